What follows belongs to an exercise in optimizing a design on an open flow for small area and a short achievable clock period; a production flow would make more cautious choices.
At most, simulation tests tie the RTL to the original design; equivalence was not proved.
The runs stand in the order in which they began. Some may have run side by side, so a run need not build on the results above it, and the first need not be the original design.
Not every run is shown, and edits may drop behaviour that the tests do not exercise.
The RTL of runs 2 to 13, 15, 16, 18, 20 to 22, 24, 30 and 35 was laid out without a check of its function. The flow treats the clock pin as an ideal source, which a real chip does not have.

$ cat flow/run.sh
#!/bin/bash
# synth_recipe.tcl (not shown) runs the flow's synth.tcl, then flattens the netlist and writes it again
# the make line also repeats each setting of config.mk as NAME=value (left out here)
make -C /OpenROAD-flow-scripts/flow DESIGN_CONFIG=/design/flow/config.mk WORK_HOME=/design/flow/orfs CLKGATE_MAP_FILE= SYNTH_SCRIPT=/design/flow/synth_recipe.tcl finish
$ cat flow/config.mk
export PLATFORM = sky130hd
export DESIGN_NAME = cordic
export DESIGN_NICKNAME = cordic
export VERILOG_FILES = /design/flow/design.v
export SDC_FILE = /design/flow/constraint.sdc
export NUM_CORES = 4
export LEC_CHECK = 0
export CAP_MARGIN = 20
export CORE_MARGIN = 2
export CORE_UTILIZATION = 40
export SLEW_MARGIN = 20
$ cat flow/constraint.sdc
create_clock -name core_clock -period 4.0 [get_ports {clk}]
set_input_delay 0.8000 -clock core_clock [delete_from_list [all_inputs] [get_ports {clk}]]
set_output_delay 0.8000 -clock core_clock [all_outputs]
set_load 0.01 [all_outputs]
$ cat flow/design.v
module cordic #(
    parameter data_width = 16,
    parameter iterations = 15
    )(
    input clk,
    input reset_n,
    input logic signed [data_width-1:0] angle,
    input logic signed [data_width-1:0] x_i,
    input logic signed [data_width-1:0] y_i,
    output logic signed [data_width-1:0] cos,
    output logic signed [data_width-1:0] sin,
    input valid_in,
    output logic valid_out
    );
    logic signed [data_width-1:0] atan_table [0:iterations-1];
    assign atan_table[0]  = 'd12867;   
    assign atan_table[1]  = 'd7596;    
    assign atan_table[2]  = 'd4013;    
    assign atan_table[3]  = 'd2037;    
    assign atan_table[4]  = 'd1021;    
    assign atan_table[5]  = 'd511;     
    assign atan_table[6]  = 'd256;     
    assign atan_table[7]  = 'd128;     
    assign atan_table[8]  = 'd64;      
    assign atan_table[9]  = 'd32;      
    assign atan_table[10] = 'd16;      
    assign atan_table[11] = 'd8;       
    assign atan_table[12] = 'd4;       
    assign atan_table[13] = 'd2;       
    assign atan_table[14] = 'd1;       
    logic signed [data_width-1:0] x [0:iterations], y [0:iterations], z [0:iterations];
    logic [$clog2(iterations)-1:0] iteration;
    logic valid_pipe [0:iterations];
    always_ff @(posedge clk or negedge reset_n) begin
        if (!reset_n) begin
            x[0] <= 0;
            y[0] <= 0;
            z[0] <= 0;
            valid_pipe[0] <= 0;
        end else if (valid_in) begin
            case (angle[15:14])
                2'b00: begin
                    x[0] <= x_i;
                    y[0] <= y_i;
                    z[0] <= angle;
                end
                2'b01: begin
                    x[0] <= -y_i;
                    y[0] <= x_i;
                    z[0] <= {2'b00, angle[13:0]};
                end
                2'b10: begin
                    x[0] <= -x_i;
                    y[0] <= -y_i;
                    z[0] <= {2'b11, angle[13:0]};
                end
                2'b11: begin
                    x[0] <= y_i;
                    y[0] <= -x_i;
                    z[0] <= -angle;
                end
            endcase
            valid_pipe[0] <= 1;
        end else begin
            valid_pipe[0] <= 0;
        end
    end
    genvar i;
    generate
        for (i = 0; i < iterations; i = i + 1) begin : cordic_pipeline
            always_ff @(posedge clk or negedge reset_n) begin
                if (!reset_n) begin
                    x[i+1] <= 0;
                    y[i+1] <= 0;
                    z[i+1] <= 0;
                    valid_pipe[i+1] <= 0;
                end else if (valid_pipe[i]) begin
                    if (z[i] < 0) begin
                        x[i+1] <= x[i] + (y[i] >>> i);
                        y[i+1] <= y[i] - (x[i] >>> i);
                        z[i+1] <= z[i] + atan_table[i];
                    end else begin
                        x[i+1] <= x[i] - (y[i] >>> i);
                        y[i+1] <= y[i] + (x[i] >>> i);
                        z[i+1] <= z[i] - atan_table[i];
                    end
                    valid_pipe[i+1] <= 1;
                end else begin
                    valid_pipe[i+1] <= 0;
                end
            end
        end
    endgenerate
    assign cos = x[iterations];
    assign sin = y[iterations];
    assign valid_out = valid_pipe[iterations];
endmodule
==> impl_metrics.yaml, run 1 <==
outcome:
  status: "timing/DRC/antenna clean"
critical_path:
  crit_fanout: 6
  crit_type: "reg2reg"
  endpoint_kind: "flop"
  worstPathRequired_ns: 4.54
  arrival_ns: 4.24
  setup.worst_path.start_class: "flop"
timing:
  period_needed_ns: 3.704
  slew_viol_final: 0
  rsz0062_at_grt: "false"
  hold_viol: 0
  setup_violations: 0
  tns_ns: 0
  layout_worst_path_cycle_share_pct: 92.60
  fin_skew_ns: 0.05209
  maxSlewHeadroom_pct: 39.65
  timing_worst_slew_pin_value_ns: 0.9053
  timing.fmax_ghz: 0.2700
clocking:
  path_clk_slew_ns: 0.06
  root_buffer: "clkbuf_16"
  cts-hold-fix-buffers: 0
  cts_sinks: 744
  ctsResizeCount: 0
  clock_latency_ns: 0.72
  h-tree-depth: 3
  clock_path_buffers: 3
  cts_tree: "done"
  cts_setup_buffers: 0
  cts_buffers: 93
placed_design:
  portBuffers: 83
  dp_hpwl_mm: 116.3
  gp_congestion: 0.8799
synthesis:
  synth_cell_types: 87
  synth_top_family_by_area: "compound AO/OA/AOI/OAI gates"
  synthMuxAreaShare_pct: 9.107
  ys_ff_latch: 744
  synth-adder-area-share_pct: 16.05
  yosysSeqAreaShare_pct: 30.56
  synth.avg_cell_area_um2: 9.173
  synth_edf_count: 0
  synthTopCellsByArea: "dfrtp_1, ha_1, mux2_2"
  synthCells: 6641
  synth_compound_area_share_pct: 19.25
  ys.flop_type: "dfrtp_1"
  yosys_warnings: 6
  synthSimpleGateAreaFrac_pct: 11.08
  syn_area_um2: 60920
  syn_nets: 7447
  yosys.area_share.xor_xnor_pct: 10.52
  yosys.area.top_type_share_pct: 30.56
  async_reset_ff_share_pct: 100.0
  yosys.area.top_type: "dfrtp_1"
floorplanning:
  start_util_pct: 40.20
  die_area_um2: 155400
  die_h_um: 394.3
  fp.dieW_um: 394.3
  core_area_um2: 151500
  io-pin-count: 84
  rows: 143
routing:
  dr.pass1.iters: 5
  dr.first_iter.drc_count: 2508
  wl_per_cell_um: 16.97
  routed.top_layer: "met4"
  drc: 0
  wl_mm: 149.4
  final_antenna_net_count: 0
  viasPerCell: 5.416
  vias: 47690
  wl_met2_mm: 72.10
  route.met3.wl_mm: 4.001
  wl_met1_mm: 69.74
global_routing:
  antenna_found_initial: 0
  grt.total_usage_pct: 19.14
  grt_overflow: 0
  grt_pass1_vias: 47410
  grt_first_pass_wirelength_mm: 248.6
  grt_max_degree: 108
worst_hold_path:
  hp-class: "in2async"
run:
  max_cap_viol_count: 0
final_layout:
  drive_gt1_share_pct: 10.61
  finalNetCount: 7503
  num_antenna_cells: 0
  area_growth_pct: 11.09
[placed cells by master, fill, tap and decap left out, types with 81 or more instances in the layout]
cell / count
ha_1: 711
clkbuf_16: 94
nand2b_1: 84
mux2_2: 411
o21ai_0: 423
clkdlybuf4s50_1: 81
xor2_1: 230
xnor2_1: 499
a21oi_1: 654
a21o_1: 208
nor2_1: 529
inv_1: 350
nor3_1: 129
nand3_1: 89
nand2_1: 372
mux2i_1: 86
dfrtp_1: 731
[Yosys cell counts (25+ instances only)]
library cell / n
nand2b_1: 84
ha_1: 711
mux2_2: 411
a211oi_1: 65
nor2b_1: 56
nand3_1: 89
a21o_1: 208
buf_1: 45
fa_1: 44
o31ai_1: 50
nor4_1: 25
nor3_1: 129
mux2i_1: 86
or3_1: 34
dfrtp_1: 744
o211ai_1: 54
nor2_1: 529
o21a_1: 77
o21bai_1: 77
xnor2_1: 499
a31oi_1: 80
o21ai_0: 423
xor2_1: 230
nand2_1: 372
inv_1: 350
clkbuf_1: 146
a21oi_1: 654
[cells by family after synthesis]
kind of cell,Yosys count
buffers and inverters,552
multiplexers,500
AND/OR/NAND/NOR,1464
AO/OA/AOI/OAI,1896
adder cells (fa/ha/maj),755
flip-flops,744
XOR/XNOR,730
[path summary, 6_finish.rpt]
check,start,end,cells after the start,slack [ns]
min reg2reg,y[15][3],y[15][3],1,0.48
max in group asynchronous,reset_n,valid_pipe[5],2,2.90
max,y[3][8],x[4][15],12,0.30
min,reset_n,y[9][0],1,0.05
min in group core_clock,y[15][3],y[15][3],1,0.48
max reg2reg,y[3][8],x[4][15],12,0.30
[critical path: stages, from the launching register on]
cell and delay [ns]:
dfrtp_1 0.44, or3_1 0.42, nor3b_1 0.50, nor2_1 0.10, xnor2_1 0.15, ha_1 0.36, a21oi_1 0.23, o211ai_1 0.12
a221oi_1 0.28, o31ai_1 0.19, a21o_1 0.21, a2111oi_0 0.48, a211oi_1 0.08
[routing by layer]
layer | GRT usage, % | vias up
met3 | 2.213 | 194
met1 | 25.15 | 22970
met5 | 0 | -
li1 | - | 23940
met2 | 33.29 | 586
met4 | 4.899 | 0
[stage by stage]
| step | cell area (um2) | hold WS, ns | setup slack [ns] | instances | utilization, % |
|---|---|---|---|---|---|
| after floorplan | 60920 | 0.3519 | 0.6269 | 6641 | - |
| after global placement | 64220 | 0.4673 | 0.3242 | 8632 | 42.37 |
| after detailed placement | 64220 | 0.4712 | 0.3513 | 8632 | 42.37 |
| after CTS | 67670 | 0.02128 | 0.3228 | 8805 | 44.65 |
| after global routing | 67680 | 0.04295 | 0.03062 | 8805 | 44.66 |
| final | 67680 | 0.05053 | 0.2960 | 8805 | 44.66 |
[sequential cells by signal (all words and copies together) (netlist names)]
| signal | cells |
|---|---|
| valid_pipe | 16 |
| x | 255 |
| y | 256 |
| z | 217 |
[final cells by class]
type                    count  area (um2)
fillers                 14670       83870
flip-flops and latches    744       18640
well taps                2030        2540
repair buffers            160        1509
inverters                 353        1325
clock inverters            55       899.6
clock buffers             118        2552
multi-input cells        5345       40210
Power of run 1 is left out: the tool's default activity adds up to more than one toggle a clock period on the data nets, which glitch-free logic cannot reach.
==> inputs of run 2 (changes only) <==
==> flow/design.v (replaced) <==
module cordic #(
    parameter data_width = 16,
    parameter iterations = 15
    )(
    input clk,
    input reset_n,
    input logic signed [data_width-1:0] angle,
    input logic signed [data_width-1:0] x_i,
    input logic signed [data_width-1:0] y_i,
    output logic signed [data_width-1:0] cos,
    output logic signed [data_width-1:0] sin,
    input valid_in,
    output logic valid_out
    );
    logic [14:0] vp;
    always_ff @(posedge clk or negedge reset_n)
        if (!reset_n) vp <= '0;
        else vp <= {vp[13:0], valid_in};
    assign valid_out = vp[14];
    logic [15:0] s0, d0, e0, n0;
    assign s0 = x_i + y_i;
    assign d0 = x_i - y_i;
    assign e0 = y_i - x_i;
    assign n0 = ~x_i + ~y_i + 16'd2;
    logic [15:0] z0;
    always_comb case (angle[15:14])
        2'b00: z0 = angle;
        2'b01: z0 = {2'b00, angle[13:0]};
        2'b10: z0 = {2'b11, angle[13:0]};
        default: z0 = -angle;
    endcase
    logic [15:0] x1n, y1n;
    always_comb case (angle[15:14])
        2'b00: begin x1n = d0; y1n = s0; end
        2'b11: begin x1n = s0; y1n = e0; end
        default: begin x1n = n0; y1n = d0; end
    endcase
    logic [15:0] z1n;
    assign z1n = (angle[15] & ~angle[14]) ? z0 + 16'sd12867 : z0 - 16'sd12867;
    logic signed [15:0] x1, y1;
    logic signed [14:0] z1;
    always_ff @(posedge clk) begin x1 <= x1n; y1 <= y1n; z1 <= z1n[14:0]; end
    logic signed [15:0] x2_c, y2_c;
    logic signed [15:0] xh1, yh1;
    assign xh1 = x1 >>> 1;
    assign yh1 = y1 >>> 1;
    assign x2_c = x1 + (yh1 ^ {16{~z1[14]}}) + {15'd0, ~z1[14]};
    assign y2_c = y1 + (xh1 ^ {16{z1[14]}}) + {15'd0, z1[14]};
    logic signed [13:0] z2_c;
    logic signed [14:0] z2_f;
    assign z2_f = z1[14] ? z1 + 15'sd7596 : z1 - 15'sd7596;
    assign z2_c = z2_f[13:0];
    logic signed [15:0] x2, y2;
    logic signed [13:0] z2;
    always_ff @(posedge clk) begin x2 <= x2_c; y2 <= y2_c; z2 <= z2_c; end
    logic signed [15:0] x3_c, y3_c;
    logic signed [15:0] xh2, yh2;
    assign xh2 = x2 >>> 2;
    assign yh2 = y2 >>> 2;
    assign x3_c = x2 + (yh2 ^ {16{~z2[13]}}) + {15'd0, ~z2[13]};
    assign y3_c = y2 + (xh2 ^ {16{z2[13]}}) + {15'd0, z2[13]};
    logic signed [12:0] z3_c;
    logic signed [13:0] z3_f;
    assign z3_f = z2[13] ? z2 + 14'sd4013 : z2 - 14'sd4013;
    assign z3_c = z3_f[12:0];
    logic signed [15:0] x3, y3;
    logic signed [12:0] z3;
    always_ff @(posedge clk) begin x3 <= x3_c; y3 <= y3_c; z3 <= z3_c; end
    logic signed [15:0] x4_c, y4_c;
    logic signed [15:0] xh3, yh3;
    assign xh3 = x3 >>> 3;
    assign yh3 = y3 >>> 3;
    assign x4_c = x3 + (yh3 ^ {16{~z3[12]}}) + {15'd0, ~z3[12]};
    assign y4_c = y3 + (xh3 ^ {16{z3[12]}}) + {15'd0, z3[12]};
    logic signed [11:0] z4_c;
    logic signed [12:0] z4_f;
    assign z4_f = z3[12] ? z3 + 13'sd2037 : z3 - 13'sd2037;
    assign z4_c = z4_f[11:0];
    logic signed [15:0] x4, y4;
    logic signed [11:0] z4;
    always_ff @(posedge clk) begin x4 <= x4_c; y4 <= y4_c; z4 <= z4_c; end
    logic signed [15:0] x5_c, y5_c;
    logic signed [15:0] xh4, yh4;
    assign xh4 = x4 >>> 4;
    assign yh4 = y4 >>> 4;
    assign x5_c = x4 + (yh4 ^ {16{~z4[11]}}) + {15'd0, ~z4[11]};
    assign y5_c = y4 + (xh4 ^ {16{z4[11]}}) + {15'd0, z4[11]};
    logic signed [10:0] z5_c;
    logic signed [11:0] z5_f;
    assign z5_f = z4[11] ? z4 + 12'sd1021 : z4 - 12'sd1021;
    assign z5_c = z5_f[10:0];
    logic signed [15:0] x5, y5;
    logic signed [10:0] z5;
    always_ff @(posedge clk) begin x5 <= x5_c; y5 <= y5_c; z5 <= z5_c; end
    logic signed [15:0] x6_c, y6_c;
    logic signed [15:0] xh5, yh5;
    assign xh5 = x5 >>> 5;
    assign yh5 = y5 >>> 5;
    assign x6_c = x5 + (yh5 ^ {16{~z5[10]}}) + {15'd0, ~z5[10]};
    assign y6_c = y5 + (xh5 ^ {16{z5[10]}}) + {15'd0, z5[10]};
    logic signed [9:0] z6_c;
    logic signed [10:0] z6_f;
    assign z6_f = z5[10] ? z5 + 11'sd511 : z5 - 11'sd511;
    assign z6_c = z6_f[9:0];
    logic signed [15:0] x6, y6;
    logic signed [9:0] z6;
    always_ff @(posedge clk) begin x6 <= x6_c; y6 <= y6_c; z6 <= z6_c; end
    logic signed [15:0] x7_c, y7_c;
    logic signed [15:0] xh6, yh6;
    assign xh6 = x6 >>> 6;
    assign yh6 = y6 >>> 6;
    assign x7_c = x6 + (yh6 ^ {16{~z6[9]}}) + {15'd0, ~z6[9]};
    assign y7_c = y6 + (xh6 ^ {16{z6[9]}}) + {15'd0, z6[9]};
    logic signed [8:0] z7_c;
    assign z7_c = {~z6[8], z6[7:0]};
    logic signed [15:0] x7, y7;
    logic signed [8:0] z7;
    always_ff @(posedge clk) begin x7 <= x7_c; y7 <= y7_c; z7 <= z7_c; end
    logic signed [15:0] x8_c, y8_c;
    logic signed [15:0] xh7, yh7;
    assign xh7 = x7 >>> 7;
    assign yh7 = y7 >>> 7;
    assign x8_c = x7 + (yh7 ^ {16{~z7[8]}}) + {15'd0, ~z7[8]};
    assign y8_c = y7 + (xh7 ^ {16{z7[8]}}) + {15'd0, z7[8]};
    logic signed [7:0] z8_c;
    assign z8_c = {~z7[7], z7[6:0]};
    logic signed [15:0] x8, y8;
    logic signed [7:0] z8;
    always_ff @(posedge clk) begin x8 <= x8_c; y8 <= y8_c; z8 <= z8_c; end
    logic signed [15:0] x9_c, y9_c;
    logic signed [15:0] xh8, yh8;
    assign xh8 = x8 >>> 8;
    assign yh8 = y8 >>> 8;
    assign x9_c = x8 + (yh8 ^ {16{~z8[7]}}) + {15'd0, ~z8[7]};
    assign y9_c = y8 + (xh8 ^ {16{z8[7]}}) + {15'd0, z8[7]};
    logic signed [6:0] z9_c;
    assign z9_c = {~z8[6], z8[5:0]};
    logic signed [15:0] x9, y9;
    logic signed [6:0] z9;
    always_ff @(posedge clk) begin x9 <= x9_c; y9 <= y9_c; z9 <= z9_c; end
    logic signed [15:0] x10_c, y10_c;
    logic signed [15:0] xh9, yh9;
    assign xh9 = x9 >>> 9;
    assign yh9 = y9 >>> 9;
    assign x10_c = x9 + (yh9 ^ {16{~z9[6]}}) + {15'd0, ~z9[6]};
    assign y10_c = y9 + (xh9 ^ {16{z9[6]}}) + {15'd0, z9[6]};
    logic signed [5:0] z10_c;
    assign z10_c = {~z9[5], z9[4:0]};
    logic signed [15:0] x10, y10;
    logic signed [5:0] z10;
    always_ff @(posedge clk) begin x10 <= x10_c; y10 <= y10_c; z10 <= z10_c; end
    logic signed [15:0] x11_c, y11_c;
    logic signed [15:0] xh10, yh10;
    assign xh10 = x10 >>> 10;
    assign yh10 = y10 >>> 10;
    assign x11_c = x10 + (yh10 ^ {16{~z10[5]}}) + {15'd0, ~z10[5]};
    assign y11_c = y10 + (xh10 ^ {16{z10[5]}}) + {15'd0, z10[5]};
    logic signed [4:0] z11_c;
    assign z11_c = {~z10[4], z10[3:0]};
    logic signed [15:0] x11, y11;
    logic signed [4:0] z11;
    always_ff @(posedge clk) begin x11 <= x11_c; y11 <= y11_c; z11 <= z11_c; end
    logic signed [15:0] x12_c, y12_c;
    logic signed [15:0] xh11, yh11;
    assign xh11 = x11 >>> 11;
    assign yh11 = y11 >>> 11;
    assign x12_c = x11 + (yh11 ^ {16{~z11[4]}}) + {15'd0, ~z11[4]};
    assign y12_c = y11 + (xh11 ^ {16{z11[4]}}) + {15'd0, z11[4]};
    logic signed [3:0] z12_c;
    assign z12_c = {~z11[3], z11[2:0]};
    logic signed [15:0] x12, y12;
    logic signed [3:0] z12;
    always_ff @(posedge clk) begin x12 <= x12_c; y12 <= y12_c; z12 <= z12_c; end
    logic signed [15:0] x13_c, y13_c;
    logic signed [15:0] xh12, yh12;
    assign xh12 = x12 >>> 12;
    assign yh12 = y12 >>> 12;
    assign x13_c = x12 + (yh12 ^ {16{~z12[3]}}) + {15'd0, ~z12[3]};
    assign y13_c = y12 + (xh12 ^ {16{z12[3]}}) + {15'd0, z12[3]};
    logic signed [2:0] z13_c;
    assign z13_c = {~z12[2], z12[1:0]};
    logic signed [15:0] x13, y13;
    logic signed [2:0] z13;
    always_ff @(posedge clk) begin x13 <= x13_c; y13 <= y13_c; z13 <= z13_c; end
    logic signed [15:0] x14_c, y14_c;
    logic signed [15:0] xh13, yh13;
    assign xh13 = x13 >>> 13;
    assign yh13 = y13 >>> 13;
    assign x14_c = x13 + (yh13 ^ {16{~z13[2]}}) + {15'd0, ~z13[2]};
    assign y14_c = y13 + (xh13 ^ {16{z13[2]}}) + {15'd0, z13[2]};
    logic signed [1:0] z14_c;
    assign z14_c = {~z13[1], z13[0:0]};
    logic signed [15:0] x14, y14;
    logic signed [1:0] z14;
    always_ff @(posedge clk) begin x14 <= x14_c; y14 <= y14_c; z14 <= z14_c; end
    logic signed [15:0] x15_c, y15_c;
    logic signed [15:0] xh14, yh14;
    assign xh14 = x14 >>> 14;
    assign yh14 = y14 >>> 14;
    assign x15_c = x14 + (yh14 ^ {16{~z14[1]}}) + {15'd0, ~z14[1]};
    assign y15_c = y14 + (xh14 ^ {16{z14[1]}}) + {15'd0, z14[1]};
    logic signed [15:0] x15, y15;
    always_ff @(posedge clk) begin x15 <= x15_c; y15 <= y15_c; end
    assign cos = x15;
    assign sin = y15;
endmodule
--- a/flow/config.mk
+++ b/flow/config.mk
@@ -7,2 +7,3 @@
 export LEC_CHECK = 0
+export ABC_AREA = 1
 export CAP_MARGIN = 20
==> impl_metrics.yaml, run 2 <==
critical_path:
  rr_worst_depth: 9
  arrival_ns: 3.68
  critPathTopFamily: "compound AO/OA/AOI/OAI gates"
  endpoint_kind: "flop"
  worst_path_largest_cell_delay_ns: 0.75
  cp_num_cells: 9
  crit_slowest_cell: "dfxtp_1"
  crit_type: "reg2reg"
  critPathLaunch: "z4[11]"
  worstPathRequired_ns: 4.48
  crit_chain: "buf_4 -> xor2_1 -> ha_1 -> a21oi_1 -> a21boi_0 -> o21ai_0 -> a31oi_1 -> o21ai_0 -> xor2_1"
  setup.worst_path.start_class: "flop"
  crit_fanout: 13
  regToRegStartpoint: "z4[11]"
  path_buf_inv: 1
final_layout:
  nFillCells: 9673
  fin_util_pct: 45.24
  area_growth_pct: 12.46
  multi_input_area_um2: 25290
  num_antenna_cells: 0
  seq_area_um2: 12170
  layout_common_cells: "nand2_1, dfxtp_1, ha_1, xor2_1, a21oi_1"
  final_cell_area_um2: 44330
  finalNetCount: 5555
  mostFrequentLayoutCell: "nand2_1"
  drive_gt1_share_pct: 4.668
clocking:
  cts-hold-fix-buffers: 0
  path_clk_slew_ns: 0.06
  cts_tree: "done"
  cts_buffers: 70
  clock_latency_ns: 0.63
  root_buffer: "clkbuf_16"
  ctsResizeCount: 0
  clock_path_buffers: 3
  cts_setup_buffers: 0
  h-tree-depth: 3
  cts_sinks: 604
routing:
  drc: 0
  final_antenna_net_count: 0
  wl_mm: 88.10
  wl_per_cell_um: 14.03
  vias: 31010
  viasPerCell: 4.939
  dr.first_iter.drc_count: 1453
  dr.pass1.iters: 5
timing:
  timing.fmax_ghz: 0.3129
  rsz0062_at_grt: "false"
  fin_skew_ns: 0.02957
  timing_worst_slew_pin_value_ns: 0.8361
  hold_viol: 0
  maxSlewHeadroom_pct: 43.86
  setup_violations: 0
  period_needed_ns: 3.196
  slew_viol_final: 0
  holdWs_ns: 0.3012
  tns_ns: 0
  layout_worst_path_cycle_share_pct: 79.90
synthesis:
  ys.flop_type: "dfxtp_1"
  synth_cell_types: 55
  async_reset_ff_share_pct: 2.483
  ys_top_cells_by_count: "nand2_1, dfxtp_1, ha_1"
  syn_area_um2: 39420
  synthCells: 4794
  syn_nets: 5412
  synth.most_common_cell: "nand2_1"
  ys_ff_latch: 604
  yosys.area.top_type: "dfxtp_1"
  synthTopCellsByArea: "dfxtp_1, ha_1, xor2_1"
  yosys_warnings: 1
  synth.avg_cell_area_um2: 8.222
  yosys.area.top_type_share_pct: 29.91
  synth_edf_count: 0
  yosysSeqAreaShare_pct: 30.87
floorplanning:
  rows: 115
  fp.dieW_um: 317.9
  die_h_um: 317.9
  io-pin-count: 84
  start_util_pct: 40.23
  core_area_um2: 97990
  die_area_um2: 101100
run:
  max_cap_viol_count: 0
placed_design:
  gp_congestion: 0.9074
  portBuffers: 83
  dpl_cell_area_um2: 41860
  dp_hpwl_mm: 72.35
global_routing:
  grt_max_degree: 47
  grt_first_pass_wirelength_mm: 148.2
  grt_pass1_vias: 30640
  grt_overflow: 0
  grt.total_usage_pct: 17.32
  antenna_found_initial: 0
outcome:
  status: "timing/DRC/antenna clean"
worst_hold_path:
  min-delay-start: "z6[4]"
  hold_depth: 0
  hp-class: "reg2reg"
## run 2: cell count changes after synthesis, moves of 267 or more
cell     previous run  this run
nor2_1            529       175
dfxtp_1             0       589
nand2_1           372       871
mux2_2            411         0
dfrtp_1           744        15
xor2_1            230       497
## run 2: final timing paths
check | to | slack, ns
max | y5[12] | 0.80
min | z7[4] | 0.30
max reg2reg | y5[12] | 0.80
min reg2reg | z7[4] | 0.30
max in group asynchronous | vp[11] | 3.06
min in group asynchronous | vp[12] | 0.55
## run 2: layout make-up
| type | count | share of cell area (%) |
|---|---|---|
| tap | 1287 | 3.633 |
| timing repair buffer | 123 | 2.552 |
| clock inverter | 29 | 1.016 |
| clock buffer | 97 | 4.522 |
| multi-input combinational | 3692 | 57.04 |
| inverter | 446 | 3.782 |
| sequential | 604 | 27.45 |
## run 2: cells by family (layout without fill, tap and decap cells)
group	count (synthesis)	in the layout	synth area share, %
simple gates	1433	1433	15.61
xor+xnor	732	732	16.26
flops	604	604	30.87
compound gates	960	960	13.52
fa+ha+maj	567	567	18.70
buf+inv	498	695	5.041
## run 2: per-stage QoR
stage | setup WS [ns] | cells
final | 0.8041 | 6278
after global routing | 0.5150 | 6278
after floorplan | 1.096 | 4794
after CTS | 0.6280 | 6278
after global placement | 0.2647 | 6152
after detailed placement | 0.2640 | 6152
## run 2: layer usage
metal | vias up | global-route usage, % | routed length [um] | share of wire [%]
li1 | 16460 | - | - | -
met1 | 14000 | 22.07 | 41100 | 47
met2 | 423 | 30.60 | 42560 | 48
met3 | 127 | 2.197 | 2642 | 3.0
met4 | 0 | 4.720 | 1794 | 2.0
met5 | - | 0 | 0 | 0
Power of run 2 is left out for the same reason.
==> inputs of run 3 (changes only) <==
--- a/flow/design.v
+++ b/flow/design.v
@@ -14,2 +14,86 @@
     );
+    function automatic [15:0] rca(input [15:0] a, input [15:0] b, input cin);
+        logic c;
+        c = cin;
+        for (int k = 0; k < 16; k++) begin
+            rca[k] = a[k] ^ b[k] ^ c;
+            c = (a[k] & b[k]) | (c & (a[k] ^ b[k]));
+        end
+    endfunction
+    function automatic [15:0] sk(input [15:0] a, input [15:0] b, input cin);
+        logic [15:0] p0, g, p;
+        p0 = a ^ b;
+        g = a & b;
+        p = p0;
+        g[0] = g[0] | (p0[0] & cin);
+        for (int l = 0; l < 4; l++)
+            for (int j = 0; j < 16; j++)
+                if ((j >> l) & 1) begin
+                    g[j] = g[j] | (p[j] & g[((j >> l) << l) - 1]);
+                    p[j] = p[j] & p[((j >> l) << l) - 1];
+                end
+        sk = p0 ^ {g[14:0], cin};
+    endfunction
+    function automatic [15:0] ks(input [15:0] a, input [15:0] b, input cin);
+        logic [15:0] p0, g, p, gn, pn;
+        p0 = a ^ b;
+        g = a & b;
+        p = p0;
+        g[0] = g[0] | (p0[0] & cin);
+        for (int l = 0; l < 4; l++) begin
+            gn = g; pn = p;
+            for (int j = 0; j < 16; j++)
+                if (j >= (1 << l)) begin
+                    gn[j] = g[j] | (p[j] & g[j - (1 << l)]);
+                    pn[j] = p[j] & p[j - (1 << l)];
+                end
+            g = gn; p = pn;
+        end
+        ks = p0 ^ {g[14:0], cin};
+    endfunction
+    function automatic [15:0] bk(input [15:0] a, input [15:0] b, input cin);
+        logic [15:0] p0, g, p;
+        p0 = a ^ b;
+        g = a & b;
+        p = p0;
+        g[0] = g[0] | (p0[0] & cin);
+        for (int l = 0; l < 4; l++)
+            for (int j = 0; j < 16; j++)
+                if (((j + 1) % (2 << l)) == 0) begin
+                    g[j] = g[j] | (p[j] & g[j - (1 << l)]);
+                    p[j] = p[j] & p[j - (1 << l)];
+                end
+        for (int l = 2; l >= 0; l--)
+            for (int j = 0; j < 16; j++)
+                if (((j + 1) % (2 << l)) == (1 << l) && j >= (2 << l)) begin
+                    g[j] = g[j] | (p[j] & g[j - (1 << l)]);
+                    p[j] = p[j] & p[j - (1 << l)];
+                end
+        bk = p0 ^ {g[14:0], cin};
+    endfunction
+    function automatic [15:0] rpg(input [15:0] a, input [15:0] b, input cin);
+        logic [15:0] p0, g;
+        p0 = a ^ b;
+        g = a & b;
+        g[0] = g[0] | (p0[0] & cin);
+        for (int j = 1; j < 16; j++) g[j] = g[j] | (p0[j] & g[j-1]);
+        rpg = p0 ^ {g[14:0], cin};
+    endfunction
+    function automatic [15:0] csel(input [15:0] a, input [15:0] b, input cin);
+        logic c, c0, c1;
+        logic [7:0] h0, h1;
+        c = cin;
+        for (int k = 0; k < 8; k++) begin
+            csel[k] = a[k] ^ b[k] ^ c;
+            c = (a[k] & b[k]) | (c & (a[k] ^ b[k]));
+        end
+        c0 = 1'b0; c1 = 1'b1;
+        for (int k = 8; k < 16; k++) begin
+            h0[k-8] = a[k] ^ b[k] ^ c0;
+            h1[k-8] = a[k] ^ b[k] ^ c1;
+            c0 = (a[k] & b[k]) | (c0 & (a[k] ^ b[k]));
+            c1 = (a[k] & b[k]) | (c1 & (a[k] ^ b[k]));
+        end
+        csel[15:8] = c ? h1 : h0;
+    endfunction
     logic [14:0] vp;
@@ -42,2 +126,4 @@
     always_ff @(posedge clk) begin x1 <= x1n; y1 <= y1n; z1 <= z1n[14:0]; end
+    logic sx1;
+    always_ff @(posedge clk) sx1 <= ~z1n[14];
     logic signed [15:0] x2_c, y2_c;
@@ -46,4 +132,4 @@
     assign yh1 = y1 >>> 1;
-    assign x2_c = x1 + (yh1 ^ {16{~z1[14]}}) + {15'd0, ~z1[14]};
-    assign y2_c = y1 + (xh1 ^ {16{z1[14]}}) + {15'd0, z1[14]};
+    assign x2_c = sk(x1, yh1 ^ {16{sx1}}, sx1);
+    assign y2_c = sk(y1, xh1 ^ {16{z1[14]}}, z1[14]);
     logic signed [13:0] z2_c;
@@ -55,2 +141,4 @@
     always_ff @(posedge clk) begin x2 <= x2_c; y2 <= y2_c; z2 <= z2_c; end
+    logic sx2;
+    always_ff @(posedge clk) sx2 <= ~z2_c[13];
     logic signed [15:0] x3_c, y3_c;
@@ -59,4 +147,4 @@
     assign yh2 = y2 >>> 2;
-    assign x3_c = x2 + (yh2 ^ {16{~z2[13]}}) + {15'd0, ~z2[13]};
-    assign y3_c = y2 + (xh2 ^ {16{z2[13]}}) + {15'd0, z2[13]};
+    assign x3_c = sk(x2, yh2 ^ {16{sx2}}, sx2);
+    assign y3_c = sk(y2, xh2 ^ {16{z2[13]}}, z2[13]);
     logic signed [12:0] z3_c;
@@ -68,2 +156,4 @@
     always_ff @(posedge clk) begin x3 <= x3_c; y3 <= y3_c; z3 <= z3_c; end
+    logic sx3;
+    always_ff @(posedge clk) sx3 <= ~z3_c[12];
     logic signed [15:0] x4_c, y4_c;
@@ -72,4 +162,4 @@
     assign yh3 = y3 >>> 3;
-    assign x4_c = x3 + (yh3 ^ {16{~z3[12]}}) + {15'd0, ~z3[12]};
-    assign y4_c = y3 + (xh3 ^ {16{z3[12]}}) + {15'd0, z3[12]};
+    assign x4_c = sk(x3, yh3 ^ {16{sx3}}, sx3);
+    assign y4_c = sk(y3, xh3 ^ {16{z3[12]}}, z3[12]);
     logic signed [11:0] z4_c;
@@ -81,2 +171,4 @@
     always_ff @(posedge clk) begin x4 <= x4_c; y4 <= y4_c; z4 <= z4_c; end
+    logic sx4;
+    always_ff @(posedge clk) sx4 <= ~z4_c[11];
     logic signed [15:0] x5_c, y5_c;
@@ -85,4 +177,4 @@
     assign yh4 = y4 >>> 4;
-    assign x5_c = x4 + (yh4 ^ {16{~z4[11]}}) + {15'd0, ~z4[11]};
-    assign y5_c = y4 + (xh4 ^ {16{z4[11]}}) + {15'd0, z4[11]};
+    assign x5_c = sk(x4, yh4 ^ {16{sx4}}, sx4);
+    assign y5_c = sk(y4, xh4 ^ {16{z4[11]}}, z4[11]);
     logic signed [10:0] z5_c;
@@ -94,2 +186,4 @@
     always_ff @(posedge clk) begin x5 <= x5_c; y5 <= y5_c; z5 <= z5_c; end
+    logic sx5;
+    always_ff @(posedge clk) sx5 <= ~z5_c[10];
     logic signed [15:0] x6_c, y6_c;
@@ -98,4 +192,4 @@
     assign yh5 = y5 >>> 5;
-    assign x6_c = x5 + (yh5 ^ {16{~z5[10]}}) + {15'd0, ~z5[10]};
-    assign y6_c = y5 + (xh5 ^ {16{z5[10]}}) + {15'd0, z5[10]};
+    assign x6_c = sk(x5, yh5 ^ {16{sx5}}, sx5);
+    assign y6_c = sk(y5, xh5 ^ {16{z5[10]}}, z5[10]);
     logic signed [9:0] z6_c;
@@ -107,2 +201,4 @@
     always_ff @(posedge clk) begin x6 <= x6_c; y6 <= y6_c; z6 <= z6_c; end
+    logic sx6;
+    always_ff @(posedge clk) sx6 <= ~z6_c[9];
     logic signed [15:0] x7_c, y7_c;
@@ -111,4 +207,4 @@
     assign yh6 = y6 >>> 6;
-    assign x7_c = x6 + (yh6 ^ {16{~z6[9]}}) + {15'd0, ~z6[9]};
-    assign y7_c = y6 + (xh6 ^ {16{z6[9]}}) + {15'd0, z6[9]};
+    assign x7_c = sk(x6, yh6 ^ {16{sx6}}, sx6);
+    assign y7_c = sk(y6, xh6 ^ {16{z6[9]}}, z6[9]);
     logic signed [8:0] z7_c;
@@ -118,2 +214,4 @@
     always_ff @(posedge clk) begin x7 <= x7_c; y7 <= y7_c; z7 <= z7_c; end
+    logic sx7;
+    always_ff @(posedge clk) sx7 <= ~z7_c[8];
     logic signed [15:0] x8_c, y8_c;
@@ -122,4 +220,4 @@
     assign yh7 = y7 >>> 7;
-    assign x8_c = x7 + (yh7 ^ {16{~z7[8]}}) + {15'd0, ~z7[8]};
-    assign y8_c = y7 + (xh7 ^ {16{z7[8]}}) + {15'd0, z7[8]};
+    assign x8_c = sk(x7, yh7 ^ {16{sx7}}, sx7);
+    assign y8_c = sk(y7, xh7 ^ {16{z7[8]}}, z7[8]);
     logic signed [7:0] z8_c;
@@ -129,2 +227,4 @@
     always_ff @(posedge clk) begin x8 <= x8_c; y8 <= y8_c; z8 <= z8_c; end
+    logic sx8;
+    always_ff @(posedge clk) sx8 <= ~z8_c[7];
     logic signed [15:0] x9_c, y9_c;
@@ -133,4 +233,4 @@
     assign yh8 = y8 >>> 8;
-    assign x9_c = x8 + (yh8 ^ {16{~z8[7]}}) + {15'd0, ~z8[7]};
-    assign y9_c = y8 + (xh8 ^ {16{z8[7]}}) + {15'd0, z8[7]};
+    assign x9_c = sk(x8, yh8 ^ {16{sx8}}, sx8);
+    assign y9_c = sk(y8, xh8 ^ {16{z8[7]}}, z8[7]);
     logic signed [6:0] z9_c;
@@ -140,2 +240,4 @@
     always_ff @(posedge clk) begin x9 <= x9_c; y9 <= y9_c; z9 <= z9_c; end
+    logic sx9;
+    always_ff @(posedge clk) sx9 <= ~z9_c[6];
     logic signed [15:0] x10_c, y10_c;
@@ -144,4 +246,4 @@
     assign yh9 = y9 >>> 9;
-    assign x10_c = x9 + (yh9 ^ {16{~z9[6]}}) + {15'd0, ~z9[6]};
-    assign y10_c = y9 + (xh9 ^ {16{z9[6]}}) + {15'd0, z9[6]};
+    assign x10_c = sk(x9, yh9 ^ {16{sx9}}, sx9);
+    assign y10_c = sk(y9, xh9 ^ {16{z9[6]}}, z9[6]);
     logic signed [5:0] z10_c;
@@ -151,2 +253,4 @@
     always_ff @(posedge clk) begin x10 <= x10_c; y10 <= y10_c; z10 <= z10_c; end
+    logic sx10;
+    always_ff @(posedge clk) sx10 <= ~z10_c[5];
     logic signed [15:0] x11_c, y11_c;
@@ -155,4 +259,4 @@
     assign yh10 = y10 >>> 10;
-    assign x11_c = x10 + (yh10 ^ {16{~z10[5]}}) + {15'd0, ~z10[5]};
-    assign y11_c = y10 + (xh10 ^ {16{z10[5]}}) + {15'd0, z10[5]};
+    assign x11_c = sk(x10, yh10 ^ {16{sx10}}, sx10);
+    assign y11_c = sk(y10, xh10 ^ {16{z10[5]}}, z10[5]);
     logic signed [4:0] z11_c;
@@ -162,2 +266,4 @@
     always_ff @(posedge clk) begin x11 <= x11_c; y11 <= y11_c; z11 <= z11_c; end
+    logic sx11;
+    always_ff @(posedge clk) sx11 <= ~z11_c[4];
     logic signed [15:0] x12_c, y12_c;
@@ -166,4 +272,4 @@
     assign yh11 = y11 >>> 11;
-    assign x12_c = x11 + (yh11 ^ {16{~z11[4]}}) + {15'd0, ~z11[4]};
-    assign y12_c = y11 + (xh11 ^ {16{z11[4]}}) + {15'd0, z11[4]};
+    assign x12_c = sk(x11, yh11 ^ {16{sx11}}, sx11);
+    assign y12_c = sk(y11, xh11 ^ {16{z11[4]}}, z11[4]);
     logic signed [3:0] z12_c;
@@ -173,2 +279,4 @@
     always_ff @(posedge clk) begin x12 <= x12_c; y12 <= y12_c; z12 <= z12_c; end
+    logic sx12;
+    always_ff @(posedge clk) sx12 <= ~z12_c[3];
     logic signed [15:0] x13_c, y13_c;
@@ -177,4 +285,4 @@
     assign yh12 = y12 >>> 12;
-    assign x13_c = x12 + (yh12 ^ {16{~z12[3]}}) + {15'd0, ~z12[3]};
-    assign y13_c = y12 + (xh12 ^ {16{z12[3]}}) + {15'd0, z12[3]};
+    assign x13_c = sk(x12, yh12 ^ {16{sx12}}, sx12);
+    assign y13_c = sk(y12, xh12 ^ {16{z12[3]}}, z12[3]);
     logic signed [2:0] z13_c;
@@ -184,2 +292,4 @@
     always_ff @(posedge clk) begin x13 <= x13_c; y13 <= y13_c; z13 <= z13_c; end
+    logic sx13;
+    always_ff @(posedge clk) sx13 <= ~z13_c[2];
     logic signed [15:0] x14_c, y14_c;
@@ -188,4 +298,4 @@
     assign yh13 = y13 >>> 13;
-    assign x14_c = x13 + (yh13 ^ {16{~z13[2]}}) + {15'd0, ~z13[2]};
-    assign y14_c = y13 + (xh13 ^ {16{z13[2]}}) + {15'd0, z13[2]};
+    assign x14_c = sk(x13, yh13 ^ {16{sx13}}, sx13);
+    assign y14_c = sk(y13, xh13 ^ {16{z13[2]}}, z13[2]);
     logic signed [1:0] z14_c;
@@ -195,2 +305,4 @@
     always_ff @(posedge clk) begin x14 <= x14_c; y14 <= y14_c; z14 <= z14_c; end
+    logic sx14;
+    always_ff @(posedge clk) sx14 <= ~z14_c[1];
     logic signed [15:0] x15_c, y15_c;
@@ -199,4 +311,4 @@
     assign yh14 = y14 >>> 14;
-    assign x15_c = x14 + (yh14 ^ {16{~z14[1]}}) + {15'd0, ~z14[1]};
-    assign y15_c = y14 + (xh14 ^ {16{z14[1]}}) + {15'd0, z14[1]};
+    assign x15_c = sk(x14, yh14 ^ {16{sx14}}, sx14);
+    assign y15_c = sk(y14, xh14 ^ {16{z14[1]}}, z14[1]);
     logic signed [15:0] x15, y15;
==> impl_metrics.yaml, run 3 <==
synthesis:
  syn_nets: 4873
  yosys.area.top_type: "dfxtp_1"
  async_reset_ff_share_pct: 2.427
  yosys_warnings: 1
  synth.avg_cell_area_um2: 8.755
  ys_ff_latch: 618
  yosysSeqAreaShare_pct: 33.82
  synthCells: 4203
  yosys.area.top_type_share_pct: 32.80
  synth.most_common_cell: "nand2_1"
  synthTopCellsByArea: "dfxtp_1, ha_1, xor2_1"
  synth_cell_types: 55
  synth_edf_count: 0
  ys_top_cells_by_count: "nand2_1, dfxtp_1, xor2_1"
  ys.flop_type: "dfxtp_1"
  syn_area_um2: 36800
critical_path:
  endpoint_kind: "flop"
  setup.worst_path.start_class: "primary input"
  rr_worst_depth: 13
  critPathLaunch: "x_i[1]"
  crit_type: "in2reg"
  regToRegStartpoint: "x14[15]"
  crit_fanout: 4
  timing.reg2reg.setup_slack_ns: 1.03
  r2r-end: "y15[9]"
  arrival_ns: 3.51
  worstPathRequired_ns: 4.49
worst_hold_path:
  min-delay-start: "z10[1]"
  hold_depth: 0
  holdPathEnd: "z11[1]"
  hp-class: "reg2reg"
clocking:
  ctsResizeCount: 0
  clock_path_buffers: 3
  cts_tree: "done"
  cts-hold-fix-buffers: 0
  root_buffer: "clkbuf_16"
  cts_sinks: 618
  cts_setup_buffers: 0
  h-tree-depth: 3
  cts_buffers: 70
  path_clk_slew_ns: 0.06
  clock_latency_ns: 0.62
timing:
  setup_violations: 0
  timing.fmax_ghz: 0.3314
  tns_ns: 0
  rsz0062_at_grt: "false"
  hold_viol: 0
  maxSlewHeadroom_pct: 49.68
  fin_skew_ns: 0.02610
  layout_worst_path_cycle_share_pct: 75.43
  timing_worst_slew_pin_value_ns: 0.7538
  slew_viol_final: 0
  holdWs_ns: 0.3024
  period_needed_ns: 3.017
floorplanning:
  fp.dieW_um: 307.3
  die_h_um: 307.3
  die_area_um2: 94440
  core_area_um2: 91390
  start_util_pct: 40.27
  io-pin-count: 84
  rows: 111
routing:
  wl_per_cell_um: 12.72
  wl_mm: 70.97
  viasPerCell: 4.719
  dr.pass1.iters: 5
  vias: 26330
  final_antenna_net_count: 0
  dr.first_iter.drc_count: 891
  drc: 0
final_layout:
  drive_gt1_share_pct: 3.940
  finalNetCount: 5008
  mostFrequentLayoutCell: "nand2_1"
  fin_util_pct: 45.39
  layout_common_cells: "nand2_1, dfxtp_1, xor2_1, ha_1, inv_1"
  nFillCells: 8769
  area_growth_pct: 12.73
global_routing:
  grt_max_degree: 40
  grt.total_usage_pct: 15.34
  met2_usage_pct: 28.82
  grt_first_pass_wirelength_mm: 121.6
  antenna_found_initial: 5
  gr-usage-met3_pct: 2.560
  grt_overflow: 0
  grt_pass1_vias: 26360
  grt_util_met1_pct: 17.47
  busiest_layer: "met2"
run:
  max_cap_viol_count: 0
placed_design:
  portBuffers: 83
  gp_congestion: 0.9006
  dp_hpwl_mm: 57.70
outcome:
  status: "timing/DRC/antenna clean"
==> run 3: worst max-delay path by stage <==
stage                     endpoint  slack, ns
after floorplan              y3[8]       1.00
after global placement       x1[9]       0.36
after detailed placement     x1[9]       0.34
after CTS                   x15[9]       0.99
after global routing        x1[14]       0.66
final                        x1[9]       0.98
==> run 3: critical path, cell delays in order <==
cell	delay (ns)
clkdlybuf4s50_1	0.58
inv_1	0.15
ha_1	0.37
ha_1	0.19
inv_1	0.07
fa_1	0.49
o21bai_2	0.18
a21o_1	0.12
nand2_1	0.04
nand2_1	0.13
inv_1	0.07
o21ai_0	0.14
nand2_1	0.07
nand3_1	0.07
nand2_1	0.05
==> run 3: kinds of logic (layout without fill, tap and decap cells) <==
| family | after synthesis | in the layout | share of synthesized area [%] |
|---|---|---|---|
| and+or+nand+nor | 1316 | 1316 | 14.80 |
| muxes | 26 | 26 | 0.7072 |
| xor gates and xnor gates | 580 | 580 | 13.88 |
| buffers and inverters | 493 | 681 | 5.172 |
| AOI/OAI and AO/OA | 551 | 551 | 8.089 |
| other | 0 | 2 | 0 |
| DFF | 618 | 618 | 33.82 |
| adders and majority gates | 619 | 619 | 23.54 |
==> run 3: area by class of cell <==
cell class	instances	area, um2	area share, %
Antenna cell	2	5.005	0.01206
Clock buffer	100	2036	4.907
Clock inverter	25	321.6	0.7751
Inverter	437	1640	3.954
Multi-Input combinational cell	3092	22450	54.12
Sequential cell	618	12450	30.00
Tap cell	1186	1484	3.577
Timing Repair Buffer	119	1101	2.654
==> run 3: stage by stage <==
| step | setup slack (ns) | instances | instance area, um2 |
|---|---|---|---|
| 2_1_floorplan | 1.004 | 4203 | 36800 |
| 3_3_place_gp | 0.3639 | 5452 | 39120 |
| 3_5_place_dp | 0.3428 | 5452 | 39120 |
| 4_1_cts | 0.9940 | 5577 | 41480 |
| 5_1_grt | 0.6609 | 5577 | 41480 |
| 6_report | 0.9826 | 5579 | 41480 |
==> run 3: per-layer routing <==
layer,vias up,wire length (um)
met5,-,34
met4,6,2075
met3,147,2189
met2,311,35890
met1,11900,30790
li1,13960,-
Power of run 3 is left out for the same reason.
==> inputs of run 4 (changes only) <==
==> flow/design.v: back to that of run 2 <==
--- a/flow/config.mk
+++ b/flow/config.mk
@@ -11,2 +11,3 @@
 export CORE_UTILIZATION = 40
+export SETUP_SLACK_MARGIN = 1.0
 export SLEW_MARGIN = 20
==> impl_metrics.yaml, run 4 <==
floorplanning:
  start_util_pct: 40.23
  core_area_um2: 97990
  die_h_um: 317.9
  io-pin-count: 84
  fp.dieW_um: 317.9
  rows: 115
  die_area_um2: 101100
final_layout:
  seq_area_um2: 12190
  finalNonFillerCells: 6278
  multi_input_area_um2: 25430
  num_antenna_cells: 0
  mostFrequentLayoutCell: "nand2_1"
  nFillCells: 9655
  layout_common_cells: "nand2_1, dfxtp_1, ha_1, xor2_1, a21oi_1"
  area_growth_pct: 12.89
  finalNetCount: 5555
  drive_gt1_share_pct: 5.029
synthesis:
  synth.avg_cell_area_um2: 8.222
  syn_area_um2: 39420
  syn_nets: 5412
  synthTopCellsByArea: "dfxtp_1, ha_1, xor2_1"
  synth_edf_count: 0
  ys_top_cells_by_count: "nand2_1, dfxtp_1, ha_1"
  synth_cell_types: 55
  synth.most_common_cell: "nand2_1"
  async_reset_ff_share_pct: 2.483
  yosysSeqAreaShare_pct: 30.87
  yosys.area.top_type_share_pct: 29.91
  yosys_warnings: 1
  synthCells: 4794
  yosys.area.top_type: "dfxtp_1"
  ys_ff_latch: 604
  ys.flop_type: "dfxtp_1"
clocking:
  cts_buffers: 70
  clock_path_buffers: 3
  root_buffer: "clkbuf_16"
  clock_latency_ns: 0.64
  path_clk_slew_ns: 0.06
  cts_sinks: 604
  cts_tree: "done"
  h-tree-depth: 3
global_routing:
  grt_overflow: 0
  grt_max_degree: 47
  grt.total_usage_pct: 17.32
  grt_first_pass_wirelength_mm: 148.3
  antenna_found_initial: 0
  grt_pass1_vias: 30650
routing:
  vias: 31060
  route.met3.wl_mm: 2.538
  final_antenna_net_count: 0
  drc: 0
  dr.first_iter.drc_count: 1488
  wl_per_cell_um: 14.05
  viasPerCell: 4.947
  wl_mm: 88.19
  dr.pass1.iters: 5
  routed.top_layer: "met4"
  wl_met2_mm: 42.60
  wl_met1_mm: 41.23
critical_path:
  endpoint_kind: "flop"
  arrival_ns: 3.33
  crit_fanout: 7
  setup.worst_path.start_class: "primary input"
  worstPathRequired_ns: 4.48
  crit_type: "in2reg"
placed_design:
  place_ws_ns: 0.2640
  portBuffers: 83
  placedCellCount: 6152
  dp_hpwl_mm: 72.35
  gp_congestion: 0.9074
timing:
  setup_violations: 0
  tns_ns: 0
  fin_skew_ns: 0.02968
  layout_worst_path_cycle_share_pct: 71.29
  rsz0062_at_grt: "true"
  maxSlewHeadroom_pct: 43.10
  period_needed_ns: 2.852
  slew_viol_final: 0
  timing_worst_slew_pin_value_ns: 0.8474
  hold_viol: 0
  timing.final.ws_setup_ns: 1.148
  timing.fmax_ghz: 0.3507
worst_hold_path:
  hp-class: "reg2reg"
outcome:
  status: "timing/DRC/antenna clean"
run:
  max_cap_viol_count: 0
run 4: changes by cell type after synthesis, moves of 26 or more:
cell,delta
nand3_1,-40
a21oi_1,+125
ha_1,+33
o21ai_0,+120
fa_1,-85
o31ai_1,+26
nand4_1,+45
xnor2_1,+174
a211oi_1,+29
a31oi_1,+82
mux2i_1,-26
a21boi_0,+26
nand2_1,+44
run 4: layout make-up:
cell class,count,share of cell area (%)
multi-input combinational,3692,57.15
timing repair buffer,123,2.567
tap,1287,3.619
sequential,604,27.38
clock inverter,29,1.012
clock buffer,97,4.504
inverter,446,3.768
run 4: cell families (layout without fill, tap and decap cells):
family | Yosys count | after routing | synth area share (%)
flops | 604 | 604 | 30.87
compound gates | 960 | 960 | 13.52
buf+inv | 498 | 695 | 5.041
simple gates | 1433 | 1433 | 15.61
xor+xnor | 732 | 732 | 16.26
fa+ha+maj | 567 | 567 | 18.70
run 4: timing repair:
action	in CTS	in global routing
resized for setup	7	39
setup endpoints to repair	17	55
hold buffers	0	0
pin swaps	0	2
setup buffers	0	0
run 4: layer usage:
metal,vias up,GRT usage [%]
met5,-,0
met4,0,4.741
met3,127,2.216
met2,396,30.59
met1,14080,22.08
li1,16460,-
run 4: worst paths after layout:
kind / startpoint / to / depth (start not counted) / slack [ns]
hold / removal: z6[4] / z7[4] / 0 / 0.30
max in group asynchronous: reset_n / vp[11] / 1 / 3.06
hold reg to reg: z6[4] / z7[4] / 0 / 0.30
setup / recovery: x_i[2] / x1[10] / 12 / 1.15
setup reg to reg: z11[4] / x12[12] / 9 / 1.16
min in group asynchronous: reset_n / vp[12] / 1 / 0.55
run 4: critical path: stages:
cell,delay (ns)
clkdlybuf4s50_1,0.51
inv_1,0.08
ha_1,0.33
buf_4,0.18
ha_1,0.18
a21oi_1,0.19
nand2_1,0.11
a21oi_1,0.25
o21ai_1,0.19
or2_2,0.31
a21oi_1,0.13
a31oi_1,0.06
run 4: per-stage QoR:
step / hold slack, ns / util [%] / area, um2
after detailed placement: 0.3121 / 42.72 / 41860
after CTS: 0.2984 / 45.27 / 44360
after global placement: 0.3100 / 42.71 / 41850
final: 0.3013 / 45.41 / 44500
after floorplan: 0.3096 / - / 39420
after global routing: 0.3088 / 45.41 / 44500
Power of run 4 is left out for the same reason.
==> inputs of run 5 (changes only) <==
==> flow/design.v: back to that of run 3 <==
--- a/flow/config.mk
+++ b/flow/config.mk
@@ -11,3 +11,3 @@
 export CORE_UTILIZATION = 40
-export SETUP_SLACK_MARGIN = 1.0
+export SETUP_SLACK_MARGIN = 2.5
 export SLEW_MARGIN = 20
==> impl_metrics.yaml, run 5 <==
placed_design:
  dpl_cell_area_um2: 40980
  portBuffers: 83
  dp_hpwl_mm: 59.20
  placedCellCount: 5428
  gp_congestion: 0.8706
global_routing:
  grt_util_met1_pct: 21.29
  grt_max_degree: 23
  antenna_found_initial: 0
  busiest_layer: "met2"
  grt_first_pass_wirelength_mm: 148.2
  grt_pass1_vias: 31310
  grt_overflow: 0
  grt.total_usage_pct: 18.92
  met2_usage_pct: 35.85
  gr-usage-met3_pct: 2.257
floorplanning:
  start_util_pct: 40.27
  fp.dieW_um: 307.3
  io-pin-count: 84
  rows: 111
  die_h_um: 307.3
  die_area_um2: 94440
  core_area_um2: 91390
critical_path:
  rr_worst_depth: 13
  regToRegStartpoint: "sx14"
  r2r-end: "x15[9]"
  crit_end: "x15[9]"
  crit_path_frequent_cell: "nand2_2"
  worst_path_largest_cell_delay_ns: 0.36
  worstPathRequired_ns: 4.50
  crit_chain: "or2_4 -> nand2_4 -> clkinvlp_4 -> ha_4 -> a21oi_2 -> nand2_2 -> nand3_2 -> nand2_2 -> nand2_2 -> nand2_2 -> a21o_1 -> fa_2 -> xor2_1"
  crit_slowest_cell: "dfxtp_4"
  endpoint_kind: "flop"
  arrival_ns: 3.03
  setup.worst_path.start_class: "flop"
  critPathLaunch: "sx14"
  timing.reg2reg.setup_slack_ns: 1.47
  crit_type: "reg2reg"
  crit_fanout: 6
synthesis:
  syn_nets: 4873
  ys_ff_latch: 618
  synthCells: 4203
  yosys.area.top_type_share_pct: 32.80
  ys_top_cells_by_count: "nand2_1, dfxtp_1, xor2_1"
  synthTopCellsByArea: "dfxtp_1, ha_1, xor2_1"
  syn_area_um2: 36800
  synth.most_common_cell: "nand2_1"
  async_reset_ff_share_pct: 2.427
  yosys.area.top_type: "dfxtp_1"
  ys.flop_type: "dfxtp_1"
  yosysSeqAreaShare_pct: 33.82
  synth_cell_types: 55
  synth_edf_count: 0
  synth.avg_cell_area_um2: 8.755
  yosys_warnings: 1
timing:
  slew_viol_final: 0
  timing.fmax_ghz: 0.3946
  hold_viol: 0
  setup_violations: 0
  holdWs_ns: 0.3150
  fin_skew_ns: 0.02334
  maxSlewHeadroom_pct: 58.05
  layout_worst_path_cycle_share_pct: 63.36
  period_needed_ns: 2.534
  rsz0062_at_grt: "true"
  timing_worst_slew_pin_value_ns: 0.6273
  tns_ns: 0
worst_hold_path:
  hp-class: "reg2reg"
  min-delay-start: "z9[3]"
  hold_depth: 0
routing:
  dr.pass1.iters: 5
  drc: 0
  viasPerCell: 4.892
  dr.first_iter.drc_count: 993
  wl_mm: 101.4
  vias: 30970
  final_antenna_net_count: 0
  wl_per_cell_um: 16.01
clocking:
  root_buffer: "clkbuf_16"
  cts_sinks: 618
  clock_latency_ns: 0.62
  cts_tree: "done"
  h-tree-depth: 3
  path_clk_slew_ns: 0.06
  cts_buffers: 71
  clock_path_buffers: 3
final_layout:
  layout_common_cells: "dfxtp_1, nand2_1, buf_6, xor2_1, ha_1"
  drive_gt1_share_pct: 48.14
  mostFrequentLayoutCell: "dfxtp_1"
  num_antenna_cells: 0
  final_cell_area_um2: 57480
  finalNetCount: 5759
  finalNonFillerCells: 6331
  area_growth_pct: 56.19
run:
  max_cap_viol_count: 0
outcome:
  status: "timing/DRC/antenna clean"
-- run 5: cell types whose count changed after synthesis, sizes merged, moves of 26 or more --
cell,before,now
nand4,68,23
a211oi,30,1
ha,530,497
a21oi,469,339
a21boi,28,2
o21ai,273,132
fa,37,122
mux2i,0,26
nand2,889,834
o31ai,27,1
xnor2,235,61
a31oi,85,3
nand3,193,232
-- run 5: how the worst min path moves through the flow --
stage	endpoint	slack (ns)
floorplan	z10[1]	0.31
global placement	z7[4]	0.31
detailed placement	z10[2]	0.31
CTS	z10[3]	0.32
global route	z13[1]	0.33
finish	z10[3]	0.32
-- run 5: metal layers --
metal  wire length (um)  part of all wire (%)
met4               4425                   4.4
met3               2611                   2.6
met5                  0                     0
met2              54680                    54
met1              39650                    39
-- run 5: critical path, delay by kind of cell (launching register included) --
kind	cells	cell delay, ns
adders and majority gates	2	0.65
buffers and inverters	1	0.20
and+or+nand+nor	7	0.69
AOI/OAI and AO/OA	2	0.36
DFF	1	0.36
xor gates and xnor gates	1	0.14
-- run 5: logic make-up after synthesis --
kind of cell	share of synthesized area, %
DFF	33.82
AOI/OAI and AO/OA	8.089
muxes	0.7072
xor gates and xnor gates	13.88
and+or+nand+nor	14.80
buffers and inverters	5.172
adders and majority gates	23.54
-- run 5: cell type report --
class	count	area, um2
Clock buffer	104	2112
Timing Repair Buffer	868	8574
Sequential cell	618	12680
Timing Repair inverter	1	7.507
Inverter	437	1785
Clock inverter	25	307.8
Multi-Input combinational cell	3092	30530
Tap cell	1186	1484
Fill cell	6717	33910
-- run 5: metrics by stage --
step | setup WS (ns) | util, %
after floorplan | 1.433 | -
after global placement | 0.4514 | 44.84
after detailed placement | 0.4201 | 44.84
after CTS | 1.590 | 57.39
after global routing | 1.318 | 62.90
final | 1.466 | 62.90
-- run 5: timing repair --
item	in CTS	in global routing
endpoints found under the setup margin	530	521
pin swaps	537	488
hold buffers	0	0
setup buffers	574	198
cloned	2	0
resized for setup	1440	727
Power of run 5 is left out for the same reason.
==> inputs of run 6 (changes only) <==
--- a/flow/config.mk
+++ b/flow/config.mk
@@ -11,3 +11,3 @@
 export CORE_UTILIZATION = 40
-export SETUP_SLACK_MARGIN = 2.5
+export SETUP_SLACK_MARGIN = 1.5
 export SLEW_MARGIN = 20
==> impl_metrics.yaml, run 6 <==
outcome:
  status: "timing/DRC/antenna clean"
synthesis:
  async_reset_ff_share_pct: 2.427
  yosys.area.top_type_share_pct: 32.80
  synth_cell_types: 55
  yosysSeqAreaShare_pct: 33.82
  synthTopCellsByArea: "dfxtp_1, ha_1, xor2_1"
  ys.flop_type: "dfxtp_1"
  yosys.area.top_type: "dfxtp_1"
  synth_edf_count: 0
  synthCells: 4203
  syn_area_um2: 36800
  ys_ff_latch: 618
  yosys_warnings: 1
  synth.avg_cell_area_um2: 8.755
  syn_nets: 4873
  synth.most_common_cell: "nand2_1"
  ys_top_cells_by_count: "nand2_1, dfxtp_1, xor2_1"
floorplanning:
  io-pin-count: 84
  die_h_um: 307.3
  core_area_um2: 91390
  rows: 111
  start_util_pct: 40.27
  fp.dieW_um: 307.3
  die_area_um2: 94440
timing:
  hold_viol: 0
  timing.fmax_ghz: 0.3969
  tns_ns: 0
  slew_viol_final: 0
  setup_violations: 0
  maxSlewHeadroom_pct: 59.30
  fin_skew_ns: 0.01723
  period_needed_ns: 2.520
  timing_worst_slew_pin_value_ns: 0.6085
  layout_worst_path_cycle_share_pct: 62.99
  rsz0062_at_grt: "true"
worst_hold_path:
  hp-class: "reg2reg"
  hold_depth: 0
routing:
  dr.first_iter.drc_count: 902
  wl_mm: 76.58
  final_antenna_net_count: 0
  drc: 0
  viasPerCell: 4.755
  vias: 27040
  wl_per_cell_um: 13.47
  dr.pass1.iters: 7
final_layout:
  finalNetCount: 5113
  final_cell_area_um2: 44220
  drive_gt1_share_pct: 14.54
  area_growth_pct: 20.17
  mostFrequentLayoutCell: "nand2_1"
  layout_common_cells: "nand2_1, dfxtp_1, xor2_1, ha_1, inv_1"
critical_path:
  rr_worst_depth: 13
  setup.worst_path.start_class: "flop"
  crit_path_frequent_cell: "nand2_2"
  arrival_ns: 3.02
  crit_slowest_cell: "fa_2"
  critPathTopFamily: "simple AND/OR/NAND/NOR gates"
  crit_fanout: 6
  worstPathRequired_ns: 4.50
  endpoint_kind: "flop"
  cp_num_cells: 13
  crit_chain: "or2_4 -> nand2_4 -> clkinvlp_4 -> ha_4 -> a21oi_2 -> nand2_2 -> nand3_2 -> nand2_2 -> nand2_2 -> nand2_2 -> a21o_4 -> fa_2 -> xor2_1"
  worst_path_largest_cell_delay_ns: 0.35
  path_buf_inv: 1
  crit_type: "reg2reg"
global_routing:
  grt_first_pass_wirelength_mm: 126.7
  grt_overflow: 0
  grt_max_degree: 23
  grt.total_usage_pct: 16.17
  grt_pass1_vias: 26810
  antenna_found_initial: 2
clocking:
  h-tree-depth: 3
  clock_path_buffers: 3
  cts_buffers: 70
  cts-hold-fix-buffers: 0
  cts_tree: "done"
  path_clk_slew_ns: 0.06
  cts_sinks: 618
  clock_latency_ns: 0.61
  root_buffer: "clkbuf_16"
placed_design:
  portBuffers: 83
  dp_hpwl_mm: 59.70
  dpl_cell_area_um2: 39360
  gp_congestion: 0.9001
run:
  max_cap_viol_count: 0
-- run 6: cell count changes in the layout (fill, tap and decap cells not counted), moves of 83 or more --
| cell | previous run | this run |
|---|---|---|
| nand2_2 | 297 | 97 |
| a21oi_2 | 145 | 44 |
| nand2_4 | 88 | 5 |
| a21oi_1 | 149 | 289 |
| xor2_1 | 385 | 492 |
| nand2_1 | 445 | 732 |
| fa_1 | 2 | 110 |
| ha_4 | 118 | 30 |
| nand3_2 | 128 | 13 |
| nand3_1 | 76 | 217 |
| buf_4 | 342 | 127 |
| buf_6 | 412 | 8 |
| ha_1 | 372 | 458 |
| fa_2 | 120 | 12 |
-- run 6: metrics by stage --
| stage | instances | hold WS, ns | utilization (%) | worst slack, ns |
|---|---|---|---|---|
| after floorplan | 4203 | 0.3096 | - | 1.391 |
| after global placement | 5437 | 0.3107 | 43.07 | 0.4162 |
| after detailed placement | 5437 | 0.3121 | 43.07 | 0.4321 |
| after CTS | 5610 | 0.3196 | 46.81 | 1.388 |
| after global routing | 5684 | 0.3275 | 48.39 | 1.397 |
| final | 5686 | 0.3176 | 48.39 | 1.480 |
-- run 6: kinds of logic (layout without fill, tap and decap cells) --
logic type	count (synthesis)	in the layout	share of synthesized area (%)
AO/OA/AOI/OAI	551	551	8.089
XOR/XNOR	580	580	13.88
adder cells (fa/ha/maj)	619	619	23.54
buffers and inverters	493	788	5.172
flip-flops	618	618	33.82
multiplexers	26	26	0.7072
other	0	2	0
AND/OR/NAND/NOR	1316	1316	14.80
-- run 6: final cells by class --
type	count	area, um2
antenna	2	5.005
clock buffer	93	2022
clock inverter	34	554.3
fill	8630	47160
inverter	437	1668
multi-input combinational	3092	23900
sequential	618	12590
tap	1186	1484
timing repair buffer	224	2002
-- run 6: metal layers --
| metal | share of wire, % | GRT usage (%) |
|---|---|---|
| met5 | 0 | 0 |
| met4 | 3.3 | 5.468 |
| met3 | 2.9 | 2.409 |
| met2 | 51 | 30.23 |
| met1 | 43 | 18.68 |
-- run 6: repair_timing --
action,CTS,global route
setup endpoints to repair,228,224
gates resized for setup,137,313
buffers inserted,46,74
pin swaps,32,105
-- run 6: worst reg2reg max path: cells and delay by family (launching register included) --
| kind | cells | cell delay (ns) |
|---|---|---|
| AND/OR/NAND/NOR | 7 | 0.72 |
| adder cells (fa/ha/maj) | 2 | 0.65 |
| AO/OA/AOI/OAI | 2 | 0.38 |
| flip-flops | 1 | 0.32 |
| buffers and inverters | 1 | 0.20 |
| XOR/XNOR | 1 | 0.14 |
-- run 6: worst paths after layout --
path                       endpoint  startpoint  slack (ns)
max                          x15[9]     y14[15]        1.48
min in group asynchronous     vp[2]     reset_n        0.58
min reg2reg                   z8[5]       z7[5]        0.32
max reg2reg                  x15[9]     y14[15]        1.48
max in group asynchronous     vp[5]     reset_n        3.03
min                           z8[5]       z7[5]        0.32
Power of run 6 is left out for the same reason.
--- run 7: outline of the changes from run 6 ---
flow/design.v: 318 -> 1758 lines; modules unchanged: 0
  cordic: edited, 318 -> 1758 lines, shown in part
==> module cordic as of run 7, first 52 of 1758 lines <==
module cordic #(
    parameter data_width = 16,
    parameter iterations = 15
    )(
    input clk,
    input reset_n,
    input logic signed [data_width-1:0] angle,
    input logic signed [data_width-1:0] x_i,
    input logic signed [data_width-1:0] y_i,
    output logic signed [data_width-1:0] cos,
    output logic signed [data_width-1:0] sin,
    input valid_in,
    output logic valid_out
    );
    logic [14:0] vp;
    always_ff @(posedge clk or negedge reset_n)
        if (!reset_n) vp <= '0;
        else vp <= {vp[13:0], valid_in};
    assign valid_out = vp[14];
    logic [15:0] s0, d0, e0, n0;
    assign s0 = x_i + y_i;
    assign d0 = x_i - y_i;
    assign e0 = y_i - x_i;
    assign n0 = ~x_i + ~y_i + 16'd2;
    logic [14:0] zop, zc;
    always_comb case (angle[15:14])
        2'b00: begin zop = angle[14:0]; zc = -15'sd12867; end
        2'b01: begin zop = {1'b0, angle[13:0]}; zc = -15'sd12867; end
        2'b10: begin zop = {1'b1, angle[13:0]}; zc = 15'sd12867; end
        default: begin zop = ~angle[14:0]; zc = -15'sd12866; end
    endcase
    logic [15:0] x1n, y1n;
    always_comb case (angle[15:14])
        2'b00: begin x1n = d0; y1n = s0; end
        2'b11: begin x1n = s0; y1n = e0; end
        default: begin x1n = n0; y1n = d0; end
    endcase
    logic [14:0] z1n;
    assign z1n = zop + zc;
    logic signed [15:0] x1, y1;
    logic signed [14:0] z1;
    always_ff @(posedge clk) begin x1 <= x1n; y1 <= y1n; z1 <= z1n[14:0]; end
    logic sx1;
    always_ff @(posedge clk) sx1 <= ~z1n[14];
    logic [15:0] xo1, yo1;
    logic signed [15:0] ys1, xs1;
    assign ys1 = y1 >>> 1;
    assign xs1 = x1 >>> 1;
    assign xo1 = ys1 ^ {16{sx1}};
    assign yo1 = xs1 ^ {16{z1[14]}};
    logic [15:0] xn2;
    logic [13:0] xn2_p, xn2_g;
==> impl_metrics.yaml, run 7 <==
routing:
  vias: 28300
  final_antenna_net_count: 0
  dr.pass1.iters: 5
  wl_mm: 78.16
  dr.first_iter.drc_count: 1222
  wl_per_cell_um: 13.05
  drc: 0
  viasPerCell: 4.724
critical_path:
  setup.worst_path.start_class: "flop"
  crit_type: "reg2reg"
  arrival_ns: 3.22
  worstPathRequired_ns: 4.53
  endpoint_kind: "flop"
  crit_fanout: 5
  timing.reg2reg.setup_slack_ns: 1.31
clocking:
  h-tree-depth: 3
  cts-hold-fix-buffers: 0
  path_clk_slew_ns: 0.06
  cts_sinks: 618
  root_buffer: "clkbuf_16"
  cts_tree: "done"
  cts_buffers: 71
  clock_path_buffers: 3
  clock_latency_ns: 0.61
outcome:
  status: "timing/DRC/antenna clean"
final_layout:
  drive_gt1_share_pct: 14.29
  finalNonFillerCells: 5990
  finalNetCount: 5182
  mostFrequentLayoutCell: "nand2_1"
  area_growth_pct: 19.69
  nFillCells: 8614
  layout_common_cells: "nand2_1, inv_1, dfxtp_1, xor2_1, nand3_1"
  fin_util_pct: 48.28
synthesis:
  synthTopCellsByArea: "dfxtp_1, ha_1, xor2_1"
  async_reset_ff_share_pct: 2.427
  syn_area_um2: 36260
  yosys_warnings: 1
  synth.most_common_cell: "nand2_1"
  yosys.area.top_type: "dfxtp_1"
  yosys.area.top_type_share_pct: 33.30
  ys.flop_type: "dfxtp_1"
  yosysSeqAreaShare_pct: 34.33
  synthCells: 4526
  syn_nets: 4948
  synth.avg_cell_area_um2: 8.011
  ys_top_cells_by_count: "nand2_1, inv_1, dfxtp_1"
  ys_ff_latch: 618
  synth_edf_count: 0
  synth_cell_types: 67
timing:
  timing.final.ws_setup_ns: 1.309
  period_needed_ns: 2.691
  timing.fmax_ghz: 0.3716
  setup_violations: 0
  timing_worst_slew_pin_value_ns: 0.8764
  maxSlewHeadroom_pct: 41.57
  layout_worst_path_cycle_share_pct: 67.28
  fin_skew_ns: 0.02394
  hold_viol: 0
  tns_ns: 0
  rsz0062_at_grt: "true"
  slew_viol_final: 0
floorplanning:
  die_h_um: 305.1
  die_area_um2: 93060
  core_area_um2: 89870
  fp.dieW_um: 305.1
  rows: 110
  io-pin-count: 84
  start_util_pct: 40.34
global_routing:
  antenna_found_initial: 1
  grt_overflow: 0
  grt_pass1_vias: 27100
  grt_first_pass_wirelength_mm: 128.1
  grt_max_degree: 45
  grt.total_usage_pct: 16.41
placed_design:
  place_ws_ns: 0.5261
  dp_hpwl_mm: 60.58
  gp_congestion: 0.9003
  placedCellCount: 5732
  portBuffers: 83
worst_hold_path:
  hp-class: "reg2reg"
run:
  max_cap_viol_count: 0
==> run 7: cell type report <==
class,count,area [um2],area share (%)
well taps,1176,1471,3.391
clock buffers,89,1924,4.434
repair buffers,234,2095,4.827
inverters,718,2733,6.297
multi-input cells,3117,22130,51.00
clock inverters,37,478.0,1.101
diodes,1,2.502,0.005767
flip-flops and latches,618,12560,28.94
==> run 7: critical path, cell delays in order (launching register included) <==
cell	delay, ns
dfxtp_4	0.40
xnor2_4	0.14
fa_2	0.40
nor2_2	0.10
a211oi_2	0.05
o21ai_2	0.18
a21o_1	0.17
a21oi_2	0.07
fa_2	0.37
inv_2	0.07
nand4_1	0.13
nor2_2	0.21
nand3_2	0.09
o31ai_2	0.08
xor2_1	0.16
==> run 7: cells by family after synthesis <==
| kind of cell | Yosys count | share of synthesized area, % |
|---|---|---|
| flops | 618 | 34.33 |
| buf+inv | 791 | 8.476 |
| fa+ha+maj | 371 | 14.73 |
| compound gates | 540 | 8.403 |
| simple gates | 1610 | 19.42 |
| mux | 10 | 0.2761 |
| xor+xnor | 586 | 14.36 |
==> run 7: through the flow <==
step | instance area, um2 | hold slack [ns]
2_1_floorplan | 36510 | 0.3096
3_3_place_gp | 38540 | 0.3109
3_5_place_dp | 38540 | 0.3121
4_1_cts | 41810 | 0.3203
5_1_grt | 43400 | 0.3176
6_report | 43400 | 0.3212
==> run 7: final timing paths <==
kind,endpoint,startpoint,depth (start not counted)
worst max-delay path,y7[15],z6[9],14
worst min-delay path,z13[1],z12[1],0
worst max register to register,y7[15],z6[9],14
worst min register to register,z13[1],z12[1],0
max in group asynchronous,vp[0],reset_n,1
min in group asynchronous,vp[4],reset_n,1
==> run 7: per-layer routing <==
metal / routed length, um / track usage, %
met5: 0 / 0
met4: 1915 / 4.743
met3: 2457 / 2.441
met2: 38830 / 29.40
met1: 34960 / 20.30
==> run 7: timing repair <==
action,CTS,global route
endpoints found under the setup margin,186,163
gates resized for setup,156,275
buffers inserted,43,88
pin swaps,48,101
Power of run 7 is not shown: the default activity estimate is doubtful for this run.
## Run 8: large edit since run 7, in outline
flow/design.v: 1758 -> 2502 lines; modules unchanged: 0
  cordic: edited, 1758 -> 2502 lines, shown in part
==> module cordic, changes in run 8, first 53 of 1758 lines <==
@@ -58,2 +58,6 @@
     assign xn2_G1_1 = xn2_g[1] | (xn2_p[1] & xn2_G0_0);
+    logic xn2_G1_2;
+    assign xn2_G1_2 = xn2_g[2] | (xn2_p[2] & xn2_g[1]);
+    logic xn2_P1_2;
+    assign xn2_P1_2 = xn2_p[2] & xn2_p[1];
     logic xn2_G1_3;
@@ -62,2 +66,6 @@
     assign xn2_P1_3 = xn2_p[3] & xn2_p[2];
+    logic xn2_G1_4;
+    assign xn2_G1_4 = xn2_g[4] | (xn2_p[4] & xn2_g[3]);
+    logic xn2_P1_4;
+    assign xn2_P1_4 = xn2_p[4] & xn2_p[3];
     logic xn2_G1_5;
@@ -66,2 +74,6 @@
     assign xn2_P1_5 = xn2_p[5] & xn2_p[4];
+    logic xn2_G1_6;
+    assign xn2_G1_6 = xn2_g[6] | (xn2_p[6] & xn2_g[5]);
+    logic xn2_P1_6;
+    assign xn2_P1_6 = xn2_p[6] & xn2_p[5];
     logic xn2_G1_7;
@@ -70,2 +82,6 @@
     assign xn2_P1_7 = xn2_p[7] & xn2_p[6];
+    logic xn2_G1_8;
+    assign xn2_G1_8 = xn2_g[8] | (xn2_p[8] & xn2_g[7]);
+    logic xn2_P1_8;
+    assign xn2_P1_8 = xn2_p[8] & xn2_p[7];
     logic xn2_G1_9;
@@ -74,2 +90,6 @@
     assign xn2_P1_9 = xn2_p[9] & xn2_p[8];
+    logic xn2_G1_10;
+    assign xn2_G1_10 = xn2_g[10] | (xn2_p[10] & xn2_g[9]);
+    logic xn2_P1_10;
+    assign xn2_P1_10 = xn2_p[10] & xn2_p[9];
     logic xn2_G1_11;
@@ -78,2 +98,6 @@
     assign xn2_P1_11 = xn2_p[11] & xn2_p[10];
+    logic xn2_G1_12;
+    assign xn2_G1_12 = xn2_g[12] | (xn2_p[12] & xn2_g[11]);
+    logic xn2_P1_12;
+    assign xn2_P1_12 = xn2_p[12] & xn2_p[11];
     logic xn2_G1_13;
@@ -83,9 +107,17 @@
     logic xn2_G2_2;
-    assign xn2_G2_2 = xn2_g[2] | (xn2_p[2] & xn2_G1_1);
+    assign xn2_G2_2 = xn2_G1_2 | (xn2_P1_2 & xn2_G0_0);
     logic xn2_G2_3;
     assign xn2_G2_3 = xn2_G1_3 | (xn2_P1_3 & xn2_G1_1);
+    logic xn2_G2_4;
+    assign xn2_G2_4 = xn2_G1_4 | (xn2_P1_4 & xn2_G1_2);
+    logic xn2_P2_4;
+    assign xn2_P2_4 = xn2_P1_4 & xn2_P1_2;
+    logic xn2_G2_5;
==> impl_metrics.yaml, run 8 <==
global_routing:
  grt_first_pass_wirelength_mm: 135.5
  grt_max_degree: 39
  grt.total_usage_pct: 17.16
  grt_overflow: 0
  gr-usage-met3_pct: 2.295
  busiest_layer: "met2"
  antenna_found_initial: 0
  met2_usage_pct: 30.74
  grt_util_met1_pct: 21.14
  grt_pass1_vias: 28240
timing:
  timing_worst_slew_pin_value_ns: 0.6325
  timing.final.ws_setup_ns: 1.551
  maxSlewHeadroom_pct: 57.70
  timing.fmax_ghz: 0.4083
  rsz0062_at_grt: "true"
  slew_viol_final: 0
  tns_ns: 0
  period_needed_ns: 2.449
  fin_skew_ns: 0.03869
  setup_violations: 0
  layout_worst_path_cycle_share_pct: 61.24
  hold_viol: 0
routing:
  wl_mm: 82.57
  dr.first_iter.drc_count: 1374
  final_antenna_net_count: 0
  dr.pass1.iters: 7
  viasPerCell: 4.794
  drc: 0
  wl_per_cell_um: 13.48
  vias: 29360
floorplanning:
  core_area_um2: 91660
  rows: 111
  die_h_um: 308.0
  die_area_um2: 94890
  start_util_pct: 40.34
  io-pin-count: 84
  fp.dieW_um: 308.0
synthesis:
  ys.flop_type: "dfxtp_1"
  yosys_warnings: 1
  syn_area_um2: 36980
  synth_edf_count: 0
  synth.avg_cell_area_um2: 7.822
  synthTopCellsByArea: "dfxtp_1, xor2_1, ha_1"
  synthCells: 4727
  synth_cell_types: 65
  syn_nets: 5123
  async_reset_ff_share_pct: 2.427
  synth.most_common_cell: "nand2_1"
  yosysSeqAreaShare_pct: 33.66
  ys_ff_latch: 618
  ys_top_cells_by_count: "nand2_1, dfxtp_1, xor2_1"
  yosys.area.top_type_share_pct: 32.65
  yosys.area.top_type: "dfxtp_1"
final_layout:
  fin_util_pct: 47.08
  finalNetCount: 5275
  nFillCells: 8981
  final_cell_area_um2: 43150
  area_growth_pct: 16.71
  num_antenna_cells: 0
  layout_common_cells: "nand2_1, xor2_1, dfxtp_1, inv_1, nor2_1"
  mostFrequentLayoutCell: "nand2_1"
  drive_gt1_share_pct: 10.06
clocking:
  cts-hold-fix-buffers: 0
  clock_path_buffers: 3
  h-tree-depth: 3
  cts_sinks: 618
  path_clk_slew_ns: 0.06
  clock_latency_ns: 0.63
  cts_tree: "done"
  cts_buffers: 72
  root_buffer: "clkbuf_16"
critical_path:
  critPathTopFamily: "simple AND/OR/NAND/NOR gates"
  crit_chain: "clkdlybuf4s50_1 -> inv_2 -> ha_4 -> ha_4 -> nand2_1 -> nor2_2 -> nand3_1 -> nand3_2 -> nand2_1 -> o21bai_1 -> a21oi_1 -> o21ai_0 -> nand2_1"
  setup.worst_path.start_class: "primary input"
  crit_slowest_cell: "clkdlybuf4s50_1"
  crit_type: "in2reg"
  worst_path_largest_cell_delay_ns: 0.53
  endpoint_kind: "flop"
  path_buf_inv: 2
  worstPathRequired_ns: 4.52
  crit_fanout: 6
  crit_path_frequent_cell: "nand2_1"
  timing.reg2reg.setup_slack_ns: 1.66
  arrival_ns: 2.97
run:
  max_cap_viol_count: 0
worst_hold_path:
  hp-class: "reg2reg"
placed_design:
  portBuffers: 83
  place_ws_ns: 0.4864
  dpl_cell_area_um2: 39100
  gp_congestion: 0.8800
  dp_hpwl_mm: 65.62
outcome:
  status: "timing/DRC/antenna clean"
==> run 8: per-stage QoR <==
stage / hold slack, ns / instances
detailed placement: 0.3121 / 5944
global placement: 0.3096 / 5944
global route: 0.3147 / 6124
CTS: 0.2937 / 6081
floorplan: 0.3096 / 4727
finish: 0.2952 / 6124
==> run 8: path summary, 6_finish.rpt <==
check	start	end	cells past startpoint
min in group asynchronous	reset_n	vp[14]	1
hold reg to reg	z8[3]	z9[3]	0
max in group asynchronous	reset_n	vp[10]	1
hold / removal	z8[3]	z9[3]	0
setup reg to reg	z3[12]	y4[13]	11
setup / recovery	y_i[10]	x1[15]	13
==> run 8: cell families (layout without fill, tap and decap cells) <==
| family | count (synthesis) | in the layout | share of synthesized area, % |
|---|---|---|---|
| AO/OA/AOI/OAI | 739 | 739 | 11.03 |
| XOR/XNOR | 677 | 677 | 16.26 |
| adder cells (fa/ha/maj) | 345 | 345 | 12.43 |
| buffers and inverters | 646 | 857 | 6.967 |
| flip-flops | 618 | 618 | 33.66 |
| multiplexers | 1 | 1 | 0.02707 |
| AND/OR/NAND/NOR | 1701 | 1701 | 19.63 |
==> run 8: metal layers <==
layer  part of all wire (%)  up-vias
met1                     45    13220
met5                      0        -
met2                     49      428
met4                    2.4        0
met3                    3.4      129
li1                       -    15580
==> run 8: area by class of cell <==
class / instances / area, um2 / share of cell area, %
clock buffers: 95 / 2019 / 4.680
multi-input cells: 3463 / 22820 / 52.87
well taps: 1186 / 1484 / 3.439
inverters: 576 / 2186 / 5.065
repair buffers: 148 / 1425 / 3.302
clock inverters: 38 / 711.9 / 1.650
flip-flops and latches: 618 / 12510 / 28.99
==> run 8: what timing repair did <==
action | in CTS | in global routing
setup endpoints to repair | 97 | 123
gates resized for setup | 75 | 215
gates cloned | 0 | 1
setup buffers | 4 | 42
pin swaps | 5 | 27
==> run 8: worst reg2reg max path: stages, from the launching register on <==
cell	delay, ns
dfxtp_1	0.33
buf_12	0.17
inv_2	0.19
or2_2	0.16
nand2_1	0.08
fa_1	0.41
nand3_1	0.10
nand2_2	0.12
nand3_1	0.15
o2111ai_4	0.19
o21ai_0	0.23
xor2_1	0.16
Power of run 8 is not shown: default switching activity piles up to over one toggle a cycle in this logic, so the estimate is an artifact.
==> inputs of run 9 (changes only) <==
==> flow/design.v: back to that of run 3 <==
--- a/flow/config.mk
+++ b/flow/config.mk
@@ -11,2 +11,4 @@
 export CORE_UTILIZATION = 40
+export CTS_BUF_LIST = sky130_fd_sc_hd__clkbuf_4
+export CTS_CLUSTER_SIZE = 20
 export SETUP_SLACK_MARGIN = 1.5
==> impl_metrics.yaml, run 9 <==
final_layout:
  drive_gt1_share_pct: 14.40
  fin_util_pct: 47.07
  finalNetCount: 5185
  multi_input_area_um2: 23410
  area_growth_pct: 16.88
  finalNonFillerCells: 5842
  mostFrequentLayoutCell: "nand2_1"
  seq_area_um2: 12590
  layout_common_cells: "nand2_1, dfxtp_1, xor2_1, ha_1, inv_1"
  nFillCells: 8819
routing:
  wl_mm: 75.87
  final_antenna_net_count: 0
  drc: 0
  dr.first_iter.drc_count: 924
  wl_per_cell_um: 12.99
  viasPerCell: 4.707
  vias: 27500
  dr.pass1.iters: 5
clocking:
  path_clk_slew_ns: 0.07
  cts_buffers: 167
  h-tree-depth: 4
  clock_latency_ns: 1.01
  cts_sinks: 618
  cts_tree: "done"
  clock_path_buffers: 3
  root_buffer: "clkbuf_4"
  cts-hold-fix-buffers: 0
timing:
  tns_ns: 0
  layout_worst_path_cycle_share_pct: 63.27
  fin_skew_ns: 0.09034
  period_needed_ns: 2.531
  slew_viol_final: 0
  holdWs_ns: 0.1901
  timing_worst_slew_pin_value_ns: 0.6283
  timing.fmax_ghz: 0.3951
  hold_viol: 0
  maxSlewHeadroom_pct: 57.97
  rsz0062_at_grt: "true"
  setup_violations: 0
floorplanning:
  core_area_um2: 91390
  io-pin-count: 84
  die_area_um2: 94440
  die_h_um: 307.3
  rows: 111
  fp.dieW_um: 307.3
  start_util_pct: 40.27
placed_design:
  portBuffers: 83
  placedCellCount: 5437
  gp_congestion: 0.9001
  dp_hpwl_mm: 59.70
critical_path:
  crit_type: "reg2reg"
  endpoint_kind: "flop"
  setup.worst_path.start_class: "flop"
  arrival_ns: 3.38
  crit_chain: "or2_4 -> nand2_4 -> clkinvlp_4 -> ha_1 -> a21oi_1 -> nand2_2 -> nand2_2 -> nand2_2 -> a21o_4 -> fa_2 -> xor2_1"
  crit_slowest_cell: "ha_1"
  crit_fanout: 6
  worstPathRequired_ns: 4.85
  crit_path_frequent_cell: "nand2_2"
  worst_path_largest_cell_delay_ns: 0.39
synthesis:
  synth.most_common_cell: "nand2_1"
  syn_nets: 4873
  ys_top_cells_by_count: "nand2_1, dfxtp_1, xor2_1"
  async_reset_ff_share_pct: 2.427
  synth_edf_count: 0
  synth.avg_cell_area_um2: 8.755
  yosysSeqAreaShare_pct: 33.82
  synthCells: 4203
  yosys.area.top_type: "dfxtp_1"
  synth_cell_types: 55
  ys.flop_type: "dfxtp_1"
  synthTopCellsByArea: "dfxtp_1, ha_1, xor2_1"
  ys_ff_latch: 618
  yosys.area.top_type_share_pct: 32.80
  syn_area_um2: 36800
  yosys_warnings: 1
outcome:
  status: "timing/DRC/antenna clean"
global_routing:
  grt_overflow: 0
  antenna_found_initial: 4
  grt_max_degree: 23
  grt_pass1_vias: 27330
  grt.total_usage_pct: 16.18
  grt_first_pass_wirelength_mm: 125.9
worst_hold_path:
  hp-class: "in2async"
run:
  max_cap_viol_count: 0
run 9: path summary, 6_finish.rpt:
kind	from	cells past startpoint	endpoint	slack [ns]
setup / recovery	sx14	11	x15[9]	1.47
hold / removal	reset_n	1	vp[8]	0.19
setup reg to reg	sx14	11	x15[9]	1.47
hold reg to reg	z11[2]	0	z12[2]	0.31
max in group asynchronous	reset_n	1	vp[6]	3.40
min in group core_clock	valid_in	1	vp[0]	0.25
run 9: per-stage QoR:
stage	area (um2)	setup WS (ns)
after floorplan	37210	1.391
after global placement	39360	0.4162
after detailed placement	39360	0.4321
after CTS	41770	1.483
after global routing	42990	1.377
final	43010	1.469
run 9: what timing repair did:
item | 4_1_cts | 5_1_grt
endpoints found under the setup margin | 223 | 214
resized for setup | 91 | 233
buffers inserted | 32 | 63
pin swaps | 13 | 62
run 9: per-layer routing:
| metal | global-route usage (%) | wire (um) | up-vias |
|---|---|---|---|
| li1 | - | - | 14440 |
| met1 | 17.91 | 31910 | 12470 |
| met2 | 29.64 | 38590 | 418 |
| met3 | 3.331 | 2902 | 172 |
| met4 | 7.317 | 2473 | 0 |
| met5 | 0 | 0 | - |
run 9: cell type report:
| cell class | count | share of cell area [%] |
|---|---|---|
| multi-input cells | 3092 | 54.43 |
| flip-flops and latches | 618 | 29.27 |
| repair buffers | 199 | 4.148 |
| clock buffers | 225 | 3.927 |
| inverters | 437 | 3.846 |
| well taps | 1186 | 3.450 |
| clock inverters | 76 | 0.8727 |
| diodes | 9 | 0.05236 |
run 9: critical path: cells and delay by family (launching register included):
kind | cells | cell delay, ns
buffers and inverters | 1 | 0.20
adder cells (fa/ha/maj) | 2 | 0.72
AO/OA/AOI/OAI | 2 | 0.45
AND/OR/NAND/NOR | 5 | 0.57
flip-flops | 1 | 0.32
XOR/XNOR | 1 | 0.14
run 9: logic make-up after synthesis:
| family | count (synthesis) | synth area share [%] |
|---|---|---|
| compound gates | 551 | 8.089 |
| fa+ha+maj | 619 | 23.54 |
| simple gates | 1316 | 14.80 |
| buf+inv | 493 | 5.172 |
| flops | 618 | 33.82 |
| mux | 26 | 0.7072 |
| xor+xnor | 580 | 13.88 |
Power of run 9 is left out for the same reason.
==> inputs of run 10 (changes only) <==
==> flow/flow/run.sh (new file) <==
#!/bin/bash
# Standard ORFS layout, except that synthesis does not extract full/half adder cells
# (ADDER_MAP_FILE empty), so ABC maps all arithmetic to plain gates.
set -euo pipefail
bash standard.sh ADDER_MAP_FILE= finish > make_finish.log 2>&1
==> flow/standard.sh (new file) <==
#!/bin/bash
# synth_recipe.tcl (not shown) runs the flow's synth.tcl, then flattens the netlist and writes it again
# the make line also repeats each setting of config.mk as NAME=value (left out here)
make -C /OpenROAD-flow-scripts/flow DESIGN_CONFIG=/design/flow/config.mk WORK_HOME=/design/flow/orfs CLKGATE_MAP_FILE= SYNTH_SCRIPT=/design/flow/synth_recipe.tcl "${@:-finish}"
--- a/flow/config.mk
+++ b/flow/config.mk
@@ -11,4 +11,2 @@
 export CORE_UTILIZATION = 40
-export CTS_BUF_LIST = sky130_fd_sc_hd__clkbuf_4
-export CTS_CLUSTER_SIZE = 20
 export SETUP_SLACK_MARGIN = 1.5
removed: flow/run.sh
==> impl_metrics.yaml, run 10 <==
timing:
  timing.fmax_ghz: 0.4210
  rsz0062_at_grt: "true"
  layout_worst_path_cycle_share_pct: 59.38
  tns_ns: 0
  fin_skew_ns: 0.01960
  setup_violations: 0
  timing_worst_slew_pin_value_ns: 0.6312
  period_needed_ns: 2.375
  slew_viol_final: 0
  hold_viol: 0
  maxSlewHeadroom_pct: 57.79
synthesis:
  yosys.area.top_type: "dfxtp_1"
  synth.avg_cell_area_um2: 6.314
  synthTopCellsByArea: "dfxtp_1, nand2_1, xor2_1"
  async_reset_ff_share_pct: 2.427
  synth_edf_count: 0
  synthSimpleGateAreaFrac_pct: 38.67
  synthMuxAreaShare_pct: 0
  synth-adder-area-share_pct: 0.04837
  yosys.area.top_type_share_pct: 29.17
  synth_top_family_by_area: "simple AND/OR/NAND/NOR gates"
  synth.most_common_cell: "nand2_1"
  yosys.area_share.xor_xnor_pct: 12.78
  synth_cell_types: 67
  synthCells: 6555
  yosysSeqAreaShare_pct: 30.07
  yosys_warnings: 1
  ys.flop_type: "dfxtp_1"
  syn_nets: 6606
  syn_area_um2: 41390
  ys_ff_latch: 618
  ys_top_cells_by_count: "nand2_1, inv_1, dfxtp_1"
  synth_compound_area_share_pct: 7.948
critical_path:
  path_buf_inv: 4
  timing.reg2reg.setup_slack_ns: 1.73
  setup.worst_path.start_class: "primary input"
  regToRegStartpoint: "z2[13]"
  critPathTopFamily: "simple AND/OR/NAND/NOR gates"
  critPathLaunch: "y_i[6]"
  rr_worst_depth: 13
  crit_type: "in2reg"
  r2r-end: "y3[13]"
  crit_slowest_cell: "clkdlybuf4s50_1"
  crit_fanout: 4
  arrival_ns: 2.90
  worst_path_largest_cell_delay_ns: 0.49
  crit_chain: "clkdlybuf4s50_1 -> inv_1 -> nand2_1 -> inv_1 -> o21ai_0 -> o21ai_0 -> nand2_1 -> nand3_1 -> nor2_1 -> nand3b_1 -> nand2_1 -> inv_1 -> o21ai_1"
  crit_end: "x1[12]"
  cp_num_cells: 13
  endpoint_kind: "flop"
  worstPathRequired_ns: 4.52
clocking:
  clock_latency_ns: 0.63
  cts_tree: "done"
  cts_buffers: 71
  h-tree-depth: 3
  root_buffer: "clkbuf_16"
  path_clk_slew_ns: 0.07
  cts_sinks: 618
  cts-hold-fix-buffers: 0
  clock_path_buffers: 3
run:
  max_cap_viol_count: 0
global_routing:
  grt.total_usage_pct: 18.00
  grt_first_pass_wirelength_mm: 162.5
  grt_overflow: 0
  antenna_found_initial: 0
  grt_max_degree: 35
  grt_pass1_vias: 34940
final_layout:
  layout_common_cells: "nand2_1, inv_1, dfxtp_1, nor2_1, xor2_1"
  finalNonFillerCells: 8089
  num_antenna_cells: 0
  drive_gt1_share_pct: 7.707
  nFillCells: 10790
  mostFrequentLayoutCell: "nand2_1"
  finalNetCount: 6720
  area_growth_pct: 11.19
floorplanning:
  start_util_pct: 40.51
  die_h_um: 325.7
  die_area_um2: 106100
  core_area_um2: 102200
  rows: 117
  io-pin-count: 84
  fp.dieW_um: 325.7
routing:
  dr.pass1.iters: 5
  dr.first_iter.drc_count: 1854
  vias: 37360
  final_antenna_net_count: 0
  wl_per_cell_um: 11.83
  drc: 0
  viasPerCell: 4.618
  wl_mm: 95.71
placed_design:
  dp_hpwl_mm: 77.02
  portBuffers: 83
  gp_congestion: 0.8849
  placedCellCount: 7948
outcome:
  status: "timing/DRC/antenna clean"
worst_hold_path:
  hp-class: "reg2reg"
## run 10: changes by cell type after synthesis, sizes merged, moves of 122 or more
cell	before	now
nand2	834	2485
or2	6	137
inv	435	962
fa	122	0
ha	497	0
nor2	174	550
## run 10: what timing repair did
action                                  4_1_cts  5_1_grt
pin swaps                                     0        4
endpoints found under the setup margin       22      133
gates resized for setup                       4       69
buffers inserted                              0       16
## run 10: cells by family after synthesis
| group | Yosys count |
|---|---|
| simple gates | 3753 |
| buf+inv | 1037 |
| flops | 618 |
| xor+xnor | 590 |
| compound gates | 555 |
| fa+ha+maj | 2 |
## run 10: final cells by class
type	instances	area (um2)	share of cell area [%]
flip-flops and latches	618	12470	27.11
clock inverters	33	401.6	0.8728
clock buffers	92	1956	4.250
well taps	1368	1712	3.720
repair buffers	111	1066	2.317
inverters	967	3672	7.980
multi-input cells	4900	24740	53.76
## run 10: worst min-delay path by stage
stage                from      to  cells past startpoint
finish              z7[2]   z8[2]                      0
detailed placement  z9[1]  z10[1]                      0
floorplan           z9[1]  z10[1]                      0
CTS                 z7[2]   z8[2]                      0
global placement    z8[4]   z9[4]                      0
global route        z7[1]   z8[1]                      0
## run 10: worst reg2reg max path: stages, from the launching register on
cell      delay [ns]
dfxtp_1         0.35
buf_6           0.32
nand2_1         0.16
nand3_1         0.12
and2_1          0.17
nand2_1         0.06
nand2_1         0.12
nand3_1         0.10
nand2_1         0.17
nand3_2         0.15
nand2_4         0.14
nand3_1         0.10
nand3b_1        0.10
nand2_1         0.09
## run 10: layer usage
metal / share of wire [%] / GRT usage, % / wire, um
met1: 47 / 22.57 / 45430
met2: 47 / 32.16 / 44700
met3: 2.8 / 2.083 / 2693
met4: 3.0 / 5.440 / 2882
met5: 0 / 0 / 0
## run 10: metrics by stage
step                      hold slack (ns)  worst slack, ns  area, um2  util (%)
final                              0.3194            1.625      46020     45.04
after CTS                          0.3185            1.500      45700     44.72
after global placement             0.3098           0.8553      43340     42.41
after floorplan                    0.3096            1.842      41390         -
after global routing               0.3308            1.482      46020     45.04
after detailed placement           0.3121           0.8460      43340     42.41
Power of run 10 is left out for the same reason.
==> inputs of run 11 (changes only) <==
==> flow/run.sh (new file) <==
#!/bin/bash
# synth_recipe.tcl (not shown) runs the flow's synth.tcl, then flattens the netlist and writes it again
# the make line also repeats each setting of config.mk as NAME=value (left out here)
make -C /OpenROAD-flow-scripts/flow DESIGN_CONFIG=/design/flow/config.mk WORK_HOME=/design/flow/orfs CLKGATE_MAP_FILE= SYNTH_SCRIPT=/design/flow/synth_recipe.tcl finish
--- a/flow/config.mk
+++ b/flow/config.mk
@@ -10,3 +10,3 @@
 export CORE_MARGIN = 2
-export CORE_UTILIZATION = 40
+export CORE_UTILIZATION = 60
 export SETUP_SLACK_MARGIN = 1.5
removed: flow/flow/run.sh
removed: flow/standard.sh
==> impl_metrics.yaml, run 11 <==
critical_path:
  timing.reg2reg.setup_slack_ns: 1.49
  setup.worst_path.start_class: "flop"
  regToRegStartpoint: "x14[15]"
  r2r-end: "y15[9]"
  arrival_ns: 2.99
  rr_worst_depth: 13
  worstPathRequired_ns: 4.48
  endpoint_kind: "flop"
  crit_type: "reg2reg"
  crit_fanout: 6
synthesis:
  syn_area_um2: 36800
  yosys_warnings: 1
  synthCells: 4203
  yosys.area.top_type: "dfxtp_1"
  yosysSeqAreaShare_pct: 33.82
  synth_cell_types: 55
  syn_nets: 4873
  ys_ff_latch: 618
  synthTopCellsByArea: "dfxtp_1, ha_1, xor2_1"
  synth_edf_count: 0
  async_reset_ff_share_pct: 2.427
  ys.flop_type: "dfxtp_1"
  yosys.area.top_type_share_pct: 32.80
  ys_top_cells_by_count: "nand2_1, dfxtp_1, xor2_1"
  synth.avg_cell_area_um2: 8.755
  synth.most_common_cell: "nand2_1"
clocking:
  h-tree-depth: 3
  path_clk_slew_ns: 0.06
  clock_path_buffers: 3
  cts-hold-fix-buffers: 0
  cts_tree: "done"
  root_buffer: "clkbuf_16"
  clock_latency_ns: 0.61
  cts_sinks: 618
  cts_buffers: 68
timing:
  period_needed_ns: 2.507
  timing.fmax_ghz: 0.3988
  setup_violations: 0
  fin_skew_ns: 0.02108
  slew_viol_final: 0
  timing_worst_slew_pin_value_ns: 0.7026
  timing.final.ws_setup_ns: 1.493
  layout_worst_path_cycle_share_pct: 62.68
  hold_viol: 0
  tns_ns: 0
  maxSlewHeadroom_pct: 53.11
  rsz0062_at_grt: "true"
global_routing:
  grt.total_usage_pct: 24.04
  grt_pass1_vias: 26240
  grt_max_degree: 24
  grt_overflow: 0
  antenna_found_initial: 0
  grt_first_pass_wirelength_mm: 125.8
outcome:
  status: "timing/DRC/antenna clean"
final_layout:
  seq_area_um2: 12590
  drive_gt1_share_pct: 14.49
  layout_common_cells: "nand2_1, dfxtp_1, xor2_1, ha_1, inv_1"
  finalNetCount: 5132
  finalNonFillerCells: 5294
  nFillCells: 4644
  multi_input_area_um2: 23970
  area_growth_pct: 18.73
  num_antenna_cells: 0
  mostFrequentLayoutCell: "nand2_1"
worst_hold_path:
  hold_depth: 0
  hp-class: "reg2reg"
  holdPathEnd: "z7[4]"
  min-delay-start: "z6[4]"
floorplanning:
  start_util_pct: 60.85
  core_area_um2: 60470
  die_area_um2: 63330
  rows: 90
  fp.dieW_um: 251.7
  die_h_um: 251.7
  io-pin-count: 84
routing:
  vias: 27200
  drc: 0
  wl_per_cell_um: 14.57
  viasPerCell: 5.139
  dr.first_iter.drc_count: 1275
  wl_mm: 77.13
  final_antenna_net_count: 0
  dr.pass1.iters: 6
run:
  max_cap_viol_count: 0
placed_design:
  placedCellCount: 5045
  portBuffers: 83
  gp_congestion: 0.9844
  dp_hpwl_mm: 58.90
  place_ws_ns: 0.4287
## run 11: metal layers
metal / vias to the layer above / part of all wire (%) / global-route usage, % / wire length, um
li1: 14190 / - / - / -
met1: 12460 / 45 / 30.97 / 34690
met2: 414 / 49 / 42.27 / 37750
met3: 132 / 3.3 / 2.909 / 2546
met4: 0 / 2.8 / 7.075 / 2147
met5: - / 0 / 0 / 0
## run 11: repair_timing
| item | CTS | global route |
|---|---|---|
| endpoints found under the setup margin | 229 | 224 |
| buffers inserted | 41 | 88 |
| pin swaps | 26 | 83 |
| resized for setup | 136 | 312 |
## run 11: cell families after synthesis
logic type,share of synthesized area (%)
AOI/OAI and AO/OA,8.089
xor gates and xnor gates,13.88
buffers and inverters,5.172
muxes,0.7072
and+or+nand+nor,14.80
adders and majority gates,23.54
DFF,33.82
## run 11: final cells by class
class	count	share of cell area, %
clock inverter	22	0.6815
tap	782	2.239
clock buffer	98	4.499
multi-input combinational	3092	54.87
sequential	618	28.82
inverter	437	3.797
timing repair buffer	245	5.097
## run 11: metrics by stage
stage / utilization, % / area, um2 / hold WS (ns)
after floorplan: - / 37210 / 0.3096
final: 72.26 / 43690 / 0.3162
after global placement: 64.41 / 38950 / 0.3100
after global routing: 72.26 / 43690 / 0.3249
after CTS: 69.39 / 41960 / 0.3057
after detailed placement: 64.41 / 38950 / 0.3121
## run 11: how the worst max path moves through the flow
stage                       start  slack [ns]  cells after the start      end
after floorplan            x_i[1]        1.39                     14    x1[9]
after global placement     x_i[3]        0.45                     14   y1[12]
after detailed placement   x_i[3]        0.43                     14   y1[14]
after CTS                 y_i[10]        1.50                     10   x1[15]
after global routing      y14[15]        1.37                     18  x15[11]
final                     x14[15]        1.49                     13   y15[9]
## run 11: worst max-delay path: stages (launching register included)
cell and delay (ns):
dfxtp_2 0.33, or2_4 0.25, nand2_4 0.09, clkinvlp_4 0.22, ha_4 0.32, a21oi_2 0.13
nand2_2 0.08, nand3_2 0.07, nand2_2 0.07, nand2_2 0.06, nand2_2 0.05, a21o_1 0.22
fa_2 0.34, xor2_1 0.15
Power of run 11 is left out for the same reason.
--- run 12: outline of the changes from run 11 ---
flow/design.v: 318 -> 1270 lines; modules unchanged: 0
  cordic: edited, 318 -> 1270 lines, shown in part
==> module cordic as of run 12, first 52 of 1270 lines <==
module cordic #(
    parameter data_width = 16,
    parameter iterations = 15
    )(
    input clk,
    input reset_n,
    input logic signed [data_width-1:0] angle,
    input logic signed [data_width-1:0] x_i,
    input logic signed [data_width-1:0] y_i,
    output logic signed [data_width-1:0] cos,
    output logic signed [data_width-1:0] sin,
    input valid_in,
    output logic valid_out
    );
    logic [14:0] vp;
    always_ff @(posedge clk or negedge reset_n)
        if (!reset_n) vp <= '0;
        else vp <= {vp[13:0], valid_in};
    assign valid_out = vp[14];
    logic [15:0] s0, d0, e0, n0;
    assign s0 = x_i + y_i;
    assign d0 = x_i - y_i;
    assign e0 = y_i - x_i;
    assign n0 = ~x_i + ~y_i + 16'd2;
    logic [14:0] zop, zc;
    always_comb case (angle[15:14])
        2'b00: begin zop = angle[14:0]; zc = -15'sd12867; end
        2'b01: begin zop = {1'b0, angle[13:0]}; zc = -15'sd12867; end
        2'b10: begin zop = {1'b1, angle[13:0]}; zc = 15'sd12867; end
        default: begin zop = ~angle[14:0]; zc = -15'sd12866; end
    endcase
    logic [15:0] x1n, y1n;
    always_comb case (angle[15:14])
        2'b00: begin x1n = d0; y1n = s0; end
        2'b11: begin x1n = s0; y1n = e0; end
        default: begin x1n = n0; y1n = d0; end
    endcase
    logic [14:0] z1n;
    assign z1n = zop + zc;
    logic signed [15:0] x1, y1;
    logic signed [14:0] z1;
    always_ff @(posedge clk) begin x1 <= x1n; y1 <= y1n; z1 <= z1n[14:0]; end
    logic sx1;
    always_ff @(posedge clk) sx1 <= ~z1n[14];
    logic [15:0] xo1, yo1;
    logic signed [15:0] ys1, xs1;
    assign ys1 = y1 >>> 1;
    assign xs1 = x1 >>> 1;
    assign xo1 = ys1 ^ {16{sx1}};
    assign yo1 = xs1 ^ {16{z1[14]}};
    logic [15:0] xn2;
    logic [13:0] xn2_p, xn2_g;
removed: flow/run.sh
==> flow/flow/run.sh (new file) <==
#!/bin/bash
# Standard ORFS layout, except that synthesis does not extract full/half adder cells
# (ADDER_MAP_FILE empty), so ABC maps all arithmetic to plain gates.
set -euo pipefail
bash standard.sh ADDER_MAP_FILE= finish > make_finish.log 2>&1
==> flow/standard.sh (new file) <==
#!/bin/bash
# synth_recipe.tcl (not shown) runs the flow's synth.tcl, then flattens the netlist and writes it again
# the make line also repeats each setting of config.mk as NAME=value (left out here)
make -C /OpenROAD-flow-scripts/flow DESIGN_CONFIG=/design/flow/config.mk WORK_HOME=/design/flow/orfs CLKGATE_MAP_FILE= SYNTH_SCRIPT=/design/flow/synth_recipe.tcl "${@:-finish}"
--- a/flow/config.mk
+++ b/flow/config.mk
@@ -10,3 +10,5 @@
 export CORE_MARGIN = 2
-export CORE_UTILIZATION = 60
+export CORE_UTILIZATION = 40
+export CTS_BUF_LIST = sky130_fd_sc_hd__clkbuf_4
+export CTS_CLUSTER_SIZE = 20
 export SETUP_SLACK_MARGIN = 1.5
==> impl_metrics.yaml, run 12 <==
timing:
  setup_violations: 0
  hold_viol: 0
  period_needed_ns: 2.891
  slew_viol_final: 0
  rsz0062_at_grt: "true"
  holdWs_ns: 0.2290
  timing_worst_slew_pin_value_ns: 0.7188
  maxSlewHeadroom_pct: 52.08
  layout_worst_path_cycle_share_pct: 72.27
  timing.fmax_ghz: 0.3459
  tns_ns: 0
  fin_skew_ns: 0.07435
synthesis:
  synth_edf_count: 0
  ys_top_cells_by_count: "nand2_1, inv_1, xor2_1"
  ys.flop_type: "dfxtp_1"
  synth.avg_cell_area_um2: 7.595
  synth_cell_types: 74
  synthTopCellsByArea: "dfxtp_1, xor2_1, nand2_1"
  synthCells: 4541
  yosys.area.top_type_share_pct: 35.00
  async_reset_ff_share_pct: 2.427
  yosys.area.top_type: "dfxtp_1"
  syn_area_um2: 34490
  synth.most_common_cell: "nand2_1"
  ys_ff_latch: 618
  syn_nets: 4592
  yosys_warnings: 1
  yosysSeqAreaShare_pct: 36.09
final_layout:
  multi_input_area_um2: 21060
  area_growth_pct: 31.14
  finalNonFillerCells: 6458
  nFillCells: 7841
  finalNetCount: 5241
  mostFrequentLayoutCell: "inv_1"
  drive_gt1_share_pct: 30.36
  layout_common_cells: "inv_1, nand2_1, xor2_1, dfxtp_1, buf_4"
  seq_area_um2: 12570
critical_path:
  timing.reg2reg.setup_slack_ns: 1.11
  endpoint_kind: "flop"
  r2r-end: "y2[1]"
  arrival_ns: 3.76
  crit_type: "reg2reg"
  crit_fanout: 5
  crit_end: "y2[1]"
  critPathLaunch: "z1[14]"
  worstPathRequired_ns: 4.87
  setup.worst_path.start_class: "flop"
  regToRegStartpoint: "z1[14]"
  rr_worst_depth: 21
global_routing:
  grt_max_degree: 31
  grt_overflow: 0
  grt_pass1_vias: 27350
  antenna_found_initial: 2
  grt_first_pass_wirelength_mm: 124.7
  grt.total_usage_pct: 17.02
clocking:
  clock_latency_ns: 1.00
  path_clk_slew_ns: 0.06
  cts_sinks: 618
  cts-hold-fix-buffers: 0
  root_buffer: "clkbuf_4"
  cts_tree: "done"
  cts_buffers: 166
  h-tree-depth: 4
  clock_path_buffers: 3
routing:
  wl_mm: 81.09
  drc: 0
  dr.first_iter.drc_count: 1000
  wl_per_cell_um: 12.56
  vias: 28700
  viasPerCell: 4.444
  dr.pass1.iters: 5
  final_antenna_net_count: 0
floorplanning:
  io-pin-count: 84
  start_util_pct: 40.44
  die_area_um2: 88590
  core_area_um2: 85280
  rows: 107
  die_h_um: 297.6
  fp.dieW_um: 297.6
placed_design:
  gp_congestion: 0.9101
  dp_hpwl_mm: 55.11
  portBuffers: 83
  placedCellCount: 5733
outcome:
  status: "timing/DRC/antenna clean"
run:
  max_cap_viol_count: 0
worst_hold_path:
  hp-class: "in2async"
## run 12: worst max-delay path, stage by stage, from the launching register on
cell	delay, ns
dfxtp_4	0.46
buf_12	0.15
nand2_2	0.06
nand3_4	0.08
nand3_2	0.09
buf_4	0.14
buf_4	0.12
buf_4	0.12
buf_4	0.12
buf_4	0.12
buf_4	0.12
buf_4	0.12
buf_4	0.12
buf_4	0.12
buf_4	0.12
buf_4	0.12
buf_4	0.13
buf_4	0.12
buf_4	0.12
buf_4	0.12
inv_1	0.05
nor2_1	0.04
## run 12: cell families (layout without fill, tap and decap cells)
kind of cell,count (synthesis),after routing,synth area share (%)
simple gates,1688,1689,21.95
xor+xnor,915,915,23.45
buf+inv,861,1631,10.04
flops,618,618,36.09
compound gates,441,442,7.883
mux,17,17,0.5587
fa+ha+maj,1,1,0.02902
other cells,0,1,0
## run 12: what timing repair did
item,CTS,global route
resized for setup,296,572
pin swaps,132,291
endpoints found under the setup margin,204,205
setup buffers,277,151
gates cloned,2,3
## run 12: stage by stage
stage | area [um2] | utilization (%) | setup slack [ns]
2_1_floorplan | 34700 | - | 1.215
4_1_cts | 41820 | 49.03 | 1.296
6_report | 45230 | 53.04 | 1.109
3_5_place_dp | 36740 | 43.08 | 0.1763
3_3_place_gp | 36740 | 43.08 | 0.09760
5_1_grt | 45230 | 53.04 | 0.9528
## run 12: area by class of cell
cell class,count,area share (%)
tap,1144,3.165
clock inverter,50,0.7331
antenna,1,0.005533
inverter,790,6.692
timing repair buffer,550,11.05
multi-input combinational,3064,46.56
clock buffer,241,4.000
sequential,618,27.79
## run 12: worst min path at each step
stage / to / slack [ns] / cells after the start
floorplan: z10[1] / 0.31 / 0
global placement: z12[1] / 0.31 / 0
detailed placement: z7[6] / 0.31 / 0
CTS: vp[12] / 0.11 / 1
global route: vp[12] / 0.17 / 1
finish: vp[3] / 0.23 / 1
## run 12: per-layer routing
metal	track usage (%)	routed length (um)
met5	0	0
met4	8.634	3677
met3	3.265	2577
met2	31.57	41960
met1	18.26	32880
Power of run 12 is left out for the same reason.
==> inputs of run 13 (changes only) <==
==> flow/design.v: back to that of run 8 <==
==> flow/run.sh (new file) <==
#!/bin/bash
# synth_recipe.tcl (not shown) runs the flow's synth.tcl, then flattens the netlist and writes it again
# the make line also repeats each setting of config.mk as NAME=value (left out here)
make -C /OpenROAD-flow-scripts/flow DESIGN_CONFIG=/design/flow/config.mk WORK_HOME=/design/flow/orfs CLKGATE_MAP_FILE= SYNTH_SCRIPT=/design/flow/synth_recipe.tcl finish
--- a/flow/config.mk
+++ b/flow/config.mk
@@ -13,3 +13,3 @@
 export CTS_CLUSTER_SIZE = 20
-export SETUP_SLACK_MARGIN = 1.5
+export SETUP_SLACK_MARGIN = 1.8
 export SLEW_MARGIN = 20
removed: flow/flow/run.sh
removed: flow/standard.sh
==> impl_metrics.yaml, run 13 <==
synthesis:
  synthCells: 4727
  ys.flop_type: "dfxtp_1"
  synth.avg_cell_area_um2: 7.822
  async_reset_ff_share_pct: 2.427
  synth_edf_count: 0
  ys_top_cells_by_count: "nand2_1, dfxtp_1, xor2_1"
  synth_cell_types: 65
  yosys.area.top_type_share_pct: 32.65
  synth.most_common_cell: "nand2_1"
  yosys.area.top_type: "dfxtp_1"
  ys_ff_latch: 618
  syn_area_um2: 36980
  yosys_warnings: 1
  syn_nets: 5123
  synthTopCellsByArea: "dfxtp_1, xor2_1, ha_1"
  yosysSeqAreaShare_pct: 33.66
timing:
  rsz0062_at_grt: "true"
  timing_worst_slew_pin_value_ns: 0.7596
  timing.fmax_ghz: 0.4280
  period_needed_ns: 2.336
  fin_skew_ns: 0.05838
  timing.final.ws_setup_ns: 1.664
  holdWs_ns: 0.1296
  maxSlewHeadroom_pct: 49.05
  slew_viol_final: 0
  tns_ns: 0
  setup_violations: 0
  layout_worst_path_cycle_share_pct: 58.41
  hold_viol: 0
critical_path:
  crit_type: "reg2out"
  critPathLaunch: "vp[14]"
  critPathTopFamily: "flip-flops"
  rr_worst_depth: 15
  crit_chain: "buf_2"
  setup.worst_path.start_class: "flop"
  endpoint_kind: "output port"
  r2r-end: "x7[8]"
  worstPathRequired_ns: 3.20
  worst_path_largest_cell_delay_ns: 0.35
  path_buf_inv: 1
  timing.reg2reg.setup_slack_ns: 1.74
  arrival_ns: 1.54
  regToRegStartpoint: "y6[6]"
  crit_slowest_cell: "dfrtp_1"
  crit_fanout: 1
routing:
  routed.top_layer: "met4"
  vias: 30890
  wl_mm: 89.18
  wl_met2_mm: 44.50
  dr.pass1.iters: 9
  final_antenna_net_count: 0
  route.met3.wl_mm: 3.126
  viasPerCell: 4.798
  drc: 0
  dr.first_iter.drc_count: 1447
  wl_per_cell_um: 13.85
  wl_met1_mm: 39.10
placed_design:
  gp_congestion: 0.8759
  place_ws_ns: 0.5413
  placedCellCount: 5937
  portBuffers: 83
  dp_hpwl_mm: 65.39
global_routing:
  grt_pass1_vias: 29770
  grt_max_degree: 39
  grt_first_pass_wirelength_mm: 140.7
  antenna_found_initial: 2
  grt_overflow: 0
  grt.total_usage_pct: 17.91
final_layout:
  layout_common_cells: "nand2_1, xor2_1, dfxtp_1, inv_1, nor2_1"
  area_growth_pct: 22.30
  finalNonFillerCells: 6437
  mostFrequentLayoutCell: "nand2_1"
  drive_gt1_share_pct: 21.19
  finalNetCount: 5527
  nFillCells: 8816
floorplanning:
  start_util_pct: 40.34
  fp.dieW_um: 308.0
  die_area_um2: 94890
  io-pin-count: 84
  core_area_um2: 91660
  rows: 111
  die_h_um: 308.0
run:
  max_cap_viol_count: 0
clocking:
  cts_tree: "done"
  h-tree-depth: 4
  cts_buffers: 165
  cts_sinks: 618
  clock_latency_ns: 1.08
  root_buffer: "clkbuf_4"
  clock_path_buffers: 3
  path_clk_slew_ns: 0.07
outcome:
  status: "timing/DRC/antenna clean"
worst_hold_path:
  hp-class: "in2async"
[run 13: cell type report]
| cell class | instances | area [um2] | share of cell area [%] |
|---|---|---|---|
| multi-input combinational | 3467 | 24220 | 53.56 |
| timing repair buffer | 303 | 2639 | 5.835 |
| antenna | 7 | 17.52 | 0.03874 |
| inverter | 576 | 2201 | 4.867 |
| tap | 1186 | 1484 | 3.281 |
| clock inverter | 52 | 341.6 | 0.7553 |
| clock buffer | 228 | 1712 | 3.785 |
| sequential | 618 | 12610 | 27.88 |
[run 13: timing repair]
action                     4_1_cts  5_1_grt
pin swaps                       42      216
setup endpoints to repair      226      192
hold buffers                     0        0
setup buffers                   56      149
resized for setup              302      431
cloned                           1        7
[run 13: routing by layer]
| metal | vias up | global-route usage, % |
|---|---|---|
| met3 | 179 | 3.140 |
| met5 | - | 0 |
| li1 | 16210 | - |
| met1 | 13990 | 21.29 |
| met2 | 504 | 31.87 |
| met4 | 0 | 7.033 |
[run 13: cells by family (layout without fill, tap and decap cells)]
kind of cell / Yosys count / after routing / share of synthesized area [%]
AOI/OAI and AO/OA: 739 / 739 / 11.03
DFF: 618 / 618 / 33.66
muxes: 1 / 1 / 0.02707
buffers and inverters: 646 / 1159 / 6.967
adders and majority gates: 345 / 345 / 12.43
other: 0 / 7 / 0
xor gates and xnor gates: 677 / 677 / 16.26
and+or+nand+nor: 1701 / 1705 / 19.63
[run 13: worst max path at each step]
stage	end	slack (ns)	depth (start not counted)
5_1_grt	sin[8]	1.48	1
4_1_cts	sin[8]	1.56	1
3_5_place_dp	sx1	0.54	17
3_3_place_gp	z1[14]	0.59	17
6_report	valid_out	1.66	1
2_1_floorplan	sx1	1.36	17
[run 13: metrics by stage]
stage	area, um2	utilization [%]
floorplan	37670	-
global placement	39570	43.17
detailed placement	39570	43.17
CTS	42490	46.35
global route	45220	49.34
finish	45220	49.34
Power of run 13 is left out for the same reason.
==> run 14: too many edits to list; what changed since run 13 <==
flow/design.v: 2502 -> 1758 lines; modules unchanged: 0
  cordic: edited, 2502 -> 1758 lines, shown in part
==> module cordic, changes in run 14, first 53 of 1680 lines <==
@@ -58,6 +58,2 @@
     assign xn2_G1_1 = xn2_g[1] | (xn2_p[1] & xn2_G0_0);
-    logic xn2_G1_2;
-    assign xn2_G1_2 = xn2_g[2] | (xn2_p[2] & xn2_g[1]);
-    logic xn2_P1_2;
-    assign xn2_P1_2 = xn2_p[2] & xn2_p[1];
     logic xn2_G1_3;
@@ -66,6 +62,2 @@
     assign xn2_P1_3 = xn2_p[3] & xn2_p[2];
-    logic xn2_G1_4;
-    assign xn2_G1_4 = xn2_g[4] | (xn2_p[4] & xn2_g[3]);
-    logic xn2_P1_4;
-    assign xn2_P1_4 = xn2_p[4] & xn2_p[3];
     logic xn2_G1_5;
@@ -74,6 +66,2 @@
     assign xn2_P1_5 = xn2_p[5] & xn2_p[4];
-    logic xn2_G1_6;
-    assign xn2_G1_6 = xn2_g[6] | (xn2_p[6] & xn2_g[5]);
-    logic xn2_P1_6;
-    assign xn2_P1_6 = xn2_p[6] & xn2_p[5];
     logic xn2_G1_7;
@@ -82,6 +70,2 @@
     assign xn2_P1_7 = xn2_p[7] & xn2_p[6];
-    logic xn2_G1_8;
-    assign xn2_G1_8 = xn2_g[8] | (xn2_p[8] & xn2_g[7]);
-    logic xn2_P1_8;
-    assign xn2_P1_8 = xn2_p[8] & xn2_p[7];
     logic xn2_G1_9;
@@ -90,6 +74,2 @@
     assign xn2_P1_9 = xn2_p[9] & xn2_p[8];
-    logic xn2_G1_10;
-    assign xn2_G1_10 = xn2_g[10] | (xn2_p[10] & xn2_g[9]);
-    logic xn2_P1_10;
-    assign xn2_P1_10 = xn2_p[10] & xn2_p[9];
     logic xn2_G1_11;
@@ -98,6 +78,2 @@
     assign xn2_P1_11 = xn2_p[11] & xn2_p[10];
-    logic xn2_G1_12;
-    assign xn2_G1_12 = xn2_g[12] | (xn2_p[12] & xn2_g[11]);
-    logic xn2_P1_12;
-    assign xn2_P1_12 = xn2_p[12] & xn2_p[11];
     logic xn2_G1_13;
@@ -107,17 +83,9 @@
     logic xn2_G2_2;
-    assign xn2_G2_2 = xn2_G1_2 | (xn2_P1_2 & xn2_G0_0);
+    assign xn2_G2_2 = xn2_g[2] | (xn2_p[2] & xn2_G1_1);
     logic xn2_G2_3;
     assign xn2_G2_3 = xn2_G1_3 | (xn2_P1_3 & xn2_G1_1);
-    logic xn2_G2_4;
-    assign xn2_G2_4 = xn2_G1_4 | (xn2_P1_4 & xn2_G1_2);
-    logic xn2_P2_4;
-    assign xn2_P2_4 = xn2_P1_4 & xn2_P1_2;
-    logic xn2_G2_5;
removed: flow/run.sh
==> flow/flow/run.sh (new file) <==
#!/bin/bash
# Standard ORFS layout, except that synthesis does not extract full/half adder cells
# (ADDER_MAP_FILE empty), so ABC maps all arithmetic to plain gates.
set -euo pipefail
bash standard.sh ADDER_MAP_FILE= finish > make_finish.log 2>&1
==> flow/standard.sh (new file) <==
#!/bin/bash
# synth_recipe.tcl (not shown) runs the flow's synth.tcl, then flattens the netlist and writes it again
# the make line also repeats each setting of config.mk as NAME=value (left out here)
make -C /OpenROAD-flow-scripts/flow DESIGN_CONFIG=/design/flow/config.mk WORK_HOME=/design/flow/orfs CLKGATE_MAP_FILE= SYNTH_SCRIPT=/design/flow/synth_recipe.tcl "${@:-finish}"
==> impl_metrics.yaml, run 14 <==
outcome:
  status: "timing/DRC/antenna clean"
synthesis:
  synthTopCellsByArea: "dfxtp_1, nand2_1, inv_1"
  synth.avg_cell_area_um2: 6.518
  ys.flop_type: "dfxtp_1"
  yosys.area.top_type: "dfxtp_1"
  async_reset_ff_share_pct: 2.427
  synth_cell_types: 68
  synth.most_common_cell: "nand2_1"
  ys_top_cells_by_count: "nand2_1, inv_1, dfxtp_1"
  synth_edf_count: 0
  syn_nets: 5872
  yosys.area.top_type_share_pct: 31.82
  ys_ff_latch: 618
  yosysSeqAreaShare_pct: 32.81
  synthCells: 5821
  syn_area_um2: 37940
  yosys_warnings: 1
placed_design:
  dp_hpwl_mm: 73.37
  gp_congestion: 0.9200
  portBuffers: 83
timing:
  tns_ns: 0
  hold_viol: 0
  maxSlewHeadroom_pct: 48.87
  timing_worst_slew_pin_value_ns: 0.7669
  slew_viol_final: 0
  setup_violations: 0
  fin_skew_ns: 0.08539
  timing.fmax_ghz: 0.4288
  period_needed_ns: 2.332
  rsz0062_at_grt: "true"
  layout_worst_path_cycle_share_pct: 58.30
final_layout:
  seq_area_um2: 12530
  nFillCells: 9911
  fin_util_pct: 46.35
  drive_gt1_share_pct: 11.91
  finalNetCount: 6143
  area_growth_pct: 14.36
  mostFrequentLayoutCell: "nand2_1"
  layout_common_cells: "nand2_1, inv_1, dfxtp_1, nand3_1, nor2_1"
  multi_input_area_um2: 22310
floorplanning:
  start_util_pct: 40.53
  core_area_um2: 93610
  io-pin-count: 84
  die_h_um: 312.0
  die_area_um2: 97330
  rows: 112
  fp.dieW_um: 312.0
global_routing:
  grt_max_degree: 37
  grt.total_usage_pct: 19.05
  grt_overflow: 0
  grt_pass1_vias: 33330
  grt_first_pass_wirelength_mm: 154.8
  antenna_found_initial: 2
clocking:
  cts_tree: "done"
  cts_buffers: 169
  root_buffer: "clkbuf_4"
  clock_path_buffers: 3
  clock_latency_ns: 1.07
  cts_sinks: 618
  cts-hold-fix-buffers: 0
  path_clk_slew_ns: 0.06
  h-tree-depth: 4
critical_path:
  setup.worst_path.start_class: "flop"
  crit_fanout: 1
  crit_slowest_cell: "dfrtp_1"
  arrival_ns: 1.53
  path_buf_inv: 1
  worstPathRequired_ns: 3.20
  endpoint_kind: "output port"
  critPathTopFamily: "flip-flops"
  cp_num_cells: 1
  worst_path_largest_cell_delay_ns: 0.36
  crit_type: "reg2out"
  rr_worst_depth: 13
  crit_chain: "buf_2"
routing:
  dr.pass1.iters: 6
  final_antenna_net_count: 0
  vias: 35190
  drc: 0
  wl_per_cell_um: 12.61
  viasPerCell: 4.710
  dr.first_iter.drc_count: 1757
  wl_mm: 94.23
worst_hold_path:
  hp-class: "in2async"
run:
  max_cap_viol_count: 0
==> run 14: cell count changes after synthesis, sizes merged, moves of 27 or more <==
cell	delta
or2	+51
xnor2	+90
nor2	+191
o21ai	-32
a21boi	+27
nand3	+294
xor2	-236
fa	-37
ha	-308
inv	+283
nand2	+897
a21oi	-160
==> run 14: layer usage <==
metal  track usage, %  part of all wire (%)  up-vias
met5                0                     0        -
met3            3.172                   3.5      199
met2            34.58                    49      583
li1                 -                     -    18820
met4            7.878                   3.4        0
met1            22.08                    44    15580
==> run 14: kinds of logic after synthesis <==
group / after synthesis / synth area share [%]
xor+xnor: 531 / 12.47
compound gates: 553 / 8.591
simple gates: 3183 / 35.83
flops: 618 / 32.81
mux: 2 / 0.05277
buf+inv: 934 / 10.25
==> run 14: timing repair <==
item                       in CTS  in global routing
setup endpoints to repair     142                232
buffers inserted                4                 63
resized for setup             186                239
pin swaps                       1                 29
gates cloned                    2                  5
==> run 14: layout make-up <==
| type | count | share of cell area (%) |
|---|---|---|
| multi-input cells | 4273 | 51.42 |
| flip-flops and latches | 618 | 28.87 |
| inverters | 858 | 7.552 |
| clock buffers | 226 | 3.910 |
| repair buffers | 171 | 3.677 |
| well taps | 1254 | 3.616 |
| clock inverters | 64 | 0.9026 |
| diodes | 6 | 0.03460 |
| repair inverters | 1 | 0.01730 |
==> run 14: final timing paths <==
| path | start | to | slack (ns) |
|---|---|---|---|
| worst max-delay path | vp[14] | valid_out | 1.67 |
| worst max register to register | z6[9] | y7[12] | 1.85 |
| worst min register to register | z10[1] | z11[1] | 0.30 |
| min in group core_clock | valid_in | vp[0] | 0.22 |
| worst min-delay path | reset_n | vp[2] | 0.15 |
| max in group asynchronous | reset_n | vp[11] | 3.45 |
==> run 14: per-stage QoR <==
stage	hold slack (ns)	instances	setup slack, ns	area [um2]
after floorplan	0.3096	5821	1.812	37950
after global placement	0.3102	7101	0.7152	39830
after detailed placement	0.3128	7101	0.7394	39830
after CTS	0.02474	7397	1.509	41970
after global routing	0.1027	7470	1.532	43390
final	0.1453	7471	1.668	43390
Power of run 14 is not shown: the default activity estimate is doubtful for this run.
==> inputs of run 15 (changes only) <==
--- a/flow/design.v
+++ b/flow/design.v
@@ -14,21 +14,23 @@
     );
-    logic [14:0] vp;
+    logic [15:0] vp;
     always_ff @(posedge clk or negedge reset_n)
         if (!reset_n) vp <= '0;
-        else vp <= {vp[13:0], valid_in};
-    assign valid_out = vp[14];
+        else vp <= {vp[14:0], valid_in};
+    assign valid_out = vp[15];
+    logic [15:0] a_r, x_r, y_r;
+    always_ff @(posedge clk) begin a_r <= angle; x_r <= x_i; y_r <= y_i; end
     logic [15:0] s0, d0, e0, n0;
-    assign s0 = x_i + y_i;
-    assign d0 = x_i - y_i;
-    assign e0 = y_i - x_i;
-    assign n0 = ~x_i + ~y_i + 16'd2;
+    assign s0 = x_r + y_r;
+    assign d0 = x_r - y_r;
+    assign e0 = y_r - x_r;
+    assign n0 = ~x_r + ~y_r + 16'd2;
     logic [14:0] zop, zc;
-    always_comb case (angle[15:14])
-        2'b00: begin zop = angle[14:0]; zc = -15'sd12867; end
-        2'b01: begin zop = {1'b0, angle[13:0]}; zc = -15'sd12867; end
-        2'b10: begin zop = {1'b1, angle[13:0]}; zc = 15'sd12867; end
-        default: begin zop = ~angle[14:0]; zc = -15'sd12866; end
+    always_comb case (a_r[15:14])
+        2'b00: begin zop = a_r[14:0]; zc = -15'sd12867; end
+        2'b01: begin zop = {1'b0, a_r[13:0]}; zc = -15'sd12867; end
+        2'b10: begin zop = {1'b1, a_r[13:0]}; zc = 15'sd12867; end
+        default: begin zop = ~a_r[14:0]; zc = -15'sd12866; end
     endcase
     logic [15:0] x1n, y1n;
-    always_comb case (angle[15:14])
+    always_comb case (a_r[15:14])
         2'b00: begin x1n = d0; y1n = s0; end
--- a/flow/config.mk
+++ b/flow/config.mk
@@ -11,5 +11,3 @@
 export CORE_UTILIZATION = 40
-export CTS_BUF_LIST = sky130_fd_sc_hd__clkbuf_4
-export CTS_CLUSTER_SIZE = 20
-export SETUP_SLACK_MARGIN = 1.8
+export SETUP_SLACK_MARGIN = 2.0
 export SLEW_MARGIN = 20
==> impl_metrics.yaml, run 15 <==
critical_path:
  regToRegStartpoint: "sx4"
  crit_type: "reg2reg"
  timing.reg2reg.setup_slack_ns: 1.96
  endpoint_kind: "flop"
  crit_fanout: 6
  arrival_ns: 2.57
  worstPathRequired_ns: 4.52
  setup.worst_path.start_class: "flop"
  rr_worst_depth: 13
  r2r-end: "x5[9]"
placed_design:
  portBuffers: 83
  dp_hpwl_mm: 70.21
  gp_congestion: 0.9164
clocking:
  cts_sinks: 667
  h-tree-depth: 3
  clock_path_buffers: 3
  cts-hold-fix-buffers: 0
  cts_tree: "done"
  cts_buffers: 79
  clock_latency_ns: 0.67
  root_buffer: "clkbuf_16"
  path_clk_slew_ns: 0.06
routing:
  drc: 0
  wl_mm: 97.53
  dr.pass1.iters: 6
  final_antenna_net_count: 0
  vias: 35260
  wl_met1_mm: 41.24
  wl_met2_mm: 49.40
  wl_per_cell_um: 13.24
  dr.first_iter.drc_count: 1979
  routed.top_layer: "met4"
  route.met3.wl_mm: 3.038
  viasPerCell: 4.787
final_layout:
  nFillCells: 9146
  layout_common_cells: "nand2_1, inv_1, dfxtp_1, nor2_1, nand3_1"
  multi_input_area_um2: 24420
  area_growth_pct: 26.83
  finalNetCount: 6090
  num_antenna_cells: 0
  drive_gt1_share_pct: 21.19
  mostFrequentLayoutCell: "nand2_1"
  seq_area_um2: 13600
timing:
  period_needed_ns: 2.042
  rsz0062_at_grt: "true"
  setup_violations: 0
  slew_viol_final: 0
  timing_worst_slew_pin_value_ns: 0.6782
  tns_ns: 0
  maxSlewHeadroom_pct: 54.65
  fin_skew_ns: 0.03472
  layout_worst_path_cycle_share_pct: 51.04
  timing.fmax_ghz: 0.4898
  hold_viol: 0
synthesis:
  ys_ff_latch: 667
  synth_edf_count: 0
  yosys_warnings: 1
  yosysSeqAreaShare_pct: 35.34
  syn_nets: 5765
  syn_area_um2: 38010
  ys.flop_type: "dfxtp_1"
  async_reset_ff_share_pct: 2.399
  yosys.area.top_type_share_pct: 34.29
  synth.most_common_cell: "nand2_1"
  synth.avg_cell_area_um2: 6.652
  ys_top_cells_by_count: "nand2_1, inv_1, dfxtp_1"
  yosys.area.top_type: "dfxtp_1"
  synthCells: 5714
  synth_cell_types: 65
  synthTopCellsByArea: "dfxtp_1, nand2_1, xor2_1"
floorplanning:
  rows: 113
  start_util_pct: 40.19
  die_h_um: 312.3
  fp.dieW_um: 312.3
  core_area_um2: 94590
  die_area_um2: 97510
  io-pin-count: 84
run:
  max_cap_viol_count: 0
global_routing:
  antenna_found_initial: 0
  grt.total_usage_pct: 18.54
  grt_max_degree: 29
  grt_pass1_vias: 32260
  grt_overflow: 0
  grt_first_pass_wirelength_mm: 151.8
outcome:
  status: "timing/DRC/antenna clean"
worst_hold_path:
  min-delay-start: "z9[4]"
  hp-class: "reg2reg"
  hold_depth: 0
  holdPathEnd: "z10[4]"
run 15: changes by cell type after synthesis, sizes merged, moves of 5 or more:
cell / previous run / this run
buf: 59 / 54
nor2: 530 / 544
nand4: 70 / 52
dfxtp: 603 / 651
xor2: 345 / 370
nand2b: 10 / 3
nand2: 1858 / 1839
or2: 68 / 62
nand3: 546 / 449
nor3: 41 / 51
a31oi: 12 / 19
inv: 857 / 806
clkbuf: 17 / 8
run 15: layer usage:
layer,vias up,global-route usage [%]
met5,-,0
met4,0,7.539
met3,238,2.376
met2,617,34.14
met1,15950,21.57
li1,18460,-
run 15: kinds of logic after synthesis:
group                     count (synthesis)  synth area share [%]
and+or+nand+nor                        3063                 33.74
buffers and inverters                   870                 9.279
DFF                                     667                 35.34
xor gates and xnor gates                560                 13.19
AOI/OAI and AO/OA                       552                 8.397
muxes                                     2               0.05267
run 15: final cells by class:
class | count | area share, %
clock buffers | 99 | 4.464
clock inverters | 45 | 1.438
inverters | 808 | 6.491
multi-input cells | 4188 | 50.66
flip-flops and latches | 667 | 28.20
well taps | 1265 | 3.283
repair buffers | 295 | 5.463
run 15: metrics by stage:
stage | hold WS, ns | setup WS (ns) | std cells | instance area [um2] | util, %
2_1_floorplan | 0.3096 | 2.199 | 5714 | 38010 | -
4_1_cts | 0.3233 | 1.973 | 7206 | 43930 | 46.44
6_report | 0.3227 | 1.958 | 7367 | 48210 | 50.97
5_1_grt | 0.3273 | 1.844 | 7367 | 48210 | 50.97
3_3_place_gp | 0.3111 | 1.148 | 7011 | 40020 | 42.31
3_5_place_dp | 0.3121 | 1.153 | 7011 | 40020 | 42.31
run 15: timing repair:
item,CTS,global route
setup endpoints to repair,333,269
gates resized for setup,360,871
buffers inserted,48,146
pin swaps,25,247
cloned,3,15
run 15: worst max-delay path, cell delays in order (launching register included):
cell and delay [ns]:
dfxtp_2 0.33, buf_8 0.13, clkinvlp_4 0.20, nand2_2 0.13
nand2_1 0.06, nand2_1 0.09, nand2_2 0.10, nor2_4 0.13
and2_1 0.15, nand2_2 0.07, nand2_4 0.10, buf_4 0.14
a21oi_4 0.06, xor2_2 0.19
run 15: worst max path at each step:
stage | start | end | slack, ns | depth (start not counted)
finish | sx4 | x5[9] | 1.96 | 13
global route | sx4 | x5[14] | 1.84 | 16
CTS | sx4 | x5[14] | 1.97 | 12
detailed placement | z4[11] | y5[12] | 1.15 | 15
global placement | z4[11] | y5[12] | 1.15 | 15
floorplan | z1[14] | y2[15] | 2.20 | 15
Power of run 15 is not shown: default switching activity piles up to over one toggle a cycle in this logic, so the estimate is an artifact.
==> inputs of run 16 (changes only) <==
--- a/flow/config.mk
+++ b/flow/config.mk
@@ -11,2 +11,4 @@
 export CORE_UTILIZATION = 40
+export CTS_BUF_LIST = sky130_fd_sc_hd__clkbuf_8
+export CTS_CLUSTER_SIZE = 20
 export SETUP_SLACK_MARGIN = 2.0
==> impl_metrics.yaml, run 16 <==
floorplanning:
  rows: 113
  die_h_um: 312.3
  start_util_pct: 40.19
  die_area_um2: 97510
  io-pin-count: 84
  fp.dieW_um: 312.3
  core_area_um2: 94590
outcome:
  status: "timing/DRC/antenna clean"
clocking:
  clock_latency_ns: 0.78
  path_clk_slew_ns: 0.06
  cts-hold-fix-buffers: 0
  cts_tree: "done"
  cts_sinks: 667
  root_buffer: "clkbuf_8"
  cts_buffers: 114
  clock_path_buffers: 3
  h-tree-depth: 3
timing:
  maxSlewHeadroom_pct: 54.56
  rsz0062_at_grt: "true"
  tns_ns: 0
  slew_viol_final: 0
  period_needed_ns: 2.070
  layout_worst_path_cycle_share_pct: 51.74
  fin_skew_ns: 0.03568
  setup_violations: 0
  timing.fmax_ghz: 0.4832
  hold_viol: 0
  timing_worst_slew_pin_value_ns: 0.6794
critical_path:
  path_buf_inv: 1
  crit_type: "reg2out"
  crit_slowest_cell: "dfrtp_1"
  regToRegStartpoint: "z1[14]"
  crit_fanout: 1
  arrival_ns: 1.27
  endpoint_kind: "output port"
  critPathTopFamily: "flip-flops"
  worst_path_largest_cell_delay_ns: 0.35
  crit_chain: "buf_2"
  worstPathRequired_ns: 3.20
  critPathLaunch: "vp[15]"
  setup.worst_path.start_class: "flop"
synthesis:
  synth.most_common_cell: "nand2_1"
  syn_nets: 5765
  synthCells: 5714
  ys_top_cells_by_count: "nand2_1, inv_1, dfxtp_1"
  synth_cell_types: 65
  synth_edf_count: 0
  yosys.area.top_type_share_pct: 34.29
  synth.avg_cell_area_um2: 6.652
  syn_area_um2: 38010
  yosys.area.top_type: "dfxtp_1"
  ys_ff_latch: 667
  yosys_warnings: 1
  yosysSeqAreaShare_pct: 35.34
  synthTopCellsByArea: "dfxtp_1, nand2_1, xor2_1"
  async_reset_ff_share_pct: 2.399
  ys.flop_type: "dfxtp_1"
routing:
  final_antenna_net_count: 0
  dr.pass1.iters: 7
  drc: 0
  dr.first_iter.drc_count: 1815
  wl_mm: 97.56
  vias: 35410
  viasPerCell: 4.747
  wl_per_cell_um: 13.08
worst_hold_path:
  hp-class: "reg2reg"
  min-delay-start: "z7[1]"
final_layout:
  layout_common_cells: "nand2_1, inv_1, dfxtp_1, nor2_1, nand3_1"
  finalNetCount: 6146
  mostFrequentLayoutCell: "nand2_1"
  nFillCells: 9171
  multi_input_area_um2: 24480
  seq_area_um2: 13630
  area_growth_pct: 27.30
  drive_gt1_share_pct: 22.78
global_routing:
  grt.total_usage_pct: 18.54
  grt_pass1_vias: 32520
  antenna_found_initial: 1
  grt_max_degree: 29
  grt_overflow: 0
  grt_first_pass_wirelength_mm: 152.0
run:
  max_cap_viol_count: 0
placed_design:
  dp_hpwl_mm: 70.21
  portBuffers: 83
  gp_congestion: 0.9164
## run 16: cell counts after synthesis
Identical to the previous run, type by type.
## run 16: stage by stage
step / utilization [%] / area, um2 / cells / hold slack, ns / setup slack, ns
final: 51.16 / 48390 / 7459 / 0.3058 / 1.930
after detailed placement: 42.31 / 40020 / 7011 / 0.3121 / 1.153
after floorplan: - / 38010 / 5714 / 0.3096 / 2.199
after global routing: 51.16 / 48390 / 7459 / 0.2991 / 1.843
after CTS: 46.11 / 43610 / 7268 / 0.2973 / 1.822
after global placement: 42.31 / 40020 / 7011 / 0.3111 / 1.148
## run 16: layout make-up
cell class | instances | area share (%)
diodes | 1 | 0.005172
clock buffers | 147 | 4.181
clock inverters | 67 | 1.301
inverters | 808 | 6.418
multi-input cells | 4187 | 50.60
flip-flops and latches | 667 | 28.16
well taps | 1265 | 3.271
repair buffers | 317 | 6.061
## run 16: timing repair
| item | 4_1_cts | 5_1_grt |
|---|---|---|
| setup endpoints to repair | 338 | 304 |
| buffers inserted | 41 | 176 |
| pin swaps | 20 | 272 |
| gates cloned | 2 | 14 |
| gates resized for setup | 353 | 934 |
## run 16: cell families after synthesis
family	count (synthesis)	synth area share, %
compound gates	552	8.397
xor+xnor	560	13.19
buf+inv	870	9.279
flops	667	35.34
mux	2	0.05267
simple gates	3063	33.74
## run 16: final timing paths
path / slack (ns) / to / cells past startpoint
max: 1.93 / valid_out / 1
min reg2reg: 0.31 / z8[1] / 0
max in group asynchronous: 3.14 / vp[5] / 1
max reg2reg: 1.97 / y2[10] / 11
min in group asynchronous: 0.43 / vp[2] / 1
min: 0.31 / z8[1] / 0
## run 16: metal layers
layer	GRT usage, %	part of all wire [%]	wire length [um]
met5	0	0	0
met4	7.747	4.5	4385
met3	3.033	3.5	3371
met2	33.67	50	48790
met1	21.46	42	41010
Power of run 16 is left out for the same reason.
==> inputs of run 17 (changes only) <==
--- a/flow/design.v
+++ b/flow/design.v
@@ -14,23 +14,21 @@
     );
-    logic [15:0] vp;
+    logic [14:0] vp;
     always_ff @(posedge clk or negedge reset_n)
         if (!reset_n) vp <= '0;
-        else vp <= {vp[14:0], valid_in};
-    assign valid_out = vp[15];
-    logic [15:0] a_r, x_r, y_r;
-    always_ff @(posedge clk) begin a_r <= angle; x_r <= x_i; y_r <= y_i; end
+        else vp <= {vp[13:0], valid_in};
+    assign valid_out = vp[14];
     logic [15:0] s0, d0, e0, n0;
-    assign s0 = x_r + y_r;
-    assign d0 = x_r - y_r;
-    assign e0 = y_r - x_r;
-    assign n0 = ~x_r + ~y_r + 16'd2;
+    assign s0 = x_i + y_i;
+    assign d0 = x_i - y_i;
+    assign e0 = y_i - x_i;
+    assign n0 = ~x_i + ~y_i + 16'd2;
     logic [14:0] zop, zc;
-    always_comb case (a_r[15:14])
-        2'b00: begin zop = a_r[14:0]; zc = -15'sd12867; end
-        2'b01: begin zop = {1'b0, a_r[13:0]}; zc = -15'sd12867; end
-        2'b10: begin zop = {1'b1, a_r[13:0]}; zc = 15'sd12867; end
-        default: begin zop = ~a_r[14:0]; zc = -15'sd12866; end
+    always_comb case (angle[15:14])
+        2'b00: begin zop = angle[14:0]; zc = -15'sd12867; end
+        2'b01: begin zop = {1'b0, angle[13:0]}; zc = -15'sd12867; end
+        2'b10: begin zop = {1'b1, angle[13:0]}; zc = 15'sd12867; end
+        default: begin zop = ~angle[14:0]; zc = -15'sd12866; end
     endcase
     logic [15:0] x1n, y1n;
-    always_comb case (a_r[15:14])
+    always_comb case (angle[15:14])
         2'b00: begin x1n = d0; y1n = s0; end
--- a/flow/config.mk
+++ b/flow/config.mk
@@ -11,4 +11,2 @@
 export CORE_UTILIZATION = 40
-export CTS_BUF_LIST = sky130_fd_sc_hd__clkbuf_8
-export CTS_CLUSTER_SIZE = 20
 export SETUP_SLACK_MARGIN = 2.0
==> impl_metrics.yaml, run 17 <==
floorplanning:
  die_h_um: 312.0
  fp.dieW_um: 312.0
  io-pin-count: 84
  core_area_um2: 93610
  die_area_um2: 97330
  start_util_pct: 40.53
  rows: 112
critical_path:
  rr_worst_depth: 10
  setup.worst_path.start_class: "flop"
  crit_slowest_cell: "dfxtp_4"
  critPathLaunch: "z4[11]"
  arrival_ns: 2.58
  crit_chain: "buf_12 -> buf_12 -> xnor2_2 -> xor2_2 -> nor3_4 -> buf_4 -> nand2_2 -> nand3_1 -> nand3_2 -> nand2_2"
  worstPathRequired_ns: 4.50
  crit_end: "y5[12]"
  endpoint_kind: "flop"
  timing.reg2reg.setup_slack_ns: 1.92
  crit_type: "reg2reg"
  crit_fanout: 5
  r2r-end: "y5[12]"
  worst_path_largest_cell_delay_ns: 0.39
  regToRegStartpoint: "z4[11]"
final_layout:
  num_antenna_cells: 0
  finalNetCount: 6256
  drive_gt1_share_pct: 24.12
  layout_common_cells: "nand2_1, inv_1, dfxtp_1, nand3_1, nor2_1"
  area_growth_pct: 29.07
  mostFrequentLayoutCell: "nand2_1"
clocking:
  cts_tree: "done"
  cts_sinks: 618
  h-tree-depth: 3
  root_buffer: "clkbuf_16"
  path_clk_slew_ns: 0.06
  cts_buffers: 70
  cts-hold-fix-buffers: 0
  clock_latency_ns: 0.64
  clock_path_buffers: 3
global_routing:
  grt_overflow: 0
  grt_first_pass_wirelength_mm: 157.6
  grt.total_usage_pct: 19.36
  grt_pass1_vias: 33090
  antenna_found_initial: 0
  grt_max_degree: 31
routing:
  wl_per_cell_um: 13.84
  vias: 36540
  wl_mm: 104.0
  viasPerCell: 4.863
  dr.pass1.iters: 6
  drc: 0
  dr.first_iter.drc_count: 1944
  final_antenna_net_count: 0
synthesis:
  syn_area_um2: 37940
  synth.most_common_cell: "nand2_1"
  synthCells: 5821
  ys_ff_latch: 618
  async_reset_ff_share_pct: 2.427
  synth.avg_cell_area_um2: 6.518
  ys.flop_type: "dfxtp_1"
  syn_nets: 5872
  yosys.area.top_type: "dfxtp_1"
  yosys_warnings: 1
  ys_top_cells_by_count: "nand2_1, inv_1, dfxtp_1"
  synthTopCellsByArea: "dfxtp_1, nand2_1, inv_1"
  synth_cell_types: 68
  synth_edf_count: 0
  yosysSeqAreaShare_pct: 32.81
  yosys.area.top_type_share_pct: 31.82
timing:
  maxSlewHeadroom_pct: 50.65
  timing.fmax_ghz: 0.4806
  period_needed_ns: 2.081
  layout_worst_path_cycle_share_pct: 52.02
  tns_ns: 0
  rsz0062_at_grt: "true"
  hold_viol: 0
  timing_worst_slew_pin_value_ns: 0.7384
  setup_violations: 0
  fin_skew_ns: 0.02463
  slew_viol_final: 0
run:
  max_cap_viol_count: 0
worst_hold_path:
  hp-class: "reg2reg"
placed_design:
  dp_hpwl_mm: 73.80
  gp_congestion: 0.9004
  portBuffers: 83
outcome:
  status: "timing/DRC/antenna clean"
run 17: changes by cell type in the layout (fill, tap and decap cells not counted), moves of 34 or more:
cell | previous run | this run
clkbuf_16 | 4 | 80
nand3_1 | 388 | 454
nor2_1 | 393 | 359
nand2_2 | 219 | 271
buf_4 | 183 | 221
clkbuf_8 | 147 | 11
dfxtp_2 | 72 | 31
nand2_1 | 1533 | 1489
run 17: final cells by class:
type | count | area [um2]
flip-flops and latches | 618 | 12590
clock buffers | 94 | 1952
clock inverters | 33 | 430.4
repair inverters | 3 | 21.27
inverters | 858 | 3353
well taps | 1254 | 1569
fillers | 9114 | 44640
repair buffers | 369 | 3413
multi-input cells | 4285 | 25640
run 17: through the flow:
step / setup slack [ns] / hold WS, ns / utilization, % / instance area (um2) / instances
floorplan: 1.904 / 0.3096 / - / 38230 / 5821
CTS: 1.982 / 0.3100 / 47.29 / 44270 / 7328
global placement: 0.7781 / 0.3106 / 42.84 / 40100 / 7101
finish: 1.919 / 0.3075 / 52.31 / 48970 / 7514
detailed placement: 0.7506 / 0.3121 / 42.84 / 40100 / 7101
global route: 1.851 / 0.3121 / 52.31 / 48970 / 7514
run 17: repair_timing:
action                     in CTS  in global routing
resized for setup             427                938
setup endpoints to repair     306                271
setup buffers                  90                165
cloned                         10                 21
pin swaps                      67                289
run 17: how the worst min path moves through the flow:
stage | depth (start not counted) | endpoint | from
2_1_floorplan | 0 | z10[1] | z9[1]
3_3_place_gp | 0 | z12[2] | z11[2]
3_5_place_dp | 0 | z11[2] | z10[2]
4_1_cts | 0 | z7[6] | z6[6]
5_1_grt | 0 | z7[2] | z6[2]
6_report | 0 | z7[2] | z6[2]
run 17: metal layers:
metal / track usage, % / vias up / share of wire, %
met4: 6.184 / 0 / 3.2
met2: 35.82 / 646 / 51
met1: 22.97 / 16720 / 42
li1: - / 18980 / -
met5: 0 / - / 0
met3: 2.601 / 191 / 3.2
run 17: cells by family after synthesis:
group                  Yosys count  share of synthesized area, %
AND/OR/NAND/NOR               3183                         35.83
buffers and inverters          934                         10.25
flip-flops                     618                         32.81
AO/OA/AOI/OAI                  553                         8.591
XOR/XNOR                       531                         12.47
multiplexers                     2                       0.05277
run 17: critical path, delay by kind of cell, from the launching register on:
| family | cells | cell delay [ns] |
|---|---|---|
| buffers and inverters | 3 | 0.46 |
| flip-flops | 1 | 0.39 |
| XOR/XNOR | 2 | 0.60 |
| AND/OR/NAND/NOR | 5 | 0.50 |
Power of run 17 is left out for the same reason.
==> inputs of run 18 (changes only) <==
--- a/flow/design.v
+++ b/flow/design.v
@@ -14,21 +14,23 @@
     );
-    logic [14:0] vp;
+    logic [15:0] vp;
     always_ff @(posedge clk or negedge reset_n)
         if (!reset_n) vp <= '0;
-        else vp <= {vp[13:0], valid_in};
-    assign valid_out = vp[14];
+        else vp <= {vp[14:0], valid_in};
+    assign valid_out = vp[15];
+    logic [15:0] a_r, x_r, y_r;
+    always_ff @(posedge clk) begin a_r <= angle; x_r <= x_i; y_r <= y_i; end
     logic [15:0] s0, d0, e0, n0;
-    assign s0 = x_i + y_i;
-    assign d0 = x_i - y_i;
-    assign e0 = y_i - x_i;
-    assign n0 = ~x_i + ~y_i + 16'd2;
+    assign s0 = x_r + y_r;
+    assign d0 = x_r - y_r;
+    assign e0 = y_r - x_r;
+    assign n0 = ~x_r + ~y_r + 16'd2;
     logic [14:0] zop, zc;
-    always_comb case (angle[15:14])
-        2'b00: begin zop = angle[14:0]; zc = -15'sd12867; end
-        2'b01: begin zop = {1'b0, angle[13:0]}; zc = -15'sd12867; end
-        2'b10: begin zop = {1'b1, angle[13:0]}; zc = 15'sd12867; end
-        default: begin zop = ~angle[14:0]; zc = -15'sd12866; end
+    always_comb case (a_r[15:14])
+        2'b00: begin zop = a_r[14:0]; zc = -15'sd12867; end
+        2'b01: begin zop = {1'b0, a_r[13:0]}; zc = -15'sd12867; end
+        2'b10: begin zop = {1'b1, a_r[13:0]}; zc = 15'sd12867; end
+        default: begin zop = ~a_r[14:0]; zc = -15'sd12866; end
     endcase
     logic [15:0] x1n, y1n;
-    always_comb case (angle[15:14])
+    always_comb case (a_r[15:14])
         2'b00: begin x1n = d0; y1n = s0; end
==> flow/flow/run.sh (replaced) <==
#!/bin/bash
# Standard ORFS layout with two synthesis changes: no full/half adder cell extraction
# (ADDER_MAP_FILE empty) and ABC mapping with flow/abc.script. Everything else, including
# the register mapping, flattening and renaming of synth_recipe.tcl, is unchanged.
set -euo pipefail
W=$PWD
sed "s|log_cmd abc {\*}\$abc_args|log_cmd abc {*}[lreplace \$abc_args 1 1 $W/flow/abc.script]|" \
    "$FLOW_HOME/scripts/synth.tcl" > "$W/synth_abc.tcl"
grep -q "flow/abc.script" "$W/synth_abc.tcl"
sed "s|source \$::env(SCRIPTS_DIR)/synth.tcl|source $W/synth_abc.tcl|" "$W/synth_recipe.tcl" > "$W/my_synth.tcl"
grep -q "synth_abc.tcl" "$W/my_synth.tcl"
bash standard.sh ADDER_MAP_FILE= SYNTH_SCRIPT="$W/my_synth.tcl" finish > "$W/make_finish.log" 2>&1
==> flow/flow/abc.script (new file) <==
strash
dch
amap
topo
stime -c
buffer -c
upsize -c
dnsize -c
==> impl_metrics.yaml, run 18 <==
placed_design:
  place_ws_ns: 0.5372
  dp_hpwl_mm: 59.16
  portBuffers: 83
  gp_congestion: 0.8921
timing:
  period_needed_ns: 3.597
  rsz0062_at_grt: "true"
  setup_violations: 0
  holdWs_ns: 0.3126
  fin_skew_ns: 0.03482
  timing.fmax_ghz: 0.2780
  layout_worst_path_cycle_share_pct: 89.94
  tns_ns: 0
  timing_worst_slew_pin_value_ns: 1.101
  slew_viol_final: 0
  hold_viol: 0
  maxSlewHeadroom_pct: 25.84
  timing.final.ws_setup_ns: 0.4025
synthesis:
  synth_cell_types: 63
  ys_top_cells_by_count: "nand2_1, dfxtp_1, o21ai_0"
  synthTopCellsByArea: "dfxtp_1, o21ai_0, nand2_1"
  yosys.area.top_type: "dfxtp_1"
  synth_edf_count: 0
  synthCells: 4383
  syn_nets: 4434
  yosysSeqAreaShare_pct: 42.91
  synth.avg_cell_area_um2: 7.142
  ys_ff_latch: 667
  synth.most_common_cell: "nand2_1"
  ys.flop_type: "dfxtp_1"
  yosys.area.top_type_share_pct: 41.63
  syn_area_um2: 31300
  async_reset_ff_share_pct: 2.399
  yosys_warnings: 1
routing:
  final_antenna_net_count: 0
  viasPerCell: 5.462
  vias: 36150
  wl_per_cell_um: 17.33
  dr.first_iter.drc_count: 2056
  drc: 0
  dr.pass1.iters: 8
  wl_mm: 114.7
floorplanning:
  rows: 102
  start_util_pct: 40.41
  io-pin-count: 84
  core_area_um2: 77470
  die_area_um2: 80510
  fp.dieW_um: 283.7
  die_h_um: 283.7
final_layout:
  finalNetCount: 5567
  mostFrequentLayoutCell: "nand2_1"
  fin_util_pct: 69.50
  area_growth_pct: 72.00
  layout_common_cells: "nand2_1, dfxtp_1, buf_4, buf_6, nor2_1"
  drive_gt1_share_pct: 46.15
clocking:
  clock_latency_ns: 0.66
  cts-hold-fix-buffers: 0
  root_buffer: "clkbuf_16"
  cts_buffers: 77
  clock_path_buffers: 3
  h-tree-depth: 3
  path_clk_slew_ns: 0.06
  cts_sinks: 667
  cts_tree: "done"
critical_path:
  crit_fanout: 6
  worstPathRequired_ns: 4.58
  endpoint_kind: "flop"
  crit_type: "reg2reg"
  setup.worst_path.start_class: "flop"
  arrival_ns: 4.18
  rr_worst_depth: 14
outcome:
  status: "timing/DRC/antenna clean"
global_routing:
  grt_pass1_vias: 32830
  grt_first_pass_wirelength_mm: 157.8
  grt_overflow: 0
  grt.total_usage_pct: 23.41
  grt_max_degree: 29
  antenna_found_initial: 4
run:
  max_cap_viol_count: 0
worst_hold_path:
  hold_depth: 0
  hp-class: "reg2reg"
run 18: cell count changes after synthesis, moves of 48 or more:
cell	previous run	this run
o22ai_1	9	291
a21oi_1	136	423
xnor2_1	181	2
xor2_1	341	2
nand2_2	48	0
nand2_1	1795	759
nand3_1	540	41
o21ai_0	213	648
inv_1	833	402
dfxtp_1	603	651
nor2_1	512	572
run 18: path summary, 6_finish.rpt:
path                               from  endpoint  slack [ns]
worst min-delay path              z7[5]     z8[5]        0.31
worst min register to register    z7[5]     z8[5]        0.31
max in group asynchronous       reset_n    vp[11]        2.99
min in group asynchronous       reset_n     vp[0]        0.57
worst max register to register   z4[11]    y5[12]        0.40
worst max-delay path             z4[11]    y5[12]        0.40
run 18: routing by layer:
metal  share of wire [%]  vias up  GRT usage, %
met5               0.010        -             0
met4                 6.0        2         10.86
met3                 4.2      432         3.248
met2                  52     1068         44.02
met1                  38    16840         25.82
li1                    -    17810             -
run 18: kinds of logic (layout without fill, tap and decap cells):
family / after synthesis / after routing / synth area share (%)
flip-flops: 667 / 667 / 42.91
other: 0 / 1 / 0
AO/OA/AOI/OAI: 1650 / 1652 / 30.45
AND/OR/NAND/NOR: 1584 / 1584 / 20.76
XOR/XNOR: 4 / 4 / 0.1119
buffers and inverters: 478 / 1671 / 5.764
run 18: area by class of cell:
class	count	area, um2
Clock buffer	113	2303
Clock inverter	28	396.6
Fill cell	5495	23630
Antenna cell	1	2.502
Sequential cell	667	13670
Inverter	414	1899
Timing Repair inverter	9	73.82
Tap cell	1040	1301
Timing Repair Buffer	1107	10500
Multi-Input combinational cell	3240	23690
run 18: what timing repair did:
action	CTS	global route
setup endpoints to repair	418	442
buffers inserted	744	266
cloned	15	0
hold endpoints to repair	0	0
pin swaps	414	423
resized for setup	983	1187
run 18: metrics by stage:
stage	std cells	cell area [um2]
after detailed placement	5452	35340
after global routing	6618	53840
final	6619	53840
after global placement	5452	35340
after CTS	6352	47330
after floorplan	4383	33590
run 18: critical path: stages (launching register included):
cell      delay, ns
dfxtp_4        0.39
clkinv_8       0.08
buf_4          0.15
o21ai_1        0.65
o21ai_0        0.47
nor3_2         0.32
a211oi_2       0.09
o31ai_4        0.46
nand3b_1       0.19
nand3_4        0.14
clkinv_4       0.11
buf_6          0.13
o22ai_4        0.15
nand2_1        0.09
o21ai_1        0.09
Power of run 18 is left out for the same reason.
==> inputs of run 19 (changes only) <==
--- a/flow/design.v
+++ b/flow/design.v
@@ -14,23 +14,21 @@
     );
-    logic [15:0] vp;
+    logic [14:0] vp;
     always_ff @(posedge clk or negedge reset_n)
         if (!reset_n) vp <= '0;
-        else vp <= {vp[14:0], valid_in};
-    assign valid_out = vp[15];
-    logic [15:0] a_r, x_r, y_r;
-    always_ff @(posedge clk) begin a_r <= angle; x_r <= x_i; y_r <= y_i; end
+        else vp <= {vp[13:0], valid_in};
+    assign valid_out = vp[14];
     logic [15:0] s0, d0, e0, n0;
-    assign s0 = x_r + y_r;
-    assign d0 = x_r - y_r;
-    assign e0 = y_r - x_r;
-    assign n0 = ~x_r + ~y_r + 16'd2;
+    assign s0 = x_i + y_i;
+    assign d0 = x_i - y_i;
+    assign e0 = y_i - x_i;
+    assign n0 = ~x_i + ~y_i + 16'd2;
     logic [14:0] zop, zc;
-    always_comb case (a_r[15:14])
-        2'b00: begin zop = a_r[14:0]; zc = -15'sd12867; end
-        2'b01: begin zop = {1'b0, a_r[13:0]}; zc = -15'sd12867; end
-        2'b10: begin zop = {1'b1, a_r[13:0]}; zc = 15'sd12867; end
-        default: begin zop = ~a_r[14:0]; zc = -15'sd12866; end
+    always_comb case (angle[15:14])
+        2'b00: begin zop = angle[14:0]; zc = -15'sd12867; end
+        2'b01: begin zop = {1'b0, angle[13:0]}; zc = -15'sd12867; end
+        2'b10: begin zop = {1'b1, angle[13:0]}; zc = 15'sd12867; end
+        default: begin zop = ~angle[14:0]; zc = -15'sd12866; end
     endcase
     logic [15:0] x1n, y1n;
-    always_comb case (a_r[15:14])
+    always_comb case (angle[15:14])
         2'b00: begin x1n = d0; y1n = s0; end
==> flow/flow/run.sh (replaced) <==
#!/bin/bash
# Standard ORFS layout with two changes: synthesis does not extract full/half adder cells
# (ADDER_MAP_FILE empty), so ABC maps all arithmetic to plain gates; and clock tree
# synthesis inserts no dummy loads.
set -euo pipefail
bash standard.sh ADDER_MAP_FILE= \
  "CTS_ARGS=-sink_clustering_enable -repair_clock_nets -dont_use_dummy_load" \
  finish > make_finish.log 2>&1
--- a/flow/config.mk
+++ b/flow/config.mk
@@ -11,3 +11,3 @@
 export CORE_UTILIZATION = 40
-export SETUP_SLACK_MARGIN = 2.0
+export SETUP_SLACK_MARGIN = 1.9
 export SLEW_MARGIN = 20
removed: flow/flow/abc.script
==> impl_metrics.yaml, run 19 <==
clocking:
  clock_latency_ns: 0.61
  cts_buffers: 71
  clock_path_buffers: 3
  cts_tree: "done"
  h-tree-depth: 3
  path_clk_slew_ns: 0.06
  cts-hold-fix-buffers: 0
  root_buffer: "clkbuf_16"
  cts_sinks: 618
outcome:
  status: "timing/DRC/antenna clean"
routing:
  dr.first_iter.drc_count: 1695
  final_antenna_net_count: 0
  wl_per_cell_um: 13.01
  drc: 0
  wl_mm: 95.34
  viasPerCell: 4.772
  dr.pass1.iters: 6
  vias: 34980
timing:
  fin_skew_ns: 0.06529
  maxSlewHeadroom_pct: 50.43
  layout_worst_path_cycle_share_pct: 54.39
  hold_viol: 0
  tns_ns: 0
  period_needed_ns: 2.176
  timing_worst_slew_pin_value_ns: 0.7417
  timing.fmax_ghz: 0.4597
  slew_viol_final: 0
  rsz0062_at_grt: "true"
  setup_violations: 0
floorplanning:
  io-pin-count: 84
  die_area_um2: 97330
  rows: 112
  start_util_pct: 40.53
  die_h_um: 312.0
  fp.dieW_um: 312.0
  core_area_um2: 93610
global_routing:
  antenna_found_initial: 2
  grt_first_pass_wirelength_mm: 152.7
  grt_pass1_vias: 32370
  grt_max_degree: 37
  grt_overflow: 0
  grt.total_usage_pct: 18.69
critical_path:
  crit_chain: "buf_12 -> clkinvlp_4 -> buf_12 -> nand2_1 -> a21o_1 -> a21boi_1 -> nand2_4 -> buf_4 -> a21oi_1 -> o21ai_0 -> xnor2_1"
  setup.worst_path.start_class: "flop"
  timing.reg2reg.setup_slack_ns: 1.82
  worst_path_largest_cell_delay_ns: 0.37
  regToRegStartpoint: "z5[10]"
  r2r-end: "y6[7]"
  crit_path_frequent_cell: "buf_12"
  crit_slowest_cell: "dfxtp_4"
  worstPathRequired_ns: 4.47
  endpoint_kind: "flop"
  arrival_ns: 2.65
  crit_type: "reg2reg"
  rr_worst_depth: 11
  crit_fanout: 4
final_layout:
  layout_common_cells: "nand2_1, inv_1, dfxtp_1, nand3_1, nor2_1"
  fin_util_pct: 48.13
  nFillCells: 9608
  area_growth_pct: 18.75
  num_antenna_cells: 0
  finalNetCount: 6129
  finalNonFillerCells: 7330
  final_cell_area_um2: 45050
  drive_gt1_share_pct: 14.29
  mostFrequentLayoutCell: "nand2_1"
worst_hold_path:
  min-delay-start: "z9[4]"
  hold_depth: 0
  holdPathEnd: "z10[4]"
  hp-class: "reg2reg"
synthesis:
  yosysSeqAreaShare_pct: 32.81
  yosys.area.top_type_share_pct: 31.82
  ys_ff_latch: 618
  synth.most_common_cell: "nand2_1"
  yosys.area.top_type: "dfxtp_1"
  synthCells: 5821
  syn_nets: 5872
  synth_edf_count: 0
  synth_cell_types: 68
  synthTopCellsByArea: "dfxtp_1, nand2_1, inv_1"
  syn_area_um2: 37940
  yosys_warnings: 1
  ys.flop_type: "dfxtp_1"
  synth.avg_cell_area_um2: 6.518
  async_reset_ff_share_pct: 2.427
  ys_top_cells_by_count: "nand2_1, inv_1, dfxtp_1"
placed_design:
  dpl_cell_area_um2: 39870
  placedCellCount: 7100
  portBuffers: 83
  gp_congestion: 0.9473
  dp_hpwl_mm: 73.13
run:
  max_cap_viol_count: 0
run 19: final cells by class:
type	count	area, um2	share of cell area, %
clock buffer	71	1777	3.943
inverter	858	3327	7.384
multi-input combinational	4280	23550	52.27
sequential	618	12540	27.82
tap	1254	1569	3.482
timing repair buffer	248	2291	5.085
timing repair inverter	1	5.005	0.01111
run 19: worst max path at each step:
stage,startpoint,end,slack (ns)
after global placement,x_i[10],y1[15],0.78
after CTS,z5[10],y6[12],1.90
after global routing,z5[10],y6[7],1.69
after floorplan,angle[15],z1[13],1.89
after detailed placement,x_i[10],y1[15],0.76
final,z5[10],y6[7],1.82
run 19: what timing repair did:
action | CTS | global route
setup endpoints to repair | 252 | 215
setup buffers | 46 | 98
pin swaps | 38 | 95
cloned | 5 | 10
gates resized for setup | 309 | 414
run 19: cells by family after synthesis:
family                    count (synthesis)  share of synthesized area [%]
buffers and inverters                   934                          10.25
DFF                                     618                          32.81
and+or+nand+nor                        3183                          35.83
xor gates and xnor gates                531                          12.47
muxes                                     2                        0.05277
AOI/OAI and AO/OA                       553                          8.591
run 19: stage by stage:
stage	setup WS (ns)	hold WS, ns
2_1_floorplan	1.886	0.3096
3_3_place_gp	0.7802	0.3097
3_5_place_dp	0.7571	0.3146
4_1_cts	1.895	0.2960
5_1_grt	1.691	0.2807
6_report	1.824	0.2919
run 19: worst max-delay path: cells and delay by family (launching register included):
kind | cells | cell delay (ns)
compound gates | 4 | 0.84
xor+xnor | 1 | 0.16
buf+inv | 4 | 0.53
flops | 1 | 0.37
simple gates | 2 | 0.17
run 19: routing by layer:
metal  vias up  global-route usage (%)  share of wire [%]
li1      18660                       -                  -
met1     15540                   22.32                 44
met2       573                   33.82                 49
met3       207                   2.628                3.4
met4         2                   7.037                3.9
met5         -                       0              0.016
Power of run 19 is not shown: the default activity estimate is doubtful for this run.
==> inputs of run 20 (changes only) <==
--- a/flow/design.v
+++ b/flow/design.v
@@ -14,21 +14,23 @@
     );
-    logic [14:0] vp;
+    logic [15:0] vp;
     always_ff @(posedge clk or negedge reset_n)
         if (!reset_n) vp <= '0;
-        else vp <= {vp[13:0], valid_in};
-    assign valid_out = vp[14];
+        else vp <= {vp[14:0], valid_in};
+    assign valid_out = vp[15];
+    logic [15:0] a_r, x_r, y_r;
+    always_ff @(posedge clk) begin a_r <= angle; x_r <= x_i; y_r <= y_i; end
     logic [15:0] s0, d0, e0, n0;
-    assign s0 = x_i + y_i;
-    assign d0 = x_i - y_i;
-    assign e0 = y_i - x_i;
-    assign n0 = ~x_i + ~y_i + 16'd2;
+    assign s0 = x_r + y_r;
+    assign d0 = x_r - y_r;
+    assign e0 = y_r - x_r;
+    assign n0 = ~x_r + ~y_r + 16'd2;
     logic [14:0] zop, zc;
-    always_comb case (angle[15:14])
-        2'b00: begin zop = angle[14:0]; zc = -15'sd12867; end
-        2'b01: begin zop = {1'b0, angle[13:0]}; zc = -15'sd12867; end
-        2'b10: begin zop = {1'b1, angle[13:0]}; zc = 15'sd12867; end
-        default: begin zop = ~angle[14:0]; zc = -15'sd12866; end
+    always_comb case (a_r[15:14])
+        2'b00: begin zop = a_r[14:0]; zc = -15'sd12867; end
+        2'b01: begin zop = {1'b0, a_r[13:0]}; zc = -15'sd12867; end
+        2'b10: begin zop = {1'b1, a_r[13:0]}; zc = 15'sd12867; end
+        default: begin zop = ~a_r[14:0]; zc = -15'sd12866; end
     endcase
     logic [15:0] x1n, y1n;
-    always_comb case (angle[15:14])
+    always_comb case (a_r[15:14])
         2'b00: begin x1n = d0; y1n = s0; end
==> flow/flow/run.sh (replaced) <==
#!/bin/bash
# Standard ORFS layout with three changes: synthesis does not extract full/half adder cells
# (ADDER_MAP_FILE empty), so ABC maps all arithmetic to plain gates; every port still gets
# its own buffer, but a sky130_fd_sc_hd__buf_2 rather than the delay cell the default picks;
# and clock tree synthesis inserts no dummy loads.
set -euo pipefail
bash standard.sh ADDER_MAP_FILE= \
  "BUFFER_PORTS_ARGS=-buffer_cell sky130_fd_sc_hd__buf_2" \
  "CTS_ARGS=-sink_clustering_enable -repair_clock_nets -dont_use_dummy_load" \
  finish > make_finish.log 2>&1
--- a/flow/config.mk
+++ b/flow/config.mk
@@ -11,3 +11,3 @@
 export CORE_UTILIZATION = 40
-export SETUP_SLACK_MARGIN = 1.9
+export SETUP_SLACK_MARGIN = 1.8
 export SLEW_MARGIN = 20
==> impl_metrics.yaml, run 20 <==
timing:
  layout_worst_path_cycle_share_pct: 52.32
  timing_worst_slew_pin_value_ns: 0.5827
  fin_skew_ns: 0.06732
  timing.fmax_ghz: 0.4778
  rsz0062_at_grt: "true"
  setup_violations: 0
  period_needed_ns: 2.093
  slew_viol_final: 0
  tns_ns: 0
  maxSlewHeadroom_pct: 61.15
  hold_viol: 0
floorplanning:
  start_util_pct: 40.19
  die_h_um: 312.3
  rows: 113
  die_area_um2: 97510
  fp.dieW_um: 312.3
  core_area_um2: 94590
  io-pin-count: 84
routing:
  wl_mm: 88.74
  viasPerCell: 4.699
  dr.pass1.iters: 7
  vias: 33530
  wl_per_cell_um: 12.44
  final_antenna_net_count: 0
  dr.first_iter.drc_count: 1685
  drc: 0
critical_path:
  rr_worst_depth: 17
  crit_chain: "buf_8 -> clkinvlp_4 -> buf_6 -> nand2_1 -> nand2_1 -> nand2_1 -> nand2_2 -> nor2_2 -> and2_1 -> nand2_1 -> nand2_2 -> nand2_4 -> buf_4 -> nand3_1 -> nand2_1 -> nand2_1 -> nand2_1"
  crit_slowest_cell: "dfxtp_1"
  arrival_ns: 2.57
  regToRegStartpoint: "sx5"
  r2r-end: "x6[12]"
  endpoint_kind: "flop"
  crit_fanout: 8
  critPathTopFamily: "simple AND/OR/NAND/NOR gates"
  worst_path_largest_cell_delay_ns: 0.33
  path_buf_inv: 4
  setup.worst_path.start_class: "flop"
  crit_path_frequent_cell: "nand2_1"
  worstPathRequired_ns: 4.47
  timing.reg2reg.setup_slack_ns: 1.91
  crit_type: "reg2reg"
synthesis:
  ys_top_cells_by_count: "nand2_1, inv_1, dfxtp_1"
  ys.flop_type: "dfxtp_1"
  synth.most_common_cell: "nand2_1"
  synthTopCellsByArea: "dfxtp_1, nand2_1, xor2_1"
  async_reset_ff_share_pct: 2.399
  synth_cell_types: 65
  syn_nets: 5765
  syn_area_um2: 38010
  synthCells: 5714
  synth_edf_count: 0
  synth.avg_cell_area_um2: 6.652
  yosys.area.top_type: "dfxtp_1"
  yosys_warnings: 1
  ys_ff_latch: 667
  yosys.area.top_type_share_pct: 34.29
  yosysSeqAreaShare_pct: 35.34
final_layout:
  area_growth_pct: 12.30
  drive_gt1_share_pct: 9.199
  finalNetCount: 5923
  layout_common_cells: "nand2_1, inv_1, dfxtp_1, nor2_1, nand3_1"
  num_antenna_cells: 0
  mostFrequentLayoutCell: "nand2_1"
clocking:
  clock_latency_ns: 0.65
  cts_tree: "done"
  clock_path_buffers: 3
  cts_sinks: 667
  path_clk_slew_ns: 0.05
  cts_buffers: 78
  root_buffer: "clkbuf_16"
  h-tree-depth: 3
run:
  max_cap_viol_count: 0
outcome:
  status: "timing/DRC/antenna clean"
global_routing:
  grt.total_usage_pct: 17.86
  grt_first_pass_wirelength_mm: 146.4
  grt_overflow: 0
  grt_pass1_vias: 31360
  grt_max_degree: 37
  antenna_found_initial: 0
placed_design:
  dp_hpwl_mm: 69.93
  gp_congestion: 0.9083
  portBuffers: 83
worst_hold_path:
  hp-class: "in2async"
## run 20: changes by cell type after synthesis, moves of 16 or more
| cell | change |
|---|---|
| dfxtp_1 | +48 |
| nor2_1 | +22 |
| nand4_1 | -17 |
| inv_2 | +20 |
| o21ai_1 | +43 |
| nand2_2 | -16 |
| o21ai_0 | -28 |
| inv_1 | -69 |
| nand3_1 | -94 |
| xor2_1 | +19 |
## run 20: worst max path at each step
stage | start | to | cells past startpoint
global placement | z3[12] | y4[13] | 14
CTS | z3[12] | y4[15] | 13
global route | y11[12] | x12[15] | 15
detailed placement | z3[12] | y4[15] | 13
finish | sx5 | x6[12] | 17
floorplan | z1[14] | y2[15] | 15
## run 20: cell families after synthesis
group,Yosys count,synth area share [%]
AOI/OAI and AO/OA,552,8.397
DFF,667,35.34
buffers and inverters,870,9.279
xor gates and xnor gates,560,13.19
and+or+nand+nor,3063,33.74
muxes,2,0.05267
## run 20: cell type report
cell class                 count  area [um2]
sequential                   667       13510
timing repair buffer         140       935.9
tap                         1265        1583
fill                        9778       51900
clock buffer                  78        1952
inverter                     808        3054
multi-input combinational   4177       21650
## run 20: through the flow
stage	utilization, %	area [um2]	setup slack (ns)	hold slack, ns	cells
global placement	41.89	39620	1.491	0.3110	7013
floorplan	-	38010	2.199	0.3096	5714
finish	45.13	42690	1.907	0.07964	7135
global route	45.13	42690	1.744	0.07205	7135
CTS	44.10	41720	1.799	0.03443	7096
detailed placement	41.89	39620	1.425	0.3121	7013
## run 20: worst register-to-register path, delay by kind of cell, from the launching register on
kind	cells	cell delay, ns
AND/OR/NAND/NOR	13	1.01
flip-flops	1	0.33
buffers and inverters	4	0.63
## run 20: timing repair
action	CTS	global route
setup buffers	5	38
hold buffers	0	0
pin swaps	1	16
cloned	0	1
hold endpoints to repair	0	0
setup endpoints to repair	144	200
resized for setup	35	202
## run 20: layer usage
metal	global-route usage [%]	part of all wire, %
met5	0	0
met4	7.452	3.9
met1	21.18	44
met3	2.349	3.1
met2	32.24	49
Power of run 20 is not shown: the default activity estimate is doubtful for this run.
==> inputs of run 21 (changes only) <==
==> flow/design.v: back to that of run 8 <==
==> impl_metrics.yaml, run 21 <==
outcome:
  status: "timing/DRC/antenna clean"
global_routing:
  grt_first_pass_wirelength_mm: 165.7
  grt_max_degree: 26
  grt_pass1_vias: 33520
  antenna_found_initial: 0
  grt_overflow: 0
  grt.total_usage_pct: 20.20
routing:
  wl_per_cell_um: 13.78
  final_antenna_net_count: 0
  dr.pass1.iters: 5
  dr.first_iter.drc_count: 2261
  vias: 36600
  drc: 0
  wl_mm: 103.0
  viasPerCell: 4.897
synthesis:
  yosys.area.top_type_share_pct: 31.00
  yosysSeqAreaShare_pct: 31.97
  syn_area_um2: 38930
  synth.most_common_cell: "nand2_1"
  synthTopCellsByArea: "dfxtp_1, nand2_1, xor2_1"
  synth_cell_types: 67
  syn_nets: 6094
  synth_edf_count: 0
  synth.avg_cell_area_um2: 6.443
  ys.flop_type: "dfxtp_1"
  ys_ff_latch: 618
  async_reset_ff_share_pct: 2.427
  yosys.area.top_type: "dfxtp_1"
  synthCells: 6043
  ys_top_cells_by_count: "nand2_1, inv_1, dfxtp_1"
  yosys_warnings: 1
placed_design:
  portBuffers: 83
  dp_hpwl_mm: 82.42
  place_ws_ns: 0.9560
  gp_congestion: 0.9302
timing:
  slew_viol_final: 0
  maxSlewHeadroom_pct: 50.19
  rsz0062_at_grt: "true"
  hold_viol: 0
  timing.fmax_ghz: 0.4703
  timing_worst_slew_pin_value_ns: 0.7393
  layout_worst_path_cycle_share_pct: 53.16
  period_needed_ns: 2.126
  fin_skew_ns: 0.04570
  holdWs_ns: 0.07462
  timing.final.ws_setup_ns: 1.874
  tns_ns: 0
  setup_violations: 0
final_layout:
  fin_util_pct: 45.09
  seq_area_um2: 12510
  multi_input_area_um2: 23440
  nFillCells: 10080
  drive_gt1_share_pct: 9.587
  finalNetCount: 6249
  area_growth_pct: 11.84
  layout_common_cells: "nand2_1, inv_1, dfxtp_1, nand3_1, nor2_1"
  mostFrequentLayoutCell: "nand2_1"
clocking:
  cts_tree: "done"
  cts_sinks: 618
  root_buffer: "clkbuf_16"
  h-tree-depth: 3
  clock_path_buffers: 3
  path_clk_slew_ns: 0.05
  cts_buffers: 74
  clock_latency_ns: 0.63
floorplanning:
  die_area_um2: 99850
  io-pin-count: 84
  rows: 114
  core_area_um2: 96570
  fp.dieW_um: 316.0
  die_h_um: 316.0
  start_util_pct: 40.32
critical_path:
  setup.worst_path.start_class: "primary input"
  crit_fanout: 5
  arrival_ns: 2.59
  timing.reg2reg.setup_slack_ns: 1.94
  crit_end: "x1[15]"
  worstPathRequired_ns: 4.47
  endpoint_kind: "flop"
  crit_type: "in2reg"
  regToRegStartpoint: "y5[12]"
  r2r-end: "x6[14]"
  critPathLaunch: "x_i[7]"
  rr_worst_depth: 13
worst_hold_path:
  hp-class: "in2async"
run:
  max_cap_viol_count: 0
==> run 21: how the worst min path moves through the flow <==
stage / end
after detailed placement: z9[3]
after CTS: vp[0]
after global routing: vp[7]
after floorplan: z10[1]
after global placement: z2[0]
final: vp[0]
==> run 21: area by class of cell <==
type / instances / area share, %
Timing Repair Buffer: 146 / 2.279
Antenna cell: 2 / 0.01149
Tap cell: 1276 / 3.667
Multi-Input combinational cell: 4528 / 53.83
Sequential cell: 618 / 28.73
Clock buffer: 74 / 4.253
Inverter: 830 / 7.227
==> run 21: critical path: stages <==
cell and delay, ns:
buf_2 0.11, inv_1 0.06, nand2_1 0.10, nand2_1 0.22
nor2_1 0.11, o21ai_0 0.43, nor2_1 0.12, nor2_2 0.15
nor2_1 0.07, nor2_1 0.14, nand3b_1 0.10, nand3_1 0.08
nand3_1 0.09
==> run 21: per-layer routing <==
layer  up-vias  GRT usage, %  wire length, um
li1      19300             -                -
met3       124         2.532             4668
met4         0         4.976             1921
met1     16470         27.95            49740
met2       701         33.29            46650
met5         -             0                0
==> run 21: through the flow <==
stage | instances | instance area (um2)
finish | 7474 | 43540
global route | 7472 | 43540
CTS | 7419 | 42400
detailed placement | 7344 | 40430
global placement | 7344 | 40430
floorplan | 6043 | 38930
==> run 21: kinds of logic (layout without fill, tap and decap cells) <==
group	count (synthesis)	count (layout)	synth area share, %
xor gates and xnor gates	543	543	12.31
AOI/OAI and AO/OA	630	630	9.486
other	0	2	0
DFF	618	618	31.97
buffers and inverters	899	1050	9.583
and+or+nand+nor	3353	3355	36.65
==> run 21: timing repair <==
item / 4_1_cts / 5_1_grt
cloned: 1 / 2
buffers inserted: 0 / 51
pin swaps: 0 / 24
setup endpoints to repair: 165 / 192
endpoints found under the hold margin: 0 / 0
hold buffers: 0 / 0
resized for setup: 34 / 222
Power of run 21 is not shown: the default activity estimate is doubtful for this run.
## Run 22: large edit since run 21, in outline
flow/design.v: 2502 -> 1638 lines; modules unchanged: 0
  cordic: edited, 2502 -> 1638 lines, shown in part
==> module cordic as of run 22, first 52 of 1638 lines <==
module cordic #(
    parameter data_width = 16,
    parameter iterations = 15
    )(
    input clk,
    input reset_n,
    input logic signed [data_width-1:0] angle,
    input logic signed [data_width-1:0] x_i,
    input logic signed [data_width-1:0] y_i,
    output logic signed [data_width-1:0] cos,
    output logic signed [data_width-1:0] sin,
    input valid_in,
    output logic valid_out
    );
    logic [14:0] vp;
    always_ff @(posedge clk or negedge reset_n)
        if (!reset_n) vp <= '0;
        else vp <= {vp[13:0], valid_in};
    assign valid_out = vp[14];
    logic [15:0] s0, d0, e0, n0;
    assign s0 = x_i + y_i;
    assign d0 = x_i - y_i;
    assign e0 = y_i - x_i;
    assign n0 = ~x_i + ~y_i + 16'd2;
    logic [14:0] zop, zc;
    always_comb case (angle[15:14])
        2'b00: begin zop = angle[14:0]; zc = -15'sd12867; end
        2'b01: begin zop = {1'b0, angle[13:0]}; zc = -15'sd12867; end
        2'b10: begin zop = {1'b1, angle[13:0]}; zc = 15'sd12867; end
        default: begin zop = ~angle[14:0]; zc = -15'sd12866; end
    endcase
    logic [15:0] x1n, y1n;
    always_comb case (angle[15:14])
        2'b00: begin x1n = d0; y1n = s0; end
        2'b11: begin x1n = s0; y1n = e0; end
        default: begin x1n = n0; y1n = d0; end
    endcase
    logic [14:0] z1n;
    assign z1n = zop + zc;
    logic signed [15:0] x1, y1;
    logic signed [14:0] z1;
    always_ff @(posedge clk) begin x1 <= x1n; y1 <= y1n; z1 <= z1n[14:0]; end
    logic sx1;
    always_ff @(posedge clk) sx1 <= ~z1n[14];
    logic [15:0] xo1, yo1;
    logic signed [15:0] ys1, xs1;
    assign ys1 = y1 >>> 1;
    assign xs1 = x1 >>> 1;
    assign xo1 = ys1 ^ {16{sx1}};
    assign yo1 = xs1 ^ {16{z1[14]}};
    logic [15:0] xn2;
    logic [13:0] xn2_p, xn2_g;
==> impl_metrics.yaml, run 22 <==
outcome:
  status: "timing/DRC/antenna clean"
final_layout:
  finalNetCount: 6120
  drive_gt1_share_pct: 9.412
  area_growth_pct: 12.62
  nFillCells: 9762
  mostFrequentLayoutCell: "nand2_1"
  num_antenna_cells: 0
  finalNonFillerCells: 7321
  layout_common_cells: "nand2_1, inv_1, dfxtp_1, nand3_1, nor2_1"
  fin_util_pct: 45.50
critical_path:
  worst_path_largest_cell_delay_ns: 0.41
  crit_fanout: 9
  regToRegStartpoint: "z1[14]"
  arrival_ns: 2.65
  endpoint_kind: "flop"
  crit_chain: "buf_2 -> inv_1 -> nand2_1 -> nand2_2 -> nand2_1 -> nor3_1 -> nand2_1 -> nand3_1 -> nand3b_1 -> nand2_1 -> nand2_1 -> nand3_1 -> nand2_1 -> inv_1 -> nand2_1"
  worstPathRequired_ns: 4.47
  r2r-end: "y2[13]"
  crit_path_frequent_cell: "nand2_1"
  crit_type: "in2reg"
  setup.worst_path.start_class: "primary input"
  rr_worst_depth: 12
  timing.reg2reg.setup_slack_ns: 1.93
  crit_slowest_cell: "nor3_1"
floorplanning:
  die_area_um2: 96730
  core_area_um2: 93330
  rows: 112
  die_h_um: 311.0
  start_util_pct: 40.40
  fp.dieW_um: 311.0
  io-pin-count: 84
global_routing:
  grt_first_pass_wirelength_mm: 150.3
  grt_overflow: 0
  antenna_found_initial: 0
  grt.total_usage_pct: 18.43
  grt_max_degree: 38
  grt_pass1_vias: 31410
routing:
  viasPerCell: 4.690
  route.met3.wl_mm: 2.727
  dr.pass1.iters: 5
  dr.first_iter.drc_count: 1786
  routed.top_layer: "met4"
  drc: 0
  wl_mm: 92.23
  vias: 34340
  wl_per_cell_um: 12.60
  wl_met1_mm: 43.17
  wl_met2_mm: 44.31
  final_antenna_net_count: 0
clocking:
  path_clk_slew_ns: 0.06
  clock_latency_ns: 0.62
  root_buffer: "clkbuf_16"
  cts_buffers: 69
  cts_tree: "done"
  h-tree-depth: 3
  cts_sinks: 618
  clock_path_buffers: 3
placed_design:
  dp_hpwl_mm: 72.31
  gp_congestion: 0.8903
  placedCellCount: 7188
  portBuffers: 83
synthesis:
  synth.most_common_cell: "nand2_1"
  synth_top_family_by_area: "simple AND/OR/NAND/NOR gates"
  ys_ff_latch: 618
  synth.avg_cell_area_um2: 6.379
  synth_cell_types: 55
  ys.flop_type: "dfxtp_1"
  async_reset_ff_share_pct: 2.427
  synthCells: 5910
  synth_edf_count: 0
  synthMuxAreaShare_pct: 0
  synthSimpleGateAreaFrac_pct: 36.05
  synth_compound_area_share_pct: 7.560
  yosys.area.top_type: "dfxtp_1"
  yosys_warnings: 1
  synth-adder-area-share_pct: 0
  syn_area_um2: 37700
  ys_top_cells_by_count: "nand2_1, inv_1, dfxtp_1"
  synthTopCellsByArea: "dfxtp_1, nand2_1, inv_1"
  yosys.area.top_type_share_pct: 32.02
  yosysSeqAreaShare_pct: 33.01
  yosys.area_share.xor_xnor_pct: 12.51
  syn_nets: 5961
timing:
  period_needed_ns: 2.174
  timing.fmax_ghz: 0.4599
  timing_worst_slew_pin_value_ns: 0.7679
  rsz0062_at_grt: "true"
  slew_viol_final: 0
  tns_ns: 0
  layout_worst_path_cycle_share_pct: 54.35
  hold_viol: 0
  setup_violations: 0
  fin_skew_ns: 0.06883
  maxSlewHeadroom_pct: 48.26
worst_hold_path:
  hp-class: "in2async"
run:
  max_cap_viol_count: 0
[run 22: cells by family (layout without fill, tap and decap cells)]
kind of cell,count (synthesis),after routing
compound gates,506,506
xor+xnor,531,531
buf+inv,1011,1165
flops,618,618
simple gates,3244,3247
[run 22: worst max path at each step]
stage                   start      to  cells after the start
floorplan           angle[15]  z1[11]                     14
global placement    angle[15]  z1[10]                     13
detailed placement  angle[15]  z1[14]                     14
CTS                   x_i[11]  x1[14]                     15
global route           y_i[5]  x1[14]                     15
finish                 y_i[5]  x1[14]                     15
[run 22: repair_timing]
action | 4_1_cts | 5_1_grt
endpoints found under the setup margin | 163 | 223
setup buffers | 8 | 52
pin swaps | 0 | 21
cloned | 0 | 4
hold buffers | 0 | 0
resized for setup | 50 | 251
[run 22: cell type report]
class	count	area (um2)	area share, %
multi-input cells	4284	21950	51.69
flip-flops and latches	618	12520	29.49
inverters	935	3560	8.383
clock buffers	69	1727	4.066
repair buffers	161	1136	2.676
well taps	1254	1569	3.695
[run 22: stage by stage]
step / hold slack [ns] / area, um2 / setup WS, ns
after floorplan: 0.3096 / 37720 / 1.765
after global placement: 0.3103 / 39250 / 1.184
after detailed placement: 0.3121 / 39250 / 1.158
after CTS: 0.04953 / 41180 / 1.804
after global routing: 0.07258 / 42460 / 1.730
final: 0.07681 / 42460 / 1.826
[run 22: critical path, delay by kind of cell]
family	cells	cell delay, ns
and+or+nand+nor	12	1.62
buffers and inverters	3	0.23
[run 22: routing by layer]
| metal | GRT usage [%] | vias to the layer above |
|---|---|---|
| met5 | 0 | - |
| met4 | 4.732 | 0 |
| met3 | 2.106 | 128 |
| met2 | 32.73 | 495 |
| met1 | 23.62 | 15180 |
| li1 | - | 18530 |
Power of run 22 is left out: the tool's default activity adds up to more than one toggle a clock period on the data nets, which glitch-free logic cannot reach.
==> inputs of run 23 (changes only) <==
==> flow/design.v: back to that of run 14 <==
==> impl_metrics.yaml, run 23 <==
outcome:
  status: "timing/DRC/antenna clean"
clocking:
  clock_latency_ns: 0.63
  cts-hold-fix-buffers: 0
  cts_tree: "done"
  clock_path_buffers: 3
  root_buffer: "clkbuf_16"
  h-tree-depth: 3
  path_clk_slew_ns: 0.06
  cts_sinks: 618
  cts_buffers: 69
critical_path:
  endpoint_kind: "flop"
  arrival_ns: 2.56
  crit_fanout: 8
  rr_worst_depth: 13
  setup.worst_path.start_class: "primary input"
  worstPathRequired_ns: 4.47
  crit_type: "in2reg"
final_layout:
  final_cell_area_um2: 42410
  layout_common_cells: "nand2_1, inv_1, dfxtp_1, nand3_1, nor2_1"
  fin_util_pct: 45.30
  finalNetCount: 6040
  area_growth_pct: 11.77
  mostFrequentLayoutCell: "nand2_1"
  drive_gt1_share_pct: 9.471
  nFillCells: 9759
synthesis:
  synth.avg_cell_area_um2: 6.518
  ys_ff_latch: 618
  ys_top_cells_by_count: "nand2_1, inv_1, dfxtp_1"
  yosys_warnings: 1
  yosysSeqAreaShare_pct: 32.81
  yosys.area.top_type: "dfxtp_1"
  syn_area_um2: 37940
  synthCells: 5821
  synthMuxAreaShare_pct: 0.05277
  synth_top_family_by_area: "simple AND/OR/NAND/NOR gates"
  synth_compound_area_share_pct: 8.591
  synth_cell_types: 68
  synth.most_common_cell: "nand2_1"
  synthTopCellsByArea: "dfxtp_1, nand2_1, inv_1"
  synthSimpleGateAreaFrac_pct: 35.83
  synth_edf_count: 0
  syn_nets: 5872
  synth-adder-area-share_pct: 0
  yosys.area_share.xor_xnor_pct: 12.47
  ys.flop_type: "dfxtp_1"
  async_reset_ff_share_pct: 2.427
  yosys.area.top_type_share_pct: 31.82
placed_design:
  portBuffers: 83
  dp_hpwl_mm: 73.06
  dpl_cell_area_um2: 39370
  gp_congestion: 0.9427
global_routing:
  grt_max_degree: 37
  antenna_found_initial: 2
  grt_pass1_vias: 31820
  grt.total_usage_pct: 18.48
  grt_overflow: 0
  grt_first_pass_wirelength_mm: 150.7
worst_hold_path:
  hp-class: "in2async"
timing:
  timing_worst_slew_pin_value_ns: 0.7199
  slew_viol_final: 0
  maxSlewHeadroom_pct: 52.01
  timing.fmax_ghz: 0.4781
  period_needed_ns: 2.092
  fin_skew_ns: 0.08254
  setup_violations: 0
  tns_ns: 0
  rsz0062_at_grt: "true"
  hold_viol: 0
  layout_worst_path_cycle_share_pct: 52.29
routing:
  wl_per_cell_um: 12.77
  drc: 0
  final_antenna_net_count: 0
  viasPerCell: 4.748
  dr.first_iter.drc_count: 1776
  dr.pass1.iters: 5
  vias: 34390
  wl_mm: 92.47
floorplanning:
  io-pin-count: 84
  die_h_um: 312.0
  die_area_um2: 97330
  start_util_pct: 40.53
  core_area_um2: 93610
  fp.dieW_um: 312.0
  rows: 112
run:
  max_cap_viol_count: 0
==> run 23: cell type report <==
class	count	area [um2]	area share, %
timing repair inverter	1	7.507	0.01770
multi-input combinational	4273	22140	52.20
antenna	1	2.502	0.005901
inverter	858	3281	7.736
clock buffer	69	1727	4.072
sequential	618	12510	29.51
timing repair buffer	168	1169	2.756
tap	1254	1569	3.700
==> run 23: per-stage QoR <==
stage               worst slack [ns]  hold WS (ns)  cells
global route                   1.781       0.06501   7241
global placement               1.013        0.3104   7095
floorplan                      1.812        0.3096   5821
finish                         1.908       0.06975   7242
detailed placement            0.9985        0.3121   7095
CTS                            1.809       0.04181   7166
==> run 23: logic make-up after synthesis <==
kind of cell / count (synthesis)
AND/OR/NAND/NOR: 3183
XOR/XNOR: 531
multiplexers: 2
flip-flops: 618
AO/OA/AOI/OAI: 553
buffers and inverters: 934
==> run 23: per-layer routing <==
metal	vias up	track usage, %	share of wire [%]
met5	-	0	0
met3	181	2.216	3.0
met4	0	7.266	3.7
li1	18440	-	-
met1	15240	21.98	44
met2	525	33.70	49
==> run 23: final timing paths <==
| path | startpoint | endpoint | slack, ns |
|---|---|---|---|
| max | y_i[8] | x1[12] | 1.91 |
| min | reset_n | vp[4] | 0.07 |
| max reg2reg | sx4 | x5[15] | 1.94 |
| min reg2reg | z7[1] | z8[1] | 0.25 |
| max in group asynchronous | reset_n | vp[11] | 3.70 |
| min in group core_clock | z7[1] | z8[1] | 0.25 |
==> run 23: what timing repair did <==
item,CTS,global route
setup buffers,0,70
hold endpoints to repair,0,0
setup endpoints to repair,155,216
cloned,2,5
pin swaps,1,19
gates resized for setup,47,172
==> run 23: worst max-delay path: stages <==
cell and delay (ns):
buf_2 0.12, inv_1 0.07, nand2_1 0.17, nand2_4 0.17, inv_2 0.09, nand2_1 0.15, nand2_1 0.12, inv_1 0.09
nand2_1 0.11, nor3_1 0.23, nand3_1 0.14, nand3_1 0.10, nand2_1 0.05, nand3_1 0.07, nand3_1 0.08
Power of run 23 is not shown: the default activity estimate is doubtful for this run.
==> inputs of run 24 (changes only) <==
--- a/flow/design.v
+++ b/flow/design.v
@@ -14,7 +14,7 @@
     );
-    logic [14:0] vp;
+    logic [13:0] vp;
     always_ff @(posedge clk or negedge reset_n)
         if (!reset_n) vp <= '0;
-        else vp <= {vp[13:0], valid_in};
-    assign valid_out = vp[14];
+        else vp <= {vp[12:0], valid_in};
+    assign valid_out = vp[13];
     logic [15:0] s0, d0, e0, n0;
@@ -1697,4 +1697,4 @@
     logic sx14;
-    always_ff @(posedge clk) begin x14 <= xn14; y14 <= yn14; z14 <= zn14; end
-    always_ff @(posedge clk) sx14 <= ~zn14[1];
+    assign x14 = xn14; assign y14 = yn14; assign z14 = zn14;
+    assign sx14 = ~zn14[1];
     logic [15:0] xo14, yo14;
@@ -1705,50 +1705,80 @@
     assign yo14 = xs14 ^ {16{z14[1]}};
+    logic [4:0] o13x, o14x, o13y, o14y, ox, oy;
+    assign o13x = {{2{xo13[2]}}, xo13[2:0]} + {4'd0, sx13};
+    assign o14x = {{3{xo14[1]}}, xo14[1:0]} + {4'd0, sx14};
+    assign o13y = {{2{yo13[2]}}, yo13[2:0]} + {4'd0, z13[2]};
+    assign o14y = {{3{yo14[1]}}, yo14[1:0]} + {4'd0, z14[1]};
+    assign ox = o13x + o14x;
+    assign oy = o13y + o14y;
+    logic [15:0] ox16, oy16;
+    assign ox16 = {{11{ox[4]}}, ox};
+    assign oy16 = {{11{oy[4]}}, oy};
     logic [15:0] xn15;
-    logic [0:0] xn15_p, xn15_g;
-    assign xn15_p = x14[0:0] ^ xo14[0:0];
-    assign xn15_g = x14[0:0] & xo14[0:0];
+    logic [3:0] xn15_p, xn15_g;
+    assign xn15_p = x13[3:0] ^ ox16[3:0];
+    assign xn15_g = x13[3:0] & ox16[3:0];
     logic xn15_G0_0;
-    assign xn15_G0_0 = xn15_g[0] | (xn15_p[0] & sx14);
-    assign xn15[0] = xn15_p[0] ^ sx14;
+    assign xn15_G0_0 = xn15_g[0] | (xn15_p[0] & 1'b0);
+    logic xn15_G1_1;
+    assign xn15_G1_1 = xn15_g[1] | (xn15_p[1] & xn15_G0_0);
+    logic xn15_G1_3;
+    assign xn15_G1_3 = xn15_g[3] | (xn15_p[3] & xn15_g[2]);
+    logic xn15_P1_3;
+    assign xn15_P1_3 = xn15_p[3] & xn15_p[2];
+    logic xn15_G2_2;
+    assign xn15_G2_2 = xn15_g[2] | (xn15_p[2] & xn15_G1_1);
+    logic xn15_G2_3;
+    assign xn15_G2_3 = xn15_G1_3 | (xn15_P1_3 & xn15_G1_1);
+    assign xn15[0] = xn15_p[0] ^ 1'b0;
+    assign xn15[1] = xn15_p[1] ^ xn15_G0_0;
+    assign xn15[2] = xn15_p[2] ^ xn15_G1_1;
+    assign xn15[3] = xn15_p[3] ^ xn15_G2_2;
     logic xn15_cH;
-    assign xn15_cH = xn15_G0_0;
-    assign xn15[1] = x14[1] ^ (xn15_cH ? (~xo14[1] & 1'b1) : (xo14[1] & 1'b1));
-    assign xn15[2] = x14[2] ^ (xn15_cH ? (~xo14[1] & x14[1]) : (xo14[1] & ~x14[1]));
-    assign xn15[3] = x14[3] ^ (xn15_cH ? (~xo14[1] & x14[1] & x14[2]) : (xo14[1] & ~x14[1] & ~x14[2]));
-    assign xn15[4] = x14[4] ^ (xn15_cH ? (~xo14[1] & x14[1] & x14[2] & x14[3]) : (xo14[1] & ~x14[1] & ~x14[2] & ~x14[3]));
-    assign xn15[5] = x14[5] ^ (xn15_cH ? (~xo14[1] & x14[1] & x14[2] & x14[3] & x14[4]) : (xo14[1] & ~x14[1] & ~x14[2] & ~x14[3] & ~x14[4]));
-    assign xn15[6] = x14[6] ^ (xn15_cH ? (~xo14[1] & x14[1] & x14[2] & x14[3] & x14[4] & x14[5]) : (xo14[1] & ~x14[1] & ~x14[2] & ~x14[3] & ~x14[4] & ~x14[5]));
-    assign xn15[7] = x14[7] ^ (xn15_cH ? (~xo14[1] & x14[1] & x14[2] & x14[3] & x14[4] & x14[5] & x14[6]) : (xo14[1] & ~x14[1] & ~x14[2] & ~x14[3] & ~x14[4] & ~x14[5] & ~x14[6]));
-    assign xn15[8] = x14[8] ^ (xn15_cH ? (~xo14[1] & x14[1] & x14[2] & x14[3] & x14[4] & x14[5] & x14[6] & x14[7]) : (xo14[1] & ~x14[1] & ~x14[2] & ~x14[3] & ~x14[4] & ~x14[5] & ~x14[6] & ~x14[7]));
-    assign xn15[9] = x14[9] ^ (xn15_cH ? (~xo14[1] & x14[1] & x14[2] & x14[3] & x14[4] & x14[5] & x14[6] & x14[7] & x14[8]) : (xo14[1] & ~x14[1] & ~x14[2] & ~x14[3] & ~x14[4] & ~x14[5] & ~x14[6] & ~x14[7] & ~x14[8]));
-    assign xn15[10] = x14[10] ^ (xn15_cH ? (~xo14[1] & x14[1] & x14[2] & x14[3] & x14[4] & x14[5] & x14[6] & x14[7] & x14[8] & x14[9]) : (xo14[1] & ~x14[1] & ~x14[2] & ~x14[3] & ~x14[4] & ~x14[5] & ~x14[6] & ~x14[7] & ~x14[8] & ~x14[9]));
-    assign xn15[11] = x14[11] ^ (xn15_cH ? (~xo14[1] & x14[1] & x14[2] & x14[3] & x14[4] & x14[5] & x14[6] & x14[7] & x14[8] & x14[9] & x14[10]) : (xo14[1] & ~x14[1] & ~x14[2] & ~x14[3] & ~x14[4] & ~x14[5] & ~x14[6] & ~x14[7] & ~x14[8] & ~x14[9] & ~x14[10]));
-    assign xn15[12] = x14[12] ^ (xn15_cH ? (~xo14[1] & x14[1] & x14[2] & x14[3] & x14[4] & x14[5] & x14[6] & x14[7] & x14[8] & x14[9] & x14[10] & x14[11]) : (xo14[1] & ~x14[1] & ~x14[2] & ~x14[3] & ~x14[4] & ~x14[5] & ~x14[6] & ~x14[7] & ~x14[8] & ~x14[9] & ~x14[10] & ~x14[11]));
-    assign xn15[13] = x14[13] ^ (xn15_cH ? (~xo14[1] & x14[1] & x14[2] & x14[3] & x14[4] & x14[5] & x14[6] & x14[7] & x14[8] & x14[9] & x14[10] & x14[11] & x14[12]) : (xo14[1] & ~x14[1] & ~x14[2] & ~x14[3] & ~x14[4] & ~x14[5] & ~x14[6] & ~x14[7] & ~x14[8] & ~x14[9] & ~x14[10] & ~x14[11] & ~x14[12]));
-    assign xn15[14] = x14[14] ^ (xn15_cH ? (~xo14[1] & x14[1] & x14[2] & x14[3] & x14[4] & x14[5] & x14[6] & x14[7] & x14[8] & x14[9] & x14[10] & x14[11] & x14[12] & x14[13]) : (xo14[1] & ~x14[1] & ~x14[2] & ~x14[3] & ~x14[4] & ~x14[5] & ~x14[6] & ~x14[7] & ~x14[8] & ~x14[9] & ~x14[10] & ~x14[11] & ~x14[12] & ~x14[13]));
-    assign xn15[15] = x14[15] ^ (xn15_cH ? (~xo14[1] & x14[1] & x14[2] & x14[3] & x14[4] & x14[5] & x14[6] & x14[7] & x14[8] & x14[9] & x14[10] & x14[11] & x14[12] & x14[13] & x14[14]) : (xo14[1] & ~x14[1] & ~x14[2] & ~x14[3] & ~x14[4] & ~x14[5] & ~x14[6] & ~x14[7] & ~x14[8] & ~x14[9] & ~x14[10] & ~x14[11] & ~x14[12] & ~x14[13] & ~x14[14]));
+    assign xn15_cH = xn15_G2_3;
+    assign xn15[4] = x13[4] ^ (xn15_cH ? (~ox16[4] & 1'b1) : (ox16[4] & 1'b1));
+    assign xn15[5] = x13[5] ^ (xn15_cH ? (~ox16[4] & x13[4]) : (ox16[4] & ~x13[4]));
+    assign xn15[6] = x13[6] ^ (xn15_cH ? (~ox16[4] & x13[4] & x13[5]) : (ox16[4] & ~x13[4] & ~x13[5]));
+    assign xn15[7] = x13[7] ^ (xn15_cH ? (~ox16[4] & x13[4] & x13[5] & x13[6]) : (ox16[4] & ~x13[4] & ~x13[5] & ~x13[6]));
+    assign xn15[8] = x13[8] ^ (xn15_cH ? (~ox16[4] & x13[4] & x13[5] & x13[6] & x13[7]) : (ox16[4] & ~x13[4] & ~x13[5] & ~x13[6] & ~x13[7]));
+    assign xn15[9] = x13[9] ^ (xn15_cH ? (~ox16[4] & x13[4] & x13[5] & x13[6] & x13[7] & x13[8]) : (ox16[4] & ~x13[4] & ~x13[5] & ~x13[6] & ~x13[7] & ~x13[8]));
+    assign xn15[10] = x13[10] ^ (xn15_cH ? (~ox16[4] & x13[4] & x13[5] & x13[6] & x13[7] & x13[8] & x13[9]) : (ox16[4] & ~x13[4] & ~x13[5] & ~x13[6] & ~x13[7] & ~x13[8] & ~x13[9]));
+    assign xn15[11] = x13[11] ^ (xn15_cH ? (~ox16[4] & x13[4] & x13[5] & x13[6] & x13[7] & x13[8] & x13[9] & x13[10]) : (ox16[4] & ~x13[4] & ~x13[5] & ~x13[6] & ~x13[7] & ~x13[8] & ~x13[9] & ~x13[10]));
+    assign xn15[12] = x13[12] ^ (xn15_cH ? (~ox16[4] & x13[4] & x13[5] & x13[6] & x13[7] & x13[8] & x13[9] & x13[10] & x13[11]) : (ox16[4] & ~x13[4] & ~x13[5] & ~x13[6] & ~x13[7] & ~x13[8] & ~x13[9] & ~x13[10] & ~x13[11]));
+    assign xn15[13] = x13[13] ^ (xn15_cH ? (~ox16[4] & x13[4] & x13[5] & x13[6] & x13[7] & x13[8] & x13[9] & x13[10] & x13[11] & x13[12]) : (ox16[4] & ~x13[4] & ~x13[5] & ~x13[6] & ~x13[7] & ~x13[8] & ~x13[9] & ~x13[10] & ~x13[11] & ~x13[12]));
+    assign xn15[14] = x13[14] ^ (xn15_cH ? (~ox16[4] & x13[4] & x13[5] & x13[6] & x13[7] & x13[8] & x13[9] & x13[10] & x13[11] & x13[12] & x13[13]) : (ox16[4] & ~x13[4] & ~x13[5] & ~x13[6] & ~x13[7] & ~x13[8] & ~x13[9] & ~x13[10] & ~x13[11] & ~x13[12] & ~x13[13]));
+    assign xn15[15] = x13[15] ^ (xn15_cH ? (~ox16[4] & x13[4] & x13[5] & x13[6] & x13[7] & x13[8] & x13[9] & x13[10] & x13[11] & x13[12] & x13[13] & x13[14]) : (ox16[4] & ~x13[4] & ~x13[5] & ~x13[6] & ~x13[7] & ~x13[8] & ~x13[9] & ~x13[10] & ~x13[11] & ~x13[12] & ~x13[13] & ~x13[14]));
     logic [15:0] yn15;
-    logic [0:0] yn15_p, yn15_g;
-    assign yn15_p = y14[0:0] ^ yo14[0:0];
-    assign yn15_g = y14[0:0] & yo14[0:0];
+    logic [3:0] yn15_p, yn15_g;
+    assign yn15_p = y13[3:0] ^ oy16[3:0];
+    assign yn15_g = y13[3:0] & oy16[3:0];
     logic yn15_G0_0;
-    assign yn15_G0_0 = yn15_g[0] | (yn15_p[0] & z14[1]);
-    assign yn15[0] = yn15_p[0] ^ z14[1];
+    assign yn15_G0_0 = yn15_g[0] | (yn15_p[0] & 1'b0);
+    logic yn15_G1_1;
+    assign yn15_G1_1 = yn15_g[1] | (yn15_p[1] & yn15_G0_0);
+    logic yn15_G1_3;
+    assign yn15_G1_3 = yn15_g[3] | (yn15_p[3] & yn15_g[2]);
+    logic yn15_P1_3;
+    assign yn15_P1_3 = yn15_p[3] & yn15_p[2];
+    logic yn15_G2_2;
+    assign yn15_G2_2 = yn15_g[2] | (yn15_p[2] & yn15_G1_1);
+    logic yn15_G2_3;
+    assign yn15_G2_3 = yn15_G1_3 | (yn15_P1_3 & yn15_G1_1);
+    assign yn15[0] = yn15_p[0] ^ 1'b0;
+    assign yn15[1] = yn15_p[1] ^ yn15_G0_0;
+    assign yn15[2] = yn15_p[2] ^ yn15_G1_1;
+    assign yn15[3] = yn15_p[3] ^ yn15_G2_2;
     logic yn15_cH;
-    assign yn15_cH = yn15_G0_0;
-    assign yn15[1] = y14[1] ^ (yn15_cH ? (~yo14[1] & 1'b1) : (yo14[1] & 1'b1));
-    assign yn15[2] = y14[2] ^ (yn15_cH ? (~yo14[1] & y14[1]) : (yo14[1] & ~y14[1]));
-    assign yn15[3] = y14[3] ^ (yn15_cH ? (~yo14[1] & y14[1] & y14[2]) : (yo14[1] & ~y14[1] & ~y14[2]));
-    assign yn15[4] = y14[4] ^ (yn15_cH ? (~yo14[1] & y14[1] & y14[2] & y14[3]) : (yo14[1] & ~y14[1] & ~y14[2] & ~y14[3]));
-    assign yn15[5] = y14[5] ^ (yn15_cH ? (~yo14[1] & y14[1] & y14[2] & y14[3] & y14[4]) : (yo14[1] & ~y14[1] & ~y14[2] & ~y14[3] & ~y14[4]));
-    assign yn15[6] = y14[6] ^ (yn15_cH ? (~yo14[1] & y14[1] & y14[2] & y14[3] & y14[4] & y14[5]) : (yo14[1] & ~y14[1] & ~y14[2] & ~y14[3] & ~y14[4] & ~y14[5]));
-    assign yn15[7] = y14[7] ^ (yn15_cH ? (~yo14[1] & y14[1] & y14[2] & y14[3] & y14[4] & y14[5] & y14[6]) : (yo14[1] & ~y14[1] & ~y14[2] & ~y14[3] & ~y14[4] & ~y14[5] & ~y14[6]));
-    assign yn15[8] = y14[8] ^ (yn15_cH ? (~yo14[1] & y14[1] & y14[2] & y14[3] & y14[4] & y14[5] & y14[6] & y14[7]) : (yo14[1] & ~y14[1] & ~y14[2] & ~y14[3] & ~y14[4] & ~y14[5] & ~y14[6] & ~y14[7]));
-    assign yn15[9] = y14[9] ^ (yn15_cH ? (~yo14[1] & y14[1] & y14[2] & y14[3] & y14[4] & y14[5] & y14[6] & y14[7] & y14[8]) : (yo14[1] & ~y14[1] & ~y14[2] & ~y14[3] & ~y14[4] & ~y14[5] & ~y14[6] & ~y14[7] & ~y14[8]));
-    assign yn15[10] = y14[10] ^ (yn15_cH ? (~yo14[1] & y14[1] & y14[2] & y14[3] & y14[4] & y14[5] & y14[6] & y14[7] & y14[8] & y14[9]) : (yo14[1] & ~y14[1] & ~y14[2] & ~y14[3] & ~y14[4] & ~y14[5] & ~y14[6] & ~y14[7] & ~y14[8] & ~y14[9]));
-    assign yn15[11] = y14[11] ^ (yn15_cH ? (~yo14[1] & y14[1] & y14[2] & y14[3] & y14[4] & y14[5] & y14[6] & y14[7] & y14[8] & y14[9] & y14[10]) : (yo14[1] & ~y14[1] & ~y14[2] & ~y14[3] & ~y14[4] & ~y14[5] & ~y14[6] & ~y14[7] & ~y14[8] & ~y14[9] & ~y14[10]));
-    assign yn15[12] = y14[12] ^ (yn15_cH ? (~yo14[1] & y14[1] & y14[2] & y14[3] & y14[4] & y14[5] & y14[6] & y14[7] & y14[8] & y14[9] & y14[10] & y14[11]) : (yo14[1] & ~y14[1] & ~y14[2] & ~y14[3] & ~y14[4] & ~y14[5] & ~y14[6] & ~y14[7] & ~y14[8] & ~y14[9] & ~y14[10] & ~y14[11]));
-    assign yn15[13] = y14[13] ^ (yn15_cH ? (~yo14[1] & y14[1] & y14[2] & y14[3] & y14[4] & y14[5] & y14[6] & y14[7] & y14[8] & y14[9] & y14[10] & y14[11] & y14[12]) : (yo14[1] & ~y14[1] & ~y14[2] & ~y14[3] & ~y14[4] & ~y14[5] & ~y14[6] & ~y14[7] & ~y14[8] & ~y14[9] & ~y14[10] & ~y14[11] & ~y14[12]));
-    assign yn15[14] = y14[14] ^ (yn15_cH ? (~yo14[1] & y14[1] & y14[2] & y14[3] & y14[4] & y14[5] & y14[6] & y14[7] & y14[8] & y14[9] & y14[10] & y14[11] & y14[12] & y14[13]) : (yo14[1] & ~y14[1] & ~y14[2] & ~y14[3] & ~y14[4] & ~y14[5] & ~y14[6] & ~y14[7] & ~y14[8] & ~y14[9] & ~y14[10] & ~y14[11] & ~y14[12] & ~y14[13]));
-    assign yn15[15] = y14[15] ^ (yn15_cH ? (~yo14[1] & y14[1] & y14[2] & y14[3] & y14[4] & y14[5] & y14[6] & y14[7] & y14[8] & y14[9] & y14[10] & y14[11] & y14[12] & y14[13] & y14[14]) : (yo14[1] & ~y14[1] & ~y14[2] & ~y14[3] & ~y14[4] & ~y14[5] & ~y14[6] & ~y14[7] & ~y14[8] & ~y14[9] & ~y14[10] & ~y14[11] & ~y14[12] & ~y14[13] & ~y14[14]));
+    assign yn15_cH = yn15_G2_3;
+    assign yn15[4] = y13[4] ^ (yn15_cH ? (~oy16[4] & 1'b1) : (oy16[4] & 1'b1));
+    assign yn15[5] = y13[5] ^ (yn15_cH ? (~oy16[4] & y13[4]) : (oy16[4] & ~y13[4]));
+    assign yn15[6] = y13[6] ^ (yn15_cH ? (~oy16[4] & y13[4] & y13[5]) : (oy16[4] & ~y13[4] & ~y13[5]));
+    assign yn15[7] = y13[7] ^ (yn15_cH ? (~oy16[4] & y13[4] & y13[5] & y13[6]) : (oy16[4] & ~y13[4] & ~y13[5] & ~y13[6]));
+    assign yn15[8] = y13[8] ^ (yn15_cH ? (~oy16[4] & y13[4] & y13[5] & y13[6] & y13[7]) : (oy16[4] & ~y13[4] & ~y13[5] & ~y13[6] & ~y13[7]));
+    assign yn15[9] = y13[9] ^ (yn15_cH ? (~oy16[4] & y13[4] & y13[5] & y13[6] & y13[7] & y13[8]) : (oy16[4] & ~y13[4] & ~y13[5] & ~y13[6] & ~y13[7] & ~y13[8]));
+    assign yn15[10] = y13[10] ^ (yn15_cH ? (~oy16[4] & y13[4] & y13[5] & y13[6] & y13[7] & y13[8] & y13[9]) : (oy16[4] & ~y13[4] & ~y13[5] & ~y13[6] & ~y13[7] & ~y13[8] & ~y13[9]));
+    assign yn15[11] = y13[11] ^ (yn15_cH ? (~oy16[4] & y13[4] & y13[5] & y13[6] & y13[7] & y13[8] & y13[9] & y13[10]) : (oy16[4] & ~y13[4] & ~y13[5] & ~y13[6] & ~y13[7] & ~y13[8] & ~y13[9] & ~y13[10]));
+    assign yn15[12] = y13[12] ^ (yn15_cH ? (~oy16[4] & y13[4] & y13[5] & y13[6] & y13[7] & y13[8] & y13[9] & y13[10] & y13[11]) : (oy16[4] & ~y13[4] & ~y13[5] & ~y13[6] & ~y13[7] & ~y13[8] & ~y13[9] & ~y13[10] & ~y13[11]));
+    assign yn15[13] = y13[13] ^ (yn15_cH ? (~oy16[4] & y13[4] & y13[5] & y13[6] & y13[7] & y13[8] & y13[9] & y13[10] & y13[11] & y13[12]) : (oy16[4] & ~y13[4] & ~y13[5] & ~y13[6] & ~y13[7] & ~y13[8] & ~y13[9] & ~y13[10] & ~y13[11] & ~y13[12]));
+    assign yn15[14] = y13[14] ^ (yn15_cH ? (~oy16[4] & y13[4] & y13[5] & y13[6] & y13[7] & y13[8] & y13[9] & y13[10] & y13[11] & y13[12] & y13[13]) : (oy16[4] & ~y13[4] & ~y13[5] & ~y13[6] & ~y13[7] & ~y13[8] & ~y13[9] & ~y13[10] & ~y13[11] & ~y13[12] & ~y13[13]));
+    assign yn15[15] = y13[15] ^ (yn15_cH ? (~oy16[4] & y13[4] & y13[5] & y13[6] & y13[7] & y13[8] & y13[9] & y13[10] & y13[11] & y13[12] & y13[13] & y13[14]) : (oy16[4] & ~y13[4] & ~y13[5] & ~y13[6] & ~y13[7] & ~y13[8] & ~y13[9] & ~y13[10] & ~y13[11] & ~y13[12] & ~y13[13] & ~y13[14]));
     logic signed [15:0] x15, y15;
==> impl_metrics.yaml, run 24 <==
outcome:
  status: "timing/DRC/antenna clean"
synthesis:
  syn_area_um2: 33570
  synth-adder-area-share_pct: 0.02981
  yosys.area.top_type: "dfxtp_1"
  synthCells: 4833
  synthMuxAreaShare_pct: 0.3838
  ys_top_cells_by_count: "nand2_1, inv_1, dfxtp_1"
  yosys_warnings: 1
  synth_edf_count: 0
  yosys.area.top_type_share_pct: 33.93
  synthTopCellsByArea: "dfxtp_1, nand2_1, xor2_1"
  ys.flop_type: "dfxtp_1"
  ys_ff_latch: 583
  syn_nets: 4884
  synth_cell_types: 65
  yosys.area_share.xor_xnor_pct: 20.36
  synth_compound_area_share_pct: 8.102
  synth_top_family_by_area: "simple AND/OR/NAND/NOR gates"
  synth.avg_cell_area_um2: 6.947
  async_reset_ff_share_pct: 2.401
  yosysSeqAreaShare_pct: 34.97
  synthSimpleGateAreaFrac_pct: 26.24
  synth.most_common_cell: "nand2_1"
routing:
  wl_per_cell_um: 15.09
  dr.pass1.iters: 5
  dr.first_iter.drc_count: 1493
  vias: 32550
  wl_mm: 101.4
  drc: 0
  viasPerCell: 4.842
  final_antenna_net_count: 0
critical_path:
  setup.worst_path.start_class: "flop"
  path_buf_inv: 4
  arrival_ns: 3.48
  worstPathRequired_ns: 4.60
  timing.reg2reg.setup_slack_ns: 1.12
  crit_path_frequent_cell: "nand2_4"
  endpoint_kind: "flop"
  crit_slowest_cell: "dfxtp_4"
  critPathTopFamily: "simple AND/OR/NAND/NOR gates"
  crit_fanout: 8
  worst_path_largest_cell_delay_ns: 0.41
  crit_type: "reg2reg"
timing:
  hold_viol: 0
  maxSlewHeadroom_pct: 61.68
  tns_ns: 0
  period_needed_ns: 2.879
  layout_worst_path_cycle_share_pct: 71.97
  timing.fmax_ghz: 0.3473
  setup_violations: 0
  rsz0062_at_grt: "true"
  fin_skew_ns: 0.07498
  timing_worst_slew_pin_value_ns: 0.5688
  slew_viol_final: 0
clocking:
  root_buffer: "clkbuf_16"
  clock_path_buffers: 3
  cts_buffers: 70
  path_clk_slew_ns: 0.06
  cts_sinks: 583
  h-tree-depth: 3
  clock_latency_ns: 0.65
  cts-hold-fix-buffers: 0
  cts_tree: "done"
final_layout:
  fin_util_pct: 60.36
  finalNetCount: 5694
  drive_gt1_share_pct: 40.37
  final_cell_area_um2: 50350
  nFillCells: 6708
  mostFrequentLayoutCell: "nand2_1"
  finalNonFillerCells: 6722
  layout_common_cells: "nand2_1, inv_1, dfxtp_1, xor2_1, buf_4"
  area_growth_pct: 49.97
floorplanning:
  io-pin-count: 84
  die_h_um: 293.7
  start_util_pct: 40.25
  core_area_um2: 83420
  fp.dieW_um: 293.7
  die_area_um2: 86270
  rows: 106
global_routing:
  grt_overflow: 0
  grt_pass1_vias: 30030
  grt_max_degree: 31
  grt_first_pass_wirelength_mm: 141.9
  grt.total_usage_pct: 19.96
  antenna_found_initial: 1
worst_hold_path:
  hp-class: "in2async"
placed_design:
  portBuffers: 83
  dpl_cell_area_um2: 36000
  placedCellCount: 5940
  dp_hpwl_mm: 58.95
  gp_congestion: 0.8954
run:
  max_cap_viol_count: 0
run 24: path summary, 6_finish.rpt:
path	start	to	cells past startpoint
setup reg to reg	x13[13]	x15[15]	26
setup / recovery	x13[13]	x15[15]	26
min in group core_clock	valid_in	vp[0]	1
max in group asynchronous	reset_n	vp[8]	1
hold reg to reg	z8[4]	z9[4]	0
hold / removal	reset_n	vp[1]	1
run 24: repair_timing:
action / CTS / global route
endpoints found under the setup margin: 286 / 295
setup buffers: 471 / 229
pin swaps: 339 / 522
gates cloned: 10 / 1
resized for setup: 750 / 1118
run 24: metrics by stage:
stage / setup WS (ns) / hold WS (ns)
detailed placement: 0.7931 / 0.3121
CTS: 1.295 / 0.03642
global route: 0.9790 / 0.04958
global placement: 0.8104 / 0.3107
floorplan: 1.365 / 0.3096
finish: 1.121 / 0.04661
run 24: cell type report:
class | instances | area (um2) | share of cell area [%]
repair buffers | 806 | 7303 | 14.50
clock buffers | 70 | 1752 | 3.479
well taps | 1080 | 1351 | 2.684
multi-input cells | 3395 | 24850 | 49.34
inverters | 787 | 3128 | 6.212
flip-flops and latches | 583 | 11970 | 23.77
diodes | 1 | 2.502 | 0.004970
run 24: per-layer routing:
metal,track usage [%],part of all wire [%],wire (um),vias up
li1,-,-,-,16400
met1,22.61,39,39840,15170
met2,37.40,53,53720,678
met3,3.104,3.5,3601,303
met4,7.479,4.2,4283,0
met5,0,0,0,-
run 24: logic make-up (layout without fill, tap and decap cells):
family | after synthesis | in the layout
and+or+nand+nor | 2127 | 2131
buffers and inverters | 861 | 1663
xor gates and xnor gates | 778 | 778
DFF | 583 | 583
AOI/OAI and AO/OA | 471 | 473
muxes | 12 | 12
adders and majority gates | 1 | 1
other | 0 | 1
Power of run 24 is left out: the tool's default activity adds up to more than one toggle a clock period on the data nets, which glitch-free logic cannot reach.
==> inputs of run 25 (changes only) <==
==> flow/design.v: back to that of run 14 <==
==> flow/flow/run.sh (replaced) <==
#!/bin/bash
# Standard ORFS layout with three changes: synthesis does not extract full/half adder cells
# (ADDER_MAP_FILE empty), so ABC maps all arithmetic to plain gates; every port still gets
# its own buffer, but a sky130_fd_sc_hd__buf_2 rather than the delay cell the default picks;
# and clock tree synthesis inserts no dummy loads and uses the settings in flow/cts_args.
set -euo pipefail
CTS_EXTRA=$(cat flow/cts_args)
bash standard.sh ADDER_MAP_FILE= \
  "BUFFER_PORTS_ARGS=-buffer_cell sky130_fd_sc_hd__buf_2" \
  "CTS_ARGS=-sink_clustering_enable -repair_clock_nets -dont_use_dummy_load $CTS_EXTRA" \
  finish > make_finish.log 2>&1
==> flow/flow/cts_args (new file) <==
-sink_clustering_size 30 -sink_clustering_max_diameter 120
==> impl_metrics.yaml, run 25 <==
synthesis:
  yosys.area.top_type_share_pct: 31.82
  yosys.area.top_type: "dfxtp_1"
  ys_ff_latch: 618
  synthTopCellsByArea: "dfxtp_1, nand2_1, inv_1"
  yosysSeqAreaShare_pct: 32.81
  synth_edf_count: 0
  synth_compound_area_share_pct: 8.591
  synthCells: 5821
  ys_top_cells_by_count: "nand2_1, inv_1, dfxtp_1"
  yosys_warnings: 1
  synthMuxAreaShare_pct: 0.05277
  synth_cell_types: 68
  synth_top_family_by_area: "simple AND/OR/NAND/NOR gates"
  synthSimpleGateAreaFrac_pct: 35.83
  yosys.area_share.xor_xnor_pct: 12.47
  syn_area_um2: 37940
  syn_nets: 5872
  synth.avg_cell_area_um2: 6.518
  async_reset_ff_share_pct: 2.427
  synth-adder-area-share_pct: 0
  ys.flop_type: "dfxtp_1"
  synth.most_common_cell: "nand2_1"
global_routing:
  grt_first_pass_wirelength_mm: 148.6
  antenna_found_initial: 2
  grt_max_degree: 37
  grt_overflow: 0
  grt_pass1_vias: 31300
  grt.total_usage_pct: 18.02
critical_path:
  worst_path_largest_cell_delay_ns: 0.40
  cp_num_cells: 10
  rr_worst_depth: 10
  path_buf_inv: 4
  crit_chain: "buf_4 -> buf_4 -> xnor2_2 -> or2_1 -> nand2_1 -> inv_1 -> a31oi_4 -> nand2_4 -> xnor2_1 -> inv_1"
  endpoint_kind: "flop"
  arrival_ns: 2.56
  crit_type: "reg2reg"
  crit_slowest_cell: "dfxtp_4"
  timing.reg2reg.setup_slack_ns: 1.90
  crit_fanout: 7
  critPathTopFamily: "buffers and inverters"
  crit_end: "y4[12]"
  critPathLaunch: "z3[12]"
  r2r-end: "y4[12]"
  regToRegStartpoint: "z3[12]"
  worstPathRequired_ns: 4.46
  setup.worst_path.start_class: "flop"
run:
  max_cap_viol_count: 0
clocking:
  cts_tree: "done"
  root_buffer: "clkbuf_16"
  cts-hold-fix-buffers: 0
  h-tree-depth: 1
  cts_buffers: 24
  path_clk_slew_ns: 0.11
  clock_latency_ns: 0.62
  clock_path_buffers: 3
  cts_sinks: 618
timing:
  timing.fmax_ghz: 0.4758
  hold_viol: 0
  setup_violations: 0
  layout_worst_path_cycle_share_pct: 52.54
  maxSlewHeadroom_pct: 55.93
  tns_ns: 0
  period_needed_ns: 2.102
  fin_skew_ns: 0.06908
  rsz0062_at_grt: "true"
  timing.final.ws_setup_ns: 1.898
  slew_viol_final: 0
  timing_worst_slew_pin_value_ns: 0.6610
routing:
  wl_per_cell_um: 12.68
  vias: 34190
  final_antenna_net_count: 0
  dr.pass1.iters: 6
  dr.first_iter.drc_count: 1805
  viasPerCell: 4.750
  drc: 0
  wl_mm: 91.27
placed_design:
  placedCellCount: 7095
  place_ws_ns: 0.9985
  portBuffers: 83
  gp_congestion: 0.9427
  dpl_cell_area_um2: 39370
  dp_hpwl_mm: 73.06
final_layout:
  area_growth_pct: 9.023
  finalNonFillerCells: 7198
  final_cell_area_um2: 41360
  mostFrequentLayoutCell: "nand2_1"
  nFillCells: 9867
  layout_common_cells: "nand2_1, inv_1, dfxtp_1, nand3_1, nor2_1"
  drive_gt1_share_pct: 8.817
  finalNetCount: 5996
floorplanning:
  io-pin-count: 84
  start_util_pct: 40.53
  core_area_um2: 93610
  die_h_um: 312.0
  fp.dieW_um: 312.0
  die_area_um2: 97330
  rows: 112
worst_hold_path:
  hp-class: "in2async"
outcome:
  status: "timing/DRC/antenna clean"
run 25: how the worst min path moves through the flow:
stage	endpoint	slack, ns	cells past startpoint
after global placement	z11[3]	0.31	0
after floorplan	z10[1]	0.31	0
after CTS	vp[1]	0.02	1
after detailed placement	z9[2]	0.31	0
after global routing	vp[13]	0.05	1
final	vp[4]	0.05	1
run 25: area by class of cell:
cell class,instances,area (um2),area share [%]
repair buffers,168,1200,2.901
well taps,1254,1569,3.793
clock buffers,24,600.6,1.452
flip-flops and latches,618,12530,30.29
repair inverters,1,7.507,0.01815
diodes,1,2.502,0.006050
multi-input cells,4274,22180,53.62
inverters,858,3276,7.919
run 25: logic make-up after synthesis:
family,count (synthesis)
AO/OA/AOI/OAI,553
XOR/XNOR,531
multiplexers,2
flip-flops,618
buffers and inverters,934
AND/OR/NAND/NOR,3183
run 25: routing by layer:
layer	part of all wire, %	GRT usage [%]	wire [um]	vias up
met3	2.5	1.321	2237	141
met4	3.3	5.769	3049	0
li1	-	-	-	18340
met1	45	21.97	41000	15220
met2	49	33.42	44990	484
met5	0	0	0	-
run 25: what timing repair did:
item	4_1_cts	5_1_grt
setup endpoints to repair	161	215
resized for setup	42	179
hold endpoints to repair	0	0
buffers inserted	1	69
cloned	2	6
pin swaps	1	23
run 25: per-stage QoR:
step	hold WS [ns]	util, %
2_1_floorplan	0.3096	-
3_3_place_gp	0.3104	42.06
3_5_place_dp	0.3121	42.06
4_1_cts	0.02241	42.85
5_1_grt	0.04553	44.18
6_report	0.05376	44.19
Power of run 25 is not shown: the default activity estimate is doubtful for this run.
==> inputs of run 26 (changes only) <==
==> flow/flow/run.sh (replaced) <==
#!/bin/bash
# Standard ORFS layout with three changes: synthesis does not extract full/half adder cells
# (ADDER_MAP_FILE empty), so ABC maps all arithmetic to plain gates; every port still gets
# its own buffer, but a sky130_fd_sc_hd__buf_2 rather than the delay cell the default picks;
# and clock tree synthesis inserts no dummy loads.
set -euo pipefail
bash standard.sh ADDER_MAP_FILE= \
  "BUFFER_PORTS_ARGS=-buffer_cell sky130_fd_sc_hd__buf_2" \
  "CTS_ARGS=-sink_clustering_enable -repair_clock_nets -dont_use_dummy_load" \
  finish > make_finish.log 2>&1
--- a/flow/config.mk
+++ b/flow/config.mk
@@ -11,3 +11,3 @@
 export CORE_UTILIZATION = 40
-export SETUP_SLACK_MARGIN = 1.8
+export SETUP_SLACK_MARGIN = 2.0
 export SLEW_MARGIN = 20
removed: flow/flow/cts_args
==> impl_metrics.yaml, run 26 <==
floorplanning:
  core_area_um2: 93610
  die_area_um2: 97330
  fp.dieW_um: 312.0
  die_h_um: 312.0
  rows: 112
  io-pin-count: 84
  start_util_pct: 40.53
synthesis:
  yosysSeqAreaShare_pct: 32.81
  ys_top_cells_by_count: "nand2_1, inv_1, dfxtp_1"
  synth_cell_types: 68
  synth.avg_cell_area_um2: 6.518
  synth_edf_count: 0
  syn_area_um2: 37940
  synth.most_common_cell: "nand2_1"
  syn_nets: 5872
  ys.flop_type: "dfxtp_1"
  yosys.area.top_type_share_pct: 31.82
  async_reset_ff_share_pct: 2.427
  yosys_warnings: 1
  yosys.area.top_type: "dfxtp_1"
  ys_ff_latch: 618
  synthTopCellsByArea: "dfxtp_1, nand2_1, inv_1"
  synthCells: 5821
global_routing:
  grt_first_pass_wirelength_mm: 152.1
  grt_max_degree: 27
  grt_overflow: 0
  antenna_found_initial: 0
  gr-usage-met3_pct: 2.555
  grt_util_met1_pct: 22.70
  grt_pass1_vias: 32020
  grt.total_usage_pct: 18.58
  busiest_layer: "met2"
  met2_usage_pct: 33.84
timing:
  layout_worst_path_cycle_share_pct: 51.50
  tns_ns: 0
  timing.fmax_ghz: 0.4854
  hold_viol: 0
  rsz0062_at_grt: "true"
  maxSlewHeadroom_pct: 57.28
  fin_skew_ns: 0.07570
  timing_worst_slew_pin_value_ns: 0.6392
  holdWs_ns: 0.06816
  period_needed_ns: 2.060
  slew_viol_final: 0
  setup_violations: 0
critical_path:
  crit_chain: "buf_8 -> clkinvlp_4 -> buf_6 -> nand2_2 -> nand2_4 -> nor2_4 -> buf_4 -> buf_4 -> buf_4 -> buf_4 -> buf_4 -> buf_4 -> buf_4 -> nand3_1 -> nand3_2 -> nand2_1"
  crit_slowest_cell: "dfxtp_4"
  crit_type: "reg2reg"
  timing.reg2reg.setup_slack_ns: 1.94
  worst_path_largest_cell_delay_ns: 0.37
  critPathTopFamily: "buffers and inverters"
  cp_num_cells: 16
  worstPathRequired_ns: 4.54
  rr_worst_depth: 16
  setup.worst_path.start_class: "flop"
  crit_fanout: 5
  crit_path_frequent_cell: "buf_4"
  regToRegStartpoint: "z5[10]"
  endpoint_kind: "flop"
  path_buf_inv: 10
  arrival_ns: 2.60
  r2r-end: "y6[11]"
placed_design:
  gp_congestion: 0.9326
  dp_hpwl_mm: 72.06
  portBuffers: 83
routing:
  drc: 0
  dr.first_iter.drc_count: 2050
  viasPerCell: 4.813
  wl_per_cell_um: 13.22
  dr.pass1.iters: 7
  wl_mm: 97.36
  vias: 35440
  final_antenna_net_count: 0
clocking:
  cts_buffers: 70
  cts-hold-fix-buffers: 0
  path_clk_slew_ns: 0.06
  clock_latency_ns: 0.62
  h-tree-depth: 3
  cts_sinks: 618
  root_buffer: "clkbuf_16"
  clock_path_buffers: 3
  cts_tree: "done"
worst_hold_path:
  hp-class: "in2async"
outcome:
  status: "timing/DRC/antenna clean"
final_layout:
  finalNetCount: 6161
  area_growth_pct: 21.15
  nFillCells: 9380
  num_antenna_cells: 0
  mostFrequentLayoutCell: "nand2_1"
  layout_common_cells: "nand2_1, inv_1, dfxtp_1, nand3_1, nor2_1"
  drive_gt1_share_pct: 18.99
run:
  max_cap_viol_count: 0
==> run 26: cell counts after synthesis <==
No cell type changed its count.
==> run 26: worst register-to-register path, cell delays in order, from the launching register on <==
cell,delay [ns]
dfxtp_4,0.37
buf_8,0.14
clkinvlp_4,0.13
buf_6,0.13
nand2_2,0.06
nand2_4,0.10
nor2_4,0.04
buf_4,0.13
buf_4,0.12
buf_4,0.12
buf_4,0.12
buf_4,0.12
buf_4,0.12
buf_4,0.12
nand3_1,0.08
nand3_2,0.08
nand2_1,0.08
==> run 26: cell families after synthesis <==
| family | count (synthesis) | synth area share, % |
|---|---|---|
| compound gates | 553 | 8.591 |
| flops | 618 | 32.81 |
| mux | 2 | 0.05277 |
| simple gates | 3183 | 35.83 |
| buf+inv | 934 | 10.25 |
| xor+xnor | 531 | 12.47 |
==> run 26: timing repair <==
item | 4_1_cts | 5_1_grt
pin swaps | 29 | 203
cloned | 5 | 16
gates resized for setup | 151 | 665
buffers inserted | 44 | 130
endpoints found under the setup margin | 269 | 245
==> run 26: layout make-up <==
cell class	instances	area (um2)	area share [%]
inverter	858	3329	7.244
sequential	618	12590	27.39
timing repair buffer	278	2355	5.123
multi-input combinational	4283	24360	53.00
tap	1254	1569	3.414
clock buffer	70	1752	3.811
timing repair inverter	1	7.507	0.01633
==> run 26: worst max path at each step <==
stage	startpoint	end	slack, ns
2_1_floorplan	angle[15]	z1[13]	1.90
3_3_place_gp	x_i[10]	x1[14]	1.25
3_5_place_dp	x_i[10]	x1[14]	1.23
4_1_cts	z5[10]	y6[11]	1.99
5_1_grt	z5[10]	y6[11]	1.82
6_report	z5[10]	y6[11]	1.94
==> run 26: per-layer routing <==
| metal | vias to the layer above | routed length [um] |
|---|---|---|
| met3 | 176 | 3103 |
| li1 | 18710 | - |
| met5 | - | 0 |
| met1 | 15960 | 42690 |
| met4 | 0 | 2891 |
| met2 | 588 | 48680 |
==> run 26: stage by stage <==
stage / setup WS, ns / utilization, % / cell area (um2) / instances
floorplan: 1.904 / - / 38230 / 5821
global placement: 1.252 / 42.36 / 39660 / 7097
detailed placement: 1.232 / 42.36 / 39660 / 7097
CTS: 1.987 / 45.19 / 42300 / 7216
global route: 1.817 / 49.10 / 45960 / 7362
finish: 1.940 / 49.10 / 45960 / 7362
Power of run 26 is left out: the tool's default activity adds up to more than one toggle a clock period on the data nets, which glitch-free logic cannot reach.
==> inputs of run 27 (changes only) <==
==> flow/flow/run.sh (replaced) <==
#!/bin/bash
# Standard ORFS layout with three changes: synthesis does not extract full/half adder cells
# (ADDER_MAP_FILE empty), so ABC maps all arithmetic to plain gates; every port still gets
# its own buffer, but a sky130_fd_sc_hd__buf_2 rather than the delay cell the default picks;
# and clock tree synthesis inserts no dummy loads and uses the settings in flow/cts_args.
set -euo pipefail
CTS_EXTRA=$(cat flow/cts_args)
bash standard.sh ADDER_MAP_FILE= \
  "BUFFER_PORTS_ARGS=-buffer_cell sky130_fd_sc_hd__buf_2" \
  "CTS_ARGS=-sink_clustering_enable -repair_clock_nets -dont_use_dummy_load $CTS_EXTRA" \
  finish > make_finish.log 2>&1
==> flow/flow/cts_args (new file) <==
-buf_list sky130_fd_sc_hd__clkbuf_8
--- a/flow/config.mk
+++ b/flow/config.mk
@@ -11,3 +11,3 @@
 export CORE_UTILIZATION = 40
-export SETUP_SLACK_MARGIN = 2.0
+export SETUP_SLACK_MARGIN = 1.8
 export SLEW_MARGIN = 20
==> impl_metrics.yaml, run 27 <==
final_layout:
  finalNonFillerCells: 7268
  drive_gt1_share_pct: 9.548
  nFillCells: 9854
  finalNetCount: 6065
  seq_area_um2: 12510
  layout_common_cells: "nand2_1, inv_1, dfxtp_1, nand3_1, nor2_1"
  mostFrequentLayoutCell: "nand2_1"
  multi_input_area_um2: 22070
  area_growth_pct: 10.59
floorplanning:
  die_area_um2: 97330
  io-pin-count: 84
  start_util_pct: 40.53
  core_area_um2: 93610
  rows: 112
  fp.dieW_um: 312.0
  die_h_um: 312.0
clocking:
  clock_latency_ns: 0.74
  cts_tree: "done"
  root_buffer: "clkbuf_8"
  cts_buffers: 102
  path_clk_slew_ns: 0.06
  cts_sinks: 618
  clock_path_buffers: 3
  h-tree-depth: 3
global_routing:
  grt.total_usage_pct: 18.46
  antenna_found_initial: 3
  grt_first_pass_wirelength_mm: 150.7
  grt_pass1_vias: 31920
  grt_overflow: 0
  grt_max_degree: 37
  gr-usage-met3_pct: 2.575
  grt_util_met1_pct: 21.82
  busiest_layer: "met2"
  met2_usage_pct: 33.54
synthesis:
  synthTopCellsByArea: "dfxtp_1, nand2_1, inv_1"
  yosysSeqAreaShare_pct: 32.81
  synth.avg_cell_area_um2: 6.518
  async_reset_ff_share_pct: 2.427
  synth.most_common_cell: "nand2_1"
  yosys.area.top_type_share_pct: 31.82
  synthCells: 5821
  synth_edf_count: 0
  ys_top_cells_by_count: "nand2_1, inv_1, dfxtp_1"
  synth_cell_types: 68
  syn_area_um2: 37940
  ys.flop_type: "dfxtp_1"
  syn_nets: 5872
  yosys.area.top_type: "dfxtp_1"
  ys_ff_latch: 618
  yosys_warnings: 1
timing:
  period_needed_ns: 2.078
  layout_worst_path_cycle_share_pct: 51.95
  timing.fmax_ghz: 0.4812
  rsz0062_at_grt: "true"
  hold_viol: 0
  slew_viol_final: 0
  tns_ns: 0
  setup_violations: 0
  timing_worst_slew_pin_value_ns: 0.6711
  maxSlewHeadroom_pct: 55.26
  fin_skew_ns: 0.08099
critical_path:
  crit_slowest_cell: "nor3_1"
  path_buf_inv: 4
  rr_worst_depth: 14
  regToRegStartpoint: "sx5"
  arrival_ns: 2.63
  crit_chain: "buf_2 -> inv_1 -> nand2_1 -> nand2_2 -> inv_2 -> nand2_1 -> nand2_1 -> inv_1 -> nand2_1 -> nor3_1 -> nand3_1 -> nand3_1 -> nand2_1 -> nand3_1 -> nand3_1"
  worstPathRequired_ns: 4.55
  worst_path_largest_cell_delay_ns: 0.26
  critPathTopFamily: "simple AND/OR/NAND/NOR gates"
  setup.worst_path.start_class: "primary input"
  crit_type: "in2reg"
  endpoint_kind: "flop"
  r2r-end: "x6[10]"
  crit_end: "x1[12]"
  critPathLaunch: "y_i[8]"
  cp_num_cells: 15
  timing.reg2reg.setup_slack_ns: 1.92
  crit_path_frequent_cell: "nand2_1"
  crit_fanout: 8
routing:
  dr.first_iter.drc_count: 1695
  final_antenna_net_count: 0
  viasPerCell: 4.749
  wl_mm: 92.37
  drc: 0
  dr.pass1.iters: 6
  vias: 34510
  wl_per_cell_um: 12.71
worst_hold_path:
  hp-class: "in2reg"
  hold_depth: 1
placed_design:
  placedCellCount: 7095
  gp_congestion: 0.9427
  dp_hpwl_mm: 73.06
  portBuffers: 83
run:
  max_cap_viol_count: 0
outcome:
  status: "timing/DRC/antenna clean"
[run 27: worst min path at each step]
stage,slack [ns],end,start
2_1_floorplan,0.31,z10[1],z9[1]
3_3_place_gp,0.31,z11[3],z10[3]
3_5_place_dp,0.31,z9[2],z8[2]
4_1_cts,0.12,vp[0],valid_in
5_1_grt,0.12,vp[0],valid_in
6_report,0.20,vp[0],valid_in
[run 27: kinds of logic after synthesis]
family,count (synthesis),synth area share [%]
AO/OA/AOI/OAI,553,8.591
XOR/XNOR,531,12.47
buffers and inverters,934,10.25
flip-flops,618,32.81
multiplexers,2,0.05277
AND/OR/NAND/NOR,3183,35.83
[run 27: worst register-to-register path: stages, from the launching register on]
cell and delay (ns):
dfxtp_1 0.31, buf_8 0.14, clkinvlp_4 0.14, buf_4 0.13
nand2_1 0.05, nand3_1 0.08, inv_1 0.06, a21boi_0 0.32
nand2_4 0.12, nand2_1 0.14, nand2_4 0.10, nand2_8 0.14
nand2_8 0.08, xnor2_1 0.15, inv_1 0.06
[run 27: cell type report]
cell class | count | area share (%)
repair buffers | 160 | 2.669
well taps | 1254 | 3.739
multi-input cells | 4273 | 52.60
repair inverters | 1 | 0.01193
inverters | 858 | 7.801
diodes | 2 | 0.01193
flip-flops and latches | 618 | 29.82
clock buffers | 102 | 3.346
[run 27: per-layer routing]
metal  share of wire [%]  vias up  wire, um
li1                    -    18480         -
met1                  44    15300     40780
met2                  49      555     45330
met3                 3.3      183      3042
met4                 3.5        0      3220
met5                   0        -         0
[run 27: metrics by stage]
step,utilization (%),setup WS (ns),hold WS (ns),instance area [um2]
after floorplan,-,1.812,0.3096,37950
after global placement,42.06,1.013,0.3104,39370
after detailed placement,42.06,0.9985,0.3121,39370
after CTS,43.70,1.698,0.1157,40910
after global routing,44.82,1.768,0.1238,41960
final,44.82,1.922,0.1995,41960
[run 27: what timing repair did]
item | 4_1_cts | 5_1_grt
hold buffers | 1 | 0
endpoints found under the hold margin | 15 | 0
resized for setup | 41 | 150
endpoints found under the setup margin | 156 | 214
pin swaps | 1 | 18
buffers inserted | 0 | 61
cloned | 2 | 5
Power of run 27 is not shown: the default activity estimate is doubtful for this run.
==> inputs of run 28 (changes only) <==
--- a/flow/design.v
+++ b/flow/design.v
@@ -19,7 +19,12 @@
     assign valid_out = vp[14];
-    logic [15:0] s0, d0, e0, n0;
-    assign s0 = x_i + y_i;
-    assign d0 = x_i - y_i;
-    assign e0 = y_i - x_i;
-    assign n0 = ~x_i + ~y_i + 16'd2;
+    logic nxx, nxy, nyx, nyy;
+    assign nxx = angle[15] ^ angle[14];
+    assign nxy = ~(angle[15] & angle[14]);
+    assign nyx = angle[15] & angle[14];
+    assign nyy = angle[15] ^ angle[14];
+    logic [15:0] my_i;
+    assign my_i = -y_i;
+    logic [15:0] x1n, y1n;
+    assign x1n = (x_i ^ {16{nxx}}) + (nxy ? my_i : y_i) + {15'd0, nxx};
+    assign y1n = (x_i ^ {16{nyx}}) + (y_i ^ {16{nyy}}) + {15'd0, nyx | nyy};
     logic [14:0] zop, zc;
@@ -31,8 +36,2 @@
     endcase
-    logic [15:0] x1n, y1n;
-    always_comb case (angle[15:14])
-        2'b00: begin x1n = d0; y1n = s0; end
-        2'b11: begin x1n = s0; y1n = e0; end
-        default: begin x1n = n0; y1n = d0; end
-    endcase
     logic [14:0] z1n;
==> flow/flow/run.sh (replaced) <==
#!/bin/bash
# Standard ORFS layout with three changes: synthesis does not extract full/half adder cells
# (ADDER_MAP_FILE empty), so ABC maps all arithmetic to plain gates; every port still gets
# its own buffer, but a sky130_fd_sc_hd__buf_2 rather than the delay cell the default picks;
# and clock tree synthesis inserts no dummy loads.
set -euo pipefail
bash standard.sh ADDER_MAP_FILE= \
  "BUFFER_PORTS_ARGS=-buffer_cell sky130_fd_sc_hd__buf_2" \
  "CTS_ARGS=-sink_clustering_enable -repair_clock_nets -dont_use_dummy_load" \
  finish > make_finish.log 2>&1
removed: flow/flow/cts_args
==> impl_metrics.yaml, run 28 <==
synthesis:
  yosysSeqAreaShare_pct: 35.02
  syn_area_um2: 35600
  synthCells: 5329
  ys.flop_type: "dfxtp_1"
  synth.most_common_cell: "nand2_1"
  synth_edf_count: 0
  async_reset_ff_share_pct: 2.423
  syn_nets: 5380
  yosys_warnings: 1
  yosys.area.top_type_share_pct: 33.96
  synth.avg_cell_area_um2: 6.681
  ys_ff_latch: 619
  yosys.area.top_type: "dfxtp_1"
  synthTopCellsByArea: "dfxtp_1, nand2_1, xor2_1"
  ys_top_cells_by_count: "nand2_1, inv_1, dfxtp_1"
  synth_cell_types: 52
floorplanning:
  rows: 109
  fp.dieW_um: 302.3
  core_area_um2: 88240
  io-pin-count: 84
  die_h_um: 302.3
  start_util_pct: 40.35
  die_area_um2: 91410
critical_path:
  worst_path_largest_cell_delay_ns: 0.37
  crit_chain: "bufbuf_16 -> nand2_1 -> inv_1 -> nor2_4 -> inv_1 -> nor4_4 -> nand3_1 -> nand2_2 -> nand3_1 -> nand3_2 -> xor2_4 -> inv_1"
  crit_path_frequent_cell: "inv_1"
  r2r-end: "z3[12]"
  regToRegStartpoint: "z2[13]"
  timing.reg2reg.setup_slack_ns: 1.90
  crit_type: "reg2reg"
  critPathTopFamily: "simple AND/OR/NAND/NOR gates"
  endpoint_kind: "flop"
  crit_fanout: 17
  cp_num_cells: 12
  path_buf_inv: 4
  setup.worst_path.start_class: "flop"
  worstPathRequired_ns: 4.48
  rr_worst_depth: 12
  crit_slowest_cell: "dfxtp_4"
  arrival_ns: 2.58
clocking:
  cts_sinks: 619
  path_clk_slew_ns: 0.06
  cts_buffers: 71
  clock_path_buffers: 3
  clock_latency_ns: 0.64
  cts-hold-fix-buffers: 0
  cts_tree: "done"
  root_buffer: "clkbuf_16"
  h-tree-depth: 3
global_routing:
  grt_max_degree: 24
  grt.total_usage_pct: 16.95
  grt_pass1_vias: 28670
  antenna_found_initial: 0
  grt_overflow: 0
  grt_first_pass_wirelength_mm: 129.5
placed_design:
  dp_hpwl_mm: 61.26
  portBuffers: 83
  gp_congestion: 0.8864
routing:
  viasPerCell: 4.632
  wl_mm: 79.84
  drc: 0
  dr.first_iter.drc_count: 1403
  vias: 31190
  dr.pass1.iters: 5
  wl_per_cell_um: 11.86
  final_antenna_net_count: 0
timing:
  rsz0062_at_grt: "true"
  timing.fmax_ghz: 0.4752
  period_needed_ns: 2.104
  timing_worst_slew_pin_value_ns: 0.6062
  setup_violations: 0
  slew_viol_final: 0
  fin_skew_ns: 0.08438
  hold_viol: 0
  holdWs_ns: 0.07767
  maxSlewHeadroom_pct: 59.59
  layout_worst_path_cycle_share_pct: 52.61
  tns_ns: 0
worst_hold_path:
  hp-class: "in2async"
final_layout:
  finalNetCount: 5622
  mostFrequentLayoutCell: "nand2_1"
  area_growth_pct: 17.03
  drive_gt1_share_pct: 13.72
  num_antenna_cells: 0
  layout_common_cells: "nand2_1, inv_1, dfxtp_1, nor2_1, xor2_1"
run:
  max_cap_viol_count: 0
outcome:
  status: "timing/DRC/antenna clean"
[run 28: changes by cell type in the layout (fill, tap and decap cells not counted), sizes merged, moves of 32 or more]
| cell | change |
|---|---|
| buf | +63 |
| or2 | +54 |
| xor2 | +63 |
| xnor2 | +47 |
| nor2 | -32 |
| inv | -91 |
| nand2 | -192 |
| nand3 | -165 |
| clkbuf | -32 |
[run 28: worst reg2reg max path: cells and delay by family (launching register included)]
| family | cells | cell delay (ns) |
|---|---|---|
| flops | 1 | 0.37 |
| buf+inv | 4 | 0.50 |
| simple gates | 7 | 0.89 |
| xor+xnor | 1 | 0.22 |
[run 28: cell type report]
cell class                 instances  area, um2
fill                            8867      46570
sequential                       619      12570
timing repair buffer             222       1698
tap                             1165       1458
multi-input combinational       3892      21240
clock buffer                      71       1777
inverter                         765       2925
[run 28: timing repair]
item / CTS / global route
pin swaps: 8 / 86
endpoints found under the setup margin: 225 / 230
cloned: 4 / 7
buffers inserted: 22 / 104
gates resized for setup: 105 / 346
[run 28: logic make-up after synthesis]
kind of cell / synth area share, %
AND/OR/NAND/NOR: 32.95
flip-flops: 35.02
AO/OA/AOI/OAI: 6.920
XOR/XNOR: 15.83
buffers and inverters: 9.281
[run 28: worst max path at each step]
stage                         start     end  slack, ns
after floorplan           angle[14]   y1[9]       1.78
after global routing         z2[13]  z3[12]       1.71
after detailed placement  angle[14]  x1[12]       0.88
after CTS                    z2[13]  z3[12]       1.77
after global placement    angle[15]  x1[12]       0.85
final                        z2[13]  z3[12]       1.90
[run 28: stage by stage]
step | setup slack (ns) | cell area [um2] | utilization [%] | instances
6_report | 1.896 | 41670 | 47.22 | 6734
5_1_grt | 1.711 | 41670 | 47.22 | 6734
4_1_cts | 1.768 | 39600 | 44.88 | 6623
3_5_place_dp | 0.8806 | 37230 | 42.19 | 6526
3_3_place_gp | 0.8483 | 37230 | 42.19 | 6526
2_1_floorplan | 1.780 | 35740 | - | 5329
[run 28: layer usage]
layer	part of all wire (%)	GRT usage [%]
met5	0	0
met4	2.7	5.587
met3	3.3	2.241
met2	49	31.01
met1	45	20.34
Power of run 28 is not shown: default switching activity piles up to over one toggle a cycle in this logic, so the estimate is an artifact.
==> inputs of run 29 (changes only) <==
--- a/flow/design.v
+++ b/flow/design.v
@@ -19,12 +19,7 @@
     assign valid_out = vp[14];
-    logic nxx, nxy, nyx, nyy;
-    assign nxx = angle[15] ^ angle[14];
-    assign nxy = ~(angle[15] & angle[14]);
-    assign nyx = angle[15] & angle[14];
-    assign nyy = angle[15] ^ angle[14];
-    logic [15:0] my_i;
-    assign my_i = -y_i;
-    logic [15:0] x1n, y1n;
-    assign x1n = (x_i ^ {16{nxx}}) + (nxy ? my_i : y_i) + {15'd0, nxx};
-    assign y1n = (x_i ^ {16{nyx}}) + (y_i ^ {16{nyy}}) + {15'd0, nyx | nyy};
+    logic [15:0] s0, d0, e0, n0;
+    assign s0 = x_i + y_i;
+    assign d0 = x_i - y_i;
+    assign e0 = y_i - x_i;
+    assign n0 = ~x_i + ~y_i + 16'd2;
     logic [14:0] zop, zc;
@@ -36,2 +31,8 @@
     endcase
+    logic [15:0] x1n, y1n;
+    always_comb case (angle[15:14])
+        2'b00: begin x1n = d0; y1n = s0; end
+        2'b11: begin x1n = s0; y1n = e0; end
+        default: begin x1n = n0; y1n = d0; end
+    endcase
     logic [14:0] z1n;
==> flow/flow/run.sh (replaced) <==
#!/bin/bash
# Standard ORFS layout with three changes: synthesis does not extract full/half adder cells
# (ADDER_MAP_FILE empty), so ABC maps all arithmetic to plain gates; every port still gets
# its own buffer, but a sky130_fd_sc_hd__buf_2 rather than the delay cell the default picks;
# and clock tree synthesis inserts no dummy loads and uses the settings in flow/cts_args.
set -euo pipefail
CTS_EXTRA=$(cat flow/cts_args)
bash standard.sh ADDER_MAP_FILE= \
  "BUFFER_PORTS_ARGS=-buffer_cell sky130_fd_sc_hd__buf_2" \
  "CTS_ARGS=-sink_clustering_enable -repair_clock_nets -dont_use_dummy_load $CTS_EXTRA" \
  finish > make_finish.log 2>&1
==> flow/flow/cts_args (new file) <==
-sink_clustering_size 24 -sink_clustering_max_diameter 100
==> impl_metrics.yaml, run 29 <==
outcome:
  status: "timing/DRC/antenna clean"
critical_path:
  timing.reg2reg.setup_slack_ns: 1.91
  worst_path_largest_cell_delay_ns: 0.39
  worstPathRequired_ns: 4.47
  crit_fanout: 11
  r2r-end: "y4[12]"
  crit_type: "in2reg"
  crit_slowest_cell: "nor2_1"
  arrival_ns: 2.61
  regToRegStartpoint: "z3[12]"
  rr_worst_depth: 10
  crit_path_frequent_cell: "nand2_1"
  endpoint_kind: "flop"
  setup.worst_path.start_class: "primary input"
  crit_chain: "buf_2 -> inv_1 -> nand2_1 -> nand2_2 -> inv_1 -> nand2_1 -> nor2_1 -> nand3_1 -> nand2_1 -> nand2_1 -> nand3_1 -> nand2_1 -> inv_1 -> nand2_1"
final_layout:
  drive_gt1_share_pct: 9.227
  layout_common_cells: "nand2_1, inv_1, dfxtp_1, nand3_1, nor2_1"
  finalNetCount: 6014
  finalNonFillerCells: 7216
  mostFrequentLayoutCell: "nand2_1"
  fin_util_pct: 44.55
  area_growth_pct: 9.920
timing:
  fin_skew_ns: 0.08012
  rsz0062_at_grt: "false"
  slew_viol_final: 0
  timing.fmax_ghz: 0.4673
  tns_ns: 0
  period_needed_ns: 2.140
  setup_violations: 0
  layout_worst_path_cycle_share_pct: 53.49
  maxSlewHeadroom_pct: 55.08
  timing_worst_slew_pin_value_ns: 0.6738
  hold_viol: 0
clocking:
  h-tree-depth: 1
  cts_buffers: 31
  cts_tree: "done"
  path_clk_slew_ns: 0.09
  root_buffer: "clkbuf_16"
  cts_sinks: 618
  clock_latency_ns: 0.68
  clock_path_buffers: 3
synthesis:
  yosysSeqAreaShare_pct: 32.81
  ys.flop_type: "dfxtp_1"
  synthTopCellsByArea: "dfxtp_1, nand2_1, inv_1"
  yosys.area.top_type: "dfxtp_1"
  synth.avg_cell_area_um2: 6.518
  syn_area_um2: 37940
  synth_cell_types: 68
  async_reset_ff_share_pct: 2.427
  synth_edf_count: 0
  synthCells: 5821
  synth.most_common_cell: "nand2_1"
  yosys.area.top_type_share_pct: 31.82
  yosys_warnings: 1
  ys_ff_latch: 618
  syn_nets: 5872
  ys_top_cells_by_count: "nand2_1, inv_1, dfxtp_1"
placed_design:
  dp_hpwl_mm: 73.06
  placedCellCount: 7095
  gp_congestion: 0.9427
  portBuffers: 83
routing:
  wl_mm: 92.02
  wl_per_cell_um: 12.75
  drc: 0
  dr.first_iter.drc_count: 1696
  final_antenna_net_count: 0
  vias: 34270
  dr.pass1.iters: 7
  viasPerCell: 4.749
global_routing:
  antenna_found_initial: 2
  grt.total_usage_pct: 18.14
  grt_max_degree: 37
  grt_first_pass_wirelength_mm: 149.3
  grt_overflow: 0
  grt_pass1_vias: 31490
floorplanning:
  core_area_um2: 93610
  start_util_pct: 40.53
  io-pin-count: 84
  die_area_um2: 97330
  die_h_um: 312.0
  fp.dieW_um: 312.0
  rows: 112
worst_hold_path:
  hp-class: "in2reg"
  hold_depth: 1
  holdPathEnd: "vp[0]"
  min-delay-start: "valid_in"
run:
  max_cap_viol_count: 0
[run 29: logic make-up after synthesis]
logic type / share of synthesized area (%)
compound gates: 8.591
xor+xnor: 12.47
simple gates: 35.83
buf+inv: 10.25
flops: 32.81
mux: 0.05277
[run 29: through the flow]
| stage | setup WS (ns) | hold WS (ns) | cell area [um2] |
|---|---|---|---|
| after floorplan | 1.812 | 0.3096 | 37950 |
| after global placement | 1.013 | 0.3104 | 39370 |
| after detailed placement | 0.9985 | 0.3121 | 39370 |
| after CTS | 1.809 | 0.1896 | 40320 |
| after global routing | 1.714 | 0.1970 | 41700 |
| final | 1.860 | 0.2429 | 41700 |
[run 29: layer usage]
layer / vias to the layer above / track usage, % / share of wire, %
li1: 18370 / - / -
met3: 166 / 1.606 / 2.7
met4: 0 / 6.239 / 3.6
met1: 15230 / 21.99 / 45
met2: 506 / 33.42 / 49
met5: - / 0 / 0
[run 29: critical path, delay by kind of cell]
family / cells / cell delay, ns
buffers and inverters: 4 / 0.43
AND/OR/NAND/NOR: 10 / 1.37
[run 29: cell type report]
cell class | instances | area [um2]
tap | 1254 | 1569
timing repair buffer | 180 | 1330
antenna | 1 | 2.502
multi-input combinational | 4273 | 22220
clock buffer | 31 | 775.7
fill | 9835 | 51910
sequential | 618 | 12530
timing repair inverter | 1 | 5.005
inverter | 858 | 3276
[run 29: timing repair]
| item | CTS | global route |
|---|---|---|
| buffers inserted | 1 | 78 |
| setup endpoints to repair | 162 | 209 |
| cloned | 2 | 7 |
| hold buffers | 1 | 0 |
| hold endpoints to repair | 7 | 0 |
| pin swaps | 1 | 27 |
| gates resized for setup | 47 | 185 |
[run 29: how the worst max path moves through the flow]
| stage | from | end | slack [ns] | cells after the start |
|---|---|---|---|---|
| after floorplan | y_i[3] | x1[8] | 1.81 | 13 |
| after global placement | x_i[10] | x1[15] | 1.01 | 14 |
| after detailed placement | x_i[10] | x1[15] | 1.0 | 14 |
| after CTS | x_i[10] | y1[15] | 1.81 | 13 |
| after global routing | z6[9] | y7[12] | 1.71 | 14 |
| final | x_i[10] | x1[15] | 1.86 | 14 |
Power of run 29 is not shown: the default activity estimate is doubtful for this run.
==> inputs of run 30 (changes only) <==
--- a/flow/design.v
+++ b/flow/design.v
@@ -42,4 +42,2 @@
     always_ff @(posedge clk) begin x1 <= x1n; y1 <= y1n; z1 <= z1n[14:0]; end
-    logic sx1;
-    always_ff @(posedge clk) sx1 <= ~z1n[14];
     logic [15:0] xo1, yo1;
@@ -48,3 +46,3 @@
     assign xs1 = x1 >>> 1;
-    assign xo1 = ys1 ^ {16{sx1}};
+    assign xo1 = ys1 ^ {16{~z1[14]}};
     assign yo1 = xs1 ^ {16{z1[14]}};
@@ -55,3 +53,3 @@
     logic xn2_G0_0;
-    assign xn2_G0_0 = xn2_g[0] | (xn2_p[0] & sx1);
+    assign xn2_G0_0 = xn2_g[0] | (xn2_p[0] & ~z1[14]);
     logic xn2_G1_1;
@@ -130,3 +128,3 @@
     assign xn2_G4_13 = xn2_G3_13 | (xn2_P3_13 & xn2_G3_7);
-    assign xn2[0] = xn2_p[0] ^ sx1;
+    assign xn2[0] = xn2_p[0] ^ ~z1[14];
     assign xn2[1] = xn2_p[1] ^ xn2_G0_0;
@@ -252,5 +250,3 @@
     logic [13:0] z2;
-    logic sx2;
     always_ff @(posedge clk) begin x2 <= xn2; y2 <= yn2; z2 <= zn2; end
-    always_ff @(posedge clk) sx2 <= ~zn2[13];
     logic [15:0] xo2, yo2;
@@ -259,3 +255,3 @@
     assign xs2 = x2 >>> 2;
-    assign xo2 = ys2 ^ {16{sx2}};
+    assign xo2 = ys2 ^ {16{~z2[13]}};
     assign yo2 = xs2 ^ {16{z2[13]}};
@@ -266,3 +262,3 @@
     logic xn3_G0_0;
-    assign xn3_G0_0 = xn3_g[0] | (xn3_p[0] & sx2);
+    assign xn3_G0_0 = xn3_g[0] | (xn3_p[0] & ~z2[13]);
     logic xn3_G1_1;
@@ -331,3 +327,3 @@
     assign xn3_G4_12 = xn3_G3_12 | (xn3_P3_12 & xn3_G3_7);
-    assign xn3[0] = xn3_p[0] ^ sx2;
+    assign xn3[0] = xn3_p[0] ^ ~z2[13];
     assign xn3[1] = xn3_p[1] ^ xn3_G0_0;
@@ -443,5 +439,3 @@
     logic [12:0] z3;
-    logic sx3;
     always_ff @(posedge clk) begin x3 <= xn3; y3 <= yn3; z3 <= zn3; end
-    always_ff @(posedge clk) sx3 <= ~zn3[12];
     logic [15:0] xo3, yo3;
@@ -450,3 +444,3 @@
     assign xs3 = x3 >>> 3;
-    assign xo3 = ys3 ^ {16{sx3}};
+    assign xo3 = ys3 ^ {16{~z3[12]}};
     assign yo3 = xs3 ^ {16{z3[12]}};
@@ -457,3 +451,3 @@
     logic xn4_G0_0;
-    assign xn4_G0_0 = xn4_g[0] | (xn4_p[0] & sx3);
+    assign xn4_G0_0 = xn4_g[0] | (xn4_p[0] & ~z3[12]);
     logic xn4_G1_1;
@@ -516,3 +510,3 @@
     assign xn4_G4_11 = xn4_G2_11 | (xn4_P2_11 & xn4_G3_7);
-    assign xn4[0] = xn4_p[0] ^ sx3;
+    assign xn4[0] = xn4_p[0] ^ ~z3[12];
     assign xn4[1] = xn4_p[1] ^ xn4_G0_0;
@@ -622,5 +616,3 @@
     logic [11:0] z4;
-    logic sx4;
     always_ff @(posedge clk) begin x4 <= xn4; y4 <= yn4; z4 <= zn4; end
-    always_ff @(posedge clk) sx4 <= ~zn4[11];
     logic [15:0] xo4, yo4;
@@ -629,3 +621,3 @@
     assign xs4 = x4 >>> 4;
-    assign xo4 = ys4 ^ {16{sx4}};
+    assign xo4 = ys4 ^ {16{~z4[11]}};
     assign yo4 = xs4 ^ {16{z4[11]}};
@@ -636,3 +628,3 @@
     logic xn5_G0_0;
-    assign xn5_G0_0 = xn5_g[0] | (xn5_p[0] & sx4);
+    assign xn5_G0_0 = xn5_g[0] | (xn5_p[0] & ~z4[11]);
     logic xn5_G1_1;
@@ -685,3 +677,3 @@
     assign xn5_G4_10 = xn5_G2_10 | (xn5_P2_10 & xn5_G3_7);
-    assign xn5[0] = xn5_p[0] ^ sx4;
+    assign xn5[0] = xn5_p[0] ^ ~z4[11];
     assign xn5[1] = xn5_p[1] ^ xn5_G0_0;
@@ -781,5 +773,3 @@
     logic [10:0] z5;
-    logic sx5;
     always_ff @(posedge clk) begin x5 <= xn5; y5 <= yn5; z5 <= zn5; end
-    always_ff @(posedge clk) sx5 <= ~zn5[10];
     logic [15:0] xo5, yo5;
@@ -788,3 +778,3 @@
     assign xs5 = x5 >>> 5;
-    assign xo5 = ys5 ^ {16{sx5}};
+    assign xo5 = ys5 ^ {16{~z5[10]}};
     assign yo5 = xs5 ^ {16{z5[10]}};
@@ -795,3 +785,3 @@
     logic xn6_G0_0;
-    assign xn6_G0_0 = xn6_g[0] | (xn6_p[0] & sx5);
+    assign xn6_G0_0 = xn6_g[0] | (xn6_p[0] & ~z5[10]);
     logic xn6_G1_1;
@@ -838,3 +828,3 @@
     assign xn6_G4_9 = xn6_G1_9 | (xn6_P1_9 & xn6_G3_7);
-    assign xn6[0] = xn6_p[0] ^ sx5;
+    assign xn6[0] = xn6_p[0] ^ ~z5[10];
     assign xn6[1] = xn6_p[1] ^ xn6_G0_0;
@@ -928,5 +918,3 @@
     logic [9:0] z6;
-    logic sx6;
     always_ff @(posedge clk) begin x6 <= xn6; y6 <= yn6; z6 <= zn6; end
-    always_ff @(posedge clk) sx6 <= ~zn6[9];
     logic [15:0] xo6, yo6;
@@ -935,3 +923,3 @@
     assign xs6 = x6 >>> 6;
-    assign xo6 = ys6 ^ {16{sx6}};
+    assign xo6 = ys6 ^ {16{~z6[9]}};
     assign yo6 = xs6 ^ {16{z6[9]}};
@@ -942,3 +930,3 @@
     logic xn7_G0_0;
-    assign xn7_G0_0 = xn7_g[0] | (xn7_p[0] & sx6);
+    assign xn7_G0_0 = xn7_g[0] | (xn7_p[0] & ~z6[9]);
     logic xn7_G1_1;
@@ -979,3 +967,3 @@
     assign xn7_G4_8 = xn7_g[8] | (xn7_p[8] & xn7_G3_7);
-    assign xn7[0] = xn7_p[0] ^ sx6;
+    assign xn7[0] = xn7_p[0] ^ ~z6[9];
     assign xn7[1] = xn7_p[1] ^ xn7_G0_0;
@@ -1061,5 +1049,3 @@
     logic [8:0] z7;
-    logic sx7;
     always_ff @(posedge clk) begin x7 <= xn7; y7 <= yn7; z7 <= zn7; end
-    always_ff @(posedge clk) sx7 <= ~zn7[8];
     logic [15:0] xo7, yo7;
@@ -1068,3 +1054,3 @@
     assign xs7 = x7 >>> 7;
-    assign xo7 = ys7 ^ {16{sx7}};
+    assign xo7 = ys7 ^ {16{~z7[8]}};
     assign yo7 = xs7 ^ {16{z7[8]}};
@@ -1075,3 +1061,3 @@
     logic xn8_G0_0;
-    assign xn8_G0_0 = xn8_g[0] | (xn8_p[0] & sx7);
+    assign xn8_G0_0 = xn8_g[0] | (xn8_p[0] & ~z7[8]);
     logic xn8_G1_1;
@@ -1110,3 +1096,3 @@
     assign xn8_G3_7 = xn8_G2_7 | (xn8_P2_7 & xn8_G2_3);
-    assign xn8[0] = xn8_p[0] ^ sx7;
+    assign xn8[0] = xn8_p[0] ^ ~z7[8];
     assign xn8[1] = xn8_p[1] ^ xn8_G0_0;
@@ -1190,5 +1176,3 @@
     logic [7:0] z8;
-    logic sx8;
     always_ff @(posedge clk) begin x8 <= xn8; y8 <= yn8; z8 <= zn8; end
-    always_ff @(posedge clk) sx8 <= ~zn8[7];
     logic [15:0] xo8, yo8;
@@ -1197,3 +1181,3 @@
     assign xs8 = x8 >>> 8;
-    assign xo8 = ys8 ^ {16{sx8}};
+    assign xo8 = ys8 ^ {16{~z8[7]}};
     assign yo8 = xs8 ^ {16{z8[7]}};
@@ -1204,3 +1188,3 @@
     logic xn9_G0_0;
-    assign xn9_G0_0 = xn9_g[0] | (xn9_p[0] & sx8);
+    assign xn9_G0_0 = xn9_g[0] | (xn9_p[0] & ~z8[7]);
     logic xn9_G1_1;
@@ -1229,3 +1213,3 @@
     assign xn9_G3_6 = xn9_G2_6 | (xn9_P2_6 & xn9_G2_3);
-    assign xn9[0] = xn9_p[0] ^ sx8;
+    assign xn9[0] = xn9_p[0] ^ ~z8[7];
     assign xn9[1] = xn9_p[1] ^ xn9_G0_0;
@@ -1299,5 +1283,3 @@
     logic [6:0] z9;
-    logic sx9;
     always_ff @(posedge clk) begin x9 <= xn9; y9 <= yn9; z9 <= zn9; end
-    always_ff @(posedge clk) sx9 <= ~zn9[6];
     logic [15:0] xo9, yo9;
@@ -1306,3 +1288,3 @@
     assign xs9 = x9 >>> 9;
-    assign xo9 = ys9 ^ {16{sx9}};
+    assign xo9 = ys9 ^ {16{~z9[6]}};
     assign yo9 = xs9 ^ {16{z9[6]}};
@@ -1313,3 +1295,3 @@
     logic xn10_G0_0;
-    assign xn10_G0_0 = xn10_g[0] | (xn10_p[0] & sx9);
+    assign xn10_G0_0 = xn10_g[0] | (xn10_p[0] & ~z9[6]);
     logic xn10_G1_1;
@@ -1332,3 +1314,3 @@
     assign xn10_G3_5 = xn10_G1_5 | (xn10_P1_5 & xn10_G2_3);
-    assign xn10[0] = xn10_p[0] ^ sx9;
+    assign xn10[0] = xn10_p[0] ^ ~z9[6];
     assign xn10[1] = xn10_p[1] ^ xn10_G0_0;
@@ -1396,5 +1378,3 @@
     logic [5:0] z10;
-    logic sx10;
     always_ff @(posedge clk) begin x10 <= xn10; y10 <= yn10; z10 <= zn10; end
-    always_ff @(posedge clk) sx10 <= ~zn10[5];
     logic [15:0] xo10, yo10;
@@ -1403,3 +1383,3 @@
     assign xs10 = x10 >>> 10;
-    assign xo10 = ys10 ^ {16{sx10}};
+    assign xo10 = ys10 ^ {16{~z10[5]}};
     assign yo10 = xs10 ^ {16{z10[5]}};
@@ -1410,3 +1390,3 @@
     logic xn11_G0_0;
-    assign xn11_G0_0 = xn11_g[0] | (xn11_p[0] & sx10);
+    assign xn11_G0_0 = xn11_g[0] | (xn11_p[0] & ~z10[5]);
     logic xn11_G1_1;
@@ -1423,3 +1403,3 @@
     assign xn11_G3_4 = xn11_g[4] | (xn11_p[4] & xn11_G2_3);
-    assign xn11[0] = xn11_p[0] ^ sx10;
+    assign xn11[0] = xn11_p[0] ^ ~z10[5];
     assign xn11[1] = xn11_p[1] ^ xn11_G0_0;
@@ -1481,5 +1461,3 @@
     logic [4:0] z11;
-    logic sx11;
     always_ff @(posedge clk) begin x11 <= xn11; y11 <= yn11; z11 <= zn11; end
-    always_ff @(posedge clk) sx11 <= ~zn11[4];
     logic [15:0] xo11, yo11;
@@ -1488,3 +1466,3 @@
     assign xs11 = x11 >>> 11;
-    assign xo11 = ys11 ^ {16{sx11}};
+    assign xo11 = ys11 ^ {16{~z11[4]}};
     assign yo11 = xs11 ^ {16{z11[4]}};
@@ -1495,3 +1473,3 @@
     logic xn12_G0_0;
-    assign xn12_G0_0 = xn12_g[0] | (xn12_p[0] & sx11);
+    assign xn12_G0_0 = xn12_g[0] | (xn12_p[0] & ~z11[4]);
     logic xn12_G1_1;
@@ -1506,3 +1484,3 @@
     assign xn12_G2_3 = xn12_G1_3 | (xn12_P1_3 & xn12_G1_1);
-    assign xn12[0] = xn12_p[0] ^ sx11;
+    assign xn12[0] = xn12_p[0] ^ ~z11[4];
     assign xn12[1] = xn12_p[1] ^ xn12_G0_0;
@@ -1562,5 +1540,3 @@
     logic [3:0] z12;
-    logic sx12;
     always_ff @(posedge clk) begin x12 <= xn12; y12 <= yn12; z12 <= zn12; end
-    always_ff @(posedge clk) sx12 <= ~zn12[3];
     logic [15:0] xo12, yo12;
@@ -1569,3 +1545,3 @@
     assign xs12 = x12 >>> 12;
-    assign xo12 = ys12 ^ {16{sx12}};
+    assign xo12 = ys12 ^ {16{~z12[3]}};
     assign yo12 = xs12 ^ {16{z12[3]}};
@@ -1576,3 +1552,3 @@
     logic xn13_G0_0;
-    assign xn13_G0_0 = xn13_g[0] | (xn13_p[0] & sx12);
+    assign xn13_G0_0 = xn13_g[0] | (xn13_p[0] & ~z12[3]);
     logic xn13_G1_1;
@@ -1581,3 +1557,3 @@
     assign xn13_G2_2 = xn13_g[2] | (xn13_p[2] & xn13_G1_1);
-    assign xn13[0] = xn13_p[0] ^ sx12;
+    assign xn13[0] = xn13_p[0] ^ ~z12[3];
     assign xn13[1] = xn13_p[1] ^ xn13_G0_0;
@@ -1631,5 +1607,3 @@
     logic [2:0] z13;
-    logic sx13;
     always_ff @(posedge clk) begin x13 <= xn13; y13 <= yn13; z13 <= zn13; end
-    always_ff @(posedge clk) sx13 <= ~zn13[2];
     logic [15:0] xo13, yo13;
@@ -1638,3 +1612,3 @@
     assign xs13 = x13 >>> 13;
-    assign xo13 = ys13 ^ {16{sx13}};
+    assign xo13 = ys13 ^ {16{~z13[2]}};
     assign yo13 = xs13 ^ {16{z13[2]}};
@@ -1645,6 +1619,6 @@
     logic xn14_G0_0;
-    assign xn14_G0_0 = xn14_g[0] | (xn14_p[0] & sx13);
+    assign xn14_G0_0 = xn14_g[0] | (xn14_p[0] & ~z13[2]);
     logic xn14_G1_1;
     assign xn14_G1_1 = xn14_g[1] | (xn14_p[1] & xn14_G0_0);
-    assign xn14[0] = xn14_p[0] ^ sx13;
+    assign xn14[0] = xn14_p[0] ^ ~z13[2];
     assign xn14[1] = xn14_p[1] ^ xn14_G0_0;
@@ -1696,5 +1670,3 @@
     logic [1:0] z14;
-    logic sx14;
     always_ff @(posedge clk) begin x14 <= xn14; y14 <= yn14; z14 <= zn14; end
-    always_ff @(posedge clk) sx14 <= ~zn14[1];
     logic [15:0] xo14, yo14;
@@ -1703,3 +1675,3 @@
     assign xs14 = x14 >>> 14;
-    assign xo14 = ys14 ^ {16{sx14}};
+    assign xo14 = ys14 ^ {16{~z14[1]}};
     assign yo14 = xs14 ^ {16{z14[1]}};
@@ -1710,4 +1682,4 @@
     logic xn15_G0_0;
-    assign xn15_G0_0 = xn15_g[0] | (xn15_p[0] & sx14);
-    assign xn15[0] = xn15_p[0] ^ sx14;
+    assign xn15_G0_0 = xn15_g[0] | (xn15_p[0] & ~z14[1]);
+    assign xn15[0] = xn15_p[0] ^ ~z14[1];
     logic xn15_cH;
==> flow/flow/run.sh (replaced) <==
#!/bin/bash
# Standard ORFS layout with three changes: synthesis does not extract full/half adder cells
# (ADDER_MAP_FILE empty), so ABC maps all arithmetic to plain gates; every port still gets
# its own buffer, but a sky130_fd_sc_hd__buf_2 rather than the delay cell the default picks;
# and clock tree synthesis inserts no dummy loads.
set -euo pipefail
bash standard.sh ADDER_MAP_FILE= \
  "BUFFER_PORTS_ARGS=-buffer_cell sky130_fd_sc_hd__buf_2" \
  "CTS_ARGS=-sink_clustering_enable -repair_clock_nets -dont_use_dummy_load" \
  finish > make_finish.log 2>&1
removed: flow/flow/cts_args
==> impl_metrics.yaml, run 30 <==
run:
  max_cap_viol_count: 0
routing:
  viasPerCell: 4.790
  wl_met2_mm: 44.11
  wl_mm: 91.13
  drc: 0
  dr.first_iter.drc_count: 2026
  route.met3.wl_mm: 2.929
  wl_per_cell_um: 12.74
  wl_met1_mm: 42.19
  dr.pass1.iters: 6
  final_antenna_net_count: 0
  routed.top_layer: "met4"
  vias: 34260
critical_path:
  crit_type: "in2reg"
  crit_chain: "clkbuf_4 -> nand2_1 -> buf_6 -> clkinvlp_4 -> a21oi_1 -> o21ai_0 -> a21oi_1 -> inv_1 -> a21oi_1 -> nand2_1 -> xor2_1"
  regToRegStartpoint: "z1[14]"
  crit_path_frequent_cell: "a21oi_1"
  crit_fanout: 16
  worstPathRequired_ns: 4.46
  setup.worst_path.start_class: "primary input"
  endpoint_kind: "flop"
  critPathLaunch: "angle[15]"
  arrival_ns: 2.60
  crit_slowest_cell: "a21oi_1"
  worst_path_largest_cell_delay_ns: 0.30
synthesis:
  synth.avg_cell_area_um2: 6.499
  yosysSeqAreaShare_pct: 32.63
  synth.most_common_cell: "nand2_1"
  synthCells: 5738
  yosys.area.top_type: "dfxtp_1"
  async_reset_ff_share_pct: 2.483
  synth_edf_count: 0
  ys_top_cells_by_count: "nand2_1, inv_1, dfxtp_1"
  syn_area_um2: 37290
  ys.flop_type: "dfxtp_1"
  synth_cell_types: 68
  yosys_warnings: 1
  yosys.area.top_type_share_pct: 31.62
  synthTopCellsByArea: "dfxtp_1, nand2_1, xor2_1"
  ys_ff_latch: 604
  syn_nets: 5789
global_routing:
  grt.total_usage_pct: 18.63
  grt_first_pass_wirelength_mm: 148.3
  antenna_found_initial: 0
  grt_overflow: 0
  grt_pass1_vias: 31070
  grt_max_degree: 30
floorplanning:
  io-pin-count: 84
  die_h_um: 309.3
  rows: 111
  die_area_um2: 95690
  fp.dieW_um: 309.3
  start_util_pct: 40.50
  core_area_um2: 92080
timing:
  period_needed_ns: 2.138
  fin_skew_ns: 0.1053
  layout_worst_path_cycle_share_pct: 53.44
  timing.final.ws_setup_ns: 1.862
  maxSlewHeadroom_pct: 55.52
  setup_violations: 0
  rsz0062_at_grt: "true"
  slew_viol_final: 0
  holdWs_ns: 0.08177
  tns_ns: 0
  timing_worst_slew_pin_value_ns: 0.6672
  hold_viol: 0
  timing.fmax_ghz: 0.4678
placed_design:
  portBuffers: 83
  gp_congestion: 0.8950
  dp_hpwl_mm: 70.99
  place_ws_ns: 1.052
clocking:
  h-tree-depth: 3
  clock_path_buffers: 3
  cts-hold-fix-buffers: 0
  cts_buffers: 71
  cts_sinks: 604
  cts_tree: "done"
  clock_latency_ns: 0.65
  root_buffer: "clkbuf_16"
  path_clk_slew_ns: 0.06
final_layout:
  finalNetCount: 5963
  seq_area_um2: 12210
  mostFrequentLayoutCell: "nand2_1"
  num_antenna_cells: 0
  drive_gt1_share_pct: 9.628
  nFillCells: 9520
  layout_common_cells: "nand2_1, inv_1, dfxtp_1, nand3_1, nor2_1"
  area_growth_pct: 13.17
  multi_input_area_um2: 22260
outcome:
  status: "timing/DRC/antenna clean"
worst_hold_path:
  hp-class: "in2async"
==> run 30: changes by cell type after synthesis, sizes merged, moves of 6 or more <==
cell,previous run,this run
nand3b,25,39
xnor2,186,154
inv,857,789
dfxtp,603,589
nor2,530,502
nand3,546,538
o21ai,272,279
nand2,1858,1889
a21oi,148,140
nand2b,10,4
or2,68,59
xor2,345,380
==> run 30: repair_timing <==
action / in CTS / in global routing
buffers inserted: 5 / 64
cloned: 2 / 9
endpoints found under the setup margin: 205 / 229
gates resized for setup: 50 / 215
pin swaps: 1 / 21
==> run 30: worst paths after layout <==
path	slack, ns	cells after the start	endpoint
setup / recovery	1.86	11	z1[9]
hold / removal	0.08	1	vp[7]
setup reg to reg	1.91	13	x2[14]
hold reg to reg	0.27	0	z9[1]
max in group asynchronous	3.67	1	vp[6]
min in group core_clock	0.27	0	z9[1]
==> run 30: kinds of logic after synthesis <==
group                     after synthesis  share of synthesized area (%)
xor gates and xnor gates              534                          12.78
muxes                                   3                        0.08053
DFF                                   604                          32.63
AOI/OAI and AO/OA                     544                          8.499
buffers and inverters                 874                          9.763
and+or+nand+nor                      3179                          36.25
==> run 30: final cells by class <==
| class | instances | area share (%) |
|---|---|---|
| Sequential cell | 604 | 28.94 |
| Timing Repair Buffer | 175 | 3.202 |
| Tap cell | 1243 | 3.685 |
| Inverter | 794 | 7.213 |
| Clock buffer | 71 | 4.210 |
| Multi-Input combinational cell | 4265 | 52.74 |
| Timing Repair inverter | 1 | 0.01186 |
==> run 30: stage by stage <==
step | cells | util (%) | area, um2
floorplan | 5738 | - | 37310
global placement | 7002 | 42.09 | 38760
detailed placement | 7002 | 42.09 | 38760
CTS | 7080 | 44.28 | 40780
global route | 7153 | 45.83 | 42200
finish | 7153 | 45.83 | 42200
==> run 30: per-layer routing <==
layer  vias to the layer above  global-route usage, %
li1                      18240                      -
met1                     15370                  23.70
met2                       517                  33.17
met3                       130                  2.336
met4                         0                  4.719
met5                         -                      0
==> run 30: critical path, delay by kind of cell <==
family,cells,cell delay (ns)
buf+inv,4,0.72
simple gates,2,0.18
compound gates,4,0.75
xor+xnor,1,0.14
Power of run 30 is not shown: the default activity estimate is doubtful for this run.
==> inputs of run 31 (changes only) <==
==> flow/design.v: back to that of run 14 <==
--- a/flow/config.mk
+++ b/flow/config.mk
@@ -10,4 +10,4 @@
 export CORE_MARGIN = 2
-export CORE_UTILIZATION = 40
-export SETUP_SLACK_MARGIN = 1.8
+export CORE_UTILIZATION = 55
+export SETUP_SLACK_MARGIN = 1.7
 export SLEW_MARGIN = 20
==> impl_metrics.yaml, run 31 <==
synthesis:
  yosys.area.top_type: "dfxtp_1"
  yosys.area.top_type_share_pct: 31.82
  yosysSeqAreaShare_pct: 32.81
  synthTopCellsByArea: "dfxtp_1, nand2_1, inv_1"
  yosys_warnings: 1
  synthCells: 5821
  ys_top_cells_by_count: "nand2_1, inv_1, dfxtp_1"
  async_reset_ff_share_pct: 2.427
  ys.flop_type: "dfxtp_1"
  ys_ff_latch: 618
  synth_cell_types: 68
  synth.most_common_cell: "nand2_1"
  syn_nets: 5872
  syn_area_um2: 37940
  synth.avg_cell_area_um2: 6.518
  synth_edf_count: 0
outcome:
  status: "timing/DRC/antenna clean"
global_routing:
  antenna_found_initial: 0
  grt_max_degree: 32
  grt_pass1_vias: 31800
  grt.total_usage_pct: 25.60
  grt_overflow: 0
  grt_first_pass_wirelength_mm: 150.2
clocking:
  path_clk_slew_ns: 0.06
  cts-hold-fix-buffers: 0
  cts_sinks: 618
  cts_buffers: 69
  clock_latency_ns: 0.61
  clock_path_buffers: 3
  root_buffer: "clkbuf_16"
  h-tree-depth: 3
  cts_tree: "done"
routing:
  wl_per_cell_um: 13.44
  drc: 0
  dr.pass1.iters: 7
  viasPerCell: 5.026
  dr.first_iter.drc_count: 1609
  final_antenna_net_count: 0
  vias: 34390
  wl_mm: 91.94
floorplanning:
  die_area_um2: 71100
  start_util_pct: 55.41
  io-pin-count: 84
  rows: 96
  core_area_um2: 68470
  fp.dieW_um: 266.6
  die_h_um: 266.6
timing:
  tns_ns: 0
  fin_skew_ns: 0.06538
  timing_worst_slew_pin_value_ns: 0.7905
  setup_violations: 0
  rsz0062_at_grt: "true"
  layout_worst_path_cycle_share_pct: 54.24
  holdWs_ns: 0.09410
  hold_viol: 0
  period_needed_ns: 2.170
  slew_viol_final: 0
  maxSlewHeadroom_pct: 47.24
  timing.fmax_ghz: 0.4609
critical_path:
  worstPathRequired_ns: 4.47
  regToRegStartpoint: "z2[13]"
  r2r-end: "y3[13]"
  crit_fanout: 8
  rr_worst_depth: 11
  setup.worst_path.start_class: "flop"
  timing.reg2reg.setup_slack_ns: 1.83
  crit_type: "reg2reg"
  crit_chain: "buf_4 -> buf_4 -> xnor2_1 -> or2_2 -> o21ai_1 -> nand2_1 -> nand2_1 -> a21oi_2 -> nand2_4 -> xnor2_1 -> inv_1"
  arrival_ns: 2.64
  endpoint_kind: "flop"
  crit_slowest_cell: "dfxtp_4"
  worst_path_largest_cell_delay_ns: 0.47
final_layout:
  num_antenna_cells: 0
  layout_common_cells: "nand2_1, inv_1, dfxtp_1, nand3_1, nor2_1"
  mostFrequentLayoutCell: "nand2_1"
  drive_gt1_share_pct: 8.089
  finalNetCount: 6012
  area_growth_pct: 9.158
worst_hold_path:
  hp-class: "in2async"
placed_design:
  gp_congestion: 0.9690
  dp_hpwl_mm: 72.21
  portBuffers: 83
run:
  max_cap_viol_count: 0
[run 31: cell types whose count changed after synthesis, sizes merged, moves of 6 or more]
| cell | change |
|---|---|
| inv | +68 |
| xor2 | -35 |
| xnor2 | +32 |
| nand2 | -31 |
| nor2 | +28 |
| dfxtp | +14 |
| nand3b | -14 |
| or2 | +9 |
| a21oi | +8 |
| nand3 | +8 |
| o21ai | -7 |
| nand2b | +6 |
[run 31: repair_timing]
item	4_1_cts	5_1_grt
gates resized for setup	27	100
gates cloned	1	4
pin swaps	0	8
setup endpoints to repair	103	174
setup buffers	2	40
[run 31: metal layers]
metal  wire length, um  vias up  global-route usage, %  share of wire [%]
met5                 0        -                      0                  0
met4              3561        0                  10.04                3.9
met3              3080      191                  2.685                3.4
met2             44830      553                  46.63                 49
met1             40460    15270                  30.75                 44
li1                  -    18370                      -                  -
[run 31: worst max path at each step]
stage	start	endpoint	slack, ns
final	z2[13]	y3[13]	1.83
after global placement	y_i[5]	x1[12]	1.22
after global routing	y_i[8]	x1[12]	1.57
after floorplan	angle[15]	z1[13]	1.78
after detailed placement	angle[15]	z1[12]	1.19
after CTS	sx9	x10[10]	1.70
[run 31: kinds of logic after synthesis]
group,synth area share [%]
XOR/XNOR,12.47
flip-flops,32.81
AO/OA/AOI/OAI,8.591
multiplexers,0.05277
AND/OR/NAND/NOR,35.83
buffers and inverters,10.25
[run 31: area by class of cell]
class                      count  area (um2)
fill                        6775       27050
timing repair buffer         141       894.6
inverter                     858        3263
sequential                   618       12500
multi-input combinational   4273       21930
tap                          882        1104
clock buffer                  69        1727
[run 31: metrics by stage]
step	cell area (um2)	utilization [%]	setup slack (ns)	cells
floorplan	37940	-	1.780	5821
global placement	38920	56.84	1.216	6725
detailed placement	38920	56.84	1.190	6725
CTS	40740	59.50	1.703	6797
global route	41410	60.49	1.567	6841
finish	41410	60.49	1.830	6841
[run 31: worst max-delay path: cells and delay by family, from the launching register on]
kind / cells / cell delay [ns]
compound gates: 2 / 0.35
xor+xnor: 2 / 0.22
buf+inv: 3 / 0.42
flops: 1 / 0.47
simple gates: 4 / 0.59
Power of run 31 is not shown: the default activity estimate is doubtful for this run.
==> inputs of run 32 (changes only) <==
--- a/flow/design.v
+++ b/flow/design.v
@@ -19,7 +19,12 @@
     assign valid_out = vp[14];
-    logic [15:0] s0, d0, e0, n0;
-    assign s0 = x_i + y_i;
-    assign d0 = x_i - y_i;
-    assign e0 = y_i - x_i;
-    assign n0 = ~x_i + ~y_i + 16'd2;
+    logic nxx, nxy, nyx, nyy;
+    assign nxx = angle[15] ^ angle[14];
+    assign nxy = ~(angle[15] & angle[14]);
+    assign nyx = angle[15] & angle[14];
+    assign nyy = angle[15] ^ angle[14];
+    logic [15:0] my_i;
+    assign my_i = -y_i;
+    logic [15:0] x1n, y1n;
+    assign x1n = (x_i ^ {16{nxx}}) + (nxy ? my_i : y_i) + {15'd0, nxx};
+    assign y1n = (x_i ^ {16{nyx}}) + (y_i ^ {16{nyy}}) + {15'd0, nyx | nyy};
     logic [14:0] zop, zc;
@@ -31,8 +36,2 @@
     endcase
-    logic [15:0] x1n, y1n;
-    always_comb case (angle[15:14])
-        2'b00: begin x1n = d0; y1n = s0; end
-        2'b11: begin x1n = s0; y1n = e0; end
-        default: begin x1n = n0; y1n = d0; end
-    endcase
     logic [14:0] z1n;
==> flow/flow/run.sh (replaced) <==
#!/bin/bash
# Standard ORFS layout with three changes: synthesis does not extract full/half adder cells
# (ADDER_MAP_FILE empty), so ABC maps all arithmetic to plain gates; every port still gets
# its own buffer, but a sky130_fd_sc_hd__buf_2 rather than the delay cell the default picks;
# and clock tree synthesis inserts no dummy loads and uses the settings in flow/cts_args.
set -euo pipefail
CTS_EXTRA=$(cat flow/cts_args)
bash standard.sh ADDER_MAP_FILE= \
  "BUFFER_PORTS_ARGS=-buffer_cell sky130_fd_sc_hd__buf_2" \
  "CTS_ARGS=-sink_clustering_enable -repair_clock_nets -dont_use_dummy_load $CTS_EXTRA" \
  finish > make_finish.log 2>&1
==> flow/flow/cts_args (new file) <==
-sink_clustering_size 30 -sink_clustering_max_diameter 120
--- a/flow/config.mk
+++ b/flow/config.mk
@@ -10,4 +10,4 @@
 export CORE_MARGIN = 2
-export CORE_UTILIZATION = 55
-export SETUP_SLACK_MARGIN = 1.7
+export CORE_UTILIZATION = 40
+export SETUP_SLACK_MARGIN = 1.8
 export SLEW_MARGIN = 20
==> impl_metrics.yaml, run 32 <==
outcome:
  status: "timing/DRC/antenna clean"
timing:
  timing.fmax_ghz: 0.4783
  fin_skew_ns: 0.06824
  holdWs_ns: 0.04910
  maxSlewHeadroom_pct: 48.62
  slew_viol_final: 0
  layout_worst_path_cycle_share_pct: 52.27
  timing_worst_slew_pin_value_ns: 0.7707
  rsz0062_at_grt: "true"
  period_needed_ns: 2.091
  hold_viol: 0
  setup_violations: 0
  tns_ns: 0
synthesis:
  synth-adder-area-share_pct: 0
  ys.flop_type: "dfxtp_1"
  synthMuxAreaShare_pct: 0
  yosys_warnings: 1
  synth.most_common_cell: "nand2_1"
  yosys.area_share.xor_xnor_pct: 15.83
  synth.avg_cell_area_um2: 6.681
  syn_area_um2: 35600
  yosysSeqAreaShare_pct: 35.02
  yosys.area.top_type_share_pct: 33.96
  async_reset_ff_share_pct: 2.423
  synthCells: 5329
  synth_cell_types: 52
  ys_top_cells_by_count: "nand2_1, inv_1, dfxtp_1"
  synthTopCellsByArea: "dfxtp_1, nand2_1, xor2_1"
  syn_nets: 5380
  synth_compound_area_share_pct: 6.920
  yosys.area.top_type: "dfxtp_1"
  ys_ff_latch: 619
  synth_edf_count: 0
  synth_top_family_by_area: "simple AND/OR/NAND/NOR gates"
  synthSimpleGateAreaFrac_pct: 32.95
critical_path:
  setup.worst_path.start_class: "primary input"
  worstPathRequired_ns: 4.45
  endpoint_kind: "flop"
  arrival_ns: 2.54
  crit_type: "in2reg"
  crit_fanout: 7
global_routing:
  grt_util_met1_pct: 20.34
  grt_pass1_vias: 28130
  grt_max_degree: 31
  grt_overflow: 0
  antenna_found_initial: 0
  grt.total_usage_pct: 16.49
  grt_first_pass_wirelength_mm: 127.4
  gr-usage-met3_pct: 1.472
  busiest_layer: "met2"
  met2_usage_pct: 30.89
floorplanning:
  die_area_um2: 91410
  core_area_um2: 88240
  io-pin-count: 84
  fp.dieW_um: 302.3
  start_util_pct: 40.35
  rows: 109
  die_h_um: 302.3
routing:
  final_antenna_net_count: 0
  vias: 30860
  wl_mm: 77.68
  dr.pass1.iters: 8
  drc: 0
  dr.first_iter.drc_count: 1438
  wl_per_cell_um: 11.65
  viasPerCell: 4.628
clocking:
  cts_buffers: 25
  h-tree-depth: 1
  cts-hold-fix-buffers: 0
  root_buffer: "clkbuf_16"
  clock_latency_ns: 0.62
  clock_path_buffers: 3
  cts_sinks: 619
  cts_tree: "done"
  path_clk_slew_ns: 0.11
run:
  max_cap_viol_count: 0
final_layout:
  area_growth_pct: 12.92
  finalNetCount: 5556
  final_cell_area_um2: 40200
  fin_util_pct: 45.56
  drive_gt1_share_pct: 12.28
  layout_common_cells: "nand2_1, inv_1, dfxtp_1, nor2_1, xor2_1"
  mostFrequentLayoutCell: "nand2_1"
  num_antenna_cells: 0
placed_design:
  dpl_cell_area_um2: 37230
  dp_hpwl_mm: 61.26
  gp_congestion: 0.8864
  portBuffers: 83
worst_hold_path:
  hp-class: "in2async"
-- run 32: changes by cell type in the layout (fill, tap and decap cells not counted), sizes merged, moves of 54 or more --
cell,before,now
inv,852,760
buf,138,198
or2,68,122
nand2,1862,1670
nand3,546,381
xor2,345,408
-- run 32: final cells by class --
type	count	area (um2)
fillers	9044	48040
well taps	1165	1458
inverters	765	2925
repair buffers	202	1518
flip-flops and latches	619	12570
multi-input cells	3892	21100
clock buffers	25	625.6
-- run 32: critical path, cell delays in order --
cell,delay [ns]
buf_8,0.14
inv_12,0.06
nand2_8,0.09
nand2_8,0.14
buf_4,0.13
xor2_1,0.20
or2_2,0.18
nand2_2,0.09
nor2_1,0.16
nand3_1,0.11
nor3_1,0.14
nand2_1,0.13
nand3_1,0.11
nand2_1,0.05
-- run 32: logic make-up (layout without fill, tap and decap cells) --
kind of cell / count (synthesis) / after routing
and+or+nand+nor: 2799 / 2806
buffers and inverters: 825 / 992
xor gates and xnor gates: 641 / 641
DFF: 619 / 619
AOI/OAI and AO/OA: 445 / 445
-- run 32: timing repair --
action | CTS | global route
setup endpoints to repair | 223 | 230
gates resized for setup | 96 | 320
pin swaps | 10 | 72
cloned | 5 | 4
setup buffers | 18 | 90
-- run 32: path summary, 6_finish.rpt --
kind,startpoint,endpoint,slack (ns),depth (start not counted)
min in group core_clock,valid_in,vp[0],0.28,1
min,reset_n,vp[0],0.05,1
min reg2reg,z1[0],z2[0],0.29,0
max in group asynchronous,reset_n,vp[12],3.71,1
max,angle[14],y1[14],1.91,14
max reg2reg,y10[10],x11[7],1.92,13
-- run 32: per-layer routing --
layer  vias up  part of all wire (%)
li1      16730                     -
met1     13740                    45
met2       324                    50
met3        73                   2.5
met4         0                   2.0
met5         -                     0
-- run 32: metrics by stage --
step           worst slack, ns  std cells
2_1_floorplan            1.780       5329
3_3_place_gp            0.8483       6526
3_5_place_dp            0.8806       6526
4_1_cts                  1.678       6574
5_1_grt                  1.732       6668
6_report                 1.909       6668
Power of run 32 is left out: the tool's default activity adds up to more than one toggle a clock period on the data nets, which glitch-free logic cannot reach.
==> inputs of run 33 (changes only) <==
==> flow/flow/cts_args (replaced) <==
-buf_list sky130_fd_sc_hd__clkbuf_8
==> impl_metrics.yaml, run 33 <==
final_layout:
  area_growth_pct: 15.43
  nFillCells: 8948
  layout_common_cells: "nand2_1, inv_1, dfxtp_1, nor2_1, xor2_1"
  drive_gt1_share_pct: 13.67
  mostFrequentLayoutCell: "nand2_1"
  finalNetCount: 5636
  finalNonFillerCells: 6749
floorplanning:
  start_util_pct: 40.35
  rows: 109
  die_h_um: 302.3
  fp.dieW_um: 302.3
  core_area_um2: 88240
  die_area_um2: 91410
  io-pin-count: 84
routing:
  wl_met2_mm: 39.29
  vias: 31280
  wl_mm: 79.58
  viasPerCell: 4.634
  wl_per_cell_um: 11.79
  wl_met1_mm: 35.47
  final_antenna_net_count: 0
  dr.pass1.iters: 5
  drc: 0
  route.met3.wl_mm: 2.677
  dr.first_iter.drc_count: 1511
  routed.top_layer: "met4"
critical_path:
  crit_fanout: 4
  crit_path_frequent_cell: "nand2_4"
  arrival_ns: 2.72
  worstPathRequired_ns: 4.62
  crit_chain: "inv_2 -> nand2_2 -> nand2_4 -> nand2_4 -> nor2_4 -> nand2_4 -> nor3_4 -> nand4_1 -> nor3_4 -> nand4_1 -> nand3_1 -> nand2_1"
  setup.worst_path.start_class: "flop"
  endpoint_kind: "flop"
  timing.reg2reg.setup_slack_ns: 1.90
  worst_path_largest_cell_delay_ns: 0.36
  crit_slowest_cell: "dfxtp_4"
  crit_type: "reg2reg"
synthesis:
  synth.avg_cell_area_um2: 6.681
  yosys_warnings: 1
  synth.most_common_cell: "nand2_1"
  synthCells: 5329
  async_reset_ff_share_pct: 2.423
  yosys.area.top_type: "dfxtp_1"
  ys_top_cells_by_count: "nand2_1, inv_1, dfxtp_1"
  ys_ff_latch: 619
  yosysSeqAreaShare_pct: 35.02
  ys.flop_type: "dfxtp_1"
  syn_area_um2: 35600
  synth_edf_count: 0
  yosys.area.top_type_share_pct: 33.96
  synth_cell_types: 52
  syn_nets: 5380
  synthTopCellsByArea: "dfxtp_1, nand2_1, xor2_1"
timing:
  tns_ns: 0
  timing_worst_slew_pin_value_ns: 0.5817
  timing.fmax_ghz: 0.4770
  setup_violations: 0
  hold_viol: 0
  rsz0062_at_grt: "true"
  timing.final.ws_setup_ns: 1.903
  layout_worst_path_cycle_share_pct: 52.41
  maxSlewHeadroom_pct: 60.81
  slew_viol_final: 0
  fin_skew_ns: 0.08570
  period_needed_ns: 2.097
clocking:
  path_clk_slew_ns: 0.06
  cts_tree: "done"
  clock_latency_ns: 0.71
  root_buffer: "clkbuf_8"
  h-tree-depth: 3
  cts_sinks: 619
  clock_path_buffers: 3
  cts_buffers: 108
placed_design:
  placedCellCount: 6526
  dp_hpwl_mm: 61.26
  place_ws_ns: 0.8806
  portBuffers: 83
  gp_congestion: 0.8864
outcome:
  status: "timing/DRC/antenna clean"
global_routing:
  grt.total_usage_pct: 16.92
  grt_pass1_vias: 28830
  antenna_found_initial: 1
  grt_overflow: 0
  grt_max_degree: 36
  grt_first_pass_wirelength_mm: 129.4
worst_hold_path:
  hp-class: "in2reg"
run:
  max_cap_viol_count: 0
run 33: cell counts after synthesis:
No cell type changed its count.
run 33: cells by family after synthesis:
logic type / synth area share (%)
buf+inv: 9.281
flops: 35.02
simple gates: 32.95
xor+xnor: 15.83
compound gates: 6.920
run 33: repair_timing:
action                     in CTS  in global routing
hold endpoints to repair       15                  0
setup endpoints to repair     207                229
resized for setup             107                326
buffers inserted               22                 82
pin swaps                       5                 92
hold buffers                    1                  0
gates cloned                    2                  7
run 33: through the flow:
stage	hold slack, ns	util (%)	cell area (um2)
after floorplan	0.3096	-	35740
after global placement	0.3100	42.19	37230
after detailed placement	0.3121	42.19	37230
after CTS	0.1059	44.55	39310
after global routing	0.1431	46.58	41100
final	0.1984	46.58	41100
run 33: final timing paths:
| kind | startpoint | end | cells after the start |
|---|---|---|---|
| max | sx14 | x15[15] | 12 |
| min | valid_in | vp[0] | 1 |
| max reg2reg | sx14 | x15[15] | 12 |
| min reg2reg | z7[6] | z8[6] | 0 |
| max in group asynchronous | reset_n | vp[5] | 2 |
| min in group asynchronous | reset_n | vp[2] | 2 |
run 33: layout make-up:
type / count / area, um2 / area share, %
Inverter: 765 / 2923 / 7.112
Clock buffer: 108 / 1486 / 3.617
Timing Repair Buffer: 200 / 1500 / 3.650
Antenna cell: 1 / 2.502 / 0.006089
Multi-Input combinational cell: 3891 / 21170 / 51.51
Tap cell: 1165 / 1458 / 3.547
Sequential cell: 619 / 12560 / 30.56
run 33: routing by layer:
metal  vias up  global-route usage, %
li1      16870                      -
met1     13880                  20.00
met2       371                  30.89
met3       149                  2.557
met4         0                  5.976
met5         -                      0
run 33: worst max-delay path, delay by kind of cell, from the launching register on:
kind	cells	cell delay, ns
flops	1	0.36
buf+inv	1	0.06
simple gates	11	1.58
Power of run 33 is left out for the same reason.
==> inputs of run 34 (changes only) <==
==> flow/flow/cts_args (replaced) <==
-sink_clustering_size 30 -sink_clustering_max_diameter 80
==> impl_metrics.yaml, run 34 <==
synthesis:
  yosys_warnings: 1
  synth_top_family_by_area: "simple AND/OR/NAND/NOR gates"
  ys.flop_type: "dfxtp_1"
  ys_top_cells_by_count: "nand2_1, inv_1, dfxtp_1"
  synth.avg_cell_area_um2: 6.681
  yosysSeqAreaShare_pct: 35.02
  synthCells: 5329
  synth_cell_types: 52
  syn_area_um2: 35600
  synth-adder-area-share_pct: 0
  yosys.area.top_type: "dfxtp_1"
  synthMuxAreaShare_pct: 0
  synth_edf_count: 0
  synthSimpleGateAreaFrac_pct: 32.95
  synthTopCellsByArea: "dfxtp_1, nand2_1, xor2_1"
  synth.most_common_cell: "nand2_1"
  synth_compound_area_share_pct: 6.920
  yosys.area_share.xor_xnor_pct: 15.83
  syn_nets: 5380
  async_reset_ff_share_pct: 2.423
  ys_ff_latch: 619
  yosys.area.top_type_share_pct: 33.96
timing:
  period_needed_ns: 2.117
  slew_viol_final: 0
  tns_ns: 0
  rsz0062_at_grt: "true"
  layout_worst_path_cycle_share_pct: 52.92
  timing.fmax_ghz: 0.4724
  hold_viol: 0
  fin_skew_ns: 0.09830
  timing_worst_slew_pin_value_ns: 0.6128
  setup_violations: 0
  maxSlewHeadroom_pct: 58.72
outcome:
  status: "timing/DRC/antenna clean"
critical_path:
  crit_fanout: 4
  setup.worst_path.start_class: "flop"
  endpoint_kind: "flop"
  regToRegStartpoint: "sx14"
  critPathLaunch: "sx14"
  crit_type: "reg2reg"
  worstPathRequired_ns: 4.51
  rr_worst_depth: 12
  arrival_ns: 2.63
run:
  max_cap_viol_count: 0
final_layout:
  layout_common_cells: "nand2_1, inv_1, dfxtp_1, nor2_1, xor2_1"
  drive_gt1_share_pct: 14.13
  final_cell_area_um2: 41130
  finalNetCount: 5582
  area_growth_pct: 15.54
  mostFrequentLayoutCell: "nand2_1"
routing:
  viasPerCell: 4.643
  dr.first_iter.drc_count: 1440
  dr.pass1.iters: 6
  wl_mm: 79.75
  drc: 0
  wl_per_cell_um: 11.91
  vias: 31080
  final_antenna_net_count: 0
floorplanning:
  rows: 109
  fp.dieW_um: 302.3
  start_util_pct: 40.35
  io-pin-count: 84
  die_h_um: 302.3
  die_area_um2: 91410
  core_area_um2: 88240
clocking:
  h-tree-depth: 2
  cts-hold-fix-buffers: 0
  root_buffer: "clkbuf_16"
  path_clk_slew_ns: 0.10
  cts_sinks: 619
  clock_path_buffers: 3
  cts_buffers: 35
  clock_latency_ns: 0.61
  cts_tree: "done"
global_routing:
  grt_pass1_vias: 28180
  grt_overflow: 0
  grt_first_pass_wirelength_mm: 127.8
  grt.total_usage_pct: 16.64
  grt_max_degree: 31
  antenna_found_initial: 0
worst_hold_path:
  hp-class: "in2async"
placed_design:
  dpl_cell_area_um2: 37230
  gp_congestion: 0.8864
  portBuffers: 83
  dp_hpwl_mm: 61.26
[run 34: cell types whose count changed in the layout (fill, tap and decap cells not counted), sizes merged]
cell / delta
nand2: +1
buf: +16
clkbuf: -70
dlygate4sd3: -1
[run 34: layout make-up]
class                   count  area (um2)
fillers                  8914       47100
multi-input cells        3892       21590
flip-flops and latches    619       12570
inverters                 765        2925
repair buffers            218        1709
well taps                1165        1458
clock buffers              35       875.8
diodes                      1       2.502
[run 34: stage by stage]
stage,hold slack (ns),cells,util (%),setup WS (ns)
floorplan,0.3096,5329,-,1.780
global placement,0.3100,6526,42.19,0.8483
detailed placement,0.3121,6526,42.19,0.8806
CTS,0.03001,6588,43.90,1.797
global route,0.05036,6694,46.61,1.712
finish,0.06418,6695,46.62,1.883
[run 34: final timing paths]
check / endpoint / slack (ns)
setup / recovery: x15[15] / 1.88
setup reg to reg: x15[15] / 1.88
min in group core_clock: z2[0] / 0.29
max in group asynchronous: vp[12] / 3.67
hold reg to reg: z2[0] / 0.29
hold / removal: vp[1] / 0.06
[run 34: kinds of logic (layout without fill, tap and decap cells)]
kind of cell,count (synthesis),in the layout
xor+xnor,641,641
buf+inv,825,1018
other cells,0,1
simple gates,2799,2806
compound gates,445,445
flops,619,619
[run 34: critical path, stage by stage (launching register included)]
cell,delay [ns]
dfxtp_4,0.37
inv_2,0.06
nand2_2,0.06
nand2_4,0.09
nand2_4,0.06
nor2_4,0.14
nand2_4,0.07
nor3_4,0.24
nand4_1,0.29
nor3_4,0.32
nand4_1,0.17
nand3_1,0.10
nand2_1,0.05
[run 34: layer usage]
layer	vias up	track usage (%)	wire length (um)
met5	-	0	0
li1	16790	-	-
met1	13890	20.31	35950
met4	0	3.949	1632
met3	92	2.097	2267
met2	321	30.82	39900
[run 34: timing repair]
item	in CTS	in global routing
endpoints found under the setup margin	224	230
buffers inserted	23	98
resized for setup	114	437
pin swaps	9	114
gates cloned	4	8
Power of run 34 is left out for the same reason.
==> inputs of run 35 (changes only) <==
--- a/flow/design.v
+++ b/flow/design.v
@@ -14,23 +14,25 @@
     );
-    logic [14:0] vp;
+    logic [15:0] vp;
     always_ff @(posedge clk or negedge reset_n)
         if (!reset_n) vp <= '0;
-        else vp <= {vp[13:0], valid_in};
-    assign valid_out = vp[14];
+        else vp <= {vp[14:0], valid_in};
+    assign valid_out = vp[15];
+    logic [15:0] a_r, x_r, y_r;
+    always_ff @(posedge clk) begin a_r <= angle; x_r <= x_i; y_r <= y_i; end
     logic nxx, nxy, nyx, nyy;
-    assign nxx = angle[15] ^ angle[14];
-    assign nxy = ~(angle[15] & angle[14]);
-    assign nyx = angle[15] & angle[14];
-    assign nyy = angle[15] ^ angle[14];
+    assign nxx = a_r[15] ^ a_r[14];
+    assign nxy = ~(a_r[15] & a_r[14]);
+    assign nyx = a_r[15] & a_r[14];
+    assign nyy = a_r[15] ^ a_r[14];
     logic [15:0] my_i;
-    assign my_i = -y_i;
+    assign my_i = -y_r;
     logic [15:0] x1n, y1n;
-    assign x1n = (x_i ^ {16{nxx}}) + (nxy ? my_i : y_i) + {15'd0, nxx};
-    assign y1n = (x_i ^ {16{nyx}}) + (y_i ^ {16{nyy}}) + {15'd0, nyx | nyy};
+    assign x1n = (x_r ^ {16{nxx}}) + (nxy ? my_i : y_r) + {15'd0, nxx};
+    assign y1n = (x_r ^ {16{nyx}}) + (y_r ^ {16{nyy}}) + {15'd0, nyx | nyy};
     logic [14:0] zop, zc;
-    always_comb case (angle[15:14])
-        2'b00: begin zop = angle[14:0]; zc = -15'sd12867; end
-        2'b01: begin zop = {1'b0, angle[13:0]}; zc = -15'sd12867; end
-        2'b10: begin zop = {1'b1, angle[13:0]}; zc = 15'sd12867; end
-        default: begin zop = ~angle[14:0]; zc = -15'sd12866; end
+    always_comb case (a_r[15:14])
+        2'b00: begin zop = a_r[14:0]; zc = -15'sd12867; end
+        2'b01: begin zop = {1'b0, a_r[13:0]}; zc = -15'sd12867; end
+        2'b10: begin zop = {1'b1, a_r[13:0]}; zc = 15'sd12867; end
+        default: begin zop = ~a_r[14:0]; zc = -15'sd12866; end
     endcase
==> flow/flow/cts_args (replaced) <==
-sink_clustering_size 30 -sink_clustering_max_diameter 120
==> impl_metrics.yaml, run 35 <==
outcome:
  status: "timing/DRC/antenna clean"
synthesis:
  ys_ff_latch: 668
  synth-adder-area-share_pct: 0
  async_reset_ff_share_pct: 2.395
  synthSimpleGateAreaFrac_pct: 32.43
  ys.flop_type: "dfxtp_1"
  yosys_warnings: 1
  syn_nets: 5469
  synth_compound_area_share_pct: 6.431
  synth_cell_types: 54
  synth_edf_count: 0
  synthTopCellsByArea: "dfxtp_1, nand2_1, xor2_1"
  synth.avg_cell_area_um2: 6.787
  yosys.area_share.xor_xnor_pct: 15.45
  synth_top_family_by_area: "simple AND/OR/NAND/NOR gates"
  synthCells: 5418
  yosys.area.top_type: "dfxtp_1"
  ys_top_cells_by_count: "nand2_1, inv_1, dfxtp_1"
  yosysSeqAreaShare_pct: 36.58
  synthMuxAreaShare_pct: 0
  syn_area_um2: 36770
  yosys.area.top_type_share_pct: 35.50
  synth.most_common_cell: "nand2_1"
critical_path:
  endpoint_kind: "flop"
  worst_path_largest_cell_delay_ns: 0.51
  setup.worst_path.start_class: "flop"
  crit_chain: "inv_8 -> nand2_8 -> nand2_8 -> xor2_2 -> or2_1 -> nand2_2 -> inv_2 -> nand2_4 -> o21a_1 -> nor2_1 -> nor2_1 -> nand2_1 -> nand2_1 -> nand2_1"
  crit_path_frequent_cell: "nand2_1"
  crit_fanout: 8
  worstPathRequired_ns: 4.46
  arrival_ns: 2.69
  crit_slowest_cell: "dfxtp_4"
  critPathTopFamily: "simple AND/OR/NAND/NOR gates"
  path_buf_inv: 2
  crit_type: "reg2reg"
floorplanning:
  fp.dieW_um: 307.2
  rows: 111
  core_area_um2: 91390
  die_area_um2: 94370
  io-pin-count: 84
  start_util_pct: 40.24
  die_h_um: 307.2
timing:
  rsz0062_at_grt: "true"
  layout_worst_path_cycle_share_pct: 55.75
  period_needed_ns: 2.230
  fin_skew_ns: 0.04574
  setup_violations: 0
  slew_viol_final: 0
  timing.fmax_ghz: 0.4484
  timing_worst_slew_pin_value_ns: 0.5862
  tns_ns: 0
  maxSlewHeadroom_pct: 60.51
  hold_viol: 0
global_routing:
  grt.total_usage_pct: 16.36
  grt_max_degree: 31
  grt_pass1_vias: 28610
  antenna_found_initial: 0
  grt_overflow: 0
  grt_first_pass_wirelength_mm: 130.8
placed_design:
  placedCellCount: 6637
  portBuffers: 83
  dp_hpwl_mm: 62.54
  gp_congestion: 0.8517
clocking:
  path_clk_slew_ns: 0.11
  clock_latency_ns: 0.61
  cts_sinks: 668
  root_buffer: "clkbuf_16"
  h-tree-depth: 1
  cts_tree: "done"
  cts_buffers: 28
  clock_path_buffers: 3
routing:
  wl_mm: 81.88
  viasPerCell: 4.658
  drc: 0
  dr.first_iter.drc_count: 1601
  wl_per_cell_um: 12.07
  dr.pass1.iters: 5
  final_antenna_net_count: 0
  vias: 31610
final_layout:
  mostFrequentLayoutCell: "nand2_1"
  finalNetCount: 5653
  finalNonFillerCells: 6786
  nFillCells: 9224
  seq_area_um2: 13560
  area_growth_pct: 13.81
  layout_common_cells: "nand2_1, inv_1, dfxtp_1, nor2_1, xor2_1"
  multi_input_area_um2: 21530
  num_antenna_cells: 0
  drive_gt1_share_pct: 13.39
worst_hold_path:
  hp-class: "in2async"
run:
  max_cap_viol_count: 0
run 35: area by class of cell:
type / count / share of cell area (%)
Timing Repair Buffer: 201 / 3.752
Inverter: 789 / 7.172
Clock buffer: 28 / 1.674
Sequential cell: 668 / 32.40
Multi-Input combinational cell: 3913 / 51.44
Tap cell: 1186 / 3.546
Timing Repair inverter: 1 / 0.02093
run 35: metal layers:
metal,GRT usage (%),vias to the layer above,routed length (um)
met2,30.29,395,40160
met5,0,-,0
met1,20.40,14170,37420
li1,-,16950,-
met3,1.507,97,2604
met4,3.687,0,1691
run 35: worst paths after layout:
path                          start  endpoint  slack (ns)  depth (start not counted)
max                         a_r[15]    y1[14]        1.77                         14
min reg2reg                  z11[2]    z12[2]        0.33                          0
min                         reset_n     vp[0]        0.03                          1
max reg2reg                 a_r[15]    y1[14]        1.77                         14
min in group core_clock    valid_in     vp[0]        0.26                          1
max in group asynchronous   reset_n     vp[2]        3.72                          1
run 35: timing repair:
action / 4_1_cts / 5_1_grt
endpoints found under the setup margin: 234 / 242
hold buffers: 0 / 0
resized for setup: 108 / 396
pin swaps: 9 / 98
cloned: 5 / 9
buffers inserted: 11 / 96
run 35: metrics by stage:
stage	hold slack, ns	setup WS [ns]	utilization (%)	area (um2)
floorplan	0.3096	2.006	-	36770
global placement	0.3098	1.293	41.96	38340
detailed placement	0.3121	1.222	41.96	38340
CTS	0.004600	1.723	43.30	39570
global route	0.02980	1.609	45.80	41850
finish	0.03451	1.770	45.80	41850
run 35: worst register-to-register path, delay by kind of cell, from the launching register on:
kind	cells	cell delay, ns
xor+xnor	1	0.16
flops	1	0.51
compound gates	1	0.14
buf+inv	2	0.12
simple gates	10	1.14
run 35: cells by family (layout without fill, tap and decap cells):
| family | Yosys count | in the layout |
|---|---|---|
| AOI/OAI and AO/OA | 429 | 430 |
| xor gates and xnor gates | 647 | 647 |
| buffers and inverters | 847 | 1019 |
| DFF | 668 | 668 |
| and+or+nand+nor | 2827 | 2836 |
Power of run 35 is left out for the same reason.
==> inputs of run 36 (changes only) <==
--- a/flow/design.v
+++ b/flow/design.v
@@ -14,25 +14,23 @@
     );
-    logic [15:0] vp;
+    logic [14:0] vp;
     always_ff @(posedge clk or negedge reset_n)
         if (!reset_n) vp <= '0;
-        else vp <= {vp[14:0], valid_in};
-    assign valid_out = vp[15];
-    logic [15:0] a_r, x_r, y_r;
-    always_ff @(posedge clk) begin a_r <= angle; x_r <= x_i; y_r <= y_i; end
+        else vp <= {vp[13:0], valid_in};
+    assign valid_out = vp[14];
     logic nxx, nxy, nyx, nyy;
-    assign nxx = a_r[15] ^ a_r[14];
-    assign nxy = ~(a_r[15] & a_r[14]);
-    assign nyx = a_r[15] & a_r[14];
-    assign nyy = a_r[15] ^ a_r[14];
+    assign nxx = angle[15] ^ angle[14];
+    assign nxy = ~(angle[15] & angle[14]);
+    assign nyx = angle[15] & angle[14];
+    assign nyy = angle[15] ^ angle[14];
     logic [15:0] my_i;
-    assign my_i = -y_r;
+    assign my_i = -y_i;
     logic [15:0] x1n, y1n;
-    assign x1n = (x_r ^ {16{nxx}}) + (nxy ? my_i : y_r) + {15'd0, nxx};
-    assign y1n = (x_r ^ {16{nyx}}) + (y_r ^ {16{nyy}}) + {15'd0, nyx | nyy};
+    assign x1n = (x_i ^ {16{nxx}}) + (nxy ? my_i : y_i) + {15'd0, nxx};
+    assign y1n = (x_i ^ {16{nyx}}) + (y_i ^ {16{nyy}}) + {15'd0, nyx | nyy};
     logic [14:0] zop, zc;
-    always_comb case (a_r[15:14])
-        2'b00: begin zop = a_r[14:0]; zc = -15'sd12867; end
-        2'b01: begin zop = {1'b0, a_r[13:0]}; zc = -15'sd12867; end
-        2'b10: begin zop = {1'b1, a_r[13:0]}; zc = 15'sd12867; end
-        default: begin zop = ~a_r[14:0]; zc = -15'sd12866; end
+    always_comb case (angle[15:14])
+        2'b00: begin zop = angle[14:0]; zc = -15'sd12867; end
+        2'b01: begin zop = {1'b0, angle[13:0]}; zc = -15'sd12867; end
+        2'b10: begin zop = {1'b1, angle[13:0]}; zc = 15'sd12867; end
+        default: begin zop = ~angle[14:0]; zc = -15'sd12866; end
     endcase
--- a/flow/config.mk
+++ b/flow/config.mk
@@ -11,3 +11,3 @@
 export CORE_UTILIZATION = 40
-export SETUP_SLACK_MARGIN = 1.8
+export SETUP_SLACK_MARGIN = 1.9
 export SLEW_MARGIN = 20
==> impl_metrics.yaml, run 36 <==
outcome:
  status: "timing/DRC/antenna clean"
placed_design:
  dp_hpwl_mm: 60.72
  portBuffers: 83
  gp_congestion: 0.8420
  place_ws_ns: 0.9783
critical_path:
  cp_num_cells: 11
  endpoint_kind: "flop"
  arrival_ns: 2.54
  path_buf_inv: 3
  crit_chain: "buf_12 -> buf_8 -> xnor2_2 -> or2_4 -> nand2_4 -> o21ai_2 -> a31oi_4 -> buf_6 -> nand3_2 -> nand3_1 -> nand2_1"
  crit_type: "reg2reg"
  worst_path_largest_cell_delay_ns: 0.41
  critPathTopFamily: "simple AND/OR/NAND/NOR gates"
  crit_slowest_cell: "dfxtp_4"
  setup.worst_path.start_class: "flop"
  worstPathRequired_ns: 4.46
  rr_worst_depth: 11
  crit_fanout: 5
timing:
  timing.final.ws_setup_ns: 1.917
  layout_worst_path_cycle_share_pct: 52.08
  hold_viol: 0
  period_needed_ns: 2.083
  maxSlewHeadroom_pct: 60.39
  rsz0062_at_grt: "true"
  fin_skew_ns: 0.08424
  tns_ns: 0
  setup_violations: 0
  slew_viol_final: 0
  timing_worst_slew_pin_value_ns: 0.5941
  timing.fmax_ghz: 0.4801
clocking:
  clock_path_buffers: 3
  h-tree-depth: 1
  path_clk_slew_ns: 0.12
  cts_tree: "done"
  cts_sinks: 619
  cts-hold-fix-buffers: 0
  cts_buffers: 28
  clock_latency_ns: 0.64
  root_buffer: "clkbuf_16"
synthesis:
  ys_top_cells_by_count: "nand2_1, inv_1, dfxtp_1"
  syn_area_um2: 35600
  yosysSeqAreaShare_pct: 35.02
  synth.most_common_cell: "nand2_1"
  synth_edf_count: 0
  synthCells: 5329
  ys.flop_type: "dfxtp_1"
  synthTopCellsByArea: "dfxtp_1, nand2_1, xor2_1"
  yosys_warnings: 1
  synth.avg_cell_area_um2: 6.681
  synth_cell_types: 52
  yosys.area.top_type: "dfxtp_1"
  ys_ff_latch: 619
  async_reset_ff_share_pct: 2.423
  syn_nets: 5380
  yosys.area.top_type_share_pct: 33.96
global_routing:
  grt_pass1_vias: 28190
  grt.total_usage_pct: 16.80
  antenna_found_initial: 0
  grt_max_degree: 31
  grt_overflow: 0
  grt_first_pass_wirelength_mm: 129.1
floorplanning:
  rows: 109
  io-pin-count: 84
  start_util_pct: 40.35
  core_area_um2: 88240
  die_h_um: 302.3
  fp.dieW_um: 302.3
  die_area_um2: 91410
routing:
  dr.pass1.iters: 5
  final_antenna_net_count: 0
  dr.first_iter.drc_count: 1248
  viasPerCell: 4.663
  vias: 31640
  drc: 0
  wl_per_cell_um: 12.31
  wl_mm: 83.57
final_layout:
  area_growth_pct: 22.57
  mostFrequentLayoutCell: "nand2_1"
  layout_common_cells: "nand2_1, inv_1, dfxtp_1, nor2_1, xor2_1"
  num_antenna_cells: 0
  fin_util_pct: 49.45
  finalNetCount: 5674
  drive_gt1_share_pct: 21.54
run:
  max_cap_viol_count: 0
worst_hold_path:
  hp-class: "in2async"
[run 36: changes by cell type after synthesis, sizes merged, moves of 3 or more]
cell / change
o211ai: +4
a21o: +3
inv: -23
nand4: -4
nand3: -6
buf: +3
nor3: -8
o21ai: +9
a31oi: +3
a21boi: +4
nand3b: -7
xor2: -6
a21oi: -7
dfxtp: -48
[run 36: metrics by stage]
stage / cells / area (um2) / hold slack [ns]
2_1_floorplan: 5329 / 35820 / 0.3096
3_3_place_gp: 6525 / 37290 / 0.3110
3_5_place_dp: 6525 / 37290 / 0.3121
4_1_cts: 6603 / 39130 / 0.04759
5_1_grt: 6786 / 43640 / 0.07322
6_report: 6786 / 43640 / 0.08354
[run 36: cells by family (layout without fill, tap and decap cells)]
kind of cell / count (synthesis) / in the layout / share of synthesized area [%]
and+or+nand+nor: 2799 / 2806 / 32.95
xor gates and xnor gates: 641 / 641 / 15.83
buffers and inverters: 825 / 1110 / 9.281
AOI/OAI and AO/OA: 445 / 445 / 6.920
DFF: 619 / 619 / 35.02
[run 36: worst paths after layout]
kind	slack, ns	to	start
max in group asynchronous	3.61	vp[13]	reset_n
min	0.08	vp[12]	reset_n
min reg2reg	0.31	z2[1]	z1[1]
min in group core_clock	0.28	vp[0]	valid_in
max reg2reg	1.92	x4[13]	sx3
max	1.92	x4[13]	sx3
[run 36: what timing repair did]
| action | 4_1_cts | 5_1_grt |
|---|---|---|
| cloned | 6 | 11 |
| pin swaps | 25 | 282 |
| buffers inserted | 44 | 172 |
| gates resized for setup | 213 | 825 |
| endpoints found under the setup margin | 275 | 232 |
[run 36: final cells by class]
type	instances	area (um2)
Fill cell	8666	44600
Multi-Input combinational cell	3892	23180
Sequential cell	619	12610
Inverter	765	2953
Timing Repair Buffer	317	2733
Tap cell	1165	1458
Clock buffer	28	700.7
[run 36: worst reg2reg max path: cells and delay by family, from the launching register on]
| kind | cells | cell delay [ns] |
|---|---|---|
| buffers and inverters | 3 | 0.46 |
| DFF | 1 | 0.41 |
| AOI/OAI and AO/OA | 2 | 0.29 |
| xor gates and xnor gates | 1 | 0.14 |
| and+or+nand+nor | 5 | 0.61 |
[run 36: per-layer routing]
| layer | part of all wire [%] | vias up | global-route usage, % |
|---|---|---|---|
| met1 | 44 | 14320 | 20.46 |
| li1 | - | 16970 | - |
| met3 | 1.9 | 89 | 1.365 |
| met5 | 0 | - | 0 |
| met4 | 2.1 | 0 | 3.760 |
| met2 | 52 | 265 | 31.84 |
Power of run 36 is left out for the same reason.
==> inputs of run 37 (changes only) <==
==> flow/flow/cts_args (replaced) <==
-sink_clustering_size 20 -sink_clustering_max_diameter 80
--- a/flow/config.mk
+++ b/flow/config.mk
@@ -11,3 +11,3 @@
 export CORE_UTILIZATION = 40
-export SETUP_SLACK_MARGIN = 1.9
+export SETUP_SLACK_MARGIN = 1.8
 export SLEW_MARGIN = 20
==> impl_metrics.yaml, run 37 <==
clocking:
  clock_path_buffers: 3
  clock_latency_ns: 0.60
  cts_sinks: 619
  path_clk_slew_ns: 0.09
  cts_buffers: 39
  h-tree-depth: 2
  cts-hold-fix-buffers: 0
  cts_tree: "done"
  root_buffer: "clkbuf_16"
global_routing:
  grt_pass1_vias: 28320
  grt_max_degree: 21
  antenna_found_initial: 0
  grt_overflow: 0
  grt_first_pass_wirelength_mm: 128.5
  grt.total_usage_pct: 16.75
final_layout:
  finalNonFillerCells: 6690
  layout_common_cells: "nand2_1, inv_1, dfxtp_1, nor2_1, xor2_1"
  drive_gt1_share_pct: 13.09
  nFillCells: 8967
  finalNetCount: 5578
  final_cell_area_um2: 40830
  area_growth_pct: 14.68
  num_antenna_cells: 0
  mostFrequentLayoutCell: "nand2_1"
timing:
  holdWs_ns: 0.08032
  layout_worst_path_cycle_share_pct: 52.93
  setup_violations: 0
  maxSlewHeadroom_pct: 51.89
  slew_viol_final: 0
  period_needed_ns: 2.117
  hold_viol: 0
  fin_skew_ns: 0.06640
  rsz0062_at_grt: "true"
  timing_worst_slew_pin_value_ns: 0.7216
  timing.fmax_ghz: 0.4724
  tns_ns: 0
placed_design:
  dpl_cell_area_um2: 37230
  gp_congestion: 0.8864
  placedCellCount: 6526
  portBuffers: 83
  dp_hpwl_mm: 61.26
routing:
  dr.pass1.iters: 6
  dr.first_iter.drc_count: 1466
  viasPerCell: 4.635
  wl_per_cell_um: 11.84
  drc: 0
  vias: 31010
  wl_mm: 79.20
  final_antenna_net_count: 0
critical_path:
  worstPathRequired_ns: 4.47
  crit_path_frequent_cell: "nand2_2"
  crit_fanout: 17
  regToRegStartpoint: "z2[13]"
  setup.worst_path.start_class: "flop"
  crit_type: "reg2reg"
  crit_slowest_cell: "dfxtp_4"
  arrival_ns: 2.59
  critPathLaunch: "z2[13]"
  critPathTopFamily: "simple AND/OR/NAND/NOR gates"
  path_buf_inv: 4
  endpoint_kind: "flop"
  worst_path_largest_cell_delay_ns: 0.39
  crit_chain: "bufbuf_16 -> nand2_2 -> inv_1 -> nor2_2 -> nand2_2 -> nor4_4 -> nand3_1 -> nand2_2 -> nand3_2 -> nand3_2 -> xor2_2 -> buf_6 -> inv_1"
synthesis:
  syn_nets: 5380
  synth.most_common_cell: "nand2_1"
  synthTopCellsByArea: "dfxtp_1, nand2_1, xor2_1"
  synth_cell_types: 52
  yosys.area.top_type_share_pct: 33.96
  yosys_warnings: 1
  synth.avg_cell_area_um2: 6.681
  synth_edf_count: 0
  async_reset_ff_share_pct: 2.423
  yosys.area.top_type: "dfxtp_1"
  synthCells: 5329
  ys.flop_type: "dfxtp_1"
  syn_area_um2: 35600
  ys_ff_latch: 619
  ys_top_cells_by_count: "nand2_1, inv_1, dfxtp_1"
  yosysSeqAreaShare_pct: 35.02
floorplanning:
  core_area_um2: 88240
  start_util_pct: 40.35
  io-pin-count: 84
  die_area_um2: 91410
  fp.dieW_um: 302.3
  rows: 109
  die_h_um: 302.3
run:
  max_cap_viol_count: 0
worst_hold_path:
  hp-class: "in2async"
outcome:
  status: "timing/DRC/antenna clean"
run 37: cell counts after synthesis:
No cell type changed its count.
run 37: worst register-to-register path: cells and delay by family, from the launching register on:
family                 cells  cell delay [ns]
XOR/XNOR                   1             0.15
buffers and inverters      4             0.52
flip-flops                 1             0.39
AND/OR/NAND/NOR            8             0.96
run 37: path summary, 6_finish.rpt:
path	to	slack, ns	depth (start not counted)
worst min register to register	z8[1]	0.30	0
max in group asynchronous	vp[12]	3.67	1
worst max-delay path	z3[12]	1.88	13
worst max register to register	z3[12]	1.88	13
worst min-delay path	vp[1]	0.08	1
min in group core_clock	z8[1]	0.30	0
run 37: area by class of cell:
cell class	instances	area, um2	area share (%)
tap	1165	1458	3.570
sequential	619	12570	30.78
inverter	765	2925	7.165
clock buffer	39	975.9	2.390
multi-input combinational	3893	21280	52.13
timing repair buffer	209	1620	3.968
run 37: through the flow:
| stage | util [%] | setup WS, ns |
|---|---|---|
| after CTS | 43.99 | 1.794 |
| after global routing | 46.27 | 1.713 |
| after floorplan | - | 1.780 |
| final | 46.27 | 1.883 |
| after global placement | 42.19 | 0.8483 |
| after detailed placement | 42.19 | 0.8806 |
run 37: cell families after synthesis:
family,Yosys count,share of synthesized area [%]
AOI/OAI and AO/OA,445,6.920
xor gates and xnor gates,641,15.83
buffers and inverters,825,9.281
DFF,619,35.02
and+or+nand+nor,2799,32.95
run 37: timing repair:
item                                    4_1_cts  5_1_grt
buffers inserted                             21       91
endpoints found under the setup margin      231      229
gates cloned                                  5        8
gates resized for setup                     112      341
pin swaps                                     9       92
run 37: metal layers:
metal	global-route usage [%]	vias up	wire length (um)
li1	-	16770	-
met1	20.44	13810	35770
met2	30.87	326	39350
met3	2.112	105	2266
met4	4.314	0	1816
met5	0	-	0
Power of run 37 is left out for the same reason.
==> inputs of run 38 (changes only) <==
--- a/flow/config.mk
+++ b/flow/config.mk
@@ -11,3 +11,3 @@
 export CORE_UTILIZATION = 40
-export SETUP_SLACK_MARGIN = 1.8
+export SETUP_SLACK_MARGIN = 1.75
 export SLEW_MARGIN = 20
==> impl_metrics.yaml, run 38 <==
final_layout:
  final_cell_area_um2: 40320
  finalNetCount: 5556
  mostFrequentLayoutCell: "nand2_1"
  layout_common_cells: "nand2_1, inv_1, dfxtp_1, nor2_1, xor2_1"
  area_growth_pct: 13.26
  nFillCells: 9022
  drive_gt1_share_pct: 11.72
  fin_util_pct: 45.70
  seq_area_um2: 12560
  multi_input_area_um2: 20910
  num_antenna_cells: 0
critical_path:
  critPathTopFamily: "simple AND/OR/NAND/NOR gates"
  crit_slowest_cell: "dfxtp_4"
  path_buf_inv: 1
  worstPathRequired_ns: 4.41
  crit_fanout: 7
  timing.reg2reg.setup_slack_ns: 1.87
  cp_num_cells: 11
  worst_path_largest_cell_delay_ns: 0.40
  setup.worst_path.start_class: "flop"
  arrival_ns: 2.54
  endpoint_kind: "flop"
  crit_path_frequent_cell: "nand2_1"
  crit_chain: "buf_8 -> xnor2_1 -> or2_2 -> nand2_1 -> o21ai_0 -> a31oi_2 -> nand2_2 -> nand2_2 -> nand2_1 -> nand2_1 -> nand2_1"
  crit_type: "reg2reg"
  rr_worst_depth: 11
timing:
  fin_skew_ns: 0.07434
  maxSlewHeadroom_pct: 60.50
  layout_worst_path_cycle_share_pct: 53.23
  tns_ns: 0
  setup_violations: 0
  timing_worst_slew_pin_value_ns: 0.5926
  slew_viol_final: 0
  rsz0062_at_grt: "true"
  timing.final.ws_setup_ns: 1.871
  period_needed_ns: 2.129
  timing.fmax_ghz: 0.4697
  hold_viol: 0
synthesis:
  synth.most_common_cell: "nand2_1"
  yosys.area.top_type_share_pct: 33.96
  syn_nets: 5380
  ys_top_cells_by_count: "nand2_1, inv_1, dfxtp_1"
  synth.avg_cell_area_um2: 6.681
  synthTopCellsByArea: "dfxtp_1, nand2_1, xor2_1"
  yosys.area.top_type: "dfxtp_1"
  synthCells: 5329
  ys_ff_latch: 619
  yosysSeqAreaShare_pct: 35.02
  syn_area_um2: 35600
  yosys_warnings: 1
  ys.flop_type: "dfxtp_1"
  synth_edf_count: 0
  synth_cell_types: 52
  async_reset_ff_share_pct: 2.423
clocking:
  cts_buffers: 42
  path_clk_slew_ns: 0.08
  cts-hold-fix-buffers: 0
  cts_tree: "done"
  clock_latency_ns: 0.62
  root_buffer: "clkbuf_16"
  cts_sinks: 619
  clock_path_buffers: 3
  h-tree-depth: 2
routing:
  wl_per_cell_um: 11.94
  dr.first_iter.drc_count: 1388
  dr.pass1.iters: 5
  final_antenna_net_count: 0
  drc: 0
  viasPerCell: 4.629
  wl_mm: 79.65
  vias: 30870
floorplanning:
  die_area_um2: 91410
  start_util_pct: 40.35
  io-pin-count: 84
  fp.dieW_um: 302.3
  rows: 109
  core_area_um2: 88240
  die_h_um: 302.3
placed_design:
  place_ws_ns: 0.9029
  dpl_cell_area_um2: 37150
  portBuffers: 83
  gp_congestion: 0.8649
  dp_hpwl_mm: 61.90
worst_hold_path:
  hp-class: "in2async"
global_routing:
  grt_max_degree: 34
  grt_pass1_vias: 28220
  antenna_found_initial: 0
  grt_first_pass_wirelength_mm: 128.9
  grt_overflow: 0
  grt.total_usage_pct: 16.85
outcome:
  status: "timing/DRC/antenna clean"
run:
  max_cap_viol_count: 0
[run 38: worst register-to-register path: stages, from the launching register on]
cell,delay (ns)
dfxtp_4,0.40
buf_8,0.16
xnor2_1,0.14
or2_2,0.28
nand2_1,0.14
o21ai_0,0.13
a31oi_2,0.29
nand2_2,0.15
nand2_2,0.09
nand2_1,0.05
nand2_1,0.05
nand2_1,0.08
[run 38: final cells by class]
type | count | share of cell area [%]
clock buffer | 42 | 2.606
inverter | 765 | 7.199
multi-input combinational | 3889 | 51.86
sequential | 619 | 31.15
timing repair buffer | 188 | 3.565
tap | 1165 | 3.615
[run 38: stage by stage]
step                      hold slack (ns)  instances
final                             0.06797       6668
after global routing              0.05222       6668
after global placement             0.3108       6526
after detailed placement           0.3121       6526
after floorplan                    0.3096       5329
after CTS                         0.02565       6586
[run 38: repair_timing]
item / CTS / global route
setup endpoints to repair: 218 / 227
gates resized for setup: 87 / 297
gates cloned: 1 / 6
buffers inserted: 17 / 76
pin swaps: 4 / 72
endpoints found under the hold margin: 0 / 0
[run 38: final timing paths]
path | to | startpoint
worst max register to register | x4[15] | sx3
max in group asynchronous | vp[5] | reset_n
worst min-delay path | vp[3] | reset_n
min in group core_clock | z9[4] | z8[4]
worst min register to register | z9[4] | z8[4]
worst max-delay path | x4[15] | sx3
[run 38: logic make-up after synthesis]
logic type | after synthesis | synth area share, %
AOI/OAI and AO/OA | 445 | 6.920
xor gates and xnor gates | 641 | 15.83
buffers and inverters | 825 | 9.281
DFF | 619 | 35.02
and+or+nand+nor | 2799 | 32.95
[run 38: layer usage]
layer | track usage [%] | wire (um) | part of all wire (%) | vias up
met3 | 1.961 | 2403 | 3.0 | 95
met1 | 20.54 | 36230 | 45 | 13720
met2 | 31.46 | 39530 | 50 | 336
li1 | - | - | - | 16720
met4 | 3.748 | 1483 | 1.9 | 0
met5 | 0 | 0 | 0 | -
Power of run 38 is left out for the same reason.

re-timing with driven ports:
The results above use ideal ports. As a check the final layouts listed here were re-extracted and re-timed, cells and wires unchanged.
Step 1 (the two cells are an assumption about what drives the block):
set clk [get_ports {clk}]
set_driving_cell -lib_cell sky130_fd_sc_hd__clkbuf_16 $clk
set_driving_cell -lib_cell sky130_fd_sc_hd__buf_2 [delete_from_list [all_inputs] $clk]
Step 2 times the ports against the registers' clock, not the clock port: input delays grow and output delays shrink by t, the midpoint of the rising clock arrivals with the driver on.
Slacks: ideal ports / drivers / drivers and shift; pairs: ideal ports / drivers.
run | t, ns | slack for setup (ns) | worst hold slack (ns) | worst setup path after step 2 | cell pins on the clock port's net
run 1 | 0.778 | 0.296 / 0.296 / 0.296 | 0.051 / 0.032 / 0.477 | register to register | 1
run 2 | 0.680 | 0.804 / 0.804 / 0.249 | 0.301 / 0.301 / 0.301 | input to register | 1
run 3 | 0.671 | 0.983 / 1.027 / 0.356 | 0.302 / 0.302 / 0.302 | input to register | 1
run 4 | 0.682 | 1.148 / 1.158 / 0.507 | 0.301 / 0.301 / 0.301 | input to register | 1
run 5 | 0.675 | 1.466 / 1.466 / 1.096 | 0.315 / 0.315 / 0.315 | input to register | 1
run 6 | 0.670 | 1.480 / 1.480 / 0.929 | 0.318 / 0.318 / 0.318 | input to register | 1
run 7 | 0.661 | 1.309 / 1.309 / 0.912 | 0.321 / 0.321 / 0.321 | input to register | 1
run 8 | 0.675 | 1.551 / 1.592 / 0.916 | 0.295 / 0.295 / 0.295 | input to register | 1
run 9 | 1.031 | 1.469 / 1.469 / 0.585 | 0.190 / 0.149 / 0.307 | input to register | 1
run 10 | 0.688 | 1.625 / 1.656 / 0.972 | 0.319 / 0.319 / 0.319 | input to register | 1
run 11 | 0.663 | 1.493 / 1.493 / 0.896 | 0.316 / 0.316 / 0.316 | input to register | 1
run 12 | 1.025 | 1.109 / 1.109 / 0.518 | 0.229 / 0.200 / 0.323 | input to register | 1
run 13 | 1.123 | 1.664 / 1.600 / 0.765 | 0.130 / 0.092 / 0.302 | input to register | 1
run 14 | 1.085 | 1.668 / 1.604 / 0.856 | 0.145 / 0.107 / 0.300 | input to register | 1
run 15 | 0.720 | 1.958 / 1.958 / 1.958 | 0.323 / 0.323 / 0.323 | register to register | 1
run 16 | 0.825 | 1.930 / 1.867 / 1.968 | 0.306 / 0.306 / 0.306 | register to register | 1
run 17 | 0.694 | 1.919 / 1.919 / 1.395 | 0.307 / 0.307 / 0.307 | input to register | 1
run 18 | 0.716 | 0.403 / 0.403 / 0.403 | 0.313 / 0.313 / 0.313 | register to register | 1
run 19 | 0.643 | 1.824 / 1.824 / 1.318 | 0.292 / 0.292 / 0.292 | input to register | 1
run 20 | 0.676 | 1.907 / 1.907 / 1.907 | 0.080 / 0.036 / 0.325 | register to register | 1
run 21 | 0.666 | 1.874 / 1.919 / 1.253 | 0.075 / 0.034 / 0.317 | input to register | 1
run 22 | 0.647 | 1.826 / 1.869 / 1.222 | 0.077 / 0.036 / 0.264 | input to register | 1
run 23 | 0.656 | 1.908 / 1.944 / 1.290 | 0.070 / 0.028 / 0.246 | input to register | 1
run 24 | 0.669 | 1.121 / 1.121 / 0.984 | 0.047 / 0.003 / 0.316 | input to register | 1
run 25 | 0.651 | 1.898 / 1.898 / 1.285 | 0.054 / 0.012 / 0.281 | input to register | 1
run 26 | 0.652 | 1.940 / 1.940 / 1.405 | 0.068 / 0.031 / 0.254 | input to register | 1
run 27 | 0.746 | 1.922 / 1.924 / 1.209 | 0.199 / 0.169 / 0.247 | input to register | 1
run 28 | 0.658 | 1.896 / 1.896 / 1.290 | 0.078 / 0.038 / 0.262 | input to register | 1
run 29 | 0.691 | 1.860 / 1.902 / 1.211 | 0.243 / 0.208 / 0.267 | input to register | 1
run 30 | 0.661 | 1.862 / 1.906 / 1.244 | 0.082 / 0.039 / 0.275 | input to register | 1
run 31 | 0.643 | 1.830 / 1.830 / 1.242 | 0.094 / 0.056 / 0.324 | input to register | 1
run 32 | 0.637 | 1.909 / 1.917 / 1.291 | 0.049 / 0.006 / 0.286 | input to register | 1
run 33 | 0.733 | 1.903 / 1.903 / 1.205 | 0.198 / 0.161 / 0.292 | input to register | 1
run 34 | 0.623 | 1.883 / 1.883 / 1.342 | 0.064 / 0.023 / 0.292 | input to register | 1
run 35 | 0.660 | 1.770 / 1.770 / 1.770 | 0.035 / -0.002 / 0.330 | register to register | 1
run 36 | 0.657 | 1.917 / 1.915 / 1.258 | 0.084 / 0.044 / 0.308 | input to register | 1
run 37 | 0.625 | 1.883 / 1.883 / 1.323 | 0.080 / 0.038 / 0.304 | input to register | 1
run 38 | 0.629 | 1.871 / 1.871 / 1.286 | 0.068 / 0.034 / 0.302 | input to register | 1
After both steps every run listed still meets setup and hold. The setup slack of run 13, which loses most, moves by -0.064 ns with the drivers and by -0.899 ns with both steps.
